Source: an optimization exercise on an open RTL-to-GDS flow (aim: small area, a short achievable clock period and few clock cycles per item). Production flows keep margins and buffers that such runs may drop. Where RTL was checked, it was by simulation tests only, not by an equivalence proof against the original. Runs are listed by start time; runs that overlapped did not see each other's results, and the first one shown may already differ from the original design. Not every run is shown, and edits may drop behaviour that the tests do not exercise. For runs 2 to 4, 6, 9 to 14, 20, 24 and 28, only the layout was checked, not whether the RTL still works. No activity file was given, so power comes from the tool's default toggle rates.

### flow/design.v
`timescale 1ns / 1ps
typedef struct packed {
    logic load_A;
    logic load_B;
    logic load_add;
    logic shift_HQ_LQ_Q_1;
    logic add_sub;
} mult_control_t;
module multiplicacion #(
    parameter N = 32
    ) (
    input logic clk, rst,
    input logic valid,
    input logic [N-1:0] A, B,
    output logic [2*N-1:0] Mult,
    output logic done
    );
    mult_control_t mult_control;
    logic [1:0] Q_LSB;
    maquina_estados #(.N(N)) FSM (.clk(clk), .rst(rst), .valid(valid), .Q_LSB(Q_LSB), .mult_control(mult_control), .done(done));
    mult_with_no_sm #(.N(N)) Booth (.clk(clk), .rst(rst), .A(A), .B(B), .mult_control(mult_control), .Q_LSB(Q_LSB), .Y(Mult));
endmodule
module maquina_estados #(
    parameter N = 32
    ) (
    input logic clk, rst,
    input logic valid,
    input logic [1:0] Q_LSB,
    output mult_control_t mult_control,
    output logic done
    );
    localparam CW = $clog2(N+1);
    localparam [CW-1:0] ULTIMA = N;
    localparam
        Esperar = 3'b000,
        Inicio = 3'b001,
        Agregar = 3'b010,
        Sumar = 3'b011,
        Restar = 3'b100,
        Shift = 3'b101,
        Comprobar = 3'b110;
    logic [2:0] estado;
    logic [CW-1:0] iteraciones;
    always_ff @(posedge clk)
    begin
        if (rst)
        begin
            estado <= Esperar;
            iteraciones <= ULTIMA;
            done <= 1'b0;
        end
        else
        begin
            done <= 1'b0;
            case (estado)
                Esperar:
                begin
                    iteraciones <= ULTIMA;
                    if (valid)
                        estado <= Inicio;
                end
                Inicio:
                begin
                    if (Q_LSB[1] == Q_LSB[0])
                        estado <= Shift;
                    else
                        estado <= Agregar;
                end
                Agregar:
                begin 
                    if (Q_LSB[1] == 0)
                        estado <= Sumar;
                    else
                        estado <= Restar;
                end
                Sumar:
                    estado <= Shift;
                Restar:
                    estado <= Shift;
                Shift:
                    estado <= Comprobar;
                Comprobar:
                begin
                    if (iteraciones == '0)
                    begin
                        done <= 1'b1;
                        estado <= Esperar;
                    end
                    else
                    begin
                        iteraciones <= iteraciones - 1'b1;
                        estado <= Inicio;
                    end
                end
                default:
                    estado <= Esperar;
            endcase
        end
    end
    always_comb
    begin
        mult_control.load_A = 0;
        mult_control.load_B = 0;
        mult_control.add_sub = 0;
        mult_control.load_add = 0;
        mult_control.shift_HQ_LQ_Q_1 = 0;
        case (estado)
            Esperar:
            begin
                mult_control.load_A = 1;
                mult_control.load_B = 1;
            end
            Sumar:
            begin
                mult_control.add_sub = 1;
                mult_control.load_add = 1;
            end
            Restar:
            begin
                mult_control.add_sub = 0;
                mult_control.load_add = 1;
            end
            Shift:
                mult_control.shift_HQ_LQ_Q_1 = 1;
            default: ;
        endcase
    end
endmodule
module mult_with_no_sm#(
    parameter N = 32
    ) (
        input logic clk,
        input logic rst,
        input logic [N-1:0] A,
        input logic [N-1:0] B,
        input mult_control_t mult_control,
        output logic [1:0] Q_LSB,
        output logic [2*N-1:0] Y
    );
    logic [N:0] M;
    logic [N:0] adder_sub_out;
    logic [2*N+2:0] shift;
    logic [N:0] HQ;
    logic [N:0] LQ;
    logic Q_1;
    always_ff@ (posedge clk)
    begin
        if (rst)
            M <= 0;
        else
        begin
            if (mult_control.load_A)
                M <= {1'b0, A};
            else
                M <= M;
        end
    end
    always_comb
    begin
        if (mult_control.add_sub)
            adder_sub_out = HQ + M;
        else
            adder_sub_out = HQ - M;
    end
    always_comb
    begin
        HQ = shift [2*N+2:N+2];
        LQ = shift [N+1:1];
        Q_1 = shift [0];
        Y = {HQ[N-2:0], LQ};
        Q_LSB = {LQ[0], Q_1};
    end
    always_ff@ (posedge clk)
    begin
        if (rst)
            shift <= 0;
        else if (mult_control.shift_HQ_LQ_Q_1)
            shift <= $signed (shift)>>>1;
        else
        begin
            if (mult_control.load_B)
                shift <= {{(N+1){1'b0}}, 1'b0, B, 1'b0};
            else if (mult_control.load_add)
                shift [2*N+2:N+2] <= adder_sub_out;
        end
    end
endmodule
### flow/run.sh
#!/bin/bash
# synth_recipe.tcl (not shown) runs the flow's synth.tcl, then flattens the netlist and writes it again
# the make line also repeats each setting of config.mk as NAME=value (left out here)
make -C /OpenROAD-flow-scripts/flow DESIGN_CONFIG=/design/flow/config.mk WORK_HOME=/design/flow/orfs CLKGATE_MAP_FILE= SYNTH_SCRIPT=/design/flow/synth_recipe.tcl finish
### flow/config.mk
export PLATFORM = sky130hd
export DESIGN_NAME = multiplicacion
export DESIGN_NICKNAME = multiplicacion
export VERILOG_FILES = /design/flow/design.v
export SDC_FILE = /design/flow/constraint.sdc
export NUM_CORES = 4
export LEC_CHECK = 0
export CAP_MARGIN = 20
export CORE_MARGIN = 2
export CORE_UTILIZATION = 40
export SLEW_MARGIN = 20
### flow/constraint.sdc
create_clock -name core_clock -period 5.0 [get_ports {clk}]
set_input_delay 1.0000 -clock core_clock [delete_from_list [all_inputs] [get_ports {clk}]]
set_output_delay 1.0000 -clock core_clock [all_outputs]
set_load 0.01 [all_outputs]
==> impl_results.md, run 1 <==
- Fin crit share: 0.865
- R2R cell count: 17
- Worst hold path class: reg -> reg
- Residual DRC: 0
- Row count: 48
- Crit path buffers/inverters: 1
- Routed WL: 19000 um
- CTS tree: yes
- Final setup vio count: 0
- R2R setup slack: around 0.68 ns
- Arrival time worst endpoint: 4.55 ns
- # hold bufs at CTS: 0
- Top post-synthesis cells by area: dfxtp_1, nand2_1, ha_1, a21oi_1, nor2_1
- Clock latency (worst-skew pair): 0.37 ns
- Post-DRT Antenna Nets: 0
- Layout cell share with drive strength beyond 1: 0.0527
- Area growth, synth to finish: 22.3%
- Biggest cell delay along the critical path: between 0.6 and 0.7 ns
- Register area share after synthesis: 0.311
- Clock root cell: clkbuf_16
- Slew margin rel.: 0.361
- Most area-hungry cell type in the Yosys netlist: dfxtp_1
- Initial antenna violation count: 0
- DR vias/cell: 5.47
- Layout Skew: roughly 0.015 ns
- Crit path max fanout: 5
- Max Cap Violations: 0
- Worst Path Required: 5.22 ns
- Crit-path cells: or4_1, nor3_1, nand2_1, nor3_1, nor2_1, xnor2_1, ha_1, and2_1, and3_1, a21oi_1, o21ai_1, a21oi_1, o311ai_2, buf_4, a311o_1, o2111ai_1, a211oi_1
- IO buf count: around 130
- IO Count: 132
- Crit path capture type: flop
- CP top delay family: simple AND/OR/NAND/NOR gates
- Synth Area in XOR/XNOR: 0.0774
- Die area: between 15000 and 20000 um2
- TritonRoute pass-1 iters: 5
- Adder-cell share of the synthesized area: 0.0792
- Starting DRC count in detailed routing: 364
- Main combinational cell family by area after synthesis: compound AO/OA/AOI/OAI gates
- Gr usage total: 0.210
- Multiplexer area fraction after synthesis: 0.00820
- Synth top area share: 0.311
- Syn avg cell area: 7.73 um2
- WL per Instance: 15.7 um
- First-pass GRT wire length: 31400 um
- Die height: 136 um
- Slowest cell on crit path: or4_1
- Sum Neg Setup Slack: 0 ns
- Core area: 17200 um2
- Fmax: 231 MHz
- Largest net degree at the start of global routing: 68
- H-tree depth: 3
- Crit path to: Booth.shift[64]$_SDFFE_PP0P_
- Final instance area: around 8600 um2
- Final GP Congestion: 0.891
- Outcome: timing/DRC/antenna clean
- Chip width: 136 um
- Clock slew at reported path FFs: roughly 0.080 ns
- RSZ-0062 raised after global routing: false
- Min Clock Period, post-route: 4.32 ns
- Critical Path Source Type: flop
- Placed inst area: 8300 um2
- Max Slew Vio Count: 0
- TritonCTS buffer count: 9
- Slew @ Worst Pin: 0.958 ns
- VDD IR max: 268 uV
- Cell Area, Synth: 7020 um2
- Initial Util: 0.407
- Yosys warnings: 2
- Setup Fix Bufs, Post-CTS: 0
- Clock buffer depth: 2
- Worst path depth: 17
- Number of instances resized during post-cts repair: 0
- DP Wirelength: 13400 um
- Final number of hold-violating endpoints: 0
- Vias in the first global route: 6411
- Via count: 6628
- Post-synth EDFFs: 0
- WS Path Type: reg -> reg
- Ys async rst share: 0
- Grt ovf: 0
- Critical path origin: Booth.M[0]$_SDFFE_PP0P_
- Most common cell after layout, fill and taps aside: nand2_1
- Predominant post-synthesis flop cell: dfxtp_1
- Crit Reg-Reg Startpoint: Booth.M[0]$_SDFFE_PP0P_
- R2R Path End: Booth.shift[64]$_SDFFE_PP0P_
- Synth Area in Compound Gates: 0.242
- Nets: 1091
- Antenna fix cells: 0
- Clock sinks: 109
- Power per cell area: 568 nW/um2
- Post-Synth Simple-Gate Area: 0.211
- #FFs+latches synth: 109
- Cells after synthesis: 908
- Hold Crit Depth: 2
- Library cells used by synthesis: 71
- Most frequent cells in the layout: nand2_1, clkdlybuf4s50_1, dfxtp_1, nor2_1, a21oi_1
- Leak: 3.37 nW
==> cell usage after synthesis (all sizes together), types with 20 or more instances <==
master	n
a221oi	23
nand2	146
ha	42
nor3	49
xor2	28
o21ai	34
dfxtp	109
nor2	90
xnor2	34
a21oi	88
buf	37
clkbuf	45
o22ai	20
==> area by class of cell <==
type / count / area (um2)
clock inverters: 5 / 42.5
inverters: 19 / 71.3
repair buffers: 144 / 1410
well taps: 225 / 282
multi-input cells: 698 / 4360
flip-flops and latches: 109 / 2180
clock buffers: 11 / 233
fillers: 1687 / 8660
==> worst min-delay path by stage <==
stage / start / endpoint
final: Booth.M[31]$_SDFFE_PP0P_ / Booth.M[31]$_SDFFE_PP0P_
after global routing: Booth.M[31]$_SDFFE_PP0P_ / Booth.M[31]$_SDFFE_PP0P_
after CTS: Booth.M[31]$_SDFFE_PP0P_ / Booth.M[31]$_SDFFE_PP0P_
after detailed placement: Booth.M[31]$_SDFFE_PP0P_ / Booth.M[31]$_SDFFE_PP0P_
after global placement: Booth.M[20]$_SDFFE_PP0P_ / Booth.M[20]$_SDFFE_PP0P_
after floorplan: Booth.M[20]$_SDFFE_PP0P_ / Booth.M[20]$_SDFFE_PP0P_
==> stage by stage <==
step           hold slack, ns  setup WS [ns]  power, mW  instances  utilization
2_1_floorplan           0.436          0.823       3.44        908            -
5_1_grt                 0.477          0.271       5.30       1211        0.498
3_5_place_dp            0.449          0.658       4.18       1195        0.482
6_report                0.462          0.675       4.87       1211        0.498
3_3_place_gp            0.444          0.775       4.18       1195        0.482
4_1_cts                 0.460          0.646       4.89       1211        0.498
==> kinds of logic (layout without fill, tap and decap cells) <==
kind of cell,after synthesis,after routing
AO/OA/AOI/OAI,255,255
adder cells (fa/ha/maj),44,44
AND/OR/NAND/NOR,332,332
flip-flops,109,109
XOR/XNOR,62,62
multiplexers,5,5
buffers and inverters,101,179
==> layer usage <==
layer / GRT usage / share of wire
met1: 0.266 / 0.47
met2: 0.346 / 0.45
met3: 0.0589 / 0.069
met4: 0.0619 / 0.016
met5: 0 / 0
==> registers in the layout, summed over array words and instances, names as in the netlist <==
signal and flops:
FSM.done 1, FSM.estado 3, Booth.shift 67, Booth.M 32, FSM.iteraciones 6
==> worst min-delay path, cell delays in order, from the launching register on <==
cell,delay [ns]
dfxtp_1,0.32
nand2_1,0.05
a21oi_1,0.05
==> power breakdown <==
part           total (mW)  switching [mW]  internal (mW)
Sequential           1.30           0.234           1.06
Combinational        2.88            1.55           1.33
Clock               0.698           0.352          0.346
Testbench counts, summed over its fixed seeds: cycles 319,564, items 2,400.
--- run 2: outline of the changes from run 1 ---
flow/design.v: 187 -> 2421 lines; modules unchanged: 0
  multiplicacion: edited, 14 -> 2420 lines, shown in part
  removed: maquina_estados, mult_with_no_sm
  code outside the modules changed too, not shown
==> module multiplicacion, changes in run 2, first 103 of 2419 lines <==
@@ -7,8 +7,2414 @@
     output logic [2*N-1:0] Mult,
     output logic done
     );
-    mult_control_t mult_control;
-    logic [1:0] Q_LSB;
-    maquina_estados #(.N(N)) FSM (.clk(clk), .rst(rst), .valid(valid), .Q_LSB(Q_LSB), .mult_control(mult_control), .done(done));
-    mult_with_no_sm #(.N(N)) Booth (.clk(clk), .rst(rst), .A(A), .B(B), .mult_control(mult_control), .Q_LSB(Q_LSB), .Y(Mult));
+  logic one0;
+  logic two0;
+  logic neg0;
+  logic one1;
+  logic two1;
+  logic neg1;
+  logic one2;
+  logic two2;
+  logic neg2;
+  logic one3;
+  logic two3;
+  logic neg3;
+  logic one4;
+  logic two4;
+  logic neg4;
+  logic one5;
+  logic two5;
+  logic neg5;
+  logic one6;
+  logic two6;
+  logic neg6;
+  logic one7;
+  logic two7;
+  logic neg7;
+  logic one8;
+  logic two8;
+  logic neg8;
+  logic one9;
+  logic two9;
+  logic neg9;
+  logic one10;
+  logic two10;
+  logic neg10;
+  logic one11;
+  logic two11;
+  logic neg11;
+  logic one12;
+  logic two12;
+  logic neg12;
+  logic one13;
+  logic two13;
+  logic neg13;
+  logic one14;
+  logic two14;
+  logic neg14;
+  logic one15;
+  logic two15;
+  logic neg15;
+  logic s1;
+  logic c2;
+  logic s3;
+  logic c4;
+  logic s5;
+  logic c6;
+  logic s7;
+  logic c8;
+  logic s9;
+  logic c10;
+  logic s11;
+  logic c12;
+  logic s13;
+  logic c14;
+  logic s15;
+  logic c16;
+  logic s17;
+  logic c18;
+  logic s19;
+  logic c20;
+  logic s21;
+  logic c22;
+  logic s23;
+  logic c24;
+  logic s25;
+  logic c26;
+  logic s27;
+  logic c28;
+  logic s29;
+  logic c30;
+  logic s31;
+  logic c32;
+  logic s33;
+  logic c34;
+  logic s35;
+  logic c36;
+  logic s37;
+  logic c38;
+  logic s39;
+  logic c40;
+  logic s41;
+  logic c42;
+  logic s43;
+  logic c44;
+  logic s45;
+  logic c46;
+  logic s47;
==> impl_results.md, run 2 <==
- Outcome: finished with violations
- Layout check failures: setup timing
- RSZ-0062 raised after global routing: true
- Clock sinks: 82 (-25%)
- First-pass GRT wire length: 227000 um (+620%)
- Die height: 298 um (+120%)
- Area growth, synth to finish: 17.8%
- Most common cell after layout, fill and taps aside: nand2_1
- Gr busiest metal: met2
- Post-synth EDFFs: 0 (unchanged)
- Worst hold path class: in -> reg
- Pre-CTS WS: -6.31 ns (-6.97 ns)
- Final setup vio count: 50 (+50)
- Chip width: 298 um (+120%)
- Row count: 107 (+120%)
- VDD IR max: 1170 uV (+340%)
- TritonRoute pass-1 iters: 10 (+5)
- TritonCTS buffer count: 9 (unchanged)
- Post-DRT Antenna Nets: 0 (unchanged)
- DP Wirelength: 117000 um (+770%)
- Post-synth top cells: nand2_1, clkbuf_1, fa_1, inv_1, a21oi_1
- Placed inst area: 39200 um2 (+370%)
- Nets: 5562 (+410%)
- Register area share after synthesis: 0.0475 (-0.264)
- Die area: 88800 um2 (+380%)
- Final instance area: 40700 um2 (+370%)
- Power per cell area: 655 nW/um2 (+15%)
- CTS tree: yes
- IO Count: 132 (unchanged)
- WL per Instance: 25.0 um (+60%)
- Most area-hungry cell type in the Yosys netlist: fa_1
- IO buf count: 131 (unchanged)
- Starting DRC count in detailed routing: 5539 (+1400%)
- Max Cap Violations: 0 (unchanged)
- Layout cell share with drive strength beyond 1: 0.185 (+0.133)
- Crit path max fanout: 4 (-1)
- #FFs+latches synth: 82 (-25%)
- Hold Slack: 1.10 ns (+0.640 ns)
- Leak: 16.5 nW (+390%)
- Worst Path Required: 5.31 ns (+0.09 ns)
- Vias in the first global route: 34400 (+440%)
- Initial Util: 0.405 (-0.00214)
- Total power: 26.7 mW (+450%)
- Clock buffer depth: 2 (unchanged)
- Gr usage total: 0.336 (+0.126)
- Fmax: 93.9 MHz (-59%)
- Yosys warnings: 1 (-1)
- Top post-synthesis cells by area: fa_1, nand2_1, a22oi_1, a21oi_1, clkbuf_1
- Most frequent CP cell: fa_2
- Cells after synthesis: 4904 (+440%)
- Slew @ Worst Pin: 0.892 ns (-0.0660 ns)
- Met3 usage: 0.111 (+0.0524)
- Min Clock Period, post-route: 10.65 ns (+6.33 ns)
- Largest net degree at the start of global routing: 93 (+37%)
- WS Path Type: in -> reg
- Cell Area, Synth: 34600 um2 (+390%)
- Clock root cell: clkbuf_16
- Arrival time worst endpoint: 10.96 ns (+6.41 ns)
- GR Util met2: 0.479 (+0.132)
- Final GP Congestion: 0.964 (+8.2%)
- H-tree depth: 3 (unchanged)
- M1 GR Usage: 0.478 (+0.212)
- Library cells used by synthesis: 59 (-17%)
- Max Slew Vio Count: 0 (unchanged)
- Routed WL: 153000 um (+700%)
- DR vias/cell: 6.19 (+13%)
- Slew margin rel.: 0.405 (+0.0447)
- Crit path capture type: flop
- Biggest cell delay along the critical path: 0.52 ns (-0.09 ns)
- Fin worst setup slack: -5.65 ns (-6.33 ns)
- Initial antenna violation count: 6 (+6)
- Final number of hold-violating endpoints: 0 (unchanged)
- Grt ovf: 0 (unchanged)
- Fillers: 8618 (+410%)
- Ys async rst share: 0 (unchanged)
- Synth top area share: 0.294 (-0.0170)
- Slowest cell on crit path: fa_2
- Via count: 37800 (+470%)
- Syn avg cell area: 7.05 um2 (-8.7%)
- Most frequent cells in the layout: nand2_1, buf_4, inv_1, a21oi_1, fa_1
- Clock slew at reported path FFs: 0.06 ns (-0.02 ns)
- Sum Neg Setup Slack: -87.50 ns (-87.50 ns)
- Residual DRC: 0 (unchanged)
- Core area: 85400 um2 (+400%)
- Critical Path Source Type: input pin
- Predominant post-synthesis flop cell: dfxtp_1
- Fin crit share: 2.13 (+1.27)
- Most common cell in the netlist: nand2_1
## run 2: final timing paths
| path | start | to | cells after the start |
|---|---|---|---|
| min | B[1] | q0_1$_DFF_P_ | 2 |
| max | B[2] | q31_0$_DFF_P_ | 39 |
## run 2: worst max-delay path: cells and delay by family
kind	cells	cell delay (ns)
fa+ha+maj	29	9.04
buf+inv	6	0.36
compound gates	2	0.24
xor+xnor	1	0.17
simple gates	1	0.16
## run 2: logic make-up after synthesis
family                   Yosys count  share of synthesized area
XOR/XNOR                          91                     0.0230
adder cells (fa/ha/maj)          704                      0.353
AND/OR/NAND/NOR                 1234                      0.149
buffers and inverters           1146                      0.124
flip-flops                        82                     0.0475
AO/OA/AOI/OAI                   1645                      0.303
multiplexers                       2                   0.000579
## run 2: through the flow
step / std cells / util
final: 6108 / 0.477
after global routing: 6103 / 0.477
after CTS: 6101 / 0.474
after detailed placement: 6060 / 0.458
after global placement: 6060 / 0.458
after floorplan: 4904 / -
## run 2: power by group
group / leakage, nW / internal, mW / total (mW) / switching (mW)
clock: 0.138 / 0.340 / 0.642 / 0.302
combinational: 15.7 / 10.2 / 24.2 / 14.1
sequential: 0.692 / 1.47 / 1.81 / 0.347
## run 2: routing by layer
metal,routed length [um],part of all wire,up-vias
met4,5260,0.034,6
li1,-,-,16900
met2,63100,0.41,2294
met5,34,0.00022,-
met3,21400,0.14,266
met1,63200,0.41,18400
## run 2: repair_timing
| action | CTS | global route |
|---|---|---|
| setup buffers | 25 | 2 |
| resized for setup | 226 | 79 |
| setup endpoints to repair | 54 | 57 |
| gates cloned | 5 | 0 |
| pin swaps | 63 | 36 |
| hold buffers | 0 | 0 |
## run 2: cell type report
| class | count | area (um2) | area share |
|---|---|---|---|
| multi-input combinational | 3676 | 29500 | 0.724 |
| clock inverter | 6 | 47.5 | 0.00117 |
| antenna | 6 | 15.0 | 0.000369 |
| sequential | 82 | 1640 | 0.0403 |
| inverter | 501 | 1910 | 0.0468 |
| clock buffer | 9 | 225 | 0.00553 |
| tap | 1144 | 1430 | 0.0351 |
| timing repair buffer | 684 | 5990 | 0.147 |
==> run 3: too many edits to list; what changed since run 2 <==
flow/design.v: 2421 -> 2513 lines; modules unchanged: 0
  multiplicacion: edited, 2420 -> 2512 lines, shown in part
==> module multiplicacion, changes in run 3, first 113 of 2455 lines <==
@@ -1111,81 +1111,127 @@
   logic q0_1;
   logic q1_0;
   logic q2_0;
+  logic q2_1;
   logic q3_0;
+  logic q3_1;
   logic q4_0;
+  logic q4_1;
   logic q5_0;
+  logic q5_1;
   logic q6_0;
+  logic q6_1;
   logic q7_0;
+  logic q7_1;
   logic q8_0;
+  logic q8_1;
   logic q9_0;
+  logic q9_1;
   logic q10_0;
+  logic q10_1;
   logic q11_0;
+  logic q11_1;
   logic q12_0;
+  logic q12_1;
   logic q13_0;
+  logic q13_1;
   logic q14_0;
+  logic q14_1;
   logic q15_0;
+  logic q15_1;
   logic q16_0;
+  logic q16_1;
   logic q17_0;
+  logic q17_1;
   logic q18_0;
+  logic q18_1;
   logic q19_0;
+  logic q19_1;
   logic q20_0;
+  logic q20_1;
   logic q21_0;
+  logic q21_1;
   logic q22_0;
+  logic q22_1;
   logic q23_0;
+  logic q23_1;
   logic q24_0;
+  logic q24_1;
   logic q25_0;
+  logic q25_1;
   logic q26_0;
+  logic q26_1;
   logic q27_0;
+  logic q27_1;
   logic q28_0;
+  logic q28_1;
   logic q29_0;
+  logic q29_1;
   logic q30_0;
+  logic q30_1;
   logic q31_0;
+  logic q31_1;
   logic q32_0;
   logic q32_1;
   logic q33_0;
+  logic q33_1;
   logic q34_0;
+  logic q34_1;
   logic q35_0;
   logic q35_1;
   logic q36_0;
+  logic q36_1;
   logic q37_0;
   logic q37_1;
   logic q38_0;
+  logic q38_1;
   logic q39_0;
   logic q39_1;
   logic q40_0;
+  logic q40_1;
   logic q41_0;
   logic q41_1;
   logic q42_0;
+  logic q42_1;
   logic q43_0;
   logic q43_1;
   logic q44_0;
+  logic q44_1;
   logic q45_0;
   logic q45_1;
   logic q46_0;
+  logic q46_1;
   logic q47_0;
   logic q47_1;
   logic q48_0;
+  logic q48_1;
   logic q49_0;
   logic q49_1;
   logic q50_0;
+  logic q50_1;
   logic q51_0;
   logic q51_1;
   logic q52_0;
+  logic q52_1;
   logic q53_0;
   logic q53_1;
   logic q54_0;
+  logic q54_1;
   logic q55_0;
   logic q55_1;
   logic q56_0;
+  logic q56_1;
==> impl_results.md, run 3 <==
- Power per cell area: 504 nW/um2 (-23%)
- Max Slew Vio Count: 0 (unchanged)
- Most area-hungry cell type in the Yosys netlist: fa_1
- Final setup vio count: 0 (-100%)
- Leak: 19.9 nW (+20%)
- Top post-synthesis cells by area: fa_1, nand2_1, a21oi_1, dfxtp_1, inv_1
- Vias in the first global route: 37000 (+7.6%)
- Gr usage total: 0.310 (-0.0256)
- Hold Crit Depth: 4 (+2)
- Row count: 112 (+4.7%)
- H-tree depth: 4 (+1)
- Residual DRC: 0 (unchanged)
- WL per Instance: 21.9 um (-13%)
- Chip width: 310 um (+4.2%)
- Hold EP: q2_1$_DFF_P_
- Most common cell after layout, fill and taps aside: nand2_1
- Arrival time worst endpoint: 5.24 ns (-5.72 ns)
- FF+latch area: 2560 um2 (+56%)
- Layout cell share with drive strength beyond 1: 0.166 (-0.0197)
- Worst hold path class: in -> reg
- Starting DRC count in detailed routing: 5044 (-8.9%)
- WS Path Type: in -> reg
- Critical Path Source Type: input pin
- Initial antenna violation count: 5 (-1)
- Worst Path Required: 5.36 ns (+0.05 ns)
- Final number of hold-violating endpoints: 0 (unchanged)
- Most common cell in the netlist: nand2_1
- Clock sinks: 128 (+56%)
- IO Count: 132 (unchanged)
- Routed WL: 152000 um (-0.86%)
- Most frequent cells in the layout: nand2_1, buf_4, inv_1, a21oi_1, fa_1
- Die area: 96400 um2 (+8.5%)
- Area growth, synth to finish: 20.6%
- Total placed cells including tap cells: 6881 (+14%)
- Outcome: timing/DRC/antenna clean
- Cell Area, Synth: 37600 um2 (+8.7%)
- Max Cap Violations: 0 (unchanged)
- First-pass GRT wire length: 227000 um (+0.29%)
- HP Start: B[2]
- Register area share after synthesis: 0.0682 (+0.0207)
- Post-synth EDFFs: 0 (unchanged)
- Crit path capture type: flop
- Clock slew at reported path FFs: 0.07 ns (about the same)
- Area of the multi-input gates: 30700 um2 (+4.2%)
- Post-synth top cells: nand2_1, a21oi_1, inv_1, clkbuf_1, fa_1
- DP Wirelength: 122000 um (+4.8%)
- Core area: 93200 um2 (+9.1%)
- Clock root cell: clkbuf_16
- Predominant post-synthesis flop cell: dfxtp_1
- Die height: 310 um (+4.2%)
- Layout Cells excl Fill: 6929 (+13%)
- Clock buffer depth: 2 (unchanged)
- Fmax: 205 MHz (+120%)
- IO buf count: 131 (unchanged)
- Post-DRT Antenna Nets: 0 (unchanged)
- Slew margin rel.: 0.483 (+0.0774)
- Final instance area: 45300 um2 (+11%)
- Nets: 6311 (+13%)
- TritonRoute pass-1 iters: 6 (-4)
- Crit path max fanout: 10 (+6)
- Syn avg cell area: 6.95 um2 (-1.5%)
- #FFs+latches synth: 128 (+56%)
- Yosys warnings: 1 (unchanged)
- Final GP Congestion: 1.01 (+4.9%)
- Library cells used by synthesis: 68 (+15%)
- Fin crit share: 0.976 (-1.15)
- DR vias/cell: 5.88 (-5.0%)
- Synth top area share: 0.249 (-0.0447)
- Grt ovf: 0 (unchanged)
- Slew @ Worst Pin: 0.776 ns (-0.116 ns)
- Initial Util: 0.403 (-0.00166)
- Placed inst area: 44300 um2 (+13%)
- Fillers: 9173 (+6.4%)
- VDD IR max: 452 uV (-61%)
- Ys async rst share: 0 (unchanged)
- CTS tree: yes
- Total power: 22.9 mW (-14%)
- Cells after synthesis: 5410 (+10%)
- Largest net degree at the start of global routing: 60 (-35%)
- Via count: 40800 (+7.8%)
- # hold bufs at CTS: 0 (unchanged)
- Min Clock Period, post-route: 4.88 ns (-5.77 ns)
- TritonCTS buffer count: 17 (+8)
run 3: cell count changes in the layout (fill, tap and decap cells not counted), sizes merged, moves of 46 or more:
| cell | before | now |
|---|---|---|
| ha | 33 | 115 |
| a221oi | 85 | 168 |
| o221ai | 85 | 26 |
| nor2b | 57 | 111 |
| inv | 498 | 564 |
| dfxtp | 82 | 128 |
| a21oi | 420 | 562 |
| a22oi | 328 | 149 |
| buf | 603 | 834 |
| nor2 | 306 | 446 |
run 3: where the power goes:
part	internal, mW	switching [mW]	total (mW)	leakage, nW
Sequential	1.80	0.227	2.03	1.08
Clock	0.677	0.626	1.30	0.298
Combinational	8.55	11.0	19.5	18.5
run 3: kinds of logic after synthesis:
logic type | count (synthesis) | share of synthesized area
compound gates | 1754 | 0.295
fa+ha+maj | 739 | 0.329
buf+inv | 1231 | 0.123
flops | 128 | 0.0682
simple gates | 1460 | 0.162
mux | 5 | 0.00133
xor+xnor | 93 | 0.0217
run 3: final cells by class:
| class | instances | area share |
|---|---|---|
| Clock buffer | 17 | 0.00939 |
| Inverter | 556 | 0.0461 |
| Antenna cell | 1 | 0.0000552 |
| Sequential cell | 128 | 0.0566 |
| Clock inverter | 15 | 0.00406 |
| Multi-Input combinational cell | 4051 | 0.678 |
| Timing Repair Buffer | 907 | 0.171 |
| Tap cell | 1254 | 0.0346 |
run 3: how the worst max path moves through the flow:
stage             startpoint            end
3_3_place_gp           B[24]  q35_1$_DFF_P_
4_1_cts        q10_0$_DFF_P_       Mult[63]
2_1_floorplan           B[4]  q31_1$_DFF_P_
3_5_place_dp           B[24]  q35_1$_DFF_P_
6_report               B[26]  q37_1$_DFF_P_
5_1_grt        q25_0$_DFF_P_       Mult[60]
run 3: timing repair:
action,4_1_cts,5_1_grt
resized for setup,32,52
cloned,0,1
pin swaps,7,13
setup buffers,2,13
setup endpoints to repair,24,52
run 3: stage by stage:
| stage | hold slack (ns) | TNS [ns] | worst slack (ns) | utilization |
|---|---|---|---|---|
| CTS | 0.822 | 0 | 0.000790 | 0.483 |
| floorplan | 1.03 | -0.0114 | -0.0114 | - |
| global placement | 1.35 | -16.89 | -0.579 | 0.475 |
| detailed placement | 1.36 | -17.90 | -0.575 | 0.475 |
| finish | 0.850 | 0 | 0.119 | 0.486 |
| global route | 0.889 | -0.0209 | -0.0145 | 0.486 |
run 3: critical path, cell delays in order:
cell             delay, ns
clkdlybuf4s50_1       0.45
buf_4                 0.17
xor2_1                0.18
and2_1                0.33
buf_12                0.17
a22oi_1               0.06
o21ai_0               0.14
fa_1                  0.52
fa_1                  0.55
inv_1                 0.06
fa_1                  0.50
inv_1                 0.05
fa_1                  0.49
inv_1                 0.06
fa_1                  0.49
run 3: routing by layer:
metal  vias to the layer above  global-route usage  part of all wire
met1                     19700               0.444              0.44
li1                      18900                   -                 -
met2                      1996               0.470              0.43
met3                       219              0.0589              0.10
met5                         -                   0           0.00022
met4                         6              0.0934             0.031
==> run 4: too many edits to list; what changed since run 3 <==
flow/design.v: 2513 -> 1995 lines; modules unchanged: 0
  multiplicacion: edited, 2512 -> 1986 lines, shown in part
  fa_cell: new, 4 lines
  ha_cell: new, 4 lines
==> module multiplicacion as of run 4, first 128 of 1986 lines <==
module multiplicacion #(
    parameter N = 32
    ) (
    input logic clk, rst,
    input logic valid,
    input logic [N-1:0] A, B,
    output logic [2*N-1:0] Mult,
    output logic done
    );
  logic one0;
  logic two0;
  logic neg0;
  logic one1;
  logic two1;
  logic neg1;
  logic one2;
  logic two2;
  logic neg2;
  logic one3;
  logic two3;
  logic neg3;
  logic one4;
  logic two4;
  logic neg4;
  logic one5;
  logic two5;
  logic neg5;
  logic one6;
  logic two6;
  logic neg6;
  logic one7;
  logic two7;
  logic neg7;
  logic one8;
  logic two8;
  logic neg8;
  logic one9;
  logic two9;
  logic neg9;
  logic one10;
  logic two10;
  logic neg10;
  logic one11;
  logic two11;
  logic neg11;
  logic one12;
  logic two12;
  logic neg12;
  logic one13;
  logic two13;
  logic neg13;
  logic one14;
  logic two14;
  logic neg14;
  logic one15;
  logic two15;
  logic neg15;
  logic s1;
  logic c2;
  logic s3;
  logic c4;
  logic s5;
  logic c6;
  logic s7;
  logic c8;
  logic s9;
  logic c10;
  logic s11;
  logic c12;
  logic s13;
  logic c14;
  logic s15;
  logic c16;
  logic s17;
  logic c18;
  logic s19;
  logic c20;
  logic s21;
  logic c22;
  logic s23;
  logic c24;
  logic s25;
  logic c26;
  logic s27;
  logic c28;
  logic s29;
  logic c30;
  logic s31;
  logic c32;
  logic s33;
  logic c34;
  logic s35;
  logic c36;
  logic s37;
  logic c38;
  logic s39;
  logic c40;
  logic s41;
  logic c42;
  logic s43;
  logic c44;
  logic s45;
  logic c46;
  logic s47;
  logic c48;
  logic s49;
  logic c50;
  logic s51;
  logic c52;
  logic s53;
  logic c54;
  logic s55;
  logic c56;
  logic s57;
  logic c58;
  logic s59;
  logic c60;
  logic s61;
  logic c62;
  logic s63;
  logic c64;
  logic s65;
  logic c66;
  logic s67;
  logic c68;
  logic s69;
  logic c70;
  logic s71;
==> module fa_cell as of run 4 <==
module fa_cell (input logic a, b, c, output logic s, co);
  assign s = a ^ b ^ c;
  assign co = (a & b) | (a & c) | (b & c);
endmodule
==> module ha_cell as of run 4 <==
module ha_cell (input logic a, b, output logic s, co);
  assign s = a ^ b;
  assign co = a & b;
endmodule
--- a/flow/config.mk
+++ b/flow/config.mk
@@ -5,7 +5,10 @@
 export SDC_FILE = /design/flow/constraint.sdc
 export NUM_CORES = 4
 export LEC_CHECK = 0
+export ABC_AREA = 1
 export CAP_MARGIN = 20
 export CORE_MARGIN = 2
-export CORE_UTILIZATION = 40
+export CORE_UTILIZATION = 55
+export SETUP_SLACK_MARGIN = 1.0
 export SLEW_MARGIN = 20
+export SYNTH_HIERARCHICAL = 1
==> impl_results.md, run 4 <==
- Syn avg cell area: 8.19 um2 (+18%)
- Final instance area: 38500 um2 (-15%)
- Multiplexer area fraction after synthesis: 0 (-0.00133)
- WS Path Type: in -> reg
- Fmax: 218 MHz (+6.2%)
- Adder-cell share of the synthesized area: 0.385 (+0.0555)
- Core area: 51300 um2 (-45%)
- Pre-CTS WS: -0.464 ns (+0.111 ns)
- CTS tree: yes
- IO Count: 132 (unchanged)
- RSZ-0062 raised after global routing: true
- Post-synth EDFFs: 0 (unchanged)
- HP Start: B[1]
- Vias in the first global route: 27800 (-25%)
- Initial Util: 0.556 (+0.153)
- Final number of hold-violating endpoints: 0 (unchanged)
- Final setup vio count: 0 (unchanged)
- H-tree depth: 4 (unchanged)
- Most area-hungry cell type in the Yosys netlist: fa_1
- Synth Area in Compound Gates: 0.126 (-0.169)
- Slew margin rel.: 0.582 (+0.0998)
- Clock slew at reported path FFs: 0.06 ns (about the same)
- Ys async rst share: 0 (unchanged)
- Row count: 83 (-26%)
- Yosys warnings: 7 (+6)
- Arrival time worst endpoint: 4.90 ns (-0.34 ns)
- Cells after synthesis: 3482 (-36%)
- Clock root cell: clkbuf_16
- Synth Area in XOR/XNOR: 0.167 (+0.145)
- Max Cap Violations: 0 (unchanged)
- TritonRoute pass-1 iters: 8 (+2)
- Layout cell share with drive strength beyond 1: 0.318 (+0.153)
- Placed inst area: 33300 um2 (-25%)
- Crit path capture type: flop
- TritonCTS buffer count: 17 (unchanged)
- Post-synth top cells: nand2_1, xor2_1, o22ai_1, fa_1, inv_1
- Critical Path Source Type: input pin
- IO buf count: 131 (unchanged)
- Gr usage total: 0.447 (+0.137)
- Most common cell in the netlist: nand2_1
- Routed WL: 125000 um (-18%)
- Sum Neg Setup Slack: 0 ns (unchanged)
- Fin worst setup slack: 0.405 ns (+0.286 ns)
- Clock buffer depth: 2 (unchanged)
- Outcome: timing/DRC/antenna clean
- Area growth, synth to finish: 35.0%
- FF+latch area: 2560 um2 (about the same)
- Most common cell after layout, fill and taps aside: nand2_1
- First-pass GRT wire length: 176000 um (-23%)
- Largest net degree at the start of global routing: 30 (-50%)
- Nets: 4485 (-29%)
- Register area share after synthesis: 0.0898 (+0.0216)
- Area of the multi-input gates: 26700 um2 (-13%)
- #FFs+latches synth: 128 (unchanged)
- Fin crit share: 0.919 (-0.0572)
- Slew @ Worst Pin: 0.626 ns (-0.150 ns)
- Main combinational cell family by area after synthesis: adder cells
- Fillers: 3646 (-60%)
- Predominant post-synthesis flop cell: dfxtp_1
- Synth top area share: 0.337 (+0.0875)
- Crit path max fanout: 7 (-3)
- Starting DRC count in detailed routing: 3767 (-25%)
- Cell Area, Synth: 28500 um2 (-24%)
- Top post-synthesis cells by area: fa_1, xor2_1, o22ai_1, nand2_1, dfxtp_1
- Die area: 53700 um2 (-44%)
- Hold EP: q0_0$_DFF_P_
- Post-Synth Simple-Gate Area: 0.135 (-0.0264)
- Worst hold path class: in -> reg
- Worst Path Required: 5.30 ns (-0.06 ns)
- Final GP Congestion: 1.06 (+4.8%)
- Chip width: 232 um (-25%)
- Max Slew Vio Count: 0 (unchanged)
- Hold Crit Depth: 1 (-3)
- Clock sinks: 128 (unchanged)
- Via count: 28100 (-31%)
- Most frequent cells in the layout: nand2_1, xor2_1, inv_1, o22ai_1, buf_4
- Die height: 232 um (-25%)
- Initial antenna violation count: 7 (+2)
- DP Wirelength: 91800 um (-25%)
- Min Clock Period, post-route: 4.60 ns (-0.286 ns)
- WL per Instance: 27.6 um (+26%)
- Post-DRT Antenna Nets: 0 (unchanged)
- DR vias/cell: 6.22 (+5.7%)
- Library cells used by synthesis: 35 (-49%)
- Residual DRC: 0 (unchanged)
- Grt ovf: 0 (unchanged)
## run 4: cell count changes in the layout (fill, tap and decap cells not counted), sizes merged, moves of 111 or more
cell    previous run  this run
a22oi            149         0
maj3             156         0
o21ai            330        19
xor2              41       543
a221oi           168         0
o22ai            233       496
inv              564       425
nor2             446       154
nor2b            111         0
a21oi            562        57
buf              834       459
## run 4: how the worst max path moves through the flow
stage	from	to	cells after the start
final	B[19]	q34_1$_DFF_P_	14
after global routing	B[7]	q31_1$_DFF_P_	15
after CTS	B[9]	q37_1$_DFF_P_	14
after detailed placement	B[22]	q32_1$_DFF_P_	11
after global placement	B[22]	q32_1$_DFF_P_	11
after floorplan	B[11]	q35_1$_DFF_P_	13
## run 4: per-module statistics from Yosys, one instance, submodules excluded
module / copies in the design / cells inside
multiplicacion: 1 / 2956
fa_cell: 480 / 1
ha_cell: 46 / 1
## run 4: final cells by class
type                       count  area share
antenna                        4    0.000260
clock buffer                  17      0.0110
clock inverter                13     0.00367
inverter                     433      0.0445
multi-input combinational   2675       0.692
sequential                   128      0.0666
tap                          680      0.0221
timing repair buffer         572       0.159
timing repair inverter         2    0.000390
## run 4: logic make-up after synthesis
| group | count (synthesis) |
|---|---|
| flip-flops | 128 |
| AND/OR/NAND/NOR | 948 |
| XOR/XNOR | 544 |
| buffers and inverters | 694 |
| adder cells (fa/ha/maj) | 589 |
| other | 1 |
| AO/OA/AOI/OAI | 578 |
## run 4: worst max-delay path: stages
cell      delay, ns
buf_12         0.13
nand2_8        0.07
inv_4          0.04
nor2_4         0.15
clkinv_4       0.13
buf_4          0.21
o22ai_1        0.21
xor2_1         0.27
ha_1           0.29
fa_1           0.47
fa_1           0.42
fa_1           0.48
fa_2           0.57
fa_2           0.44
## run 4: repair_timing
item,4_1_cts,5_1_grt
buffers inserted,66,45
cloned,13,2
endpoints found under the setup margin,91,113
pin swaps,134,187
hold buffers,0,0
gates resized for setup,410,468
## run 4: metal layers
layer | wire length [um] | track usage | share of wire | vias up
met1 | 45600 | 0.577 | 0.37 | 13700
li1 | - | - | - | 11700
met5 | 32 | 0 | 0.00026 | -
met2 | 53100 | 0.672 | 0.43 | 2138
met3 | 16800 | 0.142 | 0.13 | 542
met4 | 9160 | 0.238 | 0.073 | 4
## run 4: stage by stage
step,hold slack (ns),std cells,util
floorplan,1.03,3497,-
global placement,1.29,4364,0.648
detailed placement,1.28,4364,0.648
CTS,0.721,4473,0.703
global route,0.730,4522,0.751
finish,0.739,4524,0.751
Power of run 4 is not shown: the default activity estimate is doubtful for this run.
==> inputs of run 5 (changes only) <==
--- a/flow/design.v
+++ b/flow/design.v
@@ -1113,128 +1113,189 @@
   logic q1_0;
   logic q2_0;
   logic q2_1;
+  logic q2_2;
   logic q3_0;
   logic q3_1;
   logic q4_0;
   logic q4_1;
+  logic q4_2;
   logic q5_0;
   logic q5_1;
+  logic q5_2;
   logic q6_0;
   logic q6_1;
+  logic q6_2;
   logic q7_0;
   logic q7_1;
+  logic q7_2;
   logic q8_0;
   logic q8_1;
+  logic q8_2;
   logic q9_0;
   logic q9_1;
+  logic q9_2;
   logic q10_0;
   logic q10_1;
+  logic q10_2;
   logic q11_0;
   logic q11_1;
+  logic q11_2;
   logic q12_0;
   logic q12_1;
+  logic q12_2;
   logic q13_0;
   logic q13_1;
+  logic q13_2;
   logic q14_0;
   logic q14_1;
+  logic q14_2;
   logic q15_0;
   logic q15_1;
+  logic q15_2;
   logic q16_0;
   logic q16_1;
+  logic q16_2;
   logic q17_0;
   logic q17_1;
+  logic q17_2;
   logic q18_0;
   logic q18_1;
+  logic q18_2;
   logic q19_0;
   logic q19_1;
+  logic q19_2;
   logic q20_0;
   logic q20_1;
+  logic q20_2;
   logic q21_0;
   logic q21_1;
+  logic q21_2;
   logic q22_0;
   logic q22_1;
+  logic q22_2;
   logic q23_0;
   logic q23_1;
+  logic q23_2;
   logic q24_0;
   logic q24_1;
+  logic q24_2;
   logic q25_0;
   logic q25_1;
+  logic q25_2;
   logic q26_0;
   logic q26_1;
+  logic q26_2;
   logic q27_0;
   logic q27_1;
+  logic q27_2;
   logic q28_0;
   logic q28_1;
+  logic q28_2;
   logic q29_0;
   logic q29_1;
+  logic q29_2;
   logic q30_0;
   logic q30_1;
+  logic q30_2;
   logic q31_0;
   logic q31_1;
+  logic q31_2;
   logic q32_0;
   logic q32_1;
+  logic q32_2;
   logic q33_0;
   logic q33_1;
+  logic q33_2;
   logic q34_0;
   logic q34_1;
+  logic q34_2;
   logic q35_0;
   logic q35_1;
+  logic q35_2;
   logic q36_0;
   logic q36_1;
+  logic q36_2;
   logic q37_0;
   logic q37_1;
+  logic q37_2;
   logic q38_0;
   logic q38_1;
+  logic q38_2;
   logic q39_0;
   logic q39_1;
+  logic q39_2;
   logic q40_0;
   logic q40_1;
+  logic q40_2;
   logic q41_0;
   logic q41_1;
+  logic q41_2;
   logic q42_0;
   logic q42_1;
+  logic q42_2;
   logic q43_0;
   logic q43_1;
+  logic q43_2;
   logic q44_0;
   logic q44_1;
+  logic q44_2;
   logic q45_0;
   logic q45_1;
+  logic q45_2;
   logic q46_0;
   logic q46_1;
+  logic q46_2;
   logic q47_0;
   logic q47_1;
+  logic q47_2;
   logic q48_0;
   logic q48_1;
+  logic q48_2;
   logic q49_0;
   logic q49_1;
+  logic q49_2;
   logic q50_0;
   logic q50_1;
+  logic q50_2;
   logic q51_0;
   logic q51_1;
+  logic q51_2;
   logic q52_0;
   logic q52_1;
+  logic q52_2;
   logic q53_0;
   logic q53_1;
+  logic q53_2;
   logic q54_0;
   logic q54_1;
+  logic q54_2;
   logic q55_0;
   logic q55_1;
+  logic q55_2;
   logic q56_0;
   logic q56_1;
+  logic q56_2;
   logic q57_0;
   logic q57_1;
+  logic q57_2;
   logic q58_0;
   logic q58_1;
+  logic q58_2;
   logic q59_0;
   logic q59_1;
+  logic q59_2;
   logic q60_0;
   logic q60_1;
+  logic q60_2;
   logic q61_0;
   logic q61_1;
+  logic q61_2;
   logic q62_0;
   logic q62_1;
+  logic q62_2;
   logic q63_0;
   logic q63_1;
+  logic q63_2;
   assign one0 = B[0] ^ 1'b0;
   assign two0 = (B[1] & ~B[0] & ~1'b0) | (~B[1] & B[0] & 1'b0);
   assign neg0 = B[1];
@@ -1781,68 +1842,68 @@
   fa_cell u_s923 (.a(s809), .b(pp14[32]), .c(pp15[30]), .s(s923), .co(c924));
   fa_cell u_s925 (.a(pp16[29]), .b(~neg14), .c(c810), .s(s925), .co(c926));
   ha_cell u_s927 (.a(1'b1), .b(pp16[30]), .s(s927), .co(c928));
-  ha_cell u_s929 (.a(neg1), .b(pp0[2]), .s(s929), .co(c930));
-  ha_cell u_s931 (.a(pp0[3]), .b(pp1[1]), .s(s931), .co(c932));
-  fa_cell u_s933 (.a(pp1[2]), .b(pp2[0]), .c(s811), .s(s933), .co(c934));
-  fa_cell u_s935 (.a(pp2[1]), .b(c812), .c(s813), .s(s935), .co(c936));
-  fa_cell u_s937 (.a(c814), .b(s599), .c(s815), .s(s937), .co(c938));
-  fa_cell u_s939 (.a(s601), .b(c816), .c(s817), .s(s939), .co(c940));
-  fa_cell u_s941 (.a(s603), .b(c818), .c(s819), .s(s941), .co(c942));
-  fa_cell u_s943 (.a(s607), .b(c820), .c(s821), .s(s943), .co(c944));
-  fa_cell u_s945 (.a(c822), .b(s613), .c(s823), .s(s945), .co(c946));
-  fa_cell u_s947 (.a(s617), .b(c824), .c(s825), .s(s947), .co(c948));
-  fa_cell u_s949 (.a(s621), .b(c826), .c(s827), .s(s949), .co(c950));
-  fa_cell u_s951 (.a(s625), .b(c828), .c(s829), .s(s951), .co(c952));
-  fa_cell u_s953 (.a(s629), .b(c830), .c(s831), .s(s953), .co(c954));
-  fa_cell u_s955 (.a(s633), .b(c832), .c(s833), .s(s955), .co(c956));
-  fa_cell u_s957 (.a(c834), .b(s637), .c(s835), .s(s957), .co(c958));
-  fa_cell u_s959 (.a(c836), .b(s641), .c(s837), .s(s959), .co(c960));
-  fa_cell u_s961 (.a(s645), .b(c838), .c(s839), .s(s961), .co(c962));
-  fa_cell u_s963 (.a(s649), .b(c840), .c(s841), .s(s963), .co(c964));
-  fa_cell u_s965 (.a(s653), .b(c842), .c(s843), .s(s965), .co(c966));
-  fa_cell u_s967 (.a(s657), .b(c844), .c(s845), .s(s967), .co(c968));
-  fa_cell u_s969 (.a(s661), .b(c846), .c(s847), .s(s969), .co(c970));
-  fa_cell u_s971 (.a(s665), .b(c848), .c(s849), .s(s971), .co(c972));
-  fa_cell u_s973 (.a(s669), .b(c850), .c(s851), .s(s973), .co(c974));
-  fa_cell u_s975 (.a(s673), .b(c852), .c(s853), .s(s975), .co(c976));
-  fa_cell u_s977 (.a(c854), .b(s677), .c(s855), .s(s977), .co(c978));
-  fa_cell u_s979 (.a(s681), .b(c856), .c(s857), .s(s979), .co(c980));
-  fa_cell u_s981 (.a(s685), .b(c858), .c(s859), .s(s981), .co(c982));
-  fa_cell u_s983 (.a(s689), .b(c860), .c(s861), .s(s983), .co(c984));
-  fa_cell u_s985 (.a(s693), .b(c862), .c(s863), .s(s985), .co(c986));
-  fa_cell u_s987 (.a(s697), .b(c864), .c(s865), .s(s987), .co(c988));
-  fa_cell u_s989 (.a(s701), .b(c866), .c(s867), .s(s989), .co(c990));
-  fa_cell u_s991 (.a(s705), .b(c868), .c(s869), .s(s991), .co(c992));
-  fa_cell u_s993 (.a(s709), .b(c870), .c(s871), .s(s993), .co(c994));
-  fa_cell u_s995 (.a(s713), .b(c872), .c(s873), .s(s995), .co(c996));
-  fa_cell u_s997 (.a(s717), .b(c874), .c(s875), .s(s997), .co(c998));
-  fa_cell u_s999 (.a(s721), .b(c876), .c(s877), .s(s999), .co(c1000));
-  fa_cell u_s1001 (.a(s725), .b(c878), .c(s879), .s(s1001), .co(c1002));
-  fa_cell u_s1003 (.a(s729), .b(c880), .c(s881), .s(s1003), .co(c1004));
-  fa_cell u_s1005 (.a(s733), .b(c882), .c(s883), .s(s1005), .co(c1006));
-  fa_cell u_s1007 (.a(s737), .b(c884), .c(s885), .s(s1007), .co(c1008));
-  fa_cell u_s1009 (.a(s741), .b(c886), .c(s887), .s(s1009), .co(c1010));
-  fa_cell u_s1011 (.a(s745), .b(c888), .c(s889), .s(s1011), .co(c1012));
-  fa_cell u_s1013 (.a(c746), .b(s891), .c(c890), .s(s1013), .co(c1014));
-  fa_cell u_s1015 (.a(s753), .b(c892), .c(s893), .s(s1015), .co(c1016));
-  fa_cell u_s1017 (.a(s757), .b(c894), .c(s895), .s(s1017), .co(c1018));
-  fa_cell u_s1019 (.a(s761), .b(c896), .c(s897), .s(s1019), .co(c1020));
-  fa_cell u_s1021 (.a(s765), .b(c898), .c(s899), .s(s1021), .co(c1022));
-  fa_cell u_s1023 (.a(s769), .b(c900), .c(s901), .s(s1023), .co(c1024));
-  fa_cell u_s1025 (.a(c770), .b(c902), .c(s903), .s(s1025), .co(c1026));
-  fa_cell u_s1027 (.a(c774), .b(c904), .c(s905), .s(s1027), .co(c1028));
-  fa_cell u_s1029 (.a(c778), .b(s907), .c(c906), .s(s1029), .co(c1030));
-  fa_cell u_s1031 (.a(s785), .b(s909), .c(c908), .s(s1031), .co(c1032));
-  fa_cell u_s1033 (.a(s789), .b(c910), .c(s911), .s(s1033), .co(c1034));
-  fa_cell u_s1035 (.a(s793), .b(c912), .c(s913), .s(s1035), .co(c1036));
-  fa_cell u_s1037 (.a(s797), .b(c914), .c(s915), .s(s1037), .co(c1038));
-  fa_cell u_s1039 (.a(c798), .b(s917), .c(c916), .s(s1039), .co(c1040));
-  fa_cell u_s1041 (.a(s803), .b(c918), .c(s919), .s(s1041), .co(c1042));
-  fa_cell u_s1043 (.a(s807), .b(c920), .c(s921), .s(s1043), .co(c1044));
-  fa_cell u_s1045 (.a(c808), .b(s923), .c(c922), .s(s1045), .co(c1046));
-  fa_cell u_s1047 (.a(pp15[31]), .b(s925), .c(c924), .s(s1047), .co(c1048));
-  fa_cell u_s1049 (.a(s927), .b(pp15[32]), .c(c926), .s(s1049), .co(c1050));
-  fa_cell u_s1051 (.a(pp16[31]), .b(~neg15), .c(c928), .s(s1051), .co(c1052));
+  ha_cell u_s929 (.a(q2_0), .b(q2_1), .s(s929), .co(c930));
+  ha_cell u_s931 (.a(q3_0), .b(q3_1), .s(s931), .co(c932));
+  fa_cell u_s933 (.a(q4_0), .b(q4_1), .c(q4_2), .s(s933), .co(c934));
+  fa_cell u_s935 (.a(q5_0), .b(q5_1), .c(q5_2), .s(s935), .co(c936));
+  fa_cell u_s937 (.a(q6_0), .b(q6_1), .c(q6_2), .s(s937), .co(c938));
+  fa_cell u_s939 (.a(q7_0), .b(q7_1), .c(q7_2), .s(s939), .co(c940));
+  fa_cell u_s941 (.a(q8_0), .b(q8_1), .c(q8_2), .s(s941), .co(c942));
+  fa_cell u_s943 (.a(q9_0), .b(q9_1), .c(q9_2), .s(s943), .co(c944));
+  fa_cell u_s945 (.a(q10_0), .b(q10_1), .c(q10_2), .s(s945), .co(c946));
+  fa_cell u_s947 (.a(q11_0), .b(q11_1), .c(q11_2), .s(s947), .co(c948));
+  fa_cell u_s949 (.a(q12_0), .b(q12_1), .c(q12_2), .s(s949), .co(c950));
+  fa_cell u_s951 (.a(q13_0), .b(q13_1), .c(q13_2), .s(s951), .co(c952));
+  fa_cell u_s953 (.a(q14_0), .b(q14_1), .c(q14_2), .s(s953), .co(c954));
+  fa_cell u_s955 (.a(q15_0), .b(q15_1), .c(q15_2), .s(s955), .co(c956));
+  fa_cell u_s957 (.a(q16_0), .b(q16_1), .c(q16_2), .s(s957), .co(c958));
+  fa_cell u_s959 (.a(q17_0), .b(q17_1), .c(q17_2), .s(s959), .co(c960));
+  fa_cell u_s961 (.a(q18_0), .b(q18_1), .c(q18_2), .s(s961), .co(c962));
+  fa_cell u_s963 (.a(q19_0), .b(q19_1), .c(q19_2), .s(s963), .co(c964));
+  fa_cell u_s965 (.a(q20_0), .b(q20_1), .c(q20_2), .s(s965), .co(c966));
+  fa_cell u_s967 (.a(q21_0), .b(q21_1), .c(q21_2), .s(s967), .co(c968));
+  fa_cell u_s969 (.a(q22_0), .b(q22_1), .c(q22_2), .s(s969), .co(c970));
+  fa_cell u_s971 (.a(q23_0), .b(q23_1), .c(q23_2), .s(s971), .co(c972));
+  fa_cell u_s973 (.a(q24_0), .b(q24_1), .c(q24_2), .s(s973), .co(c974));
+  fa_cell u_s975 (.a(q25_0), .b(q25_1), .c(q25_2), .s(s975), .co(c976));
+  fa_cell u_s977 (.a(q26_0), .b(q26_1), .c(q26_2), .s(s977), .co(c978));
+  fa_cell u_s979 (.a(q27_0), .b(q27_1), .c(q27_2), .s(s979), .co(c980));
+  fa_cell u_s981 (.a(q28_0), .b(q28_1), .c(q28_2), .s(s981), .co(c982));
+  fa_cell u_s983 (.a(q29_0), .b(q29_1), .c(q29_2), .s(s983), .co(c984));
+  fa_cell u_s985 (.a(q30_0), .b(q30_1), .c(q30_2), .s(s985), .co(c986));
+  fa_cell u_s987 (.a(q31_0), .b(q31_1), .c(q31_2), .s(s987), .co(c988));
+  fa_cell u_s989 (.a(q32_0), .b(q32_1), .c(q32_2), .s(s989), .co(c990));
+  fa_cell u_s991 (.a(q33_0), .b(q33_1), .c(q33_2), .s(s991), .co(c992));
+  fa_cell u_s993 (.a(q34_0), .b(q34_1), .c(q34_2), .s(s993), .co(c994));
+  fa_cell u_s995 (.a(q35_0), .b(q35_1), .c(q35_2), .s(s995), .co(c996));
+  fa_cell u_s997 (.a(q36_0), .b(q36_1), .c(q36_2), .s(s997), .co(c998));
+  fa_cell u_s999 (.a(q37_0), .b(q37_1), .c(q37_2), .s(s999), .co(c1000));
+  fa_cell u_s1001 (.a(q38_0), .b(q38_1), .c(q38_2), .s(s1001), .co(c1002));
+  fa_cell u_s1003 (.a(q39_0), .b(q39_1), .c(q39_2), .s(s1003), .co(c1004));
+  fa_cell u_s1005 (.a(q40_0), .b(q40_1), .c(q40_2), .s(s1005), .co(c1006));
+  fa_cell u_s1007 (.a(q41_0), .b(q41_1), .c(q41_2), .s(s1007), .co(c1008));
+  fa_cell u_s1009 (.a(q42_0), .b(q42_1), .c(q42_2), .s(s1009), .co(c1010));
+  fa_cell u_s1011 (.a(q43_0), .b(q43_1), .c(q43_2), .s(s1011), .co(c1012));
+  fa_cell u_s1013 (.a(q44_0), .b(q44_1), .c(q44_2), .s(s1013), .co(c1014));
+  fa_cell u_s1015 (.a(q45_0), .b(q45_1), .c(q45_2), .s(s1015), .co(c1016));
+  fa_cell u_s1017 (.a(q46_0), .b(q46_1), .c(q46_2), .s(s1017), .co(c1018));
+  fa_cell u_s1019 (.a(q47_0), .b(q47_1), .c(q47_2), .s(s1019), .co(c1020));
+  fa_cell u_s1021 (.a(q48_0), .b(q48_1), .c(q48_2), .s(s1021), .co(c1022));
+  fa_cell u_s1023 (.a(q49_0), .b(q49_1), .c(q49_2), .s(s1023), .co(c1024));
+  fa_cell u_s1025 (.a(q50_0), .b(q50_1), .c(q50_2), .s(s1025), .co(c1026));
+  fa_cell u_s1027 (.a(q51_0), .b(q51_1), .c(q51_2), .s(s1027), .co(c1028));
+  fa_cell u_s1029 (.a(q52_0), .b(q52_1), .c(q52_2), .s(s1029), .co(c1030));
+  fa_cell u_s1031 (.a(q53_0), .b(q53_1), .c(q53_2), .s(s1031), .co(c1032));
+  fa_cell u_s1033 (.a(q54_0), .b(q54_1), .c(q54_2), .s(s1033), .co(c1034));
+  fa_cell u_s1035 (.a(q55_0), .b(q55_1), .c(q55_2), .s(s1035), .co(c1036));
+  fa_cell u_s1037 (.a(q56_0), .b(q56_1), .c(q56_2), .s(s1037), .co(c1038));
+  fa_cell u_s1039 (.a(q57_0), .b(q57_1), .c(q57_2), .s(s1039), .co(c1040));
+  fa_cell u_s1041 (.a(q58_0), .b(q58_1), .c(q58_2), .s(s1041), .co(c1042));
+  fa_cell u_s1043 (.a(q59_0), .b(q59_1), .c(q59_2), .s(s1043), .co(c1044));
+  fa_cell u_s1045 (.a(q60_0), .b(q60_1), .c(q60_2), .s(s1045), .co(c1046));
+  fa_cell u_s1047 (.a(q61_0), .b(q61_1), .c(q61_2), .s(s1047), .co(c1048));
+  fa_cell u_s1049 (.a(q62_0), .b(q62_1), .c(q62_2), .s(s1049), .co(c1050));
+  fa_cell u_s1051 (.a(q63_0), .b(q63_1), .c(q63_2), .s(s1051), .co(c1052));
   always_ff @(posedge clk)
   begin
     if (rst)
@@ -1855,134 +1916,195 @@
     q0_0 <= neg0;
     q0_1 <= pp0[0];
     q1_0 <= pp0[1];
-    q2_0 <= s929;
-    q2_1 <= pp1[0];
-    q3_0 <= c930;
-    q3_1 <= s931;
-    q4_0 <= c932;
-    q4_1 <= s933;
-    q5_0 <= c934;
-    q5_1 <= s935;
-    q6_0 <= c936;
-    q6_1 <= s937;
-    q7_0 <= c938;
-    q7_1 <= s939;
-    q8_0 <= c940;
-    q8_1 <= s941;
-    q9_0 <= c942;
-    q9_1 <= s943;
-    q10_0 <= c944;
-    q10_1 <= s945;
-    q11_0 <= c946;
-    q11_1 <= s947;
-    q12_0 <= c948;
-    q12_1 <= s949;
-    q13_0 <= c950;
-    q13_1 <= s951;
-    q14_0 <= c952;
-    q14_1 <= s953;
-    q15_0 <= c954;
-    q15_1 <= s955;
-    q16_0 <= c956;
-    q16_1 <= s957;
-    q17_0 <= c958;
-    q17_1 <= s959;
-    q18_0 <= c960;
-    q18_1 <= s961;
-    q19_0 <= c962;
-    q19_1 <= s963;
-    q20_0 <= c964;
-    q20_1 <= s965;
-    q21_0 <= c966;
-    q21_1 <= s967;
-    q22_0 <= c968;
-    q22_1 <= s969;
-    q23_0 <= c970;
-    q23_1 <= s971;
-    q24_0 <= c972;
-    q24_1 <= s973;
-    q25_0 <= c974;
-    q25_1 <= s975;
-    q26_0 <= c976;
-    q26_1 <= s977;
-    q27_0 <= c978;
-    q27_1 <= s979;
-    q28_0 <= c980;
-    q28_1 <= s981;
-    q29_0 <= c982;
-    q29_1 <= s983;
-    q30_0 <= c984;
-    q30_1 <= s985;
-    q31_0 <= c986;
-    q31_1 <= s987;
-    q32_0 <= c988;
-    q32_1 <= s989;
-    q33_0 <= c990;
-    q33_1 <= s991;
-    q34_0 <= c992;
-    q34_1 <= s993;
-    q35_0 <= c994;
-    q35_1 <= s995;
-    q36_0 <= c996;
-    q36_1 <= s997;
-    q37_0 <= c998;
-    q37_1 <= s999;
-    q38_0 <= c1000;
-    q38_1 <= s1001;
-    q39_0 <= c1002;
-    q39_1 <= s1003;
-    q40_0 <= c1004;
-    q40_1 <= s1005;
-    q41_0 <= c1006;
-    q41_1 <= s1007;
-    q42_0 <= c1008;
-    q42_1 <= s1009;
-    q43_0 <= c1010;
-    q43_1 <= s1011;
-    q44_0 <= c1012;
-    q44_1 <= s1013;
-    q45_0 <= c1014;
-    q45_1 <= s1015;
-    q46_0 <= c1016;
-    q46_1 <= s1017;
-    q47_0 <= c1018;
-    q47_1 <= s1019;
-    q48_0 <= c1020;
-    q48_1 <= s1021;
-    q49_0 <= c1022;
-    q49_1 <= s1023;
-    q50_0 <= c1024;
-    q50_1 <= s1025;
-    q51_0 <= c1026;
-    q51_1 <= s1027;
-    q52_0 <= c1028;
-    q52_1 <= s1029;
-    q53_0 <= c1030;
-    q53_1 <= s1031;
-    q54_0 <= c1032;
-    q54_1 <= s1033;
-    q55_0 <= c1034;
-    q55_1 <= s1035;
-    q56_0 <= c1036;
-    q56_1 <= s1037;
-    q57_0 <= c1038;
-    q57_1 <= s1039;
-    q58_0 <= c1040;
-    q58_1 <= s1041;
-    q59_0 <= c1042;
-    q59_1 <= s1043;
-    q60_0 <= c1044;
-    q60_1 <= s1045;
-    q61_0 <= c1046;
-    q61_1 <= s1047;
-    q62_0 <= c1048;
-    q62_1 <= s1049;
-    q63_0 <= c1050;
-    q63_1 <= s1051;
+    q2_0 <= neg1;
+    q2_1 <= pp0[2];
+    q2_2 <= pp1[0];
+    q3_0 <= pp0[3];
+    q3_1 <= pp1[1];
+    q4_0 <= s811;
+    q4_1 <= pp1[2];
+    q4_2 <= pp2[0];
+    q5_0 <= c812;
+    q5_1 <= s813;
+    q5_2 <= pp2[1];
+    q6_0 <= c814;
+    q6_1 <= s815;
+    q6_2 <= s599;
+    q7_0 <= c816;
+    q7_1 <= s817;
+    q7_2 <= s601;
+    q8_0 <= c818;
+    q8_1 <= s819;
+    q8_2 <= s603;
+    q9_0 <= c820;
+    q9_1 <= s821;
+    q9_2 <= s607;
+    q10_0 <= c822;
+    q10_1 <= s823;
+    q10_2 <= s613;
+    q11_0 <= c824;
+    q11_1 <= s825;
+    q11_2 <= s617;
+    q12_0 <= c826;
+    q12_1 <= s827;
+    q12_2 <= s621;
+    q13_0 <= c828;
+    q13_1 <= s829;
+    q13_2 <= s625;
+    q14_0 <= c830;
+    q14_1 <= s831;
+    q14_2 <= s629;
+    q15_0 <= c832;
+    q15_1 <= s833;
+    q15_2 <= s633;
+    q16_0 <= c834;
+    q16_1 <= s835;
+    q16_2 <= s637;
+    q17_0 <= c836;
+    q17_1 <= s837;
+    q17_2 <= s641;
+    q18_0 <= c838;
+    q18_1 <= s839;
+    q18_2 <= s645;
+    q19_0 <= c840;
+    q19_1 <= s841;
+    q19_2 <= s649;
+    q20_0 <= c842;
+    q20_1 <= s843;
+    q20_2 <= s653;
+    q21_0 <= c844;
+    q21_1 <= s845;
+    q21_2 <= s657;
+    q22_0 <= c846;
+    q22_1 <= s847;
+    q22_2 <= s661;
+    q23_0 <= c848;
+    q23_1 <= s849;
+    q23_2 <= s665;
+    q24_0 <= c850;
+    q24_1 <= s851;
+    q24_2 <= s669;
+    q25_0 <= c852;
+    q25_1 <= s853;
+    q25_2 <= s673;
+    q26_0 <= c854;
+    q26_1 <= s855;
+    q26_2 <= s677;
+    q27_0 <= c856;
+    q27_1 <= s857;
+    q27_2 <= s681;
+    q28_0 <= c858;
+    q28_1 <= s859;
+    q28_2 <= s685;
+    q29_0 <= c860;
+    q29_1 <= s861;
+    q29_2 <= s689;
+    q30_0 <= c862;
+    q30_1 <= s863;
+    q30_2 <= s693;
+    q31_0 <= c864;
+    q31_1 <= s865;
+    q31_2 <= s697;
+    q32_0 <= c866;
+    q32_1 <= s867;
+    q32_2 <= s701;
+    q33_0 <= c868;
+    q33_1 <= s869;
+    q33_2 <= s705;
+    q34_0 <= c870;
+    q34_1 <= s871;
+    q34_2 <= s709;
+    q35_0 <= c872;
+    q35_1 <= s873;
+    q35_2 <= s713;
+    q36_0 <= c874;
+    q36_1 <= s875;
+    q36_2 <= s717;
+    q37_0 <= c876;
+    q37_1 <= s877;
+    q37_2 <= s721;
+    q38_0 <= c878;
+    q38_1 <= s879;
+    q38_2 <= s725;
+    q39_0 <= c880;
+    q39_1 <= s881;
+    q39_2 <= s729;
+    q40_0 <= c882;
+    q40_1 <= s883;
+    q40_2 <= s733;
+    q41_0 <= c884;
+    q41_1 <= s885;
+    q41_2 <= s737;
+    q42_0 <= c886;
+    q42_1 <= s887;
+    q42_2 <= s741;
+    q43_0 <= c888;
+    q43_1 <= s889;
+    q43_2 <= s745;
+    q44_0 <= c890;
+    q44_1 <= s891;
+    q44_2 <= c746;
+    q45_0 <= c892;
+    q45_1 <= s893;
+    q45_2 <= s753;
+    q46_0 <= c894;
+    q46_1 <= s895;
+    q46_2 <= s757;
+    q47_0 <= c896;
+    q47_1 <= s897;
+    q47_2 <= s761;
+    q48_0 <= c898;
+    q48_1 <= s899;
+    q48_2 <= s765;
+    q49_0 <= c900;
+    q49_1 <= s901;
+    q49_2 <= s769;
+    q50_0 <= c902;
+    q50_1 <= s903;
+    q50_2 <= c770;
+    q51_0 <= c904;
+    q51_1 <= s905;
+    q51_2 <= c774;
+    q52_0 <= c906;
+    q52_1 <= s907;
+    q52_2 <= c778;
+    q53_0 <= c908;
+    q53_1 <= s909;
+    q53_2 <= s785;
+    q54_0 <= c910;
+    q54_1 <= s911;
+    q54_2 <= s789;
+    q55_0 <= c912;
+    q55_1 <= s913;
+    q55_2 <= s793;
+    q56_0 <= c914;
+    q56_1 <= s915;
+    q56_2 <= s797;
+    q57_0 <= c916;
+    q57_1 <= s917;
+    q57_2 <= c798;
+    q58_0 <= c918;
+    q58_1 <= s919;
+    q58_2 <= s803;
+    q59_0 <= c920;
+    q59_1 <= s921;
+    q59_2 <= s807;
+    q60_0 <= c922;
+    q60_1 <= s923;
+    q60_2 <= c808;
+    q61_0 <= c924;
+    q61_1 <= s925;
+    q61_2 <= pp15[31];
+    q62_0 <= c926;
+    q62_1 <= s927;
+    q62_2 <= pp15[32];
+    q63_0 <= c928;
+    q63_1 <= pp16[31];
+    q63_2 <= ~neg15;
   end
   logic [2*N-1:0] row_a, row_b;
-  assign row_a = {q63_0, q62_0, q61_0, q60_0, q59_0, q58_0, q57_0, q56_0, q55_0, q54_0, q53_0, q52_0, q51_0, q50_0, q49_0, q48_0, q47_0, q46_0, q45_0, q44_0, q43_0, q42_0, q41_0, q40_0, q39_0, q38_0, q37_0, q36_0, q35_0, q34_0, q33_0, q32_0, q31_0, q30_0, q29_0, q28_0, q27_0, q26_0, q25_0, q24_0, q23_0, q22_0, q21_0, q20_0, q19_0, q18_0, q17_0, q16_0, q15_0, q14_0, q13_0, q12_0, q11_0, q10_0, q9_0, q8_0, q7_0, q6_0, q5_0, q4_0, q3_0, q2_0, q1_0, q0_0};
-  assign row_b = {q63_1, q62_1, q61_1, q60_1, q59_1, q58_1, q57_1, q56_1, q55_1, q54_1, q53_1, q52_1, q51_1, q50_1, q49_1, q48_1, q47_1, q46_1, q45_1, q44_1, q43_1, q42_1, q41_1, q40_1, q39_1, q38_1, q37_1, q36_1, q35_1, q34_1, q33_1, q32_1, q31_1, q30_1, q29_1, q28_1, q27_1, q26_1, q25_1, q24_1, q23_1, q22_1, q21_1, q20_1, q19_1, q18_1, q17_1, q16_1, q15_1, q14_1, q13_1, q12_1, q11_1, q10_1, q9_1, q8_1, q7_1, q6_1, q5_1, q4_1, q3_1, q2_1, 1'b0, q0_1};
+  assign row_a = {c1050, c1048, c1046, c1044, c1042, c1040, c1038, c1036, c1034, c1032, c1030, c1028, c1026, c1024, c1022, c1020, c1018, c1016, c1014, c1012, c1010, c1008, c1006, c1004, c1002, c1000, c998, c996, c994, c992, c990, c988, c986, c984, c982, c980, c978, c976, c974, c972, c970, c968, c966, c964, c962, c960, c958, c956, c954, c952, c950, c948, c946, c944, c942, c940, c938, c936, c934, c932, c930, s929, q1_0, q0_0};
+  assign row_b = {s1051, s1049, s1047, s1045, s1043, s1041, s1039, s1037, s1035, s1033, s1031, s1029, s1027, s1025, s1023, s1021, s1019, s1017, s1015, s1013, s1011, s1009, s1007, s1005, s1003, s1001, s999, s997, s995, s993, s991, s989, s987, s985, s983, s981, s979, s977, s975, s973, s971, s969, s967, s965, s963, s961, s959, s957, s955, s953, s951, s949, s947, s945, s943, s941, s939, s937, s935, s933, s931, q2_2, 1'b0, q0_1};
   assign Mult = row_a + row_b;
 endmodule
 module fa_cell (input logic a, b, c, output logic s, co);
--- a/flow/config.mk
+++ b/flow/config.mk
@@ -9,6 +9,5 @@
 export CAP_MARGIN = 20
 export CORE_MARGIN = 2
 export CORE_UTILIZATION = 55
-export SETUP_SLACK_MARGIN = 1.0
 export SLEW_MARGIN = 20
 export SYNTH_HIERARCHICAL = 1
==> impl_results.md, run 5 <==
- First-pass GRT wire length: 169000 um (-3.9%)
- DR vias/cell: 6.16 (-1.0%)
- Die area: 56000 um2 (+4.2%)
- Initial antenna violation count: 6 (-1)
- IO buf count: 131 (unchanged)
- Yosys warnings: 7 (unchanged)
- Clock root cell: clkbuf_16
- Core area: 53600 um2 (+4.5%)
- RSZ-0062 raised after global routing: false
- Min Clock Period, post-route: 4.77 ns (+0.177 ns)
- TritonCTS buffer count: 17 (unchanged)
- Fin crit share: 0.954 (+0.0354)
- Library cells used by synthesis: 35 (unchanged)
- Outcome: timing/DRC/antenna clean
- DP Wirelength: 91800 um (about the same)
- Cells after synthesis: 3543 (+1.8%)
- Layout Cells excl Fill: 4337 (-4.1%)
- Slew @ Worst Pin: 0.720 ns (+0.0938 ns)
- Fmax: 210 MHz (-3.7%)
- Largest net degree at the start of global routing: 35 (+17%)
- Post-DRT Antenna Nets: 0 (unchanged)
- Clock buffer depth: 2 (unchanged)
- Final Core Density: 0.615 (-0.135)
- Top post-synthesis cells by area: fa_1, xor2_1, dfxtp_1, o22ai_1, nand2_1
- Area growth, synth to finish: 10.9%
- Row count: 85 (+2.4%)
- Starting DRC count in detailed routing: 3214 (-15%)
- Area of the multi-input gates: 23200 um2 (-13%)
- TritonRoute pass-1 iters: 8 (unchanged)
- Syn avg cell area: 8.40 um2 (+2.5%)
- Predominant post-synthesis flop cell: dfxtp_1
- WL per Instance: 26.4 um (-4.3%)
- Arrival time worst endpoint: 3.77 ns (-1.13 ns)
- CTS tree: yes
- Grt ovf: 0 (unchanged)
- Post-synth top cells: nand2_1, xor2_1, o22ai_1, fa_1, inv_1
- Final GP Congestion: 1.01 (-4.6%)
- H-tree depth: 4 (unchanged)
- Cell Area, Synth: 29700 um2 (+4.3%)
- Max Cap Violations: 0 (unchanged)
- Ys async rst share: 0 (unchanged)
- WS Path Type: reg -> out
- FF+latch area: 3780 um2 (+48%)
- Clock sinks: 189 (+48%)
- Most area-hungry cell type in the Yosys netlist: fa_1
- Layout cell share with drive strength beyond 1: 0.0850 (-0.233)
- Fillers: 4795 (+32%)
- Residual DRC: 0 (unchanged)
- Gr usage total: 0.411 (-0.0360)
- # hold bufs at CTS: 0 (unchanged)
- Die height: 237 um (+2.1%)
- Chip width: 237 um (+2.1%)
- Initial Util: 0.555 (-0.00107)
- Vias in the first global route: 26300 (-5.2%)
- Critical Path Source Type: flop
- Final number of hold-violating endpoints: 0 (unchanged)
- Synth top area share: 0.323 (-0.0138)
- Setup Fix Bufs, Post-CTS: 0 (-100%)
- Post-synth EDFFs: 0 (unchanged)
- Most frequent cells in the layout: nand2_1, xor2_1, o22ai_1, fa_1, inv_1
- Via count: 26700 (-5.1%)
- Clock slew at reported path FFs: 0.07 ns (about the same)
- Nets: 4280 (-4.6%)
- Most common cell after layout, fill and taps aside: nand2_1
- Final setup vio count: 0 (unchanged)
- Max Slew Vio Count: 0 (unchanged)
- Crit path max fanout: 4 (-3)
- IO Count: 132 (unchanged)
- Crit path capture type: output port
- Register area share after synthesis: 0.127 (+0.0374)
- Slew margin rel.: 0.520 (-0.0625)
- Total placed cells including tap cells: 4301 (-1.4%)
- Worst hold path class: in -> reg
- #FFs+latches synth: 189 (+48%)
- Routed WL: 114000 um (-8.2%)
- Number of instances resized during post-cts repair: 0 (-100%)
- Most common cell in the netlist: nand2_1
- Worst Path Required: 4.00 ns (-1.30 ns)
run 5: area by class of cell:
type | count | area share
Antenna cell | 5 | 0.000379
Inverter | 433 | 0.0493
Timing Repair Buffer | 308 | 0.0872
Tap cell | 696 | 0.0264
Clock buffer | 17 | 0.0129
Clock inverter | 14 | 0.00474
Multi-Input combinational cell | 2675 | 0.704
Sequential cell | 189 | 0.115
run 5: metal layers:
layer / wire length (um) / global-route usage / share of wire / vias up
li1: - / - / - / 11500
met1: 44600 / 0.548 / 0.39 / 12900
met2: 49000 / 0.616 / 0.43 / 1952
met3: 14400 / 0.124 / 0.13 / 332
met4: 6250 / 0.191 / 0.055 / 4
met5: 141 / 0 / 0.0012 / -
run 5: final timing paths:
path	startpoint	end	depth (start not counted)
hold / removal	B[5]	q4_0$_DFF_P_	2
setup / recovery	q22_1$_DFF_P_	Mult[63]	13
run 5: logic make-up (layout without fill, tap and decap cells):
group,count (synthesis),count (layout),synth area share
buffers and inverters,694,772,0.0936
AOI/OAI and AO/OA,578,578,0.120
xor gates and xnor gates,544,544,0.160
DFF,189,189,0.127
other,1,21,0.000126
adders and majority gates,589,589,0.369
and+or+nand+nor,948,948,0.130
run 5: modules after synthesis, one instance, submodules excluded:
module          area [um2]  flops+latches  cells inside
fa_cell               20.0              0             1
ha_cell               12.5              0             1
multiplicacion       19600            189          3017
run 5: worst max-delay path, stage by stage, from the launching register on:
cell and delay, ns:
dfxtp_1 0.35, fa_1 0.51, ha_1 0.45, nand2_1 0.14, nor2_2 0.17, inv_1 0.07, nor2_1 0.42, a21oi_1 0.16
nand2_2 0.21, nand2_2 0.08, nand2_1 0.07, nand2_1 0.05, nand2_1 0.07, clkdlybuf4s50_1 0.54
run 5: through the flow:
stage,setup TNS [ns],hold slack [ns],instance area [um2],worst slack (ns)
detailed placement,-0.00925,1.40,32400,-0.00925
CTS,0,0.898,33000,0.260
floorplan,0,1.03,29800,0.700
global placement,0,1.40,32400,0.0372
finish,0,0.922,33000,0.228
global route,0,0.913,33000,0.110
Testbench counts for the RTL of run 5, summed over its fixed seeds: cycles 2,408, items 2,400.
Power of run 5 is not shown: the default activity estimate is doubtful for this run.
==> inputs of run 6 (changes only) <==
==> flow/design.v: back to that of run 4 <==
==> flow/flow/run.sh (new file) <==
#!/bin/bash
set -e
cat standard.sh > standard_sh_copy.txt
export BUFFER_PORTS_ARGS="-buffer_cell sky130_fd_sc_hd__buf_4"
bash standard.sh > standard.log 2>&1
==> flow/standard.sh (new file) <==
#!/bin/bash
# synth_recipe.tcl (not shown) runs the flow's synth.tcl, then flattens the netlist and writes it again
# the make line also repeats each setting of config.mk as NAME=value (left out here)
make -C /OpenROAD-flow-scripts/flow DESIGN_CONFIG=/design/flow/config.mk WORK_HOME=/design/flow/orfs CLKGATE_MAP_FILE= SYNTH_SCRIPT=/design/flow/synth_recipe.tcl "${@:-finish}"
removed: flow/run.sh
==> impl_results.md, run 6 <==
- Outcome: timing/DRC/antenna clean
- DP Wirelength: 86200 um (-6.1%)
- Min Clock Period, post-route: 4.85 ns (+0.0825 ns)
- RSZ-0062 raised after global routing: false
- Predominant post-synthesis flop cell: dfxtp_1
- Clock sinks: 128 (-32%)
- Via count: 26100 (-2.1%)
- Crit-path cells: buf_4, nand2_1, nor2_1, a21oi_2, buf_4, o22ai_1, xor2_1, fa_1, fa_1, fa_1, fa_1, fa_1
- Nets: 4241 (-0.91%)
- Layout Cells excl Fill: 4279 (-1.3%)
- Fin crit share: 0.971 (+0.0165)
- Max Cap Violations: 0 (unchanged)
- Synth top area share: 0.337 (+0.0138)
- Area growth, synth to finish: 11.6%
- Ys async rst share: 0 (unchanged)
- Crit path capture type: flop
- Final GP Congestion: 1.01 (+0.26%)
- Gr usage total: 0.413 (+0.00141)
- Row count: 83 (-2.4%)
- Clock slew at reported path FFs: 0.06 ns (about the same)
- Critical Path Source Type: input pin
- Initial Util: 0.556 (+0.00107)
- Most frequent cells in the layout: nand2_1, xor2_1, o22ai_1, fa_1, inv_1
- # hold bufs at CTS: 0 (unchanged)
- Core area: 51300 um2 (-4.3%)
- Sum Neg Setup Slack: 0 ns (unchanged)
- Final Core Density: 0.620 (+0.00488)
- TritonRoute pass-1 iters: 6 (-2)
- Routed WL: 109000 um (-4.8%)
- CTS tree: yes
- Yosys warnings: 7 (unchanged)
- Syn avg cell area: 8.19 um2 (-2.4%)
- Post-synth EDFFs: 0 (unchanged)
- Residual DRC: 0 (unchanged)
- WS Path Type: in -> reg
- Final setup vio count: 0 (unchanged)
- Clock buffer depth: 2 (unchanged)
- Vias in the first global route: 26300 (unchanged)
- Die area: 53700 um2 (-4.0%)
- Fmax: 206 MHz (-1.7%)
- Post-synth top cells: nand2_1, xor2_1, o22ai_1, fa_1, inv_1
- Grt ovf: 0 (unchanged)
- #FFs+latches synth: 128 (-32%)
- Cells after synthesis: 3482 (-1.7%)
- Largest net degree at the start of global routing: 35 (unchanged)
- Number of instances resized during post-cts repair: 0 (unchanged)
- Cell Area, Synth: 28500 um2 (-4.1%)
- Final instance area: 31800 um2 (-3.5%)
- Slowest cell on crit path: a21oi_2
- Starting DRC count in detailed routing: 2829 (-12%)
- Max Slew Vio Count: 0 (unchanged)
- Post-DRT Antenna Nets: 0 (unchanged)
- Arrival time worst endpoint: 5.20 ns (+1.43 ns)
- Worst hold path class: in -> reg
- First-pass GRT wire length: 163000 um (-3.4%)
- HP Start: rst
- Initial antenna violation count: 3 (-3)
- Biggest cell delay along the critical path: 0.79 ns (+0.25 ns)
- Most common cell in the netlist: nand2_1
- IO buf count: 131 (unchanged)
- IO Count: 132 (unchanged)
- Most frequent CP cell: fa_1
- Crit path max fanout: 16 (+12)
- Chip width: 232 um (-2.0%)
- Top post-synthesis cells by area: fa_1, xor2_1, o22ai_1, nand2_1, dfxtp_1
- Library cells used by synthesis: 35 (unchanged)
- Most area-hungry cell type in the Yosys netlist: fa_1
- TritonCTS buffer count: 17 (unchanged)
- Final number of hold-violating endpoints: 0 (unchanged)
- Placed inst area: 31200 um2 (-3.8%)
- H-tree depth: 4 (unchanged)
- Total placed cells including tap cells: 4246 (-1.3%)
- WL per Instance: 25.5 um (-3.5%)
- Die height: 232 um (-2.0%)
- Worst Path Required: 5.35 ns (+1.35 ns)
- Setup Fix Bufs, Post-CTS: 0 (unchanged)
- Clock root cell: clkbuf_16
- Slew margin rel.: 0.265 (-0.255)
- Layout cell share with drive strength beyond 1: 0.124 (+0.0387)
- Register area share after synthesis: 0.0898 (-0.0374)
- Slew @ Worst Pin: 1.10 ns (+0.383 ns)
- DR vias/cell: 6.11 (-0.80%)
- Hold Crit Depth: 2 (unchanged)
- Most common cell after layout, fill and taps aside: nand2_1
- Hold EP: done$_SDFF_PP0_
## run 6: changes by cell type after synthesis
cell     before  now
dfxtp_1     189  128
## run 6: worst max-delay path by stage
stage / cells past startpoint / to / slack (ns) / start
2_1_floorplan: 14 / q33_1$_DFF_P_ / 0.23 / B[1]
3_3_place_gp: 12 / q35_1$_DFF_P_ / -0.18 / B[23]
3_5_place_dp: 12 / q35_1$_DFF_P_ / -0.27 / B[23]
4_1_cts: 12 / q44_1$_DFF_P_ / 0.25 / B[23]
5_1_grt: 12 / q35_1$_DFF_P_ / 0.04 / B[23]
6_report: 12 / q44_1$_DFF_P_ / 0.15 / B[23]
## run 6: layout make-up
cell class                 count  area [um2]
timing repair buffer         330        2880
inverter                     433        1630
antenna                        1        2.50
sequential                   128        2560
fill                        4593       19500
multi-input combinational   2675       23200
clock buffer                  23         488
tap                          680         851
clock inverter                 9         178
## run 6: per-layer routing
metal | wire length [um] | vias to the layer above | track usage | part of all wire
met2 | 46800 | 1762 | 0.615 | 0.43
met3 | 13200 | 329 | 0.129 | 0.12
met5 | 13 | - | 0 | 0.00012
met4 | 5860 | 2 | 0.200 | 0.054
li1 | - | 11300 | - | -
met1 | 43100 | 12700 | 0.545 | 0.40
## run 6: worst max-delay path: cells and delay by family
kind | cells | cell delay (ns)
fa+ha+maj | 5 | 2.42
simple gates | 2 | 0.15
buf+inv | 2 | 0.52
compound gates | 2 | 0.90
xor+xnor | 1 | 0.20
## run 6: kinds of logic (layout without fill, tap and decap cells)
| group | after synthesis | after routing | synth area share |
|---|---|---|---|
| adders and majority gates | 589 | 589 | 0.385 |
| AOI/OAI and AO/OA | 578 | 578 | 0.126 |
| other | 1 | 17 | 0.000131 |
| and+or+nand+nor | 948 | 948 | 0.135 |
| xor gates and xnor gates | 544 | 544 | 0.167 |
| buffers and inverters | 694 | 795 | 0.0976 |
| DFF | 128 | 128 | 0.0898 |
## run 6: metrics by stage
| step | setup WS [ns] | hold slack (ns) |
|---|---|---|
| final | 0.145 | 0.685 |
| after global routing | 0.0437 | 0.675 |
| after CTS | 0.248 | 0.660 |
| after detailed placement | -0.269 | 1.16 |
| after global placement | -0.181 | 1.16 |
| after floorplan | 0.226 | 1.03 |
## run 6: per-module statistics from Yosys (local to each module, per instance)
module / flops+latches / cells
ha_cell: 0 / 1
multiplicacion: 128 / 2956
fa_cell: 0 / 1
Power of run 6 is not shown: the default activity estimate is doubtful for this run.
==> inputs of run 7 (changes only) <==
==> flow/design.v: back to that of run 5 <==
--- a/flow/config.mk
+++ b/flow/config.mk
@@ -9,5 +9,6 @@
 export CAP_MARGIN = 20
 export CORE_MARGIN = 2
 export CORE_UTILIZATION = 55
+export SETUP_SLACK_MARGIN = 0.5
 export SLEW_MARGIN = 20
 export SYNTH_HIERARCHICAL = 1
==> impl_results.md, run 7 <==
- Cells after synthesis: 3543 (+1.8%)
- Syn avg cell area: 8.40 um2 (+2.5%)
- Worst Path Required: 4.00 ns (-1.35 ns)
- Post-DRT Antenna Nets: 0 (unchanged)
- Initial Util: 0.555 (-0.00107)
- Layout cell share with drive strength beyond 1: 0.108 (-0.0161)
- First-pass GRT wire length: 167000 um (+2.5%)
- Crit path buffers/inverters: 2 (unchanged)
- Row count: 85 (+2.4%)
- Pre-CTS WS: 0.342 ns (+0.611 ns)
- Worst hold path class: in -> reg
- Fmax: 228 MHz (+11%)
- Most frequent CP cell: nand2_1
- Final setup vio count: 0 (unchanged)
- Max Slew Vio Count: 0 (unchanged)
- Die height: 237 um (+2.1%)
- Initial antenna violation count: 3 (unchanged)
- Via count: 26300 (+0.53%)
- DP Wirelength: 89800 um (+4.2%)
- Slew margin rel.: 0.372 (+0.107)
- Area growth, synth to finish: 8.46%
- Final GP Congestion: 1.00 (-1.1%)
- Cell Area, Synth: 29700 um2 (+4.3%)
- Crit path capture type: output port
- Final Core Density: 0.602 (-0.0184)
- Setup Fix Bufs, Post-CTS: 0 (unchanged)
- Gr usage total: 0.407 (-0.00542)
- # hold bufs at CTS: 0 (unchanged)
- Outcome: timing/DRC/antenna clean
- Slowest cell on crit path: fa_1
- Nets: 4241 (unchanged)
- Yosys warnings: 7 (unchanged)
- Final number of hold-violating endpoints: 0 (unchanged)
- HP Start: rst
- Fillers: 4861 (+5.8%)
- Total placed cells including tap cells: 4262 (+0.38%)
- Clock sinks: 189 (+48%)
- Crit-path cells: fa_1, ha_1, nand2_1, nor2_2, inv_1, nor2_1, a21oi_1, nand2_2, nand2_1, nand2_1, nand2_1, nand2_1, buf_4
- Worst path depth: 13 (+1)
- Synth top area share: 0.323 (-0.0138)
- Layout Cells excl Fill: 4295 (+0.37%)
- Chip width: 237 um (+2.1%)
- Arrival time worst endpoint: 3.38 ns (-1.82 ns)
- Ys async rst share: 0 (unchanged)
- Biggest cell delay along the critical path: 0.45 ns (-0.34 ns)
- Largest net degree at the start of global routing: 49 (+40%)
- RSZ-0062 raised after global routing: false
- Most common cell in the netlist: nand2_1
- Sum Neg Setup Slack: 0 ns (unchanged)
- IO Count: 132 (unchanged)
- Die area: 56000 um2 (+4.2%)
- #FFs+latches synth: 189 (+48%)
- Max Cap Violations: 0 (unchanged)
- Critical Path Source Type: flop
- Library cells used by synthesis: 35 (unchanged)
- Post-synth top cells: nand2_1, xor2_1, o22ai_1, fa_1, inv_1
- Slew @ Worst Pin: 0.941 ns (-0.162 ns)
- H-tree depth: 4 (unchanged)
- Routed WL: 113000 um (+3.8%)
- Fin worst setup slack: 0.619 ns (+0.474 ns)
- Hold EP: done$_SDFF_PP0_
- Min Clock Period, post-route: 4.38 ns (-0.474 ns)
- Grt ovf: 0 (unchanged)
- CTS tree: yes
- DR vias/cell: 6.12 (+0.15%)
- TritonCTS buffer count: 17 (unchanged)
- Most area-hungry cell type in the Yosys netlist: fa_1
- WL per Instance: 26.4 um (+3.4%)
- Crit path max fanout: 4 (-12)
- Predominant post-synthesis flop cell: dfxtp_1
- Clock slew at reported path FFs: 0.07 ns (about the same)
- CP top delay family: simple AND/OR/NAND/NOR gates
- Clock root cell: clkbuf_16
- Top post-synthesis cells by area: fa_1, xor2_1, dfxtp_1, o22ai_1, nand2_1
- Fin crit share: 0.876 (-0.0948)
- Clock buffer depth: 2 (unchanged)
- Vias in the first global route: 26000 (-1.2%)
- Post-synth EDFFs: 0 (unchanged)
- Register area share after synthesis: 0.127 (+0.0374)
- Starting DRC count in detailed routing: 3292 (+16%)
- TritonRoute pass-1 iters: 6 (unchanged)
- Most frequent cells in the layout: nand2_1, xor2_1, o22ai_1, fa_1, inv_1
- Hold Crit Depth: 2 (unchanged)
- IO buf count: 131 (unchanged)
- Most common cell after layout, fill and taps aside: nand2_1
- WS Path Type: reg -> out
- Core area: 53600 um2 (+4.5%)
- Residual DRC: 0 (unchanged)
## run 7: cell types whose count changed in the layout (fill, tap and decap cells not counted), sizes merged
cell,before,now
buf,330,269
dfxtp,128,189
inv,431,437
clkbuf,23,18
bufinv,5,2
clkinvlp,0,2
## run 7: through the flow
| stage | hold slack [ns] | instance area [um2] |
|---|---|---|
| floorplan | 1.03 | 29800 |
| detailed placement | 1.17 | 31600 |
| global route | 0.685 | 32300 |
| finish | 0.671 | 32300 |
| CTS | 0.653 | 32300 |
| global placement | 1.17 | 31600 |
## run 7: worst max path at each step
stage | startpoint | to | slack [ns]
after floorplan | B[1] | q33_1$_DFF_P_ | 0.70
after global placement | B[17] | q39_1$_DFF_P_ | 0.38
after detailed placement | A[31] | q33_1$_DFF_P_ | 0.34
after CTS | q23_1$_DFF_P_ | Mult[47] | 0.64
after global routing | q49_0$_DFF_P_ | Mult[54] | 0.53
final | q23_1$_DFF_P_ | Mult[47] | 0.62
## run 7: Yosys stat by module (local to each module, per instance)
module | cell area (um2) | times used | flops+latches
fa_cell | 20.0 | 480 | 0
ha_cell | 12.5 | 46 | 0
multiplicacion | 19600 | 1 | 189
## run 7: cells by family (layout without fill, tap and decap cells)
family / count (synthesis) / count (layout) / synth area share
AND/OR/NAND/NOR: 948 / 948 / 0.130
buffers and inverters: 694 / 734 / 0.0936
adder cells (fa/ha/maj): 589 / 589 / 0.369
AO/OA/AOI/OAI: 578 / 578 / 0.120
XOR/XNOR: 544 / 544 / 0.160
flip-flops: 189 / 189 / 0.127
other: 1 / 17 / 0.000126
## run 7: cell type report
| cell class | instances | area, um2 | area share |
|---|---|---|---|
| Inverter | 433 | 1630 | 0.0504 |
| Sequential cell | 189 | 3780 | 0.117 |
| Antenna cell | 1 | 2.50 | 0.0000776 |
| Clock buffer | 18 | 439 | 0.0136 |
| Timing Repair Buffer | 269 | 2120 | 0.0657 |
| Tap cell | 696 | 871 | 0.0270 |
| Multi-Input combinational cell | 2675 | 23200 | 0.720 |
| Clock inverter | 14 | 179 | 0.00555 |
## run 7: per-layer routing
metal	GRT usage	vias to the layer above	wire [um]
li1	-	11400	-
met1	0.547	12800	44900
met2	0.608	1819	48400
met3	0.121	311	13800
met4	0.185	4	6090
met5	0	-	27
## run 7: repair_timing
| action | CTS | global route |
|---|---|---|
| gates resized for setup | 0 | 1 |
| setup endpoints to repair | 0 | 1 |
| endpoints found under the hold margin | 0 | 0 |
Testbench counts for the RTL of run 7, summed over its fixed seeds: cycles 2,408, items 2,400.
Power of run 7 is not shown: the default activity estimate is doubtful for this run.
==> inputs of run 8 (changes only) <==
--- a/flow/config.mk
+++ b/flow/config.mk
@@ -9,6 +9,5 @@
 export CAP_MARGIN = 20
 export CORE_MARGIN = 2
 export CORE_UTILIZATION = 55
-export SETUP_SLACK_MARGIN = 0.5
 export SLEW_MARGIN = 20
 export SYNTH_HIERARCHICAL = 1
==> impl_results.md, run 8 <==
- Outcome: timing/DRC/antenna clean
- Largest net degree at the start of global routing: 49 (unchanged)
- DP Wirelength: 89800 um (unchanged)
- Top post-synthesis cells by area: fa_1, xor2_1, dfxtp_1, o22ai_1, nand2_1
- WS Path Type: reg -> out
- Hold EP: done$_SDFF_PP0_
- Register area share after synthesis: 0.127 (unchanged)
- Clock slew at reported path FFs: 0.07 ns (about the same)
- IO buf count: 131 (unchanged)
- CTS tree: yes
- Syn avg cell area: 8.40 um2 (unchanged)
- Most area-hungry cell type in the Yosys netlist: fa_1
- Fin crit share: 0.883 (+0.00649)
- RSZ-0062 raised after global routing: false
- Grt ovf: 0 (unchanged)
- Crit path capture type: output port
- Die height: 237 um (unchanged)
- Area growth, synth to finish: 8.44% (about the same)
- Cell Area, Synth: 29700 um2 (unchanged)
- Max Cap Violations: 0 (unchanged)
- Post-synth EDFFs: 0 (unchanged)
- IO Count: 132 (unchanged)
- Library cells used by synthesis: 35 (unchanged)
- Most frequent cells in the layout: nand2_1, xor2_1, o22ai_1, fa_1, inv_1
- Sum Neg Setup Slack: 0 ns (unchanged)
- Gr usage total: 0.407 (unchanged)
- Core area: 53600 um2 (unchanged)
- Number of instances resized during post-cts repair: 0 (unchanged)
- # hold bufs at CTS: 0 (unchanged)
- Critical Path Source Type: flop
- Predominant post-synthesis flop cell: dfxtp_1
- Hold Crit Depth: 2 (unchanged)
- Setup Fix Bufs, Post-CTS: 0 (unchanged)
- TritonCTS buffer count: 17 (unchanged)
- TritonRoute pass-1 iters: 8 (+2)
- Crit path max fanout: 4 (unchanged)
- Starting DRC count in detailed routing: 3295 (+0.091%)
- Min Clock Period, post-route: 4.41 ns (+0.0325 ns)
- Max Slew Vio Count: 0 (unchanged)
- Final number of hold-violating endpoints: 0 (unchanged)
- Final GP Congestion: 1.00 (unchanged)
- WL per Instance: 26.3 um (about the same)
- Nets: 4241 (unchanged)
- Clock buffer depth: 2 (unchanged)
- First-pass GRT wire length: 167000 um (unchanged)
- Die area: 56000 um2 (unchanged)
- H-tree depth: 4 (unchanged)
- Initial Util: 0.555 (unchanged)
- Worst Path Required: 4.00 ns (about the same)
- Post-synth top cells: nand2_1, xor2_1, o22ai_1, fa_1, inv_1
- Residual DRC: 0 (unchanged)
- Most common cell after layout, fill and taps aside: nand2_1
- Post-DRT Antenna Nets: 0 (unchanged)
- #FFs+latches synth: 189 (unchanged)
- Ys async rst share: 0 (unchanged)
- Initial antenna violation count: 3 (unchanged)
- Yosys warnings: 7 (unchanged)
- Clock root cell: clkbuf_16
- DR vias/cell: 6.09 (-0.38%)
- Final setup vio count: 0 (unchanged)
- HP Start: rst
- Layout cell share with drive strength beyond 1: 0.107 (-0.000278)
- Slew margin rel.: 0.364 (-0.00769)
- Arrival time worst endpoint: 3.41 ns (+0.03 ns)
- Row count: 85 (unchanged)
- Routed WL: 113000 um (about the same)
- Vias in the first global route: 26000 (unchanged)
- Fmax: 227 MHz (-0.74%)
- Slew @ Worst Pin: 0.952 ns (+0.0115 ns)
- Most common cell in the netlist: nand2_1
- Chip width: 237 um (unchanged)
- Via count: 26200 (-0.38%)
- Worst hold path class: in -> reg
- Synth top area share: 0.323 (unchanged)
- Cells after synthesis: 3543 (unchanged)
- Clock sinks: 189 (unchanged)
run 8: Yosys stat by module, one instance, submodules excluded:
module,times used,flip-flops and latches,cells,cell area [um2]
multiplicacion,1,189,3017,19600
fa_cell,480,0,1,20.0
ha_cell,46,0,1,12.5
run 8: cell type report:
type                            count  area, um2
Antenna cell                        1       2.50
Clock buffer                       18        439
Clock inverter                     14        179
Fill cell                        4862      21300
Inverter                          433       1630
Multi-Input combinational cell   2675      23200
Sequential cell                   189       3780
Tap cell                          696        871
Timing Repair Buffer              269       2120
run 8: how the worst max path moves through the flow:
stage,endpoint,startpoint,slack (ns)
after global routing,Mult[56],q49_0$_DFF_P_,0.42
after global placement,q39_1$_DFF_P_,B[17],0.38
after floorplan,q33_1$_DFF_P_,B[1],0.70
after CTS,Mult[47],q23_1$_DFF_P_,0.64
final,Mult[47],q23_1$_DFF_P_,0.59
after detailed placement,q33_1$_DFF_P_,A[31],0.34
run 8: metal layers:
metal | GRT usage | vias to the layer above | wire [um]
met1 | 0.547 | 12800 | 44800
met3 | 0.121 | 284 | 13800
met4 | 0.185 | 4 | 5840
li1 | - | 11400 | -
met2 | 0.608 | 1763 | 48700
met5 | 0 | - | 25
run 8: through the flow:
stage,instances,hold slack (ns),util,setup slack [ns],instance area (um2)
after floorplan,3558,1.03,-,0.700,29800
after global placement,4262,1.17,0.590,0.379,31600
after detailed placement,4262,1.17,0.590,0.342,31600
after CTS,4294,0.653,0.602,0.641,32300
after global routing,4295,0.685,0.602,0.416,32300
final,4295,0.672,0.602,0.587,32300
run 8: cells by family (layout without fill, tap and decap cells):
family,Yosys count,in the layout,synth area share
AOI/OAI and AO/OA,578,578,0.120
xor gates and xnor gates,544,544,0.160
buffers and inverters,694,734,0.0936
other,1,17,0.000126
adders and majority gates,589,589,0.369
DFF,189,189,0.127
and+or+nand+nor,948,948,0.130
run 8: critical path, cell delays in order (launching register included):
cell,delay [ns]
dfxtp_1,0.46
fa_1,0.46
ha_1,0.41
nand2_1,0.15
nor2_2,0.17
inv_1,0.07
nor2_1,0.45
a21oi_1,0.16
nand2_2,0.22
nand2_1,0.11
nand2_1,0.07
nand2_1,0.05
nand2_1,0.05
buf_4,0.11
Power of run 8 is not shown: the default activity estimate is doubtful for this run.
==> inputs of run 9 (changes only) <==
--- a/flow/design.v
+++ b/flow/design.v
@@ -1108,275 +1108,265 @@
   logic c1050;
   logic s1051;
   logic c1052;
-  logic q0_0;
-  logic q0_1;
-  logic q1_0;
-  logic q2_0;
-  logic q2_1;
-  logic q2_2;
-  logic q3_0;
-  logic q3_1;
-  logic q4_0;
-  logic q4_1;
-  logic q4_2;
-  logic q5_0;
-  logic q5_1;
-  logic q5_2;
-  logic q6_0;
-  logic q6_1;
-  logic q6_2;
-  logic q7_0;
-  logic q7_1;
-  logic q7_2;
-  logic q8_0;
-  logic q8_1;
-  logic q8_2;
-  logic q9_0;
-  logic q9_1;
-  logic q9_2;
-  logic q10_0;
-  logic q10_1;
-  logic q10_2;
-  logic q11_0;
-  logic q11_1;
-  logic q11_2;
-  logic q12_0;
-  logic q12_1;
-  logic q12_2;
-  logic q13_0;
-  logic q13_1;
-  logic q13_2;
-  logic q14_0;
-  logic q14_1;
-  logic q14_2;
-  logic q15_0;
-  logic q15_1;
-  logic q15_2;
-  logic q16_0;
-  logic q16_1;
-  logic q16_2;
-  logic q17_0;
-  logic q17_1;
-  logic q17_2;
-  logic q18_0;
-  logic q18_1;
-  logic q18_2;
-  logic q19_0;
-  logic q19_1;
-  logic q19_2;
-  logic q20_0;
-  logic q20_1;
-  logic q20_2;
-  logic q21_0;
-  logic q21_1;
-  logic q21_2;
-  logic q22_0;
-  logic q22_1;
-  logic q22_2;
-  logic q23_0;
-  logic q23_1;
-  logic q23_2;
-  logic q24_0;
-  logic q24_1;
-  logic q24_2;
-  logic q25_0;
-  logic q25_1;
-  logic q25_2;
-  logic q26_0;
-  logic q26_1;
-  logic q26_2;
-  logic q27_0;
-  logic q27_1;
-  logic q27_2;
-  logic q28_0;
-  logic q28_1;
-  logic q28_2;
-  logic q29_0;
-  logic q29_1;
-  logic q29_2;
-  logic q30_0;
-  logic q30_1;
-  logic q30_2;
-  logic q31_0;
-  logic q31_1;
-  logic q31_2;
-  logic q32_0;
-  logic q32_1;
-  logic q32_2;
-  logic q33_0;
-  logic q33_1;
-  logic q33_2;
-  logic q34_0;
-  logic q34_1;
-  logic q34_2;
-  logic q35_0;
-  logic q35_1;
-  logic q35_2;
-  logic q36_0;
-  logic q36_1;
-  logic q36_2;
-  logic q37_0;
-  logic q37_1;
-  logic q37_2;
-  logic q38_0;
-  logic q38_1;
-  logic q38_2;
-  logic q39_0;
-  logic q39_1;
-  logic q39_2;
-  logic q40_0;
-  logic q40_1;
-  logic q40_2;
-  logic q41_0;
-  logic q41_1;
-  logic q41_2;
-  logic q42_0;
-  logic q42_1;
-  logic q42_2;
-  logic q43_0;
-  logic q43_1;
-  logic q43_2;
-  logic q44_0;
-  logic q44_1;
-  logic q44_2;
-  logic q45_0;
-  logic q45_1;
-  logic q45_2;
-  logic q46_0;
-  logic q46_1;
-  logic q46_2;
-  logic q47_0;
-  logic q47_1;
-  logic q47_2;
-  logic q48_0;
-  logic q48_1;
-  logic q48_2;
-  logic q49_0;
-  logic q49_1;
-  logic q49_2;
-  logic q50_0;
-  logic q50_1;
-  logic q50_2;
-  logic q51_0;
-  logic q51_1;
-  logic q51_2;
-  logic q52_0;
-  logic q52_1;
-  logic q52_2;
-  logic q53_0;
-  logic q53_1;
-  logic q53_2;
-  logic q54_0;
-  logic q54_1;
-  logic q54_2;
-  logic q55_0;
-  logic q55_1;
-  logic q55_2;
-  logic q56_0;
-  logic q56_1;
-  logic q56_2;
-  logic q57_0;
-  logic q57_1;
-  logic q57_2;
-  logic q58_0;
-  logic q58_1;
-  logic q58_2;
-  logic q59_0;
-  logic q59_1;
-  logic q59_2;
-  logic q60_0;
-  logic q60_1;
-  logic q60_2;
-  logic q61_0;
-  logic q61_1;
-  logic q61_2;
-  logic q62_0;
-  logic q62_1;
-  logic q62_2;
-  logic q63_0;
-  logic q63_1;
-  logic q63_2;
+  logic q0;
+  logic q1;
+  logic q2;
+  logic q3;
+  logic q4;
+  logic q5;
+  logic q6;
+  logic q7;
+  logic q8;
+  logic q9;
+  logic q10;
+  logic q11;
+  logic q12;
+  logic q13;
+  logic q14;
+  logic q15;
+  logic q16;
+  logic q17;
+  logic q18;
+  logic q19;
+  logic q20;
+  logic q21;
+  logic q22;
+  logic q23;
+  logic q24;
+  logic q25;
+  logic q26;
+  logic q27;
+  logic q28;
+  logic q29;
+  logic q30;
+  logic q31;
+  logic q32;
+  logic q33;
+  logic q34;
+  logic q35;
+  logic q36;
+  logic q37;
+  logic q38;
+  logic q39;
+  logic q40;
+  logic q41;
+  logic q42;
+  logic q43;
+  logic q44;
+  logic q45;
+  logic q46;
+  logic q47;
+  logic q48;
+  logic q49;
+  logic q50;
+  logic q51;
+  logic q52;
+  logic q53;
+  logic q54;
+  logic q55;
+  logic q56;
+  logic q57;
+  logic q58;
+  logic q59;
+  logic q60;
+  logic q61;
+  logic q62;
+  logic q63;
+  logic q64;
+  logic q65;
+  logic q66;
+  logic q67;
+  logic q68;
+  logic q69;
+  logic q70;
+  logic q71;
+  logic q72;
+  logic q73;
+  logic q74;
+  logic q75;
+  logic q76;
+  logic q77;
+  logic q78;
+  logic q79;
+  logic q80;
+  logic q81;
+  logic q82;
+  logic q83;
+  logic q84;
+  logic q85;
+  logic q86;
+  logic q87;
+  logic q88;
+  logic q89;
+  logic q90;
+  logic q91;
+  logic q92;
+  logic q93;
+  logic q94;
+  logic q95;
+  logic q96;
+  logic q97;
+  logic q98;
+  logic q99;
+  logic q100;
+  logic q101;
+  logic q102;
+  logic q103;
+  logic q104;
+  logic q105;
+  logic q106;
+  logic q107;
+  logic q108;
+  logic q109;
+  logic q110;
+  logic q111;
+  logic q112;
+  logic q113;
+  logic q114;
+  logic q115;
+  logic q116;
+  logic q117;
+  logic q118;
+  logic q119;
+  logic q120;
+  logic q121;
+  logic q122;
+  logic q123;
+  logic q124;
+  logic q125;
+  logic q126;
+  logic q127;
+  logic q128;
+  logic q129;
+  logic q130;
+  logic q131;
+  logic q132;
+  logic q133;
+  logic q134;
+  logic q135;
+  logic q136;
+  logic q137;
+  logic q138;
+  logic q139;
+  logic q140;
+  logic q141;
+  logic q142;
+  logic q143;
+  logic q144;
+  logic q145;
   assign one0 = B[0] ^ 1'b0;
   assign two0 = (B[1] & ~B[0] & ~1'b0) | (~B[1] & B[0] & 1'b0);
-  assign neg0 = B[1];
-  wire [32:0] pp0;
-  assign pp0 = (({1'b0, A} & {33{one0}}) | ({A, 1'b0} & {33{two0}})) ^ {33{neg0}};
+  logic [32:0] pp0;
+  logic [33:0] ax0;
+  assign ax0 = {1'b0, A, 1'b0} ^ {34{B[1]}};
+  assign neg0 = B[1] & ~(B[0] & 1'b0);
+  assign pp0 = (ax0[33:1] & {33{one0}}) | (ax0[32:0] & {33{two0}});
   assign one1 = B[2] ^ B[1];
   assign two1 = (B[3] & ~B[2] & ~B[1]) | (~B[3] & B[2] & B[1]);
-  assign neg1 = B[3];
-  wire [32:0] pp1;
-  assign pp1 = (({1'b0, A} & {33{one1}}) | ({A, 1'b0} & {33{two1}})) ^ {33{neg1}};
+  logic [32:0] pp1;
+  logic [33:0] ax1;
+  assign ax1 = {1'b0, A, 1'b0} ^ {34{B[3]}};
+  assign neg1 = B[3] & ~(B[2] & B[1]);
+  assign pp1 = (ax1[33:1] & {33{one1}}) | (ax1[32:0] & {33{two1}});
   assign one2 = B[4] ^ B[3];
   assign two2 = (B[5] & ~B[4] & ~B[3]) | (~B[5] & B[4] & B[3]);
-  assign neg2 = B[5];
-  wire [32:0] pp2;
-  assign pp2 = (({1'b0, A} & {33{one2}}) | ({A, 1'b0} & {33{two2}})) ^ {33{neg2}};
+  logic [32:0] pp2;
+  logic [33:0] ax2;
+  assign ax2 = {1'b0, A, 1'b0} ^ {34{B[5]}};
+  assign neg2 = B[5] & ~(B[4] & B[3]);
+  assign pp2 = (ax2[33:1] & {33{one2}}) | (ax2[32:0] & {33{two2}});
   assign one3 = B[6] ^ B[5];
   assign two3 = (B[7] & ~B[6] & ~B[5]) | (~B[7] & B[6] & B[5]);
-  assign neg3 = B[7];
-  wire [32:0] pp3;
-  assign pp3 = (({1'b0, A} & {33{one3}}) | ({A, 1'b0} & {33{two3}})) ^ {33{neg3}};
+  logic [32:0] pp3;
+  logic [33:0] ax3;
+  assign ax3 = {1'b0, A, 1'b0} ^ {34{B[7]}};
+  assign neg3 = B[7] & ~(B[6] & B[5]);
+  assign pp3 = (ax3[33:1] & {33{one3}}) | (ax3[32:0] & {33{two3}});
   assign one4 = B[8] ^ B[7];
   assign two4 = (B[9] & ~B[8] & ~B[7]) | (~B[9] & B[8] & B[7]);
-  assign neg4 = B[9];
-  wire [32:0] pp4;
-  assign pp4 = (({1'b0, A} & {33{one4}}) | ({A, 1'b0} & {33{two4}})) ^ {33{neg4}};
+  logic [32:0] pp4;
+  logic [33:0] ax4;
+  assign ax4 = {1'b0, A, 1'b0} ^ {34{B[9]}};
+  assign neg4 = B[9] & ~(B[8] & B[7]);
+  assign pp4 = (ax4[33:1] & {33{one4}}) | (ax4[32:0] & {33{two4}});
   assign one5 = B[10] ^ B[9];
   assign two5 = (B[11] & ~B[10] & ~B[9]) | (~B[11] & B[10] & B[9]);
-  assign neg5 = B[11];
-  wire [32:0] pp5;
-  assign pp5 = (({1'b0, A} & {33{one5}}) | ({A, 1'b0} & {33{two5}})) ^ {33{neg5}};
+  logic [32:0] pp5;
+  logic [33:0] ax5;
+  assign ax5 = {1'b0, A, 1'b0} ^ {34{B[11]}};
+  assign neg5 = B[11] & ~(B[10] & B[9]);
+  assign pp5 = (ax5[33:1] & {33{one5}}) | (ax5[32:0] & {33{two5}});
   assign one6 = B[12] ^ B[11];
   assign two6 = (B[13] & ~B[12] & ~B[11]) | (~B[13] & B[12] & B[11]);
-  assign neg6 = B[13];
-  wire [32:0] pp6;
-  assign pp6 = (({1'b0, A} & {33{one6}}) | ({A, 1'b0} & {33{two6}})) ^ {33{neg6}};
+  logic [32:0] pp6;
+  logic [33:0] ax6;
+  assign ax6 = {1'b0, A, 1'b0} ^ {34{B[13]}};
+  assign neg6 = B[13] & ~(B[12] & B[11]);
+  assign pp6 = (ax6[33:1] & {33{one6}}) | (ax6[32:0] & {33{two6}});
   assign one7 = B[14] ^ B[13];
   assign two7 = (B[15] & ~B[14] & ~B[13]) | (~B[15] & B[14] & B[13]);
-  assign neg7 = B[15];
-  wire [32:0] pp7;
-  assign pp7 = (({1'b0, A} & {33{one7}}) | ({A, 1'b0} & {33{two7}})) ^ {33{neg7}};
+  logic [32:0] pp7;
+  logic [33:0] ax7;
+  assign ax7 = {1'b0, A, 1'b0} ^ {34{B[15]}};
+  assign neg7 = B[15] & ~(B[14] & B[13]);
+  assign pp7 = (ax7[33:1] & {33{one7}}) | (ax7[32:0] & {33{two7}});
   assign one8 = B[16] ^ B[15];
   assign two8 = (B[17] & ~B[16] & ~B[15]) | (~B[17] & B[16] & B[15]);
-  assign neg8 = B[17];
-  wire [32:0] pp8;
-  assign pp8 = (({1'b0, A} & {33{one8}}) | ({A, 1'b0} & {33{two8}})) ^ {33{neg8}};
+  logic [32:0] pp8;
+  logic [33:0] ax8;
+  assign ax8 = {1'b0, A, 1'b0} ^ {34{B[17]}};
+  assign neg8 = B[17] & ~(B[16] & B[15]);
+  assign pp8 = (ax8[33:1] & {33{one8}}) | (ax8[32:0] & {33{two8}});
   assign one9 = B[18] ^ B[17];
   assign two9 = (B[19] & ~B[18] & ~B[17]) | (~B[19] & B[18] & B[17]);
-  assign neg9 = B[19];
-  wire [32:0] pp9;
-  assign pp9 = (({1'b0, A} & {33{one9}}) | ({A, 1'b0} & {33{two9}})) ^ {33{neg9}};
+  logic [32:0] pp9;
+  logic [33:0] ax9;
+  assign ax9 = {1'b0, A, 1'b0} ^ {34{B[19]}};
+  assign neg9 = B[19] & ~(B[18] & B[17]);
+  assign pp9 = (ax9[33:1] & {33{one9}}) | (ax9[32:0] & {33{two9}});
   assign one10 = B[20] ^ B[19];
   assign two10 = (B[21] & ~B[20] & ~B[19]) | (~B[21] & B[20] & B[19]);
-  assign neg10 = B[21];
-  wire [32:0] pp10;
-  assign pp10 = (({1'b0, A} & {33{one10}}) | ({A, 1'b0} & {33{two10}})) ^ {33{neg10}};
+  logic [32:0] pp10;
+  logic [33:0] ax10;
+  assign ax10 = {1'b0, A, 1'b0} ^ {34{B[21]}};
+  assign neg10 = B[21] & ~(B[20] & B[19]);
+  assign pp10 = (ax10[33:1] & {33{one10}}) | (ax10[32:0] & {33{two10}});
   assign one11 = B[22] ^ B[21];
   assign two11 = (B[23] & ~B[22] & ~B[21]) | (~B[23] & B[22] & B[21]);
-  assign neg11 = B[23];
-  wire [32:0] pp11;
-  assign pp11 = (({1'b0, A} & {33{one11}}) | ({A, 1'b0} & {33{two11}})) ^ {33{neg11}};
+  logic [32:0] pp11;
+  logic [33:0] ax11;
+  assign ax11 = {1'b0, A, 1'b0} ^ {34{B[23]}};
+  assign neg11 = B[23] & ~(B[22] & B[21]);
+  assign pp11 = (ax11[33:1] & {33{one11}}) | (ax11[32:0] & {33{two11}});
   assign one12 = B[24] ^ B[23];
   assign two12 = (B[25] & ~B[24] & ~B[23]) | (~B[25] & B[24] & B[23]);
-  assign neg12 = B[25];
-  wire [32:0] pp12;
-  assign pp12 = (({1'b0, A} & {33{one12}}) | ({A, 1'b0} & {33{two12}})) ^ {33{neg12}};
+  logic [32:0] pp12;
+  logic [33:0] ax12;
+  assign ax12 = {1'b0, A, 1'b0} ^ {34{B[25]}};
+  assign neg12 = B[25] & ~(B[24] & B[23]);
+  assign pp12 = (ax12[33:1] & {33{one12}}) | (ax12[32:0] & {33{two12}});
   assign one13 = B[26] ^ B[25];
   assign two13 = (B[27] & ~B[26] & ~B[25]) | (~B[27] & B[26] & B[25]);
-  assign neg13 = B[27];
-  wire [32:0] pp13;
-  assign pp13 = (({1'b0, A} & {33{one13}}) | ({A, 1'b0} & {33{two13}})) ^ {33{neg13}};
+  logic [32:0] pp13;
+  logic [33:0] ax13;
+  assign ax13 = {1'b0, A, 1'b0} ^ {34{B[27]}};
+  assign neg13 = B[27] & ~(B[26] & B[25]);
+  assign pp13 = (ax13[33:1] & {33{one13}}) | (ax13[32:0] & {33{two13}});
   assign one14 = B[28] ^ B[27];
   assign two14 = (B[29] & ~B[28] & ~B[27]) | (~B[29] & B[28] & B[27]);
-  assign neg14 = B[29];
-  wire [32:0] pp14;
-  assign pp14 = (({1'b0, A} & {33{one14}}) | ({A, 1'b0} & {33{two14}})) ^ {33{neg14}};
+  logic [32:0] pp14;
+  logic [33:0] ax14;
+  assign ax14 = {1'b0, A, 1'b0} ^ {34{B[29]}};
+  assign neg14 = B[29] & ~(B[28] & B[27]);
+  assign pp14 = (ax14[33:1] & {33{one14}}) | (ax14[32:0] & {33{two14}});
   assign one15 = B[30] ^ B[29];
   assign two15 = (B[31] & ~B[30] & ~B[29]) | (~B[31] & B[30] & B[29]);
-  assign neg15 = B[31];
-  wire [32:0] pp15;
-  assign pp15 = (({1'b0, A} & {33{one15}}) | ({A, 1'b0} & {33{two15}})) ^ {33{neg15}};
-  wire [31:0] pp16;
+  logic [32:0] pp15;
+  logic [33:0] ax15;
+  assign ax15 = {1'b0, A, 1'b0} ^ {34{B[31]}};
+  assign neg15 = B[31] & ~(B[30] & B[29]);
+  assign pp15 = (ax15[33:1] & {33{one15}}) | (ax15[32:0] & {33{two15}});
+  logic [31:0] pp16;
   assign pp16 = A & {32{B[31]}};
   ha_cell u_s1 (.a(neg12), .b(pp0[24]), .s(s1), .co(c2));
   ha_cell u_s3 (.a(pp0[25]), .b(pp1[23]), .s(s3), .co(c4));
@@ -1612,16 +1602,16 @@
   fa_cell u_s463 (.a(c208), .b(s215), .c(c210), .s(s463), .co(c464));
   fa_cell u_s465 (.a(c212), .b(s217), .c(s219), .s(s465), .co(c466));
   fa_cell u_s467 (.a(c214), .b(s221), .c(s55), .s(s467), .co(c468));
-  fa_cell u_s469 (.a(c216), .b(c218), .c(s223), .s(s469), .co(c470));
+  fa_cell u_s469 (.a(c216), .b(s223), .c(c218), .s(s469), .co(c470));
   fa_cell u_s471 (.a(c220), .b(s225), .c(s227), .s(s471), .co(c472));
   fa_cell u_s473 (.a(c222), .b(s229), .c(s65), .s(s473), .co(c474));
-  fa_cell u_s475 (.a(c224), .b(c226), .c(s231), .s(s475), .co(c476));
+  fa_cell u_s475 (.a(c224), .b(s231), .c(c226), .s(s475), .co(c476));
   fa_cell u_s477 (.a(c228), .b(s233), .c(s235), .s(s477), .co(c478));
   fa_cell u_s479 (.a(c230), .b(s237), .c(s75), .s(s479), .co(c480));
   fa_cell u_s481 (.a(c232), .b(c234), .c(c236), .s(s481), .co(c482));
   fa_cell u_s483 (.a(s239), .b(s241), .c(s243), .s(s483), .co(c484));
   fa_cell u_s485 (.a(c238), .b(s245), .c(s81), .s(s485), .co(c486));
-  fa_cell u_s487 (.a(c240), .b(c242), .c(s247), .s(s487), .co(c488));
+  fa_cell u_s487 (.a(s247), .b(c240), .c(c242), .s(s487), .co(c488));
   fa_cell u_s489 (.a(c244), .b(s249), .c(s251), .s(s489), .co(c490));
   fa_cell u_s491 (.a(c246), .b(s253), .c(s255), .s(s491), .co(c492));
   fa_cell u_s493 (.a(s89), .b(c248), .c(c250), .s(s493), .co(c494));
@@ -1639,12 +1629,12 @@
   fa_cell u_s517 (.a(s285), .b(s287), .c(s289), .s(s517), .co(c518));
   fa_cell u_s519 (.a(s105), .b(c284), .c(s291), .s(s519), .co(c520));
   fa_cell u_s521 (.a(c286), .b(c288), .c(c290), .s(s521), .co(c522));
-  fa_cell u_s523 (.a(c106), .b(s293), .c(s295), .s(s523), .co(c524));
-  fa_cell u_s525 (.a(s297), .b(s299), .c(c292), .s(s525), .co(c526));
-  fa_cell u_s527 (.a(pp15[13]), .b(s301), .c(c294), .s(s527), .co(c528));
-  fa_cell u_s529 (.a(c296), .b(c298), .c(c300), .s(s529), .co(c530));
+  fa_cell u_s523 (.a(s293), .b(s295), .c(s297), .s(s523), .co(c524));
+  fa_cell u_s525 (.a(s299), .b(c106), .c(c292), .s(s525), .co(c526));
+  fa_cell u_s527 (.a(pp15[13]), .b(c294), .c(c296), .s(s527), .co(c528));
+  fa_cell u_s529 (.a(c298), .b(c300), .c(s301), .s(s529), .co(c530));
   fa_cell u_s531 (.a(s303), .b(s305), .c(s307), .s(s531), .co(c532));
-  fa_cell u_s533 (.a(pp15[14]), .b(c302), .c(s315), .s(s533), .co(c534));
+  fa_cell u_s533 (.a(pp15[14]), .b(s315), .c(c302), .s(s533), .co(c534));
   fa_cell u_s535 (.a(c304), .b(c306), .c(c308), .s(s535), .co(c536));
   fa_cell u_s537 (.a(s309), .b(s311), .c(s313), .s(s537), .co(c538));
   fa_cell u_s539 (.a(pp14[17]), .b(pp15[15]), .c(c316), .s(s539), .co(c540));
@@ -1709,7 +1699,7 @@
   fa_cell u_s657 (.a(c394), .b(s397), .c(s399), .s(s657), .co(c658));
   fa_cell u_s659 (.a(c396), .b(s401), .c(c398), .s(s659), .co(c660));
   fa_cell u_s661 (.a(c400), .b(s403), .c(s405), .s(s661), .co(c662));
-  fa_cell u_s663 (.a(c402), .b(c404), .c(s407), .s(s663), .co(c664));
+  fa_cell u_s663 (.a(c402), .b(s407), .c(c404), .s(s663), .co(c664));
   fa_cell u_s665 (.a(c406), .b(s409), .c(s411), .s(s665), .co(c666));
   fa_cell u_s667 (.a(c408), .b(c410), .c(c412), .s(s667), .co(c668));
   fa_cell u_s669 (.a(s413), .b(s415), .c(s417), .s(s669), .co(c670));
@@ -1726,48 +1716,48 @@
   fa_cell u_s691 (.a(c444), .b(s449), .c(c446), .s(s691), .co(c692));
   fa_cell u_s693 (.a(s451), .b(c448), .c(s453), .s(s693), .co(c694));
   fa_cell u_s695 (.a(c450), .b(s455), .c(c452), .s(s695), .co(c696));
-  fa_cell u_s697 (.a(s457), .b(c454), .c(s459), .s(s697), .co(c698));
+  fa_cell u_s697 (.a(c454), .b(s457), .c(s459), .s(s697), .co(c698));
   fa_cell u_s699 (.a(c456), .b(s461), .c(c458), .s(s699), .co(c700));
-  fa_cell u_s701 (.a(s463), .b(c460), .c(s465), .s(s701), .co(c702));
+  fa_cell u_s701 (.a(c460), .b(s463), .c(s465), .s(s701), .co(c702));
   fa_cell u_s703 (.a(c462), .b(s467), .c(c464), .s(s703), .co(c704));
-  fa_cell u_s705 (.a(s469), .b(c466), .c(s471), .s(s705), .co(c706));
+  fa_cell u_s705 (.a(c466), .b(s469), .c(s471), .s(s705), .co(c706));
   fa_cell u_s707 (.a(c468), .b(s473), .c(c470), .s(s707), .co(c708));
-  fa_cell u_s709 (.a(s475), .b(c472), .c(s477), .s(s709), .co(c710));
+  fa_cell u_s709 (.a(c472), .b(s475), .c(s477), .s(s709), .co(c710));
   fa_cell u_s711 (.a(c474), .b(s479), .c(c476), .s(s711), .co(c712));
-  fa_cell u_s713 (.a(s481), .b(c478), .c(s483), .s(s713), .co(c714));
+  fa_cell u_s713 (.a(c478), .b(s481), .c(s483), .s(s713), .co(c714));
   fa_cell u_s715 (.a(c480), .b(s485), .c(c482), .s(s715), .co(c716));
-  fa_cell u_s717 (.a(s487), .b(c484), .c(s489), .s(s717), .co(c718));
+  fa_cell u_s717 (.a(c484), .b(s487), .c(s489), .s(s717), .co(c718));
   fa_cell u_s719 (.a(c486), .b(s491), .c(c488), .s(s719), .co(c720));
-  fa_cell u_s721 (.a(s493), .b(c490), .c(s495), .s(s721), .co(c722));
+  fa_cell u_s721 (.a(c490), .b(s493), .c(s495), .s(s721), .co(c722));
   fa_cell u_s723 (.a(c492), .b(s497), .c(c494), .s(s723), .co(c724));
-  fa_cell u_s725 (.a(s499), .b(c496), .c(s501), .s(s725), .co(c726));
-  fa_cell u_s727 (.a(c498), .b(s503), .c(c500), .s(s727), .co(c728));
-  fa_cell u_s729 (.a(s505), .b(c502), .c(s507), .s(s729), .co(c730));
+  fa_cell u_s725 (.a(c496), .b(s499), .c(s501), .s(s725), .co(c726));
+  fa_cell u_s727 (.a(c498), .b(s503), .c(s505), .s(s727), .co(c728));
+  fa_cell u_s729 (.a(c500), .b(c502), .c(s507), .s(s729), .co(c730));
   fa_cell u_s731 (.a(c504), .b(s509), .c(s511), .s(s731), .co(c732));
-  fa_cell u_s733 (.a(c506), .b(s513), .c(c508), .s(s733), .co(c734));
+  fa_cell u_s733 (.a(c506), .b(c508), .c(s513), .s(s733), .co(c734));
   fa_cell u_s735 (.a(c510), .b(c512), .c(s515), .s(s735), .co(c736));
   fa_cell u_s737 (.a(s517), .b(c514), .c(s519), .s(s737), .co(c738));
   fa_cell u_s739 (.a(c516), .b(c518), .c(s521), .s(s739), .co(c740));
-  fa_cell u_s741 (.a(s523), .b(s525), .c(c520), .s(s741), .co(c742));
+  fa_cell u_s741 (.a(s523), .b(c520), .c(s525), .s(s741), .co(c742));
   fa_cell u_s743 (.a(c522), .b(c524), .c(s527), .s(s743), .co(c744));
   fa_cell u_s745 (.a(s529), .b(s531), .c(c526), .s(s745), .co(c746));
-  fa_cell u_s747 (.a(c528), .b(c530), .c(s533), .s(s747), .co(c748));
-  fa_cell u_s749 (.a(c532), .b(s535), .c(s537), .s(s749), .co(c750));
-  fa_cell u_s751 (.a(c534), .b(s539), .c(c536), .s(s751), .co(c752));
+  fa_cell u_s747 (.a(c528), .b(c530), .c(c532), .s(s747), .co(c748));
+  fa_cell u_s749 (.a(s533), .b(s535), .c(s537), .s(s749), .co(c750));
+  fa_cell u_s751 (.a(s539), .b(c534), .c(c536), .s(s751), .co(c752));
   fa_cell u_s753 (.a(c538), .b(s541), .c(s543), .s(s753), .co(c754));
   fa_cell u_s755 (.a(s545), .b(c540), .c(c542), .s(s755), .co(c756));
   fa_cell u_s757 (.a(c544), .b(s547), .c(s549), .s(s757), .co(c758));
   fa_cell u_s759 (.a(c546), .b(s551), .c(c548), .s(s759), .co(c760));
   fa_cell u_s761 (.a(c550), .b(s553), .c(s555), .s(s761), .co(c762));
-  fa_cell u_s763 (.a(c552), .b(s557), .c(c554), .s(s763), .co(c764));
-  fa_cell u_s765 (.a(s559), .b(c556), .c(s561), .s(s765), .co(c766));
+  fa_cell u_s763 (.a(c552), .b(s557), .c(s559), .s(s763), .co(c764));
+  fa_cell u_s765 (.a(c554), .b(c556), .c(s561), .s(s765), .co(c766));
   fa_cell u_s767 (.a(c558), .b(s563), .c(s565), .s(s767), .co(c768));
   fa_cell u_s769 (.a(c560), .b(c562), .c(s567), .s(s769), .co(c770));
   fa_cell u_s771 (.a(c564), .b(c566), .c(s569), .s(s771), .co(c772));
   fa_cell u_s773 (.a(s571), .b(c568), .c(s573), .s(s773), .co(c774));
-  fa_cell u_s775 (.a(s575), .b(c570), .c(c572), .s(s775), .co(c776));
+  fa_cell u_s775 (.a(c570), .b(c572), .c(s575), .s(s775), .co(c776));
   fa_cell u_s777 (.a(s577), .b(s579), .c(c574), .s(s777), .co(c778));
-  fa_cell u_s779 (.a(c576), .b(s585), .c(c578), .s(s779), .co(c780));
+  fa_cell u_s779 (.a(s585), .b(c576), .c(c578), .s(s779), .co(c780));
   fa_cell u_s781 (.a(c580), .b(s581), .c(s583), .s(s781), .co(c782));
   fa_cell u_s783 (.a(pp15[23]), .b(c586), .c(c582), .s(s783), .co(c784));
   fa_cell u_s785 (.a(c584), .b(s587), .c(s589), .s(s785), .co(c786));
@@ -1801,109 +1791,113 @@
   fa_cell u_s841 (.a(c644), .b(s647), .c(c646), .s(s841), .co(c842));
   fa_cell u_s843 (.a(c648), .b(s651), .c(c650), .s(s843), .co(c844));
   fa_cell u_s845 (.a(c652), .b(s655), .c(c654), .s(s845), .co(c846));
-  fa_cell u_s847 (.a(c656), .b(s659), .c(c658), .s(s847), .co(c848));
-  fa_cell u_s849 (.a(c660), .b(s663), .c(c662), .s(s849), .co(c850));
-  fa_cell u_s851 (.a(c664), .b(s667), .c(c666), .s(s851), .co(c852));
-  fa_cell u_s853 (.a(c668), .b(s671), .c(c670), .s(s853), .co(c854));
+  fa_cell u_s847 (.a(c656), .b(c658), .c(s659), .s(s847), .co(c848));
+  fa_cell u_s849 (.a(c660), .b(c662), .c(s663), .s(s849), .co(c850));
+  fa_cell u_s851 (.a(c664), .b(c666), .c(s667), .s(s851), .co(c852));
+  fa_cell u_s853 (.a(c668), .b(c670), .c(s671), .s(s853), .co(c854));
   fa_cell u_s855 (.a(c672), .b(s675), .c(c674), .s(s855), .co(c856));
   fa_cell u_s857 (.a(c676), .b(s679), .c(c678), .s(s857), .co(c858));
   fa_cell u_s859 (.a(c680), .b(s683), .c(c682), .s(s859), .co(c860));
   fa_cell u_s861 (.a(c684), .b(s687), .c(c686), .s(s861), .co(c862));
   fa_cell u_s863 (.a(c688), .b(s691), .c(c690), .s(s863), .co(c864));
   fa_cell u_s865 (.a(c692), .b(s695), .c(c694), .s(s865), .co(c866));
-  fa_cell u_s867 (.a(c696), .b(s699), .c(c698), .s(s867), .co(c868));
-  fa_cell u_s869 (.a(c700), .b(s703), .c(c702), .s(s869), .co(c870));
-  fa_cell u_s871 (.a(c704), .b(s707), .c(c706), .s(s871), .co(c872));
-  fa_cell u_s873 (.a(c708), .b(s711), .c(c710), .s(s873), .co(c874));
-  fa_cell u_s875 (.a(c712), .b(s715), .c(c714), .s(s875), .co(c876));
-  fa_cell u_s877 (.a(c716), .b(s719), .c(c718), .s(s877), .co(c878));
-  fa_cell u_s879 (.a(c720), .b(s723), .c(c722), .s(s879), .co(c880));
-  fa_cell u_s881 (.a(c724), .b(s727), .c(c726), .s(s881), .co(c882));
+  fa_cell u_s867 (.a(c696), .b(c698), .c(s699), .s(s867), .co(c868));
+  fa_cell u_s869 (.a(c700), .b(c702), .c(s703), .s(s869), .co(c870));
+  fa_cell u_s871 (.a(c704), .b(c706), .c(s707), .s(s871), .co(c872));
+  fa_cell u_s873 (.a(c708), .b(c710), .c(s711), .s(s873), .co(c874));
+  fa_cell u_s875 (.a(c712), .b(c714), .c(s715), .s(s875), .co(c876));
+  fa_cell u_s877 (.a(c716), .b(c718), .c(s719), .s(s877), .co(c878));
+  fa_cell u_s879 (.a(c720), .b(c722), .c(s723), .s(s879), .co(c880));
+  fa_cell u_s881 (.a(s727), .b(c724), .c(c726), .s(s881), .co(c882));
   fa_cell u_s883 (.a(s731), .b(c728), .c(c730), .s(s883), .co(c884));
-  fa_cell u_s885 (.a(s735), .b(c732), .c(c734), .s(s885), .co(c886));
+  fa_cell u_s885 (.a(c732), .b(s735), .c(c734), .s(s885), .co(c886));
   fa_cell u_s887 (.a(c736), .b(s739), .c(c738), .s(s887), .co(c888));
   fa_cell u_s889 (.a(c740), .b(s743), .c(c742), .s(s889), .co(c890));
   fa_cell u_s891 (.a(c744), .b(s747), .c(s749), .s(s891), .co(c892));
-  fa_cell u_s893 (.a(c748), .b(s751), .c(c750), .s(s893), .co(c894));
-  fa_cell u_s895 (.a(c752), .b(s755), .c(c754), .s(s895), .co(c896));
-  fa_cell u_s897 (.a(c756), .b(s759), .c(c758), .s(s897), .co(c898));
-  fa_cell u_s899 (.a(c760), .b(s763), .c(c762), .s(s899), .co(c900));
+  fa_cell u_s893 (.a(c748), .b(c750), .c(s751), .s(s893), .co(c894));
+  fa_cell u_s895 (.a(c752), .b(c754), .c(s755), .s(s895), .co(c896));
+  fa_cell u_s897 (.a(c756), .b(c758), .c(s759), .s(s897), .co(c898));
+  fa_cell u_s899 (.a(s763), .b(c760), .c(c762), .s(s899), .co(c900));
   fa_cell u_s901 (.a(s767), .b(c764), .c(c766), .s(s901), .co(c902));
-  fa_cell u_s903 (.a(c768), .b(s771), .c(s773), .s(s903), .co(c904));
-  fa_cell u_s905 (.a(c772), .b(s775), .c(s777), .s(s905), .co(c906));
+  fa_cell u_s903 (.a(c768), .b(s771), .c(c770), .s(s903), .co(c904));
+  fa_cell u_s905 (.a(c772), .b(s775), .c(c774), .s(s905), .co(c906));
   fa_cell u_s907 (.a(c776), .b(s779), .c(s781), .s(s907), .co(c908));
   fa_cell u_s909 (.a(c780), .b(c782), .c(s783), .s(s909), .co(c910));
-  fa_cell u_s911 (.a(c784), .b(s787), .c(c786), .s(s911), .co(c912));
+  fa_cell u_s911 (.a(s787), .b(c784), .c(c786), .s(s911), .co(c912));
   fa_cell u_s913 (.a(s791), .b(c788), .c(c790), .s(s913), .co(c914));
   fa_cell u_s915 (.a(c792), .b(s795), .c(c794), .s(s915), .co(c916));
-  fa_cell u_s917 (.a(s799), .b(c796), .c(s801), .s(s917), .co(c918));
-  fa_cell u_s919 (.a(c800), .b(s805), .c(c802), .s(s919), .co(c920));
+  fa_cell u_s917 (.a(c796), .b(s799), .c(s801), .s(s917), .co(c918));
+  fa_cell u_s919 (.a(s805), .b(c800), .c(c802), .s(s919), .co(c920));
   fa_cell u_s921 (.a(pp15[29]), .b(c806), .c(c804), .s(s921), .co(c922));
   fa_cell u_s923 (.a(s809), .b(pp14[32]), .c(pp15[30]), .s(s923), .co(c924));
   fa_cell u_s925 (.a(pp16[29]), .b(~neg14), .c(c810), .s(s925), .co(c926));
   ha_cell u_s927 (.a(1'b1), .b(pp16[30]), .s(s927), .co(c928));
-  ha_cell u_s929 (.a(q2_0), .b(q2_1), .s(s929), .co(c930));
-  ha_cell u_s931 (.a(q3_0), .b(q3_1), .s(s931), .co(c932));
-  fa_cell u_s933 (.a(q4_0), .b(q4_1), .c(q4_2), .s(s933), .co(c934));
-  fa_cell u_s935 (.a(q5_0), .b(q5_1), .c(q5_2), .s(s935), .co(c936));
-  fa_cell u_s937 (.a(q6_0), .b(q6_1), .c(q6_2), .s(s937), .co(c938));
-  fa_cell u_s939 (.a(q7_0), .b(q7_1), .c(q7_2), .s(s939), .co(c940));
-  fa_cell u_s941 (.a(q8_0), .b(q8_1), .c(q8_2), .s(s941), .co(c942));
-  fa_cell u_s943 (.a(q9_0), .b(q9_1), .c(q9_2), .s(s943), .co(c944));
-  fa_cell u_s945 (.a(q10_0), .b(q10_1), .c(q10_2), .s(s945), .co(c946));
-  fa_cell u_s947 (.a(q11_0), .b(q11_1), .c(q11_2), .s(s947), .co(c948));
-  fa_cell u_s949 (.a(q12_0), .b(q12_1), .c(q12_2), .s(s949), .co(c950));
-  fa_cell u_s951 (.a(q13_0), .b(q13_1), .c(q13_2), .s(s951), .co(c952));
-  fa_cell u_s953 (.a(q14_0), .b(q14_1), .c(q14_2), .s(s953), .co(c954));
-  fa_cell u_s955 (.a(q15_0), .b(q15_1), .c(q15_2), .s(s955), .co(c956));
-  fa_cell u_s957 (.a(q16_0), .b(q16_1), .c(q16_2), .s(s957), .co(c958));
-  fa_cell u_s959 (.a(q17_0), .b(q17_1), .c(q17_2), .s(s959), .co(c960));
-  fa_cell u_s961 (.a(q18_0), .b(q18_1), .c(q18_2), .s(s961), .co(c962));
-  fa_cell u_s963 (.a(q19_0), .b(q19_1), .c(q19_2), .s(s963), .co(c964));
-  fa_cell u_s965 (.a(q20_0), .b(q20_1), .c(q20_2), .s(s965), .co(c966));
-  fa_cell u_s967 (.a(q21_0), .b(q21_1), .c(q21_2), .s(s967), .co(c968));
-  fa_cell u_s969 (.a(q22_0), .b(q22_1), .c(q22_2), .s(s969), .co(c970));
-  fa_cell u_s971 (.a(q23_0), .b(q23_1), .c(q23_2), .s(s971), .co(c972));
-  fa_cell u_s973 (.a(q24_0), .b(q24_1), .c(q24_2), .s(s973), .co(c974));
-  fa_cell u_s975 (.a(q25_0), .b(q25_1), .c(q25_2), .s(s975), .co(c976));
-  fa_cell u_s977 (.a(q26_0), .b(q26_1), .c(q26_2), .s(s977), .co(c978));
-  fa_cell u_s979 (.a(q27_0), .b(q27_1), .c(q27_2), .s(s979), .co(c980));
-  fa_cell u_s981 (.a(q28_0), .b(q28_1), .c(q28_2), .s(s981), .co(c982));
-  fa_cell u_s983 (.a(q29_0), .b(q29_1), .c(q29_2), .s(s983), .co(c984));
-  fa_cell u_s985 (.a(q30_0), .b(q30_1), .c(q30_2), .s(s985), .co(c986));
-  fa_cell u_s987 (.a(q31_0), .b(q31_1), .c(q31_2), .s(s987), .co(c988));
-  fa_cell u_s989 (.a(q32_0), .b(q32_1), .c(q32_2), .s(s989), .co(c990));
-  fa_cell u_s991 (.a(q33_0), .b(q33_1), .c(q33_2), .s(s991), .co(c992));
-  fa_cell u_s993 (.a(q34_0), .b(q34_1), .c(q34_2), .s(s993), .co(c994));
-  fa_cell u_s995 (.a(q35_0), .b(q35_1), .c(q35_2), .s(s995), .co(c996));
-  fa_cell u_s997 (.a(q36_0), .b(q36_1), .c(q36_2), .s(s997), .co(c998));
-  fa_cell u_s999 (.a(q37_0), .b(q37_1), .c(q37_2), .s(s999), .co(c1000));
-  fa_cell u_s1001 (.a(q38_0), .b(q38_1), .c(q38_2), .s(s1001), .co(c1002));
-  fa_cell u_s1003 (.a(q39_0), .b(q39_1), .c(q39_2), .s(s1003), .co(c1004));
-  fa_cell u_s1005 (.a(q40_0), .b(q40_1), .c(q40_2), .s(s1005), .co(c1006));
-  fa_cell u_s1007 (.a(q41_0), .b(q41_1), .c(q41_2), .s(s1007), .co(c1008));
-  fa_cell u_s1009 (.a(q42_0), .b(q42_1), .c(q42_2), .s(s1009), .co(c1010));
-  fa_cell u_s1011 (.a(q43_0), .b(q43_1), .c(q43_2), .s(s1011), .co(c1012));
-  fa_cell u_s1013 (.a(q44_0), .b(q44_1), .c(q44_2), .s(s1013), .co(c1014));
-  fa_cell u_s1015 (.a(q45_0), .b(q45_1), .c(q45_2), .s(s1015), .co(c1016));
-  fa_cell u_s1017 (.a(q46_0), .b(q46_1), .c(q46_2), .s(s1017), .co(c1018));
-  fa_cell u_s1019 (.a(q47_0), .b(q47_1), .c(q47_2), .s(s1019), .co(c1020));
-  fa_cell u_s1021 (.a(q48_0), .b(q48_1), .c(q48_2), .s(s1021), .co(c1022));
-  fa_cell u_s1023 (.a(q49_0), .b(q49_1), .c(q49_2), .s(s1023), .co(c1024));
-  fa_cell u_s1025 (.a(q50_0), .b(q50_1), .c(q50_2), .s(s1025), .co(c1026));
-  fa_cell u_s1027 (.a(q51_0), .b(q51_1), .c(q51_2), .s(s1027), .co(c1028));
-  fa_cell u_s1029 (.a(q52_0), .b(q52_1), .c(q52_2), .s(s1029), .co(c1030));
-  fa_cell u_s1031 (.a(q53_0), .b(q53_1), .c(q53_2), .s(s1031), .co(c1032));
-  fa_cell u_s1033 (.a(q54_0), .b(q54_1), .c(q54_2), .s(s1033), .co(c1034));
-  fa_cell u_s1035 (.a(q55_0), .b(q55_1), .c(q55_2), .s(s1035), .co(c1036));
-  fa_cell u_s1037 (.a(q56_0), .b(q56_1), .c(q56_2), .s(s1037), .co(c1038));
-  fa_cell u_s1039 (.a(q57_0), .b(q57_1), .c(q57_2), .s(s1039), .co(c1040));
-  fa_cell u_s1041 (.a(q58_0), .b(q58_1), .c(q58_2), .s(s1041), .co(c1042));
-  fa_cell u_s1043 (.a(q59_0), .b(q59_1), .c(q59_2), .s(s1043), .co(c1044));
-  fa_cell u_s1045 (.a(q60_0), .b(q60_1), .c(q60_2), .s(s1045), .co(c1046));
-  fa_cell u_s1047 (.a(q61_0), .b(q61_1), .c(q61_2), .s(s1047), .co(c1048));
-  fa_cell u_s1049 (.a(q62_0), .b(q62_1), .c(q62_2), .s(s1049), .co(c1050));
-  fa_cell u_s1051 (.a(q63_0), .b(q63_1), .c(q63_2), .s(s1051), .co(c1052));
+  ha_cell u_s929 (.a(neg1), .b(pp0[2]), .s(s929), .co(c930));
+  ha_cell u_s931 (.a(pp0[3]), .b(pp1[1]), .s(s931), .co(c932));
+  fa_cell u_s933 (.a(pp1[2]), .b(pp2[0]), .c(s811), .s(s933), .co(c934));
+  fa_cell u_s935 (.a(pp2[1]), .b(c812), .c(s813), .s(s935), .co(c936));
+  fa_cell u_s937 (.a(c814), .b(s599), .c(s815), .s(s937), .co(c938));
+  fa_cell u_s939 (.a(s601), .b(c816), .c(s817), .s(s939), .co(c940));
+  fa_cell u_s941 (.a(s603), .b(c818), .c(s819), .s(s941), .co(c942));
+  fa_cell u_s943 (.a(s607), .b(c820), .c(s821), .s(s943), .co(c944));
+  fa_cell u_s945 (.a(s613), .b(c822), .c(s823), .s(s945), .co(c946));
+  fa_cell u_s947 (.a(s617), .b(c824), .c(s825), .s(s947), .co(c948));
+  fa_cell u_s949 (.a(s621), .b(c826), .c(s827), .s(s949), .co(c950));
+  fa_cell u_s951 (.a(s625), .b(c828), .c(s829), .s(s951), .co(c952));
+  fa_cell u_s953 (.a(s629), .b(c830), .c(s831), .s(s953), .co(c954));
+  fa_cell u_s955 (.a(s633), .b(c832), .c(s833), .s(s955), .co(c956));
+  fa_cell u_s957 (.a(s637), .b(c834), .c(s835), .s(s957), .co(c958));
+  fa_cell u_s959 (.a(s641), .b(c836), .c(s837), .s(s959), .co(c960));
+  fa_cell u_s961 (.a(s645), .b(c838), .c(s839), .s(s961), .co(c962));
+  fa_cell u_s963 (.a(s649), .b(c840), .c(s841), .s(s963), .co(c964));
+  fa_cell u_s965 (.a(s653), .b(c842), .c(s843), .s(s965), .co(c966));
+  fa_cell u_s967 (.a(s657), .b(c844), .c(s845), .s(s967), .co(c968));
+  fa_cell u_s969 (.a(s661), .b(c846), .c(s847), .s(s969), .co(c970));
+  fa_cell u_s971 (.a(s665), .b(c848), .c(s849), .s(s971), .co(c972));
+  fa_cell u_s973 (.a(s669), .b(c850), .c(s851), .s(s973), .co(c974));
+  fa_cell u_s975 (.a(s673), .b(c852), .c(s853), .s(s975), .co(c976));
+  fa_cell u_s1015 (.a(s753), .b(c892), .c(s893), .s(s1015), .co(c1016));
+  fa_cell u_s1017 (.a(s757), .b(c894), .c(s895), .s(s1017), .co(c1018));
+  fa_cell u_s1019 (.a(s761), .b(c896), .c(s897), .s(s1019), .co(c1020));
+  fa_cell u_s1021 (.a(s765), .b(c898), .c(s899), .s(s1021), .co(c1022));
+  fa_cell u_s1023 (.a(s769), .b(c900), .c(s901), .s(s1023), .co(c1024));
+  fa_cell u_s1025 (.a(s773), .b(c902), .c(s903), .s(s1025), .co(c1026));
+  fa_cell u_s1027 (.a(s777), .b(c904), .c(s905), .s(s1027), .co(c1028));
+  fa_cell u_s1029 (.a(s907), .b(c778), .c(c906), .s(s1029), .co(c1030));
+  fa_cell u_s1031 (.a(s785), .b(c908), .c(s909), .s(s1031), .co(c1032));
+  fa_cell u_s1033 (.a(s789), .b(c910), .c(s911), .s(s1033), .co(c1034));
+  fa_cell u_s1035 (.a(s793), .b(c912), .c(s913), .s(s1035), .co(c1036));
+  fa_cell u_s1037 (.a(s797), .b(c914), .c(s915), .s(s1037), .co(c1038));
+  fa_cell u_s1039 (.a(s917), .b(c798), .c(c916), .s(s1039), .co(c1040));
+  fa_cell u_s1041 (.a(s803), .b(c918), .c(s919), .s(s1041), .co(c1042));
+  fa_cell u_s1043 (.a(s807), .b(c920), .c(s921), .s(s1043), .co(c1044));
+  fa_cell u_s1045 (.a(s923), .b(c808), .c(c922), .s(s1045), .co(c1046));
+  fa_cell u_s1047 (.a(pp15[31]), .b(c924), .c(s925), .s(s1047), .co(c1048));
+  fa_cell u_s1049 (.a(s927), .b(pp15[32]), .c(c926), .s(s1049), .co(c1050));
+  fa_cell u_s1051 (.a(pp16[31]), .b(~neg15), .c(c928), .s(s1051), .co(c1052));
+  fa_cell u_s977 (.a(q0), .b(q1), .c(q2), .s(s977), .co(c978));
+  fa_cell u_s979 (.a(q3), .b(q4), .c(q5), .s(s979), .co(c980));
+  fa_cell u_s981 (.a(q6), .b(q7), .c(q8), .s(s981), .co(c982));
+  fa_cell u_s983 (.a(q9), .b(q10), .c(q11), .s(s983), .co(c984));
+  fa_cell u_s985 (.a(q12), .b(q13), .c(q14), .s(s985), .co(c986));
+  fa_cell u_s987 (.a(q15), .b(q16), .c(q17), .s(s987), .co(c988));
+  fa_cell u_s989 (.a(q18), .b(q19), .c(q20), .s(s989), .co(c990));
+  fa_cell u_s991 (.a(q21), .b(q22), .c(q23), .s(s991), .co(c992));
+  fa_cell u_s993 (.a(q24), .b(q25), .c(q26), .s(s993), .co(c994));
+  fa_cell u_s995 (.a(q27), .b(q28), .c(q29), .s(s995), .co(c996));
+  fa_cell u_s997 (.a(q30), .b(q31), .c(q32), .s(s997), .co(c998));
+  fa_cell u_s999 (.a(q33), .b(q34), .c(q35), .s(s999), .co(c1000));
+  fa_cell u_s1001 (.a(q36), .b(q37), .c(q38), .s(s1001), .co(c1002));
+  fa_cell u_s1003 (.a(q39), .b(q40), .c(q41), .s(s1003), .co(c1004));
+  fa_cell u_s1005 (.a(q42), .b(q43), .c(q44), .s(s1005), .co(c1006));
+  fa_cell u_s1007 (.a(q45), .b(q46), .c(q47), .s(s1007), .co(c1008));
+  fa_cell u_s1009 (.a(q48), .b(q49), .c(q50), .s(s1009), .co(c1010));
+  fa_cell u_s1011 (.a(q51), .b(q52), .c(q53), .s(s1011), .co(c1012));
+  fa_cell u_s1013 (.a(q54), .b(q55), .c(q56), .s(s1013), .co(c1014));
+  logic [63:0] row_a, row_b;
+  assign row_a = {q101, q100, q99, q98, q97, q96, q95, q94, q93, q92, q91, q90, q89, q88, q87, q86, q85, q84, c1014, c1012, c1010, c1008, c1006, c1004, c1002, c1000, c998, c996, c994, c992, c990, c988, c986, c984, c982, c980, c978, q83, q82, q81, q80, q79, q78, q77, q76, q75, q74, q73, q72, q71, q70, q69, q68, q67, q66, q65, q64, q63, q62, q61, q60, q59, q58, q57};
+  assign row_b = {q145, q144, q143, q142, q141, q140, q139, q138, q137, q136, q135, q134, q133, q132, q131, q130, q129, q128, q127, s1013, s1011, s1009, s1007, s1005, s1003, s1001, s999, s997, s995, s993, s991, s989, s987, s985, s983, s981, s979, s977, q126, q125, q124, q123, q122, q121, q120, q119, q118, q117, q116, q115, q114, q113, q112, q111, q110, q109, q108, q107, q106, q105, q104, q103, 1'b0, q102};
+  assign Mult = row_a + row_b;
   always_ff @(posedge clk)
   begin
     if (rst)
@@ -1913,199 +1907,153 @@
   end
   always_ff @(posedge clk)
   begin
-    q0_0 <= neg0;
-    q0_1 <= pp0[0];
-    q1_0 <= pp0[1];
-    q2_0 <= neg1;
-    q2_1 <= pp0[2];
-    q2_2 <= pp1[0];
-    q3_0 <= pp0[3];
-    q3_1 <= pp1[1];
-    q4_0 <= s811;
-    q4_1 <= pp1[2];
-    q4_2 <= pp2[0];
-    q5_0 <= c812;
-    q5_1 <= s813;
-    q5_2 <= pp2[1];
-    q6_0 <= c814;
-    q6_1 <= s815;
-    q6_2 <= s599;
-    q7_0 <= c816;
-    q7_1 <= s817;
-    q7_2 <= s601;
-    q8_0 <= c818;
-    q8_1 <= s819;
-    q8_2 <= s603;
-    q9_0 <= c820;
-    q9_1 <= s821;
-    q9_2 <= s607;
-    q10_0 <= c822;
-    q10_1 <= s823;
-    q10_2 <= s613;
-    q11_0 <= c824;
-    q11_1 <= s825;
-    q11_2 <= s617;
-    q12_0 <= c826;
-    q12_1 <= s827;
-    q12_2 <= s621;
-    q13_0 <= c828;
-    q13_1 <= s829;
-    q13_2 <= s625;
-    q14_0 <= c830;
-    q14_1 <= s831;
-    q14_2 <= s629;
-    q15_0 <= c832;
-    q15_1 <= s833;
-    q15_2 <= s633;
-    q16_0 <= c834;
-    q16_1 <= s835;
-    q16_2 <= s637;
-    q17_0 <= c836;
-    q17_1 <= s837;
-    q17_2 <= s641;
-    q18_0 <= c838;
-    q18_1 <= s839;
-    q18_2 <= s645;
-    q19_0 <= c840;
-    q19_1 <= s841;
-    q19_2 <= s649;
-    q20_0 <= c842;
-    q20_1 <= s843;
-    q20_2 <= s653;
-    q21_0 <= c844;
-    q21_1 <= s845;
-    q21_2 <= s657;
-    q22_0 <= c846;
-    q22_1 <= s847;
-    q22_2 <= s661;
-    q23_0 <= c848;
-    q23_1 <= s849;
-    q23_2 <= s665;
-    q24_0 <= c850;
-    q24_1 <= s851;
-    q24_2 <= s669;
-    q25_0 <= c852;
-    q25_1 <= s853;
-    q25_2 <= s673;
-    q26_0 <= c854;
-    q26_1 <= s855;
-    q26_2 <= s677;
-    q27_0 <= c856;
-    q27_1 <= s857;
-    q27_2 <= s681;
-    q28_0 <= c858;
-    q28_1 <= s859;
-    q28_2 <= s685;
-    q29_0 <= c860;
-    q29_1 <= s861;
-    q29_2 <= s689;
-    q30_0 <= c862;
-    q30_1 <= s863;
-    q30_2 <= s693;
-    q31_0 <= c864;
-    q31_1 <= s865;
-    q31_2 <= s697;
-    q32_0 <= c866;
-    q32_1 <= s867;
-    q32_2 <= s701;
-    q33_0 <= c868;
-    q33_1 <= s869;
-    q33_2 <= s705;
-    q34_0 <= c870;
-    q34_1 <= s871;
-    q34_2 <= s709;
-    q35_0 <= c872;
-    q35_1 <= s873;
-    q35_2 <= s713;
-    q36_0 <= c874;
-    q36_1 <= s875;
-    q36_2 <= s717;
-    q37_0 <= c876;
-    q37_1 <= s877;
-    q37_2 <= s721;
-    q38_0 <= c878;
-    q38_1 <= s879;
-    q38_2 <= s725;
-    q39_0 <= c880;
-    q39_1 <= s881;
-    q39_2 <= s729;
-    q40_0 <= c882;
-    q40_1 <= s883;
-    q40_2 <= s733;
-    q41_0 <= c884;
-    q41_1 <= s885;
-    q41_2 <= s737;
-    q42_0 <= c886;
-    q42_1 <= s887;
-    q42_2 <= s741;
-    q43_0 <= c888;
-    q43_1 <= s889;
-    q43_2 <= s745;
-    q44_0 <= c890;
-    q44_1 <= s891;
-    q44_2 <= c746;
-    q45_0 <= c892;
-    q45_1 <= s893;
-    q45_2 <= s753;
-    q46_0 <= c894;
-    q46_1 <= s895;
-    q46_2 <= s757;
-    q47_0 <= c896;
-    q47_1 <= s897;
-    q47_2 <= s761;
-    q48_0 <= c898;
-    q48_1 <= s899;
-    q48_2 <= s765;
-    q49_0 <= c900;
-    q49_1 <= s901;
-    q49_2 <= s769;
-    q50_0 <= c902;
-    q50_1 <= s903;
-    q50_2 <= c770;
-    q51_0 <= c904;
-    q51_1 <= s905;
-    q51_2 <= c774;
-    q52_0 <= c906;
-    q52_1 <= s907;
-    q52_2 <= c778;
-    q53_0 <= c908;
-    q53_1 <= s909;
-    q53_2 <= s785;
-    q54_0 <= c910;
-    q54_1 <= s911;
-    q54_2 <= s789;
-    q55_0 <= c912;
-    q55_1 <= s913;
-    q55_2 <= s793;
-    q56_0 <= c914;
-    q56_1 <= s915;
-    q56_2 <= s797;
-    q57_0 <= c916;
-    q57_1 <= s917;
-    q57_2 <= c798;
-    q58_0 <= c918;
-    q58_1 <= s919;
-    q58_2 <= s803;
-    q59_0 <= c920;
-    q59_1 <= s921;
-    q59_2 <= s807;
-    q60_0 <= c922;
-    q60_1 <= s923;
-    q60_2 <= c808;
-    q61_0 <= c924;
-    q61_1 <= s925;
-    q61_2 <= pp15[31];
-    q62_0 <= c926;
-    q62_1 <= s927;
-    q62_2 <= pp15[32];
-    q63_0 <= c928;
-    q63_1 <= pp16[31];
-    q63_2 <= ~neg15;
+    q0 <= s677;
+    q1 <= c854;
+    q2 <= s855;
+    q3 <= s681;
+    q4 <= c856;
+    q5 <= s857;
+    q6 <= s685;
+    q7 <= c858;
+    q8 <= s859;
+    q9 <= s689;
+    q10 <= c860;
+    q11 <= s861;
+    q12 <= s693;
+    q13 <= c862;
+    q14 <= s863;
+    q15 <= s697;
+    q16 <= c864;
+    q17 <= s865;
+    q18 <= s701;
+    q19 <= c866;
+    q20 <= s867;
+    q21 <= s705;
+    q22 <= c868;
+    q23 <= s869;
+    q24 <= s709;
+    q25 <= c870;
+    q26 <= s871;
+    q27 <= s713;
+    q28 <= c872;
+    q29 <= s873;
+    q30 <= s717;
+    q31 <= c874;
+    q32 <= s875;
+    q33 <= s721;
+    q34 <= c876;
+    q35 <= s877;
+    q36 <= s725;
+    q37 <= c878;
+    q38 <= s879;
+    q39 <= s729;
+    q40 <= c880;
+    q41 <= s881;
+    q42 <= s733;
+    q43 <= c882;
+    q44 <= s883;
+    q45 <= s737;
+    q46 <= c884;
+    q47 <= s885;
+    q48 <= s741;
+    q49 <= c886;
+    q50 <= s887;
+    q51 <= s745;
+    q52 <= c888;
+    q53 <= s889;
+    q54 <= s891;
+    q55 <= c746;
+    q56 <= c890;
+    q57 <= neg0;
+    q58 <= pp0[1];
+    q59 <= s929;
+    q60 <= c930;
+    q61 <= c932;
+    q62 <= c934;
+    q63 <= c936;
+    q64 <= c938;
+    q65 <= c940;
+    q66 <= c942;
+    q67 <= c944;
+    q68 <= c946;
+    q69 <= c948;
+    q70 <= c950;
+    q71 <= c952;
+    q72 <= c954;
+    q73 <= c956;
+    q74 <= c958;
+    q75 <= c960;
+    q76 <= c962;
+    q77 <= c964;
+    q78 <= c966;
+    q79 <= c968;
+    q80 <= c970;
+    q81 <= c972;
+    q82 <= c974;
+    q83 <= c976;
+    q84 <= c1016;
+    q85 <= c1018;
+    q86 <= c1020;
+    q87 <= c1022;
+    q88 <= c1024;
+    q89 <= c1026;
+    q90 <= c1028;
+    q91 <= c1030;
+    q92 <= c1032;
+    q93 <= c1034;
+    q94 <= c1036;
+    q95 <= c1038;
+    q96 <= c1040;
+    q97 <= c1042;
+    q98 <= c1044;
+    q99 <= c1046;
+    q100 <= c1048;
+    q101 <= c1050;
+    q102 <= pp0[0];
+    q103 <= pp1[0];
+    q104 <= s931;
+    q105 <= s933;
+    q106 <= s935;
+    q107 <= s937;
+    q108 <= s939;
+    q109 <= s941;
+    q110 <= s943;
+    q111 <= s945;
+    q112 <= s947;
+    q113 <= s949;
+    q114 <= s951;
+    q115 <= s953;
+    q116 <= s955;
+    q117 <= s957;
+    q118 <= s959;
+    q119 <= s961;
+    q120 <= s963;
+    q121 <= s965;
+    q122 <= s967;
+    q123 <= s969;
+    q124 <= s971;
+    q125 <= s973;
+    q126 <= s975;
+    q127 <= s1015;
+    q128 <= s1017;
+    q129 <= s1019;
+    q130 <= s1021;
+    q131 <= s1023;
+    q132 <= s1025;
+    q133 <= s1027;
+    q134 <= s1029;
+    q135 <= s1031;
+    q136 <= s1033;
+    q137 <= s1035;
+    q138 <= s1037;
+    q139 <= s1039;
+    q140 <= s1041;
+    q141 <= s1043;
+    q142 <= s1045;
+    q143 <= s1047;
+    q144 <= s1049;
+    q145 <= s1051;
   end
-  logic [2*N-1:0] row_a, row_b;
-  assign row_a = {c1050, c1048, c1046, c1044, c1042, c1040, c1038, c1036, c1034, c1032, c1030, c1028, c1026, c1024, c1022, c1020, c1018, c1016, c1014, c1012, c1010, c1008, c1006, c1004, c1002, c1000, c998, c996, c994, c992, c990, c988, c986, c984, c982, c980, c978, c976, c974, c972, c970, c968, c966, c964, c962, c960, c958, c956, c954, c952, c950, c948, c946, c944, c942, c940, c938, c936, c934, c932, c930, s929, q1_0, q0_0};
-  assign row_b = {s1051, s1049, s1047, s1045, s1043, s1041, s1039, s1037, s1035, s1033, s1031, s1029, s1027, s1025, s1023, s1021, s1019, s1017, s1015, s1013, s1011, s1009, s1007, s1005, s1003, s1001, s999, s997, s995, s993, s991, s989, s987, s985, s983, s981, s979, s977, s975, s973, s971, s969, s967, s965, s963, s961, s959, s957, s955, s953, s951, s949, s947, s945, s943, s941, s939, s937, s935, s933, s931, q2_2, 1'b0, q0_1};
-  assign Mult = row_a + row_b;
 endmodule
 module fa_cell (input logic a, b, c, output logic s, co);
   assign s = a ^ b ^ c;
==> impl_results.md, run 9 <==
- Outcome: timing/DRC/antenna clean
- WS Path Type: in -> reg
- Predominant post-synthesis flop cell: dfxtp_1
- Final number of hold-violating endpoints: 0 (unchanged)
- Crit path max fanout: 32 (+28)
- Slew margin rel.: 0.465 (+0.101)
- Pre-CTS WS: 0.0450 ns (-0.297 ns)
- Syn avg cell area: 8.43 um2 (+0.42%)
- DR vias/cell: 6.09 (about the same)
- # hold bufs at CTS: 0 (unchanged)
- Clock root cell: clkbuf_16
- Multiplexer area fraction after synthesis: 0 (unchanged)
- IO buf count: 131 (unchanged)
- Max Slew Vio Count: 0 (unchanged)
- Setup Fix Bufs, Post-CTS: 0 (unchanged)
- Starting DRC count in detailed routing: 2954 (-10%)
- #FFs+latches synth: 147 (-22%)
- Synth Area in XOR/XNOR: 0.152 (-0.00795)
- Initial Util: 0.559 (+0.00354)
- Sum Neg Setup Slack: 0 ns (unchanged)
- Final Core Density: 0.602 (+0.000662)
- Top post-synthesis cells by area: fa_1, xnor2_1, o22ai_1, dfxtp_1, nand2_1
- Main combinational cell family by area after synthesis: adder cells
- RSZ-0062 raised after global routing: false
- Worst Path Required: 5.36 ns (+1.36 ns)
- Cell Area, Synth: 28800 um2 (-3.3%)
- Fillers: 4653 (-4.3%)
- Final setup vio count: 0 (unchanged)
- Nets: 4146 (-2.2%)
- Most common cell in the netlist: nand2_1
- First-pass GRT wire length: 156000 um (-6.8%)
- H-tree depth: 4 (unchanged)
- Residual DRC: 0 (unchanged)
- TritonCTS buffer count: 17 (unchanged)
- Grt ovf: 0 (unchanged)
- Die height: 233 um (-1.6%)
- Most area-hungry cell type in the Yosys netlist: fa_1
- Routed WL: 105000 um (-7.2%)
- Most common cell after layout, fill and taps aside: nand2_1
- Biggest cell delay along the critical path: 0.56 ns (+0.10 ns)
- Chip width: 233 um (-1.6%)
- Worst hold path class: in -> reg
- Core area: 51500 um2 (-3.9%)
- Register area share after synthesis: 0.102 (-0.0249)
- Library cells used by synthesis: 30 (-14%)
- Post-DRT Antenna Nets: 0 (unchanged)
- Fin crit share: 0.908 (+0.0254)
- Via count: 25200 (-3.7%)
- Slew @ Worst Pin: 0.799 ns (-0.153 ns)
- Vias in the first global route: 25300 (-2.7%)
- Synth top area share: 0.334 (+0.0110)
- Crit path capture type: flop
- WL per Instance: 25.4 um (-3.7%)
- Number of instances resized during post-cts repair: 0 (unchanged)
- Clock buffer depth: 2 (unchanged)
- Post-Synth Simple-Gate Area: 0.125 (-0.00429)
- Row count: 83 (-2.4%)
- Die area: 54200 um2 (-3.2%)
- Post-synth EDFFs: 0 (unchanged)
- Area growth, synth to finish: 7.87%
- Max Cap Violations: 0 (unchanged)
- Arrival time worst endpoint: 4.90 ns (+1.49 ns)
- Synth Area in Compound Gates: 0.127 (+0.00710)
- Layout cell share with drive strength beyond 1: 0.0859 (-0.0213)
- Crit-path cells: buf_4, buf_4, xnor2_1, o22ai_1, fa_1, fa_1, fa_1, fa_1, fa_1
- Cells after synthesis: 3412 (-3.7%)
- Yosys warnings: 7 (unchanged)
- Fmax: 220 MHz (-2.8%)
- Slowest cell on crit path: fa_1
- Clock sinks: 147 (-22%)
- Critical Path Source Type: input pin
- Initial antenna violation count: 4 (+1)
- Min Clock Period, post-route: 4.54 ns (+0.127 ns)
- Ys async rst share: 0 (unchanged)
- CTS tree: yes
- Fin worst setup slack: 0.460 ns (-0.127 ns)
- Gr usage total: 0.396 (-0.0116)
- Post-synth top cells: nand2_1, o22ai_1, fa_1, xnor2_1, inv_1
- TritonRoute pass-1 iters: 6 (-2)
- Final GP Congestion: 0.999 (-0.33%)
- Clock slew at reported path FFs: 0.08 ns (about the same)
- Most frequent cells in the layout: nand2_1, o22ai_1, fa_1, xnor2_1, inv_1
- IO Count: 132 (unchanged)
- Largest net degree at the start of global routing: 34 (-31%)
- Adder-cell share of the synthesized area: 0.402 (+0.0330)
- Most frequent CP cell: fa_1
- DP Wirelength: 85700 um (-4.6%)
-- run 9: changes by cell type in the layout (fill, tap and decap cells not counted), sizes merged, moves of 3 or more --
cell	delta
xor2	-512
clkinv	-5
a21oi	+10
nor2	-14
ha	+47
inv	-10
buf	-49
o22ai	+3
xnor2	+468
nand3	+15
dfxtp	-42
a31oi	+12
nand2	-62
-- run 9: cell type report --
type	count	area, um2	area share
tap	680	851	0.0274
timing repair buffer	220	1810	0.0585
antenna	2	5.00	0.000161
clock inverter	15	160	0.00516
sequential	147	2940	0.0948
clock buffer	17	425	0.0137
inverter	416	1560	0.0503
multi-input combinational	2641	23300	0.750
-- run 9: worst max-delay path: cells and delay by family --
kind,cells,cell delay [ns]
compound gates,1,0.54
xor+xnor,1,0.34
fa+ha+maj,5,2.40
buf+inv,2,0.59
-- run 9: layer usage --
metal,part of all wire,track usage,wire length [um],vias up
li1,-,-,-,11200
met1,0.40,0.532,42300,12200
met2,0.42,0.575,43900,1570
met3,0.12,0.126,13100,297
met4,0.055,0.192,5790,4
met5,0.00028,0.00368,29,-
-- run 9: logic make-up after synthesis --
family,Yosys count
simple gates,887
other cells,1
buf+inv,639
xor+xnor,500
flops,147
fa+ha+maj,636
compound gates,602
-- run 9: path summary, 6_finish.rpt --
path                     endpoint  slack [ns]   from  cells after the start
hold / removal    done$_SDFF_PP0_        0.67    rst                      2
setup / recovery     q130$_DFF_P_        0.46  B[15]                      9
-- run 9: through the flow --
stage / hold slack [ns] / cells / area (um2)
4_1_cts: 0.647 / 4136 / 31000
6_report: 0.669 / 4138 / 31000
3_5_place_dp: 1.16 / 4104 / 30400
2_1_floorplan: 1.03 / 3427 / 28800
3_3_place_gp: 1.16 / 4104 / 30400
5_1_grt: 0.649 / 4137 / 31000
-- run 9: Yosys stat by module (local to each module, per instance) --
module          cells inside  flip-flops and latches
multiplicacion          2886                     147
fa_cell                    1                       0
ha_cell                    1                       0
Power of run 9 is not shown: the default activity estimate is doubtful for this run.
==> inputs of run 10 (changes only) <==
--- a/flow/design.v
+++ b/flow/design.v
@@ -1108,6 +1108,390 @@
   logic c1050;
   logic s1051;
   logic c1052;
+  logic gg1053;
+  logic gp1054;
+  logic gg1055;
+  logic gp1056;
+  logic gg1057;
+  logic gp1058;
+  logic gg1059;
+  logic gp1060;
+  logic gg1061;
+  logic gp1062;
+  logic gg1063;
+  logic gp1064;
+  logic gg1065;
+  logic gp1066;
+  logic gg1067;
+  logic gp1068;
+  logic gg1069;
+  logic gp1070;
+  logic gg1071;
+  logic gp1072;
+  logic gg1073;
+  logic gp1074;
+  logic gg1075;
+  logic gp1076;
+  logic gg1077;
+  logic gp1078;
+  logic gg1079;
+  logic gp1080;
+  logic gg1081;
+  logic gp1082;
+  logic gg1083;
+  logic gp1084;
+  logic gg1085;
+  logic gp1086;
+  logic gg1087;
+  logic gp1088;
+  logic gg1089;
+  logic gp1090;
+  logic gg1091;
+  logic gp1092;
+  logic gg1093;
+  logic gp1094;
+  logic gg1095;
+  logic gp1096;
+  logic gg1097;
+  logic gp1098;
+  logic gg1099;
+  logic gp1100;
+  logic gg1101;
+  logic gp1102;
+  logic gg1103;
+  logic gp1104;
+  logic gg1105;
+  logic gp1106;
+  logic gg1107;
+  logic gp1108;
+  logic gg1109;
+  logic gp1110;
+  logic gg1111;
+  logic gp1112;
+  logic gg1113;
+  logic gp1114;
+  logic gg1115;
+  logic gp1116;
+  logic gg1117;
+  logic gp1118;
+  logic gg1119;
+  logic gp1120;
+  logic gg1121;
+  logic gp1122;
+  logic gg1123;
+  logic gp1124;
+  logic gg1125;
+  logic gp1126;
+  logic gg1127;
+  logic gp1128;
+  logic gg1129;
+  logic gp1130;
+  logic gg1131;
+  logic gp1132;
+  logic gg1133;
+  logic gp1134;
+  logic gg1135;
+  logic gp1136;
+  logic gg1137;
+  logic gp1138;
+  logic gg1139;
+  logic gp1140;
+  logic gg1141;
+  logic gp1142;
+  logic gg1143;
+  logic gp1144;
+  logic gg1145;
+  logic gp1146;
+  logic gg1147;
+  logic gp1148;
+  logic gg1149;
+  logic gp1150;
+  logic gg1151;
+  logic gp1152;
+  logic gg1153;
+  logic gp1154;
+  logic gg1155;
+  logic gp1156;
+  logic gg1157;
+  logic gp1158;
+  logic gg1159;
+  logic gp1160;
+  logic gg1161;
+  logic gp1162;
+  logic gg1163;
+  logic gp1164;
+  logic gg1165;
+  logic gp1166;
+  logic gg1167;
+  logic gp1168;
+  logic gg1169;
+  logic gp1170;
+  logic gg1171;
+  logic gp1172;
+  logic gg1173;
+  logic gp1174;
+  logic gg1175;
+  logic gp1176;
+  logic gg1177;
+  logic gp1178;
+  logic gg1179;
+  logic gp1180;
+  logic gg1181;
+  logic gp1182;
+  logic gg1183;
+  logic gp1184;
+  logic gg1185;
+  logic gp1186;
+  logic gg1187;
+  logic gp1188;
+  logic gg1189;
+  logic gp1190;
+  logic gg1191;
+  logic gp1192;
+  logic gg1193;
+  logic gp1194;
+  logic gg1195;
+  logic gp1196;
+  logic gg1197;
+  logic gp1198;
+  logic gg1199;
+  logic gp1200;
+  logic gg1201;
+  logic gp1202;
+  logic gg1203;
+  logic gp1204;
+  logic gg1205;
+  logic gp1206;
+  logic gg1207;
+  logic gp1208;
+  logic gg1209;
+  logic gp1210;
+  logic gg1211;
+  logic gp1212;
+  logic gg1213;
+  logic gp1214;
+  logic gg1215;
+  logic gp1216;
+  logic gg1217;
+  logic gp1218;
+  logic gg1219;
+  logic gp1220;
+  logic gg1221;
+  logic gp1222;
+  logic gg1223;
+  logic gp1224;
+  logic gg1225;
+  logic gp1226;
+  logic gg1227;
+  logic gp1228;
+  logic gg1229;
+  logic gp1230;
+  logic gg1231;
+  logic gp1232;
+  logic gg1233;
+  logic gp1234;
+  logic gg1235;
+  logic gp1236;
+  logic gg1237;
+  logic gp1238;
+  logic gg1239;
+  logic gp1240;
+  logic gg1241;
+  logic gp1242;
+  logic gg1243;
+  logic gp1244;
+  logic gg1245;
+  logic gp1246;
+  logic gg1247;
+  logic gp1248;
+  logic gg1249;
+  logic gp1250;
+  logic gg1251;
+  logic gp1252;
+  logic gg1253;
+  logic gp1254;
+  logic gg1255;
+  logic gp1256;
+  logic gg1257;
+  logic gp1258;
+  logic gg1259;
+  logic gp1260;
+  logic gg1261;
+  logic gp1262;
+  logic gg1263;
+  logic gp1264;
+  logic gg1265;
+  logic gp1266;
+  logic gg1267;
+  logic gp1268;
+  logic gg1269;
+  logic gp1270;
+  logic gg1271;
+  logic gp1272;
+  logic gg1273;
+  logic gp1274;
+  logic gg1275;
+  logic gp1276;
+  logic gg1277;
+  logic gp1278;
+  logic gg1279;
+  logic gp1280;
+  logic gg1281;
+  logic gp1282;
+  logic gg1283;
+  logic gp1284;
+  logic gg1285;
+  logic gp1286;
+  logic gg1287;
+  logic gp1288;
+  logic gg1289;
+  logic gp1290;
+  logic gg1291;
+  logic gp1292;
+  logic gg1293;
+  logic gp1294;
+  logic gg1295;
+  logic gp1296;
+  logic gg1297;
+  logic gp1298;
+  logic gg1299;
+  logic gp1300;
+  logic gg1301;
+  logic gp1302;
+  logic gg1303;
+  logic gp1304;
+  logic gg1305;
+  logic gp1306;
+  logic gg1307;
+  logic gp1308;
+  logic gg1309;
+  logic gp1310;
+  logic gg1311;
+  logic gp1312;
+  logic gg1313;
+  logic gp1314;
+  logic gg1315;
+  logic gp1316;
+  logic gg1317;
+  logic gp1318;
+  logic gg1319;
+  logic gp1320;
+  logic gg1321;
+  logic gp1322;
+  logic gg1323;
+  logic gp1324;
+  logic gg1325;
+  logic gp1326;
+  logic gg1327;
+  logic gp1328;
+  logic gg1329;
+  logic gp1330;
+  logic gg1331;
+  logic gp1332;
+  logic gg1333;
+  logic gp1334;
+  logic gg1335;
+  logic gp1336;
+  logic gg1337;
+  logic gp1338;
+  logic gg1339;
+  logic gp1340;
+  logic gg1341;
+  logic gp1342;
+  logic gg1343;
+  logic gp1344;
+  logic gg1345;
+  logic gp1346;
+  logic gg1347;
+  logic gp1348;
+  logic gg1349;
+  logic gp1350;
+  logic gg1351;
+  logic gp1352;
+  logic gg1353;
+  logic gp1354;
+  logic gg1355;
+  logic gp1356;
+  logic gg1357;
+  logic gp1358;
+  logic gg1359;
+  logic gp1360;
+  logic gg1361;
+  logic gp1362;
+  logic gg1363;
+  logic gp1364;
+  logic gg1365;
+  logic gp1366;
+  logic gg1367;
+  logic gp1368;
+  logic gg1369;
+  logic gp1370;
+  logic gg1371;
+  logic gp1372;
+  logic gg1373;
+  logic gp1374;
+  logic gg1375;
+  logic gp1376;
+  logic gg1377;
+  logic gp1378;
+  logic gg1379;
+  logic gp1380;
+  logic gg1381;
+  logic gp1382;
+  logic gg1383;
+  logic gp1384;
+  logic gg1385;
+  logic gp1386;
+  logic gg1387;
+  logic gp1388;
+  logic gg1389;
+  logic gp1390;
+  logic gg1391;
+  logic gp1392;
+  logic gg1393;
+  logic gp1394;
+  logic gg1395;
+  logic gp1396;
+  logic gg1397;
+  logic gp1398;
+  logic gg1399;
+  logic gp1400;
+  logic gg1401;
+  logic gp1402;
+  logic gg1403;
+  logic gp1404;
+  logic gg1405;
+  logic gp1406;
+  logic gg1407;
+  logic gp1408;
+  logic gg1409;
+  logic gp1410;
+  logic gg1411;
+  logic gp1412;
+  logic gg1413;
+  logic gp1414;
+  logic gg1415;
+  logic gp1416;
+  logic gg1417;
+  logic gp1418;
+  logic gg1419;
+  logic gp1420;
+  logic gg1421;
+  logic gp1422;
+  logic gg1423;
+  logic gp1424;
+  logic gg1425;
+  logic gp1426;
+  logic gg1427;
+  logic gp1428;
+  logic gg1429;
+  logic gp1430;
+  logic gg1431;
+  logic gp1432;
+  logic gg1433;
+  logic gp1434;
+  logic gg1435;
+  logic gp1436;
   logic q0;
   logic q1;
   logic q2;
@@ -1235,25 +1619,6 @@
   logic q124;
   logic q125;
   logic q126;
-  logic q127;
-  logic q128;
-  logic q129;
-  logic q130;
-  logic q131;
-  logic q132;
-  logic q133;
-  logic q134;
-  logic q135;
-  logic q136;
-  logic q137;
-  logic q138;
-  logic q139;
-  logic q140;
-  logic q141;
-  logic q142;
-  logic q143;
-  logic q144;
-  logic q145;
   assign one0 = B[0] ^ 1'b0;
   assign two0 = (B[1] & ~B[0] & ~1'b0) | (~B[1] & B[0] & 1'b0);
   logic [32:0] pp0;
@@ -1856,6 +2221,25 @@
   fa_cell u_s971 (.a(s665), .b(c848), .c(s849), .s(s971), .co(c972));
   fa_cell u_s973 (.a(s669), .b(c850), .c(s851), .s(s973), .co(c974));
   fa_cell u_s975 (.a(s673), .b(c852), .c(s853), .s(s975), .co(c976));
+  fa_cell u_s977 (.a(s677), .b(c854), .c(s855), .s(s977), .co(c978));
+  fa_cell u_s979 (.a(s681), .b(c856), .c(s857), .s(s979), .co(c980));
+  fa_cell u_s981 (.a(s685), .b(c858), .c(s859), .s(s981), .co(c982));
+  fa_cell u_s983 (.a(s689), .b(c860), .c(s861), .s(s983), .co(c984));
+  fa_cell u_s985 (.a(s693), .b(c862), .c(s863), .s(s985), .co(c986));
+  fa_cell u_s987 (.a(s697), .b(c864), .c(s865), .s(s987), .co(c988));
+  fa_cell u_s989 (.a(s701), .b(c866), .c(s867), .s(s989), .co(c990));
+  fa_cell u_s991 (.a(s705), .b(c868), .c(s869), .s(s991), .co(c992));
+  fa_cell u_s993 (.a(s709), .b(c870), .c(s871), .s(s993), .co(c994));
+  fa_cell u_s995 (.a(s713), .b(c872), .c(s873), .s(s995), .co(c996));
+  fa_cell u_s997 (.a(s717), .b(c874), .c(s875), .s(s997), .co(c998));
+  fa_cell u_s999 (.a(s721), .b(c876), .c(s877), .s(s999), .co(c1000));
+  fa_cell u_s1001 (.a(s725), .b(c878), .c(s879), .s(s1001), .co(c1002));
+  fa_cell u_s1003 (.a(s729), .b(c880), .c(s881), .s(s1003), .co(c1004));
+  fa_cell u_s1005 (.a(s733), .b(c882), .c(s883), .s(s1005), .co(c1006));
+  fa_cell u_s1007 (.a(s737), .b(c884), .c(s885), .s(s1007), .co(c1008));
+  fa_cell u_s1009 (.a(s741), .b(c886), .c(s887), .s(s1009), .co(c1010));
+  fa_cell u_s1011 (.a(s745), .b(c888), .c(s889), .s(s1011), .co(c1012));
+  fa_cell u_s1013 (.a(s891), .b(c746), .c(c890), .s(s1013), .co(c1014));
   fa_cell u_s1015 (.a(s753), .b(c892), .c(s893), .s(s1015), .co(c1016));
   fa_cell u_s1017 (.a(s757), .b(c894), .c(s895), .s(s1017), .co(c1018));
   fa_cell u_s1019 (.a(s761), .b(c896), .c(s897), .s(s1019), .co(c1020));
@@ -1875,29 +2259,461 @@
   fa_cell u_s1047 (.a(pp15[31]), .b(c924), .c(s925), .s(s1047), .co(c1048));
   fa_cell u_s1049 (.a(s927), .b(pp15[32]), .c(c926), .s(s1049), .co(c1050));
   fa_cell u_s1051 (.a(pp16[31]), .b(~neg15), .c(c928), .s(s1051), .co(c1052));
-  fa_cell u_s977 (.a(q0), .b(q1), .c(q2), .s(s977), .co(c978));
-  fa_cell u_s979 (.a(q3), .b(q4), .c(q5), .s(s979), .co(c980));
-  fa_cell u_s981 (.a(q6), .b(q7), .c(q8), .s(s981), .co(c982));
-  fa_cell u_s983 (.a(q9), .b(q10), .c(q11), .s(s983), .co(c984));
-  fa_cell u_s985 (.a(q12), .b(q13), .c(q14), .s(s985), .co(c986));
-  fa_cell u_s987 (.a(q15), .b(q16), .c(q17), .s(s987), .co(c988));
-  fa_cell u_s989 (.a(q18), .b(q19), .c(q20), .s(s989), .co(c990));
-  fa_cell u_s991 (.a(q21), .b(q22), .c(q23), .s(s991), .co(c992));
-  fa_cell u_s993 (.a(q24), .b(q25), .c(q26), .s(s993), .co(c994));
-  fa_cell u_s995 (.a(q27), .b(q28), .c(q29), .s(s995), .co(c996));
-  fa_cell u_s997 (.a(q30), .b(q31), .c(q32), .s(s997), .co(c998));
-  fa_cell u_s999 (.a(q33), .b(q34), .c(q35), .s(s999), .co(c1000));
-  fa_cell u_s1001 (.a(q36), .b(q37), .c(q38), .s(s1001), .co(c1002));
-  fa_cell u_s1003 (.a(q39), .b(q40), .c(q41), .s(s1003), .co(c1004));
-  fa_cell u_s1005 (.a(q42), .b(q43), .c(q44), .s(s1005), .co(c1006));
-  fa_cell u_s1007 (.a(q45), .b(q46), .c(q47), .s(s1007), .co(c1008));
-  fa_cell u_s1009 (.a(q48), .b(q49), .c(q50), .s(s1009), .co(c1010));
-  fa_cell u_s1011 (.a(q51), .b(q52), .c(q53), .s(s1011), .co(c1012));
-  fa_cell u_s1013 (.a(q54), .b(q55), .c(q56), .s(s1013), .co(c1014));
   logic [63:0] row_a, row_b;
-  assign row_a = {q101, q100, q99, q98, q97, q96, q95, q94, q93, q92, q91, q90, q89, q88, q87, q86, q85, q84, c1014, c1012, c1010, c1008, c1006, c1004, c1002, c1000, c998, c996, c994, c992, c990, c988, c986, c984, c982, c980, c978, q83, q82, q81, q80, q79, q78, q77, q76, q75, q74, q73, q72, q71, q70, q69, q68, q67, q66, q65, q64, q63, q62, q61, q60, q59, q58, q57};
-  assign row_b = {q145, q144, q143, q142, q141, q140, q139, q138, q137, q136, q135, q134, q133, q132, q131, q130, q129, q128, q127, s1013, s1011, s1009, s1007, s1005, s1003, s1001, s999, s997, s995, s993, s991, s989, s987, s985, s983, s981, s979, s977, q126, q125, q124, q123, q122, q121, q120, q119, q118, q117, q116, q115, q114, q113, q112, q111, q110, q109, q108, q107, q106, q105, q104, q103, 1'b0, q102};
-  assign Mult = row_a + row_b;
+  assign row_a = {q63, q62, q61, q60, q59, q58, q57, q56, q55, q54, q53, q52, q51, q50, q49, q48, q47, q46, q45, q44, q43, q42, q41, q40, q39, q38, q37, q36, q35, q34, q33, q32, q31, q30, q29, q28, q27, q26, q25, q24, q23, q22, q21, q20, q19, q18, q17, q16, q15, q14, q13, q12, q11, q10, q9, q8, q7, q6, q5, q4, q3, q2, q1, q0};
+  assign row_b = {q126, q125, q124, q123, q122, q121, q120, q119, q118, q117, q116, q115, q114, q113, q112, q111, q110, q109, q108, q107, q106, q105, q104, q103, q102, q101, q100, q99, q98, q97, q96, q95, q94, q93, q92, q91, q90, q89, q88, q87, q86, q85, q84, q83, q82, q81, q80, q79, q78, q77, q76, q75, q74, q73, q72, q71, q70, q69, q68, q67, q66, q65, 1'b0, q64};
+  logic [63:0] p0, g0, cy;
+  assign p0 = row_a ^ row_b;
+  assign g0 = row_a & row_b;
+  assign gg1053 = g0[1] | (p0[1] & g0[0]);
+  assign gp1054 = p0[1] & p0[0];
+  assign gg1055 = g0[3] | (p0[3] & g0[2]);
+  assign gp1056 = p0[3] & p0[2];
+  assign gg1057 = g0[5] | (p0[5] & g0[4]);
+  assign gp1058 = p0[5] & p0[4];
+  assign gg1059 = g0[7] | (p0[7] & g0[6]);
+  assign gp1060 = p0[7] & p0[6];
+  assign gg1061 = g0[9] | (p0[9] & g0[8]);
+  assign gp1062 = p0[9] & p0[8];
+  assign gg1063 = g0[11] | (p0[11] & g0[10]);
+  assign gp1064 = p0[11] & p0[10];
+  assign gg1065 = g0[13] | (p0[13] & g0[12]);
+  assign gp1066 = p0[13] & p0[12];
+  assign gg1067 = g0[15] | (p0[15] & g0[14]);
+  assign gp1068 = p0[15] & p0[14];
+  assign gg1069 = g0[17] | (p0[17] & g0[16]);
+  assign gp1070 = p0[17] & p0[16];
+  assign gg1071 = g0[19] | (p0[19] & g0[18]);
+  assign gp1072 = p0[19] & p0[18];
+  assign gg1073 = g0[21] | (p0[21] & g0[20]);
+  assign gp1074 = p0[21] & p0[20];
+  assign gg1075 = g0[23] | (p0[23] & g0[22]);
+  assign gp1076 = p0[23] & p0[22];
+  assign gg1077 = g0[25] | (p0[25] & g0[24]);
+  assign gp1078 = p0[25] & p0[24];
+  assign gg1079 = g0[27] | (p0[27] & g0[26]);
+  assign gp1080 = p0[27] & p0[26];
+  assign gg1081 = g0[29] | (p0[29] & g0[28]);
+  assign gp1082 = p0[29] & p0[28];
+  assign gg1083 = g0[31] | (p0[31] & g0[30]);
+  assign gp1084 = p0[31] & p0[30];
+  assign gg1085 = g0[33] | (p0[33] & g0[32]);
+  assign gp1086 = p0[33] & p0[32];
+  assign gg1087 = g0[35] | (p0[35] & g0[34]);
+  assign gp1088 = p0[35] & p0[34];
+  assign gg1089 = g0[37] | (p0[37] & g0[36]);
+  assign gp1090 = p0[37] & p0[36];
+  assign gg1091 = g0[39] | (p0[39] & g0[38]);
+  assign gp1092 = p0[39] & p0[38];
+  assign gg1093 = g0[41] | (p0[41] & g0[40]);
+  assign gp1094 = p0[41] & p0[40];
+  assign gg1095 = g0[43] | (p0[43] & g0[42]);
+  assign gp1096 = p0[43] & p0[42];
+  assign gg1097 = g0[45] | (p0[45] & g0[44]);
+  assign gp1098 = p0[45] & p0[44];
+  assign gg1099 = g0[47] | (p0[47] & g0[46]);
+  assign gp1100 = p0[47] & p0[46];
+  assign gg1101 = g0[49] | (p0[49] & g0[48]);
+  assign gp1102 = p0[49] & p0[48];
+  assign gg1103 = g0[51] | (p0[51] & g0[50]);
+  assign gp1104 = p0[51] & p0[50];
+  assign gg1105 = g0[53] | (p0[53] & g0[52]);
+  assign gp1106 = p0[53] & p0[52];
+  assign gg1107 = g0[55] | (p0[55] & g0[54]);
+  assign gp1108 = p0[55] & p0[54];
+  assign gg1109 = g0[57] | (p0[57] & g0[56]);
+  assign gp1110 = p0[57] & p0[56];
+  assign gg1111 = g0[59] | (p0[59] & g0[58]);
+  assign gp1112 = p0[59] & p0[58];
+  assign gg1113 = g0[61] | (p0[61] & g0[60]);
+  assign gp1114 = p0[61] & p0[60];
+  assign gg1115 = g0[63] | (p0[63] & g0[62]);
+  assign gp1116 = p0[63] & p0[62];
+  assign gg1117 = g0[2] | (p0[2] & gg1053);
+  assign gp1118 = p0[2] & gp1054;
+  assign gg1119 = gg1055 | (gp1056 & gg1053);
+  assign gp1120 = gp1056 & gp1054;
+  assign gg1121 = g0[6] | (p0[6] & gg1057);
+  assign gp1122 = p0[6] & gp1058;
+  assign gg1123 = gg1059 | (gp1060 & gg1057);
+  assign gp1124 = gp1060 & gp1058;
+  assign gg1125 = g0[10] | (p0[10] & gg1061);
+  assign gp1126 = p0[10] & gp1062;
+  assign gg1127 = gg1063 | (gp1064 & gg1061);
+  assign gp1128 = gp1064 & gp1062;
+  assign gg1129 = g0[14] | (p0[14] & gg1065);
+  assign gp1130 = p0[14] & gp1066;
+  assign gg1131 = gg1067 | (gp1068 & gg1065);
+  assign gp1132 = gp1068 & gp1066;
+  assign gg1133 = g0[18] | (p0[18] & gg1069);
+  assign gp1134 = p0[18] & gp1070;
+  assign gg1135 = gg1071 | (gp1072 & gg1069);
+  assign gp1136 = gp1072 & gp1070;
+  assign gg1137 = g0[22] | (p0[22] & gg1073);
+  assign gp1138 = p0[22] & gp1074;
+  assign gg1139 = gg1075 | (gp1076 & gg1073);
+  assign gp1140 = gp1076 & gp1074;
+  assign gg1141 = g0[26] | (p0[26] & gg1077);
+  assign gp1142 = p0[26] & gp1078;
+  assign gg1143 = gg1079 | (gp1080 & gg1077);
+  assign gp1144 = gp1080 & gp1078;
+  assign gg1145 = g0[30] | (p0[30] & gg1081);
+  assign gp1146 = p0[30] & gp1082;
+  assign gg1147 = gg1083 | (gp1084 & gg1081);
+  assign gp1148 = gp1084 & gp1082;
+  assign gg1149 = g0[34] | (p0[34] & gg1085);
+  assign gp1150 = p0[34] & gp1086;
+  assign gg1151 = gg1087 | (gp1088 & gg1085);
+  assign gp1152 = gp1088 & gp1086;
+  assign gg1153 = g0[38] | (p0[38] & gg1089);
+  assign gp1154 = p0[38] & gp1090;
+  assign gg1155 = gg1091 | (gp1092 & gg1089);
+  assign gp1156 = gp1092 & gp1090;
+  assign gg1157 = g0[42] | (p0[42] & gg1093);
+  assign gp1158 = p0[42] & gp1094;
+  assign gg1159 = gg1095 | (gp1096 & gg1093);
+  assign gp1160 = gp1096 & gp1094;
+  assign gg1161 = g0[46] | (p0[46] & gg1097);
+  assign gp1162 = p0[46] & gp1098;
+  assign gg1163 = gg1099 | (gp1100 & gg1097);
+  assign gp1164 = gp1100 & gp1098;
+  assign gg1165 = g0[50] | (p0[50] & gg1101);
+  assign gp1166 = p0[50] & gp1102;
+  assign gg1167 = gg1103 | (gp1104 & gg1101);
+  assign gp1168 = gp1104 & gp1102;
+  assign gg1169 = g0[54] | (p0[54] & gg1105);
+  assign gp1170 = p0[54] & gp1106;
+  assign gg1171 = gg1107 | (gp1108 & gg1105);
+  assign gp1172 = gp1108 & gp1106;
+  assign gg1173 = g0[58] | (p0[58] & gg1109);
+  assign gp1174 = p0[58] & gp1110;
+  assign gg1175 = gg1111 | (gp1112 & gg1109);
+  assign gp1176 = gp1112 & gp1110;
+  assign gg1177 = g0[62] | (p0[62] & gg1113);
+  assign gp1178 = p0[62] & gp1114;
+  assign gg1179 = gg1115 | (gp1116 & gg1113);
+  assign gp1180 = gp1116 & gp1114;
+  assign gg1181 = g0[4] | (p0[4] & gg1119);
+  assign gp1182 = p0[4] & gp1120;
+  assign gg1183 = gg1057 | (gp1058 & gg1119);
+  assign gp1184 = gp1058 & gp1120;
+  assign gg1185 = gg1121 | (gp1122 & gg1119);
+  assign gp1186 = gp1122 & gp1120;
+  assign gg1187 = gg1123 | (gp1124 & gg1119);
+  assign gp1188 = gp1124 & gp1120;
+  assign gg1189 = g0[12] | (p0[12] & gg1127);
+  assign gp1190 = p0[12] & gp1128;
+  assign gg1191 = gg1065 | (gp1066 & gg1127);
+  assign gp1192 = gp1066 & gp1128;
+  assign gg1193 = gg1129 | (gp1130 & gg1127);
+  assign gp1194 = gp1130 & gp1128;
+  assign gg1195 = gg1131 | (gp1132 & gg1127);
+  assign gp1196 = gp1132 & gp1128;
+  assign gg1197 = g0[20] | (p0[20] & gg1135);
+  assign gp1198 = p0[20] & gp1136;
+  assign gg1199 = gg1073 | (gp1074 & gg1135);
+  assign gp1200 = gp1074 & gp1136;
+  assign gg1201 = gg1137 | (gp1138 & gg1135);
+  assign gp1202 = gp1138 & gp1136;
+  assign gg1203 = gg1139 | (gp1140 & gg1135);
+  assign gp1204 = gp1140 & gp1136;
+  assign gg1205 = g0[28] | (p0[28] & gg1143);
+  assign gp1206 = p0[28] & gp1144;
+  assign gg1207 = gg1081 | (gp1082 & gg1143);
+  assign gp1208 = gp1082 & gp1144;
+  assign gg1209 = gg1145 | (gp1146 & gg1143);
+  assign gp1210 = gp1146 & gp1144;
+  assign gg1211 = gg1147 | (gp1148 & gg1143);
+  assign gp1212 = gp1148 & gp1144;
+  assign gg1213 = g0[36] | (p0[36] & gg1151);
+  assign gp1214 = p0[36] & gp1152;
+  assign gg1215 = gg1089 | (gp1090 & gg1151);
+  assign gp1216 = gp1090 & gp1152;
+  assign gg1217 = gg1153 | (gp1154 & gg1151);
+  assign gp1218 = gp1154 & gp1152;
+  assign gg1219 = gg1155 | (gp1156 & gg1151);
+  assign gp1220 = gp1156 & gp1152;
+  assign gg1221 = g0[44] | (p0[44] & gg1159);
+  assign gp1222 = p0[44] & gp1160;
+  assign gg1223 = gg1097 | (gp1098 & gg1159);
+  assign gp1224 = gp1098 & gp1160;
+  assign gg1225 = gg1161 | (gp1162 & gg1159);
+  assign gp1226 = gp1162 & gp1160;
+  assign gg1227 = gg1163 | (gp1164 & gg1159);
+  assign gp1228 = gp1164 & gp1160;
+  assign gg1229 = g0[52] | (p0[52] & gg1167);
+  assign gp1230 = p0[52] & gp1168;
+  assign gg1231 = gg1105 | (gp1106 & gg1167);
+  assign gp1232 = gp1106 & gp1168;
+  assign gg1233 = gg1169 | (gp1170 & gg1167);
+  assign gp1234 = gp1170 & gp1168;
+  assign gg1235 = gg1171 | (gp1172 & gg1167);
+  assign gp1236 = gp1172 & gp1168;
+  assign gg1237 = g0[60] | (p0[60] & gg1175);
+  assign gp1238 = p0[60] & gp1176;
+  assign gg1239 = gg1113 | (gp1114 & gg1175);
+  assign gp1240 = gp1114 & gp1176;
+  assign gg1241 = gg1177 | (gp1178 & gg1175);
+  assign gp1242 = gp1178 & gp1176;
+  assign gg1243 = gg1179 | (gp1180 & gg1175);
+  assign gp1244 = gp1180 & gp1176;
+  assign gg1245 = g0[8] | (p0[8] & gg1187);
+  assign gp1246 = p0[8] & gp1188;
+  assign gg1247 = gg1061 | (gp1062 & gg1187);
+  assign gp1248 = gp1062 & gp1188;
+  assign gg1249 = gg1125 | (gp1126 & gg1187);
+  assign gp1250 = gp1126 & gp1188;
+  assign gg1251 = gg1127 | (gp1128 & gg1187);
+  assign gp1252 = gp1128 & gp1188;
+  assign gg1253 = gg1189 | (gp1190 & gg1187);
+  assign gp1254 = gp1190 & gp1188;
+  assign gg1255 = gg1191 | (gp1192 & gg1187);
+  assign gp1256 = gp1192 & gp1188;
+  assign gg1257 = gg1193 | (gp1194 & gg1187);
+  assign gp1258 = gp1194 & gp1188;
+  assign gg1259 = gg1195 | (gp1196 & gg1187);
+  assign gp1260 = gp1196 & gp1188;
+  assign gg1261 = g0[24] | (p0[24] & gg1203);
+  assign gp1262 = p0[24] & gp1204;
+  assign gg1263 = gg1077 | (gp1078 & gg1203);
+  assign gp1264 = gp1078 & gp1204;
+  assign gg1265 = gg1141 | (gp1142 & gg1203);
+  assign gp1266 = gp1142 & gp1204;
+  assign gg1267 = gg1143 | (gp1144 & gg1203);
+  assign gp1268 = gp1144 & gp1204;
+  assign gg1269 = gg1205 | (gp1206 & gg1203);
+  assign gp1270 = gp1206 & gp1204;
+  assign gg1271 = gg1207 | (gp1208 & gg1203);
+  assign gp1272 = gp1208 & gp1204;
+  assign gg1273 = gg1209 | (gp1210 & gg1203);
+  assign gp1274 = gp1210 & gp1204;
+  assign gg1275 = gg1211 | (gp1212 & gg1203);
+  assign gp1276 = gp1212 & gp1204;
+  assign gg1277 = g0[40] | (p0[40] & gg1219);
+  assign gp1278 = p0[40] & gp1220;
+  assign gg1279 = gg1093 | (gp1094 & gg1219);
+  assign gp1280 = gp1094 & gp1220;
+  assign gg1281 = gg1157 | (gp1158 & gg1219);
+  assign gp1282 = gp1158 & gp1220;
+  assign gg1283 = gg1159 | (gp1160 & gg1219);
+  assign gp1284 = gp1160 & gp1220;
+  assign gg1285 = gg1221 | (gp1222 & gg1219);
+  assign gp1286 = gp1222 & gp1220;
+  assign gg1287 = gg1223 | (gp1224 & gg1219);
+  assign gp1288 = gp1224 & gp1220;
+  assign gg1289 = gg1225 | (gp1226 & gg1219);
+  assign gp1290 = gp1226 & gp1220;
+  assign gg1291 = gg1227 | (gp1228 & gg1219);
+  assign gp1292 = gp1228 & gp1220;
+  assign gg1293 = g0[56] | (p0[56] & gg1235);
+  assign gp1294 = p0[56] & gp1236;
+  assign gg1295 = gg1109 | (gp1110 & gg1235);
+  assign gp1296 = gp1110 & gp1236;
+  assign gg1297 = gg1173 | (gp1174 & gg1235);
+  assign gp1298 = gp1174 & gp1236;
+  assign gg1299 = gg1175 | (gp1176 & gg1235);
+  assign gp1300 = gp1176 & gp1236;
+  assign gg1301 = gg1237 | (gp1238 & gg1235);
+  assign gp1302 = gp1238 & gp1236;
+  assign gg1303 = gg1239 | (gp1240 & gg1235);
+  assign gp1304 = gp1240 & gp1236;
+  assign gg1305 = gg1241 | (gp1242 & gg1235);
+  assign gp1306 = gp1242 & gp1236;
+  assign gg1307 = gg1243 | (gp1244 & gg1235);
+  assign gp1308 = gp1244 & gp1236;
+  assign gg1309 = g0[16] | (p0[16] & gg1259);
+  assign gp1310 = p0[16] & gp1260;
+  assign gg1311 = gg1069 | (gp1070 & gg1259);
+  assign gp1312 = gp1070 & gp1260;
+  assign gg1313 = gg1133 | (gp1134 & gg1259);
+  assign gp1314 = gp1134 & gp1260;
+  assign gg1315 = gg1135 | (gp1136 & gg1259);
+  assign gp1316 = gp1136 & gp1260;
+  assign gg1317 = gg1197 | (gp1198 & gg1259);
+  assign gp1318 = gp1198 & gp1260;
+  assign gg1319 = gg1199 | (gp1200 & gg1259);
+  assign gp1320 = gp1200 & gp1260;
+  assign gg1321 = gg1201 | (gp1202 & gg1259);
+  assign gp1322 = gp1202 & gp1260;
+  assign gg1323 = gg1203 | (gp1204 & gg1259);
+  assign gp1324 = gp1204 & gp1260;
+  assign gg1325 = gg1261 | (gp1262 & gg1259);
+  assign gp1326 = gp1262 & gp1260;
+  assign gg1327 = gg1263 | (gp1264 & gg1259);
+  assign gp1328 = gp1264 & gp1260;
+  assign gg1329 = gg1265 | (gp1266 & gg1259);
+  assign gp1330 = gp1266 & gp1260;
+  assign gg1331 = gg1267 | (gp1268 & gg1259);
+  assign gp1332 = gp1268 & gp1260;
+  assign gg1333 = gg1269 | (gp1270 & gg1259);
+  assign gp1334 = gp1270 & gp1260;
+  assign gg1335 = gg1271 | (gp1272 & gg1259);
+  assign gp1336 = gp1272 & gp1260;
+  assign gg1337 = gg1273 | (gp1274 & gg1259);
+  assign gp1338 = gp1274 & gp1260;
+  assign gg1339 = gg1275 | (gp1276 & gg1259);
+  assign gp1340 = gp1276 & gp1260;
+  assign gg1341 = g0[48] | (p0[48] & gg1291);
+  assign gp1342 = p0[48] & gp1292;
+  assign gg1343 = gg1101 | (gp1102 & gg1291);
+  assign gp1344 = gp1102 & gp1292;
+  assign gg1345 = gg1165 | (gp1166 & gg1291);
+  assign gp1346 = gp1166 & gp1292;
+  assign gg1347 = gg1167 | (gp1168 & gg1291);
+  assign gp1348 = gp1168 & gp1292;
+  assign gg1349 = gg1229 | (gp1230 & gg1291);
+  assign gp1350 = gp1230 & gp1292;
+  assign gg1351 = gg1231 | (gp1232 & gg1291);
+  assign gp1352 = gp1232 & gp1292;
+  assign gg1353 = gg1233 | (gp1234 & gg1291);
+  assign gp1354 = gp1234 & gp1292;
+  assign gg1355 = gg1235 | (gp1236 & gg1291);
+  assign gp1356 = gp1236 & gp1292;
+  assign gg1357 = gg1293 | (gp1294 & gg1291);
+  assign gp1358 = gp1294 & gp1292;
+  assign gg1359 = gg1295 | (gp1296 & gg1291);
+  assign gp1360 = gp1296 & gp1292;
+  assign gg1361 = gg1297 | (gp1298 & gg1291);
+  assign gp1362 = gp1298 & gp1292;
+  assign gg1363 = gg1299 | (gp1300 & gg1291);
+  assign gp1364 = gp1300 & gp1292;
+  assign gg1365 = gg1301 | (gp1302 & gg1291);
+  assign gp1366 = gp1302 & gp1292;
+  assign gg1367 = gg1303 | (gp1304 & gg1291);
+  assign gp1368 = gp1304 & gp1292;
+  assign gg1369 = gg1305 | (gp1306 & gg1291);
+  assign gp1370 = gp1306 & gp1292;
+  assign gg1371 = gg1307 | (gp1308 & gg1291);
+  assign gp1372 = gp1308 & gp1292;
+  assign gg1373 = g0[32] | (p0[32] & gg1339);
+  assign gp1374 = p0[32] & gp1340;
+  assign gg1375 = gg1085 | (gp1086 & gg1339);
+  assign gp1376 = gp1086 & gp1340;
+  assign gg1377 = gg1149 | (gp1150 & gg1339);
+  assign gp1378 = gp1150 & gp1340;
+  assign gg1379 = gg1151 | (gp1152 & gg1339);
+  assign gp1380 = gp1152 & gp1340;
+  assign gg1381 = gg1213 | (gp1214 & gg1339);
+  assign gp1382 = gp1214 & gp1340;
+  assign gg1383 = gg1215 | (gp1216 & gg1339);
+  assign gp1384 = gp1216 & gp1340;
+  assign gg1385 = gg1217 | (gp1218 & gg1339);
+  assign gp1386 = gp1218 & gp1340;
+  assign gg1387 = gg1219 | (gp1220 & gg1339);
+  assign gp1388 = gp1220 & gp1340;
+  assign gg1389 = gg1277 | (gp1278 & gg1339);
+  assign gp1390 = gp1278 & gp1340;
+  assign gg1391 = gg1279 | (gp1280 & gg1339);
+  assign gp1392 = gp1280 & gp1340;
+  assign gg1393 = gg1281 | (gp1282 & gg1339);
+  assign gp1394 = gp1282 & gp1340;
+  assign gg1395 = gg1283 | (gp1284 & gg1339);
+  assign gp1396 = gp1284 & gp1340;
+  assign gg1397 = gg1285 | (gp1286 & gg1339);
+  assign gp1398 = gp1286 & gp1340;
+  assign gg1399 = gg1287 | (gp1288 & gg1339);
+  assign gp1400 = gp1288 & gp1340;
+  assign gg1401 = gg1289 | (gp1290 & gg1339);
+  assign gp1402 = gp1290 & gp1340;
+  assign gg1403 = gg1291 | (gp1292 & gg1339);
+  assign gp1404 = gp1292 & gp1340;
+  assign gg1405 = gg1341 | (gp1342 & gg1339);
+  assign gp1406 = gp1342 & gp1340;
+  assign gg1407 = gg1343 | (gp1344 & gg1339);
+  assign gp1408 = gp1344 & gp1340;
+  assign gg1409 = gg1345 | (gp1346 & gg1339);
+  assign gp1410 = gp1346 & gp1340;
+  assign gg1411 = gg1347 | (gp1348 & gg1339);
+  assign gp1412 = gp1348 & gp1340;
+  assign gg1413 = gg1349 | (gp1350 & gg1339);
+  assign gp1414 = gp1350 & gp1340;
+  assign gg1415 = gg1351 | (gp1352 & gg1339);
+  assign gp1416 = gp1352 & gp1340;
+  assign gg1417 = gg1353 | (gp1354 & gg1339);
+  assign gp1418 = gp1354 & gp1340;
+  assign gg1419 = gg1355 | (gp1356 & gg1339);
+  assign gp1420 = gp1356 & gp1340;
+  assign gg1421 = gg1357 | (gp1358 & gg1339);
+  assign gp1422 = gp1358 & gp1340;
+  assign gg1423 = gg1359 | (gp1360 & gg1339);
+  assign gp1424 = gp1360 & gp1340;
+  assign gg1425 = gg1361 | (gp1362 & gg1339);
+  assign gp1426 = gp1362 & gp1340;
+  assign gg1427 = gg1363 | (gp1364 & gg1339);
+  assign gp1428 = gp1364 & gp1340;
+  assign gg1429 = gg1365 | (gp1366 & gg1339);
+  assign gp1430 = gp1366 & gp1340;
+  assign gg1431 = gg1367 | (gp1368 & gg1339);
+  assign gp1432 = gp1368 & gp1340;
+  assign gg1433 = gg1369 | (gp1370 & gg1339);
+  assign gp1434 = gp1370 & gp1340;
+  assign gg1435 = gg1371 | (gp1372 & gg1339);
+  assign gp1436 = gp1372 & gp1340;
+  assign cy[0] = 1'b0;
+  assign cy[1] = g0[0];
+  assign cy[2] = gg1053;
+  assign cy[3] = gg1117;
+  assign cy[4] = gg1119;
+  assign cy[5] = gg1181;
+  assign cy[6] = gg1183;
+  assign cy[7] = gg1185;
+  assign cy[8] = gg1187;
+  assign cy[9] = gg1245;
+  assign cy[10] = gg1247;
+  assign cy[11] = gg1249;
+  assign cy[12] = gg1251;
+  assign cy[13] = gg1253;
+  assign cy[14] = gg1255;
+  assign cy[15] = gg1257;
+  assign cy[16] = gg1259;
+  assign cy[17] = gg1309;
+  assign cy[18] = gg1311;
+  assign cy[19] = gg1313;
+  assign cy[20] = gg1315;
+  assign cy[21] = gg1317;
+  assign cy[22] = gg1319;
+  assign cy[23] = gg1321;
+  assign cy[24] = gg1323;
+  assign cy[25] = gg1325;
+  assign cy[26] = gg1327;
+  assign cy[27] = gg1329;
+  assign cy[28] = gg1331;
+  assign cy[29] = gg1333;
+  assign cy[30] = gg1335;
+  assign cy[31] = gg1337;
+  assign cy[32] = gg1339;
+  assign cy[33] = gg1373;
+  assign cy[34] = gg1375;
+  assign cy[35] = gg1377;
+  assign cy[36] = gg1379;
+  assign cy[37] = gg1381;
+  assign cy[38] = gg1383;
+  assign cy[39] = gg1385;
+  assign cy[40] = gg1387;
+  assign cy[41] = gg1389;
+  assign cy[42] = gg1391;
+  assign cy[43] = gg1393;
+  assign cy[44] = gg1395;
+  assign cy[45] = gg1397;
+  assign cy[46] = gg1399;
+  assign cy[47] = gg1401;
+  assign cy[48] = gg1403;
+  assign cy[49] = gg1405;
+  assign cy[50] = gg1407;
+  assign cy[51] = gg1409;
+  assign cy[52] = gg1411;
+  assign cy[53] = gg1413;
+  assign cy[54] = gg1415;
+  assign cy[55] = gg1417;
+  assign cy[56] = gg1419;
+  assign cy[57] = gg1421;
+  assign cy[58] = gg1423;
+  assign cy[59] = gg1425;
+  assign cy[60] = gg1427;
+  assign cy[61] = gg1429;
+  assign cy[62] = gg1431;
+  assign cy[63] = gg1433;
+  assign Mult = p0 ^ cy;
   always_ff @(posedge clk)
   begin
     if (rst)
@@ -1907,152 +2723,133 @@
   end
   always_ff @(posedge clk)
   begin
-    q0 <= s677;
-    q1 <= c854;
-    q2 <= s855;
-    q3 <= s681;
-    q4 <= c856;
-    q5 <= s857;
-    q6 <= s685;
-    q7 <= c858;
-    q8 <= s859;
-    q9 <= s689;
-    q10 <= c860;
-    q11 <= s861;
-    q12 <= s693;
-    q13 <= c862;
-    q14 <= s863;
-    q15 <= s697;
-    q16 <= c864;
-    q17 <= s865;
-    q18 <= s701;
-    q19 <= c866;
-    q20 <= s867;
-    q21 <= s705;
-    q22 <= c868;
-    q23 <= s869;
-    q24 <= s709;
-    q25 <= c870;
-    q26 <= s871;
-    q27 <= s713;
-    q28 <= c872;
-    q29 <= s873;
-    q30 <= s717;
-    q31 <= c874;
-    q32 <= s875;
-    q33 <= s721;
-    q34 <= c876;
-    q35 <= s877;
-    q36 <= s725;
-    q37 <= c878;
-    q38 <= s879;
-    q39 <= s729;
-    q40 <= c880;
-    q41 <= s881;
-    q42 <= s733;
-    q43 <= c882;
-    q44 <= s883;
-    q45 <= s737;
-    q46 <= c884;
-    q47 <= s885;
-    q48 <= s741;
-    q49 <= c886;
-    q50 <= s887;
-    q51 <= s745;
-    q52 <= c888;
-    q53 <= s889;
-    q54 <= s891;
-    q55 <= c746;
-    q56 <= c890;
-    q57 <= neg0;
-    q58 <= pp0[1];
-    q59 <= s929;
-    q60 <= c930;
-    q61 <= c932;
-    q62 <= c934;
-    q63 <= c936;
-    q64 <= c938;
-    q65 <= c940;
-    q66 <= c942;
-    q67 <= c944;
-    q68 <= c946;
-    q69 <= c948;
-    q70 <= c950;
-    q71 <= c952;
-    q72 <= c954;
-    q73 <= c956;
-    q74 <= c958;
-    q75 <= c960;
-    q76 <= c962;
-    q77 <= c964;
-    q78 <= c966;
-    q79 <= c968;
-    q80 <= c970;
-    q81 <= c972;
-    q82 <= c974;
-    q83 <= c976;
-    q84 <= c1016;
-    q85 <= c1018;
-    q86 <= c1020;
-    q87 <= c1022;
-    q88 <= c1024;
-    q89 <= c1026;
-    q90 <= c1028;
-    q91 <= c1030;
-    q92 <= c1032;
-    q93 <= c1034;
-    q94 <= c1036;
-    q95 <= c1038;
-    q96 <= c1040;
-    q97 <= c1042;
-    q98 <= c1044;
-    q99 <= c1046;
-    q100 <= c1048;
-    q101 <= c1050;
-    q102 <= pp0[0];
-    q103 <= pp1[0];
-    q104 <= s931;
-    q105 <= s933;
-    q106 <= s935;
-    q107 <= s937;
-    q108 <= s939;
-    q109 <= s941;
-    q110 <= s943;
-    q111 <= s945;
-    q112 <= s947;
-    q113 <= s949;
-    q114 <= s951;
-    q115 <= s953;
-    q116 <= s955;
-    q117 <= s957;
-    q118 <= s959;
-    q119 <= s961;
-    q120 <= s963;
-    q121 <= s965;
-    q122 <= s967;
-    q123 <= s969;
-    q124 <= s971;
-    q125 <= s973;
-    q126 <= s975;
-    q127 <= s1015;
-    q128 <= s1017;
-    q129 <= s1019;
-    q130 <= s1021;
-    q131 <= s1023;
-    q132 <= s1025;
-    q133 <= s1027;
-    q134 <= s1029;
-    q135 <= s1031;
-    q136 <= s1033;
-    q137 <= s1035;
-    q138 <= s1037;
-    q139 <= s1039;
-    q140 <= s1041;
-    q141 <= s1043;
-    q142 <= s1045;
-    q143 <= s1047;
-    q144 <= s1049;
-    q145 <= s1051;
+    q0 <= neg0;
+    q1 <= pp0[1];
+    q2 <= s929;
+    q3 <= c930;
+    q4 <= c932;
+    q5 <= c934;
+    q6 <= c936;
+    q7 <= c938;
+    q8 <= c940;
+    q9 <= c942;
+    q10 <= c944;
+    q11 <= c946;
+    q12 <= c948;
+    q13 <= c950;
+    q14 <= c952;
+    q15 <= c954;
+    q16 <= c956;
+    q17 <= c958;
+    q18 <= c960;
+    q19 <= c962;
+    q20 <= c964;
+    q21 <= c966;
+    q22 <= c968;
+    q23 <= c970;
+    q24 <= c972;
+    q25 <= c974;
+    q26 <= c976;
+    q27 <= c978;
+    q28 <= c980;
+    q29 <= c982;
+    q30 <= c984;
+    q31 <= c986;
+    q32 <= c988;
+    q33 <= c990;
+    q34 <= c992;
+    q35 <= c994;
+    q36 <= c996;
+    q37 <= c998;
+    q38 <= c1000;
+    q39 <= c1002;
+    q40 <= c1004;
+    q41 <= c1006;
+    q42 <= c1008;
+    q43 <= c1010;
+    q44 <= c1012;
+    q45 <= c1014;
+    q46 <= c1016;
+    q47 <= c1018;
+    q48 <= c1020;
+    q49 <= c1022;
+    q50 <= c1024;
+    q51 <= c1026;
+    q52 <= c1028;
+    q53 <= c1030;
+    q54 <= c1032;
+    q55 <= c1034;
+    q56 <= c1036;
+    q57 <= c1038;
+    q58 <= c1040;
+    q59 <= c1042;
+    q60 <= c1044;
+    q61 <= c1046;
+    q62 <= c1048;
+    q63 <= c1050;
+    q64 <= pp0[0];
+    q65 <= pp1[0];
+    q66 <= s931;
+    q67 <= s933;
+    q68 <= s935;
+    q69 <= s937;
+    q70 <= s939;
+    q71 <= s941;
+    q72 <= s943;
+    q73 <= s945;
+    q74 <= s947;
+    q75 <= s949;
+    q76 <= s951;
+    q77 <= s953;
+    q78 <= s955;
+    q79 <= s957;
+    q80 <= s959;
+    q81 <= s961;
+    q82 <= s963;
+    q83 <= s965;
+    q84 <= s967;
+    q85 <= s969;
+    q86 <= s971;
+    q87 <= s973;
+    q88 <= s975;
+    q89 <= s977;
+    q90 <= s979;
+    q91 <= s981;
+    q92 <= s983;
+    q93 <= s985;
+    q94 <= s987;
+    q95 <= s989;
+    q96 <= s991;
+    q97 <= s993;
+    q98 <= s995;
+    q99 <= s997;
+    q100 <= s999;
+    q101 <= s1001;
+    q102 <= s1003;
+    q103 <= s1005;
+    q104 <= s1007;
+    q105 <= s1009;
+    q106 <= s1011;
+    q107 <= s1013;
+    q108 <= s1015;
+    q109 <= s1017;
+    q110 <= s1019;
+    q111 <= s1021;
+    q112 <= s1023;
+    q113 <= s1025;
+    q114 <= s1027;
+    q115 <= s1029;
+    q116 <= s1031;
+    q117 <= s1033;
+    q118 <= s1035;
+    q119 <= s1037;
+    q120 <= s1039;
+    q121 <= s1041;
+    q122 <= s1043;
+    q123 <= s1045;
+    q124 <= s1047;
+    q125 <= s1049;
+    q126 <= s1051;
   end
 endmodule
 module fa_cell (input logic a, b, c, output logic s, co);
==> impl_results.md, run 10 <==
- Clock slew at reported path FFs: 0.07 ns (about the same)
- Post-synth top cells: o22ai_1, fa_1, xnor2_1, nand2_1, inv_1
- Hold Crit Depth: 2 (unchanged)
- Grt ovf: 0 (unchanged)
- Yosys warnings: 7 (unchanged)
- Most area-hungry cell type in the Yosys netlist: fa_1
- WS Path Type: in -> reg
- Largest net degree at the start of global routing: 34 (unchanged)
- Slowest cell on crit path: fa_1
- Initial antenna violation count: 1 (-3)
- Sum Neg Setup Slack: 0 ns (unchanged)
- Most common cell after layout, fill and taps aside: o22ai_1
- Crit path max fanout: 11 (-66%)
- Final instance area: 29100 um2 (-6.2%)
- Gr usage total: 0.372 (-0.0239)
- Library cells used by synthesis: 39 (+30%)
- WL per Instance: 25.2 um (-0.87%)
- Syn avg cell area: 9.34 um2 (+11%)
- Placed inst area: 28500 um2 (-6.3%)
- Cells after synthesis: 2818 (-17%)
- Final Core Density: 0.613 (+0.0110)
- Vias in the first global route: 22600 (-11%)
- Leak: 12.5 nW
- H-tree depth: 4 (unchanged)
- Clock buffer depth: 2 (unchanged)
- Fmax: 218 MHz (-1.2%)
- Initial Util: 0.555 (-0.00372)
- Final GP Congestion: 0.972 (-2.7%)
- # hold bufs at CTS: 0 (unchanged)
- Post-DRT Antenna Nets: 0 (unchanged)
- Residual DRC: 0 (unchanged)
- IO buf count: 131 (unchanged)
- Die area: 49600 um2 (-8.4%)
- Starting DRC count in detailed routing: 2338 (-21%)
- Worst Path Required: 5.33 ns (-0.03 ns)
- Final number of hold-violating endpoints: 0 (unchanged)
- Critical Path Source Type: input pin
- VDD IR max: 684 uV
- Row count: 80 (-3.6%)
- Chip width: 223 um (-4.3%)
- Most frequent CP cell: fa_1
- Biggest cell delay along the critical path: 0.53 ns (-0.03 ns)
- Top post-synthesis cells by area: fa_1, xnor2_1, o22ai_1, dfxtp_1, ha_1
- Nets: 3623 (-13%)
- Register area share after synthesis: 0.0973 (-0.00494)
- Core area: 47400 um2 (-7.9%)
- First-pass GRT wire length: 136000 um (-13%)
- RSZ-0062 raised after global routing: false
- IO Count: 132 (unchanged)
- Clock sinks: 128 (-13%)
- Die height: 223 um (-4.3%)
- Predominant post-synthesis flop cell: dfxtp_1
- Fin crit share: 0.919 (+0.0107)
- Pre-CTS WS: -0.0534 ns (-0.0984 ns)
- Slew @ Worst Pin: 0.878 ns (+0.0790 ns)
- Routed WL: 89200 um (-15%)
- TritonRoute pass-1 iters: 5 (-1)
- Synth top area share: 0.369 (+0.0348)
- Cell Area, Synth: 26300 um2 (-8.5%)
- Min Clock Period, post-route: 4.59 ns (+0.0533 ns)
- Total power: 19.3 mW
- DR vias/cell: 6.20 (+1.8%)
- #FFs+latches synth: 128 (-13%)
- Max Cap Violations: 0 (unchanged)
- Clock root cell: clkbuf_16
- Post-synth EDFFs: 0 (unchanged)
- Outcome: timing/DRC/antenna clean
- TritonCTS buffer count: 17 (unchanged)
- Worst hold path class: in -> reg
- CTS tree: yes
- Max Slew Vio Count: 0 (unchanged)
- Most frequent cells in the layout: o22ai_1, fa_1, xnor2_1, nand2_1, buf_4
- Power per cell area: 662 nW/um2
- Fin worst setup slack: 0.407 ns (-0.0533 ns)
- Most common cell in the netlist: o22ai_1
- DP Wirelength: 73200 um (-15%)
- Arrival time worst endpoint: 4.92 ns (+0.02 ns)
- Crit-path cells: buf_4, inv_1, nor2_1, nand2_1, nand2_1, inv_1, buf_4, o22ai_1, fa_1, fa_1, fa_1, fa_1, fa_1, fa_1
- Setup Fix Bufs, Post-CTS: 0 (unchanged)
- Slew margin rel.: 0.408 (-0.0569)
- Final setup vio count: 0 (unchanged)
- Ys async rst share: 0 (unchanged)
- Crit path capture type: flop
- Number of instances resized during post-cts repair: 0 (unchanged)
- Via count: 22000 (-13%)
- Layout cell share with drive strength beyond 1: 0.126 (+0.0401)
- Area growth, synth to finish: 10.6%
## run 10: cell count changes in the layout (fill, tap and decap cells not counted), sizes merged, moves of 4 or more
cell and delta:
xor2 -15, nand2 -346, xnor2 +5, fa +5, nand3 -5, inv -202, dfxtp -19, a21oi +20
nand4 -7, buf +71, clkinv +4, nor2 -47
## run 10: final timing paths
kind	startpoint	to	slack [ns]
min	rst	done$_SDFF_PP0_	0.65
max	B[15]	q36$_DFF_P_	0.41
## run 10: layout make-up
class	count	area, um2
timing repair buffer	291	2450
sequential	128	2560
fill	4152	18300
multi-input combinational	2256	21900
antenna	1	2.50
clock inverter	13	128
tap	615	769
clock buffer	19	443
inverter	221	830
## run 10: stage by stage
stage / std cells / hold WS [ns]
after global routing: 3543 / 0.650
final: 3544 / 0.654
after global placement: 3511 / 1.16
after detailed placement: 3511 / 1.17
after CTS: 3543 / 0.631
after floorplan: 2833 / 1.03
## run 10: cells by family after synthesis
kind of cell,synth area share
AO/OA/AOI/OAI,0.146
adder cells (fa/ha/maj),0.443
other,0.000142
AND/OR/NAND/NOR,0.0789
flip-flops,0.0973
buffers and inverters,0.0719
XOR/XNOR,0.163
## run 10: worst max-delay path, delay by kind of cell
kind | cells | cell delay (ns)
buffers and inverters | 4 | 0.73
and+or+nand+nor | 3 | 0.20
AOI/OAI and AO/OA | 1 | 0.14
adders and majority gates | 6 | 2.84
## run 10: per-module statistics from Yosys (local to each module, per instance)
| module | area [um2] | cells | times used | flip-flops and latches |
|---|---|---|---|---|
| ha_cell | 12.5 | 1 | 46 | 0 |
| fa_cell | 20.0 | 1 | 480 | 0 |
| multiplicacion | 16100 | 2292 | 1 | 128 |
## run 10: layer usage
| layer | global-route usage | share of wire | up-vias |
|---|---|---|---|
| li1 | - | - | 9702 |
| met1 | 0.526 | 0.43 | 10800 |
| met2 | 0.535 | 0.42 | 1228 |
| met3 | 0.0901 | 0.10 | 211 |
| met4 | 0.182 | 0.052 | 0 |
| met5 | 0 | 0 | - |
## run 10: report_power, final
| group | leakage (nW) | switching, mW | internal (mW) |
|---|---|---|---|
| Clock | 0.271 | 0.572 | 0.702 |
| Combinational | 11.2 | 8.89 | 7.03 |
| Sequential | 1.08 | 0.234 | 1.83 |
==> inputs of run 11 (changes only) <==
==> flow/design.v: back to that of run 9 <==
--- a/flow/config.mk
+++ b/flow/config.mk
@@ -9,5 +9,6 @@
 export CAP_MARGIN = 20
 export CORE_MARGIN = 2
 export CORE_UTILIZATION = 55
+export SETUP_SLACK_MARGIN = 0.9
 export SLEW_MARGIN = 20
 export SYNTH_HIERARCHICAL = 1
==> impl_results.md, run 11 <==
- Outcome: timing/DRC/antenna clean
- Slew margin rel.: 0.471 (+0.0627)
- TritonCTS buffer count: 17 (unchanged)
- Slew @ Worst Pin: 0.790 ns (-0.0877 ns)
- Die area: 54200 um2 (+9.1%)
- Synth top area share: 0.334 (-0.0348)
- Fin crit share: 0.826 (-0.0928)
- Final GP Congestion: 1.01 (+3.6%)
- Cells after synthesis: 3412 (+21%)
- Worst hold path class: in -> reg
- WS Path Type: in -> reg
- Post-synth top cells: nand2_1, o22ai_1, fa_1, xnor2_1, inv_1
- Crit-path cells: buf_4, ha_1, clkinvlp_4, buf_6, o22ai_2, fa_1, fa_1, fa_1, fa_1, fa_1
- Fillers: 4664 (+12%)
- WL per Instance: 25.7 um (+2.3%)
- Worst Path Required: 5.32 ns (about the same)
- Post-DRT Antenna Nets: 0 (unchanged)
- Clock buffer depth: 2 (unchanged)
- Crit path buffers/inverters: 3 (-1)
- CTS tree: yes
- # hold bufs at CTS: 0 (unchanged)
- Initial antenna violation count: 3 (+2)
- Final number of hold-violating endpoints: 0 (unchanged)
- Syn avg cell area: 8.43 um2 (-9.7%)
- DP Wirelength: 86700 um (+18%)
- Initial Util: 0.559 (+0.00372)
- Biggest cell delay along the critical path: 0.52 ns (about the same)
- Routed WL: 107000 um (+20%)
- Grt ovf: 0 (unchanged)
- CP top delay family: adder cells
- Largest net degree at the start of global routing: 34 (unchanged)
- Vias in the first global route: 25500 (+13%)
- Residual DRC: 0 (unchanged)
- Most common cell after layout, fill and taps aside: nand2_1
- Arrival time worst endpoint: 4.45 ns (-0.47 ns)
- Clock slew at reported path FFs: 0.07 ns (about the same)
- Starting DRC count in detailed routing: 3062 (+31%)
- IO Count: 132 (unchanged)
- Layout cell share with drive strength beyond 1: 0.127 (+0.00135)
- Die height: 233 um (+4.5%)
- Clock sinks: 147 (+15%)
- Antenna fix cells: 0 (-1)
- Most frequent cells in the layout: nand2_1, xnor2_1, fa_1, o22ai_1, inv_1
- Fmax: 242 MHz (+11%)
- Most common cell in the netlist: nand2_1
- Max Slew Vio Count: 0 (unchanged)
- Most frequent CP cell: fa_1
- Cell Area, Synth: 28800 um2 (+9.3%)
- Via count: 25400 (+16%)
- Library cells used by synthesis: 30 (-23%)
- Crit path max fanout: 7 (-4)
- Max Cap Violations: 0 (unchanged)
- Sum Neg Setup Slack: 0 ns (unchanged)
- RSZ-0062 raised after global routing: true
- Chip width: 233 um (+4.5%)
- Ys async rst share: 0 (unchanged)
- Critical Path Source Type: input pin
- Clock root cell: clkbuf_16
- IO buf count: 131 (unchanged)
- Crit path capture type: flop
- Area growth, synth to finish: 10.9%
- Row count: 83 (+3.8%)
- Post-synth EDFFs: 0 (unchanged)
- Gr usage total: 0.401 (+0.0290)
- Final setup vio count: 0 (unchanged)
- TritonRoute pass-1 iters: 8 (+3)
- DR vias/cell: 6.11 (-1.6%)
- First-pass GRT wire length: 158000 um (+16%)
- H-tree depth: 4 (unchanged)
- Min Clock Period, post-route: 4.13 ns (-0.464 ns)
- Nets: 4168 (+15%)
- #FFs+latches synth: 147 (+15%)
- Core area: 51500 um2 (+8.6%)
- Slowest cell on crit path: fa_1
- Predominant post-synthesis flop cell: dfxtp_1
- Top post-synthesis cells by area: fa_1, xnor2_1, o22ai_1, dfxtp_1, nand2_1
- Register area share after synthesis: 0.102 (+0.00494)
- Final Core Density: 0.619 (+0.00570)
- Yosys warnings: 7 (unchanged)
- Most area-hungry cell type in the Yosys netlist: fa_1
[run 11: cell types whose count changed after synthesis, sizes merged, moves of 3 or more]
cell | before | now
fa | 485 | 480
nand2 | 309 | 655
inv | 220 | 416
xor2 | 16 | 31
a21o | 3 | 0
clkbuf | 86 | 52
buf | 142 | 171
nand3 | 64 | 69
a21oi | 87 | 67
xnor2 | 474 | 469
dfxtp | 128 | 147
a21boi | 3 | 0
nor2 | 93 | 140
nand4 | 1 | 8
[run 11: worst paths after layout]
| path | start | to | slack [ns] | cells after the start |
|---|---|---|---|---|
| max | B[9] | q126$_DFF_P_ | 0.87 | 10 |
| min | rst | done$_SDFF_PP0_ | 0.70 | 2 |
[run 11: per-stage QoR]
stage | instances | cell area [um2] | worst slack (ns) | hold WS (ns)
after global placement | 4113 | 30600 | 0.185 | 1.15
after global routing | 4158 | 31900 | 0.845 | 0.677
after floorplan | 3427 | 29400 | 0.880 | 1.03
after CTS | 4148 | 31400 | 0.900 | 0.671
after detailed placement | 4113 | 30600 | 0.218 | 1.17
final | 4158 | 31900 | 0.870 | 0.700
[run 11: timing repair]
action                     4_1_cts  5_1_grt
gates resized for setup         17      116
setup endpoints to repair       20       77
cloned                           0        1
pin swaps                        0        4
buffers inserted                 3        9
[run 11: Yosys stat by module (local to each module, per instance)]
module	times used	flops+latches	area (um2)	cells inside
ha_cell	46	0	12.5	1
fa_cell	480	0	20.0	1
multiplicacion	1	147	18600	2886
[run 11: logic make-up (layout without fill, tap and decap cells)]
| kind of cell | Yosys count | after routing | synth area share |
|---|---|---|---|
| compound gates | 602 | 602 | 0.127 |
| buf+inv | 639 | 690 | 0.0907 |
| other cells | 1 | 16 | 0.000130 |
| simple gates | 887 | 887 | 0.125 |
| fa+ha+maj | 636 | 636 | 0.402 |
| flops | 147 | 147 | 0.102 |
| xor+xnor | 500 | 500 | 0.152 |
[run 11: cell type report]
type                            count  area, um2  area share
Multi-Input combinational cell   2641      23900       0.749
Sequential cell                   147       2940      0.0923
Clock buffer                       18        429      0.0135
Tap cell                          680        851      0.0267
Clock inverter                     14        199     0.00624
Inverter                          416       1620      0.0507
Timing Repair Buffer              241       1980      0.0619
Timing Repair inverter              1       6.26    0.000196
[run 11: metal layers]
| metal | global-route usage | vias up | share of wire |
|---|---|---|---|
| li1 | - | 11200 | - |
| met3 | 0.116 | 309 | 0.12 |
| met1 | 0.534 | 12300 | 0.39 |
| met2 | 0.588 | 1570 | 0.42 |
| met4 | 0.218 | 0 | 0.062 |
| met5 | 0 | - | 0 |
Power of run 11 is not shown: the default activity estimate is doubtful for this run.
==> inputs of run 12 (changes only) <==
==> flow/design.v: back to that of run 10 <==
==> impl_results.md, run 12 <==
- Outcome: timing/DRC/antenna clean
- Clock power frac: 0.067
- Final GP Congestion: 0.998 (-0.92%)
- Clock buffer depth: 2 (unchanged)
- Final number of hold-violating endpoints: 0 (unchanged)
- Final setup vio count: 0 (unchanged)
- Clock root cell: clkbuf_16
- Most common cell in the netlist: o22ai_1
- Combinational power share: 0.835
- Crit path capture type: flop
- Clock slew at reported path FFs: 0.06 ns (about the same)
- Layout cell share with drive strength beyond 1: 0.284 (+0.157)
- # hold bufs at CTS: 0 (unchanged)
- Min Clock Period, post-route: 4.36 ns (+0.230 ns)
- Vias in the first global route: 23000 (-10%)
- Worst Path Required: 5.35 ns (+0.03 ns)
- Core area: 47400 um2 (-7.9%)
- Post-DRT Antenna Nets: 0 (unchanged)
- Area growth, synth to finish: 25.3%
- Gr usage total: 0.381 (-0.0192)
- DP Wirelength: 73700 um (-15%)
- Final instance area: 33000 um2 (+3.4%)
- Initial antenna violation count: 0 (-3)
- Placed inst area: 29600 um2 (-3.5%)
- Post-synth EDFFs: 0 (unchanged)
- Most area-hungry cell type in the Yosys netlist: fa_1
- Synth top area share: 0.369 (+0.0348)
- IO Count: 132 (unchanged)
- Critical Path Source Type: input pin
- Max Slew Vio Count: 0 (unchanged)
- Via count: 22600 (-11%)
- HP Start: rst
- Crit path max fanout: 5 (-2)
- WL per Instance: 25.8 um (+0.11%)
- Biggest cell delay along the critical path: 0.59 ns (+0.07 ns)
- Sequential Power Share: 0.098
- CP top delay family: adder cells
- Largest net degree at the start of global routing: 35 (+2.9%)
- Slowest cell on crit path: fa_2
- Grt ovf: 0 (unchanged)
- IO buf count: 131 (unchanged)
- Nets: 3691 (-11%)
- H-tree depth: 4 (unchanged)
- Sum Neg Setup Slack: 0 ns (unchanged)
- Arrival time worst endpoint: 4.71 ns (+0.26 ns)
- Crit-path cells: buf_12, ha_4, clkinvlp_4, buf_6, o22ai_4, ha_2, fa_1, fa_1, fa_2, fa_2, fa_2
- First-pass GRT wire length: 140000 um (-11%)
- Slew margin rel.: 0.557 (+0.0859)
- WS Path Type: in -> reg
- Top post-synthesis cells by area: fa_1, xnor2_1, o22ai_1, dfxtp_1, ha_1
- Cells after synthesis: 2818 (-17%)
- CTS tree: yes
- Max Cap Violations: 0 (unchanged)
- Hold Crit Depth: 2 (unchanged)
- Most frequent cells in the layout: xnor2_1, fa_1, o22ai_1, nand2_1, buf_4
- Sw Ratio: 0.491
- Power per cell area: 634 nW/um2
- Worst hold path class: in -> reg
- Routed WL: 93000 um (-13%)
- Register area share after synthesis: 0.0973 (-0.00494)
- TritonRoute pass-1 iters: 6 (-2)
- Die height: 223 um (-4.3%)
- Chip width: 223 um (-4.3%)
- RSZ-0062 raised after global routing: true
- Fin crit share: 0.872 (+0.0460)
- Cell Area, Synth: 26300 um2 (-8.5%)
- Syn avg cell area: 9.34 um2 (+11%)
- Die area: 49600 um2 (-8.4%)
- VDD IR max: about 910 uV
- Post-synth top cells: o22ai_1, fa_1, xnor2_1, nand2_1, inv_1
- Library cells used by synthesis: 39 (+30%)
- Initial Util: 0.555 (-0.00372)
- Predominant post-synthesis flop cell: dfxtp_1
- Crit path buffers/inverters: 3 (unchanged)
- Fmax: 229 MHz (-5.3%)
- Row count: 80 (-3.6%)
- Ys async rst share: 0 (unchanged)
- Starting DRC count in detailed routing: 2443 (-20%)
- Yosys warnings: 7 (unchanged)
- Leak: 13.8 nW
- #FFs+latches synth: 128 (-13%)
- Hold EP: done$_SDFF_PP0_
- Clock sinks: 128 (-13%)
- Slew @ Worst Pin: 0.662 ns (-0.128 ns)
- Residual DRC: 0 (unchanged)
- Most common cell after layout, fill and taps aside: xnor2_1
- DR vias/cell: 6.26 (+2.5%)
- Most frequent CP cell: fa_2
- Int Pwr: approximately 11 mW
- Net load switching power: 10.3 mW
- TritonCTS buffer count: 17 (unchanged)
-- run 12: cell count changes in the layout (fill, tap and decap cells not counted), sizes merged, moves of 7 or more --
cell and delta:
a21oi +20, inv -203, clkinv +8, dfxtp -19
buf +111, nand4 -7, nor2 -47, nand2 -346
xor2 -15
-- run 12: worst max-delay path by stage --
stage	startpoint	end	slack (ns)	depth (start not counted)
floorplan	B[13]	q96$_DFF_P_	0.47	14
detailed placement	B[7]	q93$_DFF_P_	-0.03	10
finish	B[13]	q102$_DFF_P_	0.64	11
global placement	B[7]	q93$_DFF_P_	-0.01	10
CTS	B[11]	q96$_DFF_P_	0.72	14
global route	B[11]	q101$_DFF_P_	0.61	15
-- run 12: routing by layer --
metal,global-route usage,share of wire,up-vias
li1,-,-,9863
met1,0.527,0.41,11200
met2,0.566,0.43,1276
met3,0.0981,0.10,233
met4,0.172,0.050,0
met5,0,0,-
-- run 12: per-module statistics from Yosys, one instance, submodules excluded --
module          copies in the design  area, um2  cells  flip-flops and latches
ha_cell                           46       12.5      1                       0
fa_cell                          480       20.0      1                       0
multiplicacion                     1      16100   2292                     128
-- run 12: through the flow --
step	power [mW]	setup slack, ns	hold slack (ns)	utilization	cells
3_3_place_gp	18.1	-0.0127	1.16	0.623	3504
2_1_floorplan	13.2	0.468	1.03	-	2833
4_1_cts	20.5	0.725	0.643	0.662	3573
6_report	20.9	0.641	0.673	0.695	3612
3_5_place_dp	18.5	-0.0331	1.16	0.623	3504
5_1_grt	23.2	0.605	0.659	0.695	3611
-- run 12: power groups by stage --
stage	Clock, mW	Combinational, mW	Sequential [mW]
after CTS	1.42	17.0	2.06
after floorplan	0	11.2	1.97
after global placement	0	16.0	2.07
final	1.39	17.5	2.06
after detailed placement	0	16.4	2.07
after global routing	1.46	19.6	2.10
-- run 12: area by class of cell --
class,count,area [um2]
fillers,3587,14500
well taps,615,769
clock buffers,20,447
repair buffers,358,3620
flip-flops and latches,128,2560
diodes,1,2.50
repair inverters,1,7.51
clock inverters,12,181
multi-input cells,2256,24400
inverters,221,953
-- run 12: cells by family after synthesis --
kind of cell,synth area share
fa+ha+maj,0.443
buf+inv,0.0719
flops,0.0973
compound gates,0.146
xor+xnor,0.163
other cells,0.000142
simple gates,0.0789
-- run 12: what timing repair did --
action	CTS	global route
pin swaps	37	95
setup buffers	30	36
setup endpoints to repair	81	90
gates resized for setup	140	271
cloned	7	2
==> run 13: too many edits to list; what changed since run 12 <==
flow/design.v: 2862 -> 2101 lines; modules unchanged: 2
  multiplicacion: edited, 2853 -> 2088 lines, shown in part
  booth_enc: new, 4 lines
==> module multiplicacion, changes in run 13, first 108 of 1485 lines <==
@@ -7,54 +7,86 @@
     output logic [2*N-1:0] Mult,
     output logic done
     );
-  logic one0;
-  logic two0;
   logic neg0;
-  logic one1;
-  logic two1;
+  logic one0_0;
+  logic two0_0;
+  logic one0_1;
+  logic two0_1;
   logic neg1;
-  logic one2;
-  logic two2;
+  logic one1_0;
+  logic two1_0;
+  logic one1_1;
+  logic two1_1;
   logic neg2;
-  logic one3;
-  logic two3;
+  logic one2_0;
+  logic two2_0;
+  logic one2_1;
+  logic two2_1;
   logic neg3;
-  logic one4;
-  logic two4;
+  logic one3_0;
+  logic two3_0;
+  logic one3_1;
+  logic two3_1;
   logic neg4;
-  logic one5;
-  logic two5;
+  logic one4_0;
+  logic two4_0;
+  logic one4_1;
+  logic two4_1;
   logic neg5;
-  logic one6;
-  logic two6;
+  logic one5_0;
+  logic two5_0;
+  logic one5_1;
+  logic two5_1;
   logic neg6;
-  logic one7;
-  logic two7;
+  logic one6_0;
+  logic two6_0;
+  logic one6_1;
+  logic two6_1;
   logic neg7;
-  logic one8;
-  logic two8;
+  logic one7_0;
+  logic two7_0;
+  logic one7_1;
+  logic two7_1;
   logic neg8;
-  logic one9;
-  logic two9;
+  logic one8_0;
+  logic two8_0;
+  logic one8_1;
+  logic two8_1;
   logic neg9;
-  logic one10;
-  logic two10;
+  logic one9_0;
+  logic two9_0;
+  logic one9_1;
+  logic two9_1;
   logic neg10;
-  logic one11;
-  logic two11;
+  logic one10_0;
+  logic two10_0;
+  logic one10_1;
+  logic two10_1;
   logic neg11;
-  logic one12;
-  logic two12;
+  logic one11_0;
+  logic two11_0;
+  logic one11_1;
+  logic two11_1;
   logic neg12;
-  logic one13;
-  logic two13;
+  logic one12_0;
+  logic two12_0;
+  logic one12_1;
+  logic two12_1;
   logic neg13;
-  logic one14;
-  logic two14;
+  logic one13_0;
+  logic two13_0;
+  logic one13_1;
+  logic two13_1;
   logic neg14;
-  logic one15;
-  logic two15;
+  logic one14_0;
==> module booth_enc as of run 13 <==
module booth_enc (input logic lo, mid, hi, output logic one, two);
  assign one = mid ^ lo;
  assign two = (hi & ~mid & ~lo) | (~hi & mid & lo);
endmodule
==> impl_results.md, run 13 <==
- Die height: 235 um (+5.5%)
- Die area: 55300 um2 (+11%)
- Hold EP: done$_SDFF_PP0_
- Area growth, synth to finish: 10.8%
- Worst Path Required: 5.29 ns (-0.06 ns)
- Yosys warnings: 7 (unchanged)
- Clock buffer depth: 2 (unchanged)
- Max Slew Vio Count: 0 (unchanged)
- Library cells used by synthesis: 26 (-33%)
- Most frequent cells in the layout: nand2_1, inv_1, o22ai_1, xnor2_1, fa_1
- WL per Instance: 24.8 um (-3.7%)
- Chip width: 235 um (+5.5%)
- DR vias/cell: 6.00 (-4.1%)
- Worst hold path class: in -> reg
- Synth top area share: 0.327 (-0.0418)
- Most area-hungry cell type in the Yosys netlist: fa_1
- Register area share after synthesis: 0.100 (+0.00282)
- Sum Neg Setup Slack: 0 ns (unchanged)
- Final number of hold-violating endpoints: 0 (unchanged)
- Multiplexer area fraction after synthesis: 0 (unchanged)
- Post-synth top cells: nand2_1, o22ai_1, inv_1, xnor2_1, fa_1
- Starting DRC count in detailed routing: 2635 (+7.9%)
- Post-DRT Antenna Nets: 0 (unchanged)
- Fillers: 4700 (+31%)
- WS Path Type: in -> reg
- First-pass GRT wire length: 160000 um (+14%)
- Syn avg cell area: 8.29 um2 (-11%)
- Routed WL: 108000 um (+16%)
- Cell Area, Synth: 29400 um2 (+12%)
- Clock slew at reported path FFs: 0.07 ns (about the same)
- Synth Area in XOR/XNOR: 0.162 (-0.000858)
- Adder-cell share of the synthesized area: 0.387 (-0.0559)
- Largest net degree at the start of global routing: 31 (-11%)
- Outcome: timing/DRC/antenna clean
- H-tree depth: 4 (unchanged)
- Row count: 84 (+5.0%)
- Fin crit share: 0.819 (-0.0525)
- Nets: 4336 (+17%)
- Clock root cell: clkbuf_16
- Ys async rst share: 0 (unchanged)
- TritonCTS buffer count: 17 (unchanged)
- Core area: 52700 um2 (+11%)
- CTS tree: yes
- Critical Path Source Type: input pin
- Residual DRC: 0 (unchanged)
- Arrival time worst endpoint: 4.39 ns (-0.32 ns)
- # hold bufs at CTS: 0 (unchanged)
- Via count: 26100 (+16%)
- Cells after synthesis: 3544 (+26%)
- Vias in the first global route: 26000 (+13%)
- Grt ovf: 0 (unchanged)
- Layout cell share with drive strength beyond 1: 0.117 (-0.168)
- Min Clock Period, post-route: 4.10 ns (-0.262 ns)
- Top post-synthesis cells by area: fa_1, xnor2_1, o22ai_1, dfxtp_1, nand2_1
- DP Wirelength: 90600 um (+23%)
- Slew margin rel.: 0.623 (+0.0661)
- Main combinational cell family by area after synthesis: adder cells
- Final setup vio count: 0 (unchanged)
- Predominant post-synthesis flop cell: dfxtp_1
- HP Start: rst
- Clock sinks: 147 (+15%)
- Initial antenna violation count: 3 (+3)
- Initial Util: 0.558 (+0.00313)
- Post-synth EDFFs: 0 (unchanged)
- Crit path capture type: flop
- IO Count: 132 (unchanged)
- Crit path max fanout: 17 (+12)
- Post-Synth Simple-Gate Area: 0.129 (+0.0502)
- Fmax: 244 MHz (+6.4%)
- Synth Area in Compound Gates: 0.123 (-0.0228)
- Max Cap Violations: 0 (unchanged)
- Slew @ Worst Pin: 0.565 ns (-0.0967 ns)
- IO buf count: 131 (unchanged)
- TritonRoute pass-1 iters: 6 (unchanged)
- Most common cell after layout, fill and taps aside: nand2_1
- #FFs+latches synth: 147 (+15%)
- Final GP Congestion: 1.03 (+3.3%)
- Hold Crit Depth: 2 (unchanged)
- Most common cell in the netlist: nand2_1
- RSZ-0062 raised after global routing: true
- Gr usage total: 0.388 (+0.00653)
-- run 13: changes by cell type in the layout (fill, tap and decap cells not counted), moves of 42 or more --
cell / before / now
xnor2_2: 70 / 2
nand3_1: 64 / 111
fa_2: 121 / 10
xnor2_1: 389 / 479
o22ai_4: 43 / 1
fa_1: 364 / 470
inv_1: 181 / 494
xor2_1: 16 / 62
o22ai_1: 361 / 492
nand2_1: 271 / 626
o22ai_2: 95 / 35
-- run 13: how the worst max path moves through the flow --
stage	depth (start not counted)	slack (ns)	end	from
global placement	9	0.17	q127$_DFF_P_	B[11]
CTS	12	0.85	q83$_DFF_P_	B[7]
floorplan	9	0.90	q129$_DFF_P_	B[13]
finish	10	0.90	q120$_DFF_P_	B[1]
global route	13	0.84	q123$_DFF_P_	B[11]
detailed placement	9	0.13	q127$_DFF_P_	B[11]
-- run 13: kinds of logic after synthesis --
group,count (synthesis)
xor gates and xnor gates,544
AOI/OAI and AO/OA,588
other,2
adders and majority gates,621
DFF,147
buffers and inverters,728
and+or+nand+nor,914
-- run 13: through the flow --
step                      instance area [um2]   util  setup slack (ns)  hold WS [ns]  std cells
final                                   32500  0.618             0.903         0.688       4351
after global routing                    32500  0.618             0.841         0.691       4350
after CTS                               31900  0.607             0.848         0.665       4336
after detailed placement                31300  0.594             0.130          1.16       4304
after global placement                  31300  0.594             0.169          1.16       4304
after floorplan                         29600      -             0.897          1.03       3564
-- run 13: critical path, cell delays in order --
cell	delay (ns)
buf_6	0.16
xor2_1	0.20
clkinv_1	0.08
buf_4	0.20
o22ai_2	0.24
fa_1	0.48
fa_1	0.51
fa_1	0.41
fa_1	0.57
fa_2	0.53
-- run 13: modules after synthesis (local to each module, per instance) --
| module | copies in the design | area (um2) | flip-flops and latches |
|---|---|---|---|
| booth_enc | 32 | 33.8 | 0 |
| fa_cell | 480 | 20.0 | 0 |
| ha_cell | 46 | 12.5 | 0 |
| multiplicacion | 1 | 18100 | 147 |
-- run 13: cell type report --
| cell class | count | area (um2) | share of cell area |
|---|---|---|---|
| clock buffers | 19 | 443 | 0.0136 |
| flip-flops and latches | 147 | 2940 | 0.0905 |
| multi-input cells | 2689 | 24000 | 0.737 |
| well taps | 688 | 861 | 0.0264 |
| inverters | 540 | 2100 | 0.0644 |
| clock inverters | 13 | 146 | 0.00450 |
| repair inverters | 2 | 15.0 | 0.000461 |
| repair buffers | 251 | 2040 | 0.0627 |
| diodes | 2 | 5.00 | 0.000154 |
-- run 13: metal layers --
metal | routed length [um] | GRT usage | vias to the layer above
li1 | - | - | 11700
met1 | 43900 | 0.535 | 12700
met2 | 44300 | 0.556 | 1548
met3 | 14500 | 0.131 | 217
met4 | 5080 | 0.165 | 0
met5 | 0 | 0 | -
-- run 13: repair_timing --
item,CTS,global route
buffers inserted,0,11
pin swaps,0,4
cloned,0,2
endpoints found under the setup margin,41,89
hold endpoints to repair,0,0
resized for setup,23,128
Power of run 13 is not shown: the default activity estimate is doubtful for this run.
==> inputs of run 14 (changes only) <==
==> flow/design.v: back to that of run 9 <==
--- a/flow/config.mk
+++ b/flow/config.mk
@@ -9,6 +9,6 @@
 export CAP_MARGIN = 20
 export CORE_MARGIN = 2
 export CORE_UTILIZATION = 55
-export SETUP_SLACK_MARGIN = 0.9
+export SETUP_SLACK_MARGIN = 1.3
 export SLEW_MARGIN = 20
 export SYNTH_HIERARCHICAL = 1
==> impl_results.md, run 14 <==
- Clock buffer depth: 2 (unchanged)
- Fmax: 240 MHz (-1.6%)
- Outcome: timing/DRC/antenna clean
- RSZ-0062 raised after global routing: true
- Post-synth EDFFs: 0 (unchanged)
- DP Wirelength: 88800 um (-2.1%)
- Arrival time worst endpoint: 4.51 ns (+0.12 ns)
- TritonRoute pass-1 iters: 9 (+3)
- Residual DRC: 0 (unchanged)
- Clock sinks: 147 (unchanged)
- Gr usage total: 0.458 (+0.0702)
- Clock root cell: clkbuf_16
- Hold Crit Depth: 2 (unchanged)
- CP top delay family: adder cells
- First-pass GRT wire length: 179000 um (+12%)
- CTS tree: yes
- Critical Path Source Type: input pin
- Biggest cell delay along the critical path: 0.65 ns (+0.08 ns)
- Die area: 54200 um2 (-2.0%)
- Starting DRC count in detailed routing: 3830 (+45%)
- Nets: 4373 (+0.85%)
- Max Slew Vio Count: 0 (unchanged)
- Hold EP: done$_SDFF_PP0_
- WS Path Type: in -> reg
- Cell Area, Synth: 28800 um2 (-2.1%)
- Synth top area share: 0.334 (+0.00693)
- Register area share after synthesis: 0.102 (+0.00212)
- Final GP Congestion: 1.00 (-3.0%)
- Row count: 83 (-1.2%)
- Initial Util: 0.559 (+0.000585)
- Sum Neg Setup Slack: 0 ns (unchanged)
- IO Count: 132 (unchanged)
- Fin crit share: 0.833 (+0.0137)
- Routed WL: 130000 um (+20%)
- Cells after synthesis: 3412 (-3.7%)
- Final setup vio count: 0 (unchanged)
- Slew margin rel.: 0.502 (-0.121)
- Via count: 28500 (+9.2%)
- # hold bufs at CTS: 0 (unchanged)
- DR vias/cell: 6.53 (+8.8%)
- Post-DRT Antenna Nets: 0 (unchanged)
- Top post-synthesis cells by area: fa_1, xnor2_1, o22ai_1, dfxtp_1, nand2_1
- Min Clock Period, post-route: 4.17 ns (+0.0685 ns)
- HP Start: rst
- #FFs+latches synth: 147 (unchanged)
- Worst Path Required: 5.34 ns (+0.05 ns)
- Initial antenna violation count: 5 (+2)
- Syn avg cell area: 8.43 um2 (+1.7%)
- H-tree depth: 4 (unchanged)
- Final number of hold-violating endpoints: 0 (unchanged)
- Layout cell share with drive strength beyond 1: 0.395 (+0.279)
- Slowest cell on crit path: fa_2
- Post-synth top cells: nand2_1, o22ai_1, fa_1, xnor2_1, inv_1
- Crit-path cells: buf_12, buf_4, xnor2_1, o22ai_2, fa_2, fa_2, fa_2, fa_1, fa_2
- Max Cap Violations: 0 (unchanged)
- Crit path buffers/inverters: 2 (-1)
- Area growth, synth to finish: 39.3%
- Largest net degree at the start of global routing: 33 (+6.5%)
- Vias in the first global route: 27800 (+7.0%)
- Ys async rst share: 0 (unchanged)
- Core area: 51500 um2 (-2.2%)
- Most frequent CP cell: fa_2
- Grt ovf: 0 (unchanged)
- Worst hold path class: in -> reg
- Most common cell after layout, fill and taps aside: nand2_1
- Clock slew at reported path FFs: 0.07 ns (about the same)
- Slew @ Worst Pin: 0.742 ns (+0.176 ns)
- Most area-hungry cell type in the Yosys netlist: fa_1
- Most common cell in the netlist: nand2_1
- Most frequent cells in the layout: nand2_1, xnor2_1, fa_1, inv_1, o22ai_1
- WL per Instance: 29.7 um (+20%)
- Crit path capture type: flop
- TritonCTS buffer count: 17 (unchanged)
- IO buf count: 131 (unchanged)
- Crit path max fanout: 13 (-4)
- Die height: 233 um (-1.0%)
- Yosys warnings: 7 (unchanged)
- Chip width: 233 um (-1.0%)
- Library cells used by synthesis: 30 (+15%)
- Predominant post-synthesis flop cell: dfxtp_1
==> run 14: cell count changes in the layout (fill, tap and decap cells not counted), moves of 59 or more <==
cell / before / now
nand2_2: 14 / 157
o22ai_4: 1 / 73
nand2_1: 626 / 455
xnor2_1: 479 / 336
fa_1: 470 / 314
inv_1: 494 / 310
o22ai_2: 35 / 118
fa_2: 10 / 166
o22ai_1: 492 / 308
buf_6: 16 / 83
xnor2_2: 2 / 84
nand3_1: 111 / 52
==> run 14: worst max-delay path by stage <==
stage | end | slack (ns) | depth (start not counted) | start
final | q124$_DFF_P_ | 0.83 | 9 | B[13]
after global placement | q127$_DFF_P_ | 0.33 | 9 | B[13]
after global routing | q124$_DFF_P_ | 0.93 | 9 | B[13]
after floorplan | q23$_DFF_P_ | 0.94 | 13 | B[11]
after CTS | Mult[63] | 1.17 | 13 | q44$_DFF_P_
after detailed placement | q127$_DFF_P_ | 0.30 | 9 | B[13]
==> run 14: timing repair <==
item,in CTS,in global routing
gates cloned,24,4
gates resized for setup,591,529
pin swaps,170,271
setup endpoints to repair,131,118
buffers inserted,144,45
==> run 14: Yosys stat by module (local to each module, per instance) <==
module | cell area (um2) | times used | cells inside | flops+latches
fa_cell | 20.0 | 480 | 1 | 0
ha_cell | 12.5 | 46 | 1 | 0
multiplicacion | 18600 | 1 | 2886 | 147
==> run 14: routing by layer <==
layer  global-route usage  vias to the layer above  part of all wire
li1                     -                    11700                 -
met1                0.584                    13700              0.35
met2                0.677                     2339              0.42
met3                0.157                      756              0.14
met4                0.266                        8             0.089
met5                    0                        -           0.00039
==> run 14: cell families (layout without fill, tap and decap cells) <==
kind of cell | Yosys count | count (layout) | synth area share
AO/OA/AOI/OAI | 602 | 602 | 0.127
XOR/XNOR | 500 | 500 | 0.152
adder cells (fa/ha/maj) | 636 | 636 | 0.402
buffers and inverters | 639 | 895 | 0.0907
flip-flops | 147 | 147 | 0.102
other | 1 | 19 | 0.000130
AND/OR/NAND/NOR | 887 | 887 | 0.125
==> run 14: area by class of cell <==
| type | instances | area (um2) |
|---|---|---|
| Clock buffer | 17 | 425 |
| Sequential cell | 147 | 2970 |
| Timing Repair Buffer | 442 | 5090 |
| Inverter | 416 | 1830 |
| Multi-Input combinational cell | 2641 | 28700 |
| Tap cell | 680 | 851 |
| Timing Repair inverter | 5 | 40.0 |
| Clock inverter | 15 | 138 |
| Antenna cell | 3 | 7.51 |
| Fill cell | 3277 | 11400 |
==> run 14: stage by stage <==
stage	setup slack, ns	std cells	area, um2	utilization	hold WS [ns]
after floorplan	0.939	3427	31600	-	1.03
after global placement	0.334	4114	32400	0.629	1.16
after detailed placement	0.295	4114	32400	0.629	1.16
after CTS	1.17	4314	37400	0.727	0.648
after global routing	0.934	4364	40100	0.778	0.652
final	0.835	4366	40100	0.778	0.666
Power of run 14 is not shown: the default activity estimate is doubtful for this run.
==> inputs of run 15 (changes only) <==
--- a/flow/design.v
+++ b/flow/design.v
@@ -1108,6 +1108,246 @@
   logic c1050;
   logic s1051;
   logic c1052;
+  logic gg1053;
+  logic gp1054;
+  logic gg1055;
+  logic gp1056;
+  logic gg1057;
+  logic gp1058;
+  logic gg1059;
+  logic gp1060;
+  logic gg1061;
+  logic gp1062;
+  logic gg1063;
+  logic gp1064;
+  logic gg1065;
+  logic gp1066;
+  logic gg1067;
+  logic gp1068;
+  logic gg1069;
+  logic gp1070;
+  logic gg1071;
+  logic gp1072;
+  logic gg1073;
+  logic gp1074;
+  logic gg1075;
+  logic gp1076;
+  logic gg1077;
+  logic gp1078;
+  logic gg1079;
+  logic gp1080;
+  logic gg1081;
+  logic gp1082;
+  logic gg1083;
+  logic gp1084;
+  logic gg1085;
+  logic gp1086;
+  logic gg1087;
+  logic gp1088;
+  logic gg1089;
+  logic gp1090;
+  logic gg1091;
+  logic gp1092;
+  logic gg1093;
+  logic gp1094;
+  logic gg1095;
+  logic gp1096;
+  logic gg1097;
+  logic gp1098;
+  logic gg1099;
+  logic gp1100;
+  logic gg1101;
+  logic gp1102;
+  logic gg1103;
+  logic gp1104;
+  logic gg1105;
+  logic gp1106;
+  logic gg1107;
+  logic gp1108;
+  logic gg1109;
+  logic gp1110;
+  logic gg1111;
+  logic gp1112;
+  logic gg1113;
+  logic gp1114;
+  logic gg1115;
+  logic gp1116;
+  logic gg1117;
+  logic gp1118;
+  logic gg1119;
+  logic gp1120;
+  logic gg1121;
+  logic gp1122;
+  logic gg1123;
+  logic gp1124;
+  logic gg1125;
+  logic gp1126;
+  logic gg1127;
+  logic gp1128;
+  logic gg1129;
+  logic gp1130;
+  logic gg1131;
+  logic gp1132;
+  logic gg1133;
+  logic gp1134;
+  logic gg1135;
+  logic gp1136;
+  logic gg1137;
+  logic gp1138;
+  logic gg1139;
+  logic gp1140;
+  logic gg1141;
+  logic gp1142;
+  logic gg1143;
+  logic gp1144;
+  logic gg1145;
+  logic gp1146;
+  logic gg1147;
+  logic gp1148;
+  logic gg1149;
+  logic gp1150;
+  logic gg1151;
+  logic gp1152;
+  logic gg1153;
+  logic gp1154;
+  logic gg1155;
+  logic gp1156;
+  logic gg1157;
+  logic gp1158;
+  logic gg1159;
+  logic gp1160;
+  logic gg1161;
+  logic gp1162;
+  logic gg1163;
+  logic gp1164;
+  logic gg1165;
+  logic gp1166;
+  logic gg1167;
+  logic gp1168;
+  logic gg1169;
+  logic gp1170;
+  logic gg1171;
+  logic gp1172;
+  logic gg1173;
+  logic gp1174;
+  logic gg1175;
+  logic gp1176;
+  logic gg1177;
+  logic gp1178;
+  logic gg1179;
+  logic gp1180;
+  logic gg1181;
+  logic gp1182;
+  logic gg1183;
+  logic gp1184;
+  logic gg1185;
+  logic gp1186;
+  logic gg1187;
+  logic gp1188;
+  logic gg1189;
+  logic gp1190;
+  logic gg1191;
+  logic gp1192;
+  logic gg1193;
+  logic gp1194;
+  logic gg1195;
+  logic gp1196;
+  logic gg1197;
+  logic gp1198;
+  logic gg1199;
+  logic gp1200;
+  logic gg1201;
+  logic gp1202;
+  logic gg1203;
+  logic gp1204;
+  logic gg1205;
+  logic gp1206;
+  logic gg1207;
+  logic gp1208;
+  logic gg1209;
+  logic gp1210;
+  logic gg1211;
+  logic gp1212;
+  logic gg1213;
+  logic gp1214;
+  logic gg1215;
+  logic gp1216;
+  logic gg1217;
+  logic gp1218;
+  logic gg1219;
+  logic gp1220;
+  logic gg1221;
+  logic gp1222;
+  logic gg1223;
+  logic gp1224;
+  logic gg1225;
+  logic gp1226;
+  logic gg1227;
+  logic gp1228;
+  logic gg1229;
+  logic gp1230;
+  logic gg1231;
+  logic gp1232;
+  logic gg1233;
+  logic gp1234;
+  logic gg1235;
+  logic gp1236;
+  logic gg1237;
+  logic gp1238;
+  logic gg1239;
+  logic gp1240;
+  logic gg1241;
+  logic gp1242;
+  logic gg1243;
+  logic gp1244;
+  logic gg1245;
+  logic gp1246;
+  logic gg1247;
+  logic gp1248;
+  logic gg1249;
+  logic gp1250;
+  logic gg1251;
+  logic gp1252;
+  logic gg1253;
+  logic gp1254;
+  logic gg1255;
+  logic gp1256;
+  logic gg1257;
+  logic gp1258;
+  logic gg1259;
+  logic gp1260;
+  logic gg1261;
+  logic gp1262;
+  logic gg1263;
+  logic gp1264;
+  logic gg1265;
+  logic gp1266;
+  logic gg1267;
+  logic gp1268;
+  logic gg1269;
+  logic gp1270;
+  logic gg1271;
+  logic gp1272;
+  logic gg1273;
+  logic gp1274;
+  logic gg1275;
+  logic gp1276;
+  logic gg1277;
+  logic gp1278;
+  logic gg1279;
+  logic gp1280;
+  logic gg1281;
+  logic gp1282;
+  logic gg1283;
+  logic gp1284;
+  logic gg1285;
+  logic gp1286;
+  logic gg1287;
+  logic gp1288;
+  logic gg1289;
+  logic gp1290;
+  logic gg1291;
+  logic gp1292;
   logic q0;
   logic q1;
   logic q2;
@@ -1235,25 +1475,6 @@
   logic q124;
   logic q125;
   logic q126;
-  logic q127;
-  logic q128;
-  logic q129;
-  logic q130;
-  logic q131;
-  logic q132;
-  logic q133;
-  logic q134;
-  logic q135;
-  logic q136;
-  logic q137;
-  logic q138;
-  logic q139;
-  logic q140;
-  logic q141;
-  logic q142;
-  logic q143;
-  logic q144;
-  logic q145;
   assign one0 = B[0] ^ 1'b0;
   assign two0 = (B[1] & ~B[0] & ~1'b0) | (~B[1] & B[0] & 1'b0);
   logic [32:0] pp0;
@@ -1856,6 +2077,25 @@
   fa_cell u_s971 (.a(s665), .b(c848), .c(s849), .s(s971), .co(c972));
   fa_cell u_s973 (.a(s669), .b(c850), .c(s851), .s(s973), .co(c974));
   fa_cell u_s975 (.a(s673), .b(c852), .c(s853), .s(s975), .co(c976));
+  fa_cell u_s977 (.a(s677), .b(c854), .c(s855), .s(s977), .co(c978));
+  fa_cell u_s979 (.a(s681), .b(c856), .c(s857), .s(s979), .co(c980));
+  fa_cell u_s981 (.a(s685), .b(c858), .c(s859), .s(s981), .co(c982));
+  fa_cell u_s983 (.a(s689), .b(c860), .c(s861), .s(s983), .co(c984));
+  fa_cell u_s985 (.a(s693), .b(c862), .c(s863), .s(s985), .co(c986));
+  fa_cell u_s987 (.a(s697), .b(c864), .c(s865), .s(s987), .co(c988));
+  fa_cell u_s989 (.a(s701), .b(c866), .c(s867), .s(s989), .co(c990));
+  fa_cell u_s991 (.a(s705), .b(c868), .c(s869), .s(s991), .co(c992));
+  fa_cell u_s993 (.a(s709), .b(c870), .c(s871), .s(s993), .co(c994));
+  fa_cell u_s995 (.a(s713), .b(c872), .c(s873), .s(s995), .co(c996));
+  fa_cell u_s997 (.a(s717), .b(c874), .c(s875), .s(s997), .co(c998));
+  fa_cell u_s999 (.a(s721), .b(c876), .c(s877), .s(s999), .co(c1000));
+  fa_cell u_s1001 (.a(s725), .b(c878), .c(s879), .s(s1001), .co(c1002));
+  fa_cell u_s1003 (.a(s729), .b(c880), .c(s881), .s(s1003), .co(c1004));
+  fa_cell u_s1005 (.a(s733), .b(c882), .c(s883), .s(s1005), .co(c1006));
+  fa_cell u_s1007 (.a(s737), .b(c884), .c(s885), .s(s1007), .co(c1008));
+  fa_cell u_s1009 (.a(s741), .b(c886), .c(s887), .s(s1009), .co(c1010));
+  fa_cell u_s1011 (.a(s745), .b(c888), .c(s889), .s(s1011), .co(c1012));
+  fa_cell u_s1013 (.a(s891), .b(c746), .c(c890), .s(s1013), .co(c1014));
   fa_cell u_s1015 (.a(s753), .b(c892), .c(s893), .s(s1015), .co(c1016));
   fa_cell u_s1017 (.a(s757), .b(c894), .c(s895), .s(s1017), .co(c1018));
   fa_cell u_s1019 (.a(s761), .b(c896), .c(s897), .s(s1019), .co(c1020));
@@ -1875,29 +2115,317 @@
   fa_cell u_s1047 (.a(pp15[31]), .b(c924), .c(s925), .s(s1047), .co(c1048));
   fa_cell u_s1049 (.a(s927), .b(pp15[32]), .c(c926), .s(s1049), .co(c1050));
   fa_cell u_s1051 (.a(pp16[31]), .b(~neg15), .c(c928), .s(s1051), .co(c1052));
-  fa_cell u_s977 (.a(q0), .b(q1), .c(q2), .s(s977), .co(c978));
-  fa_cell u_s979 (.a(q3), .b(q4), .c(q5), .s(s979), .co(c980));
-  fa_cell u_s981 (.a(q6), .b(q7), .c(q8), .s(s981), .co(c982));
-  fa_cell u_s983 (.a(q9), .b(q10), .c(q11), .s(s983), .co(c984));
-  fa_cell u_s985 (.a(q12), .b(q13), .c(q14), .s(s985), .co(c986));
-  fa_cell u_s987 (.a(q15), .b(q16), .c(q17), .s(s987), .co(c988));
-  fa_cell u_s989 (.a(q18), .b(q19), .c(q20), .s(s989), .co(c990));
-  fa_cell u_s991 (.a(q21), .b(q22), .c(q23), .s(s991), .co(c992));
-  fa_cell u_s993 (.a(q24), .b(q25), .c(q26), .s(s993), .co(c994));
-  fa_cell u_s995 (.a(q27), .b(q28), .c(q29), .s(s995), .co(c996));
-  fa_cell u_s997 (.a(q30), .b(q31), .c(q32), .s(s997), .co(c998));
-  fa_cell u_s999 (.a(q33), .b(q34), .c(q35), .s(s999), .co(c1000));
-  fa_cell u_s1001 (.a(q36), .b(q37), .c(q38), .s(s1001), .co(c1002));
-  fa_cell u_s1003 (.a(q39), .b(q40), .c(q41), .s(s1003), .co(c1004));
-  fa_cell u_s1005 (.a(q42), .b(q43), .c(q44), .s(s1005), .co(c1006));
-  fa_cell u_s1007 (.a(q45), .b(q46), .c(q47), .s(s1007), .co(c1008));
-  fa_cell u_s1009 (.a(q48), .b(q49), .c(q50), .s(s1009), .co(c1010));
-  fa_cell u_s1011 (.a(q51), .b(q52), .c(q53), .s(s1011), .co(c1012));
-  fa_cell u_s1013 (.a(q54), .b(q55), .c(q56), .s(s1013), .co(c1014));
   logic [63:0] row_a, row_b;
-  assign row_a = {q101, q100, q99, q98, q97, q96, q95, q94, q93, q92, q91, q90, q89, q88, q87, q86, q85, q84, c1014, c1012, c1010, c1008, c1006, c1004, c1002, c1000, c998, c996, c994, c992, c990, c988, c986, c984, c982, c980, c978, q83, q82, q81, q80, q79, q78, q77, q76, q75, q74, q73, q72, q71, q70, q69, q68, q67, q66, q65, q64, q63, q62, q61, q60, q59, q58, q57};
-  assign row_b = {q145, q144, q143, q142, q141, q140, q139, q138, q137, q136, q135, q134, q133, q132, q131, q130, q129, q128, q127, s1013, s1011, s1009, s1007, s1005, s1003, s1001, s999, s997, s995, s993, s991, s989, s987, s985, s983, s981, s979, s977, q126, q125, q124, q123, q122, q121, q120, q119, q118, q117, q116, q115, q114, q113, q112, q111, q110, q109, q108, q107, q106, q105, q104, q103, 1'b0, q102};
-  assign Mult = row_a + row_b;
+  assign row_a = {q63, q62, q61, q60, q59, q58, q57, q56, q55, q54, q53, q52, q51, q50, q49, q48, q47, q46, q45, q44, q43, q42, q41, q40, q39, q38, q37, q36, q35, q34, q33, q32, q31, q30, q29, q28, q27, q26, q25, q24, q23, q22, q21, q20, q19, q18, q17, q16, q15, q14, q13, q12, q11, q10, q9, q8, q7, q6, q5, q4, q3, q2, q1, q0};
+  assign row_b = {q126, q125, q124, q123, q122, q121, q120, q119, q118, q117, q116, q115, q114, q113, q112, q111, q110, q109, q108, q107, q106, q105, q104, q103, q102, q101, q100, q99, q98, q97, q96, q95, q94, q93, q92, q91, q90, q89, q88, q87, q86, q85, q84, q83, q82, q81, q80, q79, q78, q77, q76, q75, q74, q73, q72, q71, q70, q69, q68, q67, q66, q65, 1'b0, q64};
+  logic [63:0] p0, g0, cy;
+  assign p0 = row_a ^ row_b;
+  assign g0 = row_a & row_b;
+  assign gg1053 = g0[1] | (p0[1] & g0[0]);
+  assign gp1054 = p0[1] & p0[0];
+  assign gg1055 = g0[3] | (p0[3] & g0[2]);
+  assign gp1056 = p0[3] & p0[2];
+  assign gg1057 = g0[5] | (p0[5] & g0[4]);
+  assign gp1058 = p0[5] & p0[4];
+  assign gg1059 = g0[7] | (p0[7] & g0[6]);
+  assign gp1060 = p0[7] & p0[6];
+  assign gg1061 = g0[9] | (p0[9] & g0[8]);
+  assign gp1062 = p0[9] & p0[8];
+  assign gg1063 = g0[11] | (p0[11] & g0[10]);
+  assign gp1064 = p0[11] & p0[10];
+  assign gg1065 = g0[13] | (p0[13] & g0[12]);
+  assign gp1066 = p0[13] & p0[12];
+  assign gg1067 = g0[15] | (p0[15] & g0[14]);
+  assign gp1068 = p0[15] & p0[14];
+  assign gg1069 = g0[17] | (p0[17] & g0[16]);
+  assign gp1070 = p0[17] & p0[16];
+  assign gg1071 = g0[19] | (p0[19] & g0[18]);
+  assign gp1072 = p0[19] & p0[18];
+  assign gg1073 = g0[21] | (p0[21] & g0[20]);
+  assign gp1074 = p0[21] & p0[20];
+  assign gg1075 = g0[23] | (p0[23] & g0[22]);
+  assign gp1076 = p0[23] & p0[22];
+  assign gg1077 = g0[25] | (p0[25] & g0[24]);
+  assign gp1078 = p0[25] & p0[24];
+  assign gg1079 = g0[27] | (p0[27] & g0[26]);
+  assign gp1080 = p0[27] & p0[26];
+  assign gg1081 = g0[29] | (p0[29] & g0[28]);
+  assign gp1082 = p0[29] & p0[28];
+  assign gg1083 = g0[31] | (p0[31] & g0[30]);
+  assign gp1084 = p0[31] & p0[30];
+  assign gg1085 = g0[33] | (p0[33] & g0[32]);
+  assign gp1086 = p0[33] & p0[32];
+  assign gg1087 = g0[35] | (p0[35] & g0[34]);
+  assign gp1088 = p0[35] & p0[34];
+  assign gg1089 = g0[37] | (p0[37] & g0[36]);
+  assign gp1090 = p0[37] & p0[36];
+  assign gg1091 = g0[39] | (p0[39] & g0[38]);
+  assign gp1092 = p0[39] & p0[38];
+  assign gg1093 = g0[41] | (p0[41] & g0[40]);
+  assign gp1094 = p0[41] & p0[40];
+  assign gg1095 = g0[43] | (p0[43] & g0[42]);
+  assign gp1096 = p0[43] & p0[42];
+  assign gg1097 = g0[45] | (p0[45] & g0[44]);
+  assign gp1098 = p0[45] & p0[44];
+  assign gg1099 = g0[47] | (p0[47] & g0[46]);
+  assign gp1100 = p0[47] & p0[46];
+  assign gg1101 = g0[49] | (p0[49] & g0[48]);
+  assign gp1102 = p0[49] & p0[48];
+  assign gg1103 = g0[51] | (p0[51] & g0[50]);
+  assign gp1104 = p0[51] & p0[50];
+  assign gg1105 = g0[53] | (p0[53] & g0[52]);
+  assign gp1106 = p0[53] & p0[52];
+  assign gg1107 = g0[55] | (p0[55] & g0[54]);
+  assign gp1108 = p0[55] & p0[54];
+  assign gg1109 = g0[57] | (p0[57] & g0[56]);
+  assign gp1110 = p0[57] & p0[56];
+  assign gg1111 = g0[59] | (p0[59] & g0[58]);
+  assign gp1112 = p0[59] & p0[58];
+  assign gg1113 = g0[61] | (p0[61] & g0[60]);
+  assign gp1114 = p0[61] & p0[60];
+  assign gg1115 = g0[63] | (p0[63] & g0[62]);
+  assign gp1116 = p0[63] & p0[62];
+  assign gg1117 = gg1055 | (gp1056 & gg1053);
+  assign gp1118 = gp1056 & gp1054;
+  assign gg1119 = gg1059 | (gp1060 & gg1057);
+  assign gp1120 = gp1060 & gp1058;
+  assign gg1121 = gg1063 | (gp1064 & gg1061);
+  assign gp1122 = gp1064 & gp1062;
+  assign gg1123 = gg1067 | (gp1068 & gg1065);
+  assign gp1124 = gp1068 & gp1066;
+  assign gg1125 = gg1071 | (gp1072 & gg1069);
+  assign gp1126 = gp1072 & gp1070;
+  assign gg1127 = gg1075 | (gp1076 & gg1073);
+  assign gp1128 = gp1076 & gp1074;
+  assign gg1129 = gg1079 | (gp1080 & gg1077);
+  assign gp1130 = gp1080 & gp1078;
+  assign gg1131 = gg1083 | (gp1084 & gg1081);
+  assign gp1132 = gp1084 & gp1082;
+  assign gg1133 = gg1087 | (gp1088 & gg1085);
+  assign gp1134 = gp1088 & gp1086;
+  assign gg1135 = gg1091 | (gp1092 & gg1089);
+  assign gp1136 = gp1092 & gp1090;
+  assign gg1137 = gg1095 | (gp1096 & gg1093);
+  assign gp1138 = gp1096 & gp1094;
+  assign gg1139 = gg1099 | (gp1100 & gg1097);
+  assign gp1140 = gp1100 & gp1098;
+  assign gg1141 = gg1103 | (gp1104 & gg1101);
+  assign gp1142 = gp1104 & gp1102;
+  assign gg1143 = gg1107 | (gp1108 & gg1105);
+  assign gp1144 = gp1108 & gp1106;
+  assign gg1145 = gg1111 | (gp1112 & gg1109);
+  assign gp1146 = gp1112 & gp1110;
+  assign gg1147 = gg1115 | (gp1116 & gg1113);
+  assign gp1148 = gp1116 & gp1114;
+  assign gg1149 = gg1119 | (gp1120 & gg1117);
+  assign gp1150 = gp1120 & gp1118;
+  assign gg1151 = gg1123 | (gp1124 & gg1121);
+  assign gp1152 = gp1124 & gp1122;
+  assign gg1153 = gg1127 | (gp1128 & gg1125);
+  assign gp1154 = gp1128 & gp1126;
+  assign gg1155 = gg1131 | (gp1132 & gg1129);
+  assign gp1156 = gp1132 & gp1130;
+  assign gg1157 = gg1135 | (gp1136 & gg1133);
+  assign gp1158 = gp1136 & gp1134;
+  assign gg1159 = gg1139 | (gp1140 & gg1137);
+  assign gp1160 = gp1140 & gp1138;
+  assign gg1161 = gg1143 | (gp1144 & gg1141);
+  assign gp1162 = gp1144 & gp1142;
+  assign gg1163 = gg1147 | (gp1148 & gg1145);
+  assign gp1164 = gp1148 & gp1146;
+  assign gg1165 = gg1151 | (gp1152 & gg1149);
+  assign gp1166 = gp1152 & gp1150;
+  assign gg1167 = gg1155 | (gp1156 & gg1153);
+  assign gp1168 = gp1156 & gp1154;
+  assign gg1169 = gg1159 | (gp1160 & gg1157);
+  assign gp1170 = gp1160 & gp1158;
+  assign gg1171 = gg1163 | (gp1164 & gg1161);
+  assign gp1172 = gp1164 & gp1162;
+  assign gg1173 = gg1167 | (gp1168 & gg1165);
+  assign gp1174 = gp1168 & gp1166;
+  assign gg1175 = gg1171 | (gp1172 & gg1169);
+  assign gp1176 = gp1172 & gp1170;
+  assign gg1177 = gg1175 | (gp1176 & gg1173);
+  assign gp1178 = gp1176 & gp1174;
+  assign gg1179 = gg1169 | (gp1170 & gg1173);
+  assign gp1180 = gp1170 & gp1174;
+  assign gg1181 = gg1153 | (gp1154 & gg1165);
+  assign gp1182 = gp1154 & gp1166;
+  assign gg1183 = gg1157 | (gp1158 & gg1173);
+  assign gp1184 = gp1158 & gp1174;
+  assign gg1185 = gg1161 | (gp1162 & gg1179);
+  assign gp1186 = gp1162 & gp1180;
+  assign gg1187 = gg1121 | (gp1122 & gg1149);
+  assign gp1188 = gp1122 & gp1150;
+  assign gg1189 = gg1125 | (gp1126 & gg1165);
+  assign gp1190 = gp1126 & gp1166;
+  assign gg1191 = gg1129 | (gp1130 & gg1181);
+  assign gp1192 = gp1130 & gp1182;
+  assign gg1193 = gg1133 | (gp1134 & gg1173);
+  assign gp1194 = gp1134 & gp1174;
+  assign gg1195 = gg1137 | (gp1138 & gg1183);
+  assign gp1196 = gp1138 & gp1184;
+  assign gg1197 = gg1141 | (gp1142 & gg1179);
+  assign gp1198 = gp1142 & gp1180;
+  assign gg1199 = gg1145 | (gp1146 & gg1185);
+  assign gp1200 = gp1146 & gp1186;
+  assign gg1201 = gg1057 | (gp1058 & gg1117);
+  assign gp1202 = gp1058 & gp1118;
+  assign gg1203 = gg1061 | (gp1062 & gg1149);
+  assign gp1204 = gp1062 & gp1150;
+  assign gg1205 = gg1065 | (gp1066 & gg1187);
+  assign gp1206 = gp1066 & gp1188;
+  assign gg1207 = gg1069 | (gp1070 & gg1165);
+  assign gp1208 = gp1070 & gp1166;
+  assign gg1209 = gg1073 | (gp1074 & gg1189);
+  assign gp1210 = gp1074 & gp1190;
+  assign gg1211 = gg1077 | (gp1078 & gg1181);
+  assign gp1212 = gp1078 & gp1182;
+  assign gg1213 = gg1081 | (gp1082 & gg1191);
+  assign gp1214 = gp1082 & gp1192;
+  assign gg1215 = gg1085 | (gp1086 & gg1173);
+  assign gp1216 = gp1086 & gp1174;
+  assign gg1217 = gg1089 | (gp1090 & gg1193);
+  assign gp1218 = gp1090 & gp1194;
+  assign gg1219 = gg1093 | (gp1094 & gg1183);
+  assign gp1220 = gp1094 & gp1184;
+  assign gg1221 = gg1097 | (gp1098 & gg1195);
+  assign gp1222 = gp1098 & gp1196;
+  assign gg1223 = gg1101 | (gp1102 & gg1179);
+  assign gp1224 = gp1102 & gp1180;
+  assign gg1225 = gg1105 | (gp1106 & gg1197);
+  assign gp1226 = gp1106 & gp1198;
+  assign gg1227 = gg1109 | (gp1110 & gg1185);
+  assign gp1228 = gp1110 & gp1186;
+  assign gg1229 = gg1113 | (gp1114 & gg1199);
+  assign gp1230 = gp1114 & gp1200;
+  assign gg1231 = g0[2] | (p0[2] & gg1053);
+  assign gp1232 = p0[2] & gp1054;
+  assign gg1233 = g0[4] | (p0[4] & gg1117);
+  assign gp1234 = p0[4] & gp1118;
+  assign gg1235 = g0[6] | (p0[6] & gg1201);
+  assign gp1236 = p0[6] & gp1202;
+  assign gg1237 = g0[8] | (p0[8] & gg1149);
+  assign gp1238 = p0[8] & gp1150;
+  assign gg1239 = g0[10] | (p0[10] & gg1203);
+  assign gp1240 = p0[10] & gp1204;
+  assign gg1241 = g0[12] | (p0[12] & gg1187);
+  assign gp1242 = p0[12] & gp1188;
+  assign gg1243 = g0[14] | (p0[14] & gg1205);
+  assign gp1244 = p0[14] & gp1206;
+  assign gg1245 = g0[16] | (p0[16] & gg1165);
+  assign gp1246 = p0[16] & gp1166;
+  assign gg1247 = g0[18] | (p0[18] & gg1207);
+  assign gp1248 = p0[18] & gp1208;
+  assign gg1249 = g0[20] | (p0[20] & gg1189);
+  assign gp1250 = p0[20] & gp1190;
+  assign gg1251 = g0[22] | (p0[22] & gg1209);
+  assign gp1252 = p0[22] & gp1210;
+  assign gg1253 = g0[24] | (p0[24] & gg1181);
+  assign gp1254 = p0[24] & gp1182;
+  assign gg1255 = g0[26] | (p0[26] & gg1211);
+  assign gp1256 = p0[26] & gp1212;
+  assign gg1257 = g0[28] | (p0[28] & gg1191);
+  assign gp1258 = p0[28] & gp1192;
+  assign gg1259 = g0[30] | (p0[30] & gg1213);
+  assign gp1260 = p0[30] & gp1214;
+  assign gg1261 = g0[32] | (p0[32] & gg1173);
+  assign gp1262 = p0[32] & gp1174;
+  assign gg1263 = g0[34] | (p0[34] & gg1215);
+  assign gp1264 = p0[34] & gp1216;
+  assign gg1265 = g0[36] | (p0[36] & gg1193);
+  assign gp1266 = p0[36] & gp1194;
+  assign gg1267 = g0[38] | (p0[38] & gg1217);
+  assign gp1268 = p0[38] & gp1218;
+  assign gg1269 = g0[40] | (p0[40] & gg1183);
+  assign gp1270 = p0[40] & gp1184;
+  assign gg1271 = g0[42] | (p0[42] & gg1219);
+  assign gp1272 = p0[42] & gp1220;
+  assign gg1273 = g0[44] | (p0[44] & gg1195);
+  assign gp1274 = p0[44] & gp1196;
+  assign gg1275 = g0[46] | (p0[46] & gg1221);
+  assign gp1276 = p0[46] & gp1222;
+  assign gg1277 = g0[48] | (p0[48] & gg1179);
+  assign gp1278 = p0[48] & gp1180;
+  assign gg1279 = g0[50] | (p0[50] & gg1223);
+  assign gp1280 = p0[50] & gp1224;
+  assign gg1281 = g0[52] | (p0[52] & gg1197);
+  assign gp1282 = p0[52] & gp1198;
+  assign gg1283 = g0[54] | (p0[54] & gg1225);
+  assign gp1284 = p0[54] & gp1226;
+  assign gg1285 = g0[56] | (p0[56] & gg1185);
+  assign gp1286 = p0[56] & gp1186;
+  assign gg1287 = g0[58] | (p0[58] & gg1227);
+  assign gp1288 = p0[58] & gp1228;
+  assign gg1289 = g0[60] | (p0[60] & gg1199);
+  assign gp1290 = p0[60] & gp1200;
+  assign gg1291 = g0[62] | (p0[62] & gg1229);
+  assign gp1292 = p0[62] & gp1230;
+  assign cy[0] = 1'b0;
+  assign cy[1] = g0[0];
+  assign cy[2] = gg1053;
+  assign cy[3] = gg1231;
+  assign cy[4] = gg1117;
+  assign cy[5] = gg1233;
+  assign cy[6] = gg1201;
+  assign cy[7] = gg1235;
+  assign cy[8] = gg1149;
+  assign cy[9] = gg1237;
+  assign cy[10] = gg1203;
+  assign cy[11] = gg1239;
+  assign cy[12] = gg1187;
+  assign cy[13] = gg1241;
+  assign cy[14] = gg1205;
+  assign cy[15] = gg1243;
+  assign cy[16] = gg1165;
+  assign cy[17] = gg1245;
+  assign cy[18] = gg1207;
+  assign cy[19] = gg1247;
+  assign cy[20] = gg1189;
+  assign cy[21] = gg1249;
+  assign cy[22] = gg1209;
+  assign cy[23] = gg1251;
+  assign cy[24] = gg1181;
+  assign cy[25] = gg1253;
+  assign cy[26] = gg1211;
+  assign cy[27] = gg1255;
+  assign cy[28] = gg1191;
+  assign cy[29] = gg1257;
+  assign cy[30] = gg1213;
+  assign cy[31] = gg1259;
+  assign cy[32] = gg1173;
+  assign cy[33] = gg1261;
+  assign cy[34] = gg1215;
+  assign cy[35] = gg1263;
+  assign cy[36] = gg1193;
+  assign cy[37] = gg1265;
+  assign cy[38] = gg1217;
+  assign cy[39] = gg1267;
+  assign cy[40] = gg1183;
+  assign cy[41] = gg1269;
+  assign cy[42] = gg1219;
+  assign cy[43] = gg1271;
+  assign cy[44] = gg1195;
+  assign cy[45] = gg1273;
+  assign cy[46] = gg1221;
+  assign cy[47] = gg1275;
+  assign cy[48] = gg1179;
+  assign cy[49] = gg1277;
+  assign cy[50] = gg1223;
+  assign cy[51] = gg1279;
+  assign cy[52] = gg1197;
+  assign cy[53] = gg1281;
+  assign cy[54] = gg1225;
+  assign cy[55] = gg1283;
+  assign cy[56] = gg1185;
+  assign cy[57] = gg1285;
+  assign cy[58] = gg1227;
+  assign cy[59] = gg1287;
+  assign cy[60] = gg1199;
+  assign cy[61] = gg1289;
+  assign cy[62] = gg1229;
+  assign cy[63] = gg1291;
+  assign Mult = p0 ^ cy;
   always_ff @(posedge clk)
   begin
     if (rst)
@@ -1907,152 +2435,133 @@
   end
   always_ff @(posedge clk)
   begin
-    q0 <= s677;
-    q1 <= c854;
-    q2 <= s855;
-    q3 <= s681;
-    q4 <= c856;
-    q5 <= s857;
-    q6 <= s685;
-    q7 <= c858;
-    q8 <= s859;
-    q9 <= s689;
-    q10 <= c860;
-    q11 <= s861;
-    q12 <= s693;
-    q13 <= c862;
-    q14 <= s863;
-    q15 <= s697;
-    q16 <= c864;
-    q17 <= s865;
-    q18 <= s701;
-    q19 <= c866;
-    q20 <= s867;
-    q21 <= s705;
-    q22 <= c868;
-    q23 <= s869;
-    q24 <= s709;
-    q25 <= c870;
-    q26 <= s871;
-    q27 <= s713;
-    q28 <= c872;
-    q29 <= s873;
-    q30 <= s717;
-    q31 <= c874;
-    q32 <= s875;
-    q33 <= s721;
-    q34 <= c876;
-    q35 <= s877;
-    q36 <= s725;
-    q37 <= c878;
-    q38 <= s879;
-    q39 <= s729;
-    q40 <= c880;
-    q41 <= s881;
-    q42 <= s733;
-    q43 <= c882;
-    q44 <= s883;
-    q45 <= s737;
-    q46 <= c884;
-    q47 <= s885;
-    q48 <= s741;
-    q49 <= c886;
-    q50 <= s887;
-    q51 <= s745;
-    q52 <= c888;
-    q53 <= s889;
-    q54 <= s891;
-    q55 <= c746;
-    q56 <= c890;
-    q57 <= neg0;
-    q58 <= pp0[1];
-    q59 <= s929;
-    q60 <= c930;
-    q61 <= c932;
-    q62 <= c934;
-    q63 <= c936;
-    q64 <= c938;
-    q65 <= c940;
-    q66 <= c942;
-    q67 <= c944;
-    q68 <= c946;
-    q69 <= c948;
-    q70 <= c950;
-    q71 <= c952;
-    q72 <= c954;
-    q73 <= c956;
-    q74 <= c958;
-    q75 <= c960;
-    q76 <= c962;
-    q77 <= c964;
-    q78 <= c966;
-    q79 <= c968;
-    q80 <= c970;
-    q81 <= c972;
-    q82 <= c974;
-    q83 <= c976;
-    q84 <= c1016;
-    q85 <= c1018;
-    q86 <= c1020;
-    q87 <= c1022;
-    q88 <= c1024;
-    q89 <= c1026;
-    q90 <= c1028;
-    q91 <= c1030;
-    q92 <= c1032;
-    q93 <= c1034;
-    q94 <= c1036;
-    q95 <= c1038;
-    q96 <= c1040;
-    q97 <= c1042;
-    q98 <= c1044;
-    q99 <= c1046;
-    q100 <= c1048;
-    q101 <= c1050;
-    q102 <= pp0[0];
-    q103 <= pp1[0];
-    q104 <= s931;
-    q105 <= s933;
-    q106 <= s935;
-    q107 <= s937;
-    q108 <= s939;
-    q109 <= s941;
-    q110 <= s943;
-    q111 <= s945;
-    q112 <= s947;
-    q113 <= s949;
-    q114 <= s951;
-    q115 <= s953;
-    q116 <= s955;
-    q117 <= s957;
-    q118 <= s959;
-    q119 <= s961;
-    q120 <= s963;
-    q121 <= s965;
-    q122 <= s967;
-    q123 <= s969;
-    q124 <= s971;
-    q125 <= s973;
-    q126 <= s975;
-    q127 <= s1015;
-    q128 <= s1017;
-    q129 <= s1019;
-    q130 <= s1021;
-    q131 <= s1023;
-    q132 <= s1025;
-    q133 <= s1027;
-    q134 <= s1029;
-    q135 <= s1031;
-    q136 <= s1033;
-    q137 <= s1035;
-    q138 <= s1037;
-    q139 <= s1039;
-    q140 <= s1041;
-    q141 <= s1043;
-    q142 <= s1045;
-    q143 <= s1047;
-    q144 <= s1049;
-    q145 <= s1051;
+    q0 <= neg0;
+    q1 <= pp0[1];
+    q2 <= s929;
+    q3 <= c930;
+    q4 <= c932;
+    q5 <= c934;
+    q6 <= c936;
+    q7 <= c938;
+    q8 <= c940;
+    q9 <= c942;
+    q10 <= c944;
+    q11 <= c946;
+    q12 <= c948;
+    q13 <= c950;
+    q14 <= c952;
+    q15 <= c954;
+    q16 <= c956;
+    q17 <= c958;
+    q18 <= c960;
+    q19 <= c962;
+    q20 <= c964;
+    q21 <= c966;
+    q22 <= c968;
+    q23 <= c970;
+    q24 <= c972;
+    q25 <= c974;
+    q26 <= c976;
+    q27 <= c978;
+    q28 <= c980;
+    q29 <= c982;
+    q30 <= c984;
+    q31 <= c986;
+    q32 <= c988;
+    q33 <= c990;
+    q34 <= c992;
+    q35 <= c994;
+    q36 <= c996;
+    q37 <= c998;
+    q38 <= c1000;
+    q39 <= c1002;
+    q40 <= c1004;
+    q41 <= c1006;
+    q42 <= c1008;
+    q43 <= c1010;
+    q44 <= c1012;
+    q45 <= c1014;
+    q46 <= c1016;
+    q47 <= c1018;
+    q48 <= c1020;
+    q49 <= c1022;
+    q50 <= c1024;
+    q51 <= c1026;
+    q52 <= c1028;
+    q53 <= c1030;
+    q54 <= c1032;
+    q55 <= c1034;
+    q56 <= c1036;
+    q57 <= c1038;
+    q58 <= c1040;
+    q59 <= c1042;
+    q60 <= c1044;
+    q61 <= c1046;
+    q62 <= c1048;
+    q63 <= c1050;
+    q64 <= pp0[0];
+    q65 <= pp1[0];
+    q66 <= s931;
+    q67 <= s933;
+    q68 <= s935;
+    q69 <= s937;
+    q70 <= s939;
+    q71 <= s941;
+    q72 <= s943;
+    q73 <= s945;
+    q74 <= s947;
+    q75 <= s949;
+    q76 <= s951;
+    q77 <= s953;
+    q78 <= s955;
+    q79 <= s957;
+    q80 <= s959;
+    q81 <= s961;
+    q82 <= s963;
+    q83 <= s965;
+    q84 <= s967;
+    q85 <= s969;
+    q86 <= s971;
+    q87 <= s973;
+    q88 <= s975;
+    q89 <= s977;
+    q90 <= s979;
+    q91 <= s981;
+    q92 <= s983;
+    q93 <= s985;
+    q94 <= s987;
+    q95 <= s989;
+    q96 <= s991;
+    q97 <= s993;
+    q98 <= s995;
+    q99 <= s997;
+    q100 <= s999;
+    q101 <= s1001;
+    q102 <= s1003;
+    q103 <= s1005;
+    q104 <= s1007;
+    q105 <= s1009;
+    q106 <= s1011;
+    q107 <= s1013;
+    q108 <= s1015;
+    q109 <= s1017;
+    q110 <= s1019;
+    q111 <= s1021;
+    q112 <= s1023;
+    q113 <= s1025;
+    q114 <= s1027;
+    q115 <= s1029;
+    q116 <= s1031;
+    q117 <= s1033;
+    q118 <= s1035;
+    q119 <= s1037;
+    q120 <= s1039;
+    q121 <= s1041;
+    q122 <= s1043;
+    q123 <= s1045;
+    q124 <= s1047;
+    q125 <= s1049;
+    q126 <= s1051;
   end
 endmodule
 module fa_cell (input logic a, b, c, output logic s, co);
--- a/flow/config.mk
+++ b/flow/config.mk
@@ -9,6 +9,5 @@
 export CAP_MARGIN = 20
 export CORE_MARGIN = 2
 export CORE_UTILIZATION = 55
-export SETUP_SLACK_MARGIN = 1.3
 export SLEW_MARGIN = 20
 export SYNTH_HIERARCHICAL = 1
==> impl_results.md, run 15 <==
- Outcome: timing/DRC/antenna clean
- Post-synth top cells: fa_1, o22ai_1, xnor2_1, inv_1, ha_1
- Final Core Density: 0.622 (-0.156)
- Row count: 78 (-6.0%)
- Fin worst setup slack: 0.525 ns (-0.310 ns)
- Clock sinks: 128 (-13%)
- Crit path max fanout: 17 (+4)
- Fin crit share: 0.895 (+0.0620)
- DP Wirelength: 69900 um (-21%)
- TritonCTS buffer count: 17 (unchanged)
- Via count: 20200 (-29%)
- Die area: 47700 um2 (-12%)
- Crit path to: q101$_DFF_P_
- Crit-path cells: buf_4, inv_1, nand2_1, nand2_1, inv_1, buf_12, o22ai_1, fa_1, fa_1, fa_1, fa_1, fa_1, fa_1
- Chip width: 218 um (-6.2%)
- Placed inst area: 27600 um2 (-15%)
- Initial antenna violation count: 0 (-5)
- Setup Fix Bufs, Post-CTS: 0 (-100%)
- Leak: 11.7 nW
- Largest net degree at the start of global routing: 33 (unchanged)
- Final setup vio count: 0 (unchanged)
- TritonRoute pass-1 iters: 6 (-3)
- Arrival time worst endpoint: 4.83 ns (+0.32 ns)
- First-pass GRT wire length: 129000 um (-28%)
- Clock slew at reported path FFs: 0.06 ns (about the same)
- Sum Neg Setup Slack: 0 ns (unchanged)
- Most area-hungry cell type in the Yosys netlist: fa_1
- Most frequent cells in the layout: fa_1, o22ai_1, xnor2_1, buf_4, inv_1
- Most common cell in the netlist: fa_1
- # hold bufs at CTS: 0 (unchanged)
- Critical Path Source Type: input pin
- Gr usage total: 0.372 (-0.0861)
- RSZ-0062 raised after global routing: false
- Slew @ Worst Pin: 0.689 ns (-0.0522 ns)
- Most frequent CP cell: fa_1
- Nets: 3337 (-24%)
- Clock root cell: clkbuf_16
- WS Path Type: in -> reg
- Synth top area share: 0.405 (+0.0710)
- Worst hold path class: in -> reg
- Number of instances resized during post-cts repair: 0 (-100%)
- Slowest cell on crit path: fa_1
- Fillers: 3885 (+19%)
- Initial Util: 0.557 (-0.00194)
- Layout Cells excl Fill: 3215 (-26%)
- Starting DRC count in detailed routing: 1932 (-50%)
- VDD IR max: 939 uV
- Yosys warnings: 7 (unchanged)
- Syn avg cell area: 10.2 um2 (+20%)
- Total placed cells including tap cells: 3185 (-23%)
- Cells after synthesis: 2488 (-27%)
- Clock buffer depth: 2 (unchanged)
- Critical path origin: B[7]
- Slew margin rel.: 0.536 (+0.0335)
- Post-synth EDFFs: 0 (unchanged)
- Total power: 18.0 mW
- Pre-CTS WS: 0.0736 ns (-0.222 ns)
- Antenna fix cells: 0 (-3)
- Area growth, synth to finish: 11.7%
- Top post-synthesis cells by area: fa_1, xnor2_1, o22ai_1, dfxtp_1, ha_1
- Layout cell share with drive strength beyond 1: 0.136 (-0.259)
- DR vias/cell: 6.28 (-3.8%)
- Worst Path Required: 5.36 ns (+0.02 ns)
- Max Slew Vio Count: 0 (unchanged)
- Grt ovf: 0 (unchanged)
- Predominant post-synthesis flop cell: dfxtp_1
- Max Cap Violations: 0 (unchanged)
- Cell Area, Synth: 25300 um2 (-12%)
- Power per cell area: 638 nW/um2
- #FFs+latches synth: 128 (-13%)
- Vias in the first global route: 21700 (-22%)
- Routed WL: 84500 um (-35%)
- Hold Slack: 0.672 ns (+0.00582 ns)
- WL per Instance: 26.3 um (-12%)
- Library cells used by synthesis: 32 (+6.7%)
- Most common cell after layout, fill and taps aside: fa_1
- Post-DRT Antenna Nets: 0 (unchanged)
- Crit path capture type: flop
- Final GP Congestion: 0.983 (-1.7%)
- Ys async rst share: 0 (unchanged)
- Register area share after synthesis: 0.101 (-0.000841)
- Final number of hold-violating endpoints: 0 (unchanged)
- IO Count: 132 (unchanged)
- IO buf count: 131 (unchanged)
- Core area: 45400 um2 (-12%)
- Die height: 218 um (-6.2%)
- Residual DRC: 0 (unchanged)
- Fmax: 223 MHz (-6.9%)
- Final instance area: 28200 um2 (-30%)
- CTS tree: yes
- Min Clock Period, post-route: 4.48 ns (+0.310 ns)
- Biggest cell delay along the critical path: 0.53 ns (-0.12 ns)
- H-tree depth: 4 (unchanged)
-- run 15: cell count changes after synthesis, moves of 19 or more --
cell	change
xnor2_1	+20
dfxtp_1	-19
clkbuf_1	+89
buf_2	-87
xor2_1	-20
fa_1	+31
a21oi_1	-23
nor2_1	-76
nand3_1	-37
inv_1	-230
nand2_1	-546
-- run 15: how the worst min path moves through the flow --
stage / start / end / slack [ns] / cells past startpoint
after floorplan: B[1] / q0$_DFF_P_ / 1.03 / 0
after global routing: rst / done$_SDFF_PP0_ / 0.65 / 2
after CTS: rst / done$_SDFF_PP0_ / 0.63 / 2
after detailed placement: rst / done$_SDFF_PP0_ / 1.17 / 2
after global placement: rst / done$_SDFF_PP0_ / 1.16 / 2
final: rst / done$_SDFF_PP0_ / 0.67 / 2
-- run 15: cell families after synthesis --
family,after synthesis,synth area share
xor+xnor,500,0.173
flops,128,0.101
buf+inv,407,0.0645
compound gates,595,0.146
other cells,1,0.000148
fa+ha+maj,666,0.482
simple gates,191,0.0332
-- run 15: worst max-delay path: cells and delay by family --
family / cells / cell delay, ns
compound gates: 1 / 0.33
fa+ha+maj: 6 / 2.74
simple gates: 2 / 0.23
buf+inv: 4 / 0.51
-- run 15: per-layer routing --
layer,track usage,vias up,wire (um)
li1,-,8703,-
met1,0.453,10100,31600
met4,0.228,0,5810
met2,0.613,1062,40700
met3,0.0706,304,6470
met5,0,-,0
-- run 15: power by group --
group	total, mW	leakage (nW)	internal (mW)	switching [mW]
registers	2.13	1.08	1.84	0.288
clock network	1.31	0.281	0.790	0.517
logic	14.6	10.3	6.82	7.75
-- run 15: modules after synthesis (local to each module, per instance) --
module,area (um2),times used
multiplicacion,15100,1
fa_cell,20.0,480
ha_cell,12.5,46
-- run 15: final cells by class --
cell class / instances / area (um2) / share of cell area
Clock inverter: 12 / 160 / 0.00568
Sequential cell: 128 / 2560 / 0.0908
Tap cell: 600 / 751 / 0.0266
Clock buffer: 18 / 439 / 0.0156
Inverter: 184 / 691 / 0.0245
Timing Repair Buffer: 305 / 2490 / 0.0882
Multi-Input combinational cell: 1968 / 21100 / 0.749
Testbench counts for the RTL of run 15, summed over its fixed seeds: cycles 2,408, items 2,400.
==> inputs of run 16 (changes only) <==
==> flow/flow/run.sh (replaced) <==
#!/bin/bash
set -e
cat standard.sh > standard_sh_copy.txt
export BUFFER_PORTS_ARGS="-buffer_cell sky130_fd_sc_hd__buf_2"
bash standard.sh > standard.log 2>&1
==> impl_results.md, run 16 <==
- Outcome: timing/DRC/antenna clean
- WL per Instance: 26.0 um (-0.98%)
- Initial Util: 0.557 (unchanged)
- Fmax: 221 MHz (-1.2%)
- Residual DRC: 0 (unchanged)
- Most common cell after layout, fill and taps aside: fa_1
- DR vias/cell: 6.24 (-0.61%)
- Crit path max fanout: 14 (-3)
- Layout cell share with drive strength beyond 1: 0.140 (+0.00417)
- VDD IR max: 809 uV (-14%)
- Slew @ Worst Pin: 0.761 ns (+0.0719 ns)
- Routed WL: 84100 um (-0.49%)
- RSZ-0062 raised after global routing: false
- Post-synth EDFFs: 0 (unchanged)
- Cells after synthesis: 2488 (unchanged)
- DP Wirelength: 70100 um (+0.39%)
- Grt ovf: 0 (unchanged)
- Adder-cell share of the synthesized area: 0.482 (unchanged)
- Vias in the first global route: 21500 (-0.87%)
- Fillers: 3861 (-0.62%)
- Placed inst area: 27600 um2 (-0.20%)
- Final instance area: 28100 um2 (-0.42%)
- Most area-hungry cell type in the Yosys netlist: fa_1
- Synth top area share: 0.405 (unchanged)
- Hold Crit Depth: 2 (unchanged)
- Syn avg cell area: 10.2 um2 (unchanged)
- Crit path capture type: flop
- Library cells used by synthesis: 32 (unchanged)
- Leak: 11.7 nW (-0.11%)
- Clock sinks: 128 (unchanged)
- Post-DRT Antenna Nets: 0 (unchanged)
- Max Slew Vio Count: 0 (unchanged)
- Fin crit share: 0.906 (+0.0108)
- Predominant post-synthesis flop cell: dfxtp_1
- Critical Path Source Type: input pin
- Chip width: 218 um (unchanged)
- Final number of hold-violating endpoints: 0 (unchanged)
- Die height: 218 um (unchanged)
- # hold bufs at CTS: 0 (unchanged)
- Yosys warnings: 7 (unchanged)
- Worst Path Required: 5.34 ns (-0.02 ns)
- Most frequent cells in the layout: fa_1, o22ai_1, xnor2_1, inv_1, buf_4
- Area growth, synth to finish: 11.2%
- Number of instances resized during post-cts repair: 0 (unchanged)
- Post-synth top cells: fa_1, o22ai_1, xnor2_1, inv_1, ha_1
- H-tree depth: 4 (unchanged)
- Via count: 20200 (-0.11%)
- Initial antenna violation count: 1 (+1)
- #FFs+latches synth: 128 (unchanged)
- Multiplexer area fraction after synthesis: 0 (unchanged)
- HP Start: rst
- Arrival time worst endpoint: 4.87 ns (+0.04 ns)
- Die area: 47700 um2 (unchanged)
- Slew margin rel.: 0.487 (-0.0485)
- IO Count: 132 (unchanged)
- Power per cell area: 622 nW/um2 (-2.6%)
- Main combinational cell family by area after synthesis: adder cells
- Ys async rst share: 0 (unchanged)
- Hold EP: done$_SDFF_PP0_
- Most common cell in the netlist: fa_1
- First-pass GRT wire length: 129000 um (-0.23%)
- Final setup vio count: 0 (unchanged)
- Clock buffer depth: 2 (unchanged)
- Max Cap Violations: 0 (unchanged)
- Setup Fix Bufs, Post-CTS: 0 (unchanged)
- Min Clock Period, post-route: 4.53 ns (+0.0541 ns)
- Final GP Congestion: 0.979 (-0.45%)
- Clock slew at reported path FFs: 0.06 ns (about the same)
- CTS tree: yes
- WS Path Type: in -> reg
- Starting DRC count in detailed routing: 1864 (-3.5%)
- Row count: 78 (unchanged)
- IO buf count: 131 (unchanged)
- Largest net degree at the start of global routing: 34 (+3.0%)
- TritonRoute pass-1 iters: 7 (+1)
- Gr usage total: 0.371 (-0.00149)
- Synth Area in XOR/XNOR: 0.173 (unchanged)
- Clock root cell: clkbuf_16
- Total power: 17.5 mW (-3.0%)
- Top post-synthesis cells by area: fa_1, xnor2_1, o22ai_1, dfxtp_1, ha_1
- Post-Synth Simple-Gate Area: 0.0332 (unchanged)
- Synth Area in Compound Gates: 0.146 (unchanged)
- Cell Area, Synth: 25300 um2 (unchanged)
- Worst hold path class: in -> reg
- Nets: 3350 (+0.39%)
- TritonCTS buffer count: 17 (unchanged)
- Register area share after synthesis: 0.101 (unchanged)
- Core area: 45400 um2 (unchanged)
[run 16: cell types whose count changed in the layout (fill, tap and decap cells not counted)]
cell        change
clkinv_2        +3
buf_12         +14
buf_2         +131
clkinvlp_4      -1
clkinv_4        +1
bufinv_16       -3
clkbuf_1        +2
diode_2         +1
buf_4         -132
[run 16: logic make-up (layout without fill, tap and decap cells)]
kind of cell | after synthesis | in the layout
and+or+nand+nor | 191 | 191
DFF | 128 | 128
buffers and inverters | 407 | 534
adders and majority gates | 666 | 666
AOI/OAI and AO/OA | 595 | 595
other | 1 | 17
xor gates and xnor gates | 500 | 500
[run 16: layout make-up]
class	count	area [um2]	area share
Timing Repair Buffer	318	2430	0.0867
Inverter	184	691	0.0246
Clock inverter	12	86.3	0.00307
Sequential cell	128	2560	0.0912
Antenna cell	1	2.50	0.0000891
Tap cell	600	751	0.0267
Clock buffer	20	447	0.0159
Multi-Input combinational cell	1968	21100	0.752
[run 16: power breakdown]
part / total, mW / leakage, nW / internal [mW] / switching, mW
Sequential: 2.12 / 1.08 / 1.84 / 0.280
Clock: 1.19 / 0.257 / 0.644 / 0.549
Combinational: 14.2 / 10.4 / 6.36 / 7.80
[run 16: layer usage]
metal / GRT usage / share of wire / wire [um] / vias up
li1: - / - / - / 8753
met1: 0.453 / 0.38 / 32100 / 10200
met2: 0.622 / 0.49 / 41400 / 973
met3: 0.0713 / 0.069 / 5840 / 270
met4: 0.196 / 0.056 / 4750 / 0
met5: 0 / 0 / 0 / -
[run 16: worst max path at each step]
stage,from,depth (start not counted),end,slack [ns]
floorplan,B[3],13,q96$_DFF_P_,0.14
global placement,B[5],11,q33$_DFF_P_,0.03
detailed placement,B[17],14,q95$_DFF_P_,-0.03
CTS,q15$_DFF_P_,18,Mult[63],0.47
global route,B[5],14,q101$_DFF_P_,0.32
finish,B[17],14,q33$_DFF_P_,0.47
[run 16: per-module statistics from Yosys (local to each module, per instance)]
module	flip-flops and latches	area (um2)
ha_cell	0	12.5
multiplicacion	128	15100
fa_cell	0	20.0
[run 16: critical path, cell delays in order]
cell     delay (ns)
buf_2          0.15
buf_4          0.29
nand3_1        0.12
nand2_1        0.08
inv_1          0.05
buf_4          0.14
buf_4          0.19
o22ai_1        0.19
ha_1           0.30
fa_1           0.58
fa_1           0.44
fa_1           0.40
fa_1           0.50
fa_1           0.44
[run 16: stage by stage]
stage                     hold WS (ns)  utilization  setup TNS (ns)  std cells  setup WS [ns]
after floorplan                   1.03            -               0       2503          0.137
after global placement            1.15        0.607               0       3198         0.0273
after detailed placement          1.17        0.607         -0.0987       3198        -0.0326
after CTS                        0.641        0.619               0       3230          0.470
after global routing             0.657        0.619               0       3231          0.323
final                            0.668        0.619               0       3231          0.470
==> inputs of run 17 (changes only) <==
==> flow/flow/run.sh (replaced) <==
#!/bin/bash
set -e
cat standard.sh > standard_sh_copy.txt
export BUFFER_PORTS_ARGS="-buffer_cell sky130_fd_sc_hd__buf_4"
bash standard.sh > standard.log 2>&1
--- a/flow/config.mk
+++ b/flow/config.mk
@@ -9,5 +9,6 @@
 export CAP_MARGIN = 20
 export CORE_MARGIN = 2
 export CORE_UTILIZATION = 55
+export GPL_TIMING_DRIVEN = 0
 export SLEW_MARGIN = 20
 export SYNTH_HIERARCHICAL = 1
==> impl_results.md, run 17 <==
- Outcome: finished with violations
- Layout check failures: setup timing
- TritonCTS buffer count: 17 (unchanged)
- Core area: 45400 um2 (unchanged)
- Via count: 20500 (+1.8%)
- Area of the multi-input gates: 21200 um2 (+0.17%)
- #FFs+latches synth: 128 (unchanged)
- Initial antenna violation count: 1 (unchanged)
- Post-synth top cells: fa_1, o22ai_1, xnor2_1, inv_1, ha_1
- Yosys warnings: 7 (unchanged)
- FF+latch area: 2560 um2 (unchanged)
- TritonRoute pass-1 iters: 5 (-2)
- Slew @ Worst Pin: 0.849 ns (+0.0880 ns)
- RSZ-0062 raised after global routing: false
- Critical Path Source Type: input pin
- Crit path capture type: flop
- DP Wirelength: 74300 um (+5.9%)
- Fmax: 199 MHz (-9.8%)
- Grt ovf: 0 (unchanged)
- CTS tree: yes
- Power per cell area: 672 nW/um2 (+8.1%)
- Layout Cells excl Fill: 3235 (+0.12%)
- Fin worst setup slack: -0.0210 ns (-0.492 ns)
- Most frequent cells in the layout: fa_1, o22ai_1, xnor2_1, inv_1, ha_1
- Total power: 18.6 mW (+6.4%)
- Crit path max fanout: 10 (-4)
- Predominant post-synthesis flop cell: dfxtp_1
- Residual DRC: 0 (unchanged)
- Die area: 47700 um2 (unchanged)
- Worst hold path class: in -> reg
- Max Slew Vio Count: 0 (unchanged)
- Layout cell share with drive strength beyond 1: 0.119 (-0.0215)
- Area growth, synth to finish: 9.49%
- IO buf count: 130 (-0.76%)
- Total placed cells including tap cells: 3233 (+1.1%)
- Initial Util: 0.557 (unchanged)
- H-tree depth: 4 (unchanged)
- Syn avg cell area: 10.2 um2 (unchanged)
- First-pass GRT wire length: 131000 um (+2.0%)
- Synth top area share: 0.405 (unchanged)
- Post-DRT Antenna Nets: 0 (unchanged)
- Hold Crit Depth: 1 (-1)
- Clock sinks: 128 (unchanged)
- Final instance area: 27700 um2 (-1.6%)
- Starting DRC count in detailed routing: 2393 (+28%)
- Placed inst area: 27000 um2 (-1.9%)
- Hold EP: q0$_DFF_P_
- Clock root cell: clkbuf_16
- Cell Area, Synth: 25300 um2 (unchanged)
- Most common cell after layout, fill and taps aside: fa_1
- Chip width: 218 um (unchanged)
- Most common cell in the netlist: fa_1
- Ys async rst share: 0 (unchanged)
- Clock slew at reported path FFs: 0.06 ns (about the same)
- Routed WL: 88400 um (+5.1%)
- Top post-synthesis cells by area: fa_1, xnor2_1, o22ai_1, dfxtp_1, ha_1
- Fin crit share: 1.00 (+0.0983)
- Most area-hungry cell type in the Yosys netlist: fa_1
- Register area share after synthesis: 0.101 (unchanged)
- Gr usage total: 0.384 (+0.0139)
- Max Cap Violations: 0 (unchanged)
- Slew margin rel.: 0.428 (-0.0593)
- Arrival time worst endpoint: 5.34 ns (+0.47 ns)
- VDD IR max: 932 uV (+15%)
- Cells after synthesis: 2488 (unchanged)
- Largest net degree at the start of global routing: 34 (unchanged)
- HP Start: B[1]
- Nets: 3354 (+0.12%)
- Hold Slack: 0.651 ns (-0.0172 ns)
- Final number of hold-violating endpoints: 0 (unchanged)
- Row count: 78 (unchanged)
- Fillers: 3960 (+2.6%)
- WS Path Type: in -> reg
- Leak: 11.4 nW (-2.8%)
- IO Count: 132 (unchanged)
- # hold bufs at CTS: 0 (unchanged)
- Die height: 218 um (unchanged)
- Worst Path Required: 5.32 ns (-0.02 ns)
- Vias in the first global route: 21400 (-0.52%)
- Post-synth EDFFs: 0 (unchanged)
- WL per Instance: 27.3 um (+5.0%)
- Final GP Congestion: 1.02 (+4.3%)
- Library cells used by synthesis: 32 (unchanged)
- Clock buffer depth: 2 (unchanged)
- Min Clock Period, post-route: 5.02 ns (+0.492 ns)
- DR vias/cell: 6.35 (+1.7%)
- Final setup vio count: 1 (+1)
run 17: cell counts after synthesis:
Identical to the previous run, type by type.
run 17: cell type report:
type,count,share of cell area
multi-input combinational,1968,0.765
sequential,128,0.0927
timing repair buffer,131,0.0357
buffer,191,0.0323
tap,600,0.0271
inverter,184,0.0252
clock buffer,19,0.0164
clock inverter,13,0.00547
antenna,1,0.0000905
run 17: critical path, stage by stage:
cell and delay (ns):
buf_4 0.12, clkbuf_2 0.19, buf_2 0.28, xnor2_1 0.44, o22ai_1 0.17, fa_1 0.61, fa_1 0.47, fa_1 0.55
fa_1 0.48, fa_1 0.52, fa_1 0.49
run 17: kinds of logic after synthesis:
kind of cell / synth area share
AO/OA/AOI/OAI: 0.146
XOR/XNOR: 0.173
adder cells (fa/ha/maj): 0.482
buffers and inverters: 0.0645
flip-flops: 0.101
other: 0.000148
AND/OR/NAND/NOR: 0.0332
run 17: Yosys stat by module (local to each module, per instance):
module | cells inside | area, um2 | flops+latches
ha_cell | 1 | 12.5 | 0
fa_cell | 1 | 20.0 | 0
multiplicacion | 1962 | 15100 | 128
run 17: report_power, final:
| group | switching [mW] | leakage [nW] | internal, mW |
|---|---|---|---|
| Clock | 0.529 | 0.289 | 0.768 |
| Sequential | 0.255 | 1.08 | 1.84 |
| Combinational | 8.21 | 9.99 | 6.98 |
| Total | 9.00 | 11.4 | 9.59 |
run 17: worst max-delay path by stage:
stage	from	to	slack (ns)
floorplan	B[3]	q96$_DFF_P_	0.14
detailed placement	B[1]	q95$_DFF_P_	-1.18
global placement	B[1]	q95$_DFF_P_	-1.17
CTS	A[10]	q95$_DFF_P_	0.01
global route	B[13]	q97$_DFF_P_	0.0006
finish	B[3]	q94$_DFF_P_	-0.02
run 17: per-stage QoR:
stage / setup WS (ns) / utilization / TNS [ns]
final: -0.0210 / 0.609 / -0.0210
after global routing: 0.000627 / 0.609 / 0
after CTS: 0.00981 / 0.608 / 0
after detailed placement: -1.18 / 0.596 / -41.64
after global placement: -1.17 / 0.596 / -39.72
after floorplan: 0.137 / - / 0
run 17: routing by layer:
layer | up-vias | part of all wire | GRT usage
li1 | 8742 | - | -
met1 | 10400 | 0.39 | 0.495
met2 | 1170 | 0.47 | 0.617
met3 | 242 | 0.094 | 0.0850
met4 | 2 | 0.051 | 0.184
met5 | - | 0.00015 | 0
run 17: timing repair:
action	in CTS	in global routing
buffers inserted	1	0
setup endpoints to repair	39	26
resized for setup	31	52
==> inputs of run 18 (changes only) <==
--- a/flow/config.mk
+++ b/flow/config.mk
@@ -9,6 +9,6 @@
 export CAP_MARGIN = 20
 export CORE_MARGIN = 2
 export CORE_UTILIZATION = 55
-export GPL_TIMING_DRIVEN = 0
+export SETUP_SLACK_MARGIN = 0.65
 export SLEW_MARGIN = 20
 export SYNTH_HIERARCHICAL = 1
==> impl_results.md, run 18 <==
- Max Cap Violations: 0 (unchanged)
- Fin crit share: 0.866 (-0.138)
- Placed inst area: 27900 um2 (+3.3%)
- Grt ovf: 0 (unchanged)
- Clock power frac: 0.065 (-0.005)
- Routed WL: 86200 um (-2.5%)
- Max Slew Vio Count: 0 (unchanged)
- Final instance area: 29600 um2 (+6.9%)
- WS Path Type: in -> reg
- Outcome: timing/DRC/antenna clean
- GR Util met2: 0.621 (+0.00423)
- #FFs+latches synth: 128 (unchanged)
- Fmax: 231 MHz (+16%)
- Sequential Power Share: 0.116 (+0.003)
- Row count: 78 (unchanged)
- Total placed cells including tap cells: 3154 (-2.4%)
- FF+latch area: 2570 um2 (+0.24%)
- Final number of hold-violating endpoints: 0 (unchanged)
- Met3 usage: 0.0622 (-0.0228)
- Hold EP: done$_SDFF_PP0_
- Post-DRT Antenna Nets: 0 (unchanged)
- Gr busiest metal: met2
- Post-synth EDFFs: 0 (unchanged)
- Combinational power share: 0.819 (about the same)
- HP Start: rst
- WL per Instance: 26.9 um (-1.7%)
- TritonRoute pass-1 iters: 6 (+1)
- H-tree depth: 4 (unchanged)
- Syn avg cell area: 10.2 um2 (unchanged)
- Clock slew at reported path FFs: 0.06 ns (about the same)
- IO Count: 132 (unchanged)
- # hold bufs at CTS: 0 (unchanged)
- Yosys warnings: 7 (unchanged)
- Most frequent cells in the layout: fa_1, xnor2_1, o22ai_1, buf_4, inv_1
- Area of the multi-input gates: 22400 um2 (+5.7%)
- Most area-hungry cell type in the Yosys netlist: fa_1
- IO buf count: 131 (+0.77%)
- Top post-synthesis cells by area: fa_1, xnor2_1, o22ai_1, dfxtp_1, ha_1
- Layout Cells excl Fill: 3208 (-0.83%)
- Core area: 45400 um2 (unchanged)
- Synth top area share: 0.405 (unchanged)
- Gr usage total: 0.373 (-0.0112)
- Slew @ Worst Pin: 0.750 ns (-0.0993 ns)
- Final GP Congestion: 0.948 (-7.1%)
- Critical Path Source Type: input pin
- VDD IR max: 1060 uV (+14%)
- Die area: 47700 um2 (unchanged)
- Vias in the first global route: 21500 (+0.69%)
- Power per cell area: 635 nW/um2 (-5.6%)
- Net load switching power: 8.94 mW (-0.62%)
- Die height: 218 um (unchanged)
- Cell Area, Synth: 25300 um2 (unchanged)
- Area growth, synth to finish: 17.1%
- Worst Path Required: 5.36 ns (+0.04 ns)
- DP Wirelength: 69400 um (-6.5%)
- Sum Neg Setup Slack: 0 ns (+0.0210 ns)
- Chip width: 218 um (unchanged)
- Slew margin rel.: 0.498 (+0.0703)
- DR vias/cell: 6.36 (+0.18%)
- Register area share after synthesis: 0.101 (unchanged)
- Initial antenna violation count: 1 (unchanged)
- Predominant post-synthesis flop cell: dfxtp_1
- Initial Util: 0.557 (unchanged)
- Ys async rst share: 0 (unchanged)
- Residual DRC: 0 (unchanged)
- CTS tree: yes
- Library cells used by synthesis: 32 (unchanged)
- Fillers: 3733 (-5.7%)
- Most common cell after layout, fill and taps aside: fa_1
- Starting DRC count in detailed routing: 2006 (-16%)
- Clock root cell: clkbuf_16
- Worst hold path class: in -> reg
- Sw Ratio: 0.476 (-0.00767)
- Final Core Density: 0.652 (+0.0423)
- M1 GR Usage: 0.468 (-0.0275)
- Crit path max fanout: 15 (+5)
- Cells after synthesis: 2488 (unchanged)
- Nets: 3329 (-0.75%)
- Antenna fix cells: 0 (-1)
- Post-synth top cells: fa_1, o22ai_1, xnor2_1, inv_1, ha_1
- RSZ-0062 raised after global routing: true
- TritonCTS buffer count: 17 (unchanged)
- Largest net degree at the start of global routing: 34 (unchanged)
- Leak: 12.0 nW (+5.7%)
- First-pass GRT wire length: 130000 um (-1.3%)
- Arrival time worst endpoint: 4.69 ns (-0.65 ns)
- Final setup vio count: 0 (-1)
- Min Clock Period, post-route: 4.33 ns (-0.692 ns)
- Int Pwr: 9.83 mW (+2.5%)
- Hold Crit Depth: 2 (+1)
- Most common cell in the netlist: fa_1
- Layout cell share with drive strength beyond 1: 0.217 (+0.0982)
- Via count: 20400 (-0.65%)
- Crit path capture type: flop
- Clock buffer depth: 2 (unchanged)
- Clock sinks: 128 (unchanged)
[run 18: cell counts after synthesis]
No cell type changed its count.
[run 18: modules after synthesis, one instance, submodules excluded]
module          cell area (um2)  times used
ha_cell                    12.5          46
fa_cell                    20.0         480
multiplicacion            15100           1
[run 18: power by group through the flow]
stage	registers, mW	logic (mW)	clock network (mW)
finish	2.18	15.4	1.21
global route	2.23	17.4	1.28
CTS	2.15	15.3	1.24
detailed placement	2.16	15.1	0
global placement	2.15	14.6	0
floorplan	2.04	10.0	0
[run 18: area by class of cell]
| cell class | instances | area share |
|---|---|---|
| Inverter | 184 | 0.0261 |
| Timing Repair Buffer | 294 | 0.0863 |
| Multi-Input combinational cell | 1968 | 0.756 |
| Tap cell | 600 | 0.0254 |
| Timing Repair inverter | 3 | 0.000592 |
| Clock inverter | 10 | 0.00296 |
| Clock buffer | 21 | 0.0156 |
| Sequential cell | 128 | 0.0869 |
[run 18: per-stage QoR]
stage / power, mW / hold WS [ns] / worst slack [ns]
2_1_floorplan: 12.1 / 1.03 / 0.445
3_3_place_gp: 16.7 / 1.16 / 0.0647
3_5_place_dp: 17.2 / 1.16 / 0.00112
4_1_cts: 18.7 / 0.638 / 0.636
5_1_grt: 20.9 / 0.656 / 0.576
6_report: 18.8 / 0.667 / 0.671
[run 18: logic make-up (layout without fill, tap and decap cells)]
| family | after synthesis | count (layout) | synth area share |
|---|---|---|---|
| XOR/XNOR | 500 | 500 | 0.173 |
| other | 1 | 16 | 0.000148 |
| flip-flops | 128 | 128 | 0.101 |
| AO/OA/AOI/OAI | 595 | 595 | 0.146 |
| adder cells (fa/ha/maj) | 666 | 666 | 0.482 |
| AND/OR/NAND/NOR | 191 | 191 | 0.0332 |
| buffers and inverters | 407 | 512 | 0.0645 |
[run 18: worst max path at each step]
stage               start  slack [ns]           to
4_1_cts        q3$_DFF_P_        0.64     Mult[63]
6_report            B[11]        0.67  q99$_DFF_P_
3_5_place_dp        B[13]       0.001  q99$_DFF_P_
2_1_floorplan       B[13]        0.44  q99$_DFF_P_
3_3_place_gp        B[13]        0.06  q99$_DFF_P_
5_1_grt             B[11]        0.58  q99$_DFF_P_
[run 18: timing repair]
action,CTS,global route
setup buffers,6,12
gates resized for setup,25,152
pin swaps,5,41
setup endpoints to repair,22,46
gates cloned,1,4
[run 18: critical path, stage by stage]
cell      delay (ns)
buf_4           0.12
buf_12          0.17
nand3_1         0.08
nand2_1         0.14
clkinv_4        0.12
buf_8           0.15
o22ai_4         0.11
fa_2            0.47
fa_2            0.55
fa_2            0.44
fa_2            0.35
fa_1            0.49
fa_1            0.49
[run 18: metal layers]
metal  vias up  wire (um)  share of wire
met3       271       6630          0.077
met5         -          0              0
met2      1037      42100           0.49
li1       8703          -              -
met1     10400      32600           0.38
met4         0       4910          0.057
==> inputs of run 19 (changes only) <==
--- a/flow/config.mk
+++ b/flow/config.mk
@@ -8,7 +8,6 @@
 export ABC_AREA = 1
 export CAP_MARGIN = 20
 export CORE_MARGIN = 2
-export CORE_UTILIZATION = 55
-export SETUP_SLACK_MARGIN = 0.65
+export CORE_UTILIZATION = 70
 export SLEW_MARGIN = 20
 export SYNTH_HIERARCHICAL = 1
==> impl_results.md, run 19 <==
- Outcome: timing/DRC/antenna clean
- Int Pwr: 9.47 mW (-3.6%)
- Min Clock Period, post-route: 4.59 ns (+0.262 ns)
- Register area share after synthesis: 0.101 (unchanged)
- Starting DRC count in detailed routing: 2627 (+31%)
- Layout cell share with drive strength beyond 1: 0.131 (-0.0863)
- Clock buffer depth: 2 (unchanged)
- Met3 usage: 0.123 (+0.0606)
- TritonCTS buffer count: 17 (unchanged)
- Net load switching power: 8.68 mW (-2.9%)
- Predominant post-synthesis flop cell: dfxtp_1
- Post-synth top cells: fa_1, o22ai_1, xnor2_1, inv_1, ha_1
- Worst hold path class: in -> reg
- Final number of hold-violating endpoints: 0 (unchanged)
- Max Cap Violations: 0 (unchanged)
- Via count: 21000 (+3.0%)
- Max Slew Vio Count: 0 (unchanged)
- First-pass GRT wire length: 128000 um (-0.94%)
- IO buf count: 131 (unchanged)
- Area of the multi-input gates: 21100 um2 (-5.6%)
- Worst Path Required: 5.34 ns (-0.02 ns)
- Initial Util: 0.710 (+0.154)
- #FFs+latches synth: 128 (unchanged)
- # hold bufs at CTS: 0 (unchanged)
- TritonRoute pass-1 iters: 7 (+1)
- Most common cell after layout, fill and taps aside: fa_1
- Sw Ratio: 0.478 (+0.00198)
- Yosys warnings: 7 (unchanged)
- DP Wirelength: 66200 um (-4.6%)
- Area growth, synth to finish: 10.4%
- GR Util met2: 0.730 (+0.109)
- Top post-synthesis cells by area: fa_1, xnor2_1, o22ai_1, dfxtp_1, ha_1
- H-tree depth: 4 (unchanged)
- Leak: 11.6 nW (-3.3%)
- Sequential Power Share: 0.117 (about the same)
- Final Core Density: 0.784 (+0.132)
- Number of instances resized during post-cts repair: 0 (-100%)
- Clock power frac: 0.071 (+0.006)
- Clock sinks: 128 (unchanged)
- Clock root cell: clkbuf_16
- Critical Path Source Type: input pin
- Fin worst setup slack: 0.408 ns (-0.262 ns)
- WL per Instance: 26.9 um (about the same)
- Layout Cells excl Fill: 3063 (-4.5%)
- Arrival time worst endpoint: 4.93 ns (+0.24 ns)
- Cell Area, Synth: 25300 um2 (unchanged)
- Fin crit share: 0.918 (+0.0525)
- Gr busiest metal: met2
- Syn avg cell area: 10.2 um2 (unchanged)
- Power per cell area: 651 nW/um2 (+2.6%)
- Routed WL: 82300 um (-4.6%)
- Ys async rst share: 0 (unchanged)
- Final instance area: 27900 um2 (-5.7%)
- Library cells used by synthesis: 32 (unchanged)
- Most frequent cells in the layout: fa_1, o22ai_1, xnor2_1, buf_4, inv_1
- Slew margin rel.: 0.594 (+0.0955)
- CTS tree: yes
- Sum Neg Setup Slack: 0 ns (unchanged)
- Fillers: 2371 (-36%)
- Total placed cells including tap cells: 3031 (-3.9%)
- Clock slew at reported path FFs: 0.07 ns (about the same)
- Chip width: 194 um (-11%)
- Most common cell in the netlist: fa_1
- Placed inst area: 27300 um2 (-2.3%)
- Combinational power share: 0.811 (-0.008)
- Critical path origin: B[5]
- FF+latch area: 2560 um2 (-0.24%)
- Core area: 35600 um2 (-22%)
- Nets: 3322 (-0.21%)
- Largest net degree at the start of global routing: 33 (-2.9%)
- Fmax: 218 MHz (-5.7%)
- Cells after synthesis: 2488 (unchanged)
- IO Count: 132 (unchanged)
- Initial antenna violation count: 0 (-1)
- RSZ-0062 raised after global routing: false
- Crit path capture type: flop
- Row count: 69 (-12%)
- Crit path to: q94$_DFF_P_
- Final setup vio count: 0 (unchanged)
- Die area: 37600 um2 (-21%)
- Slew @ Worst Pin: 0.603 ns (-0.147 ns)
- Gr usage total: 0.455 (+0.0822)
- VDD IR max: 1180 uV (+11%)
- Setup Fix Bufs, Post-CTS: 0 (-6)
- Residual DRC: 0 (unchanged)
- Final GP Congestion: 1.02 (+7.4%)
- Grt ovf: 0 (unchanged)
- M1 GR Usage: 0.537 (+0.0692)
- Post-DRT Antenna Nets: 0 (unchanged)
- Vias in the first global route: 22500 (+4.5%)
- WS Path Type: in -> reg
- Most area-hungry cell type in the Yosys netlist: fa_1
- Crit path max fanout: 13 (-2)
- DR vias/cell: 6.86 (+7.9%)
- Post-synth EDFFs: 0 (unchanged)
- Synth top area share: 0.405 (unchanged)
- Pre-CTS WS: -0.00337 ns (-0.00450 ns)
- Die height: 194 um (-11%)
[run 19: cell counts after synthesis]
No cell type changed its count.
[run 19: area by class of cell]
class | instances | share of cell area
diodes | 1 | 0.0000898
clock buffers | 22 | 0.0170
clock inverters | 9 | 0.00390
inverters | 184 | 0.0248
multi-input cells | 1968 | 0.758
flip-flops and latches | 128 | 0.0919
well taps | 461 | 0.0207
repair buffers | 290 | 0.0839
[run 19: worst max-delay path: stages]
cell,delay [ns]
buf_4,0.12
ha_1,0.28
inv_1,0.41
o22ai_1,0.22
fa_1,0.49
fa_1,0.60
fa_1,0.45
fa_1,0.39
fa_1,0.51
fa_1,0.46
[run 19: worst min path at each step]
| stage | start | endpoint | slack [ns] | cells after the start |
|---|---|---|---|---|
| floorplan | B[1] | q0$_DFF_P_ | 1.03 | 0 |
| global placement | rst | done$_SDFF_PP0_ | 1.16 | 2 |
| detailed placement | rst | done$_SDFF_PP0_ | 1.16 | 2 |
| CTS | rst | done$_SDFF_PP0_ | 0.68 | 2 |
| global route | rst | done$_SDFF_PP0_ | 0.69 | 2 |
| finish | rst | done$_SDFF_PP0_ | 0.68 | 2 |
[run 19: cells by family after synthesis]
family,synth area share
flops,0.101
other cells,0.000148
xor+xnor,0.173
compound gates,0.146
simple gates,0.0332
buf+inv,0.0645
fa+ha+maj,0.482
[run 19: modules after synthesis (local to each module, per instance)]
| module | flops+latches | cells | cell area, um2 |
|---|---|---|---|
| multiplicacion | 128 | 1962 | 15100 |
| fa_cell | 0 | 1 | 20.0 |
| ha_cell | 0 | 1 | 12.5 |
[run 19: layer usage]
metal | part of all wire | vias up
met1 | 0.33 | 10300
met4 | 0.085 | 0
met5 | 0 | -
met2 | 0.47 | 1582
li1 | - | 8675
met3 | 0.12 | 465
[run 19: power by group through the flow]
| stage | Clock (mW) | Combinational, mW | Sequential, mW |
|---|---|---|---|
| after floorplan | 0 | 9.77 | 2.04 |
| after global placement | 0 | 14.0 | 2.13 |
| after detailed placement | 0 | 14.7 | 2.15 |
| after CTS | 1.30 | 14.8 | 2.13 |
| after global routing | 1.34 | 16.6 | 2.18 |
| final | 1.29 | 14.7 | 2.13 |
[run 19: through the flow]
| stage | power [mW] | hold slack (ns) |
|---|---|---|
| after global placement | 16.2 | 1.16 |
| after floorplan | 11.8 | 1.03 |
| after detailed placement | 16.9 | 1.16 |
| after CTS | 18.3 | 0.680 |
| final | 18.2 | 0.685 |
| after global routing | 20.1 | 0.688 |
==> inputs of run 20 (changes only) <==
--- a/flow/design.v
+++ b/flow/design.v
@@ -1475,118 +1475,86 @@
   logic q124;
   logic q125;
   logic q126;
+  logic [32:0] pp0;
   assign one0 = B[0] ^ 1'b0;
   assign two0 = (B[1] & ~B[0] & ~1'b0) | (~B[1] & B[0] & 1'b0);
-  logic [32:0] pp0;
-  logic [33:0] ax0;
-  assign ax0 = {1'b0, A, 1'b0} ^ {34{B[1]}};
-  assign neg0 = B[1] & ~(B[0] & 1'b0);
-  assign pp0 = (ax0[33:1] & {33{one0}}) | (ax0[32:0] & {33{two0}});
+  assign neg0 = B[1];
+  assign pp0 = (({1'b0, A} & {33{one0}}) | ({A, 1'b0} & {33{two0}})) ^ {33{neg0}};
+  logic [32:0] pp1;
   assign one1 = B[2] ^ B[1];
   assign two1 = (B[3] & ~B[2] & ~B[1]) | (~B[3] & B[2] & B[1]);
-  logic [32:0] pp1;
-  logic [33:0] ax1;
-  assign ax1 = {1'b0, A, 1'b0} ^ {34{B[3]}};
-  assign neg1 = B[3] & ~(B[2] & B[1]);
-  assign pp1 = (ax1[33:1] & {33{one1}}) | (ax1[32:0] & {33{two1}});
+  assign neg1 = B[3];
+  assign pp1 = (({1'b0, A} & {33{one1}}) | ({A, 1'b0} & {33{two1}})) ^ {33{neg1}};
+  logic [32:0] pp2;
   assign one2 = B[4] ^ B[3];
   assign two2 = (B[5] & ~B[4] & ~B[3]) | (~B[5] & B[4] & B[3]);
-  logic [32:0] pp2;
-  logic [33:0] ax2;
-  assign ax2 = {1'b0, A, 1'b0} ^ {34{B[5]}};
-  assign neg2 = B[5] & ~(B[4] & B[3]);
-  assign pp2 = (ax2[33:1] & {33{one2}}) | (ax2[32:0] & {33{two2}});
+  assign neg2 = B[5];
+  assign pp2 = (({1'b0, A} & {33{one2}}) | ({A, 1'b0} & {33{two2}})) ^ {33{neg2}};
+  logic [32:0] pp3;
   assign one3 = B[6] ^ B[5];
   assign two3 = (B[7] & ~B[6] & ~B[5]) | (~B[7] & B[6] & B[5]);
-  logic [32:0] pp3;
-  logic [33:0] ax3;
-  assign ax3 = {1'b0, A, 1'b0} ^ {34{B[7]}};
-  assign neg3 = B[7] & ~(B[6] & B[5]);
-  assign pp3 = (ax3[33:1] & {33{one3}}) | (ax3[32:0] & {33{two3}});
+  assign neg3 = B[7];
+  assign pp3 = (({1'b0, A} & {33{one3}}) | ({A, 1'b0} & {33{two3}})) ^ {33{neg3}};
+  logic [32:0] pp4;
   assign one4 = B[8] ^ B[7];
   assign two4 = (B[9] & ~B[8] & ~B[7]) | (~B[9] & B[8] & B[7]);
-  logic [32:0] pp4;
-  logic [33:0] ax4;
-  assign ax4 = {1'b0, A, 1'b0} ^ {34{B[9]}};
-  assign neg4 = B[9] & ~(B[8] & B[7]);
-  assign pp4 = (ax4[33:1] & {33{one4}}) | (ax4[32:0] & {33{two4}});
+  assign neg4 = B[9];
+  assign pp4 = (({1'b0, A} & {33{one4}}) | ({A, 1'b0} & {33{two4}})) ^ {33{neg4}};
+  logic [32:0] pp5;
   assign one5 = B[10] ^ B[9];
   assign two5 = (B[11] & ~B[10] & ~B[9]) | (~B[11] & B[10] & B[9]);
-  logic [32:0] pp5;
-  logic [33:0] ax5;
-  assign ax5 = {1'b0, A, 1'b0} ^ {34{B[11]}};
-  assign neg5 = B[11] & ~(B[10] & B[9]);
-  assign pp5 = (ax5[33:1] & {33{one5}}) | (ax5[32:0] & {33{two5}});
+  assign neg5 = B[11];
+  assign pp5 = (({1'b0, A} & {33{one5}}) | ({A, 1'b0} & {33{two5}})) ^ {33{neg5}};
+  logic [32:0] pp6;
   assign one6 = B[12] ^ B[11];
   assign two6 = (B[13] & ~B[12] & ~B[11]) | (~B[13] & B[12] & B[11]);
-  logic [32:0] pp6;
-  logic [33:0] ax6;
-  assign ax6 = {1'b0, A, 1'b0} ^ {34{B[13]}};
-  assign neg6 = B[13] & ~(B[12] & B[11]);
-  assign pp6 = (ax6[33:1] & {33{one6}}) | (ax6[32:0] & {33{two6}});
+  assign neg6 = B[13];
+  assign pp6 = (({1'b0, A} & {33{one6}}) | ({A, 1'b0} & {33{two6}})) ^ {33{neg6}};
+  logic [32:0] pp7;
   assign one7 = B[14] ^ B[13];
   assign two7 = (B[15] & ~B[14] & ~B[13]) | (~B[15] & B[14] & B[13]);
-  logic [32:0] pp7;
-  logic [33:0] ax7;
-  assign ax7 = {1'b0, A, 1'b0} ^ {34{B[15]}};
-  assign neg7 = B[15] & ~(B[14] & B[13]);
-  assign pp7 = (ax7[33:1] & {33{one7}}) | (ax7[32:0] & {33{two7}});
+  assign neg7 = B[15];
+  assign pp7 = (({1'b0, A} & {33{one7}}) | ({A, 1'b0} & {33{two7}})) ^ {33{neg7}};
+  logic [32:0] pp8;
   assign one8 = B[16] ^ B[15];
   assign two8 = (B[17] & ~B[16] & ~B[15]) | (~B[17] & B[16] & B[15]);
-  logic [32:0] pp8;
-  logic [33:0] ax8;
-  assign ax8 = {1'b0, A, 1'b0} ^ {34{B[17]}};
-  assign neg8 = B[17] & ~(B[16] & B[15]);
-  assign pp8 = (ax8[33:1] & {33{one8}}) | (ax8[32:0] & {33{two8}});
+  assign neg8 = B[17];
+  assign pp8 = (({1'b0, A} & {33{one8}}) | ({A, 1'b0} & {33{two8}})) ^ {33{neg8}};
+  logic [32:0] pp9;
   assign one9 = B[18] ^ B[17];
   assign two9 = (B[19] & ~B[18] & ~B[17]) | (~B[19] & B[18] & B[17]);
-  logic [32:0] pp9;
-  logic [33:0] ax9;
-  assign ax9 = {1'b0, A, 1'b0} ^ {34{B[19]}};
-  assign neg9 = B[19] & ~(B[18] & B[17]);
-  assign pp9 = (ax9[33:1] & {33{one9}}) | (ax9[32:0] & {33{two9}});
+  assign neg9 = B[19];
+  assign pp9 = (({1'b0, A} & {33{one9}}) | ({A, 1'b0} & {33{two9}})) ^ {33{neg9}};
+  logic [32:0] pp10;
   assign one10 = B[20] ^ B[19];
   assign two10 = (B[21] & ~B[20] & ~B[19]) | (~B[21] & B[20] & B[19]);
-  logic [32:0] pp10;
-  logic [33:0] ax10;
-  assign ax10 = {1'b0, A, 1'b0} ^ {34{B[21]}};
-  assign neg10 = B[21] & ~(B[20] & B[19]);
-  assign pp10 = (ax10[33:1] & {33{one10}}) | (ax10[32:0] & {33{two10}});
+  assign neg10 = B[21];
+  assign pp10 = (({1'b0, A} & {33{one10}}) | ({A, 1'b0} & {33{two10}})) ^ {33{neg10}};
+  logic [32:0] pp11;
   assign one11 = B[22] ^ B[21];
   assign two11 = (B[23] & ~B[22] & ~B[21]) | (~B[23] & B[22] & B[21]);
-  logic [32:0] pp11;
-  logic [33:0] ax11;
-  assign ax11 = {1'b0, A, 1'b0} ^ {34{B[23]}};
-  assign neg11 = B[23] & ~(B[22] & B[21]);
-  assign pp11 = (ax11[33:1] & {33{one11}}) | (ax11[32:0] & {33{two11}});
+  assign neg11 = B[23];
+  assign pp11 = (({1'b0, A} & {33{one11}}) | ({A, 1'b0} & {33{two11}})) ^ {33{neg11}};
+  logic [32:0] pp12;
   assign one12 = B[24] ^ B[23];
   assign two12 = (B[25] & ~B[24] & ~B[23]) | (~B[25] & B[24] & B[23]);
-  logic [32:0] pp12;
-  logic [33:0] ax12;
-  assign ax12 = {1'b0, A, 1'b0} ^ {34{B[25]}};
-  assign neg12 = B[25] & ~(B[24] & B[23]);
-  assign pp12 = (ax12[33:1] & {33{one12}}) | (ax12[32:0] & {33{two12}});
+  assign neg12 = B[25];
+  assign pp12 = (({1'b0, A} & {33{one12}}) | ({A, 1'b0} & {33{two12}})) ^ {33{neg12}};
+  logic [32:0] pp13;
   assign one13 = B[26] ^ B[25];
   assign two13 = (B[27] & ~B[26] & ~B[25]) | (~B[27] & B[26] & B[25]);
-  logic [32:0] pp13;
-  logic [33:0] ax13;
-  assign ax13 = {1'b0, A, 1'b0} ^ {34{B[27]}};
-  assign neg13 = B[27] & ~(B[26] & B[25]);
-  assign pp13 = (ax13[33:1] & {33{one13}}) | (ax13[32:0] & {33{two13}});
+  assign neg13 = B[27];
+  assign pp13 = (({1'b0, A} & {33{one13}}) | ({A, 1'b0} & {33{two13}})) ^ {33{neg13}};
+  logic [32:0] pp14;
   assign one14 = B[28] ^ B[27];
   assign two14 = (B[29] & ~B[28] & ~B[27]) | (~B[29] & B[28] & B[27]);
-  logic [32:0] pp14;
-  logic [33:0] ax14;
-  assign ax14 = {1'b0, A, 1'b0} ^ {34{B[29]}};
-  assign neg14 = B[29] & ~(B[28] & B[27]);
-  assign pp14 = (ax14[33:1] & {33{one14}}) | (ax14[32:0] & {33{two14}});
+  assign neg14 = B[29];
+  assign pp14 = (({1'b0, A} & {33{one14}}) | ({A, 1'b0} & {33{two14}})) ^ {33{neg14}};
+  logic [32:0] pp15;
   assign one15 = B[30] ^ B[29];
   assign two15 = (B[31] & ~B[30] & ~B[29]) | (~B[31] & B[30] & B[29]);
-  logic [32:0] pp15;
-  logic [33:0] ax15;
-  assign ax15 = {1'b0, A, 1'b0} ^ {34{B[31]}};
-  assign neg15 = B[31] & ~(B[30] & B[29]);
-  assign pp15 = (ax15[33:1] & {33{one15}}) | (ax15[32:0] & {33{two15}});
+  assign neg15 = B[31];
+  assign pp15 = (({1'b0, A} & {33{one15}}) | ({A, 1'b0} & {33{two15}})) ^ {33{neg15}};
   logic [31:0] pp16;
   assign pp16 = A & {32{B[31]}};
   ha_cell u_s1 (.a(neg12), .b(pp0[24]), .s(s1), .co(c2));
@@ -2568,6 +2536,10 @@
   assign s = a ^ b ^ c;
   assign co = (a & b) | (a & c) | (b & c);
 endmodule
+module booth_enc (input logic lo, mid, hi, output logic one, two);
+  assign one = mid ^ lo;
+  assign two = (hi & ~mid & ~lo) | (~hi & mid & lo);
+endmodule
 module ha_cell (input logic a, b, output logic s, co);
   assign s = a ^ b;
   assign co = a & b;
--- a/flow/config.mk
+++ b/flow/config.mk
@@ -8,6 +8,6 @@
 export ABC_AREA = 1
 export CAP_MARGIN = 20
 export CORE_MARGIN = 2
-export CORE_UTILIZATION = 70
+export CORE_UTILIZATION = 55
 export SLEW_MARGIN = 20
 export SYNTH_HIERARCHICAL = 1
==> impl_results.md, run 20 <==
- Leak: 12.8 nW (+11%)
- Critical path origin: B[3]
- Layout cell share with drive strength beyond 1: 0.147 (+0.0167)
- Library cells used by synthesis: 32 (unchanged)
- Nets: 3366 (+1.3%)
- Predominant post-synthesis flop cell: dfxtp_1
- TritonRoute pass-1 iters: 6 (-1)
- Outcome: timing/DRC/antenna clean
- Register area share after synthesis: 0.101 (-0.000216)
- Clock root cell: clkbuf_16
- WS Path Type: in -> reg
- # hold bufs at CTS: 0 (unchanged)
- CTS tree: yes
- Cell Area, Synth: 25300 um2 (+0.21%)
- Via count: 20500 (-2.2%)
- Pre-CTS WS: -0.112 ns (-0.108 ns)
- Critical Path Source Type: input pin
- Slew @ Worst Pin: 0.677 ns (+0.0735 ns)
- Core area: 45400 um2 (+28%)
- Initial Util: 0.558 (-0.152)
- Routed WL: 83200 um (+1.1%)
- TritonCTS buffer count: 17 (unchanged)
- Grt ovf: 0 (unchanged)
- DP Wirelength: 65100 um (-1.7%)
- H-tree depth: 4 (unchanged)
- Worst Path Required: 5.36 ns (+0.02 ns)
- Crit path capture type: flop
- Final instance area: 28600 um2 (+2.7%)
- Placed inst area: 28100 um2 (+2.8%)
- Fin worst setup slack: 0.345 ns (-0.0635 ns)
- DR vias/cell: 6.24 (-9.1%)
- Initial antenna violation count: 3 (+3)
- Row count: 78 (+13%)
- Area growth, synth to finish: 13.1%
- IO buf count: 131 (unchanged)
- Clock sinks: 128 (unchanged)
- Worst hold path class: in -> reg
- Most common cell in the netlist: xor2_1
- Crit path max fanout: 25 (+12)
- Min Clock Period, post-route: 4.66 ns (+0.0635 ns)
- Layout Cells excl Fill: 3294 (+7.5%)
- Starting DRC count in detailed routing: 1717 (-35%)
- Max Slew Vio Count: 0 (unchanged)
- Total placed cells including tap cells: 3261 (+7.6%)
- Final GP Congestion: 0.960 (-5.8%)
- WL per Instance: 25.3 um (-6.0%)
- Sum Neg Setup Slack: 0 ns (unchanged)
- Fmax: 215 MHz (-1.4%)
- Gr usage total: 0.361 (-0.0944)
- Most area-hungry cell type in the Yosys netlist: fa_1
- VDD IR max: 989 uV (-16%)
- Fin crit share: 0.931 (+0.0127)
- Final number of hold-violating endpoints: 0 (unchanged)
- Residual DRC: 0 (unchanged)
- Clock slew at reported path FFs: 0.06 ns (about the same)
- Synth top area share: 0.404 (-0.000861)
- Die area: 47800 um2 (+27%)
- Vias in the first global route: 21700 (-3.4%)
- Syn avg cell area: 9.82 um2 (-3.2%)
- Ys async rst share: 0 (unchanged)
- #FFs+latches synth: 128 (unchanged)
- Crit path to: q100$_DFF_P_
- Number of instances resized during post-cts repair: 0 (unchanged)
- Clock buffer depth: 2 (unchanged)
- Power per cell area: 679 nW/um2 (+4.3%)
- Cells after synthesis: 2577 (+3.6%)
- Most common cell after layout, fill and taps aside: xor2_1
- Final setup vio count: 0 (unchanged)
- Chip width: 219 um (+13%)
- Yosys warnings: 7 (unchanged)
- Die height: 219 um (+13%)
- Post-DRT Antenna Nets: 0 (unchanged)
- HP Start: rst
- Max Cap Violations: 0 (unchanged)
- First-pass GRT wire length: 128000 um (-0.59%)
- Largest net degree at the start of global routing: 41 (+24%)
- Post-synth top cells: xor2_1, fa_1, o22ai_1, inv_1, clkbuf_1
- Slew margin rel.: 0.548 (-0.0453)
- Total power: 19.4 mW (+7.1%)
- Arrival time worst endpoint: 5.02 ns (+0.09 ns)
- Top post-synthesis cells by area: fa_1, xor2_1, o22ai_1, dfxtp_1, ha_1
- Setup Fix Bufs, Post-CTS: 0 (unchanged)
- Post-synth EDFFs: 0 (unchanged)
- Fillers: 3870 (+63%)
- Most frequent cells in the layout: xor2_1, fa_1, o22ai_1, buf_4, inv_1
- IO Count: 132 (unchanged)
- RSZ-0062 raised after global routing: false
## run 20: how the worst min path moves through the flow
stage | endpoint | slack (ns) | depth (start not counted)
6_report | done$_SDFF_PP0_ | 0.66 | 2
5_1_grt | done$_SDFF_PP0_ | 0.64 | 2
4_1_cts | done$_SDFF_PP0_ | 0.63 | 2
3_5_place_dp | done$_SDFF_PP0_ | 1.16 | 2
3_3_place_gp | done$_SDFF_PP0_ | 1.16 | 2
2_1_floorplan | q0$_DFF_P_ | 1.03 | 0
## run 20: per-module statistics from Yosys, one instance, submodules excluded
| module | flops+latches | times used | cell area (um2) |
|---|---|---|---|
| multiplicacion | 128 | 1 | 15100 |
| ha_cell | 0 | 46 | 12.5 |
| fa_cell | 0 | 480 | 20.0 |
## run 20: cells by family (layout without fill, tap and decap cells)
| logic type | after synthesis | count (layout) | share of synthesized area |
|---|---|---|---|
| adder cells (fa/ha/maj) | 619 | 619 | 0.458 |
| XOR/XNOR | 544 | 544 | 0.188 |
| buffers and inverters | 462 | 563 | 0.0715 |
| AND/OR/NAND/NOR | 252 | 252 | 0.0417 |
| other | 1 | 17 | 0.000148 |
| AO/OA/AOI/OAI | 571 | 571 | 0.140 |
| flip-flops | 128 | 128 | 0.101 |
## run 20: report_power, final
part	switching [mW]	total [mW]	leakage [nW]	internal, mW
sequential	0.280	2.19	1.08	1.91
combinational	8.50	16.0	11.5	7.48
clock	0.539	1.27	0.277	0.730
## run 20: through the flow
step | util | hold WS (ns)
after floorplan | - | 1.03
after global placement | 0.618 | 1.16
after detailed placement | 0.618 | 1.16
after CTS | 0.631 | 0.628
after global routing | 0.631 | 0.640
final | 0.631 | 0.663
## run 20: worst max-delay path, stage by stage
cell	delay, ns
buf_4	0.12
nand2_1	0.08
nor2_1	0.06
a21oi_2	0.43
buf_12	0.24
o21ai_0	0.10
nand2_1	0.17
fa_1	0.47
fa_1	0.55
fa_1	0.43
fa_1	0.40
fa_1	0.53
fa_1	0.42
## run 20: layout make-up
cell class                 count  area, um2  share of cell area
clock buffer                  19        433              0.0151
timing repair buffer         330       2940               0.103
sequential                   128       2560              0.0895
inverter                     201        754              0.0263
multi-input combinational   2002      21100               0.735
antenna                        1       2.50           0.0000874
tap                          600        751              0.0262
clock inverter                13        139             0.00485
## run 20: metal layers
metal	share of wire	global-route usage	vias to the layer above	routed length [um]
met5	0.00032	0	-	27
met4	0.047	0.175	4	3890
met3	0.085	0.0853	256	7080
met2	0.48	0.590	1136	40200
met1	0.38	0.451	10400	32000
li1	-	-	8767	-
==> inputs of run 21 (changes only) <==
==> flow/design.v: back to that of run 15 <==
--- a/flow/config.mk
+++ b/flow/config.mk
@@ -5,7 +5,7 @@
 export SDC_FILE = /design/flow/constraint.sdc
 export NUM_CORES = 4
 export LEC_CHECK = 0
-export ABC_AREA = 1
+export ABC_AREA = 0
 export CAP_MARGIN = 20
 export CORE_MARGIN = 2
 export CORE_UTILIZATION = 55
==> impl_results.md, run 21 <==
- Outcome: finished with violations
- Layout check failures: setup timing
- Cell Area, Synth: 29800 um2 (+18%)
- Antenna fix cells: 0 (-1)
- Layout cell share with drive strength beyond 1: 0.166 (+0.0188)
- Layout Cells excl Fill: 4305 (+31%)
- Most common cell in the netlist: a21oi_1
- Fin crit share: 1.04 (+0.106)
- Leak: 13.9 nW (+8.6%)
- Area growth, synth to finish: 13.4%
- Chip width: 237 um (+8.3%)
- Library cells used by synthesis: 45 (+41%)
- Hold EP: done$_SDFF_PP0_
- # hold bufs at CTS: 0 (unchanged)
- Predominant post-synthesis flop cell: dfxtp_1
- Min Clock Period, post-route: 5.18 ns (+0.530 ns)
- Slew @ Worst Pin: 1.03 ns (+0.351 ns)
- Largest net degree at the start of global routing: 68 (+66%)
- Post-synth EDFFs: 0 (unchanged)
- Max Slew Vio Count: 0 (unchanged)
- Fmax: 193 MHz (-10%)
- Area of the multi-input gates: 25100 um2 (+19%)
- Die height: 237 um (+8.3%)
- Clock buffer depth: 2 (unchanged)
- Ys async rst share: 0 (unchanged)
- Most area-hungry cell type in the Yosys netlist: fa_1
- VDD IR max: 612 uV (-38%)
- Total placed cells including tap cells: 4259 (+31%)
- Most frequent cells in the layout: a21oi_1, fa_1, nor2_1, a221oi_1, buf_4
- HP Start: rst
- Row count: 85 (+9.0%)
- WS Path Type: reg -> out
- Slowest cell on crit path: or4b_4
- Register area share after synthesis: 0.0860 (-0.0152)
- Crit path capture type: output port
- H-tree depth: 4 (unchanged)
- Critical Path Source Type: flop
- Nets: 4329 (+29%)
- Residual DRC: 0 (unchanged)
- Arrival time worst endpoint: 4.18 ns (-0.84 ns)
- Sum Neg Setup Slack: -2.05 ns (-2.05 ns)
- TritonCTS buffer count: 17 (unchanged)
- Syn avg cell area: 8.25 um2 (-16%)
- Crit-path cells: ha_4, o211ai_1, o211a_1, or4b_4, a2111oi_4, clkbuf_16, buf_6, o21bai_4, buf_4, o21ba_4, o21ai_4, a31o_1, fa_1, buf_6
- Grt ovf: 0 (unchanged)
- Final instance area: 33800 um2 (+18%)
- Final number of hold-violating endpoints: 0 (unchanged)
- Crit path max fanout: 3 (-88%)
- Biggest cell delay along the critical path: 0.58 ns (+0.03 ns)
- DP Wirelength: 94300 um (+45%)
- Total power: 19.7 mW (+1.6%)
- Via count: 31000 (+51%)
- Final setup vio count: 20 (+20)
- Gr usage total: 0.445 (+0.0840)
- Power per cell area: 584 nW/um2 (-14%)
- Synth top area share: 0.343 (-0.0608)
- Cells after synthesis: 3612 (+40%)
- #FFs+latches synth: 128 (unchanged)
- CTS tree: yes
- Top post-synthesis cells by area: fa_1, a21oi_1, a221oi_1, dfxtp_1, ha_1
- Worst Path Required: 4.00 ns (-1.36 ns)
- Final Core Density: 0.629 (-0.00177)
- Starting DRC count in detailed routing: 4671 (+170%)
- Vias in the first global route: 29800 (+37%)
- Clock slew at reported path FFs: 0.06 ns (about the same)
- Fillers: 4553 (+18%)
- Most frequent CP cell: buf_6
- Max Cap Violations: 0 (unchanged)
- Clock root cell: clkbuf_16
- RSZ-0062 raised after global routing: true
- Initial antenna violation count: 1 (-2)
- CP top delay family: compound AO/OA/AOI/OAI gates
- First-pass GRT wire length: 187000 um (+46%)
- Placed inst area: 32800 um2 (+17%)
- Core area: 53700 um2 (+18%)
- Fin worst setup slack: -0.185 ns (-0.530 ns)
- Initial Util: 0.555 (-0.00303)
- Post-synth top cells: a21oi_1, fa_1, clkbuf_1, nor2_1, a221oi_1
- Worst hold path class: in -> reg
- TritonRoute pass-1 iters: 8 (+2)
- IO Count: 132 (unchanged)
- DR vias/cell: 7.19 (+15%)
- IO buf count: 131 (unchanged)
- WL per Instance: 29.0 um (+15%)
- Slew margin rel.: 0.315 (-0.233)
- Most common cell after layout, fill and taps aside: a21oi_1
- Crit path buffers/inverters: 4 (+2)
- Yosys warnings: 7 (unchanged)
- FF+latch area: 2570 um2 (+0.44%)
- Routed WL: 125000 um (+50%)
- Die area: 56000 um2 (+17%)
- Post-DRT Antenna Nets: 0 (unchanged)
- Final GP Congestion: 1.00 (+4.5%)
- Clock sinks: 128 (unchanged)
- Hold Crit Depth: 2 (unchanged)
==> run 21: changes by cell type in the layout (fill, tap and decap cells not counted), moves of 17 or more <==
cell      previous run  this run
buf_6                0        17
nor2_1              61       450
nand2_1            153        56
buf_4              293       428
a221oi_1             0       435
a21oi_1             21       892
xor2_1             523        11
inv_1              200       128
ha_1               108       134
nand2b_1             0        17
o22ai_1            496         0
mux2i_1              0        31
a22o_1               0        63
o21ai_0             16        66
==> run 21: timing repair <==
action,in CTS,in global routing
hold endpoints to repair,0,0
resized for setup,45,31
setup endpoints to repair,19,26
setup buffers,10,5
pin swaps,27,28
==> run 21: report_power, final <==
part	internal, mW	leakage [nW]	total (mW)	switching, mW
combinational	7.51	12.6	16.2	8.68
sequential	1.81	1.08	2.16	0.355
clock	0.810	0.293	1.40	0.587
==> run 21: layout make-up <==
type | instances | share of cell area
flip-flops and latches | 128 | 0.0762
clock buffers | 20 | 0.0135
inverters | 133 | 0.0148
clock inverters | 12 | 0.00467
well taps | 696 | 0.0258
repair buffers | 482 | 0.123
multi-input cells | 2834 | 0.742
==> run 21: Yosys stat by module, one instance, submodules excluded <==
module	copies in the design	cell area [um2]
fa_cell	480	20.0
ha_cell	46	12.5
multiplicacion	1	19600
==> run 21: routing by layer <==
layer	track usage	vias to the layer above	share of wire
met1	0.541	15000	0.35
li1	-	12900	-
met3	0.0927	599	0.11
met5	0	-	0.000096
met4	0.334	2	0.093
met2	0.700	2456	0.45
==> run 21: how the worst max path moves through the flow <==
stage	start	endpoint	slack (ns)	cells after the start
floorplan	B[1]	q98$_DFF_P_	0.004	13
global placement	B[8]	q103$_DFF_P_	-0.21	10
detailed placement	B[8]	q96$_DFF_P_	-0.22	10
CTS	q64$_DFF_P_	Mult[62]	-0.21	14
global route	q5$_DFF_P_	Mult[42]	-0.28	15
finish	q5$_DFF_P_	Mult[54]	-0.18	14
==> run 21: cell families after synthesis <==
kind of cell | Yosys count | synth area share
AO/OA/AOI/OAI | 1511 | 0.323
adder cells (fa/ha/maj) | 666 | 0.408
buffers and inverters | 665 | 0.0838
AND/OR/NAND/NOR | 577 | 0.0790
flip-flops | 128 | 0.0860
XOR/XNOR | 33 | 0.00970
multiplexers | 31 | 0.0104
other | 1 | 0.000126
==> run 21: through the flow <==
stage,hold WS (ns),setup slack [ns]
after CTS,0.635,-0.209
after detailed placement,1.16,-0.219
final,0.653,-0.185
after floorplan,1.03,0.00449
after global placement,1.16,-0.209
after global routing,0.647,-0.284
Testbench counts for the RTL of run 21, summed over its fixed seeds: cycles 2,408, items 2,400.
==> inputs of run 22 (changes only) <==
--- a/flow/config.mk
+++ b/flow/config.mk
@@ -5,9 +5,9 @@
 export SDC_FILE = /design/flow/constraint.sdc
 export NUM_CORES = 4
 export LEC_CHECK = 0
-export ABC_AREA = 0
-export CAP_MARGIN = 20
+export ABC_AREA = 1
+export CAP_MARGIN = 0
 export CORE_MARGIN = 2
 export CORE_UTILIZATION = 55
-export SLEW_MARGIN = 20
+export SLEW_MARGIN = 0
 export SYNTH_HIERARCHICAL = 1
==> impl_results.md, run 22 <==
- WS Path Type: in -> reg
- DR vias/cell: 6.28 (-13%)
- Final number of hold-violating endpoints: 0 (unchanged)
- Crit path capture type: flop
- IO buf count: 131 (unchanged)
- Hold Slack: 0.672 ns (+0.0193 ns)
- Post-DRT Antenna Nets: 0 (unchanged)
- Layout cell share with drive strength beyond 1: 0.136 (-0.0301)
- Fin worst setup slack: 0.525 ns (+0.709 ns)
- Critical Path Source Type: input pin
- Top post-synthesis cells by area: fa_1, xnor2_1, o22ai_1, dfxtp_1, ha_1
- Nets: 3337 (-23%)
- Min Clock Period, post-route: 4.48 ns (-0.709 ns)
- Slew @ Worst Pin: 0.689 ns (-0.338 ns)
- Final setup vio count: 0 (-100%)
- Most frequent cells in the layout: fa_1, o22ai_1, xnor2_1, buf_4, inv_1
- Setup Fix Bufs, Post-CTS: 0 (-10)
- Area growth, synth to finish: 11.7%
- Net load switching power: 8.56 mW (-11%)
- Library cells used by synthesis: 32 (-29%)
- Max Slew Vio Count: 0 (unchanged)
- Number of instances resized during post-cts repair: 0 (-100%)
- Vias in the first global route: 21700 (-27%)
- Int Pwr: 9.45 mW (-6.6%)
- Fin crit share: 0.895 (-0.142)
- Grt ovf: 0 (unchanged)
- Chip width: 218 um (-7.8%)
- Placed inst area: 27600 um2 (-16%)
- Initial antenna violation count: 0 (-1)
- Core area: 45400 um2 (-16%)
- Register area share after synthesis: 0.101 (+0.0154)
- Clock slew at reported path FFs: 0.06 ns (about the same)
- Yosys warnings: 7 (unchanged)
- Clock sinks: 128 (unchanged)
- Cell Area, Synth: 25300 um2 (-15%)
- Predominant post-synthesis flop cell: dfxtp_1
- Via count: 20200 (-35%)
- Final instance area: 28200 um2 (-17%)
- Gr usage total: 0.372 (-0.0731)
- Worst hold path class: in -> reg
- Clock root cell: clkbuf_16
- Routed WL: 84500 um (-32%)
- Most area-hungry cell type in the Yosys netlist: fa_1
- Fmax: 223 MHz (+16%)
- Crit-path cells: buf_4, inv_1, nand2_1, nand2_1, inv_1, buf_12, o22ai_1, fa_1, fa_1, fa_1, fa_1, fa_1, fa_1
- Clock power frac: 0.073 (+0.002)
- #FFs+latches synth: 128 (unchanged)
- CTS tree: yes
- Max Cap Violations: 0 (unchanged)
- Crit path max fanout: 17 (+14)
- Syn avg cell area: 10.2 um2 (+23%)
- Fillers: 3885 (-15%)
- Ys async rst share: 0 (unchanged)
- Post-synth EDFFs: 0 (unchanged)
- Sequential Power Share: 0.118 (+0.009)
- Worst Path Required: 5.36 ns (+1.36 ns)
- Outcome: timing/DRC/antenna clean
- First-pass GRT wire length: 129000 um (-31%)
- Combinational power share: 0.809 (-0.011)
- DP Wirelength: 69900 um (-26%)
- Synth top area share: 0.405 (+0.0617)
- Leak: 11.7 nW (-16%)
- WL per Instance: 26.3 um (-9.3%)
- RSZ-0062 raised after global routing: false
- Row count: 78 (-8.2%)
- Post-synth top cells: fa_1, o22ai_1, xnor2_1, inv_1, ha_1
- Residual DRC: 0 (unchanged)
- TritonRoute pass-1 iters: 6 (-2)
- IO Count: 132 (unchanged)
- Cells after synthesis: 2488 (-31%)
- Slowest cell on crit path: fa_1
- Biggest cell delay along the critical path: 0.53 ns (-0.05 ns)
- Initial Util: 0.557 (+0.00184)
- Arrival time worst endpoint: 4.83 ns (+0.65 ns)
- Slew margin rel.: 0.536 (+0.220)
- HP Start: rst
- Starting DRC count in detailed routing: 1932 (-59%)
- Antenna fix cells: 0 (unchanged)
- Pre-CTS WS: 0.0736 ns (+0.292 ns)
- Sw Ratio: 0.475 (-0.0121)
- Most common cell after layout, fill and taps aside: fa_1
- Most common cell in the netlist: fa_1
- # hold bufs at CTS: 0 (unchanged)
- Clock buffer depth: 2 (unchanged)
- TritonCTS buffer count: 17 (unchanged)
- Sum Neg Setup Slack: 0 ns (+2.05 ns)
- Largest net degree at the start of global routing: 33 (-51%)
- Die height: 218 um (-7.8%)
- Power per cell area: 638 nW/um2 (+9.2%)
- Die area: 47700 um2 (-15%)
- Critical path origin: B[7]
- VDD IR max: 939 uV (+53%)
- Final GP Congestion: 0.983 (-2.0%)
- Most frequent CP cell: fa_1
- H-tree depth: 4 (unchanged)
[run 22: power groups by stage]
stage	combinational (mW)	sequential (mW)	clock [mW]
floorplan	9.77	2.04	0
global placement	14.5	2.15	0
detailed placement	14.8	2.15	0
CTS	14.9	2.13	1.35
global route	16.6	2.17	1.38
finish	14.6	2.13	1.31
[run 22: layout make-up]
| type | count | area, um2 | area share |
|---|---|---|---|
| repair buffers | 305 | 2490 | 0.0882 |
| clock buffers | 18 | 439 | 0.0156 |
| multi-input cells | 1968 | 21100 | 0.749 |
| flip-flops and latches | 128 | 2560 | 0.0908 |
| inverters | 184 | 691 | 0.0245 |
| clock inverters | 12 | 160 | 0.00568 |
| well taps | 600 | 751 | 0.0266 |
[run 22: cells by family after synthesis]
logic type / after synthesis / share of synthesized area
DFF: 128 / 0.101
and+or+nand+nor: 191 / 0.0332
adders and majority gates: 666 / 0.482
buffers and inverters: 407 / 0.0645
xor gates and xnor gates: 500 / 0.173
other: 1 / 0.000148
AOI/OAI and AO/OA: 595 / 0.146
[run 22: per-module statistics from Yosys (local to each module, per instance)]
module / cells / cell area (um2) / flip-flops and latches / copies in the design
ha_cell: 1 / 12.5 / 0 / 46
fa_cell: 1 / 20.0 / 0 / 480
multiplicacion: 1962 / 15100 / 128 / 1
[run 22: critical path: cells and delay by family]
family | cells | cell delay, ns
AND/OR/NAND/NOR | 2 | 0.23
AO/OA/AOI/OAI | 1 | 0.33
adder cells (fa/ha/maj) | 6 | 2.74
buffers and inverters | 4 | 0.51
[run 22: metal layers]
layer,share of wire,track usage,vias to the layer above
li1,-,-,8703
met4,0.069,0.228,0
met3,0.076,0.0706,304
met1,0.37,0.453,10100
met2,0.48,0.613,1062
met5,0,0,-
[run 22: path summary, 6_finish.rpt]
check,depth (start not counted),endpoint,slack [ns]
worst max-delay path,13,q101$_DFF_P_,0.52
worst min-delay path,2,done$_SDFF_PP0_,0.67
[run 22: through the flow]
step	std cells	utilization	total power, mW
final	3215	0.622	18.0
after global placement	3185	0.609	16.6
after detailed placement	3185	0.609	16.9
after floorplan	2503	-	11.8
after CTS	3215	0.622	18.4
after global routing	3215	0.622	20.2
==> inputs of run 23 (changes only) <==
--- a/flow/config.mk
+++ b/flow/config.mk
@@ -6,8 +6,9 @@
 export NUM_CORES = 4
 export LEC_CHECK = 0
 export ABC_AREA = 1
-export CAP_MARGIN = 0
+export CAP_MARGIN = 20
 export CORE_MARGIN = 2
 export CORE_UTILIZATION = 55
-export SLEW_MARGIN = 0
+export GPL_ROUTABILITY_DRIVEN = 0
+export SLEW_MARGIN = 20
 export SYNTH_HIERARCHICAL = 1
==> impl_results.md, run 23 <==
- Min Clock Period, post-route: 4.58 ns (+0.107 ns)
- Number of instances resized during post-cts repair: 0 (unchanged)
- Fillers: 3860 (-0.64%)
- Die height: 218 um (unchanged)
- Int Pwr: 9.51 mW (+0.66%)
- Max Cap Violations: 0 (unchanged)
- Final setup vio count: 0 (unchanged)
- Area growth, synth to finish: 11.0%
- Most area-hungry cell type in the Yosys netlist: fa_1
- Clock root cell: clkbuf_16
- Fmax: 218 MHz (-2.3%)
- Yosys warnings: 7 (unchanged)
- IO buf count: 131 (unchanged)
- Max Slew Vio Count: 0 (unchanged)
- Biggest cell delay along the critical path: 0.59 ns (+0.06 ns)
- Most frequent cells in the layout: fa_1, o22ai_1, xnor2_1, buf_4, inv_1
- Syn avg cell area: 10.2 um2 (unchanged)
- RSZ-0062 raised after global routing: false
- Routed WL: 82400 um (-2.5%)
- Post-DRT Antenna Nets: 0 (unchanged)
- Cells after synthesis: 2488 (unchanged)
- Chip width: 218 um (unchanged)
- Slew margin rel.: 0.504 (-0.0310)
- Clock sinks: 128 (unchanged)
- Nets: 3310 (-0.81%)
- WS Path Type: in -> reg
- WL per Instance: 25.8 um (-1.7%)
- Vias in the first global route: 21400 (-1.2%)
- Residual DRC: 0 (unchanged)
- # hold bufs at CTS: 0 (unchanged)
- Most common cell in the netlist: fa_1
- Starting DRC count in detailed routing: 2012 (+4.1%)
- FF+latch area: 2560 um2 (unchanged)
- Synth top area share: 0.405 (unchanged)
- CTS tree: yes
- Total power: 18.1 mW (+0.69%)
- Library cells used by synthesis: 32 (unchanged)
- Sw Ratio: 0.475 (about the same)
- HP Start: rst
- Critical path origin: B[5]
- Total placed cells including tap cells: 3158 (-0.85%)
- Combinational power share: 0.809 (about the same)
- Crit path capture type: flop
- Final number of hold-violating endpoints: 0 (unchanged)
- Row count: 78 (unchanged)
- Via count: 20200 (+0.12%)
- DR vias/cell: 6.34 (+0.88%)
- Clock slew at reported path FFs: 0.07 ns (about the same)
- TritonRoute pass-1 iters: 6 (unchanged)
- Clock buffer depth: 2 (unchanged)
- Worst Path Required: 5.38 ns (+0.02 ns)
- Worst hold path class: in -> reg
- Arrival time worst endpoint: 4.96 ns (+0.13 ns)
- Net load switching power: 8.62 mW (+0.73%)
- TritonCTS buffer count: 17 (unchanged)
- Fin crit share: 0.917 (+0.0215)
- Setup Fix Bufs, Post-CTS: 0 (unchanged)
- Leak: 11.6 nW (-0.97%)
- Ys async rst share: 0 (unchanged)
- Slew @ Worst Pin: 0.736 ns (+0.0461 ns)
- Register area share after synthesis: 0.101 (unchanged)
- H-tree depth: 4 (unchanged)
- Predominant post-synthesis flop cell: dfxtp_1
- Clock power frac: 0.074 (about the same)
- DP Wirelength: 67200 um (-3.8%)
- Critical Path Source Type: input pin
- Post-synth top cells: fa_1, o22ai_1, xnor2_1, inv_1, ha_1
- Largest net degree at the start of global routing: 34 (+3.0%)
- IO Count: 132 (unchanged)
- Power per cell area: 647 nW/um2 (+1.3%)
- Sequential Power Share: 0.117 (about the same)
- Gr usage total: 0.360 (-0.0123)
- Most frequent CP cell: fa_1
- Slowest cell on crit path: fa_1
- Post-synth EDFFs: 0 (unchanged)
- Core area: 45400 um2 (unchanged)
- Die area: 47700 um2 (unchanged)
- Initial antenna violation count: 2 (+2)
- First-pass GRT wire length: 126000 um (-2.5%)
- Layout cell share with drive strength beyond 1: 0.127 (-0.00872)
- Hold Slack: 0.662 ns (-0.0100 ns)
- Top post-synthesis cells by area: fa_1, xnor2_1, o22ai_1, dfxtp_1, ha_1
- #FFs+latches synth: 128 (unchanged)
- VDD IR max: 625 uV (-33%)
- Grt ovf: 0 (unchanged)
- Most common cell after layout, fill and taps aside: fa_1
- Cell Area, Synth: 25300 um2 (unchanged)
- Crit path max fanout: 13 (-4)
- Outcome: timing/DRC/antenna clean
- Crit-path cells: buf_4, ha_1, inv_1, o22ai_1, fa_1, fa_1, fa_1, fa_1, fa_1, fa_1
- Layout Cells excl Fill: 3191 (-0.75%)
- Area of the multi-input gates: 21100 um2 (unchanged)
- Initial Util: 0.557 (unchanged)
run 23: path summary, 6_finish.rpt:
| check | depth (start not counted) | slack, ns | end |
|---|---|---|---|
| min | 2 | 0.66 | done$_SDFF_PP0_ |
| max | 10 | 0.42 | q95$_DFF_P_ |
run 23: logic make-up after synthesis:
| logic type | after synthesis | share of synthesized area |
|---|---|---|
| AOI/OAI and AO/OA | 595 | 0.146 |
| xor gates and xnor gates | 500 | 0.173 |
| adders and majority gates | 666 | 0.482 |
| buffers and inverters | 407 | 0.0645 |
| DFF | 128 | 0.101 |
| other | 1 | 0.000148 |
| and+or+nand+nor | 191 | 0.0332 |
run 23: power groups by stage:
stage	clock, mW	combinational [mW]	sequential (mW)
floorplan	0	9.77	2.04
global placement	0	14.3	2.14
detailed placement	0	14.8	2.15
CTS	1.38	14.9	2.13
global route	1.42	16.7	2.16
finish	1.35	14.7	2.12
run 23: per-module statistics from Yosys, one instance, submodules excluded:
module / copies in the design / cells / cell area (um2) / flip-flops and latches
fa_cell: 480 / 1 / 20.0 / 0
multiplicacion: 1 / 1962 / 15100 / 128
ha_cell: 46 / 1 / 12.5 / 0
run 23: metrics by stage:
step,area [um2],util,TNS [ns],setup slack [ns]
CTS,28000,0.618,0,0.491
detailed placement,27400,0.604,-0.256,-0.0465
finish,28000,0.618,0,0.417
floorplan,25300,-,0,0.137
global placement,27400,0.604,0,0.00160
global route,28000,0.618,0,0.243
run 23: worst max-delay path: cells and delay by family:
family          cells  cell delay, ns
fa+ha+maj           7            3.21
buf+inv             2            0.53
compound gates      1            0.21
run 23: final cells by class:
| type | count | area share |
|---|---|---|
| timing repair buffer | 278 | 0.0820 |
| inverter | 184 | 0.0246 |
| clock inverter | 12 | 0.00562 |
| clock buffer | 20 | 0.0163 |
| antenna | 1 | 0.0000892 |
| multi-input combinational | 1968 | 0.753 |
| sequential | 128 | 0.0914 |
| tap | 600 | 0.0268 |
run 23: metal layers:
metal / vias to the layer above / track usage / part of all wire
met3: 298 / 0.0789 / 0.082
met4: 2 / 0.204 / 0.063
met2: 1115 / 0.603 / 0.49
met1: 10100 / 0.429 / 0.36
li1: 8655 / - / -
met5: - / 0 / 0.00013
==> inputs of run 24 (changes only) <==
--- a/flow/design.v
+++ b/flow/design.v
@@ -8,54 +8,86 @@
     output logic [2*N-1:0] Mult,
     output logic done
     );
-  logic one0;
-  logic two0;
   logic neg0;
-  logic one1;
-  logic two1;
+  logic one0_0;
+  logic two0_0;
+  logic one0_1;
+  logic two0_1;
   logic neg1;
-  logic one2;
-  logic two2;
+  logic one1_0;
+  logic two1_0;
+  logic one1_1;
+  logic two1_1;
   logic neg2;
-  logic one3;
-  logic two3;
+  logic one2_0;
+  logic two2_0;
+  logic one2_1;
+  logic two2_1;
   logic neg3;
-  logic one4;
-  logic two4;
+  logic one3_0;
+  logic two3_0;
+  logic one3_1;
+  logic two3_1;
   logic neg4;
-  logic one5;
-  logic two5;
+  logic one4_0;
+  logic two4_0;
+  logic one4_1;
+  logic two4_1;
   logic neg5;
-  logic one6;
-  logic two6;
+  logic one5_0;
+  logic two5_0;
+  logic one5_1;
+  logic two5_1;
   logic neg6;
-  logic one7;
-  logic two7;
+  logic one6_0;
+  logic two6_0;
+  logic one6_1;
+  logic two6_1;
   logic neg7;
-  logic one8;
-  logic two8;
+  logic one7_0;
+  logic two7_0;
+  logic one7_1;
+  logic two7_1;
   logic neg8;
-  logic one9;
-  logic two9;
+  logic one8_0;
+  logic two8_0;
+  logic one8_1;
+  logic two8_1;
   logic neg9;
-  logic one10;
-  logic two10;
+  logic one9_0;
+  logic two9_0;
+  logic one9_1;
+  logic two9_1;
   logic neg10;
-  logic one11;
-  logic two11;
+  logic one10_0;
+  logic two10_0;
+  logic one10_1;
+  logic two10_1;
   logic neg11;
-  logic one12;
-  logic two12;
+  logic one11_0;
+  logic two11_0;
+  logic one11_1;
+  logic two11_1;
   logic neg12;
-  logic one13;
-  logic two13;
+  logic one12_0;
+  logic two12_0;
+  logic one12_1;
+  logic two12_1;
   logic neg13;
-  logic one14;
-  logic two14;
+  logic one13_0;
+  logic two13_0;
+  logic one13_1;
+  logic two13_1;
   logic neg14;
-  logic one15;
-  logic two15;
+  logic one14_0;
+  logic two14_0;
+  logic one14_1;
+  logic two14_1;
   logic neg15;
+  logic one15_0;
+  logic two15_0;
+  logic one15_1;
+  logic two15_1;
   logic s1;
   logic c2;
   logic s3;
@@ -1475,118 +1507,118 @@
   logic q124;
   logic q125;
   logic q126;
-  assign one0 = B[0] ^ 1'b0;
-  assign two0 = (B[1] & ~B[0] & ~1'b0) | (~B[1] & B[0] & 1'b0);
   logic [32:0] pp0;
+  booth_enc u_enc0_0 (.lo(1'b0), .mid(B[0]), .hi(B[1]), .one(one0_0), .two(two0_0));
+  booth_enc u_enc0_1 (.lo(1'b0), .mid(B[0]), .hi(B[1]), .one(one0_1), .two(two0_1));
   logic [33:0] ax0;
   assign ax0 = {1'b0, A, 1'b0} ^ {34{B[1]}};
   assign neg0 = B[1] & ~(B[0] & 1'b0);
-  assign pp0 = (ax0[33:1] & {33{one0}}) | (ax0[32:0] & {33{two0}});
-  assign one1 = B[2] ^ B[1];
-  assign two1 = (B[3] & ~B[2] & ~B[1]) | (~B[3] & B[2] & B[1]);
+  assign pp0 = (ax0[33:1] & {{17{one0_1}}, {16{one0_0}}}) | (ax0[32:0] & {{17{two0_1}}, {16{two0_0}}});
   logic [32:0] pp1;
+  booth_enc u_enc1_0 (.lo(B[1]), .mid(B[2]), .hi(B[3]), .one(one1_0), .two(two1_0));
+  booth_enc u_enc1_1 (.lo(B[1]), .mid(B[2]), .hi(B[3]), .one(one1_1), .two(two1_1));
   logic [33:0] ax1;
   assign ax1 = {1'b0, A, 1'b0} ^ {34{B[3]}};
   assign neg1 = B[3] & ~(B[2] & B[1]);
-  assign pp1 = (ax1[33:1] & {33{one1}}) | (ax1[32:0] & {33{two1}});
-  assign one2 = B[4] ^ B[3];
-  assign two2 = (B[5] & ~B[4] & ~B[3]) | (~B[5] & B[4] & B[3]);
+  assign pp1 = (ax1[33:1] & {{17{one1_1}}, {16{one1_0}}}) | (ax1[32:0] & {{17{two1_1}}, {16{two1_0}}});
   logic [32:0] pp2;
+  booth_enc u_enc2_0 (.lo(B[3]), .mid(B[4]), .hi(B[5]), .one(one2_0), .two(two2_0));
+  booth_enc u_enc2_1 (.lo(B[3]), .mid(B[4]), .hi(B[5]), .one(one2_1), .two(two2_1));
   logic [33:0] ax2;
   assign ax2 = {1'b0, A, 1'b0} ^ {34{B[5]}};
   assign neg2 = B[5] & ~(B[4] & B[3]);
-  assign pp2 = (ax2[33:1] & {33{one2}}) | (ax2[32:0] & {33{two2}});
-  assign one3 = B[6] ^ B[5];
-  assign two3 = (B[7] & ~B[6] & ~B[5]) | (~B[7] & B[6] & B[5]);
+  assign pp2 = (ax2[33:1] & {{17{one2_1}}, {16{one2_0}}}) | (ax2[32:0] & {{17{two2_1}}, {16{two2_0}}});
   logic [32:0] pp3;
+  booth_enc u_enc3_0 (.lo(B[5]), .mid(B[6]), .hi(B[7]), .one(one3_0), .two(two3_0));
+  booth_enc u_enc3_1 (.lo(B[5]), .mid(B[6]), .hi(B[7]), .one(one3_1), .two(two3_1));
   logic [33:0] ax3;
   assign ax3 = {1'b0, A, 1'b0} ^ {34{B[7]}};
   assign neg3 = B[7] & ~(B[6] & B[5]);
-  assign pp3 = (ax3[33:1] & {33{one3}}) | (ax3[32:0] & {33{two3}});
-  assign one4 = B[8] ^ B[7];
-  assign two4 = (B[9] & ~B[8] & ~B[7]) | (~B[9] & B[8] & B[7]);
+  assign pp3 = (ax3[33:1] & {{17{one3_1}}, {16{one3_0}}}) | (ax3[32:0] & {{17{two3_1}}, {16{two3_0}}});
   logic [32:0] pp4;
+  booth_enc u_enc4_0 (.lo(B[7]), .mid(B[8]), .hi(B[9]), .one(one4_0), .two(two4_0));
+  booth_enc u_enc4_1 (.lo(B[7]), .mid(B[8]), .hi(B[9]), .one(one4_1), .two(two4_1));
   logic [33:0] ax4;
   assign ax4 = {1'b0, A, 1'b0} ^ {34{B[9]}};
   assign neg4 = B[9] & ~(B[8] & B[7]);
-  assign pp4 = (ax4[33:1] & {33{one4}}) | (ax4[32:0] & {33{two4}});
-  assign one5 = B[10] ^ B[9];
-  assign two5 = (B[11] & ~B[10] & ~B[9]) | (~B[11] & B[10] & B[9]);
+  assign pp4 = (ax4[33:1] & {{17{one4_1}}, {16{one4_0}}}) | (ax4[32:0] & {{17{two4_1}}, {16{two4_0}}});
   logic [32:0] pp5;
+  booth_enc u_enc5_0 (.lo(B[9]), .mid(B[10]), .hi(B[11]), .one(one5_0), .two(two5_0));
+  booth_enc u_enc5_1 (.lo(B[9]), .mid(B[10]), .hi(B[11]), .one(one5_1), .two(two5_1));
   logic [33:0] ax5;
   assign ax5 = {1'b0, A, 1'b0} ^ {34{B[11]}};
   assign neg5 = B[11] & ~(B[10] & B[9]);
-  assign pp5 = (ax5[33:1] & {33{one5}}) | (ax5[32:0] & {33{two5}});
-  assign one6 = B[12] ^ B[11];
-  assign two6 = (B[13] & ~B[12] & ~B[11]) | (~B[13] & B[12] & B[11]);
+  assign pp5 = (ax5[33:1] & {{17{one5_1}}, {16{one5_0}}}) | (ax5[32:0] & {{17{two5_1}}, {16{two5_0}}});
   logic [32:0] pp6;
+  booth_enc u_enc6_0 (.lo(B[11]), .mid(B[12]), .hi(B[13]), .one(one6_0), .two(two6_0));
+  booth_enc u_enc6_1 (.lo(B[11]), .mid(B[12]), .hi(B[13]), .one(one6_1), .two(two6_1));
   logic [33:0] ax6;
   assign ax6 = {1'b0, A, 1'b0} ^ {34{B[13]}};
   assign neg6 = B[13] & ~(B[12] & B[11]);
-  assign pp6 = (ax6[33:1] & {33{one6}}) | (ax6[32:0] & {33{two6}});
-  assign one7 = B[14] ^ B[13];
-  assign two7 = (B[15] & ~B[14] & ~B[13]) | (~B[15] & B[14] & B[13]);
+  assign pp6 = (ax6[33:1] & {{17{one6_1}}, {16{one6_0}}}) | (ax6[32:0] & {{17{two6_1}}, {16{two6_0}}});
   logic [32:0] pp7;
+  booth_enc u_enc7_0 (.lo(B[13]), .mid(B[14]), .hi(B[15]), .one(one7_0), .two(two7_0));
+  booth_enc u_enc7_1 (.lo(B[13]), .mid(B[14]), .hi(B[15]), .one(one7_1), .two(two7_1));
   logic [33:0] ax7;
   assign ax7 = {1'b0, A, 1'b0} ^ {34{B[15]}};
   assign neg7 = B[15] & ~(B[14] & B[13]);
-  assign pp7 = (ax7[33:1] & {33{one7}}) | (ax7[32:0] & {33{two7}});
-  assign one8 = B[16] ^ B[15];
-  assign two8 = (B[17] & ~B[16] & ~B[15]) | (~B[17] & B[16] & B[15]);
+  assign pp7 = (ax7[33:1] & {{17{one7_1}}, {16{one7_0}}}) | (ax7[32:0] & {{17{two7_1}}, {16{two7_0}}});
   logic [32:0] pp8;
+  booth_enc u_enc8_0 (.lo(B[15]), .mid(B[16]), .hi(B[17]), .one(one8_0), .two(two8_0));
+  booth_enc u_enc8_1 (.lo(B[15]), .mid(B[16]), .hi(B[17]), .one(one8_1), .two(two8_1));
   logic [33:0] ax8;
   assign ax8 = {1'b0, A, 1'b0} ^ {34{B[17]}};
   assign neg8 = B[17] & ~(B[16] & B[15]);
-  assign pp8 = (ax8[33:1] & {33{one8}}) | (ax8[32:0] & {33{two8}});
-  assign one9 = B[18] ^ B[17];
-  assign two9 = (B[19] & ~B[18] & ~B[17]) | (~B[19] & B[18] & B[17]);
+  assign pp8 = (ax8[33:1] & {{17{one8_1}}, {16{one8_0}}}) | (ax8[32:0] & {{17{two8_1}}, {16{two8_0}}});
   logic [32:0] pp9;
+  booth_enc u_enc9_0 (.lo(B[17]), .mid(B[18]), .hi(B[19]), .one(one9_0), .two(two9_0));
+  booth_enc u_enc9_1 (.lo(B[17]), .mid(B[18]), .hi(B[19]), .one(one9_1), .two(two9_1));
   logic [33:0] ax9;
   assign ax9 = {1'b0, A, 1'b0} ^ {34{B[19]}};
   assign neg9 = B[19] & ~(B[18] & B[17]);
-  assign pp9 = (ax9[33:1] & {33{one9}}) | (ax9[32:0] & {33{two9}});
-  assign one10 = B[20] ^ B[19];
-  assign two10 = (B[21] & ~B[20] & ~B[19]) | (~B[21] & B[20] & B[19]);
+  assign pp9 = (ax9[33:1] & {{17{one9_1}}, {16{one9_0}}}) | (ax9[32:0] & {{17{two9_1}}, {16{two9_0}}});
   logic [32:0] pp10;
+  booth_enc u_enc10_0 (.lo(B[19]), .mid(B[20]), .hi(B[21]), .one(one10_0), .two(two10_0));
+  booth_enc u_enc10_1 (.lo(B[19]), .mid(B[20]), .hi(B[21]), .one(one10_1), .two(two10_1));
   logic [33:0] ax10;
   assign ax10 = {1'b0, A, 1'b0} ^ {34{B[21]}};
   assign neg10 = B[21] & ~(B[20] & B[19]);
-  assign pp10 = (ax10[33:1] & {33{one10}}) | (ax10[32:0] & {33{two10}});
-  assign one11 = B[22] ^ B[21];
-  assign two11 = (B[23] & ~B[22] & ~B[21]) | (~B[23] & B[22] & B[21]);
+  assign pp10 = (ax10[33:1] & {{17{one10_1}}, {16{one10_0}}}) | (ax10[32:0] & {{17{two10_1}}, {16{two10_0}}});
   logic [32:0] pp11;
+  booth_enc u_enc11_0 (.lo(B[21]), .mid(B[22]), .hi(B[23]), .one(one11_0), .two(two11_0));
+  booth_enc u_enc11_1 (.lo(B[21]), .mid(B[22]), .hi(B[23]), .one(one11_1), .two(two11_1));
   logic [33:0] ax11;
   assign ax11 = {1'b0, A, 1'b0} ^ {34{B[23]}};
   assign neg11 = B[23] & ~(B[22] & B[21]);
-  assign pp11 = (ax11[33:1] & {33{one11}}) | (ax11[32:0] & {33{two11}});
-  assign one12 = B[24] ^ B[23];
-  assign two12 = (B[25] & ~B[24] & ~B[23]) | (~B[25] & B[24] & B[23]);
+  assign pp11 = (ax11[33:1] & {{17{one11_1}}, {16{one11_0}}}) | (ax11[32:0] & {{17{two11_1}}, {16{two11_0}}});
   logic [32:0] pp12;
+  booth_enc u_enc12_0 (.lo(B[23]), .mid(B[24]), .hi(B[25]), .one(one12_0), .two(two12_0));
+  booth_enc u_enc12_1 (.lo(B[23]), .mid(B[24]), .hi(B[25]), .one(one12_1), .two(two12_1));
   logic [33:0] ax12;
   assign ax12 = {1'b0, A, 1'b0} ^ {34{B[25]}};
   assign neg12 = B[25] & ~(B[24] & B[23]);
-  assign pp12 = (ax12[33:1] & {33{one12}}) | (ax12[32:0] & {33{two12}});
-  assign one13 = B[26] ^ B[25];
-  assign two13 = (B[27] & ~B[26] & ~B[25]) | (~B[27] & B[26] & B[25]);
+  assign pp12 = (ax12[33:1] & {{17{one12_1}}, {16{one12_0}}}) | (ax12[32:0] & {{17{two12_1}}, {16{two12_0}}});
   logic [32:0] pp13;
+  booth_enc u_enc13_0 (.lo(B[25]), .mid(B[26]), .hi(B[27]), .one(one13_0), .two(two13_0));
+  booth_enc u_enc13_1 (.lo(B[25]), .mid(B[26]), .hi(B[27]), .one(one13_1), .two(two13_1));
   logic [33:0] ax13;
   assign ax13 = {1'b0, A, 1'b0} ^ {34{B[27]}};
   assign neg13 = B[27] & ~(B[26] & B[25]);
-  assign pp13 = (ax13[33:1] & {33{one13}}) | (ax13[32:0] & {33{two13}});
-  assign one14 = B[28] ^ B[27];
-  assign two14 = (B[29] & ~B[28] & ~B[27]) | (~B[29] & B[28] & B[27]);
+  assign pp13 = (ax13[33:1] & {{17{one13_1}}, {16{one13_0}}}) | (ax13[32:0] & {{17{two13_1}}, {16{two13_0}}});
   logic [32:0] pp14;
+  booth_enc u_enc14_0 (.lo(B[27]), .mid(B[28]), .hi(B[29]), .one(one14_0), .two(two14_0));
+  booth_enc u_enc14_1 (.lo(B[27]), .mid(B[28]), .hi(B[29]), .one(one14_1), .two(two14_1));
   logic [33:0] ax14;
   assign ax14 = {1'b0, A, 1'b0} ^ {34{B[29]}};
   assign neg14 = B[29] & ~(B[28] & B[27]);
-  assign pp14 = (ax14[33:1] & {33{one14}}) | (ax14[32:0] & {33{two14}});
-  assign one15 = B[30] ^ B[29];
-  assign two15 = (B[31] & ~B[30] & ~B[29]) | (~B[31] & B[30] & B[29]);
+  assign pp14 = (ax14[33:1] & {{17{one14_1}}, {16{one14_0}}}) | (ax14[32:0] & {{17{two14_1}}, {16{two14_0}}});
   logic [32:0] pp15;
+  booth_enc u_enc15_0 (.lo(B[29]), .mid(B[30]), .hi(B[31]), .one(one15_0), .two(two15_0));
+  booth_enc u_enc15_1 (.lo(B[29]), .mid(B[30]), .hi(B[31]), .one(one15_1), .two(two15_1));
   logic [33:0] ax15;
   assign ax15 = {1'b0, A, 1'b0} ^ {34{B[31]}};
   assign neg15 = B[31] & ~(B[30] & B[29]);
-  assign pp15 = (ax15[33:1] & {33{one15}}) | (ax15[32:0] & {33{two15}});
+  assign pp15 = (ax15[33:1] & {{17{one15_1}}, {16{one15_0}}}) | (ax15[32:0] & {{17{two15_1}}, {16{two15_0}}});
   logic [31:0] pp16;
   assign pp16 = A & {32{B[31]}};
   ha_cell u_s1 (.a(neg12), .b(pp0[24]), .s(s1), .co(c2));
@@ -2568,6 +2600,10 @@
   assign s = a ^ b ^ c;
   assign co = (a & b) | (a & c) | (b & c);
 endmodule
+module booth_enc (input logic lo, mid, hi, output logic one, two);
+  assign one = mid ^ lo;
+  assign two = (hi & ~mid & ~lo) | (~hi & mid & lo);
+endmodule
 module ha_cell (input logic a, b, output logic s, co);
   assign s = a ^ b;
   assign co = a & b;
--- a/flow/config.mk
+++ b/flow/config.mk
@@ -9,6 +9,5 @@
 export CAP_MARGIN = 20
 export CORE_MARGIN = 2
 export CORE_UTILIZATION = 55
-export GPL_ROUTABILITY_DRIVEN = 0
 export SLEW_MARGIN = 20
 export SYNTH_HIERARCHICAL = 1
==> impl_results.md, run 24 <==
- Slew @ Worst Pin: 0.802 ns (+0.0662 ns)
- Power per cell area: 647 nW/um2 (about the same)
- Cells after synthesis: 2623 (+5.4%)
- Vias in the first global route: 22100 (+3.2%)
- Top post-synthesis cells by area: fa_1, xnor2_1, o22ai_1, dfxtp_1, ha_1
- Post-DRT Antenna Nets: 0 (unchanged)
- Predominant post-synthesis flop cell: dfxtp_1
- Max Cap Violations: 0 (unchanged)
- Clock slew at reported path FFs: 0.06 ns (about the same)
- Syn avg cell area: 9.88 um2 (-2.6%)
- WS Path Type: in -> reg
- Synth top area share: 0.395 (-0.0104)
- Crit path capture type: flop
- Most frequent cells in the layout: o22ai_1, fa_1, xnor2_1, buf_4, inv_1
- #FFs+latches synth: 128 (unchanged)
- TritonRoute pass-1 iters: 6 (unchanged)
- Grt ovf: 0 (unchanged)
- Critical Path Source Type: input pin
- Final number of hold-violating endpoints: 0 (unchanged)
- Ys async rst share: 0 (unchanged)
- Max Slew Vio Count: 0 (unchanged)
- Clock root cell: clkbuf_16
- Crit path max fanout: 10 (-3)
- Die area: 48900 um2 (+2.6%)
- Layout cell share with drive strength beyond 1: 0.126 (-0.000935)
- Final setup vio count: 0 (unchanged)
- Min Clock Period, post-route: 4.55 ns (-0.0307 ns)
- Initial antenna violation count: 2 (unchanged)
- Final GP Congestion: 1.01
- Gr usage total: 0.369 (+0.00965)
- Setup Fix Bufs, Post-CTS: 0 (unchanged)
- RSZ-0062 raised after global routing: false
- Yosys warnings: 7 (unchanged)
- Fin worst setup slack: 0.448 ns (+0.0307 ns)
- Most common cell after layout, fill and taps aside: o22ai_1
- TritonCTS buffer count: 17 (unchanged)
- IO buf count: 131 (unchanged)
- Post-synth top cells: o22ai_1, fa_1, xnor2_1, inv_1, ha_1
- Fmax: 220 MHz (+0.68%)
- Pre-CTS WS: -0.00605 ns (+0.0404 ns)
- Starting DRC count in detailed routing: 1900 (-5.6%)
- Nets: 3497 (+5.6%)
- Most area-hungry cell type in the Yosys netlist: fa_1
- Die height: 221 um (+1.3%)
- Fin crit share: 0.910 (-0.00614)
- Chip width: 221 um (+1.3%)
- Cell Area, Synth: 25900 um2 (+2.6%)
- DR vias/cell: 6.16 (-2.7%)
- Total power: 18.7 mW (+3.3%)
- Area growth, synth to finish: 11.7%
- DP Wirelength: 74300 um (+11%)
- CTS tree: yes
- Residual DRC: 0 (unchanged)
- Number of instances resized during post-cts repair: 0 (unchanged)
- Outcome: timing/DRC/antenna clean
- Clock sinks: 128 (unchanged)
- Clock buffer depth: 2 (unchanged)
- Row count: 79 (+1.3%)
- Via count: 20900 (+3.6%)
- Library cells used by synthesis: 30 (-6.3%)
- IO Count: 132 (unchanged)
- WL per Instance: 26.0 um (+0.69%)
- Total placed cells including tap cells: 3367 (+6.6%)
- Register area share after synthesis: 0.0988 (-0.00261)
- Worst Path Required: 5.36 ns (-0.02 ns)
- Initial Util: 0.557 (about the same)
- Slew margin rel.: 0.466 (-0.0390)
- First-pass GRT wire length: 134000 um (+6.7%)
- Most common cell in the netlist: o22ai_1
- Largest net degree at the start of global routing: 22 (-35%)
- # hold bufs at CTS: 0 (unchanged)
- Arrival time worst endpoint: 4.91 ns (-0.05 ns)
- VDD IR max: 752 uV (+20%)
- Leak: 12.4 nW (+7.1%)
- Layout Cells excl Fill: 3398 (+6.5%)
- Final Core Density: 0.622 (+0.00411)
- H-tree depth: 4 (unchanged)
- Post-synth EDFFs: 0 (unchanged)
- Core area: 46600 um2 (+2.6%)
- Antenna fix cells: 0 (-1)
- Routed WL: 88400 um (+7.2%)
- Worst hold path class: in -> reg
[run 24: worst paths after layout]
| path | depth (start not counted) | from | to | slack [ns] |
|---|---|---|---|---|
| max | 12 | B[9] | q101$_DFF_P_ | 0.45 |
| min | 2 | rst | done$_SDFF_PP0_ | 0.67 |
[run 24: kinds of logic (layout without fill, tap and decap cells)]
group,Yosys count,count (layout),synth area share
other cells,2,22,0.000290
compound gates,586,586,0.141
fa+ha+maj,651,651,0.462
buf+inv,501,649,0.0763
flops,128,128,0.0988
simple gates,211,211,0.0380
xor+xnor,544,544,0.184
[run 24: final cells by class]
cell class | instances | area, um2
clock buffers | 19 | 443
clock inverters | 12 | 206
fillers | 3997 | 17600
inverters | 313 | 1170
multi-input cells | 2014 | 21500
flip-flops and latches | 128 | 2560
well taps | 607 | 759
repair buffers | 305 | 2350
[run 24: Yosys stat by module (local to each module, per instance)]
| module | flops+latches | cell area [um2] | times used |
|---|---|---|---|
| booth_enc | 0 | 33.8 | 32 |
| multiplicacion | 128 | 14700 | 1 |
| fa_cell | 0 | 20.0 | 480 |
| ha_cell | 0 | 12.5 | 46 |
[run 24: metal layers]
layer  part of all wire  up-vias  GRT usage  wire length [um]
li1                   -     9168          -                 -
met1               0.38    10500      0.451             33200
met4              0.061        4      0.203              5370
met5            0.00020        -          0                18
met2               0.49      994      0.622             43500
met3              0.071      240     0.0664              6260
[run 24: worst max-delay path, cell delays in order]
cell and delay, ns:
buf_4 0.16, inv_1 0.06, nand3_1 0.07, nand2_1 0.12
clkinv_1 0.37, o22ai_1 0.28, fa_1 0.49, fa_1 0.45
fa_1 0.47, fa_1 0.47, fa_1 0.54, fa_1 0.42
[run 24: power breakdown]
part / total (mW) / internal (mW) / switching [mW] / leakage [nW]
logic: 15.2 / 7.05 / 8.11 / 11.0
registers: 2.13 / 1.85 / 0.288 / 1.08
clock network: 1.43 / 0.896 / 0.529 / 0.314
[run 24: stage by stage]
| step | instance area [um2] | hold slack, ns | setup TNS, ns |
|---|---|---|---|
| after global placement | 28300 | 1.16 | 0 |
| after global routing | 29000 | 0.664 | 0 |
| after detailed placement | 28300 | 1.16 | -0.00605 |
| after floorplan | 26000 | 1.03 | 0 |
| final | 29000 | 0.670 | 0 |
| after CTS | 29000 | 0.642 | 0 |
==> inputs of run 25 (changes only) <==
==> flow/design.v: back to that of run 15 <==
--- a/flow/config.mk
+++ b/flow/config.mk
@@ -9,5 +9,6 @@
 export CAP_MARGIN = 20
 export CORE_MARGIN = 2
 export CORE_UTILIZATION = 55
+export PLACE_DENSITY = 0.75
 export SLEW_MARGIN = 20
 export SYNTH_HIERARCHICAL = 1
==> impl_results.md, run 25 <==
- Max Slew Vio Count: 0 (unchanged)
- Top post-synthesis cells by area: fa_1, xnor2_1, o22ai_1, dfxtp_1, ha_1
- Cells after synthesis: 2488 (-5.1%)
- Die area: 47700 um2 (-2.5%)
- Nets: 3319 (-5.1%)
- Post-DRT Antenna Nets: 0 (unchanged)
- Post-synth top cells: fa_1, o22ai_1, xnor2_1, inv_1, ha_1
- FF+latch area: 2560 um2 (unchanged)
- Routed WL: 82100 um (-7.1%)
- Most area-hungry cell type in the Yosys netlist: fa_1
- Arrival time worst endpoint: 5.00 ns (+0.09 ns)
- Starting DRC count in detailed routing: 2060 (+8.4%)
- Most frequent cells in the layout: fa_1, o22ai_1, xnor2_1, buf_4, inv_1
- Layout Cells excl Fill: 3199 (-5.9%)
- #FFs+latches synth: 128 (unchanged)
- Clock root cell: clkbuf_16
- Crit path capture type: flop
- WL per Instance: 25.7 um (-1.3%)
- Number of instances resized during post-cts repair: 0 (unchanged)
- Predominant post-synthesis flop cell: dfxtp_1
- Power per cell area: 642 nW/um2 (-0.63%)
- DR vias/cell: 6.47 (+5.0%)
- Post-synth EDFFs: 0 (unchanged)
- Outcome: timing/DRC/antenna clean
- Final number of hold-violating endpoints: 0 (unchanged)
- Yosys warnings: 7 (unchanged)
- Synth top area share: 0.405 (+0.0104)
- Cell Area, Synth: 25300 um2 (-2.6%)
- Die height: 218 um (-1.3%)
- Library cells used by synthesis: 32 (+6.7%)
- Worst Path Required: 5.35 ns (about the same)
- Area growth, synth to finish: 11.1%
- Initial Util: 0.557 (about the same)
- TritonCTS buffer count: 17 (unchanged)
- Fin crit share: 0.930 (+0.0193)
- WS Path Type: in -> reg
- Vias in the first global route: 22100 (+0.15%)
- Fmax: 215 MHz (-2.1%)
- Setup Fix Bufs, Post-CTS: 0 (unchanged)
- Syn avg cell area: 10.2 um2 (+2.7%)
- Min Clock Period, post-route: 4.65 ns (+0.0963 ns)
- Max Cap Violations: 0 (unchanged)
- Area of the multi-input gates: 21100 um2 (-1.6%)
- Residual DRC: 0 (unchanged)
- H-tree depth: 4 (unchanged)
- Fillers: 3713 (-7.1%)
- Antenna fix cells: 0 (unchanged)
- VDD IR max: 611 uV (-19%)
- Via count: 20700 (-1.1%)
- Most common cell after layout, fill and taps aside: fa_1
- Initial antenna violation count: 2 (unchanged)
- TritonRoute pass-1 iters: 6 (unchanged)
- Final instance area: 28100 um2 (-3.1%)
- CTS tree: yes
- Register area share after synthesis: 0.101 (+0.00261)
- Grt ovf: 0 (unchanged)
- RSZ-0062 raised after global routing: false
- # hold bufs at CTS: 0 (unchanged)
- Layout cell share with drive strength beyond 1: 0.130 (+0.00396)
- Slew margin rel.: 0.584 (+0.119)
- Total placed cells including tap cells: 3167 (-5.9%)
- Crit path max fanout: 10 (unchanged)
- Largest net degree at the start of global routing: 34 (+55%)
- DP Wirelength: 67300 um (-9.5%)
- Placed inst area: 27400 um2 (-3.1%)
- Clock slew at reported path FFs: 0.06 ns (about the same)
- Final setup vio count: 0 (unchanged)
- Slew @ Worst Pin: 0.623 ns (-0.179 ns)
- Row count: 78 (-1.3%)
- Total power: 18.0 mW (-3.8%)
- IO Count: 132 (unchanged)
- Most common cell in the netlist: fa_1
- IO buf count: 131 (unchanged)
- Gr usage total: 0.361 (-0.00831)
- Worst hold path class: in -> reg
- Ys async rst share: 0 (unchanged)
- Chip width: 218 um (-1.3%)
- Critical Path Source Type: input pin
- Core area: 45400 um2 (-2.5%)
- Final GP Congestion: 1.02 (+1.0%)
- Clock buffer depth: 2 (unchanged)
- Clock sinks: 128 (unchanged)
- Leak: 11.6 nW (-6.6%)
- First-pass GRT wire length: 127000 um (-5.4%)
run 25: path summary, 6_finish.rpt:
check | start | depth (start not counted) | end | slack [ns]
worst max-delay path | B[15] | 13 | q97$_DFF_P_ | 0.35
worst min-delay path | rst | 2 | done$_SDFF_PP0_ | 0.68
run 25: Yosys stat by module, one instance, submodules excluded:
module          times used  cells  flip-flops and latches  cell area (um2)
multiplicacion           1   1962                     128            15100
ha_cell                 46      1                       0             12.5
fa_cell                480      1                       0             20.0
run 25: area by class of cell:
cell class,count,share of cell area
multi-input combinational,1968,0.753
timing repair buffer,287,0.0826
tap,600,0.0268
sequential,128,0.0914
clock buffer,19,0.0158
clock inverter,13,0.00584
inverter,184,0.0246
run 25: critical path, stage by stage:
cell and delay, ns:
buf_4 0.14, inv_1 0.23, nor2_1 0.07, nand2_1 0.10, nand2_1 0.06, inv_1 0.32, o22ai_1 0.17, fa_1 0.50
fa_1 0.56, fa_1 0.47, fa_1 0.40, fa_1 0.49, fa_1 0.48
run 25: layer usage:
| metal | global-route usage | vias up | part of all wire |
|---|---|---|---|
| met4 | 0.240 | 4 | 0.074 |
| met3 | 0.0834 | 360 | 0.098 |
| li1 | - | 8663 | - |
| met2 | 0.583 | 1323 | 0.47 |
| met5 | 0 | - | 0.00033 |
| met1 | 0.433 | 10400 | 0.36 |
run 25: power breakdown:
part           switching [mW]  total, mW  internal, mW
Clock                   0.510       1.30         0.793
Combinational            7.78       14.6          6.82
Sequential              0.282       2.12          1.84
run 25: stage by stage:
stage / util / setup WS (ns) / setup TNS (ns) / hold slack (ns)
6_report: 0.618 / 0.352 / 0 / 0.676
5_1_grt: 0.618 / 0.271 / 0 / 0.651
3_5_place_dp: 0.605 / -0.0341 / -0.0969 / 1.16
2_1_floorplan: - / 0.137 / 0 / 1.03
3_3_place_gp: 0.605 / -0.0174 / -0.0174 / 1.16
4_1_cts: 0.618 / 0.483 / 0 / 0.637
run 25: cell families (layout without fill, tap and decap cells):
kind of cell    count (synthesis)  after routing  synth area share
buf+inv                       407            503            0.0645
fa+ha+maj                     666            666             0.482
xor+xnor                      500            500             0.173
compound gates                595            595             0.146
other cells                     1             16          0.000148
simple gates                  191            191            0.0332
flops                         128            128             0.101
Testbench counts for the RTL of run 25, summed over its fixed seeds: cycles 2,408, items 2,400.
==> inputs of run 26 (changes only) <==
==> flow/flow/run.sh (replaced) <==
#!/bin/bash
set -e
cat standard.sh > standard_sh_copy.txt
export BUFFER_PORTS_ARGS="-buffer_cell sky130_fd_sc_hd__buf_4"
bash standard.sh synth floorplan place > standard_place.log 2>&1
export SETUP_SLACK_MARGIN=0.7
bash standard.sh > standard.log 2>&1
--- a/flow/config.mk
+++ b/flow/config.mk
@@ -9,6 +9,5 @@
 export CAP_MARGIN = 20
 export CORE_MARGIN = 2
 export CORE_UTILIZATION = 55
-export PLACE_DENSITY = 0.75
 export SLEW_MARGIN = 20
 export SYNTH_HIERARCHICAL = 1
==> impl_results.md, run 26 <==
- Final setup vio count: 0 (unchanged)
- Post-DRT Antenna Nets: 0 (unchanged)
- DP Wirelength: 69900 um (+3.9%)
- Most common cell in the netlist: fa_1
- Crit path max fanout: 11 (+1)
- Max Slew Vio Count: 0 (unchanged)
- TritonRoute pass-1 iters: 5 (-1)
- Max Cap Violations: 0 (unchanged)
- Min Clock Period, post-route: 4.40 ns (-0.250 ns)
- Clock power frac: 0.069 (-0.003)
- Most area-hungry cell type in the Yosys netlist: fa_1
- Fin crit share: 0.880 (-0.0500)
- Cells after synthesis: 2488 (unchanged)
- Combinational power share: 0.814 (+0.004)
- Chip width: 218 um (unchanged)
- Clock slew at reported path FFs: 0.06 ns (about the same)
- Antenna fix cells: 0 (unchanged)
- Crit path buffers/inverters: 1 (-2)
- Initial antenna violation count: 0 (-2)
- FF+latch area: 2590 um2 (+1.1%)
- Clock sinks: 128 (unchanged)
- IO Count: 132 (unchanged)
- Crit-path cells: buf_4, xnor2_1, o22ai_1, fa_1, fa_1, fa_1, fa_1, fa_1, fa_1
- Power per cell area: 639 nW/um2 (-0.52%)
- Layout cell share with drive strength beyond 1: 0.215 (+0.0848)
- Synth top area share: 0.405 (unchanged)
- Die area: 47700 um2 (unchanged)
- Register area share after synthesis: 0.101 (unchanged)
- Crit path capture type: flop
- First-pass GRT wire length: 129000 um (+1.9%)
- Gr busiest metal: met2
- Nets: 3361 (+1.3%)
- Pre-CTS WS: 0.0736 ns (+0.108 ns)
- Sw Ratio: 0.474 (-0.00199)
- Final number of hold-violating endpoints: 0 (unchanged)
- Clock buffer depth: 2 (unchanged)
- Total power: 18.9 mW (+5.1%)
- Syn avg cell area: 10.2 um2 (unchanged)
- Net load switching power: 8.97 mW (+4.7%)
- Worst hold path class: in -> reg
- M1 GR Usage: 0.449 (+0.0159)
- Int Pwr: 9.97 mW (+5.5%)
- Routed WL: 86700 um (+5.6%)
- VDD IR max: 904 uV (+48%)
- Met3 usage: 0.0768 (-0.00654)
- Worst Path Required: 5.36 ns (about the same)
- Most frequent cells in the layout: fa_1, xnor2_1, o22ai_1, buf_4, inv_1
- Fillers: 3736 (+0.62%)
- Most frequent CP cell: fa_1
- Ys async rst share: 0 (unchanged)
- TritonCTS buffer count: 17 (unchanged)
- CP top delay family: adder cells
- Slowest cell on crit path: fa_1
- Residual DRC: 0 (unchanged)
- Grt ovf: 0 (unchanged)
- Row count: 78 (unchanged)
- Post-synth top cells: fa_1, o22ai_1, xnor2_1, inv_1, ha_1
- Largest net degree at the start of global routing: 33 (-2.9%)
- Fin worst setup slack: 0.602 ns (+0.250 ns)
- WS Path Type: in -> reg
- Slew @ Worst Pin: 0.656 ns (+0.0331 ns)
- Cell Area, Synth: 25300 um2 (unchanged)
- Predominant post-synthesis flop cell: dfxtp_1
- Area growth, synth to finish: 17.3%
- Fmax: 227 MHz (+5.7%)
- Library cells used by synthesis: 32 (unchanged)
- Outcome: timing/DRC/antenna clean
- CTS tree: yes
- Final GP Congestion: 0.983 (-3.3%)
- GR Util met2: 0.613 (+0.0299)
- Critical Path Source Type: input pin
- Post-synth EDFFs: 0 (unchanged)
- Vias in the first global route: 21800 (-1.5%)
- #FFs+latches synth: 128 (unchanged)
- Core area: 45400 um2 (unchanged)
- Starting DRC count in detailed routing: 1923 (-6.7%)
- Via count: 20500 (-0.87%)
- Die height: 218 um (unchanged)
- Most common cell after layout, fill and taps aside: fa_1
- Arrival time worst endpoint: 4.76 ns (-0.24 ns)
- Slew margin rel.: 0.558 (-0.0263)
- Biggest cell delay along the critical path: 0.55 ns (about the same)
- Hold Slack: 0.668 ns (-0.00844 ns)
- Initial Util: 0.557 (unchanged)
- Yosys warnings: 7 (unchanged)
- WL per Instance: 26.8 um (+4.3%)
- DR vias/cell: 6.34 (-2.1%)
- Clock root cell: clkbuf_16
- Sequential Power Share: 0.117 (about the same)
- Gr usage total: 0.373 (+0.0117)
- Top post-synthesis cells by area: fa_1, xnor2_1, o22ai_1, dfxtp_1, ha_1
- RSZ-0062 raised after global routing: true
- IO buf count: 131 (unchanged)
- Leak: 12.1 nW (+4.2%)
- Area of the multi-input gates: 22100 um2 (+4.8%)
- H-tree depth: 4 (unchanged)
- Sum Neg Setup Slack: 0 ns (unchanged)
-- run 26: cell counts after synthesis --
No cell type changed its count.
-- run 26: metrics by stage --
stage | utilization | area, um2 | cells
2_1_floorplan | - | 25300 | 2503
3_3_place_gp | 0.609 | 27600 | 3185
3_5_place_dp | 0.609 | 27600 | 3185
4_1_cts | 0.626 | 28400 | 3217
5_1_grt | 0.653 | 29600 | 3239
6_report | 0.653 | 29600 | 3239
-- run 26: logic make-up (layout without fill, tap and decap cells) --
logic type	after synthesis	count (layout)	synth area share
simple gates	191	191	0.0332
other cells	1	16	0.000148
buf+inv	407	543	0.0645
fa+ha+maj	666	666	0.482
flops	128	128	0.101
compound gates	595	595	0.146
xor+xnor	500	500	0.173
-- run 26: worst paths after layout --
kind                  startpoint  cells past startpoint         endpoint
worst max-delay path       A[24]                      9      q93$_DFF_P_
worst min-delay path         rst                      2  done$_SDFF_PP0_
-- run 26: repair_timing --
action / CTS / global route
pin swaps: 6 / 58
setup endpoints to repair: 29 / 44
setup buffers: 2 / 16
gates cloned: 0 / 6
hold buffers: 0 / 0
resized for setup: 40 / 209
-- run 26: power groups by stage --
stage	logic [mW]	clock network, mW	registers [mW]
2_1_floorplan	9.77	0	2.04
3_3_place_gp	14.5	0	2.15
3_5_place_dp	14.8	0	2.15
4_1_cts	15.0	1.35	2.14
5_1_grt	17.4	1.39	2.26
6_report	15.4	1.31	2.22
-- run 26: area by class of cell --
cell class,instances,area share
clock buffers,18,0.0148
clock inverters,12,0.00540
flip-flops and latches,128,0.0874
inverters,184,0.0244
multi-input cells,1968,0.747
well taps,600,0.0253
repair buffers,329,0.0958
-- run 26: Yosys stat by module, one instance, submodules excluded --
module,copies in the design,area (um2),flops+latches,cells
fa_cell,480,20.0,0,1
multiplicacion,1,15100,128,1962
ha_cell,46,12.5,0,1
-- run 26: routing by layer --
layer / up-vias / part of all wire
met5: - / 0
met4: 0 / 0.072
met1: 10300 / 0.37
met2: 1133 / 0.48
met3: 332 / 0.083
li1: 8768 / -
==> inputs of run 27 (changes only) <==
==> flow/flow/run.sh (replaced) <==
#!/bin/bash
set -e
cat standard.sh > standard_sh_copy.txt
export BUFFER_PORTS_ARGS="-buffer_cell sky130_fd_sc_hd__buf_4"
bash standard.sh > standard.log 2>&1
--- a/flow/config.mk
+++ b/flow/config.mk
@@ -9,5 +9,6 @@
 export CAP_MARGIN = 20
 export CORE_MARGIN = 2
 export CORE_UTILIZATION = 55
+export CTS_BUF_LIST = sky130_fd_sc_hd__clkbuf_4 sky130_fd_sc_hd__clkbuf_8
 export SLEW_MARGIN = 20
 export SYNTH_HIERARCHICAL = 1
==> impl_results.md, run 27 <==
- Outcome: timing/DRC/antenna clean
- Top post-synthesis cells by area: fa_1, xnor2_1, o22ai_1, dfxtp_1, ha_1
- WL per Instance: 26.3 um (-1.7%)
- Clock root cell: clkbuf_8
- Post-synth EDFFs: 0 (unchanged)
- DR vias/cell: 6.27 (-1.1%)
- Post-synth top cells: fa_1, o22ai_1, xnor2_1, inv_1, ha_1
- Max Cap Violations: 0 (unchanged)
- Final setup vio count: 0 (unchanged)
- Most frequent CP cell: nand2_2
- WS Path Type: reg -> out
- Slew margin rel.: 0.576 (+0.0181)
- Row count: 78 (unchanged)
- Clock slew at reported path FFs: 0.08 ns (+0.02 ns)
- Biggest cell delay along the critical path: 0.37 ns (-0.18 ns)
- Final Core Density: 0.618 (-0.0355)
- Clock sinks: 128 (unchanged)
- Fin crit share: 0.893 (+0.0132)
- Synth top area share: 0.405 (unchanged)
- Yosys warnings: 7 (unchanged)
- Predominant post-synthesis flop cell: dfxtp_1
- TritonRoute pass-1 iters: 5 (unchanged)
- Post-DRT Antenna Nets: 0 (unchanged)
- Power per cell area: 633 nW/um2 (-1.0%)
- Fmax: 224 MHz (-1.5%)
- Cells after synthesis: 2488 (unchanged)
- Worst hold path class: in -> reg
- Nets: 3337 (-0.71%)
- Slowest cell on crit path: fa_1
- Initial Util: 0.557 (unchanged)
- Register area share after synthesis: 0.101 (unchanged)
- Most area-hungry cell type in the Yosys netlist: fa_1
- Min Clock Period, post-route: 4.46 ns (+0.0662 ns)
- Core area: 45400 um2 (unchanged)
- Final instance area: 28000 um2 (-5.4%)
- Initial antenna violation count: 0 (unchanged)
- Layout cell share with drive strength beyond 1: 0.136 (-0.0791)
- Residual DRC: 0 (unchanged)
- Grt ovf: 0 (unchanged)
- Library cells used by synthesis: 32 (unchanged)
- Chip width: 218 um (unchanged)
- #FFs+latches synth: 128 (unchanged)
- Clock buffer depth: 2 (unchanged)
- # hold bufs at CTS: 0 (unchanged)
- Gr usage total: 0.372 (-0.00133)
- Max Slew Vio Count: 0 (unchanged)
- Crit path max fanout: 5 (-6)
- Most common cell in the netlist: fa_1
- Sum Neg Setup Slack: 0 ns (unchanged)
- Number of instances resized during post-cts repair: 0 (-100%)
- Placed inst area: 27600 um2 (unchanged)
- IO buf count: 131 (unchanged)
- Routed WL: 84600 um (-2.4%)
- First-pass GRT wire length: 129000 um (-0.45%)
- IO Count: 132 (unchanged)
- VDD IR max: 938 uV (+3.8%)
- Crit-path cells: ha_1, or2_1, nand3_1, nand2_2, nand2_1, nand2_2, nand2_2, nand2_4, nand2_2, nand2_4, nand2_4, nand2_4, nand2_2, nand2_2, nand2_2, nand2_2, fa_1, xnor2_1, buf_4
- Via count: 20200 (-1.8%)
- Syn avg cell area: 10.2 um2 (unchanged)
- Worst Path Required: 4.00 ns (-1.36 ns)
- Most common cell after layout, fill and taps aside: fa_1
- Largest net degree at the start of global routing: 33 (unchanged)
- Ys async rst share: 0 (unchanged)
- Leak: 11.6 nW (-3.9%)
- Critical Path Source Type: flop
- CTS tree: yes
- Slew @ Worst Pin: 0.629 ns (-0.0269 ns)
- Starting DRC count in detailed routing: 1892 (-1.6%)
- Most frequent cells in the layout: fa_1, o22ai_1, xnor2_1, buf_4, inv_1
- Die area: 47700 um2 (unchanged)
- Final GP Congestion: 0.983 (unchanged)
- Cell Area, Synth: 25300 um2 (unchanged)
- DP Wirelength: 69900 um (unchanged)
- Antenna fix cells: 0 (unchanged)
- Setup Fix Bufs, Post-CTS: 0 (-2)
- RSZ-0062 raised after global routing: false
- Vias in the first global route: 21600 (-0.75%)
- Die height: 218 um (unchanged)
- Crit path capture type: output port
- Area growth, synth to finish: 11.0%
- H-tree depth: 4 (unchanged)
- Arrival time worst endpoint: 3.46 ns (-1.30 ns)
- Final number of hold-violating endpoints: 0 (unchanged)
- TritonCTS buffer count: 17 (unchanged)
## run 27: cell counts after synthesis
Identical to the previous run, type by type.
## run 27: metal layers
| metal | vias up | share of wire | GRT usage |
|---|---|---|---|
| li1 | 8722 | - | - |
| met1 | 10100 | 0.37 | 0.451 |
| met2 | 1003 | 0.48 | 0.611 |
| met3 | 290 | 0.076 | 0.0717 |
| met4 | 0 | 0.069 | 0.232 |
| met5 | - | 0 | 0 |
## run 27: area by class of cell
class,instances,area (um2)
Clock buffer,18,248
Clock inverter,12,160
Fill cell,3912,17400
Inverter,184,691
Multi-Input combinational cell,1968,21100
Sequential cell,128,2560
Tap cell,600,751
Timing Repair Buffer,305,2490
## run 27: Yosys stat by module, one instance, submodules excluded
module | area, um2 | copies in the design | flops+latches
fa_cell | 20.0 | 480 | 0
ha_cell | 12.5 | 46 | 0
multiplicacion | 15100 | 1 | 128
## run 27: power by group
group	switching [mW]	internal, mW
Combinational	7.78	6.84
Clock	0.479	0.502
Sequential	0.290	1.84
## run 27: worst max-delay path: cells and delay by family, from the launching register on
| family | cells | cell delay (ns) |
|---|---|---|
| DFF | 1 | 0.31 |
| adders and majority gates | 2 | 0.68 |
| xor gates and xnor gates | 1 | 0.17 |
| and+or+nand+nor | 15 | 1.56 |
| buffers and inverters | 1 | 0.14 |
## run 27: through the flow
stage | worst slack [ns] | total power [mW] | instances | hold WS, ns
4_1_cts | 0.406 | 18.0 | 3215 | 0.547
3_3_place_gp | 0.102 | 16.6 | 3185 | 1.16
2_1_floorplan | 0.137 | 11.8 | 2503 | 1.03
3_5_place_dp | 0.0736 | 16.9 | 3185 | 1.17
5_1_grt | 0.285 | 19.8 | 3215 | 0.557
6_report | 0.536 | 17.7 | 3215 | 0.593
## run 27: path summary, 6_finish.rpt
check | from | endpoint | slack, ns | cells past startpoint
worst max-delay path | q3$_DFF_P_ | Mult[63] | 0.54 | 19
worst min-delay path | rst | done$_SDFF_PP0_ | 0.59 | 2
## run 27: kinds of logic after synthesis
group,count (synthesis),synth area share
XOR/XNOR,500,0.173
other,1,0.000148
AO/OA/AOI/OAI,595,0.146
flip-flops,128,0.101
adder cells (fa/ha/maj),666,0.482
buffers and inverters,407,0.0645
AND/OR/NAND/NOR,191,0.0332
==> inputs of run 28 (changes only) <==
--- a/flow/design.v
+++ b/flow/design.v
@@ -1475,114 +1475,114 @@
   logic q124;
   logic q125;
   logic q126;
+  logic [32:0] pp0;
   assign one0 = B[0] ^ 1'b0;
   assign two0 = (B[1] & ~B[0] & ~1'b0) | (~B[1] & B[0] & 1'b0);
-  logic [32:0] pp0;
   logic [33:0] ax0;
   assign ax0 = {1'b0, A, 1'b0} ^ {34{B[1]}};
   assign neg0 = B[1] & ~(B[0] & 1'b0);
   assign pp0 = (ax0[33:1] & {33{one0}}) | (ax0[32:0] & {33{two0}});
+  logic [32:0] pp1;
   assign one1 = B[2] ^ B[1];
   assign two1 = (B[3] & ~B[2] & ~B[1]) | (~B[3] & B[2] & B[1]);
-  logic [32:0] pp1;
   logic [33:0] ax1;
   assign ax1 = {1'b0, A, 1'b0} ^ {34{B[3]}};
   assign neg1 = B[3] & ~(B[2] & B[1]);
   assign pp1 = (ax1[33:1] & {33{one1}}) | (ax1[32:0] & {33{two1}});
+  logic [32:0] pp2;
   assign one2 = B[4] ^ B[3];
   assign two2 = (B[5] & ~B[4] & ~B[3]) | (~B[5] & B[4] & B[3]);
-  logic [32:0] pp2;
   logic [33:0] ax2;
   assign ax2 = {1'b0, A, 1'b0} ^ {34{B[5]}};
   assign neg2 = B[5] & ~(B[4] & B[3]);
   assign pp2 = (ax2[33:1] & {33{one2}}) | (ax2[32:0] & {33{two2}});
+  logic [32:0] pp3;
   assign one3 = B[6] ^ B[5];
   assign two3 = (B[7] & ~B[6] & ~B[5]) | (~B[7] & B[6] & B[5]);
-  logic [32:0] pp3;
   logic [33:0] ax3;
   assign ax3 = {1'b0, A, 1'b0} ^ {34{B[7]}};
   assign neg3 = B[7] & ~(B[6] & B[5]);
   assign pp3 = (ax3[33:1] & {33{one3}}) | (ax3[32:0] & {33{two3}});
+  logic [32:0] pp4;
   assign one4 = B[8] ^ B[7];
   assign two4 = (B[9] & ~B[8] & ~B[7]) | (~B[9] & B[8] & B[7]);
-  logic [32:0] pp4;
   logic [33:0] ax4;
   assign ax4 = {1'b0, A, 1'b0} ^ {34{B[9]}};
   assign neg4 = B[9] & ~(B[8] & B[7]);
   assign pp4 = (ax4[33:1] & {33{one4}}) | (ax4[32:0] & {33{two4}});
+  logic [32:0] pp5;
   assign one5 = B[10] ^ B[9];
   assign two5 = (B[11] & ~B[10] & ~B[9]) | (~B[11] & B[10] & B[9]);
-  logic [32:0] pp5;
   logic [33:0] ax5;
   assign ax5 = {1'b0, A, 1'b0} ^ {34{B[11]}};
   assign neg5 = B[11] & ~(B[10] & B[9]);
   assign pp5 = (ax5[33:1] & {33{one5}}) | (ax5[32:0] & {33{two5}});
+  logic [32:0] pp6;
   assign one6 = B[12] ^ B[11];
   assign two6 = (B[13] & ~B[12] & ~B[11]) | (~B[13] & B[12] & B[11]);
-  logic [32:0] pp6;
   logic [33:0] ax6;
   assign ax6 = {1'b0, A, 1'b0} ^ {34{B[13]}};
   assign neg6 = B[13] & ~(B[12] & B[11]);
   assign pp6 = (ax6[33:1] & {33{one6}}) | (ax6[32:0] & {33{two6}});
+  logic [32:0] pp7;
   assign one7 = B[14] ^ B[13];
   assign two7 = (B[15] & ~B[14] & ~B[13]) | (~B[15] & B[14] & B[13]);
-  logic [32:0] pp7;
   logic [33:0] ax7;
   assign ax7 = {1'b0, A, 1'b0} ^ {34{B[15]}};
   assign neg7 = B[15] & ~(B[14] & B[13]);
   assign pp7 = (ax7[33:1] & {33{one7}}) | (ax7[32:0] & {33{two7}});
+  logic [32:0] pp8;
   assign one8 = B[16] ^ B[15];
   assign two8 = (B[17] & ~B[16] & ~B[15]) | (~B[17] & B[16] & B[15]);
-  logic [32:0] pp8;
   logic [33:0] ax8;
   assign ax8 = {1'b0, A, 1'b0} ^ {34{B[17]}};
   assign neg8 = B[17] & ~(B[16] & B[15]);
   assign pp8 = (ax8[33:1] & {33{one8}}) | (ax8[32:0] & {33{two8}});
+  logic [32:0] pp9;
   assign one9 = B[18] ^ B[17];
   assign two9 = (B[19] & ~B[18] & ~B[17]) | (~B[19] & B[18] & B[17]);
-  logic [32:0] pp9;
   logic [33:0] ax9;
   assign ax9 = {1'b0, A, 1'b0} ^ {34{B[19]}};
   assign neg9 = B[19] & ~(B[18] & B[17]);
   assign pp9 = (ax9[33:1] & {33{one9}}) | (ax9[32:0] & {33{two9}});
+  logic [32:0] pp10;
   assign one10 = B[20] ^ B[19];
   assign two10 = (B[21] & ~B[20] & ~B[19]) | (~B[21] & B[20] & B[19]);
-  logic [32:0] pp10;
   logic [33:0] ax10;
   assign ax10 = {1'b0, A, 1'b0} ^ {34{B[21]}};
   assign neg10 = B[21] & ~(B[20] & B[19]);
   assign pp10 = (ax10[33:1] & {33{one10}}) | (ax10[32:0] & {33{two10}});
+  logic [32:0] pp11;
   assign one11 = B[22] ^ B[21];
   assign two11 = (B[23] & ~B[22] & ~B[21]) | (~B[23] & B[22] & B[21]);
-  logic [32:0] pp11;
   logic [33:0] ax11;
   assign ax11 = {1'b0, A, 1'b0} ^ {34{B[23]}};
   assign neg11 = B[23] & ~(B[22] & B[21]);
   assign pp11 = (ax11[33:1] & {33{one11}}) | (ax11[32:0] & {33{two11}});
+  logic [32:0] pp12;
   assign one12 = B[24] ^ B[23];
   assign two12 = (B[25] & ~B[24] & ~B[23]) | (~B[25] & B[24] & B[23]);
-  logic [32:0] pp12;
   logic [33:0] ax12;
   assign ax12 = {1'b0, A, 1'b0} ^ {34{B[25]}};
   assign neg12 = B[25] & ~(B[24] & B[23]);
   assign pp12 = (ax12[33:1] & {33{one12}}) | (ax12[32:0] & {33{two12}});
+  logic [32:0] pp13;
   assign one13 = B[26] ^ B[25];
   assign two13 = (B[27] & ~B[26] & ~B[25]) | (~B[27] & B[26] & B[25]);
-  logic [32:0] pp13;
   logic [33:0] ax13;
   assign ax13 = {1'b0, A, 1'b0} ^ {34{B[27]}};
   assign neg13 = B[27] & ~(B[26] & B[25]);
   assign pp13 = (ax13[33:1] & {33{one13}}) | (ax13[32:0] & {33{two13}});
+  logic [32:0] pp14;
   assign one14 = B[28] ^ B[27];
   assign two14 = (B[29] & ~B[28] & ~B[27]) | (~B[29] & B[28] & B[27]);
-  logic [32:0] pp14;
   logic [33:0] ax14;
   assign ax14 = {1'b0, A, 1'b0} ^ {34{B[29]}};
   assign neg14 = B[29] & ~(B[28] & B[27]);
   assign pp14 = (ax14[33:1] & {33{one14}}) | (ax14[32:0] & {33{two14}});
+  logic [32:0] pp15;
   assign one15 = B[30] ^ B[29];
   assign two15 = (B[31] & ~B[30] & ~B[29]) | (~B[31] & B[30] & B[29]);
-  logic [32:0] pp15;
   logic [33:0] ax15;
   assign ax15 = {1'b0, A, 1'b0} ^ {34{B[31]}};
   assign neg15 = B[31] & ~(B[30] & B[29]);
@@ -1739,7 +1739,7 @@
   fa_cell u_s295 (.a(pp7[28]), .b(pp8[26]), .c(pp9[24]), .s(s295), .co(c296));
   fa_cell u_s297 (.a(pp10[22]), .b(pp11[20]), .c(pp12[18]), .s(s297), .co(c298));
   fa_cell u_s299 (.a(pp13[16]), .b(pp14[14]), .c(pp15[12]), .s(s299), .co(c300));
-  fa_cell u_s301 (.a(pp16[11]), .b(~neg5), .c(c108), .s(s301), .co(c302));
+  fa_cell u_s301 (.a(pp16[11]), .b(c108), .c(~neg5), .s(s301), .co(c302));
   fa_cell u_s303 (.a(pp6[31]), .b(pp7[29]), .c(pp8[27]), .s(s303), .co(c304));
   fa_cell u_s305 (.a(pp9[25]), .b(pp10[23]), .c(pp11[21]), .s(s305), .co(c306));
   fa_cell u_s307 (.a(pp12[19]), .b(pp13[17]), .c(pp14[15]), .s(s307), .co(c308));
@@ -1823,16 +1823,16 @@
   fa_cell u_s463 (.a(c208), .b(s215), .c(c210), .s(s463), .co(c464));
   fa_cell u_s465 (.a(c212), .b(s217), .c(s219), .s(s465), .co(c466));
   fa_cell u_s467 (.a(c214), .b(s221), .c(s55), .s(s467), .co(c468));
-  fa_cell u_s469 (.a(c216), .b(s223), .c(c218), .s(s469), .co(c470));
+  fa_cell u_s469 (.a(c216), .b(c218), .c(s223), .s(s469), .co(c470));
   fa_cell u_s471 (.a(c220), .b(s225), .c(s227), .s(s471), .co(c472));
   fa_cell u_s473 (.a(c222), .b(s229), .c(s65), .s(s473), .co(c474));
-  fa_cell u_s475 (.a(c224), .b(s231), .c(c226), .s(s475), .co(c476));
+  fa_cell u_s475 (.a(c224), .b(c226), .c(s231), .s(s475), .co(c476));
   fa_cell u_s477 (.a(c228), .b(s233), .c(s235), .s(s477), .co(c478));
   fa_cell u_s479 (.a(c230), .b(s237), .c(s75), .s(s479), .co(c480));
   fa_cell u_s481 (.a(c232), .b(c234), .c(c236), .s(s481), .co(c482));
   fa_cell u_s483 (.a(s239), .b(s241), .c(s243), .s(s483), .co(c484));
   fa_cell u_s485 (.a(c238), .b(s245), .c(s81), .s(s485), .co(c486));
-  fa_cell u_s487 (.a(s247), .b(c240), .c(c242), .s(s487), .co(c488));
+  fa_cell u_s487 (.a(c240), .b(c242), .c(s247), .s(s487), .co(c488));
   fa_cell u_s489 (.a(c244), .b(s249), .c(s251), .s(s489), .co(c490));
   fa_cell u_s491 (.a(c246), .b(s253), .c(s255), .s(s491), .co(c492));
   fa_cell u_s493 (.a(s89), .b(c248), .c(c250), .s(s493), .co(c494));
@@ -1850,12 +1850,12 @@
   fa_cell u_s517 (.a(s285), .b(s287), .c(s289), .s(s517), .co(c518));
   fa_cell u_s519 (.a(s105), .b(c284), .c(s291), .s(s519), .co(c520));
   fa_cell u_s521 (.a(c286), .b(c288), .c(c290), .s(s521), .co(c522));
-  fa_cell u_s523 (.a(s293), .b(s295), .c(s297), .s(s523), .co(c524));
-  fa_cell u_s525 (.a(s299), .b(c106), .c(c292), .s(s525), .co(c526));
-  fa_cell u_s527 (.a(pp15[13]), .b(c294), .c(c296), .s(s527), .co(c528));
-  fa_cell u_s529 (.a(c298), .b(c300), .c(s301), .s(s529), .co(c530));
+  fa_cell u_s523 (.a(c106), .b(s293), .c(s295), .s(s523), .co(c524));
+  fa_cell u_s525 (.a(s297), .b(s299), .c(c292), .s(s525), .co(c526));
+  fa_cell u_s527 (.a(pp15[13]), .b(s301), .c(c294), .s(s527), .co(c528));
+  fa_cell u_s529 (.a(c296), .b(c298), .c(c300), .s(s529), .co(c530));
   fa_cell u_s531 (.a(s303), .b(s305), .c(s307), .s(s531), .co(c532));
-  fa_cell u_s533 (.a(pp15[14]), .b(s315), .c(c302), .s(s533), .co(c534));
+  fa_cell u_s533 (.a(pp15[14]), .b(c302), .c(s315), .s(s533), .co(c534));
   fa_cell u_s535 (.a(c304), .b(c306), .c(c308), .s(s535), .co(c536));
   fa_cell u_s537 (.a(s309), .b(s311), .c(s313), .s(s537), .co(c538));
   fa_cell u_s539 (.a(pp14[17]), .b(pp15[15]), .c(c316), .s(s539), .co(c540));
@@ -1876,7 +1876,7 @@
   fa_cell u_s569 (.a(s339), .b(pp9[32]), .c(pp10[30]), .s(s569), .co(c570));
   fa_cell u_s571 (.a(pp11[28]), .b(pp12[26]), .c(pp13[24]), .s(s571), .co(c572));
   fa_cell u_s573 (.a(pp14[22]), .b(pp15[20]), .c(c338), .s(s573), .co(c574));
-  fa_cell u_s575 (.a(pp16[19]), .b(~neg9), .c(c340), .s(s575), .co(c576));
+  fa_cell u_s575 (.a(pp16[19]), .b(c340), .c(~neg9), .s(s575), .co(c576));
   fa_cell u_s577 (.a(pp10[31]), .b(pp11[29]), .c(pp12[27]), .s(s577), .co(c578));
   fa_cell u_s579 (.a(pp13[25]), .b(pp14[23]), .c(pp15[21]), .s(s579), .co(c580));
   fa_cell u_s581 (.a(1'b1), .b(pp16[20]), .c(pp10[32]), .s(s581), .co(c582));
@@ -1920,7 +1920,7 @@
   fa_cell u_s657 (.a(c394), .b(s397), .c(s399), .s(s657), .co(c658));
   fa_cell u_s659 (.a(c396), .b(s401), .c(c398), .s(s659), .co(c660));
   fa_cell u_s661 (.a(c400), .b(s403), .c(s405), .s(s661), .co(c662));
-  fa_cell u_s663 (.a(c402), .b(s407), .c(c404), .s(s663), .co(c664));
+  fa_cell u_s663 (.a(c402), .b(c404), .c(s407), .s(s663), .co(c664));
   fa_cell u_s665 (.a(c406), .b(s409), .c(s411), .s(s665), .co(c666));
   fa_cell u_s667 (.a(c408), .b(c410), .c(c412), .s(s667), .co(c668));
   fa_cell u_s669 (.a(s413), .b(s415), .c(s417), .s(s669), .co(c670));
@@ -1937,23 +1937,23 @@
   fa_cell u_s691 (.a(c444), .b(s449), .c(c446), .s(s691), .co(c692));
   fa_cell u_s693 (.a(s451), .b(c448), .c(s453), .s(s693), .co(c694));
   fa_cell u_s695 (.a(c450), .b(s455), .c(c452), .s(s695), .co(c696));
-  fa_cell u_s697 (.a(c454), .b(s457), .c(s459), .s(s697), .co(c698));
+  fa_cell u_s697 (.a(s457), .b(c454), .c(s459), .s(s697), .co(c698));
   fa_cell u_s699 (.a(c456), .b(s461), .c(c458), .s(s699), .co(c700));
-  fa_cell u_s701 (.a(c460), .b(s463), .c(s465), .s(s701), .co(c702));
+  fa_cell u_s701 (.a(s463), .b(c460), .c(s465), .s(s701), .co(c702));
   fa_cell u_s703 (.a(c462), .b(s467), .c(c464), .s(s703), .co(c704));
-  fa_cell u_s705 (.a(c466), .b(s469), .c(s471), .s(s705), .co(c706));
+  fa_cell u_s705 (.a(s469), .b(c466), .c(s471), .s(s705), .co(c706));
   fa_cell u_s707 (.a(c468), .b(s473), .c(c470), .s(s707), .co(c708));
-  fa_cell u_s709 (.a(c472), .b(s475), .c(s477), .s(s709), .co(c710));
+  fa_cell u_s709 (.a(s475), .b(c472), .c(s477), .s(s709), .co(c710));
   fa_cell u_s711 (.a(c474), .b(s479), .c(c476), .s(s711), .co(c712));
   fa_cell u_s713 (.a(c478), .b(s481), .c(s483), .s(s713), .co(c714));
   fa_cell u_s715 (.a(c480), .b(s485), .c(c482), .s(s715), .co(c716));
-  fa_cell u_s717 (.a(c484), .b(s487), .c(s489), .s(s717), .co(c718));
+  fa_cell u_s717 (.a(s487), .b(c484), .c(s489), .s(s717), .co(c718));
   fa_cell u_s719 (.a(c486), .b(s491), .c(c488), .s(s719), .co(c720));
-  fa_cell u_s721 (.a(c490), .b(s493), .c(s495), .s(s721), .co(c722));
+  fa_cell u_s721 (.a(s493), .b(c490), .c(s495), .s(s721), .co(c722));
   fa_cell u_s723 (.a(c492), .b(s497), .c(c494), .s(s723), .co(c724));
-  fa_cell u_s725 (.a(c496), .b(s499), .c(s501), .s(s725), .co(c726));
-  fa_cell u_s727 (.a(c498), .b(s503), .c(s505), .s(s727), .co(c728));
-  fa_cell u_s729 (.a(c500), .b(c502), .c(s507), .s(s729), .co(c730));
+  fa_cell u_s725 (.a(s499), .b(c496), .c(s501), .s(s725), .co(c726));
+  fa_cell u_s727 (.a(c498), .b(s503), .c(c500), .s(s727), .co(c728));
+  fa_cell u_s729 (.a(s505), .b(c502), .c(s507), .s(s729), .co(c730));
   fa_cell u_s731 (.a(c504), .b(s509), .c(s511), .s(s731), .co(c732));
   fa_cell u_s733 (.a(c506), .b(c508), .c(s513), .s(s733), .co(c734));
   fa_cell u_s735 (.a(c510), .b(c512), .c(s515), .s(s735), .co(c736));
@@ -1962,23 +1962,23 @@
   fa_cell u_s741 (.a(s523), .b(c520), .c(s525), .s(s741), .co(c742));
   fa_cell u_s743 (.a(c522), .b(c524), .c(s527), .s(s743), .co(c744));
   fa_cell u_s745 (.a(s529), .b(s531), .c(c526), .s(s745), .co(c746));
-  fa_cell u_s747 (.a(c528), .b(c530), .c(c532), .s(s747), .co(c748));
-  fa_cell u_s749 (.a(s533), .b(s535), .c(s537), .s(s749), .co(c750));
-  fa_cell u_s751 (.a(s539), .b(c534), .c(c536), .s(s751), .co(c752));
+  fa_cell u_s747 (.a(c528), .b(c530), .c(s533), .s(s747), .co(c748));
+  fa_cell u_s749 (.a(c532), .b(s535), .c(s537), .s(s749), .co(c750));
+  fa_cell u_s751 (.a(c534), .b(s539), .c(c536), .s(s751), .co(c752));
   fa_cell u_s753 (.a(c538), .b(s541), .c(s543), .s(s753), .co(c754));
   fa_cell u_s755 (.a(s545), .b(c540), .c(c542), .s(s755), .co(c756));
   fa_cell u_s757 (.a(c544), .b(s547), .c(s549), .s(s757), .co(c758));
   fa_cell u_s759 (.a(c546), .b(s551), .c(c548), .s(s759), .co(c760));
   fa_cell u_s761 (.a(c550), .b(s553), .c(s555), .s(s761), .co(c762));
-  fa_cell u_s763 (.a(c552), .b(s557), .c(s559), .s(s763), .co(c764));
-  fa_cell u_s765 (.a(c554), .b(c556), .c(s561), .s(s765), .co(c766));
+  fa_cell u_s763 (.a(c552), .b(s557), .c(c554), .s(s763), .co(c764));
+  fa_cell u_s765 (.a(s559), .b(c556), .c(s561), .s(s765), .co(c766));
   fa_cell u_s767 (.a(c558), .b(s563), .c(s565), .s(s767), .co(c768));
   fa_cell u_s769 (.a(c560), .b(c562), .c(s567), .s(s769), .co(c770));
   fa_cell u_s771 (.a(c564), .b(c566), .c(s569), .s(s771), .co(c772));
   fa_cell u_s773 (.a(s571), .b(c568), .c(s573), .s(s773), .co(c774));
-  fa_cell u_s775 (.a(c570), .b(c572), .c(s575), .s(s775), .co(c776));
+  fa_cell u_s775 (.a(s575), .b(c570), .c(c572), .s(s775), .co(c776));
   fa_cell u_s777 (.a(s577), .b(s579), .c(c574), .s(s777), .co(c778));
-  fa_cell u_s779 (.a(s585), .b(c576), .c(c578), .s(s779), .co(c780));
+  fa_cell u_s779 (.a(c576), .b(s585), .c(c578), .s(s779), .co(c780));
   fa_cell u_s781 (.a(c580), .b(s581), .c(s583), .s(s781), .co(c782));
   fa_cell u_s783 (.a(pp15[23]), .b(c586), .c(c582), .s(s783), .co(c784));
   fa_cell u_s785 (.a(c584), .b(s587), .c(s589), .s(s785), .co(c786));
@@ -1988,7 +1988,7 @@
   fa_cell u_s793 (.a(c594), .b(c592), .c(s595), .s(s793), .co(c794));
   fa_cell u_s795 (.a(s597), .b(pp12[32]), .c(pp13[30]), .s(s795), .co(c796));
   fa_cell u_s797 (.a(pp14[28]), .b(pp15[26]), .c(c596), .s(s797), .co(c798));
-  fa_cell u_s799 (.a(pp16[25]), .b(~neg12), .c(c598), .s(s799), .co(c800));
+  fa_cell u_s799 (.a(pp16[25]), .b(c598), .c(~neg12), .s(s799), .co(c800));
   fa_cell u_s801 (.a(pp13[31]), .b(pp14[29]), .c(pp15[27]), .s(s801), .co(c802));
   fa_cell u_s803 (.a(1'b1), .b(pp16[26]), .c(pp13[32]), .s(s803), .co(c804));
   ha_cell u_s805 (.a(pp14[30]), .b(pp15[28]), .s(s805), .co(c806));
@@ -2012,8 +2012,8 @@
   fa_cell u_s841 (.a(c644), .b(s647), .c(c646), .s(s841), .co(c842));
   fa_cell u_s843 (.a(c648), .b(s651), .c(c650), .s(s843), .co(c844));
   fa_cell u_s845 (.a(c652), .b(s655), .c(c654), .s(s845), .co(c846));
-  fa_cell u_s847 (.a(c656), .b(c658), .c(s659), .s(s847), .co(c848));
-  fa_cell u_s849 (.a(c660), .b(c662), .c(s663), .s(s849), .co(c850));
+  fa_cell u_s847 (.a(c656), .b(s659), .c(c658), .s(s847), .co(c848));
+  fa_cell u_s849 (.a(c660), .b(s663), .c(c662), .s(s849), .co(c850));
   fa_cell u_s851 (.a(c664), .b(c666), .c(s667), .s(s851), .co(c852));
   fa_cell u_s853 (.a(c668), .b(c670), .c(s671), .s(s853), .co(c854));
   fa_cell u_s855 (.a(c672), .b(s675), .c(c674), .s(s855), .co(c856));
@@ -2022,36 +2022,36 @@
   fa_cell u_s861 (.a(c684), .b(s687), .c(c686), .s(s861), .co(c862));
   fa_cell u_s863 (.a(c688), .b(s691), .c(c690), .s(s863), .co(c864));
   fa_cell u_s865 (.a(c692), .b(s695), .c(c694), .s(s865), .co(c866));
-  fa_cell u_s867 (.a(c696), .b(c698), .c(s699), .s(s867), .co(c868));
-  fa_cell u_s869 (.a(c700), .b(c702), .c(s703), .s(s869), .co(c870));
-  fa_cell u_s871 (.a(c704), .b(c706), .c(s707), .s(s871), .co(c872));
-  fa_cell u_s873 (.a(c708), .b(c710), .c(s711), .s(s873), .co(c874));
-  fa_cell u_s875 (.a(c712), .b(c714), .c(s715), .s(s875), .co(c876));
-  fa_cell u_s877 (.a(c716), .b(c718), .c(s719), .s(s877), .co(c878));
-  fa_cell u_s879 (.a(c720), .b(c722), .c(s723), .s(s879), .co(c880));
-  fa_cell u_s881 (.a(s727), .b(c724), .c(c726), .s(s881), .co(c882));
-  fa_cell u_s883 (.a(s731), .b(c728), .c(c730), .s(s883), .co(c884));
+  fa_cell u_s867 (.a(c696), .b(s699), .c(c698), .s(s867), .co(c868));
+  fa_cell u_s869 (.a(c700), .b(s703), .c(c702), .s(s869), .co(c870));
+  fa_cell u_s871 (.a(c704), .b(s707), .c(c706), .s(s871), .co(c872));
+  fa_cell u_s873 (.a(c708), .b(s711), .c(c710), .s(s873), .co(c874));
+  fa_cell u_s875 (.a(c712), .b(s715), .c(c714), .s(s875), .co(c876));
+  fa_cell u_s877 (.a(c716), .b(s719), .c(c718), .s(s877), .co(c878));
+  fa_cell u_s879 (.a(c720), .b(s723), .c(c722), .s(s879), .co(c880));
+  fa_cell u_s881 (.a(c724), .b(s727), .c(c726), .s(s881), .co(c882));
+  fa_cell u_s883 (.a(s731), .b(c728), .c(s733), .s(s883), .co(c884));
   fa_cell u_s885 (.a(c732), .b(s735), .c(c734), .s(s885), .co(c886));
-  fa_cell u_s887 (.a(c736), .b(s739), .c(c738), .s(s887), .co(c888));
-  fa_cell u_s889 (.a(c740), .b(s743), .c(c742), .s(s889), .co(c890));
+  fa_cell u_s887 (.a(c736), .b(s739), .c(s741), .s(s887), .co(c888));
+  fa_cell u_s889 (.a(c740), .b(s743), .c(s745), .s(s889), .co(c890));
   fa_cell u_s891 (.a(c744), .b(s747), .c(s749), .s(s891), .co(c892));
-  fa_cell u_s893 (.a(c748), .b(c750), .c(s751), .s(s893), .co(c894));
-  fa_cell u_s895 (.a(c752), .b(c754), .c(s755), .s(s895), .co(c896));
-  fa_cell u_s897 (.a(c756), .b(c758), .c(s759), .s(s897), .co(c898));
-  fa_cell u_s899 (.a(s763), .b(c760), .c(c762), .s(s899), .co(c900));
+  fa_cell u_s893 (.a(c748), .b(s751), .c(c750), .s(s893), .co(c894));
+  fa_cell u_s895 (.a(c752), .b(s755), .c(c754), .s(s895), .co(c896));
+  fa_cell u_s897 (.a(c756), .b(s759), .c(c758), .s(s897), .co(c898));
+  fa_cell u_s899 (.a(c760), .b(s763), .c(c762), .s(s899), .co(c900));
   fa_cell u_s901 (.a(s767), .b(c764), .c(c766), .s(s901), .co(c902));
   fa_cell u_s903 (.a(c768), .b(s771), .c(c770), .s(s903), .co(c904));
   fa_cell u_s905 (.a(c772), .b(s775), .c(c774), .s(s905), .co(c906));
   fa_cell u_s907 (.a(c776), .b(s779), .c(s781), .s(s907), .co(c908));
   fa_cell u_s909 (.a(c780), .b(c782), .c(s783), .s(s909), .co(c910));
-  fa_cell u_s911 (.a(s787), .b(c784), .c(c786), .s(s911), .co(c912));
+  fa_cell u_s911 (.a(c784), .b(s787), .c(c786), .s(s911), .co(c912));
   fa_cell u_s913 (.a(s791), .b(c788), .c(c790), .s(s913), .co(c914));
   fa_cell u_s915 (.a(c792), .b(s795), .c(c794), .s(s915), .co(c916));
-  fa_cell u_s917 (.a(c796), .b(s799), .c(s801), .s(s917), .co(c918));
-  fa_cell u_s919 (.a(s805), .b(c800), .c(c802), .s(s919), .co(c920));
+  fa_cell u_s917 (.a(s799), .b(c796), .c(s801), .s(s917), .co(c918));
+  fa_cell u_s919 (.a(c800), .b(s805), .c(c802), .s(s919), .co(c920));
   fa_cell u_s921 (.a(pp15[29]), .b(c806), .c(c804), .s(s921), .co(c922));
   fa_cell u_s923 (.a(s809), .b(pp14[32]), .c(pp15[30]), .s(s923), .co(c924));
-  fa_cell u_s925 (.a(pp16[29]), .b(~neg14), .c(c810), .s(s925), .co(c926));
+  fa_cell u_s925 (.a(pp16[29]), .b(c810), .c(~neg14), .s(s925), .co(c926));
   ha_cell u_s927 (.a(1'b1), .b(pp16[30]), .s(s927), .co(c928));
   ha_cell u_s929 (.a(neg1), .b(pp0[2]), .s(s929), .co(c930));
   ha_cell u_s931 (.a(pp0[3]), .b(pp1[1]), .s(s931), .co(c932));
@@ -2061,14 +2061,14 @@
   fa_cell u_s939 (.a(s601), .b(c816), .c(s817), .s(s939), .co(c940));
   fa_cell u_s941 (.a(s603), .b(c818), .c(s819), .s(s941), .co(c942));
   fa_cell u_s943 (.a(s607), .b(c820), .c(s821), .s(s943), .co(c944));
-  fa_cell u_s945 (.a(s613), .b(c822), .c(s823), .s(s945), .co(c946));
+  fa_cell u_s945 (.a(c822), .b(s613), .c(s823), .s(s945), .co(c946));
   fa_cell u_s947 (.a(s617), .b(c824), .c(s825), .s(s947), .co(c948));
   fa_cell u_s949 (.a(s621), .b(c826), .c(s827), .s(s949), .co(c950));
   fa_cell u_s951 (.a(s625), .b(c828), .c(s829), .s(s951), .co(c952));
   fa_cell u_s953 (.a(s629), .b(c830), .c(s831), .s(s953), .co(c954));
   fa_cell u_s955 (.a(s633), .b(c832), .c(s833), .s(s955), .co(c956));
-  fa_cell u_s957 (.a(s637), .b(c834), .c(s835), .s(s957), .co(c958));
-  fa_cell u_s959 (.a(s641), .b(c836), .c(s837), .s(s959), .co(c960));
+  fa_cell u_s957 (.a(c834), .b(s637), .c(s835), .s(s957), .co(c958));
+  fa_cell u_s959 (.a(c836), .b(s641), .c(s837), .s(s959), .co(c960));
   fa_cell u_s961 (.a(s645), .b(c838), .c(s839), .s(s961), .co(c962));
   fa_cell u_s963 (.a(s649), .b(c840), .c(s841), .s(s963), .co(c964));
   fa_cell u_s965 (.a(s653), .b(c842), .c(s843), .s(s965), .co(c966));
@@ -2077,7 +2077,7 @@
   fa_cell u_s971 (.a(s665), .b(c848), .c(s849), .s(s971), .co(c972));
   fa_cell u_s973 (.a(s669), .b(c850), .c(s851), .s(s973), .co(c974));
   fa_cell u_s975 (.a(s673), .b(c852), .c(s853), .s(s975), .co(c976));
-  fa_cell u_s977 (.a(s677), .b(c854), .c(s855), .s(s977), .co(c978));
+  fa_cell u_s977 (.a(c854), .b(s677), .c(s855), .s(s977), .co(c978));
   fa_cell u_s979 (.a(s681), .b(c856), .c(s857), .s(s979), .co(c980));
   fa_cell u_s981 (.a(s685), .b(c858), .c(s859), .s(s981), .co(c982));
   fa_cell u_s983 (.a(s689), .b(c860), .c(s861), .s(s983), .co(c984));
@@ -2091,30 +2091,30 @@
   fa_cell u_s999 (.a(s721), .b(c876), .c(s877), .s(s999), .co(c1000));
   fa_cell u_s1001 (.a(s725), .b(c878), .c(s879), .s(s1001), .co(c1002));
   fa_cell u_s1003 (.a(s729), .b(c880), .c(s881), .s(s1003), .co(c1004));
-  fa_cell u_s1005 (.a(s733), .b(c882), .c(s883), .s(s1005), .co(c1006));
+  fa_cell u_s1005 (.a(c730), .b(c882), .c(s883), .s(s1005), .co(c1006));
   fa_cell u_s1007 (.a(s737), .b(c884), .c(s885), .s(s1007), .co(c1008));
-  fa_cell u_s1009 (.a(s741), .b(c886), .c(s887), .s(s1009), .co(c1010));
-  fa_cell u_s1011 (.a(s745), .b(c888), .c(s889), .s(s1011), .co(c1012));
-  fa_cell u_s1013 (.a(s891), .b(c746), .c(c890), .s(s1013), .co(c1014));
-  fa_cell u_s1015 (.a(s753), .b(c892), .c(s893), .s(s1015), .co(c1016));
+  fa_cell u_s1009 (.a(c738), .b(c886), .c(s887), .s(s1009), .co(c1010));
+  fa_cell u_s1011 (.a(c742), .b(s889), .c(c888), .s(s1011), .co(c1012));
+  fa_cell u_s1013 (.a(c746), .b(s891), .c(c890), .s(s1013), .co(c1014));
+  fa_cell u_s1015 (.a(s753), .b(s893), .c(c892), .s(s1015), .co(c1016));
   fa_cell u_s1017 (.a(s757), .b(c894), .c(s895), .s(s1017), .co(c1018));
   fa_cell u_s1019 (.a(s761), .b(c896), .c(s897), .s(s1019), .co(c1020));
   fa_cell u_s1021 (.a(s765), .b(c898), .c(s899), .s(s1021), .co(c1022));
   fa_cell u_s1023 (.a(s769), .b(c900), .c(s901), .s(s1023), .co(c1024));
   fa_cell u_s1025 (.a(s773), .b(c902), .c(s903), .s(s1025), .co(c1026));
-  fa_cell u_s1027 (.a(s777), .b(c904), .c(s905), .s(s1027), .co(c1028));
-  fa_cell u_s1029 (.a(s907), .b(c778), .c(c906), .s(s1029), .co(c1030));
+  fa_cell u_s1027 (.a(s777), .b(s905), .c(c904), .s(s1027), .co(c1028));
+  fa_cell u_s1029 (.a(c778), .b(s907), .c(c906), .s(s1029), .co(c1030));
   fa_cell u_s1031 (.a(s785), .b(c908), .c(s909), .s(s1031), .co(c1032));
   fa_cell u_s1033 (.a(s789), .b(c910), .c(s911), .s(s1033), .co(c1034));
   fa_cell u_s1035 (.a(s793), .b(c912), .c(s913), .s(s1035), .co(c1036));
   fa_cell u_s1037 (.a(s797), .b(c914), .c(s915), .s(s1037), .co(c1038));
-  fa_cell u_s1039 (.a(s917), .b(c798), .c(c916), .s(s1039), .co(c1040));
+  fa_cell u_s1039 (.a(c798), .b(s917), .c(c916), .s(s1039), .co(c1040));
   fa_cell u_s1041 (.a(s803), .b(c918), .c(s919), .s(s1041), .co(c1042));
   fa_cell u_s1043 (.a(s807), .b(c920), .c(s921), .s(s1043), .co(c1044));
-  fa_cell u_s1045 (.a(s923), .b(c808), .c(c922), .s(s1045), .co(c1046));
-  fa_cell u_s1047 (.a(pp15[31]), .b(c924), .c(s925), .s(s1047), .co(c1048));
+  fa_cell u_s1045 (.a(c808), .b(s923), .c(c922), .s(s1045), .co(c1046));
+  fa_cell u_s1047 (.a(pp15[31]), .b(s925), .c(c924), .s(s1047), .co(c1048));
   fa_cell u_s1049 (.a(s927), .b(pp15[32]), .c(c926), .s(s1049), .co(c1050));
-  fa_cell u_s1051 (.a(pp16[31]), .b(~neg15), .c(c928), .s(s1051), .co(c1052));
+  fa_cell u_s1051 (.a(pp16[31]), .b(c928), .c(~neg15), .s(s1051), .co(c1052));
   logic [63:0] row_a, row_b;
   assign row_a = {q63, q62, q61, q60, q59, q58, q57, q56, q55, q54, q53, q52, q51, q50, q49, q48, q47, q46, q45, q44, q43, q42, q41, q40, q39, q38, q37, q36, q35, q34, q33, q32, q31, q30, q29, q28, q27, q26, q25, q24, q23, q22, q21, q20, q19, q18, q17, q16, q15, q14, q13, q12, q11, q10, q9, q8, q7, q6, q5, q4, q3, q2, q1, q0};
   assign row_b = {q126, q125, q124, q123, q122, q121, q120, q119, q118, q117, q116, q115, q114, q113, q112, q111, q110, q109, q108, q107, q106, q105, q104, q103, q102, q101, q100, q99, q98, q97, q96, q95, q94, q93, q92, q91, q90, q89, q88, q87, q86, q85, q84, q83, q82, q81, q80, q79, q78, q77, q76, q75, q74, q73, q72, q71, q70, q69, q68, q67, q66, q65, 1'b0, q64};
@@ -2568,6 +2568,10 @@
   assign s = a ^ b ^ c;
   assign co = (a & b) | (a & c) | (b & c);
 endmodule
+module booth_enc (input logic lo, mid, hi, output logic one, two);
+  assign one = mid ^ lo;
+  assign two = (hi & ~mid & ~lo) | (~hi & mid & lo);
+endmodule
 module ha_cell (input logic a, b, output logic s, co);
   assign s = a ^ b;
   assign co = a & b;
==> impl_results.md, run 28 <==
- Outcome: timing/DRC/antenna clean
- Post-synth EDFFs: 0 (unchanged)
- IO Count: 132 (unchanged)
- Sequential Power Share: 0.119 (about the same)
- Fin crit share: 0.903 (+0.00994)
- Clock root cell: clkbuf_8
- Post-DRT Antenna Nets: 0 (unchanged)
- Min Clock Period, post-route: 4.51 ns (+0.0497 ns)
- Leak: 11.6 nW (-0.18%)
- WL met1: 31600 um (about the same)
- Slew @ Worst Pin: 0.712 ns (+0.0824 ns)
- Hold EP: done$_SDFF_PP0_
- First-pass GRT wire length: 128000 um (-0.51%)
- #FFs+latches synth: 128 (unchanged)
- Arrival time worst endpoint: 4.94 ns (+1.48 ns)
- Worst hold path class: in -> reg
- WL per Instance: 26.2 um (-0.28%)
- Yosys warnings: 7 (unchanged)
- Cell Area, Synth: 25300 um2 (unchanged)
- TritonCTS buffer count: 17 (unchanged)
- DP Wirelength: 69500 um (-0.56%)
- Crit path capture type: flop
- CP top delay family: adder cells
- Max Slew Vio Count: 0 (unchanged)
- Via count: 20200 (+0.43%)
- # hold bufs at CTS: 0 (unchanged)
- Number of instances resized during post-cts repair: 0 (unchanged)
- Grt ovf: 0 (unchanged)
- Core area: 45400 um2 (unchanged)
- Total placed cells including tap cells: 3164 (-0.66%)
- Crit path buffers/inverters: 4 (+3)
- Placed inst area: 27700 um2 (+0.15%)
- Fmax: 222 MHz (-1.1%)
- Slew margin rel.: 0.524 (-0.0523)
- Fillers: 3910 (-0.051%)
- Post-synth top cells: fa_1, o22ai_1, xnor2_1, inv_1, ha_1
- Row count: 78 (unchanged)
- Clock power frac: 0.054 (about the same)
- Initial Util: 0.557 (unchanged)
- FF+latch area: 2560 um2 (unchanged)
- Slowest cell on crit path: fa_1
- Chip width: 218 um (unchanged)
- Biggest cell delay along the critical path: 0.52 ns (+0.15 ns)
- Met3 routed WL: 6940 um (+7.7%)
- Final instance area: 28100 um2 (+0.15%)
- Power per cell area: 623 nW/um2 (-1.5%)
- H-tree depth: 4 (unchanged)
- Worst Path Required: 5.43 ns (+1.43 ns)
- Hold Crit Depth: 2 (unchanged)
- Max Cap Violations: 0 (unchanged)
- Most frequent cells in the layout: fa_1, o22ai_1, xnor2_1, buf_4, inv_1
- Largest net degree at the start of global routing: 34 (+3.0%)
- Area growth, synth to finish: 11.1%
- TritonRoute pass-1 iters: 6 (+1)
- RSZ-0062 raised after global routing: false
- VDD IR max: 988 uV (+5.3%)
- Sw Ratio: 0.480 (-0.00243)
- Initial antenna violation count: 1 (+1)
- Met2 WL: 40600 um (-0.20%)
- Cells after synthesis: 2488 (unchanged)
- Top post-synthesis cells by area: fa_1, xnor2_1, o22ai_1, dfxtp_1, ha_1
- Gr usage total: 0.368 (-0.00349)
- Area of the multi-input gates: 21100 um2 (unchanged)
- Fin worst setup slack: 0.486 ns (-0.0497 ns)
- Predominant post-synthesis flop cell: dfxtp_1
- Layout cell share with drive strength beyond 1: 0.130 (-0.00632)
- Final number of hold-violating endpoints: 0 (unchanged)
- Library cells used by synthesis: 32 (unchanged)
- Int Pwr: 9.10 mW (-0.86%)
- HP Start: rst
- Most frequent CP cell: fa_1
- Syn avg cell area: 10.2 um2 (unchanged)
- CTS tree: yes
- Vias in the first global route: 21300 (-1.4%)
- IO buf count: 131 (unchanged)
- Combinational power share: 0.827 (+0.002)
- WS Path Type: in -> reg
- Most common cell in the netlist: fa_1
- DR vias/cell: 6.33 (+1.0%)
- Top Layer Used: met4
- Ys async rst share: 0 (unchanged)
- Total power: 17.5 mW (-1.3%)
- Register area share after synthesis: 0.101 (unchanged)
- Pre-CTS WS: -0.0942 ns (-0.168 ns)
- Sum Neg Setup Slack: 0 ns (unchanged)
- Die area: 47700 um2 (unchanged)
- Final Core Density: 0.618 (+0.000910)
- Routed WL: 83900 um (-0.84%)
- Starting DRC count in detailed routing: 1850 (-2.2%)
- Clock slew at reported path FFs: 0.08 ns (about the same)
- Most common cell after layout, fill and taps aside: fa_1
- Final setup vio count: 0 (unchanged)
- Final GP Congestion: 0.961 (-2.2%)
- Setup Fix Bufs, Post-CTS: 0 (unchanged)
- Critical path origin: B[7]
- Layout Cells excl Fill: 3197 (-0.56%)
- Crit-path cells: buf_4, inv_1, nor2_1, nand2_1, nand2_1, inv_1, buf_12, o22ai_1, fa_1, fa_1, fa_1, fa_1, fa_1, fa_1
- Most area-hungry cell type in the Yosys netlist: fa_1
- Critical Path Source Type: input pin
- Synth top area share: 0.405 (unchanged)
- Residual DRC: 0 (unchanged)
- Crit path max fanout: 14 (+9)
- Die height: 218 um (unchanged)
- Nets: 3316 (-0.63%)
- Clock sinks: 128 (unchanged)
- Hold Slack: 0.594 ns (+0.00130 ns)
- Net load switching power: 8.40 mW (-1.8%)
- Clock buffer depth: 2 (unchanged)
[run 28: cell counts after synthesis]
No cell type changed its count.
[run 28: area by class of cell]
class	count	area share
timing repair buffer	284	0.0902
multi-input combinational	1968	0.753
clock buffer	20	0.00958
sequential	128	0.0913
tap	600	0.0267
inverter	184	0.0246
clock inverter	12	0.00481
antenna	1	0.0000892
[run 28: logic make-up after synthesis]
group                      Yosys count  share of synthesized area
xor gates and xnor gates           500                      0.173
DFF                                128                      0.101
buffers and inverters              407                     0.0645
other                                1                   0.000148
adders and majority gates          666                      0.482
AOI/OAI and AO/OA                  595                      0.146
and+or+nand+nor                    191                     0.0332
[run 28: power by group through the flow]
| stage | clock network (mW) | logic [mW] | registers (mW) |
|---|---|---|---|
| after floorplan | 0 | 9.77 | 2.04 |
| after global routing | 1.02 | 16.7 | 2.14 |
| after global placement | 0 | 14.4 | 2.10 |
| after CTS | 0.977 | 14.8 | 2.09 |
| after detailed placement | 0 | 14.8 | 2.11 |
| final | 0.944 | 14.5 | 2.08 |
[run 28: per-layer routing]
layer  vias to the layer above  GRT usage
li1                       8670          -
met2                      1096      0.612
met5                         -          0
met1                     10200      0.453
met4                         0      0.194
met3                       265     0.0750
[run 28: worst max-delay path by stage]
| stage | slack (ns) | cells after the start | to |
|---|---|---|---|
| 6_report | 0.49 | 14 | q102$_DFF_P_ |
| 3_3_place_gp | -0.01 | 14 | q100$_DFF_P_ |
| 4_1_cts | 0.51 | 14 | q102$_DFF_P_ |
| 3_5_place_dp | -0.09 | 14 | q101$_DFF_P_ |
| 5_1_grt | 0.39 | 20 | Mult[63] |
| 2_1_floorplan | 0.17 | 13 | q99$_DFF_P_ |
[run 28: per-module statistics from Yosys (local to each module, per instance)]
module,cell area [um2],times used
fa_cell,20.0,480
ha_cell,12.5,46
multiplicacion,15100,1
==> inputs of run 29 (changes only) <==
==> flow/design.v: back to that of run 15 <==
--- a/flow/config.mk
+++ b/flow/config.mk
@@ -8,7 +8,7 @@
 export ABC_AREA = 1
 export CAP_MARGIN = 20
 export CORE_MARGIN = 2
-export CORE_UTILIZATION = 55
+export CORE_UTILIZATION = 48
 export CTS_BUF_LIST = sky130_fd_sc_hd__clkbuf_4 sky130_fd_sc_hd__clkbuf_8
 export SLEW_MARGIN = 20
 export SYNTH_HIERARCHICAL = 1
==> impl_results.md, run 29 <==
- First-pass GRT wire length: 128000 um (about the same)
- Routed WL: 84300 um (+0.44%)
- Initial antenna violation count: 2 (+1)
- CTS tree: yes
- TritonCTS buffer count: 17 (unchanged)
- Predominant post-synthesis flop cell: dfxtp_1
- Yosys warnings: 7 (unchanged)
- Top post-synthesis cells by area: fa_1, xnor2_1, o22ai_1, dfxtp_1, ha_1
- Initial Util: 0.483 (-0.0740)
- Most area-hungry cell type in the Yosys netlist: fa_1
- Clock slew at reported path FFs: 0.07 ns (about the same)
- Slew margin rel.: 0.582 (+0.0583)
- Gr usage total: 0.323 (-0.0451)
- Setup Fix Bufs, Post-CTS: 0 (unchanged)
- Synth top area share: 0.405 (unchanged)
- Post-synth EDFFs: 0 (unchanged)
- M1 GR Usage: 0.390 (-0.0634)
- Fmax: 222 MHz (+0.21%)
- Residual DRC: 0 (unchanged)
- Area growth, synth to finish: 11.2% (about the same)
- RSZ-0062 raised after global routing: false
- Fillers: 4765 (+22%)
- WL per Instance: 25.6 um (-2.6%)
- TritonRoute pass-1 iters: 6 (unchanged)
- Slew @ Worst Pin: 0.625 ns (-0.0871 ns)
- Largest net degree at the start of global routing: 34 (unchanged)
- Max Cap Violations: 0 (unchanged)
- Worst Path Required: 4.00 ns (-1.43 ns)
- Gr busiest metal: met2
- Outcome: timing/DRC/antenna clean
- Vias in the first global route: 21200 (-0.65%)
- Die area: 54500 um2 (+14%)
- Placed inst area: 27700 um2 (+0.30%)
- Critical Path Source Type: flop
- DP Wirelength: 70200 um (+1.1%)
- Final instance area: 28100 um2 (about the same)
- Area of the multi-input gates: 21100 um2 (unchanged)
- Met3 usage: 0.0530 (-0.0220)
- Total power: 17.6 mW (+0.34%)
- Crit path capture type: output port
- Die height: 233 um (+6.9%)
- Clock buffer depth: 2 (unchanged)
- Final GP Congestion: 0.972 (+1.2%)
- Worst hold path class: in -> reg
- IO Count: 132 (unchanged)
- Arrival time worst endpoint: 3.50 ns (-1.44 ns)
- VDD IR max: 614 uV (-38%)
- Starting DRC count in detailed routing: 1851 (+0.054%)
- Min Clock Period, post-route: 4.50 ns (-0.00952 ns)
- Most common cell after layout, fill and taps aside: fa_1
- Sum Neg Setup Slack: 0 ns (unchanged)
- Clock root cell: clkbuf_8
- Clock sinks: 128 (unchanged)
- Total placed cells including tap cells: 3265 (+3.2%)
- Cells after synthesis: 2488 (unchanged)
- Chip width: 233 um (+6.9%)
- Final setup vio count: 0 (unchanged)
- Via count: 20100 (-0.77%)
- Power per cell area: 625 nW/um2 (+0.25%)
- IO buf count: 131 (unchanged)
- Number of instances resized during post-cts repair: 0 (unchanged)
- Grt ovf: 0 (unchanged)
- Ys async rst share: 0 (unchanged)
- Max Slew Vio Count: 0 (unchanged)
- WS Path Type: reg -> out
- Crit path max fanout: 5 (-9)
- Cell Area, Synth: 25300 um2 (unchanged)
- #FFs+latches synth: 128 (unchanged)
- Layout Cells excl Fill: 3298 (+3.2%)
- Row count: 84 (+7.7%)
- GR Util met2: 0.556 (-0.0561)
- Syn avg cell area: 10.2 um2 (unchanged)
- FF+latch area: 2560 um2 (unchanged)
- Most frequent cells in the layout: fa_1, o22ai_1, xnor2_1, buf_4, inv_1
- Library cells used by synthesis: 32 (unchanged)
- H-tree depth: 4 (unchanged)
- Core area: 52300 um2 (+15%)
- Post-DRT Antenna Nets: 0 (unchanged)
- Layout cell share with drive strength beyond 1: 0.134 (+0.00434)
- Register area share after synthesis: 0.101 (unchanged)
- Nets: 3329 (+0.39%)
- Fin crit share: 0.901 (-0.00190)
- # hold bufs at CTS: 0 (unchanged)
- Most common cell in the netlist: fa_1
- Final number of hold-violating endpoints: 0 (unchanged)
- DR vias/cell: 6.09 (-3.8%)
- Leak: 11.6 nW (-0.18%)
- Post-synth top cells: fa_1, o22ai_1, xnor2_1, inv_1, ha_1
==> run 29: cell counts after synthesis <==
Identical to the previous run, type by type.
==> run 29: Yosys stat by module (local to each module, per instance) <==
| module | area (um2) | cells inside |
|---|---|---|
| ha_cell | 12.5 | 1 |
| multiplicacion | 15100 | 1962 |
| fa_cell | 20.0 | 1 |
==> run 29: per-layer routing <==
layer,up-vias,share of wire
li1,8688,-
met2,965,0.50
met5,-,0
met1,10200,0.38
met3,227,0.066
met4,0,0.056
==> run 29: cell families (layout without fill, tap and decap cells) <==
| kind of cell | after synthesis | in the layout | synth area share |
|---|---|---|---|
| compound gates | 595 | 595 | 0.146 |
| xor+xnor | 500 | 500 | 0.173 |
| fa+ha+maj | 666 | 666 | 0.482 |
| buf+inv | 407 | 513 | 0.0645 |
| flops | 128 | 128 | 0.101 |
| other cells | 1 | 17 | 0.000148 |
| simple gates | 191 | 191 | 0.0332 |
==> run 29: per-stage QoR <==
stage | hold WS (ns) | util | worst slack [ns]
floorplan | 1.03 | - | 0.137
global placement | 1.16 | 0.530 | 0.0215
detailed placement | 1.17 | 0.530 | 0.00269
CTS | 0.540 | 0.537 | 0.350
global route | 0.560 | 0.537 | 0.275
finish | 0.591 | 0.537 | 0.495
==> run 29: where the power goes <==
group          total [mW]  leakage [nW]  internal [mW]  switching (mW)
clock               0.858         0.163          0.357           0.501
combinational        14.6          10.3           6.82            7.77
sequential           2.11          1.08           1.83           0.280
==> run 29: final cells by class <==
type | count | area share
diodes | 1 | 0.0000891
clock buffers | 19 | 0.00909
clock inverters | 13 | 0.00325
inverters | 184 | 0.0246
multi-input cells | 1968 | 0.752
flip-flops and latches | 128 | 0.0912
well taps | 688 | 0.0306
repair buffers | 297 | 0.0892
==> run 29: worst paths after layout <==
path / startpoint / endpoint / depth (start not counted) / slack, ns
hold / removal: rst / done$_SDFF_PP0_ / 2 / 0.59
setup / recovery: q7$_DFF_P_ / Mult[63] / 20 / 0.50
==> run 29: critical path: stages, from the launching register on <==
cell and delay (ns):
dfxtp_1 0.31, ha_1 0.34, nand2_1 0.10, inv_1 0.05, a21oi_1 0.17, nand2_2 0.10, nand2_1 0.08, nand2_2 0.14
nand2_2 0.12, nand2_4 0.14, nand2_2 0.12, nand2_4 0.11, nand2_4 0.10, nand2_4 0.07, nand2_2 0.07, nand2_2 0.06
nand2_2 0.07, nand2_2 0.05, fa_1 0.39, xnor2_1 0.18, buf_4 0.14
Testbench counts for the RTL of run 29, summed over its fixed seeds: cycles 2,408, items 2,400.
==> inputs of run 30 (changes only) <==
--- a/flow/config.mk
+++ b/flow/config.mk
@@ -8,7 +8,7 @@
 export ABC_AREA = 1
 export CAP_MARGIN = 20
 export CORE_MARGIN = 2
-export CORE_UTILIZATION = 48
+export CORE_UTILIZATION = 62
 export CTS_BUF_LIST = sky130_fd_sc_hd__clkbuf_4 sky130_fd_sc_hd__clkbuf_8
 export SLEW_MARGIN = 20
 export SYNTH_HIERARCHICAL = 1
==> impl_results.md, run 30 <==
- Total placed cells including tap cells: 3097 (-5.1%)
- Synth Area in XOR/XNOR: 0.173 (unchanged)
- Clock root cell: clkbuf_8
- Clock sinks: 128 (unchanged)
- Nets: 3324 (-0.15%)
- Yosys warnings: 7 (unchanged)
- # hold bufs at CTS: 0 (unchanged)
- Setup Fix Bufs, Post-CTS: 0 (unchanged)
- TritonCTS buffer count: 17 (unchanged)
- Critical Path Source Type: flop
- #FFs+latches synth: 128 (unchanged)
- IO Count: 132 (unchanged)
- Predominant post-synthesis flop cell: dfxtp_1
- Ys async rst share: 0 (unchanged)
- Post-DRT Antenna Nets: 0 (unchanged)
- Adder-cell share of the synthesized area: 0.482 (unchanged)
- Die height: 206 um (-12%)
- H-tree depth: 4 (unchanged)
- Cell Area, Synth: 25300 um2 (unchanged)
- Multiplexer area fraction after synthesis: 0 (unchanged)
- Most frequent cells in the layout: fa_1, o22ai_1, xnor2_1, buf_4, inv_1
- Min Clock Period, post-route: 4.51 ns (+0.00250 ns)
- Via count: 20300 (+1.0%)
- Biggest cell delay along the critical path: 0.37 ns (-0.02 ns)
- Clock buffer depth: 2 (unchanged)
- Row count: 73 (-13%)
- Crit path capture type: output port
- Hold Slack: 0.578 ns (-0.0127 ns)
- CP top delay family: simple AND/OR/NAND/NOR gates
- First-pass GRT wire length: 125000 um (-2.1%)
- DP Wirelength: 66300 um (-5.6%)
- WS Path Type: reg -> out
- Core area: 40000 um2 (-24%)
- Cells after synthesis: 2488 (unchanged)
- Most common cell after layout, fill and taps aside: fa_1
- Layout Cells excl Fill: 3128 (-5.2%)
- IO buf count: 131 (unchanged)
- Clock slew at reported path FFs: 0.08 ns (about the same)
- Antenna fix cells: 0 (-1)
- Outcome: timing/DRC/antenna clean
- Initial antenna violation count: 0 (-2)
- Fin crit share: 0.901 (about the same)
- Residual DRC: 0 (unchanged)
- Area growth, synth to finish: 10.2%
- Slew @ Worst Pin: 0.752 ns (+0.127 ns)
- Post-Synth Simple-Gate Area: 0.0332 (unchanged)
- Synth Area in Compound Gates: 0.146 (unchanged)
- Crit path max fanout: 5 (unchanged)
- WL per Instance: 26.0 um (+1.9%)
- Max Slew Vio Count: 0 (unchanged)
- Routed WL: 81500 um (-3.3%)
- Die area: 42400 um2 (-22%)
- Main combinational cell family by area after synthesis: adder cells
- Chip width: 206 um (-12%)
- Layout cell share with drive strength beyond 1: 0.132 (-0.00200)
- Vias in the first global route: 21700 (+2.3%)
- Crit-path cells: ha_1, or2_1, nand3_1, nand2_2, nand2_1, nand2_2, nand2_2, nand2_4, nand2_2, nand2_4, nand2_4, nand2_4, nand2_2, nand2_2, nand2_2, nand2_2, fa_1, xnor2_1, buf_4
- Syn avg cell area: 10.2 um2 (unchanged)
- CTS tree: yes
- Slew margin rel.: 0.497 (-0.0849)
- Power per cell area: 643 nW/um2 (+2.9%)
- Grt ovf: 0 (unchanged)
- TritonRoute pass-1 iters: 6 (unchanged)
- Top post-synthesis cells by area: fa_1, xnor2_1, o22ai_1, dfxtp_1, ha_1
- Max Cap Violations: 0 (unchanged)
- Most area-hungry cell type in the Yosys netlist: fa_1
- Most common cell in the netlist: fa_1
- Slowest cell on crit path: fa_1
- Worst Path Required: 4.00 ns (about the same)
- Final GP Congestion: 0.964 (-0.88%)
- Synth top area share: 0.405 (unchanged)
- Crit path buffers/inverters: 1 (-1)
- DR vias/cell: 6.49 (+6.5%)
- Most frequent CP cell: nand2_2
- VDD IR max: 825 uV (+34%)
- Final Core Density: 0.696 (+0.159)
- Largest net degree at the start of global routing: 34 (unchanged)
- Starting DRC count in detailed routing: 2161 (+17%)
- Post-synth top cells: fa_1, o22ai_1, xnor2_1, inv_1, ha_1
- Library cells used by synthesis: 32 (unchanged)
- Leak: 11.6 nW (about the same)
- Post-synth EDFFs: 0 (unchanged)
- Initial Util: 0.631 (+0.149)
- Register area share after synthesis: 0.101 (unchanged)
- Gr usage total: 0.407 (+0.0846)
- Final number of hold-violating endpoints: 0 (unchanged)
- Arrival time worst endpoint: 3.51 ns (about the same)
- Final setup vio count: 0 (unchanged)
- RSZ-0062 raised after global routing: false
- Number of instances resized during post-cts repair: 0 (unchanged)
- Fmax: 222 MHz (about the same)
- Worst hold path class: in -> reg
[run 30: power breakdown]
part           internal, mW  switching [mW]  total, mW  leakage (nW)
clock                 0.546           0.481       1.03         0.217
combinational          6.89            7.86       14.8          10.3
sequential             1.84           0.291       2.13          1.08
total                  9.27            8.63       17.9          11.6
[run 30: metrics by stage]
stage	total power, mW	setup TNS [ns]	worst slack (ns)	instance area (um2)
5_1_grt	19.9	0	0.235	27800
6_report	17.9	0	0.493	27800
2_1_floorplan	11.8	0	0.137	25300
3_3_place_gp	16.4	0	0.0344	27400
4_1_cts	18.2	0	0.409	27800
3_5_place_dp	17.0	-0.0969	-0.0633	27400
[run 30: cell type report]
cell class / instances / area (um2)
clock buffer: 18 / 241
timing repair buffer: 292 / 2380
tap: 525 / 657
fill: 3143 / 12200
clock inverter: 13 / 186
inverter: 184 / 691
multi-input combinational: 1968 / 21100
sequential: 128 / 2560
[run 30: final timing paths]
check             cells after the start  startpoint  slack, ns         endpoint
setup / recovery                     19  q3$_DFF_P_       0.49         Mult[63]
hold / removal                        2         rst       0.58  done$_SDFF_PP0_
[run 30: per-layer routing]
metal	global-route usage	share of wire	up-vias
met5	0	0	-
met4	0.273	0.079	0
met3	0.0877	0.093	388
met2	0.665	0.47	1221
met1	0.487	0.36	9990
li1	-	-	8693
[run 30: kinds of logic (layout without fill, tap and decap cells)]
group,count (synthesis),in the layout
adder cells (fa/ha/maj),666,666
AO/OA/AOI/OAI,595,595
XOR/XNOR,500,500
buffers and inverters,407,507
AND/OR/NAND/NOR,191,191
flip-flops,128,128
other,1,16
[run 30: modules after synthesis, one instance, submodules excluded]
module          area (um2)  flops+latches  times used  cells
fa_cell               20.0              0         480      1
multiplicacion       15100            128           1   1962
ha_cell               12.5              0          46      1

[afterwards: timing with drivers on the ports]
In the flow no input, the clock included, has a driving cell. The finished layouts below were timed again as built, in two steps. Step 1 assumes that a clkbuf_16 drives the clock port and a buf_2 every other input. Step 2 times the ports against the registers' clock, not the clock port: input delays grow and output delays shrink by t, the midpoint of the rising clock arrivals with the driver on. a / b / c = ideal ports / drivers / drivers and shift; a / b = the first two.
run | t (ns) | setup slack, ns | worst hold slack (ns)
run 1 | 0.401 | 0.675 / 0.675 / 0.675 | 0.462 / 0.462 / 0.462
run 2 | 0.447 | -5.653 / -5.614 / -6.061 | 1.102 / 1.071 / 1.518
run 3 | 0.557 | 0.119 / 0.085 / -0.464 | 0.850 / 0.800 / 1.358
run 4 | 0.484 | 0.405 / 0.401 / -0.083 | 0.739 / 0.741 / 1.225
run 5 | 0.538 | 0.228 / 0.169 / -0.094 | 0.922 / 0.915 / 1.453
run 6 | 0.522 | 0.145 / 0.182 / -0.341 | 0.685 / 0.661 / 1.184
run 7 | 0.540 | 0.619 / 0.559 / 0.209 | 0.671 / 0.640 / 1.180
run 8 | 0.542 | 0.587 / 0.526 / 0.205 | 0.672 / 0.640 / 1.182
run 9 | 0.536 | 0.460 / 0.429 / -0.107 | 0.669 / 0.636 / 1.172
run 10 | 0.550 | 0.407 / 0.444 / -0.106 | 0.654 / 0.625 / 1.174
run 11 | 0.520 | 0.870 / 0.914 / 0.395 | 0.700 / 0.661 / 1.180
run 12 | 0.542 | 0.641 / 0.656 / 0.114 | 0.673 / 0.637 / 1.178
run 13 | 0.500 | 0.903 / 0.921 / 0.421 | 0.688 / 0.657 / 1.157
run 14 | 0.534 | 0.835 / 0.850 / 0.316 | 0.666 / 0.630 / 1.164
run 15 | 0.538 | 0.525 / 0.548 / 0.010 | 0.672 / 0.639 / 1.176
run 16 | 0.553 | 0.470 / 0.509 / -0.044 | 0.668 / 0.631 / 1.184
run 17 | 0.532 | -0.021 / 0.017 / -0.515 | 0.651 / 0.619 / 1.151
run 18 | 0.546 | 0.671 / 0.625 / 0.109 | 0.667 / 0.630 / 1.177
run 19 | 0.524 | 0.408 / 0.435 / -0.089 | 0.685 / 0.652 / 1.176
run 20 | 0.553 | 0.345 / 0.342 / -0.211 | 0.663 / 0.628 / 1.181
run 21 | 0.557 | -0.185 / -0.250 / -0.376 | 0.653 / 0.621 / 1.178
run 22 | 0.538 | 0.525 / 0.548 / 0.010 | 0.672 / 0.639 / 1.176
run 23 | 0.550 | 0.417 / 0.452 / -0.098 | 0.662 / 0.630 / 1.180
run 24 | 0.540 | 0.448 / 0.474 / -0.059 | 0.670 / 0.641 / 1.181
run 25 | 0.535 | 0.352 / 0.388 / -0.147 | 0.676 / 0.650 / 1.185
run 26 | 0.542 | 0.602 / 0.631 / 0.089 | 0.668 / 0.635 / 1.177
run 27 | 0.615 | 0.536 / 0.477 / -0.004 | 0.593 / 0.560 / 1.176
run 28 | 0.605 | 0.486 / 0.482 / -0.122 | 0.594 / 0.561 / 1.166
run 29 | 0.619 | 0.495 / 0.441 / -0.077 | 0.591 / 0.560 / 1.179
run 30 | 0.617 | 0.493 / 0.438 / -0.090 | 0.578 / 0.552 / 1.170
Met with ideal ports but missed after step 2: setup timing in 16 of these runs. For run 28, which loses most, drivers alone change the setup slack by -0.004 ns; drivers and shift together by -0.608 ns.
